Source: an optimization exercise on an open RTL-to-GDS flow (aim: small area, a short achievable clock period and few clock cycles). Production flows keep margins and buffers that such runs may drop.
In this exercise RTL edits were held to simulation tests only and were not proved equivalent to the original.
Runs are listed by start time; runs that overlapped did not see each other's results, and the first one shown may already differ from the original design.
Not every run is shown, and edits may drop behaviour that the tests do not exercise.
Power figures rest on the tool's default switching activity, not on a simulated workload.

### run.sh
#!/bin/bash
# synth_recipe.tcl (not shown) runs the flow's synth.tcl, then flattens the netlist and writes it again
# the make line also repeats each setting of config.mk as NAME=value (left out here)
make -C /OpenROAD-flow-scripts/flow DESIGN_CONFIG=/design/flow/config.mk WORK_HOME=/design/flow/orfs CLKGATE_MAP_FILE= SYNTH_SCRIPT=/design/flow/synth_recipe.tcl finish
### config.mk
export PLATFORM = sky130hd
export DESIGN_NAME = Top
export DESIGN_NICKNAME = Top
export VERILOG_FILES = /design/flow/design.v
export SDC_FILE = /design/flow/constraint.sdc
export NUM_CORES = 4
export LEC_CHECK = 0
export CAP_MARGIN = 20
export CORE_MARGIN = 2
export CORE_UTILIZATION = 40
export SLEW_MARGIN = 20
### constraint.sdc
create_clock -name core_clock -period 10.0 [get_ports {CLK}]
set_input_delay 2.0000 -clock core_clock [delete_from_list [all_inputs] [get_ports {CLK}]]
set_output_delay 2.0000 -clock core_clock [all_outputs]
set_load 0.01 [all_outputs]
### design.v
`timescale 1ns / 1ps
module Multiplier(IN_A, IN_B, OUT);
input [7:0] IN_A, IN_B;
output [15:0] OUT;
assign OUT = ((IN_B[0] * IN_A)) + 
               ((IN_B[1] * IN_A) << 1) +
               ((IN_B[2] * IN_A) << 2) +
               ((IN_B[3] * IN_A) << 3) +
               ((IN_B[4] * IN_A) << 4) +
               ((IN_B[5] * IN_A) << 5) +
               ((IN_B[6] * IN_A) << 6) +
               ((IN_B[7] * IN_A) << 7);
endmodule
`timescale 1ns / 1ps
module ALU(CLK, SLOW_CLOCK_STRB, ARST_L, SELECT, EN, R0_INPUT, R1_INPUT, R2_INPUT, R3_INPUT, OUT, CONDITION_REG);
input [7:0] SELECT;
input CLK, SLOW_CLOCK_STRB, ARST_L;
input EN;
input [15:0] R0_INPUT;
input [15:0] R1_INPUT;
input [15:0] R2_INPUT;
input [15:0] R3_INPUT;
output reg [15:0] OUT;
wire [15:0] mul_out;
reg [15:0] in_a;
reg [15:0] in_b;
wire [3:0] reg_sel = SELECT[3:0];
Multiplier multiplier(.IN_A(in_a), .IN_B(in_b), .OUT(mul_out));
always @(*) begin
    case (reg_sel[3:2])
        2'b00:
            in_a = R0_INPUT;
        2'b01:
            in_a = R1_INPUT;
        2'b10:
            in_a = R2_INPUT;
        2'b11:
            in_a = R3_INPUT;
        default : in_a = 16'h0000;
    endcase
    case (reg_sel[1:0])
        2'b00:
            in_b = R0_INPUT;
        2'b01:
            in_b = R1_INPUT;
        2'b10:
            in_b = R2_INPUT;
        2'b11:
            in_b = R3_INPUT;
        default : in_b = 16'h0000;
    endcase
end
output reg [3:0] CONDITION_REG;  
always @(posedge CLK, negedge ARST_L)
begin
    if (ARST_L == 1'b0)
        CONDITION_REG <= 4'h0;
    else if (SLOW_CLOCK_STRB == 1) begin
        if (EN == 1'b1) begin
            if (OUT[15] == 1'b1)  
                CONDITION_REG[3] <= 1'b1;
            else
                CONDITION_REG[3] <= 1'b0;
            if (OUT == 16'h0000)  
                CONDITION_REG[2] <= 1'b1;
            else
                CONDITION_REG[2] <= 1'b0;
            if (SELECT[7:4] == 4'b0100 || SELECT[7:4] == 4'b0110 || SELECT[7:4] == 4'b1001) begin  
                if (OUT < in_a)
                    CONDITION_REG[1] <= 1'b1;
                else if (OUT < in_b)
                    CONDITION_REG[1] <= 1'b1;
                else
                    CONDITION_REG[1] <= 1'b0;
            end else
                CONDITION_REG[1] <= 1'b0;
            if (SELECT[7:4] == 4'b0100 || SELECT[7:4] == 4'b0110 || SELECT[7:4] == 4'b1001) begin  
                if (in_a[15] ^ in_b[15] != OUT[15])
                    CONDITION_REG[0] <= 1'b1;
                else
                    CONDITION_REG[0] <= 1'b0;
            end else
                CONDITION_REG[0] <= 1'b0;
        end
    end
end
always @(*) begin
    if (EN == 1'b1) begin
        case (SELECT[7:4])
            4'b0100: OUT = in_a + in_b;
            4'b0101: OUT = in_a - in_b;
            4'b0110: OUT = in_a << in_b;
            4'b0111: OUT = in_a >> in_b;
            4'b1000: OUT = in_a >>> in_b;
            4'b1001: OUT = mul_out;
            default: OUT = 16'h0000;
        endcase  
    end
    else
        OUT = 16'h0000;
end
endmodule
`timescale 1ns / 1ps
module Register(CLK, SLOW_CLOCK_STRB, ACLR_L, IN, OUT, IN_EN, MOV_EN);
input CLK, SLOW_CLOCK_STRB, ACLR_L, IN_EN, MOV_EN;
input [15:0] IN;
output [15:0] OUT;
reg [15:0] q_i;
always @(posedge CLK, negedge ACLR_L)
    begin
        if (ACLR_L == 1'b0)
            q_i <= 16'h0000;
        else if (SLOW_CLOCK_STRB == 1)
        begin
            if (IN_EN == 1'b1)
                q_i <= IN;
            else if (MOV_EN == 1'b1)
                q_i <= IN[7:0];
            else ;
        end
    end
assign OUT = q_i;
endmodule
`timescale 1ns / 1ps
module ProgramCounter(CLK, SLOW_CLOCK_STRB, ACLR_L, BRANCH, PC_COUNT, BRANCH_ADDRESS, PC_VAL);
input CLK, SLOW_CLOCK_STRB, ACLR_L, BRANCH, PC_COUNT;
input [7:0] BRANCH_ADDRESS;
output [7:0] PC_VAL;
reg [7:0] PC_VAL;
always @(posedge CLK, negedge ACLR_L)
    begin
        if (ACLR_L == 1'b0)
            PC_VAL <= 0;
        else if (SLOW_CLOCK_STRB == 1)
        begin
            if (PC_COUNT == 1'b1)
                PC_VAL <= PC_VAL + 1;
            else if (BRANCH == 1'b1)
                PC_VAL <= BRANCH_ADDRESS;
            else ;
        end
    end
endmodule
`timescale 1ns / 1ps
module CPULogic(
                CLK, SLOW_CLOCK_STRB, ARST_L, FULL_OPCODE, 
                ram_out, ram_wr, 
                pc_out, pc_count, 
                ir_in, ir_out, 
                r0_in, r0_mov, r0_out, 
                r1_in, r1_mov,  r1_out,
                r2_in, r2_mov,  r2_out,
                r3_in, r3_mov,  r3_out,
                out_in,
                alu_en, alu_sel, condition_flags,
                branch
);
input CLK, SLOW_CLOCK_STRB, ARST_L;
input [9:0] FULL_OPCODE;
input [3:0] condition_flags;
output ram_out, ram_wr;
output pc_out, pc_count;
output ir_in, ir_out;
output r0_in, r0_mov, r0_out;
output r1_in, r1_mov, r1_out;
output r2_in, r2_mov, r2_out;
output r3_in, r3_mov, r3_out;
output out_in;
output alu_en;
output [7:0] alu_sel;
output branch;
reg [1:0] fetch_step;
reg [1:0] next_fetch_step;
wire fetch_new;
wire [7:0] OPCODE;
assign OPCODE = FULL_OPCODE[9:2];
always @(posedge CLK, negedge ARST_L)
    begin
        if (ARST_L == 1'b0)
            fetch_step <= 2'b00;
        else if (SLOW_CLOCK_STRB == 1)
            fetch_step <= next_fetch_step;
    end
always @(fetch_step, fetch_new)
    begin
        casez ({fetch_step, fetch_new})
            3'b00_?: next_fetch_step = 2'b01;    
            3'b01_?: next_fetch_step = 2'b11;    
            3'b11_0: next_fetch_step = 2'b11;    
            3'b11_1: next_fetch_step = 2'b00;    
            default: next_fetch_step = 2'b11;
        endcase
    end
reg [1:0] op_step;
reg [1:0] next_op_step;
always @(posedge CLK, negedge ARST_L)
    begin
        if (ARST_L == 1'b0)
            op_step <= 2'b11;  
        else if (SLOW_CLOCK_STRB == 1)
            op_step <= next_op_step;
    end
always @(OPCODE, op_step, fetch_step)
    begin
        if (fetch_step == 2'b01)
            next_op_step <= 2'b00;  
        else begin
            casez ({OPCODE, op_step})
                11'b0000_????_00: next_op_step <= 2'b01;  
                11'b0000_????_01: next_op_step <= 2'b11;  
                11'b0001_????_00: next_op_step <= 2'b01;  
                11'b0001_????_01: next_op_step <= 2'b11;  
                11'b0010_????_00: next_op_step <= 2'b11;  
                11'b0100_????_00: next_op_step <= 2'b11;  
                11'b0101_????_00: next_op_step <= 2'b11;  
                11'b0110_????_00: next_op_step <= 2'b11;  
                11'b0111_????_00: next_op_step <= 2'b11;  
                11'b1000_????_00: next_op_step <= 2'b11;  
                11'b1001_????_00: next_op_step <= 2'b11;  
                11'b1110_????_00: next_op_step <= 2'b11;  
                11'b1111_????_00: next_op_step <= 2'b11;  
                11'b????_????_11: next_op_step <= 2'b11;
                default: next_op_step <= 2'b11;
            endcase
        end
    end
assign pc_out = (fetch_step == 2'b00) ? 1'b1 : 1'b0;
assign ram_out = (fetch_step == 2'b01 || (OPCODE[7:4] == 4'h0 && op_step == 2'b01)) ? 1'b1 : 1'b0;
assign ir_in = (fetch_step == 2'b01) ? 1'b1 : 1'b0;
assign pc_count = (fetch_step == 2'b01) ? 1'b1 : 1'b0;
assign ir_out = (OPCODE[7:4] == 4'h2 && op_step == 2'b00) || branch == 1'b1 ? 1'b1 : 1'b0;
assign r0_in = (OPCODE[7:2] == 6'b0000_00 && op_step == 2'b01) || ((OPCODE[7:4] >= 4'h4 && OPCODE[7:4] <= 4'h9) && FULL_OPCODE[1:0] == 2'b00 && op_step == 2'b00) ? 1'b1 : 1'b0;
assign r1_in = (OPCODE[7:2] == 6'b0000_01 && op_step == 2'b01) || ((OPCODE[7:4] >= 4'h4 && OPCODE[7:4] <= 4'h9) && FULL_OPCODE[1:0] == 2'b01 && op_step == 2'b00) ? 1'b1 : 1'b0;
assign r2_in = (OPCODE[7:2] == 6'b0000_10 && op_step == 2'b01) || ((OPCODE[7:4] >= 4'h4 && OPCODE[7:4] <= 4'h9) && FULL_OPCODE[1:0] == 2'b10 && op_step == 2'b00) ? 1'b1 : 1'b0;
assign r3_in = (OPCODE[7:2] == 6'b0000_11 && op_step == 2'b01) || ((OPCODE[7:4] >= 4'h4 && OPCODE[7:4] <= 4'h9) && FULL_OPCODE[1:0] == 2'b11 && op_step == 2'b00) ? 1'b1 : 1'b0;
assign ram_wr = (OPCODE[7:4] == 4'h1 && op_step == 2'b01) ? 1'b1 : 1'b0;
assign r0_out = ((OPCODE[7:4] == 4'h0 && OPCODE[1:0] == 2'b00 && op_step == 2'b00) || (OPCODE[7:4] == 4'h1 && OPCODE[1:0] == 2'b00 && op_step == 2'b00) || (OPCODE[7:2] == 6'b0001_00 && op_step == 2'b01) || (OPCODE == 8'hF0 && op_step == 2'b00)) ? 1'b1 : 1'b0;
assign r1_out = ((OPCODE[7:4] == 4'h0 && OPCODE[1:0] == 2'b01 && op_step == 2'b00) || (OPCODE[7:4] == 4'h1 && OPCODE[1:0] == 2'b01 && op_step == 2'b00) || (OPCODE[7:2] == 6'b0001_01 && op_step == 2'b01) || (OPCODE == 8'hF1 && op_step == 2'b00)) ? 1'b1 : 1'b0;
assign r2_out = ((OPCODE[7:4] == 4'h0 && OPCODE[1:0] == 2'b10 && op_step == 2'b00) || (OPCODE[7:4] == 4'h1 && OPCODE[1:0] == 2'b10 && op_step == 2'b00) || (OPCODE[7:2] == 6'b0001_10 && op_step == 2'b01) || (OPCODE == 8'hF2 && op_step == 2'b00)) ? 1'b1 : 1'b0;
assign r3_out = ((OPCODE[7:4] == 4'h0 && OPCODE[1:0] == 2'b11 && op_step == 2'b00) || (OPCODE[7:4] == 4'h1 && OPCODE[1:0] == 2'b11 && op_step == 2'b00) || (OPCODE[7:2] == 6'b0001_11 && op_step == 2'b01) || (OPCODE == 8'hF3 && op_step == 2'b00)) ? 1'b1 : 1'b0;
assign r0_mov = (OPCODE == 8'h20 && op_step == 2'b00) ? 1'b1 : 1'b0;
assign r1_mov = (OPCODE == 8'h21 && op_step == 2'b00) ? 1'b1 : 1'b0;
assign r2_mov = (OPCODE == 8'h22 && op_step == 2'b00) ? 1'b1 : 1'b0;
assign r3_mov = (OPCODE == 8'h23 && op_step == 2'b00) ? 1'b1 : 1'b0;
assign alu_en = (OPCODE[7:4] >= 4'h4 && OPCODE[7:4] <= 4'h9 && op_step == 2'b00) ? 1'b1 : 1'b0;
assign alu_sel = OPCODE;
assign branch = (OPCODE[7:4] == 4'hE && op_step == 2'b00) && 
                                 ((OPCODE[3:0] == 4'h0) ||  
    (OPCODE[3:0] == 4'h1 && condition_flags[2] == 1'b1) ||  
    (OPCODE[3:0] == 4'h2 && condition_flags[2] == 1'b0) ||  
    (OPCODE[3:0] == 4'h3 && condition_flags[1] == 1'b1) ||  
    (OPCODE[3:0] == 4'h4 && condition_flags[1] == 1'b0) ||  
    (OPCODE[3:0] == 4'h5 && condition_flags[3] == 1'b1) ||  
    (OPCODE[3:0] == 4'h6 && condition_flags[3] == 1'b0) ||  
    (OPCODE[3:0] == 4'h7 && condition_flags[0] == 1'b1) ||  
    (OPCODE[3:0] == 4'h8 && condition_flags[0] == 1'b0) ||  
    (OPCODE[3:0] == 4'h9 && condition_flags[2:1] == 2'b01) ||  
    (OPCODE[3:0] == 4'hA && (condition_flags[2] == 1'b1 || condition_flags[1] == 1'b1)) ||  
    (OPCODE[3:0] == 4'hB && condition_flags[3] == condition_flags[0]) ||  
    (OPCODE[3:0] == 4'hC && condition_flags[3] != condition_flags[0]) ||  
    (OPCODE[3:0] == 4'hD && (condition_flags[3] == condition_flags[0] && condition_flags[2] == 1'b0)) ||  
    (OPCODE[3:0] == 4'hE && (condition_flags[3] != condition_flags[0] && condition_flags[2] == 1'b1))) ? 1'b1 : 1'b0;  
assign out_in = (OPCODE[7:4] == 4'hF && op_step == 2'b00) ? 1'b1 : 1'b0;
assign fetch_new = (!(fetch_step == 2'b00 || fetch_step == 2'b01) && next_op_step == 2'b11);
endmodule
`timescale 1ns / 1ps
module Top(CLK, SLOW_CLOCK_STRB, ARST_L, SYS_OUT, OUT_VALID, MEM_ADDR, MEM_WDATA, MEM_WE, MEM_RDATA);
input CLK, SLOW_CLOCK_STRB, ARST_L;
output [15:0] SYS_OUT;
output reg OUT_VALID;
output [7:0] MEM_ADDR;
output [15:0] MEM_WDATA;
output MEM_WE;
input [15:0] MEM_RDATA;
wire [15:0] bus;
wire ram_out, ram_wr;  
wire branch, pc_out, pc_count;
wire r0_in, r1_in, r2_in, r3_in;
wire r0_out, r1_out, r2_out, r3_out;
wire r0_mov, r1_mov, r2_mov, r3_mov;
wire ir_in, ir_out;
wire out_in;
wire alu_en;
wire [7:0] alu_sel;
wire [3:0] condition_bus;
wire [15:0] r0_bus, r1_bus, r2_bus, r3_bus, ir_bus, ram_bus, alu_bus;
wire [7:0] pc_bus;
assign bus = (r0_out == 1'b1) ? r0_bus : (r1_out == 1'b1) ? r1_bus : (r2_out == 1'b1) ? r2_bus : (r3_out == 1'b1) ? r3_bus : (ir_out == 1'b1) ? ir_bus
 : (alu_en == 1'b1) ? alu_bus : (ram_out == 1'b1) ? ram_bus : (pc_out == 1'b1) ? {8'h00, pc_bus} : 16'h0000;
Register r0(
    .CLK(CLK),
    .SLOW_CLOCK_STRB(SLOW_CLOCK_STRB),
    .ACLR_L(ARST_L),
    .IN(bus),
    .OUT(r0_bus),
    .IN_EN(r0_in),
    .MOV_EN(r0_mov)
);
Register r1(
    .CLK(CLK),
    .SLOW_CLOCK_STRB(SLOW_CLOCK_STRB),
    .ACLR_L(ARST_L),
    .IN(bus),
    .OUT(r1_bus),
    .IN_EN(r1_in),
    .MOV_EN(r1_mov)
);
Register r2(
    .CLK(CLK),
    .SLOW_CLOCK_STRB(SLOW_CLOCK_STRB),
    .ACLR_L(ARST_L),
    .IN(bus),
    .OUT(r2_bus),
    .IN_EN(r2_in),
    .MOV_EN(r2_mov)
);
Register r3(
    .CLK(CLK),
    .SLOW_CLOCK_STRB(SLOW_CLOCK_STRB),
    .ACLR_L(ARST_L),
    .IN(bus),
    .OUT(r3_bus),
    .IN_EN(r3_in),
    .MOV_EN(r3_mov)
);
Register instruction_reg(
    .CLK(CLK),
    .SLOW_CLOCK_STRB(SLOW_CLOCK_STRB),
    .ACLR_L(ARST_L),
    .IN(bus),
    .OUT(ir_bus),
    .IN_EN(ir_in),
    .MOV_EN(1'b0)  
);
ALU alu(
    .CLK(CLK),
    .SLOW_CLOCK_STRB(SLOW_CLOCK_STRB),
    .ARST_L(ARST_L),
    .SELECT(alu_sel),
    .EN(alu_en),
    .R0_INPUT(r0_bus),
    .R1_INPUT(r1_bus),
    .R2_INPUT(r2_bus),
    .R3_INPUT(r3_bus),
    .OUT(alu_bus),
    .CONDITION_REG(condition_bus)
);
wire [7:0] store_addr = (ir_bus[9:8] == 2'b00) ? r0_bus[7:0] : (ir_bus[9:8] == 2'b01) ? r1_bus[7:0] :
                        (ir_bus[9:8] == 2'b10) ? r2_bus[7:0] : r3_bus[7:0];
assign ram_bus = MEM_RDATA;
assign MEM_ADDR = (ram_wr == 1'b1) ? store_addr : bus[7:0];
assign MEM_WDATA = bus;
assign MEM_WE = ram_wr;
ProgramCounter pc(
    .CLK(CLK),
    .SLOW_CLOCK_STRB(SLOW_CLOCK_STRB),
    .ACLR_L(ARST_L),
    .BRANCH(branch),
    .PC_COUNT(pc_count),
    .BRANCH_ADDRESS(bus[7:0]),
    .PC_VAL(pc_bus)
);
CPULogic cpu_logic(
    .CLK(CLK),
    .SLOW_CLOCK_STRB(SLOW_CLOCK_STRB),
    .ARST_L(ARST_L),
    .FULL_OPCODE(ir_bus[15:6]), 
    .ram_out(ram_out),
    .ram_wr(ram_wr),
    .pc_out(pc_out),
    .pc_count(pc_count),
    .ir_in(ir_in),
    .ir_out(ir_out),
    .r0_in(r0_in),
    .r1_in(r1_in),
    .r2_in(r2_in),
    .r3_in(r3_in),
    .r0_out(r0_out),
    .r1_out(r1_out),
    .r2_out(r2_out),
    .r3_out(r3_out),
    .r0_mov(r0_mov),
    .r1_mov(r1_mov),
    .r2_mov(r2_mov),
    .r3_mov(r3_mov),
    .out_in(out_in),
    .alu_en(alu_en),
    .alu_sel(alu_sel),
    .condition_flags(condition_bus),
    .branch(branch)
);
Register out(
    .CLK(CLK),
    .SLOW_CLOCK_STRB(SLOW_CLOCK_STRB),
    .ACLR_L(ARST_L),
    .IN(bus),
    .OUT(SYS_OUT),
    .IN_EN(out_in),
    .MOV_EN(1'b0)  
);
always @(posedge CLK, negedge ARST_L)
begin
    if (ARST_L == 1'b0)
        OUT_VALID <= 1'b0;
    else
        OUT_VALID <= out_in & SLOW_CLOCK_STRB;
end
endmodule
==> impl_results.html, run 1 <==
<table>
<tr><th>Metric</th><th>Value</th></tr>
<tr><th colspan="2">Clock tree</th></tr>
<tr><td>CTS Root Buffer Type</td><td>clkbuf_16</td></tr>
<tr><td>Total CTS buffers</td><td>17</td></tr>
<tr><td>CTS Buffer Depth</td><td>2</td></tr>
<tr><td>CTS clk-pin slew, worst paths</td><td>0.06 ns</td></tr>
<tr><td>Number of H-tree levels</td><td>4</td></tr>
<tr><td>Post-cts hold buffer count</td><td>0</td></tr>
<tr><td>Source-to-sink clock delay at the later pin of the worst-skew pair</td><td>0.43 ns</td></tr>
<tr><td>Clock tree sinks</td><td>113</td></tr>
<tr><td>TritonCTS clock tree</td><td>yes</td></tr>
<tr><th colspan="2">Timing</th></tr>
<tr><td>Pin slew with the least headroom to its limit</td><td>0.982 ns</td></tr>
<tr><td>Final Hold Slack</td><td>0.480 ns</td></tr>
<tr><td>Final worst-path cycle share</td><td>95.8%</td></tr>
<tr><td>Setup violation total in the final timing report</td><td>0</td></tr>
<tr><td>Setup repair after global routing missed its margin</td><td>false</td></tr>
<tr><td>Maximum frequency from static timing analysis</td><td>104 MHz</td></tr>
<tr><td>Normalized max-slew margin</td><td>34.5%</td></tr>
<tr><td>Setup skew after layout</td><td>0.00985 ns</td></tr>
<tr><td>Shortest clock period the worst path allows after layout</td><td>9.58 ns</td></tr>
<tr><td>Slew Limit Fails</td><td>0</td></tr>
<tr><td>Final setup TNS</td><td>0 ns</td></tr>
<tr><td>Final Hold Vio Count</td><td>0</td></tr>
<tr><th colspan="2">Floorplanning</th></tr>
<tr><td>Area of the core region</td><td>30300 um^2</td></tr>
<tr><td>Initial cell density of the core</td><td>40.3%</td></tr>
<tr><td>Die Outline Area</td><td>32000 um^2</td></tr>
<tr><td>Number of top-level pins</td><td>61</td></tr>
<tr><td>Die Ht</td><td>179 um</td></tr>
<tr><td>Std-Cell Rows</td><td>64</td></tr>
<tr><td>Horizontal die dimension</td><td>179 um</td></tr>
<tr><th colspan="2">Run status</th></tr>
<tr><td>Result of the run</td><td>no timing/DRC/antenna violations</td></tr>
<tr><th colspan="2">Yosys</th></tr>
<tr><td>Yosys synthesis warning count</td><td>7</td></tr>
<tr><td>Most frequent cell after synthesis</td><td>nand2_1</td></tr>
<tr><td>Asr flop ratio synth</td><td>100%</td></tr>
<tr><td>Top post-synthesis cells by count</td><td>167 x nand2_1, 158 x nor2_1, 111 x dfrtp_1</td></tr>
<tr><td>Number of instances in the synthesized netlist</td><td>1440</td></tr>
<tr><td>Prevailing post-synth register cell</td><td>dfrtp_1</td></tr>
<tr><td>Fraction of post-synthesis cell area in the top cell type by area</td><td>22.7%</td></tr>
<tr><td>Post-synth top area cell</td><td>dfrtp_1</td></tr>
<tr><td>Mean post-synth cell area</td><td>8.50 um^2</td></tr>
<tr><td>Distinct cell type count of the synthesized netlist</td><td>97</td></tr>
<tr><td>Synthesis-stage register bit count</td><td>113</td></tr>
<tr><td>Most area-consuming cells after synthesis</td><td>dfrtp_1 23%, ha_1 8.2%, fa_1 6.4%</td></tr>
<tr><td>EDFF count, synth</td><td>0</td></tr>
<tr><td>Cell area after synthesis</td><td>12200 um^2</td></tr>
<tr><td>Mapped Nets</td><td>1578</td></tr>
<tr><td>Register area share after synthesis</td><td>23.1%</td></tr>
<tr><th colspan="2">Routing</th></tr>
<tr><td>Total wire length</td><td>47.6 mm</td></tr>
<tr><td>Vias</td><td>12000</td></tr>
<tr><td>Vias/cell</td><td>6.40</td></tr>
<tr><td>Average wire length per cell after detail routing</td><td>25.4 um</td></tr>
<tr><td>Number of detailed-routing iterations run before antenna repair</td><td>6</td></tr>
<tr><td>DRC</td><td>0</td></tr>
<tr><td>1st-iter DRT viols</td><td>1259</td></tr>
<tr><td>Post-route antenna net violation count</td><td>0</td></tr>
<tr><th colspan="2">Setup path</th></tr>
<tr><td>Data required, critical path</td><td>8.00 ns</td></tr>
<tr><td>Critical Path Source Type</td><td>flop</td></tr>
<tr><td>Critical path endpoint category</td><td>primary output</td></tr>
<tr><td>Crit Path Class</td><td>reg -&gt; out</td></tr>
<tr><td>CP Max Fanout</td><td>35</td></tr>
<tr><td>Arrival time reported for the critical path endpoint</td><td>7.58 ns</td></tr>
<tr><th colspan="2">Global routing</th></tr>
<tr><td>Fraction of met1 tracks used by global routing</td><td>41.3%</td></tr>
<tr><td>Initial antenna violation count</td><td>0</td></tr>
<tr><td>Global-route met2 utilization</td><td>46.8%</td></tr>
<tr><td>Overflow left after global routing</td><td>0</td></tr>
<tr><td>Global-route wire length before repair</td><td>72.7 mm</td></tr>
<tr><td>Met3 track demand over resource</td><td>3.80%</td></tr>
<tr><td>Number of global-route vias before repair</td><td>11700</td></tr>
<tr><td>Tot GR Track Use</td><td>30.5%</td></tr>
<tr><td>Largest net degree at the start of global routing</td><td>77</td></tr>
<tr><td>GRT Max-Usage Layer</td><td>met2</td></tr>
<tr><th colspan="2">Placed design</th></tr>
<tr><td>Count of input and output buffers</td><td>60</td></tr>
<tr><td>HPWL after detailed placement</td><td>36.8 mm</td></tr>
<tr><td>Routability congestion estimate</td><td>1.01</td></tr>
<tr><th colspan="2">Worst hold path</th></tr>
<tr><td>Tightest Hold Check Type</td><td>reg -&gt; reg</td></tr>
<tr><th colspan="2">Cells and area</th></tr>
<tr><td>Core Util, Final</td><td>45.3%</td></tr>
<tr><td>Number of nets in the layout</td><td>1606</td></tr>
<tr><td>Growth of design area from synthesis to finish</td><td>12.3%</td></tr>
<tr><td>Antenna diode count</td><td>0</td></tr>
<tr><td>Share of final-layout standard cells stronger than drive strength 1</td><td>11.0%</td></tr>
<tr><th colspan="2">Flow run</th></tr>
<tr><td>Max-cap violations</td><td>0</td></tr>
</table>
## metrics by stage
stage,area [um^2],setup slack (ns),instances
floorplan,12200,1.88,1440
global placement,13100,0.742,1845
detailed placement,13200,0.631,1845
CTS,13700,0.148,1877
global route,13700,0.0157,1877
finish,13700,0.418,1877
## area by class of cell
class	instances	area, um^2
Clock buffer	17	425
Clock inverter	15	141
Fill cell	2999	16600
Inverter	93	353
Multi-Input combinational cell	1154	8670
Sequential cell	113	2830
Tap cell	396	495
Timing Repair Buffer	89	816
## path summary, 6_finish.rpt
kind	slack, ns	cells past startpoint	startpoint	endpoint
max	0.42	23	instruction_reg.q_i[8]$_DFFE_PN0P_	MEM_WDATA[15]
min	0.48	2	out.q_i[11]$_DFFE_PN0P_	out.q_i[11]$_DFFE_PN0P_
max reg2reg	2.46	26	instruction_reg.q_i[8]$_DFFE_PN0P_	alu.CONDITION_REG[1]$_DFFE_PN0P_
min reg2reg	0.48	2	out.q_i[11]$_DFFE_PN0P_	out.q_i[11]$_DFFE_PN0P_
max in group asynchronous	7.03	2	ARST_L	instruction_reg.q_i[9]$_DFFE_PN0P_
min in group asynchronous	1.54	1	ARST_L	out.q_i[3]$_DFFE_PN0P_
## cells in the final DEF (no fill, tap or decap), drive strengths merged, types with 28 or more instances in the layout
| cell type | instances |
|---|---|
| xnor2 | 28 |
| nand2 | 168 |
| ha | 80 |
| o21ai | 106 |
| nor2 | 160 |
| dfrtp | 111 |
| fa | 39 |
| a21oi | 70 |
| mux2i | 29 |
| inv | 96 |
| clkdlybuf4s50 | 59 |
| buf | 30 |
| mux4 | 32 |
## metal layers
layer	up-vias	wire length, um
met5	-	0
met4	0	3050
met3	146	3730
met2	725	21200
met1	5799	19600
li1	5347	-
## cell families after synthesis
logic type / synth area share, %
xor+xnor: 2.58
simple gates: 19.6
flops: 23.1
fa+ha+maj: 14.6
mux: 10.8
compound gates: 23.2
buf+inv: 6.13
## worst max-delay path, stage by stage, from the launching register on
cell and delay, ns:
dfrtp_1 0.37, buf_4 0.41, mux4_2 0.52, inv_1 0.39, nor2_1 0.11, fa_1 0.49
inv_1 0.05, fa_1 0.49, inv_1 0.05, fa_1 0.47, inv_1 0.05, fa_1 0.47
inv_1 0.04, ha_1 0.36, a21oi_1 0.11, nand2b_1 0.19, a311oi_1 0.33, a211oi_1 0.10
xnor2_1 0.51, nand2_1 0.14, a21oi_1 0.33, o21ai_1 0.24, a21oi_2 0.33, clkdlybuf4s50_1 0.60
## registers in the layout (all words and copies together), names as in the netlist
register and flops:
cpu_logic.fetch_step 2, instruction_reg.q_i 16, r3.q_i 16, r0.q_i 16, OUT_VALID 1, r1.q_i 16
cpu_logic.op_step 2, pc.PC_VAL 8, r2.q_i 16, out.q_i 16, alu.CONDITION_REG 4
## timing repair
action | in CTS | in global routing
setup endpoints to repair | 0 | 5
endpoints found under the hold margin | 0 | 0
buffers inserted | 0 | 0
resized for setup | 0 | 4
Testbench counts, summed over its fixed seeds: cycles 146,282.
Power of run 1 is not shown: default switching activity piles up to over one toggle a cycle in this logic, so the estimate is an artifact.
==> run 2, diff against run 1 <==
==> design.v (replaced) <==
module Top(CLK, SLOW_CLOCK_STRB, ARST_L, SYS_OUT, OUT_VALID, MEM_ADDR, MEM_WDATA, MEM_WE, MEM_RDATA);
input CLK, SLOW_CLOCK_STRB, ARST_L;
output reg [15:0] SYS_OUT;
output reg OUT_VALID;
output [7:0] MEM_ADDR;
output [15:0] MEM_WDATA;
output MEM_WE;
input [15:0] MEM_RDATA;
wire en = SLOW_CLOCK_STRB;
reg [15:0] r0, r1, r2, r3;
reg [3:0] flags;           
reg [7:0] pcd;             
reg dv;                    
reg [15:0] ir;             
reg iv;                    
reg ldp;                   
reg [1:0] ldx;             
reg rf;                    
wire [3:0] op = ir[15:12];
wire [1:0] fx = ir[11:10];
wire [1:0] fy = ir[9:8];
wire [1:0] fd = ir[7:6];
wire [7:0] imm = ir[7:0];
wire ex = iv & ~ldp;
wire is_ldr = (op == 4'h0);
wire is_str = (op == 4'h1);
wire is_mov = (op == 4'h2) & (fx == 2'b00);
wire is_alu = (op >= 4'h4) & (op <= 4'h9);
wire is_br  = (op == 4'hE);
wire is_out = (op == 4'hF);
reg [15:0] a, b;
always @(*) begin
    case (fx)
        2'd0: a = r0;
        2'd1: a = r1;
        2'd2: a = r2;
        default: a = r3;
    endcase
    case (fy)
        2'd0: b = r0;
        2'd1: b = r1;
        2'd2: b = r2;
        default: b = r3;
    endcase
end
wire fN = flags[3], fZ = flags[2], fC = flags[1], fV = flags[0];
reg cond;
always @(*) begin
    case (ir[11:8])
        4'h0: cond = 1'b1;
        4'h1: cond = fZ;
        4'h2: cond = ~fZ;
        4'h3: cond = fC;
        4'h4: cond = ~fC;
        4'h5: cond = fN;
        4'h6: cond = ~fN;
        4'h7: cond = fV;
        4'h8: cond = ~fV;
        4'h9: cond = ~fZ & fC;
        4'hA: cond = fZ | fC;
        4'hB: cond = (fN == fV);
        4'hC: cond = (fN != fV);
        4'hD: cond = (fN == fV) & ~fZ;
        4'hE: cond = (fN != fV) & fZ;
        default: cond = 1'b0;
    endcase
end
wire taken = ex & is_br & cond;
wire memop = ex & (is_ldr | is_str);
wire sub = (op == 4'h5);
wire [16:0] sum = {1'b0, a} + {1'b0, b ^ {16{sub}}} + {16'b0, sub};
wire big = |b[15:4];
wire [15:0] shl = big ? 16'h0000 : (a << b[3:0]);
wire [15:0] shr = big ? 16'h0000 : (a >> b[3:0]);
wire [15:0] prod = a[7:0] * b[7:0];
reg [15:0] res;
always @(*) begin
    case (op)
        4'h4, 4'h5: res = sum[15:0];
        4'h6: res = shl;
        4'h9: res = prod;
        default: res = shr;
    endcase
end
wire cmp_op = (op == 4'h6) | (op == 4'h9);
wire c_flag = (op == 4'h4) ? sum[16] : cmp_op ? ((res < a) | (res < b)) : 1'b0;
wire v_flag = ((op == 4'h4) | cmp_op) ? (a[15] ^ b[15] ^ res[15]) : 1'b0;
wire [3:0] new_flags = {res[15], res == 16'h0000, c_flag, v_flag};
wire [15:0] wval = is_mov ? {8'h00, imm} : res;
wire [1:0] wsel = is_mov ? fy : fd;
wire wr_ex = ex & (is_alu | is_mov);
wire [7:0] fetch_addr = pcd + {7'b0, ~rf};
assign MEM_ADDR = memop ? b[7:0] : taken ? imm : fetch_addr;
assign MEM_WE = ex & is_str;
assign MEM_WDATA = a;
wire str_hit = ex & is_str & dv & (b[7:0] == pcd);
always @(posedge CLK, negedge ARST_L) begin
    if (!ARST_L) begin
        r0 <= 16'h0; r1 <= 16'h0; r2 <= 16'h0; r3 <= 16'h0;
    end else if (en) begin
        if ((wr_ex && wsel == 2'd0) || (ldp && ldx == 2'd0)) r0 <= ldp ? MEM_RDATA : wval;
        if ((wr_ex && wsel == 2'd1) || (ldp && ldx == 2'd1)) r1 <= ldp ? MEM_RDATA : wval;
        if ((wr_ex && wsel == 2'd2) || (ldp && ldx == 2'd2)) r2 <= ldp ? MEM_RDATA : wval;
        if ((wr_ex && wsel == 2'd3) || (ldp && ldx == 2'd3)) r3 <= ldp ? MEM_RDATA : wval;
    end
end
always @(posedge CLK, negedge ARST_L) begin
    if (!ARST_L) begin
        flags <= 4'h0;
        pcd <= 8'hFF;
        dv <= 1'b0;
        iv <= 1'b0;
        ldp <= 1'b0;
        rf <= 1'b0;
        SYS_OUT <= 16'h0;
    end else if (en) begin
        if (ex & is_alu) flags <= new_flags;
        if (!memop) pcd <= MEM_ADDR;
        dv <= ~memop;
        if (!iv || ex) iv <= dv & ~taken & ~str_hit;
        ldp <= ex & is_ldr;
        rf <= str_hit;
        if (ex & is_out) SYS_OUT <= (fx == 2'b00) ? b : 16'h0000;
    end
end
always @(posedge CLK) begin
    if (en) begin
        if (!iv || ex) ir <= MEM_RDATA;
        if (ex) ldx <= fx;
    end
end
always @(posedge CLK, negedge ARST_L) begin
    if (!ARST_L)
        OUT_VALID <= 1'b0;
    else
        OUT_VALID <= ex & is_out & en;
end
endmodule
==> run 2 against run 1 <==
  * Die area is 5.4% lower
  * Flip-flop and latch count is 2 higher
  * Synthesized area is 5.6% lower
  * Sequential share of layout area is 2.3 points higher
  * Highest routed layer unchanged
==> impl_results.html, run 2 <==
<table>
<tr><th>Metric</th><th>Value</th></tr>
<tr><th colspan="2">Timing</th></tr>
<tr><td>Maximum frequency from static timing analysis</td><td>123 MHz (was 104 MHz)</td></tr>
<tr><td>Final worst-path cycle share</td><td>81.5% (was 95.8%)</td></tr>
<tr><td>Normalized max-slew margin</td><td>17.9% (was 34.5%)</td></tr>
<tr><td>Setup WS post-layout</td><td>1.85 ns (was 0.418 ns)</td></tr>
<tr><td>Setup skew after layout</td><td>0.0149 ns (was 0.00985 ns)</td></tr>
<tr><td>Shortest clock period the worst path allows after layout</td><td>8.15 ns (was 9.58 ns)</td></tr>
<tr><td>Setup repair after global routing missed its margin</td><td>false (unchanged)</td></tr>
<tr><td>Slew Limit Fails</td><td>0 (unchanged)</td></tr>
<tr><td>Final Hold Vio Count</td><td>0 (unchanged)</td></tr>
<tr><td>Setup violation total in the final timing report</td><td>0 (unchanged)</td></tr>
<tr><td>Final setup TNS</td><td>0 ns (unchanged)</td></tr>
<tr><td>Pin slew with the least headroom to its limit</td><td>1.20 ns (was 0.982 ns)</td></tr>
<tr><th colspan="2">Clock tree</th></tr>
<tr><td>CTS clk-pin slew, worst paths</td><td>0.06 ns (about the same)</td></tr>
<tr><td>Post-cts hold buffer count</td><td>0 (unchanged)</td></tr>
<tr><td>Number of H-tree levels</td><td>4 (unchanged)</td></tr>
<tr><td>CTS Root Buffer Type</td><td>clkbuf_16 (unchanged)</td></tr>
<tr><td>Post-CTS Resized</td><td>0 (unchanged)</td></tr>
<tr><td>TritonCTS clock tree</td><td>yes (unchanged)</td></tr>
<tr><td>Source-to-sink clock delay at the later pin of the worst-skew pair</td><td>0.42 ns (was 0.43 ns)</td></tr>
<tr><td>Clock tree sinks</td><td>115 (was 113)</td></tr>
<tr><td>Total CTS buffers</td><td>17 (unchanged)</td></tr>
<tr><td>Post-CTS Setup Repair Bufs</td><td>0 (unchanged)</td></tr>
<tr><td>CTS Buffer Depth</td><td>2 (unchanged)</td></tr>
<tr><th colspan="2">Floorplanning</th></tr>
<tr><td>Die Ht</td><td>174 um (was 179 um)</td></tr>
<tr><td>Area of the core region</td><td>28500 um^2 (was 30300 um^2)</td></tr>
<tr><td>Initial cell density of the core</td><td>40.5% (was 40.3%)</td></tr>
<tr><td>Std-Cell Rows</td><td>62 (was 64)</td></tr>
<tr><td>Number of top-level pins</td><td>61 (unchanged)</td></tr>
<tr><td>Horizontal die dimension</td><td>174 um (was 179 um)</td></tr>
<tr><td>Die Outline Area</td><td>30300 um^2 (was 32000 um^2)</td></tr>
<tr><th colspan="2">Global routing</th></tr>
<tr><td>Tot GR Track Use</td><td>25.7% (was 30.5%)</td></tr>
<tr><td>Largest net degree at the start of global routing</td><td>63 (was 77)</td></tr>
<tr><td>Number of global-route vias before repair</td><td>9990 (was 11700)</td></tr>
<tr><td>Global-route wire length before repair</td><td>60.1 mm (was 72.7 mm)</td></tr>
<tr><td>Initial antenna violation count</td><td>0 (unchanged)</td></tr>
<tr><td>Overflow left after global routing</td><td>0 (unchanged)</td></tr>
<tr><th colspan="2">Worst hold path</th></tr>
<tr><td>Hold Path End</td><td>r3[8]$_DFFE_PN0P_ (was out.q_i[11]$_DFFE_PN0P_)</td></tr>
<tr><td>Cells on Worst Hold Path</td><td>2 (unchanged)</td></tr>
<tr><td>Worst Min Path Start</td><td>r3[8]$_DFFE_PN0P_ (was out.q_i[11]$_DFFE_PN0P_)</td></tr>
<tr><td>Tightest Hold Check Type</td><td>reg -&gt; reg (unchanged)</td></tr>
<tr><th colspan="2">Routing</th></tr>
<tr><td>DRC</td><td>0 (unchanged)</td></tr>
<tr><td>Number of detailed-routing iterations run before antenna repair</td><td>5 (was 6)</td></tr>
<tr><td>Vias/cell</td><td>6.11 (was 6.40)</td></tr>
<tr><td>Post-route antenna net violation count</td><td>0 (unchanged)</td></tr>
<tr><td>1st-iter DRT viols</td><td>1028 (was 1259)</td></tr>
<tr><td>Total wire length</td><td>38.7 mm (was 47.6 mm)</td></tr>
<tr><td>Vias</td><td>10300 (was 12000)</td></tr>
<tr><td>Average wire length per cell after detail routing</td><td>22.9 um (was 25.4 um)</td></tr>
<tr><th colspan="2">Placed design</th></tr>
<tr><td>HPWL after detailed placement</td><td>28.1 mm (was 36.8 mm)</td></tr>
<tr><td>Pre-CTS WS</td><td>1.75 ns (was 0.631 ns)</td></tr>
<tr><td>Placed Cells incl. Taps</td><td>1657 (was 1845)</td></tr>
<tr><td>Routability congestion estimate</td><td>0.961 (was 1.01)</td></tr>
<tr><td>Count of input and output buffers</td><td>60 (unchanged)</td></tr>
<tr><th colspan="2">Yosys</th></tr>
<tr><td>Post-synth top area cell</td><td>dfrtp_1 (unchanged)</td></tr>
<tr><td>Most area-consuming cells after synthesis</td><td>dfrtp_1 19%, ha_1 9.0%, mux4_2 7.2% (was dfrtp_1 23%, ha_1 8.2%, fa_1 6.4%)</td></tr>
<tr><td>Simple-gate portion of the synthesized area</td><td>15.1% (was 19.6%)</td></tr>
<tr><td>Cell area after synthesis</td><td>11600 um^2 (was 12200 um^2)</td></tr>
<tr><td>Asr flop ratio synth</td><td>84.3% (was 100%)</td></tr>
<tr><td>Number of instances in the synthesized netlist</td><td>1284 (was 1440)</td></tr>
<tr><td>Mapped Nets</td><td>1423 (was 1578)</td></tr>
<tr><td>Main combinational cell family by area after synthesis</td><td>compound AO/OA/AOI/OAI gates (unchanged)</td></tr>
<tr><td>Xor and xnor fraction of the mapped netlist area</td><td>3.79% (was 2.58%)</td></tr>
<tr><td>Fraction of the mapped netlist area in compound gates</td><td>18.2% (was 23.2%)</td></tr>
<tr><td>Most frequent cell after synthesis</td><td>nand2_1 (unchanged)</td></tr>
<tr><td>Adder and majority cell fraction of the synthesized area</td><td>15.4% (was 14.6%)</td></tr>
<tr><td>EDFF count, synth</td><td>18 (was 0)</td></tr>
<tr><td>Prevailing post-synth register cell</td><td>dfrtp_1 (unchanged)</td></tr>
<tr><td>Multiplexer share of the synthesized area</td><td>15.1% (was 10.8%)</td></tr>
<tr><td>Register area share after synthesis</td><td>25.8% (was 23.1%)</td></tr>
<tr><td>Mean post-synth cell area</td><td>9.00 um^2 (was 8.50 um^2)</td></tr>
<tr><td>Distinct cell type count of the synthesized netlist</td><td>82 (was 97)</td></tr>
<tr><td>Top post-synthesis cells by count</td><td>124 x nand2_1, 107 x nor2_1, 95 x inv_1 (was 167 x nand2_1, 158 x nor2_1, 111 x dfrtp_1)</td></tr>
<tr><td>Yosys synthesis warning count</td><td>1 (was 7)</td></tr>
<tr><td>Synthesis-stage register bit count</td><td>115 (was 113)</td></tr>
<tr><td>Fraction of post-synthesis cell area in the top cell type by area</td><td>19.3% (was 22.7%)</td></tr>
<tr><th colspan="2">Setup path</th></tr>
<tr><td>CP Max Fanout</td><td>20 (was 35)</td></tr>
<tr><td>Worst R2R Setup Slack</td><td>1.85 ns (was 2.46 ns)</td></tr>
<tr><td>Crit Path Class</td><td>reg -&gt; reg (was reg -&gt; out)</td></tr>
<tr><td>Largest stage delay on the critical path</td><td>0.98 ns (was 0.60 ns)</td></tr>
<tr><td>R2r startpoint</td><td>ir[10]$_DFFE_PP_ (was instruction_reg.q_i[8]$_DFFE_PN0P_)</td></tr>
<tr><td>Cells along the critical path</td><td>mux4_2, inv_1, nor2_1, fa_1, fa_1, fa_1, inv_1, fa_1, inv_1, ha_1, or2_2, o311a_1, a41oi_1, nor2b_1, xor2_1, o22ai_1, or3_1, ha_1, a21o_1, a21oi_1, o21ai_0, nor4_1, o221ai_1, nand3_1 (was buf_4, mux4_2, inv_1, nor2_1, fa_1, inv_1, fa_1, inv_1, fa_1, inv_1, fa_1, inv_1, ha_1, a21oi_1, nand2b_1, a311oi_1, a211oi_1, xnor2_1, nand2_1, a21oi_1, o21ai_1, a21oi_2, clkdlybuf4s50_1)</td></tr>
<tr><td>R2R cell count</td><td>24 (was 26)</td></tr>
<tr><td>Critical path endpoint category</td><td>flop (was primary output)</td></tr>
<tr><td>Cell mode on critical path</td><td>fa_1 (was inv_1)</td></tr>
<tr><td>Crit-path slowest cell</td><td>edfxtp_1 (was clkdlybuf4s50_1)</td></tr>
<tr><td>Endpoint of the lowest-slack register-to-register path</td><td>flags[1]$_DFFE_PN0P_ (was alu.CONDITION_REG[1]$_DFFE_PN0P_)</td></tr>
<tr><td>Arrival time reported for the critical path endpoint</td><td>8.49 ns (was 7.58 ns)</td></tr>
<tr><td>Critical Path Source Type</td><td>flop (unchanged)</td></tr>
<tr><td>Data required, critical path</td><td>10.35 ns (was 8.00 ns)</td></tr>
<tr><th colspan="2">Pwr</th></tr>
<tr><td>Total power divided by cell area</td><td>285 nW/um^2</td></tr>
<tr><td>Total chip power</td><td>3.71 mW</td></tr>
<tr><td>Static leakage</td><td>5.60 nW</td></tr>
<tr><td>Maximum VDD drop</td><td>137 uV</td></tr>
<tr><th colspan="2">Cells and area</th></tr>
<tr><td>Filler-free cell count of the finished design</td><td>1690 (was 1877)</td></tr>
<tr><td>Core Util, Final</td><td>45.5% (was 45.3%)</td></tr>
<tr><td>Number of nets in the layout</td><td>1432 (was 1606)</td></tr>
<tr><td>Growth of design area from synthesis to finish</td><td>12.5% (was 12.3%)</td></tr>
<tr><td>Most frequent standard cell in the layout excluding fill and tap cells</td><td>nand2_1 (unchanged)</td></tr>
<tr><td>Most used cells in the layout excluding fill and tap cells</td><td>124 x nand2_1, 106 x nor2_1, 95 x inv_1 (was 167 x nand2_1, 158 x nor2_1, 109 x dfrtp_1)</td></tr>
<tr><td>Share of final-layout standard cells stronger than drive strength 1</td><td>10.6% (was 11.0%)</td></tr>
<tr><td>Antenna diode count</td><td>0 (unchanged)</td></tr>
<tr><th colspan="2">Run status</th></tr>
<tr><td>Result of the run</td><td>no timing/DRC/antenna violations (unchanged)</td></tr>
<tr><th colspan="2">Flow run</th></tr>
<tr><td>Max-cap violations</td><td>0 (unchanged)</td></tr>
</table>
-- run 2: changes by cell type in the layout (fill, tap and decap cells not counted), moves of 12 or more --
cell / change
buf_4: -17
dfrtp_1: -20
edfxtp_1: +18
mux2i_1: +20
nand2_1: -43
nor2_1: -52
o21ai_0: +15
o21ai_1: -22
o31ai_1: -17
xnor2_1: +12
-- run 2: area by class of cell --
cell class | instances | area (um^2)
tap | 384 | 480
clock inverter | 11 | 124
timing repair buffer | 74 | 718
inverter | 101 | 379
clock buffer | 21 | 483
sequential | 115 | 2980
fill | 2848 | 15500
multi-input combinational | 984 | 7840
-- run 2: logic make-up (layout without fill, tap and decap cells) --
| group | count (synthesis) | after routing |
|---|---|---|
| adder cells (fa/ha/maj) | 120 | 120 |
| XOR/XNOR | 50 | 50 |
| AND/OR/NAND/NOR | 373 | 373 |
| buffers and inverters | 185 | 207 |
| multiplexers | 121 | 121 |
| AO/OA/AOI/OAI | 320 | 320 |
| flip-flops | 115 | 115 |
-- run 2: worst max path at each step --
stage | from | to | slack [ns] | cells past startpoint
after floorplan | ir[8]$_DFFE_PP_ | flags[1]$_DFFE_PN0P_ | 2.99 | 27
after global placement | ir[8]$_DFFE_PP_ | flags[1]$_DFFE_PN0P_ | 1.95 | 24
after detailed placement | ir[8]$_DFFE_PP_ | flags[1]$_DFFE_PN0P_ | 1.75 | 24
after CTS | ir[8]$_DFFE_PP_ | flags[1]$_DFFE_PN0P_ | 1.72 | 24
after global routing | ir[8]$_DFFE_PP_ | flags[1]$_DFFE_PN0P_ | 1.39 | 25
final | ir[10]$_DFFE_PP_ | flags[1]$_DFFE_PN0P_ | 1.85 | 24
-- run 2: where the power goes --
| part | internal [mW] | switching [mW] |
|---|---|---|
| clock network | 0.397 | 0.226 |
| registers | 0.616 | 0.120 |
| logic | 0.909 | 1.44 |
-- run 2: worst max-delay path, delay by kind of cell, from the launching register on --
family / cells / cell delay (ns)
buffers and inverters: 3 / 0.50
xor gates and xnor gates: 1 / 0.20
muxes: 1 / 0.79
adders and majority gates: 6 / 2.74
DFF: 1 / 0.98
and+or+nand+nor: 6 / 1.56
AOI/OAI and AO/OA: 7 / 1.29
-- run 2: per-layer routing --
metal / global-route usage (%) / wire length (um) / vias to the layer above
met2: 40.8 / 18000 / 489
met4: 7.67 / 932 / 0
met1: 36.4 / 17200 / 5108
met5: 0 / 0 / -
met3: 4.05 / 2670 / 61
li1: - / - / 4670
-- run 2: per-stage QoR --
stage          instance area [um^2]  hold WS (ns)
2_1_floorplan                 11600         0.424
3_3_place_gp                  12400         0.478
3_5_place_dp                  12400         0.486
4_1_cts                       13000         0.499
5_1_grt                       13000         0.532
6_report                      13000         0.498
Testbench counts for the RTL of run 2, summed over its fixed seeds: cycles 58,587.
==> run 3, diff against run 2 <==
--- a/design.v
+++ b/design.v
@@ -1,3 +1,241 @@
+module mul8(input [7:0] a, input [7:0] b, output [15:0] p);
+wire [63:0] pp;
+assign pp[0] = a[0] & b[0];
+assign pp[1] = a[1] & b[0];
+assign pp[2] = a[2] & b[0];
+assign pp[3] = a[3] & b[0];
+assign pp[4] = a[4] & b[0];
+assign pp[5] = a[5] & b[0];
+assign pp[6] = a[6] & b[0];
+assign pp[7] = a[7] & b[0];
+assign pp[8] = a[0] & b[1];
+assign pp[9] = a[1] & b[1];
+assign pp[10] = a[2] & b[1];
+assign pp[11] = a[3] & b[1];
+assign pp[12] = a[4] & b[1];
+assign pp[13] = a[5] & b[1];
+assign pp[14] = a[6] & b[1];
+assign pp[15] = a[7] & b[1];
+assign pp[16] = a[0] & b[2];
+assign pp[17] = a[1] & b[2];
+assign pp[18] = a[2] & b[2];
+assign pp[19] = a[3] & b[2];
+assign pp[20] = a[4] & b[2];
+assign pp[21] = a[5] & b[2];
+assign pp[22] = a[6] & b[2];
+assign pp[23] = a[7] & b[2];
+assign pp[24] = a[0] & b[3];
+assign pp[25] = a[1] & b[3];
+assign pp[26] = a[2] & b[3];
+assign pp[27] = a[3] & b[3];
+assign pp[28] = a[4] & b[3];
+assign pp[29] = a[5] & b[3];
+assign pp[30] = a[6] & b[3];
+assign pp[31] = a[7] & b[3];
+assign pp[32] = a[0] & b[4];
+assign pp[33] = a[1] & b[4];
+assign pp[34] = a[2] & b[4];
+assign pp[35] = a[3] & b[4];
+assign pp[36] = a[4] & b[4];
+assign pp[37] = a[5] & b[4];
+assign pp[38] = a[6] & b[4];
+assign pp[39] = a[7] & b[4];
+assign pp[40] = a[0] & b[5];
+assign pp[41] = a[1] & b[5];
+assign pp[42] = a[2] & b[5];
+assign pp[43] = a[3] & b[5];
+assign pp[44] = a[4] & b[5];
+assign pp[45] = a[5] & b[5];
+assign pp[46] = a[6] & b[5];
+assign pp[47] = a[7] & b[5];
+assign pp[48] = a[0] & b[6];
+assign pp[49] = a[1] & b[6];
+assign pp[50] = a[2] & b[6];
+assign pp[51] = a[3] & b[6];
+assign pp[52] = a[4] & b[6];
+assign pp[53] = a[5] & b[6];
+assign pp[54] = a[6] & b[6];
+assign pp[55] = a[7] & b[6];
+assign pp[56] = a[0] & b[7];
+assign pp[57] = a[1] & b[7];
+assign pp[58] = a[2] & b[7];
+assign pp[59] = a[3] & b[7];
+assign pp[60] = a[4] & b[7];
+assign pp[61] = a[5] & b[7];
+assign pp[62] = a[6] & b[7];
+assign pp[63] = a[7] & b[7];
+wire t1;
+wire t2;
+assign t1 = pp[48] ^ pp[41];
+assign t2 = pp[48] & pp[41];
+wire t3;
+wire t4;
+assign t3 = pp[56] ^ pp[49] ^ pp[42];
+assign t4 = (pp[56] & pp[49]) | (pp[56] & pp[42]) | (pp[49] & pp[42]);
+wire t5;
+wire t6;
+assign t5 = pp[35] ^ pp[28];
+assign t6 = pp[35] & pp[28];
+wire t7;
+wire t8;
+assign t7 = pp[57] ^ pp[50] ^ pp[43];
+assign t8 = (pp[57] & pp[50]) | (pp[57] & pp[43]) | (pp[50] & pp[43]);
+wire t9;
+wire t10;
+assign t9 = pp[36] ^ pp[29];
+assign t10 = pp[36] & pp[29];
+wire t11;
+wire t12;
+assign t11 = pp[58] ^ pp[51] ^ pp[44];
+assign t12 = (pp[58] & pp[51]) | (pp[58] & pp[44]) | (pp[51] & pp[44]);
+wire t13;
+wire t14;
+assign t13 = pp[32] ^ pp[25];
+assign t14 = pp[32] & pp[25];
+wire t15;
+wire t16;
+assign t15 = pp[40] ^ pp[33] ^ pp[26];
+assign t16 = (pp[40] & pp[33]) | (pp[40] & pp[26]) | (pp[33] & pp[26]);
+wire t17;
+wire t18;
+assign t17 = pp[19] ^ pp[12];
+assign t18 = pp[19] & pp[12];
+wire t19;
+wire t20;
+assign t19 = pp[34] ^ pp[27] ^ pp[20];
+assign t20 = (pp[34] & pp[27]) | (pp[34] & pp[20]) | (pp[27] & pp[20]);
+wire t21;
+wire t22;
+assign t21 = pp[13] ^ pp[6] ^ t1;
+assign t22 = (pp[13] & pp[6]) | (pp[13] & t1) | (pp[6] & t1);
+wire t23;
+wire t24;
+assign t23 = pp[21] ^ pp[14] ^ pp[7];
+assign t24 = (pp[21] & pp[14]) | (pp[21] & pp[7]) | (pp[14] & pp[7]);
+wire t25;
+wire t26;
+assign t25 = t5 ^ t3 ^ t2;
+assign t26 = (t5 & t3) | (t5 & t2) | (t3 & t2);
+wire t27;
+wire t28;
+assign t27 = pp[22] ^ pp[15] ^ t9;
+assign t28 = (pp[22] & pp[15]) | (pp[22] & t9) | (pp[15] & t9);
+wire t29;
+wire t30;
+assign t29 = t7 ^ t6 ^ t4;
+assign t30 = (t7 & t6) | (t7 & t4) | (t6 & t4);
+wire t31;
+wire t32;
+assign t31 = pp[37] ^ pp[30] ^ pp[23];
+assign t32 = (pp[37] & pp[30]) | (pp[37] & pp[23]) | (pp[30] & pp[23]);
+wire t33;
+wire t34;
+assign t33 = t11 ^ t10 ^ t8;
+assign t34 = (t11 & t10) | (t11 & t8) | (t10 & t8);
+wire t35;
+wire t36;
+assign t35 = pp[59] ^ pp[52] ^ pp[45];
+assign t36 = (pp[59] & pp[52]) | (pp[59] & pp[45]) | (pp[52] & pp[45]);
+wire t37;
+wire t38;
+assign t37 = pp[38] ^ pp[31] ^ t12;
+assign t38 = (pp[38] & pp[31]) | (pp[38] & t12) | (pp[31] & t12);
+wire t39;
+wire t40;
+assign t39 = pp[60] ^ pp[53] ^ pp[46];
+assign t40 = (pp[60] & pp[53]) | (pp[60] & pp[46]) | (pp[53] & pp[46]);
+wire t41;
+wire t42;
+assign t41 = pp[24] ^ pp[17];
+assign t42 = pp[24] & pp[17];
+wire t43;
+wire t44;
+assign t43 = pp[18] ^ pp[11] ^ pp[4];
+assign t44 = (pp[18] & pp[11]) | (pp[18] & pp[4]) | (pp[11] & pp[4]);
+wire t45;
+wire t46;
+assign t45 = pp[5] ^ t17 ^ t15;
+assign t46 = (pp[5] & t17) | (pp[5] & t15) | (t17 & t15);
+wire t47;
+wire t48;
+assign t47 = t21 ^ t19 ^ t18;
+assign t48 = (t21 & t19) | (t21 & t18) | (t19 & t18);
+wire t49;
+wire t50;
+assign t49 = t25 ^ t23 ^ t22;
+assign t50 = (t25 & t23) | (t25 & t22) | (t23 & t22);
+wire t51;
+wire t52;
+assign t51 = t29 ^ t27 ^ t26;
+assign t52 = (t29 & t27) | (t29 & t26) | (t27 & t26);
+wire t53;
+wire t54;
+assign t53 = t33 ^ t31 ^ t30;
+assign t54 = (t33 & t31) | (t33 & t30) | (t31 & t30);
+wire t55;
+wire t56;
+assign t55 = t37 ^ t35 ^ t34;
+assign t56 = (t37 & t35) | (t37 & t34) | (t35 & t34);
+wire t57;
+wire t58;
+assign t57 = pp[39] ^ t39 ^ t38;
+assign t58 = (pp[39] & t39) | (pp[39] & t38) | (t39 & t38);
+wire t59;
+wire t60;
+assign t59 = pp[61] ^ pp[54] ^ pp[47];
+assign t60 = (pp[61] & pp[54]) | (pp[61] & pp[47]) | (pp[54] & pp[47]);
+wire t61;
+wire t62;
+assign t61 = pp[16] ^ pp[9];
+assign t62 = pp[16] & pp[9];
+wire t63;
+wire t64;
+assign t63 = pp[10] ^ pp[3] ^ t41;
+assign t64 = (pp[10] & pp[3]) | (pp[10] & t41) | (pp[3] & t41);
+wire t65;
+wire t66;
+assign t65 = t13 ^ t43 ^ t42;
+assign t66 = (t13 & t43) | (t13 & t42) | (t43 & t42);
+wire t67;
+wire t68;
+assign t67 = t14 ^ t45 ^ t44;
+assign t68 = (t14 & t45) | (t14 & t44) | (t45 & t44);
+wire t69;
+wire t70;
+assign t69 = t16 ^ t47 ^ t46;
+assign t70 = (t16 & t47) | (t16 & t46) | (t47 & t46);
+wire t71;
+wire t72;
+assign t71 = t20 ^ t49 ^ t48;
+assign t72 = (t20 & t49) | (t20 & t48) | (t49 & t48);
+wire t73;
+wire t74;
+assign t73 = t24 ^ t51 ^ t50;
+assign t74 = (t24 & t51) | (t24 & t50) | (t51 & t50);
+wire t75;
+wire t76;
+assign t75 = t28 ^ t53 ^ t52;
+assign t76 = (t28 & t53) | (t28 & t52) | (t53 & t52);
+wire t77;
+wire t78;
+assign t77 = t32 ^ t55 ^ t54;
+assign t78 = (t32 & t55) | (t32 & t54) | (t55 & t54);
+wire t79;
+wire t80;
+assign t79 = t36 ^ t57 ^ t56;
+assign t80 = (t36 & t57) | (t36 & t56) | (t57 & t56);
+wire t81;
+wire t82;
+assign t81 = t40 ^ t59 ^ t58;
+assign t82 = (t40 & t59) | (t40 & t58) | (t59 & t58);
+wire t83;
+wire t84;
+assign t83 = pp[62] ^ pp[55] ^ t60;
+assign t84 = (pp[62] & pp[55]) | (pp[62] & t60) | (pp[55] & t60);
+wire [15:0] ra = {1'b0, t84, t82, t80, t78, t76, t74, t72, t70, t68, t66, t64, t62, t61, pp[1], pp[0]};
+wire [15:0] rb = {1'b0, pp[63], t83, t81, t79, t77, t75, t73, t71, t69, t67, t65, t63, pp[2], pp[8], 1'b0};
+assign p = ra + rb;
+endmodule
 module Top(CLK, SLOW_CLOCK_STRB, ARST_L, SYS_OUT, OUT_VALID, MEM_ADDR, MEM_WDATA, MEM_WE, MEM_RDATA);
 input CLK, SLOW_CLOCK_STRB, ARST_L;
 output reg [15:0] SYS_OUT;
@@ -16,6 +254,7 @@
 reg ldp;                   
 reg [1:0] ldx;             
 reg rf;                    
+reg mc;                    
 wire [3:0] op = ir[15:12];
 wire [1:0] fx = ir[11:10];
 wire [1:0] fy = ir[9:8];
@@ -72,24 +311,29 @@
 wire big = |b[15:4];
 wire [15:0] shl = big ? 16'h0000 : (a << b[3:0]);
 wire [15:0] shr = big ? 16'h0000 : (a >> b[3:0]);
-wire [15:0] prod = a[7:0] * b[7:0];
+wire [15:0] prod;
+mul8 mul(.a(a[7:0]), .b(b[7:0]), .p(prod));
+wire cmp_op = (op == 4'h6) | (op == 4'h9);
+reg [15:0] tmp_q;
+always @(posedge CLK) tmp_q <= (op == 4'h9) ? prod : shl;
+wire mc_stall = ex & cmp_op & ~mc;    
 reg [15:0] res;
 always @(*) begin
     case (op)
         4'h4, 4'h5: res = sum[15:0];
-        4'h6: res = shl;
-        4'h9: res = prod;
+        4'h6, 4'h9: res = tmp_q;
         default: res = shr;
     endcase
 end
-wire cmp_op = (op == 4'h6) | (op == 4'h9);
 wire c_flag = (op == 4'h4) ? sum[16] : cmp_op ? ((res < a) | (res < b)) : 1'b0;
 wire v_flag = ((op == 4'h4) | cmp_op) ? (a[15] ^ b[15] ^ res[15]) : 1'b0;
 wire [3:0] new_flags = {res[15], res == 16'h0000, c_flag, v_flag};
 wire [15:0] wval = is_mov ? {8'h00, imm} : res;
 wire [1:0] wsel = is_mov ? fy : fd;
-wire wr_ex = ex & (is_alu | is_mov);
-wire [7:0] fetch_addr = pcd + {7'b0, ~rf};
+wire done = ex & ~mc_stall;
+wire wr_ex = done & (is_alu | is_mov);
+wire hold = rf | mc_stall;
+wire [7:0] fetch_addr = pcd + {7'b0, ~hold};
 assign MEM_ADDR = memop ? b[7:0] : taken ? imm : fetch_addr;
 assign MEM_WE = ex & is_str;
 assign MEM_WDATA = a;
@@ -112,12 +356,14 @@
         iv <= 1'b0;
         ldp <= 1'b0;
         rf <= 1'b0;
+        mc <= 1'b0;
         SYS_OUT <= 16'h0;
     end else if (en) begin
-        if (ex & is_alu) flags <= new_flags;
+        if (done & is_alu) flags <= new_flags;
         if (!memop) pcd <= MEM_ADDR;
-        dv <= ~memop;
-        if (!iv || ex) iv <= dv & ~taken & ~str_hit;
+        if (!mc_stall) dv <= ~memop;
+        if (!iv || done) iv <= dv & ~taken & ~str_hit;
+        mc <= mc_stall;
         ldp <= ex & is_ldr;
         rf <= str_hit;
         if (ex & is_out) SYS_OUT <= (fx == 2'b00) ? b : 16'h0000;
@@ -125,7 +371,7 @@
 end
 always @(posedge CLK) begin
     if (en) begin
-        if (!iv || ex) ir <= MEM_RDATA;
+        if (!iv || done) ir <= MEM_RDATA;
         if (ex) ldx <= fx;
     end
 end
==> run 3 against run 2 <==
  * Still clean
  * Synthesized area up 1.7%
  * Total power down 3.6%
  * Clock skew up 0.00051 ns
  * Sequential power up 12%
  * Design area up 1.4%
  * Hold slack better by 0.0051 ns
  * Final cell count down 1.2%
  * Count of clock-buffer cells in the layout down 4
  * Setup slack better by 1.5 ns
  * Critical endpoint unchanged
==> impl_results.html, run 3 <==
<table>
<tr><th>Metric</th><th>Value</th></tr>
<tr><th colspan="2">Timing</th></tr>
<tr><td>Setup skew after layout</td><td>0.0154 ns (was 0.0149 ns)</td></tr>
<tr><td>Slew Limit Fails</td><td>0 (unchanged)</td></tr>
<tr><td>Final worst-path cycle share</td><td>66.7% (was 81.5%)</td></tr>
<tr><td>Setup WS post-layout</td><td>3.33 ns (was 1.85 ns)</td></tr>
<tr><td>Pin slew with the least headroom to its limit</td><td>1.01 ns (was 1.20 ns)</td></tr>
<tr><td>Maximum frequency from static timing analysis</td><td>150 MHz (was 123 MHz)</td></tr>
<tr><td>Normalized max-slew margin</td><td>32.2% (was 17.9%)</td></tr>
<tr><td>Shortest clock period the worst path allows after layout</td><td>6.67 ns (was 8.15 ns)</td></tr>
<tr><td>Setup repair after global routing missed its margin</td><td>false (unchanged)</td></tr>
<tr><td>Final setup TNS</td><td>0 ns (unchanged)</td></tr>
<tr><td>Final Hold Vio Count</td><td>0 (unchanged)</td></tr>
<tr><td>Setup violation total in the final timing report</td><td>0 (unchanged)</td></tr>
<tr><th colspan="2">Clock tree</th></tr>
<tr><td>Source-to-sink clock delay at the later pin of the worst-skew pair</td><td>0.44 ns (was 0.42 ns)</td></tr>
<tr><td>TritonCTS clock tree</td><td>yes (unchanged)</td></tr>
<tr><td>Post-CTS Resized</td><td>0 (unchanged)</td></tr>
<tr><td>CTS Root Buffer Type</td><td>clkbuf_16 (unchanged)</td></tr>
<tr><td>Post-cts hold buffer count</td><td>0 (unchanged)</td></tr>
<tr><td>Total CTS buffers</td><td>17 (unchanged)</td></tr>
<tr><td>Post-CTS Setup Repair Bufs</td><td>0 (unchanged)</td></tr>
<tr><td>Clock tree sinks</td><td>132 (was 115)</td></tr>
<tr><td>CTS Buffer Depth</td><td>2 (unchanged)</td></tr>
<tr><td>CTS clk-pin slew, worst paths</td><td>0.08 ns (was 0.06 ns)</td></tr>
<tr><td>Number of H-tree levels</td><td>4 (unchanged)</td></tr>
<tr><th colspan="2">Yosys</th></tr>
<tr><td>Post-synth top area cell</td><td>dfrtp_1 (unchanged)</td></tr>
<tr><td>Cell area after synthesis</td><td>11700 um^2 (was 11600 um^2)</td></tr>
<tr><td>Most area-consuming cells after synthesis</td><td>dfrtp_1 19%, ha_1 7.5%, mux4_2 6.3% (was dfrtp_1 19%, ha_1 9.0%, mux4_2 7.2%)</td></tr>
<tr><td>Main combinational cell family by area after synthesis</td><td>compound AO/OA/AOI/OAI gates (unchanged)</td></tr>
<tr><td>Synthesis-stage register bit count</td><td>132 (was 115)</td></tr>
<tr><td>Asr flop ratio synth</td><td>74.2% (was 84.3%)</td></tr>
<tr><td>Xor and xnor fraction of the mapped netlist area</td><td>3.65% (was 3.79%)</td></tr>
<tr><td>Fraction of the mapped netlist area in compound gates</td><td>17.6% (was 18.2%)</td></tr>
<tr><td>Register area share after synthesis</td><td>28.3% (was 25.8%)</td></tr>
<tr><td>Multiplexer share of the synthesized area</td><td>15.6% (was 15.1%)</td></tr>
<tr><td>Distinct cell type count of the synthesized netlist</td><td>90 (was 82)</td></tr>
<tr><td>Fraction of post-synthesis cell area in the top cell type by area</td><td>19.2% (was 19.3%)</td></tr>
<tr><td>Most frequent cell after synthesis</td><td>nand2_1 (unchanged)</td></tr>
<tr><td>Mapped Nets</td><td>1378 (was 1423)</td></tr>
<tr><td>Number of instances in the synthesized netlist</td><td>1252 (was 1284)</td></tr>
<tr><td>Yosys synthesis warning count</td><td>1 (unchanged)</td></tr>
<tr><td>Prevailing post-synth register cell</td><td>dfrtp_1 (unchanged)</td></tr>
<tr><td>Mean post-synth cell area</td><td>9.38 um^2 (was 9.00 um^2)</td></tr>
<tr><td>Top post-synthesis cells by count</td><td>130 x nand2_1, 100 x inv_1, 98 x nor2_1 (was 124 x nand2_1, 107 x nor2_1, 95 x inv_1)</td></tr>
<tr><td>EDFF count, synth</td><td>18 (unchanged)</td></tr>
<tr><td>Adder and majority cell fraction of the synthesized area</td><td>13.8% (was 15.4%)</td></tr>
<tr><td>Simple-gate portion of the synthesized area</td><td>14.4% (was 15.1%)</td></tr>
<tr><th colspan="2">Pwr</th></tr>
<tr><td>Static leakage</td><td>5.81 nW (was 5.60 nW)</td></tr>
<tr><td>Total chip power</td><td>3.58 mW (was 3.71 mW)</td></tr>
<tr><td>Power spent charging and discharging nets</td><td>1.73 mW (was 1.79 mW)</td></tr>
<tr><td>Part of the total power dissipated in the clock network</td><td>18.1% (was 16.8%)</td></tr>
<tr><td>Gate power share</td><td>58.9% (was 63.4%)</td></tr>
<tr><td>Net Sw Frac</td><td>48.2% (about the same)</td></tr>
<tr><td>Internal Power</td><td>1.85 mW (was 1.92 mW)</td></tr>
<tr><td>Maximum VDD drop</td><td>106 uV (was 137 uV)</td></tr>
<tr><td>Flop pwr share</td><td>23.0% (was 19.8%)</td></tr>
<tr><td>Total power divided by cell area</td><td>271 nW/um^2 (was 285 nW/um^2)</td></tr>
<tr><th colspan="2">Cells and area</th></tr>
<tr><td>Most used cells in the layout excluding fill and tap cells</td><td>130 x nand2_1, 100 x inv_1, 98 x nor2_1 (was 124 x nand2_1, 106 x nor2_1, 95 x inv_1)</td></tr>
<tr><td>Antenna diode count</td><td>0 (unchanged)</td></tr>
<tr><td>Share of final-layout standard cells stronger than drive strength 1</td><td>13.9% (was 10.6%)</td></tr>
<tr><td>Number of nets in the layout</td><td>1398 (was 1432)</td></tr>
<tr><td>Most frequent standard cell in the layout excluding fill and tap cells</td><td>nand2_1 (unchanged)</td></tr>
<tr><td>Filler-free cell count of the finished design</td><td>1669 (was 1690)</td></tr>
<tr><td>Growth of design area from synthesis to finish</td><td>12.2% (was 12.5%)</td></tr>
<tr><td>Core Util, Final</td><td>45.8% (was 45.5%)</td></tr>
<tr><th colspan="2">Setup path</th></tr>
<tr><td>Data required, critical path</td><td>10.32 ns (was 10.35 ns)</td></tr>
<tr><td>Cells along the critical path</td><td>buf_4, mux4_2, buf_4, xor2_1, inv_1, fa_1, nor2b_1, o2111ai_1, and3_1, o31ai_1, a31oi_1, xnor2_1, a222oi_1, inv_1, ha_1, nand4_1, a2111oi_0, o31a_1, a2111oi_0, o21ai_0, a31oi_1, a211oi_1, nor2_1 (was mux4_2, inv_1, nor2_1, fa_1, fa_1, fa_1, inv_1, fa_1, inv_1, ha_1, or2_2, o311a_1, a41oi_1, nor2b_1, xor2_1, o22ai_1, or3_1, ha_1, a21o_1, a21oi_1, o21ai_0, nor4_1, o221ai_1, nand3_1)</td></tr>
<tr><td>Crit-path slowest cell</td><td>edfxtp_1 (unchanged)</td></tr>
<tr><td>Crit Path Class</td><td>reg -&gt; reg (unchanged)</td></tr>
<tr><td>Critical path endpoint category</td><td>flop (unchanged)</td></tr>
<tr><td>R2R cell count</td><td>23 (was 24)</td></tr>
<tr><td>WP buf/inv</td><td>4 (was 3)</td></tr>
<tr><td>CP Max Fanout</td><td>47 (was 20)</td></tr>
<tr><td>Cell class contributing the biggest share of worst-path delay</td><td>compound AO/OA/AOI/OAI gates (was adder cells)</td></tr>
<tr><td>Arrival time reported for the critical path endpoint</td><td>6.99 ns (was 8.49 ns)</td></tr>
<tr><td>Number of logic stages on the critical path including buffering</td><td>23 (was 24)</td></tr>
<tr><td>Critical Path Source Type</td><td>flop (unchanged)</td></tr>
<tr><td>Largest stage delay on the critical path</td><td>0.71 ns (was 0.98 ns)</td></tr>
<tr><th colspan="2">Placed design</th></tr>
<tr><td>Routability congestion estimate</td><td>0.943 (was 0.961)</td></tr>
<tr><td>Pre-CTS WS</td><td>3.49 ns (was 1.75 ns)</td></tr>
<tr><td>Count of input and output buffers</td><td>60 (unchanged)</td></tr>
<tr><td>Placed Cells incl. Taps</td><td>1637 (was 1657)</td></tr>
<tr><td>HPWL after detailed placement</td><td>27.4 mm (was 28.1 mm)</td></tr>
<tr><th colspan="2">Floorplanning</th></tr>
<tr><td>Initial cell density of the core</td><td>40.8% (was 40.5%)</td></tr>
<tr><td>Die Ht</td><td>175 um (was 174 um)</td></tr>
<tr><td>Std-Cell Rows</td><td>62 (unchanged)</td></tr>
<tr><td>Horizontal die dimension</td><td>175 um (was 174 um)</td></tr>
<tr><td>Number of top-level pins</td><td>61 (unchanged)</td></tr>
<tr><td>Die Outline Area</td><td>30800 um^2 (was 30300 um^2)</td></tr>
<tr><td>Area of the core region</td><td>28800 um^2 (was 28500 um^2)</td></tr>
<tr><th colspan="2">Worst hold path</th></tr>
<tr><td>Cells on Worst Hold Path</td><td>2 (unchanged)</td></tr>
<tr><td>Tightest Hold Check Type</td><td>reg -&gt; reg (unchanged)</td></tr>
<tr><th colspan="2">Routing</th></tr>
<tr><td>DRC</td><td>0 (unchanged)</td></tr>
<tr><td>1st-iter DRT viols</td><td>955 (was 1028)</td></tr>
<tr><td>Number of detailed-routing iterations run before antenna repair</td><td>7 (was 5)</td></tr>
<tr><td>Total wire length</td><td>37.7 mm (was 38.7 mm)</td></tr>
<tr><td>Average wire length per cell after detail routing</td><td>22.6 um (was 22.9 um)</td></tr>
<tr><td>Vias</td><td>9954 (was 10300)</td></tr>
<tr><td>Post-route antenna net violation count</td><td>0 (unchanged)</td></tr>
<tr><td>Vias/cell</td><td>5.96 (was 6.11)</td></tr>
<tr><th colspan="2">Global routing</th></tr>
<tr><td>Initial antenna violation count</td><td>0 (unchanged)</td></tr>
<tr><td>Global-route wire length before repair</td><td>58.7 mm (was 60.1 mm)</td></tr>
<tr><td>Largest net degree at the start of global routing</td><td>52 (was 63)</td></tr>
<tr><td>Tot GR Track Use</td><td>25.1% (was 25.7%)</td></tr>
<tr><td>Overflow left after global routing</td><td>0 (unchanged)</td></tr>
<tr><td>Number of global-route vias before repair</td><td>9656 (was 9990)</td></tr>
<tr><th colspan="2">Flow run</th></tr>
<tr><td>Max-cap violations</td><td>0 (unchanged)</td></tr>
<tr><th colspan="2">Run status</th></tr>
<tr><td>Result of the run</td><td>no timing/DRC/antenna violations (unchanged)</td></tr>
</table>
[run 3: kinds of logic after synthesis]
| logic type | count (synthesis) |
|---|---|
| and+or+nand+nor | 355 |
| AOI/OAI and AO/OA | 302 |
| buffers and inverters | 179 |
| DFF | 132 |
| muxes | 128 |
| adders and majority gates | 107 |
| xor gates and xnor gates | 49 |
[run 3: final cells by class]
class,instances,area [um^2]
inverters,105,394
fillers,2705,15600
well taps,384,480
repair buffers,75,711
clock buffers,17,425
multi-input cells,941,7670
clock inverters,15,179
flip-flops and latches,132,3320
[run 3: worst reg2reg max path, cell delays in order, from the launching register on]
cell	delay, ns
edfxtp_1	0.71
buf_4	0.37
mux4_2	0.53
buf_4	0.31
xor2_1	0.33
inv_1	0.08
fa_1	0.43
nor2b_1	0.17
o2111ai_1	0.14
and3_1	0.20
o31ai_1	0.52
a31oi_1	0.19
xnor2_1	0.16
a222oi_1	0.44
inv_1	0.18
ha_1	0.34
nand4_1	0.13
a2111oi_0	0.55
o31a_1	0.23
a2111oi_0	0.06
o21ai_0	0.09
a31oi_1	0.07
a211oi_1	0.26
nor2_1	0.08
[run 3: per-layer routing]
| metal | up-vias | wire length (um) | global-route usage, % |
|---|---|---|---|
| li1 | 4562 | - | - |
| met1 | 4878 | 16400 | 34.4 |
| met4 | 0 | 1550 | 10.6 |
| met3 | 86 | 2800 | 4.76 |
| met2 | 428 | 17000 | 38.7 |
| met5 | - | 0 | 0 |
[run 3: path summary, 6_finish.rpt]
kind,start,end,slack (ns)
worst max-delay path,ir[9]$_DFFE_PP_,flags[1]$_DFFE_PN0P_,3.33
worst min register to register,r0[10]$_DFFE_PN0P_,r0[10]$_DFFE_PN0P_,0.50
worst min-delay path,r0[10]$_DFFE_PN0P_,r0[10]$_DFFE_PN0P_,0.50
worst max register to register,ir[9]$_DFFE_PP_,flags[1]$_DFFE_PN0P_,3.33
max in group asynchronous,ARST_L,r3[1]$_DFFE_PN0P_,7.27
min in group asynchronous,ARST_L,r3[10]$_DFFE_PN0P_,1.59
[run 3: metrics by stage]
step | hold slack, ns | instance area, um^2
2_1_floorplan | 0.451 | 11700
3_3_place_gp | 0.474 | 12600
3_5_place_dp | 0.491 | 12600
4_1_cts | 0.508 | 13200
5_1_grt | 0.523 | 13200
6_report | 0.503 | 13200
[run 3: power groups by stage]
stage               clock network [mW]  registers (mW)  logic, mW
floorplan                            0           0.781       1.45
global placement                     0           0.822       2.05
detailed placement                   0           0.827       2.06
CTS                              0.656           0.819       2.07
global route                     0.681           0.842       2.29
finish                           0.649           0.823       2.11
Testbench counts for the RTL of run 3, summed over its fixed seeds: cycles 62,938.
==> run 4, diff against run 3 <==
--- a/config.mk
+++ b/config.mk
@@ -8,4 +8,5 @@
 export CAP_MARGIN = 20
 export CORE_MARGIN = 2
 export CORE_UTILIZATION = 40
+export SETUP_SLACK_MARGIN = 5
 export SLEW_MARGIN = 20
==> run 4 against run 3 <==
  * Design area up 14%
  * Flip-flop and latch count did not move
  * Synthesized area is the same
  * Largest power group unchanged
  * Sequential power grew 1%
  * Critical path type unchanged
  * Non-clock buffer count rose by 137
  * Combinational power is 26% higher
  * Clock power is 3% higher
  * Largest cell class unchanged
  * Count of clock-buffer cells in the layout unchanged
  * Wire length increased by 15%
  * Via count grew 11%
  * Clock skew decreased by 0.0014 ns
  * Register-to-register slack gained 1.4 ns
==> impl_results.html, run 4 <==
<table>
<tr><th>Metric</th><th>Value</th></tr>
<tr><th colspan="2">Setup path</th></tr>
<tr><td>Crit Path Class</td><td>reg -&gt; reg (unchanged)</td></tr>
<tr><td>Cells along the critical path</td><td>buf_12, buf_4, mux4_2, buf_12, xor2_1, ha_1, nor2b_4, o2111ai_2, nand3b_1, xor2_1, a222oi_1, nand2_1, ha_1, o21ai_0, nand2b_1, a21oi_1, nor3_1, o311ai_1, a211oi_2, nor2_1 (was buf_4, mux4_2, buf_4, xor2_1, inv_1, fa_1, nor2b_1, o2111ai_1, and3_1, o31ai_1, a31oi_1, xnor2_1, a222oi_1, inv_1, ha_1, nand4_1, a2111oi_0, o31a_1, a2111oi_0, o21ai_0, a31oi_1, a211oi_1, nor2_1)</td></tr>
<tr><td>Number of logic stages on the critical path including buffering</td><td>20 (was 23)</td></tr>
<tr><td>WP buf/inv</td><td>3 (was 4)</td></tr>
<tr><td>Worst setup endpoint</td><td>flags[1]$_DFFE_PN0P_ (unchanged)</td></tr>
<tr><td>Crit-path slowest cell</td><td>mux4_2 (was edfxtp_1)</td></tr>
<tr><td>Critical Path Source Type</td><td>flop (unchanged)</td></tr>
<tr><td>CP Max Fanout</td><td>8 (was 47)</td></tr>
<tr><td>Endpoint of the lowest-slack register-to-register path</td><td>flags[1]$_DFFE_PN0P_ (unchanged)</td></tr>
<tr><td>R2R cell count</td><td>20 (was 23)</td></tr>
<tr><td>Largest stage delay on the critical path</td><td>0.54 ns (was 0.71 ns)</td></tr>
<tr><td>Launching instance or port of the critical path</td><td>ir[9]$_DFFE_PP_ (unchanged)</td></tr>
<tr><td>Arrival time reported for the critical path endpoint</td><td>5.62 ns (was 6.99 ns)</td></tr>
<tr><td>Critical path endpoint category</td><td>flop (unchanged)</td></tr>
<tr><td>Worst R2R Setup Slack</td><td>4.70 ns (was 3.33 ns)</td></tr>
<tr><td>Data required, critical path</td><td>10.33 ns (was 10.32 ns)</td></tr>
<tr><td>Cell class contributing the biggest share of worst-path delay</td><td>compound AO/OA/AOI/OAI gates (unchanged)</td></tr>
<tr><td>R2r startpoint</td><td>ir[9]$_DFFE_PP_ (unchanged)</td></tr>
<tr><th colspan="2">Clock tree</th></tr>
<tr><td>Source-to-sink clock delay at the later pin of the worst-skew pair</td><td>0.44 ns (about the same)</td></tr>
<tr><td>Total CTS buffers</td><td>17 (unchanged)</td></tr>
<tr><td>CTS Root Buffer Type</td><td>clkbuf_16 (unchanged)</td></tr>
<tr><td>TritonCTS clock tree</td><td>yes (unchanged)</td></tr>
<tr><td>Number of H-tree levels</td><td>4 (unchanged)</td></tr>
<tr><td>CTS clk-pin slew, worst paths</td><td>0.07 ns (was 0.08 ns)</td></tr>
<tr><td>CTS Buffer Depth</td><td>2 (unchanged)</td></tr>
<tr><td>Post-cts hold buffer count</td><td>0 (unchanged)</td></tr>
<tr><td>Clock tree sinks</td><td>132 (unchanged)</td></tr>
<tr><th colspan="2">Cells and area</th></tr>
<tr><td>Growth of design area from synthesis to finish</td><td>28.4% (was 12.2%)</td></tr>
<tr><td>Antenna diode count</td><td>0 (unchanged)</td></tr>
<tr><td>Filler-free cell count of the finished design</td><td>1811 (was 1669)</td></tr>
<tr><td>Most frequent standard cell in the layout excluding fill and tap cells</td><td>nand2_1 (unchanged)</td></tr>
<tr><td>Number of nets in the layout</td><td>1540 (was 1398)</td></tr>
<tr><td>Core Util, Final</td><td>52.4% (was 45.8%)</td></tr>
<tr><td>Most used cells in the layout excluding fill and tap cells</td><td>129 x nand2_1, 126 x buf_4, 95 x nor2_1 (was 130 x nand2_1, 100 x inv_1, 98 x nor2_1)</td></tr>
<tr><td>Share of final-layout standard cells stronger than drive strength 1</td><td>28.4% (was 13.9%)</td></tr>
<tr><td>Area of all placed cells without fillers</td><td>15100 um^2 (was 13200 um^2)</td></tr>
<tr><th colspan="2">Timing</th></tr>
<tr><td>Maximum frequency from static timing analysis</td><td>189 MHz (was 150 MHz)</td></tr>
<tr><td>Final Hold Vio Count</td><td>0 (unchanged)</td></tr>
<tr><td>Setup skew after layout</td><td>0.0139 ns (was 0.0154 ns)</td></tr>
<tr><td>Slew Limit Fails</td><td>0 (unchanged)</td></tr>
<tr><td>Setup repair after global routing missed its margin</td><td>true (was false)</td></tr>
<tr><td>Setup WS post-layout</td><td>4.70 ns (was 3.33 ns)</td></tr>
<tr><td>Normalized max-slew margin</td><td>37.4% (was 32.2%)</td></tr>
<tr><td>Setup violation total in the final timing report</td><td>0 (unchanged)</td></tr>
<tr><td>Final Hold Slack</td><td>0.505 ns (was 0.503 ns)</td></tr>
<tr><td>Final setup TNS</td><td>0 ns (unchanged)</td></tr>
<tr><td>Final worst-path cycle share</td><td>53.0% (was 66.7%)</td></tr>
<tr><td>Shortest clock period the worst path allows after layout</td><td>5.30 ns (was 6.67 ns)</td></tr>
<tr><td>Pin slew with the least headroom to its limit</td><td>0.937 ns (was 1.01 ns)</td></tr>
<tr><th colspan="2">Routing</th></tr>
<tr><td>Post-route antenna net violation count</td><td>0 (unchanged)</td></tr>
<tr><td>DRC</td><td>0 (unchanged)</td></tr>
<tr><td>Total wire length</td><td>43.3 mm (was 37.7 mm)</td></tr>
<tr><td>Vias</td><td>11100 (was 9954)</td></tr>
<tr><td>Number of detailed-routing iterations run before antenna repair</td><td>5 (was 7)</td></tr>
<tr><td>1st-iter DRT viols</td><td>1307 (was 955)</td></tr>
<tr><td>Vias/cell</td><td>6.12 (was 5.96)</td></tr>
<tr><td>Average wire length per cell after detail routing</td><td>23.9 um (was 22.6 um)</td></tr>
<tr><th colspan="2">Floorplanning</th></tr>
<tr><td>Number of top-level pins</td><td>61 (unchanged)</td></tr>
<tr><td>Area of the core region</td><td>28800 um^2 (unchanged)</td></tr>
<tr><td>Initial cell density of the core</td><td>40.8% (unchanged)</td></tr>
<tr><td>Die Outline Area</td><td>30800 um^2 (unchanged)</td></tr>
<tr><td>Die Ht</td><td>175 um (unchanged)</td></tr>
<tr><td>Std-Cell Rows</td><td>62 (unchanged)</td></tr>
<tr><td>Horizontal die dimension</td><td>175 um (unchanged)</td></tr>
<tr><th colspan="2">Global routing</th></tr>
<tr><td>Tot GR Track Use</td><td>28.1% (was 25.1%)</td></tr>
<tr><td>Largest net degree at the start of global routing</td><td>63 (was 52)</td></tr>
<tr><td>Initial antenna violation count</td><td>0 (unchanged)</td></tr>
<tr><td>Overflow left after global routing</td><td>0 (unchanged)</td></tr>
<tr><td>Global-route wire length before repair</td><td>65.1 mm (was 58.7 mm)</td></tr>
<tr><td>Number of global-route vias before repair</td><td>10700 (was 9656)</td></tr>
<tr><th colspan="2">Placed design</th></tr>
<tr><td>Count of input and output buffers</td><td>60 (unchanged)</td></tr>
<tr><td>Instance area at placement</td><td>12600 um^2 (about the same)</td></tr>
<tr><td>Pre-CTS WS</td><td>3.76 ns (was 3.49 ns)</td></tr>
<tr><td>HPWL after detailed placement</td><td>27.2 mm (was 27.4 mm)</td></tr>
<tr><td>Routability congestion estimate</td><td>0.928 (was 0.943)</td></tr>
<tr><td>Placed Cells incl. Taps</td><td>1637 (unchanged)</td></tr>
<tr><th colspan="2">Pwr</th></tr>
<tr><td>Total chip power</td><td>4.16 mW (was 3.58 mW)</td></tr>
<tr><td>Maximum VDD drop</td><td>135 uV (was 106 uV)</td></tr>
<tr><td>Total power divided by cell area</td><td>276 nW/um^2 (was 271 nW/um^2)</td></tr>
<tr><td>Static leakage</td><td>6.70 nW (was 5.81 nW)</td></tr>
<tr><th colspan="2">Yosys</th></tr>
<tr><td>Mean post-synth cell area</td><td>9.38 um^2 (unchanged)</td></tr>
<tr><td>Distinct cell type count of the synthesized netlist</td><td>90 (unchanged)</td></tr>
<tr><td>EDFF count, synth</td><td>18 (unchanged)</td></tr>
<tr><td>Mapped Nets</td><td>1378 (unchanged)</td></tr>
<tr><td>Most frequent cell after synthesis</td><td>nand2_1 (unchanged)</td></tr>
<tr><td>Post-synth top area cell</td><td>dfrtp_1 (unchanged)</td></tr>
<tr><td>Number of instances in the synthesized netlist</td><td>1252 (unchanged)</td></tr>
<tr><td>Yosys synthesis warning count</td><td>1 (unchanged)</td></tr>
<tr><td>Asr flop ratio synth</td><td>74.2% (unchanged)</td></tr>
<tr><td>Prevailing post-synth register cell</td><td>dfrtp_1 (unchanged)</td></tr>
<tr><td>Most area-consuming cells after synthesis</td><td>dfrtp_1 19%, ha_1 7.5%, mux4_2 6.3% (unchanged)</td></tr>
<tr><td>Synthesis-stage register bit count</td><td>132 (unchanged)</td></tr>
<tr><td>Top post-synthesis cells by count</td><td>130 x nand2_1, 100 x inv_1, 98 x nor2_1 (unchanged)</td></tr>
<tr><td>Cell area after synthesis</td><td>11700 um^2 (unchanged)</td></tr>
<tr><td>Register area share after synthesis</td><td>28.3% (unchanged)</td></tr>
<tr><td>Fraction of post-synthesis cell area in the top cell type by area</td><td>19.2% (unchanged)</td></tr>
<tr><th colspan="2">Worst hold path</th></tr>
<tr><td>Cells on Worst Hold Path</td><td>2 (unchanged)</td></tr>
<tr><td>Tightest Hold Check Type</td><td>reg -&gt; reg (unchanged)</td></tr>
<tr><th colspan="2">Flow run</th></tr>
<tr><td>Max-cap violations</td><td>0 (unchanged)</td></tr>
<tr><th colspan="2">Run status</th></tr>
<tr><td>Result of the run</td><td>no timing/DRC/antenna violations (unchanged)</td></tr>
</table>
-- run 4: cell types whose count changed in the layout (fill, tap and decap cells not counted), moves of 7 or more --
cell,previous run,this run
buf_12,0,11
ha_1,70,59
inv_1,100,82
clkdlybuf4s50_1,59,51
buf_4,16,126
bufbuf_16,0,9
ha_4,0,8
buf_2,0,7
o21ai_0,67,59
a21oi_1,66,56
buf_6,0,7
inv_2,0,9
a21oi_2,0,7
-- run 4: metal layers --
layer,GRT usage [%],up-vias,wire [um]
li1,-,4862,-
met1,38.2,5399,17400
met2,43.5,665,19700
met3,4.83,149,4000
met4,13.5,0,2260
met5,0,-,0
-- run 4: repair_timing --
item | in CTS | in global routing
hold endpoints to repair | 0 | 0
resized for setup | 128 | 37
pin swaps | 50 | 30
setup endpoints to repair | 23 | 14
cloned | 14 | 0
buffers inserted | 102 | 26
-- run 4: worst min-delay path by stage --
stage	slack [ns]	to	start
2_1_floorplan	0.45	ldx[0]$_DFFE_PP_	ir[10]$_DFFE_PP_
3_3_place_gp	0.47	mc$_DFFE_PN0P_	mc$_DFFE_PN0P_
3_5_place_dp	0.49	mc$_DFFE_PN0P_	mc$_DFFE_PN0P_
4_1_cts	0.50	r2[10]$_DFFE_PN0P_	r2[10]$_DFFE_PN0P_
5_1_grt	0.52	SYS_OUT[7]$_DFFE_PN0P_	SYS_OUT[7]$_DFFE_PN0P_
6_report	0.51	r0[10]$_DFFE_PN0P_	r0[10]$_DFFE_PN0P_
-- run 4: layout make-up --
type / instances / area, um^2
repair inverters: 3 / 15.0
flip-flops and latches: 132 / 3320
clock inverters: 15 / 188
clock buffers: 17 / 425
repair buffers: 212 / 2090
multi-input cells: 943 / 8110
well taps: 384 / 480
fillers: 2529 / 13700
inverters: 105 / 443
-- run 4: power breakdown --
part | internal (mW) | leakage [nW] | total, mW | switching [mW]
logic | 1.15 | 4.81 | 2.66 | 1.52
clock network | 0.360 | 0.294 | 0.666 | 0.306
registers | 0.697 | 1.59 | 0.833 | 0.136
total | 2.21 | 6.70 | 4.16 | 1.96
-- run 4: kinds of logic (layout without fill, tap and decap cells) --
logic type      Yosys count  count (layout)  synth area share (%)
simple gates            355             356                  14.4
mux                     128             129                  15.6
compound gates          302             302                  17.6
xor+xnor                 49              49                  3.65
flops                   132             132                  28.3
buf+inv                 179             352                  6.65
fa+ha+maj               107             107                  13.8
-- run 4: tightest hold or removal path, delay by kind of cell (launching register included) --
kind	cells	cell delay, ns
simple gates	1	0.05
compound gates	1	0.06
flops	1	0.36
==> run 5, diff against run 4 <==
--- a/design.v
+++ b/design.v
@@ -307,27 +307,34 @@
 wire taken = ex & is_br & cond;
 wire memop = ex & (is_ldr | is_str);
 wire sub = (op == 4'h5);
-wire [16:0] sum = {1'b0, a} + {1'b0, b ^ {16{sub}}} + {16'b0, sub};
+wire [15:0] bx = b ^ {16{sub}};
+wire [16:0] sum = {1'b0, a} + {1'b0, bx} + {16'b0, sub};
+wire zsum = &((a ^ bx) ~^ {a[14:0] | bx[14:0], sub});
 wire big = |b[15:4];
-wire [15:0] shl = big ? 16'h0000 : (a << b[3:0]);
-wire [15:0] shr = big ? 16'h0000 : (a >> b[3:0]);
+wire lsl = (op == 4'h6);
+reg [15:0] a_rev, shl;
+integer i;
+always @(*) for (i = 0; i < 16; i = i + 1) a_rev[i] = a[15 - i];
+wire [15:0] sh_in = lsl ? a_rev : a;
+wire [15:0] shr = big ? 16'h0000 : (sh_in >> b[3:0]);
+always @(*) for (i = 0; i < 16; i = i + 1) shl[i] = shr[15 - i];
 wire [15:0] prod;
 mul8 mul(.a(a[7:0]), .b(b[7:0]), .p(prod));
-wire cmp_op = (op == 4'h6) | (op == 4'h9);
+wire cmp_op = lsl | (op == 4'h9);
 reg [15:0] tmp_q;
 always @(posedge CLK) tmp_q <= (op == 4'h9) ? prod : shl;
 wire mc_stall = ex & cmp_op & ~mc;    
+wire addsub = (op == 4'h4) | sub;
 reg [15:0] res;
 always @(*) begin
-    case (op)
-        4'h4, 4'h5: res = sum[15:0];
-        4'h6, 4'h9: res = tmp_q;
-        default: res = shr;
-    endcase
+    if (addsub) res = sum[15:0];
+    else if (cmp_op) res = tmp_q;
+    else res = shr;
 end
-wire c_flag = (op == 4'h4) ? sum[16] : cmp_op ? ((res < a) | (res < b)) : 1'b0;
+wire z_flag = addsub ? zsum : cmp_op ? ~|tmp_q : ~|shr;
+wire c_flag = (op == 4'h4) ? sum[16] : cmp_op ? ((tmp_q < a) | (tmp_q < b)) : 1'b0;
 wire v_flag = ((op == 4'h4) | cmp_op) ? (a[15] ^ b[15] ^ res[15]) : 1'b0;
-wire [3:0] new_flags = {res[15], res == 16'h0000, c_flag, v_flag};
+wire [3:0] new_flags = {res[15], z_flag, c_flag, v_flag};
 wire [15:0] wval = is_mov ? {8'h00, imm} : res;
 wire [1:0] wsel = is_mov ? fy : fd;
 wire done = ex & ~mc_stall;
==> run 5 against run 4 <==
  * Non-clock buffer count shrank 54
  * Critical path depth shrank 2
  * Flip-flop and latch count is the same
  * Utilization shrank 3.3 points
  * Wire length shrank 0.88%
  * Register-to-register slack gained 0.14 ns
  * Highest routed layer unchanged
==> impl_results.html, run 5 <==
<table>
<tr><th>Metric</th><th>Value</th></tr>
<tr><th colspan="2">Clock tree</th></tr>
<tr><td>Number of H-tree levels</td><td>4 (unchanged)</td></tr>
<tr><td>CTS Root Buffer Type</td><td>clkbuf_16 (unchanged)</td></tr>
<tr><td>Total CTS buffers</td><td>17 (unchanged)</td></tr>
<tr><td>Source-to-sink clock delay at the later pin of the worst-skew pair</td><td>0.45 ns (was 0.44 ns)</td></tr>
<tr><td>CTS Buffer Depth</td><td>2 (unchanged)</td></tr>
<tr><td>TritonCTS clock tree</td><td>yes (unchanged)</td></tr>
<tr><td>CTS clk-pin slew, worst paths</td><td>0.07 ns (about the same)</td></tr>
<tr><td>Clock tree sinks</td><td>132 (unchanged)</td></tr>
<tr><th colspan="2">Yosys</th></tr>
<tr><td>Adder and majority cell fraction of the synthesized area</td><td>15.0% (was 13.8%)</td></tr>
<tr><td>Prevailing post-synth register cell</td><td>dfrtp_1 (unchanged)</td></tr>
<tr><td>Fraction of post-synthesis cell area in the top cell type by area</td><td>19.0% (was 19.2%)</td></tr>
<tr><td>Cell area after synthesis</td><td>11800 um^2 (was 11700 um^2)</td></tr>
<tr><td>Most frequent cell after synthesis</td><td>nand2_1 (unchanged)</td></tr>
<tr><td>Xor and xnor fraction of the mapped netlist area</td><td>5.17% (was 3.65%)</td></tr>
<tr><td>Asr flop ratio synth</td><td>74.2% (unchanged)</td></tr>
<tr><td>Post-synth top area cell</td><td>dfrtp_1 (unchanged)</td></tr>
<tr><td>Number of instances in the synthesized netlist</td><td>1274 (was 1252)</td></tr>
<tr><td>Register area share after synthesis</td><td>28.0% (was 28.3%)</td></tr>
<tr><td>Synthesis-stage register bit count</td><td>132 (unchanged)</td></tr>
<tr><td>Fraction of the mapped netlist area in compound gates</td><td>16.3% (was 17.6%)</td></tr>
<tr><td>Distinct cell type count of the synthesized netlist</td><td>91 (was 90)</td></tr>
<tr><td>Simple-gate portion of the synthesized area</td><td>14.7% (was 14.4%)</td></tr>
<tr><td>Yosys synthesis warning count</td><td>1 (unchanged)</td></tr>
<tr><td>Mean post-synth cell area</td><td>9.30 um^2 (was 9.38 um^2)</td></tr>
<tr><td>EDFF count, synth</td><td>18 (unchanged)</td></tr>
<tr><td>Mapped Nets</td><td>1413 (was 1378)</td></tr>
<tr><td>Top post-synthesis cells by count</td><td>126 x nand2_1, 109 x inv_1, 99 x nor2_1 (was 130 x nand2_1, 100 x inv_1, 98 x nor2_1)</td></tr>
<tr><td>Main combinational cell family by area after synthesis</td><td>compound AO/OA/AOI/OAI gates (unchanged)</td></tr>
<tr><td>Multiplexer share of the synthesized area</td><td>14.2% (was 15.6%)</td></tr>
<tr><td>Most area-consuming cells after synthesis</td><td>dfrtp_1 19%, ha_1 8.8%, mux4_2 6.3% (was dfrtp_1 19%, ha_1 7.5%, mux4_2 6.3%)</td></tr>
<tr><th colspan="2">Cells and area</th></tr>
<tr><td>Area of the multi-input gates</td><td>8150 um^2 (was 8110 um^2)</td></tr>
<tr><td>Core Util, Final</td><td>49.1% (was 52.4%)</td></tr>
<tr><td>Number of nets in the layout</td><td>1519 (was 1540)</td></tr>
<tr><td>Fillers</td><td>2760 (was 2529)</td></tr>
<tr><td>Register cell area after layout</td><td>3320 um^2 (unchanged)</td></tr>
<tr><td>Area of all placed cells without fillers</td><td>14400 um^2 (was 15100 um^2)</td></tr>
<tr><td>Share of final-layout standard cells stronger than drive strength 1</td><td>22.6% (was 28.4%)</td></tr>
<tr><td>Antenna diode count</td><td>0 (unchanged)</td></tr>
<tr><td>Growth of design area from synthesis to finish</td><td>21.9% (was 28.4%)</td></tr>
<tr><td>Most used cells in the layout excluding fill and tap cells</td><td>124 x nand2_1, 95 x inv_1, 90 x dfrtp_1, 90 x nor2_1, 82 x buf_4 (was 129 x nand2_1, 126 x buf_4, 95 x nor2_1)</td></tr>
<tr><td>Most frequent standard cell in the layout excluding fill and tap cells</td><td>nand2_1 (unchanged)</td></tr>
<tr><th colspan="2">Timing</th></tr>
<tr><td>Shortest clock period the worst path allows after layout</td><td>5.16 ns (was 5.30 ns)</td></tr>
<tr><td>Setup repair after global routing missed its margin</td><td>true (unchanged)</td></tr>
<tr><td>Final Hold Vio Count</td><td>0 (unchanged)</td></tr>
<tr><td>Final setup TNS</td><td>0 ns (unchanged)</td></tr>
<tr><td>Slew Limit Fails</td><td>0 (unchanged)</td></tr>
<tr><td>Final worst-path cycle share</td><td>51.6% (was 53.0%)</td></tr>
<tr><td>Maximum frequency from static timing analysis</td><td>194 MHz (was 189 MHz)</td></tr>
<tr><td>Pin slew with the least headroom to its limit</td><td>0.993 ns (was 0.937 ns)</td></tr>
<tr><td>Normalized max-slew margin</td><td>33.7% (was 37.4%)</td></tr>
<tr><td>Setup skew after layout</td><td>0.0148 ns (was 0.0139 ns)</td></tr>
<tr><td>Setup violation total in the final timing report</td><td>0 (unchanged)</td></tr>
<tr><th colspan="2">Placed design</th></tr>
<tr><td>Count of input and output buffers</td><td>60 (unchanged)</td></tr>
<tr><td>Instance area at placement</td><td>12800 um^2 (was 12600 um^2)</td></tr>
<tr><td>Routability congestion estimate</td><td>0.991 (was 0.928)</td></tr>
<tr><td>HPWL after detailed placement</td><td>29.0 mm (was 27.2 mm)</td></tr>
<tr><th colspan="2">Setup path</th></tr>
<tr><td>Critical path endpoint category</td><td>flop (unchanged)</td></tr>
<tr><td>Arrival time reported for the critical path endpoint</td><td>5.49 ns (was 5.62 ns)</td></tr>
<tr><td>Data required, critical path</td><td>10.33 ns (about the same)</td></tr>
<tr><td>Critical Path Source Type</td><td>flop (unchanged)</td></tr>
<tr><td>CP Max Fanout</td><td>5 (was 8)</td></tr>
<tr><td>Endpoint of the lowest-slack register-to-register path</td><td>tmp_q[12]$_DFF_P_ (was flags[1]$_DFFE_PN0P_)</td></tr>
<tr><td>R2R cell count</td><td>18 (was 20)</td></tr>
<tr><td>R2r startpoint</td><td>ir[9]$_DFFE_PP_ (unchanged)</td></tr>
<tr><td>Worst R2R Setup Slack</td><td>4.84 ns (was 4.70 ns)</td></tr>
<tr><td>Crit Path Class</td><td>reg -&gt; reg (unchanged)</td></tr>
<tr><th colspan="2">Routing</th></tr>
<tr><td>Vias/cell</td><td>6.05 (was 6.12)</td></tr>
<tr><td>Total wire length</td><td>42.9 mm (was 43.3 mm)</td></tr>
<tr><td>Average wire length per cell after detail routing</td><td>24.1 um (was 23.9 um)</td></tr>
<tr><td>Vias</td><td>10800 (was 11100)</td></tr>
<tr><td>DRC</td><td>0 (unchanged)</td></tr>
<tr><td>Post-route antenna net violation count</td><td>0 (unchanged)</td></tr>
<tr><td>1st-iter DRT viols</td><td>1121 (was 1307)</td></tr>
<tr><td>Number of detailed-routing iterations run before antenna repair</td><td>5 (unchanged)</td></tr>
<tr><th colspan="2">Global routing</th></tr>
<tr><td>Overflow left after global routing</td><td>0 (unchanged)</td></tr>
<tr><td>Tot GR Track Use</td><td>28.1% (about the same)</td></tr>
<tr><td>Number of global-route vias before repair</td><td>10700 (about the same)</td></tr>
<tr><td>Initial antenna violation count</td><td>0 (unchanged)</td></tr>
<tr><td>Largest net degree at the start of global routing</td><td>67 (was 63)</td></tr>
<tr><td>Global-route wire length before repair</td><td>65.4 mm (was 65.1 mm)</td></tr>
<tr><th colspan="2">Floorplanning</th></tr>
<tr><td>Area of the core region</td><td>29400 um^2 (was 28800 um^2)</td></tr>
<tr><td>Die Outline Area</td><td>31000 um^2 (was 30800 um^2)</td></tr>
<tr><td>Number of top-level pins</td><td>61 (unchanged)</td></tr>
<tr><td>Die Ht</td><td>176 um (was 175 um)</td></tr>
<tr><td>Horizontal die dimension</td><td>176 um (was 175 um)</td></tr>
<tr><td>Std-Cell Rows</td><td>63 (was 62)</td></tr>
<tr><td>Initial cell density of the core</td><td>40.3% (was 40.8%)</td></tr>
<tr><th colspan="2">Worst hold path</th></tr>
<tr><td>Tightest Hold Check Type</td><td>reg -&gt; reg (unchanged)</td></tr>
<tr><td>Hold Path End</td><td>r3[9]$_DFFE_PN0P_ (was r0[10]$_DFFE_PN0P_)</td></tr>
<tr><td>Cells on Worst Hold Path</td><td>2 (unchanged)</td></tr>
<tr><td>Worst Min Path Start</td><td>r3[9]$_DFFE_PN0P_ (was r0[10]$_DFFE_PN0P_)</td></tr>
<tr><th colspan="2">Flow run</th></tr>
<tr><td>Max-cap violations</td><td>0 (unchanged)</td></tr>
<tr><th colspan="2">Run status</th></tr>
<tr><td>Result of the run</td><td>no timing/DRC/antenna violations (unchanged)</td></tr>
</table>
[run 5: cell count changes after synthesis, moves of 9 or more]
| cell | previous run | this run |
|---|---|---|
| ha_1 | 70 | 83 |
| xnor2_1 | 18 | 55 |
| xor2_1 | 31 | 15 |
| a21oi_1 | 66 | 57 |
| nand2b_1 | 15 | 6 |
| nor4_1 | 6 | 17 |
| inv_1 | 100 | 109 |
[run 5: layout make-up]
cell class / count / area share (%)
multi-input cells: 958 / 56.4
flip-flops and latches: 132 / 23.0
repair buffers: 158 / 9.94
well taps: 390 / 3.38
inverters: 112 / 3.15
clock buffers: 17 / 2.95
clock inverters: 15 / 1.12
repair inverters: 1 / 0.0347
[run 5: per-stage QoR]
stage	std cells	setup slack [ns]	hold WS [ns]
2_1_floorplan	1274	5.00	0.460
3_3_place_gp	1665	4.06	0.474
3_5_place_dp	1665	3.85	0.493
4_1_cts	1762	4.87	0.507
5_1_grt	1783	4.70	0.528
6_report	1783	4.84	0.505
[run 5: logic make-up (layout without fill, tap and decap cells)]
family / after synthesis / in the layout
fa+ha+maj: 120 / 120
mux: 120 / 122
simple gates: 358 / 359
xor+xnor: 70 / 70
flops: 132 / 132
buf+inv: 187 / 303
compound gates: 287 / 287
[run 5: routing by layer]
metal | track usage, % | up-vias | wire length [um]
met5 | 0 | - | 0
met4 | 10.5 | 0 | 1630
met3 | 7.00 | 103 | 4100
met2 | 43.2 | 535 | 19200
met1 | 38.3 | 5362 | 18000
li1 | - | 4793 | -
[run 5: timing repair]
action,CTS,global route
endpoints found under the setup margin,57,21
cloned,8,0
hold buffers,0,0
gates resized for setup,65,43
pin swaps,26,32
setup buffers,57,21
[run 5: worst max-delay path by stage]
stage | cells past startpoint | end | from | slack (ns)
3_5_place_dp | 18 | tmp_q[13]$_DFF_P_ | ir[8]$_DFFE_PP_ | 3.85
3_3_place_gp | 18 | tmp_q[15]$_DFF_P_ | ir[8]$_DFFE_PP_ | 4.06
5_1_grt | 18 | tmp_q[12]$_DFF_P_ | ir[9]$_DFFE_PP_ | 4.70
4_1_cts | 18 | tmp_q[12]$_DFF_P_ | ir[9]$_DFFE_PP_ | 4.87
2_1_floorplan | 18 | tmp_q[12]$_DFF_P_ | ir[11]$_DFFE_PP_ | 5.00
6_report | 18 | tmp_q[12]$_DFF_P_ | ir[9]$_DFFE_PP_ | 4.84
[run 5: worst max-delay path, cell delays in order, from the launching register on]
cell and delay, ns:
edfxtp_1 0.44, buf_6 0.16, mux4_2 0.64, inv_4 0.14
nor2_4 0.04, fa_1 0.51, inv_2 0.04, fa_1 0.49
inv_1 0.05, fa_1 0.49, inv_1 0.04, fa_1 0.49
inv_2 0.05, ha_4 0.28, nand3_2 0.08, o2111a_2 0.26
or3_4 0.42, xnor2_4 0.16, mux2_2 0.26
Testbench counts for the RTL of run 5, summed over its fixed seeds: cycles 62,938.
Power of run 5 is not shown: the default activity estimate is doubtful for this run.
==> run 6, diff against run 5 <==
--- a/config.mk
+++ b/config.mk
@@ -5,6 +5,7 @@
 export SDC_FILE = /design/flow/constraint.sdc
 export NUM_CORES = 4
 export LEC_CHECK = 0
+export ABC_AREA = 1
 export CAP_MARGIN = 20
 export CORE_MARGIN = 2
 export CORE_UTILIZATION = 40
==> run 6 against run 5 <==
  * Critical path depth down 3
  * Hold slack got worse by 0.021 ns
  * Final cell count rose by 22%
  * Via count is 17% higher
  * Global-route usage is 1.5 points higher
  * Synthesized area barely moved
  * Setup slack better by 0.19 ns
  * Wire length increased by 8.6%
  * Flip-flop and latch count did not move
  * Critical endpoint is now MEM_ADDR[0]
==> impl_results.html, run 6 <==
<table>
<tr><th>Metric</th><th>Value</th></tr>
<tr><th colspan="2">Setup path</th></tr>
<tr><td>Crit Path Class</td><td>reg -&gt; out (was reg -&gt; reg)</td></tr>
<tr><td>Critical path endpoint category</td><td>primary output (was flop)</td></tr>
<tr><td>Worst setup endpoint</td><td>MEM_ADDR[0] (was tmp_q[12]$_DFF_P_)</td></tr>
<tr><td>Data required, critical path</td><td>8.00 ns (was 10.33 ns)</td></tr>
<tr><td>Endpoint of the lowest-slack register-to-register path</td><td>tmp_q[13]$_DFF_P_ (was tmp_q[12]$_DFF_P_)</td></tr>
<tr><td>Cells along the critical path</td><td>buf_12, nor2_4, buf_6, buf_4, nand2_1, o2111ai_1, a22oi_2, buf_6, a41oi_4, buf_12, buf_4, nand2_1, o211ai_1, o21ai_1, dlygate4sd1_1 (was buf_6, mux4_2, inv_4, nor2_4, fa_1, inv_2, fa_1, inv_1, fa_1, inv_1, fa_1, inv_2, ha_4, nand3_2, o2111a_2, or3_4, xnor2_4, mux2_2)</td></tr>
<tr><td>Worst R2R Setup Slack</td><td>5.06 ns (was 4.84 ns)</td></tr>
<tr><td>Arrival time reported for the critical path endpoint</td><td>2.97 ns (was 5.49 ns)</td></tr>
<tr><td>R2R cell count</td><td>25 (was 18)</td></tr>
<tr><td>Largest stage delay on the critical path</td><td>0.43 ns (was 0.64 ns)</td></tr>
<tr><td>Critical Path Source Type</td><td>flop (unchanged)</td></tr>
<tr><td>CP Max Fanout</td><td>16 (was 5)</td></tr>
<tr><td>R2r startpoint</td><td>ir[8]$_DFFE_PP_ (was ir[9]$_DFFE_PP_)</td></tr>
<tr><td>Launching instance or port of the critical path</td><td>ir[9]$_DFFE_PP_ (unchanged)</td></tr>
<tr><td>Crit-path slowest cell</td><td>edfxtp_1 (was mux4_2)</td></tr>
<tr><th colspan="2">Clock tree</th></tr>
<tr><td>Post-cts hold buffer count</td><td>0 (unchanged)</td></tr>
<tr><td>Number of H-tree levels</td><td>4 (unchanged)</td></tr>
<tr><td>TritonCTS clock tree</td><td>yes (unchanged)</td></tr>
<tr><td>Source-to-sink clock delay at the later pin of the worst-skew pair</td><td>0.44 ns (was 0.45 ns)</td></tr>
<tr><td>Total CTS buffers</td><td>17 (unchanged)</td></tr>
<tr><td>CTS clk-pin slew, worst paths</td><td>0.07 ns (about the same)</td></tr>
<tr><td>Clock tree sinks</td><td>132 (unchanged)</td></tr>
<tr><td>CTS Buffer Depth</td><td>2 (unchanged)</td></tr>
<tr><td>CTS Root Buffer Type</td><td>clkbuf_16 (unchanged)</td></tr>
<tr><th colspan="2">Placed design</th></tr>
<tr><td>HPWL after detailed placement</td><td>33.7 mm (was 29.0 mm)</td></tr>
<tr><td>Count of input and output buffers</td><td>60 (unchanged)</td></tr>
<tr><td>Routability congestion estimate</td><td>0.999 (was 0.991)</td></tr>
<tr><td>Instance area at placement</td><td>12700 um^2 (was 12800 um^2)</td></tr>
<tr><th colspan="2">Yosys</th></tr>
<tr><td>Cell area after synthesis</td><td>11900 um^2 (was 11800 um^2)</td></tr>
<tr><td>Most area-consuming cells after synthesis</td><td>dfrtp_1 19%, nand2_1 11%, nand3_1 9.6% (was dfrtp_1 19%, ha_1 8.8%, mux4_2 6.3%)</td></tr>
<tr><td>Post-synth top area cell</td><td>dfrtp_1 (unchanged)</td></tr>
<tr><td>Distinct cell type count of the synthesized netlist</td><td>56 (was 91)</td></tr>
<tr><td>EDFF count, synth</td><td>18 (unchanged)</td></tr>
<tr><td>Synthesis-stage register bit count</td><td>132 (unchanged)</td></tr>
<tr><td>Yosys synthesis warning count</td><td>1 (unchanged)</td></tr>
<tr><td>Mean post-synth cell area</td><td>7.10 um^2 (was 9.30 um^2)</td></tr>
<tr><td>Fraction of post-synthesis cell area in the top cell type by area</td><td>19.0% (about the same)</td></tr>
<tr><td>Number of instances in the synthesized netlist</td><td>1669 (was 1274)</td></tr>
<tr><td>Top post-synthesis cells by count</td><td>350 x nand2_1, 227 x nand3_1, 193 x inv_1 (was 126 x nand2_1, 109 x inv_1, 99 x nor2_1)</td></tr>
<tr><td>Most frequent cell after synthesis</td><td>nand2_1 (unchanged)</td></tr>
<tr><td>Mapped Nets</td><td>1808 (was 1413)</td></tr>
<tr><td>Prevailing post-synth register cell</td><td>dfrtp_1 (unchanged)</td></tr>
<tr><td>Asr flop ratio synth</td><td>74.2% (unchanged)</td></tr>
<tr><td>Register area share after synthesis</td><td>28.0% (about the same)</td></tr>
<tr><th colspan="2">Routing</th></tr>
<tr><td>Met2 wire length</td><td>20.6 mm (was 19.2 mm)</td></tr>
<tr><td>Number of detailed-routing iterations run before antenna repair</td><td>6 (was 5)</td></tr>
<tr><td>Average wire length per cell after detail routing</td><td>21.3 um (was 24.1 um)</td></tr>
<tr><td>Post-route antenna net violation count</td><td>0 (unchanged)</td></tr>
<tr><td>WL met3</td><td>3.94 mm (was 4.10 mm)</td></tr>
<tr><td>Sum of routed wire segments on met1</td><td>19.8 mm (was 18.0 mm)</td></tr>
<tr><td>Total wire length</td><td>46.6 mm (was 42.9 mm)</td></tr>
<tr><td>Vias/cell</td><td>5.77 (was 6.05)</td></tr>
<tr><td>Highest metal layer with signal wires</td><td>met4 (unchanged)</td></tr>
<tr><td>1st-iter DRT viols</td><td>1726 (was 1121)</td></tr>
<tr><td>DRC</td><td>0 (unchanged)</td></tr>
<tr><td>Vias</td><td>12600 (was 10800)</td></tr>
<tr><th colspan="2">Cells and area</th></tr>
<tr><td>Growth of design area from synthesis to finish</td><td>22.5% (was 21.9%)</td></tr>
<tr><td>Antenna diode count</td><td>0 (unchanged)</td></tr>
<tr><td>Area of all placed cells without fillers</td><td>14500 um^2 (was 14400 um^2)</td></tr>
<tr><td>Most frequent standard cell in the layout excluding fill and tap cells</td><td>nand2_1 (unchanged)</td></tr>
<tr><td>Share of final-layout standard cells stronger than drive strength 1</td><td>15.6% (was 22.6%)</td></tr>
<tr><td>Most used cells in the layout excluding fill and tap cells</td><td>329 x nand2_1, 217 x nand3_1, 177 x inv_1 (was 124 x nand2_1, 95 x inv_1, 90 x dfrtp_1, 90 x nor2_1, 82 x buf_4)</td></tr>
<tr><td>Number of nets in the layout</td><td>1920 (was 1519)</td></tr>
<tr><th colspan="2">Global routing</th></tr>
<tr><td>Number of global-route vias before repair</td><td>11600 (was 10700)</td></tr>
<tr><td>Overflow left after global routing</td><td>0 (unchanged)</td></tr>
<tr><td>Global-route wire length before repair</td><td>69.1 mm (was 65.4 mm)</td></tr>
<tr><td>Largest net degree at the start of global routing</td><td>71 (was 67)</td></tr>
<tr><td>Tot GR Track Use</td><td>29.5% (was 28.1%)</td></tr>
<tr><td>Initial antenna violation count</td><td>0 (unchanged)</td></tr>
<tr><th colspan="2">Worst hold path</th></tr>
<tr><td>Worst Min Path Start</td><td>iv$_DFFE_PN0P_ (was r3[9]$_DFFE_PN0P_)</td></tr>
<tr><td>Tightest Hold Check Type</td><td>reg -&gt; reg (unchanged)</td></tr>
<tr><th colspan="2">Timing</th></tr>
<tr><td>Setup skew after layout</td><td>0.0134 ns (was 0.0148 ns)</td></tr>
<tr><td>Shortest clock period the worst path allows after layout</td><td>4.97 ns (was 5.16 ns)</td></tr>
<tr><td>Final Hold Vio Count</td><td>0 (unchanged)</td></tr>
<tr><td>Setup repair after global routing missed its margin</td><td>true (unchanged)</td></tr>
<tr><td>Maximum frequency from static timing analysis</td><td>201 MHz (was 194 MHz)</td></tr>
<tr><td>Final setup TNS</td><td>0 ns (unchanged)</td></tr>
<tr><td>Slew Limit Fails</td><td>0 (unchanged)</td></tr>
<tr><td>Final Hold Slack</td><td>0.484 ns (was 0.505 ns)</td></tr>
<tr><td>Final worst-path cycle share</td><td>49.7% (was 51.6%)</td></tr>
<tr><td>Normalized max-slew margin</td><td>37.8% (was 33.7%)</td></tr>
<tr><td>Setup violation total in the final timing report</td><td>0 (unchanged)</td></tr>
<tr><td>Pin slew with the least headroom to its limit</td><td>0.933 ns (was 0.993 ns)</td></tr>
<tr><th colspan="2">Flow run</th></tr>
<tr><td>Max-cap violations</td><td>0 (unchanged)</td></tr>
<tr><th colspan="2">Floorplanning</th></tr>
<tr><td>Horizontal die dimension</td><td>176 um (about the same)</td></tr>
<tr><td>Area of the core region</td><td>29400 um^2 (unchanged)</td></tr>
<tr><td>Initial cell density of the core</td><td>40.3% (about the same)</td></tr>
<tr><td>Die Ht</td><td>176 um (about the same)</td></tr>
<tr><td>Std-Cell Rows</td><td>63 (unchanged)</td></tr>
<tr><td>Die Outline Area</td><td>31000 um^2 (about the same)</td></tr>
<tr><td>Number of top-level pins</td><td>61 (unchanged)</td></tr>
<tr><th colspan="2">Run status</th></tr>
<tr><td>Result of the run</td><td>no timing/DRC/antenna violations (unchanged)</td></tr>
</table>
-- run 6: stage by stage --
stage	instances	utilization (%)	setup slack (ns)
final	2184	49.4	5.03
after global routing	2184	49.4	4.86
after CTS	2136	47.0	4.81
after detailed placement	2065	43.2	3.58
after global placement	2065	43.2	3.81
after floorplan	1669	-	5.04
-- run 6: how the worst min path moves through the flow --
| stage | end | slack, ns | cells after the start |
|---|---|---|---|
| after CTS | iv$_DFFE_PN0P_ | 0.49 | 2 |
| after global routing | rf$_DFFE_PN0P_ | 0.50 | 2 |
| after global placement | rf$_DFFE_PN0P_ | 0.46 | 2 |
| after detailed placement | rf$_DFFE_PN0P_ | 0.47 | 2 |
| after floorplan | ldx[0]$_DFFE_PP_ | 0.42 | 0 |
| final | iv$_DFFE_PN0P_ | 0.48 | 2 |
-- run 6: cells by family (layout without fill, tap and decap cells) --
family / count (synthesis) / count (layout) / synth area share (%)
flops: 132 / 132 / 28.0
buf+inv: 270 / 392 / 9.48
fa+ha+maj: 120 / 120 / 15.0
compound gates: 297 / 298 / 14.4
simple gates: 805 / 807 / 29.8
xor+xnor: 45 / 45 / 3.32
-- run 6: area by class of cell --
class	instances	area (um^2)
clock buffer	19	464
clock inverter	13	120
fill	2889	14900
inverter	202	822
multi-input combinational	1270	7870
sequential	132	3320
tap	390	488
timing repair buffer	158	1430
-- run 6: worst max-delay path, delay by kind of cell, from the launching register on --
kind / cells / cell delay [ns]
buffers and inverters: 7 / 1.14
AO/OA/AOI/OAI: 5 / 0.62
flip-flops: 1 / 0.43
AND/OR/NAND/NOR: 3 / 0.34
-- run 6: layer usage --
layer  up-vias  GRT usage, %
met3       124          4.50
met4         0          12.6
met2       688          45.2
met1      5982          41.5
met5         -             0
li1       5806             -
-- run 6: timing repair --
action	CTS	global route
gates resized for setup	65	105
pin swaps	11	38
endpoints found under the setup margin	34	17
buffers inserted	37	45
cloned	2	3
Power of run 6 is not shown: the default activity estimate is doubtful for this run.
==> run 7, diff against run 6 <==
--- a/config.mk
+++ b/config.mk
@@ -8,6 +8,6 @@
 export ABC_AREA = 1
 export CAP_MARGIN = 20
 export CORE_MARGIN = 2
-export CORE_UTILIZATION = 40
+export CORE_UTILIZATION = 65
 export SETUP_SLACK_MARGIN = 5
 export SLEW_MARGIN = 20
==> run 7 against run 6 <==
  * Count of clock-buffer cells in the layout stayed put
  * Still clean on timing, DRC and antenna
  * Final cell count shrank 7.1%
  * Register-to-register slack worse by 0.10 ns
  * Hold slack hardly changed
  * Clock skew down 0.0028 ns
  * Fmax shrank 1.5%
  * Design area decreased by 2.4%
  * Die area shrank 38%
  * Utilization increased by 30 points
  * Non-clock buffer count up 9
  * Sequential share of layout area is 0.55 points higher
  * Critical endpoint is now tmp_q[14]$_DFF_P_
  * Critical path depth rose by 8
==> impl_results.html, run 7 <==
<table>
<tr><th>Metric</th><th>Value</th></tr>
<tr><th colspan="2">Setup path</th></tr>
<tr><td>Critical Path Source Type</td><td>flop (unchanged)</td></tr>
<tr><td>Data required, critical path</td><td>10.31 ns (was 8.00 ns)</td></tr>
<tr><td>Endpoint of the lowest-slack register-to-register path</td><td>tmp_q[14]$_DFF_P_ (was tmp_q[13]$_DFF_P_)</td></tr>
<tr><td>Critical path endpoint category</td><td>flop (was primary output)</td></tr>
<tr><td>R2r startpoint</td><td>ir[10]$_DFFE_PP_ (was ir[8]$_DFFE_PP_)</td></tr>
<tr><td>R2R cell count</td><td>23 (was 25)</td></tr>
<tr><td>Arrival time reported for the critical path endpoint</td><td>5.35 ns (was 2.97 ns)</td></tr>
<tr><td>CP Max Fanout</td><td>6 (was 16)</td></tr>
<tr><td>Crit Path Class</td><td>reg -&gt; reg (was reg -&gt; out)</td></tr>
<tr><td>Worst R2R Setup Slack</td><td>4.96 ns (was 5.06 ns)</td></tr>
<tr><th colspan="2">Yosys</th></tr>
<tr><td>EDFF count, synth</td><td>18 (unchanged)</td></tr>
<tr><td>Distinct cell type count of the synthesized netlist</td><td>56 (unchanged)</td></tr>
<tr><td>Cell area after synthesis</td><td>11900 um^2 (unchanged)</td></tr>
<tr><td>Most frequent cell after synthesis</td><td>nand2_1 (unchanged)</td></tr>
<tr><td>Mapped Nets</td><td>1808 (unchanged)</td></tr>
<tr><td>Post-synth top area cell</td><td>dfrtp_1 (unchanged)</td></tr>
<tr><td>Most area-consuming cells after synthesis</td><td>dfrtp_1 19%, nand2_1 11%, nand3_1 9.6% (unchanged)</td></tr>
<tr><td>Top post-synthesis cells by count</td><td>350 x nand2_1, 227 x nand3_1, 193 x inv_1 (unchanged)</td></tr>
<tr><td>Prevailing post-synth register cell</td><td>dfrtp_1 (unchanged)</td></tr>
<tr><td>Fraction of post-synthesis cell area in the top cell type by area</td><td>19.0% (unchanged)</td></tr>
<tr><td>Mean post-synth cell area</td><td>7.10 um^2 (unchanged)</td></tr>
<tr><td>Register area share after synthesis</td><td>28.0% (unchanged)</td></tr>
<tr><td>Asr flop ratio synth</td><td>74.2% (unchanged)</td></tr>
<tr><td>Synthesis-stage register bit count</td><td>132 (unchanged)</td></tr>
<tr><td>Yosys synthesis warning count</td><td>1 (unchanged)</td></tr>
<tr><td>Number of instances in the synthesized netlist</td><td>1669 (unchanged)</td></tr>
<tr><th colspan="2">Routing</th></tr>
<tr><td>Vias/cell</td><td>6.48 (was 5.77)</td></tr>
<tr><td>DRC</td><td>0 (unchanged)</td></tr>
<tr><td>1st-iter DRT viols</td><td>1906 (was 1726)</td></tr>
<tr><td>Vias</td><td>13200 (was 12600)</td></tr>
<tr><td>Number of detailed-routing iterations run before antenna repair</td><td>8 (was 6)</td></tr>
<tr><td>Average wire length per cell after detail routing</td><td>21.8 um (was 21.3 um)</td></tr>
<tr><td>Post-route antenna net violation count</td><td>0 (unchanged)</td></tr>
<tr><td>Total wire length</td><td>44.2 mm (was 46.6 mm)</td></tr>
<tr><th colspan="2">Timing</th></tr>
<tr><td>Setup skew after layout</td><td>0.0106 ns (was 0.0134 ns)</td></tr>
<tr><td>Maximum frequency from static timing analysis</td><td>198 MHz (was 201 MHz)</td></tr>
<tr><td>Setup repair after global routing missed its margin</td><td>true (unchanged)</td></tr>
<tr><td>Final Hold Slack</td><td>0.484 ns (about the same)</td></tr>
<tr><td>Setup WS post-layout</td><td>4.96 ns (was 5.03 ns)</td></tr>
<tr><td>Setup violation total in the final timing report</td><td>0 (unchanged)</td></tr>
<tr><td>Shortest clock period the worst path allows after layout</td><td>5.04 ns (was 4.97 ns)</td></tr>
<tr><td>Normalized max-slew margin</td><td>28.1% (was 37.8%)</td></tr>
<tr><td>Final Hold Vio Count</td><td>0 (unchanged)</td></tr>
<tr><td>Pin slew with the least headroom to its limit</td><td>1.08 ns (was 0.933 ns)</td></tr>
<tr><td>Final setup TNS</td><td>0 ns (unchanged)</td></tr>
<tr><td>Final worst-path cycle share</td><td>50.4% (was 49.7%)</td></tr>
<tr><td>Slew Limit Fails</td><td>0 (unchanged)</td></tr>
<tr><th colspan="2">Placed design</th></tr>
<tr><td>Pre-CTS WS</td><td>3.76 ns (was 3.58 ns)</td></tr>
<tr><td>HPWL after detailed placement</td><td>30.5 mm (was 33.7 mm)</td></tr>
<tr><td>Routability congestion estimate</td><td>1.09 (was 0.999)</td></tr>
<tr><td>Count of input and output buffers</td><td>60 (unchanged)</td></tr>
<tr><td>Placed Cells incl. Taps</td><td>1904 (was 2065)</td></tr>
<tr><th colspan="2">Floorplanning</th></tr>
<tr><td>Number of top-level pins</td><td>61 (unchanged)</td></tr>
<tr><td>Die Ht</td><td>139 um (was 176 um)</td></tr>
<tr><td>Initial cell density of the core</td><td>66.2% (was 40.3%)</td></tr>
<tr><td>Std-Cell Rows</td><td>49 (was 63)</td></tr>
<tr><td>Area of the core region</td><td>17900 um^2 (was 29400 um^2)</td></tr>
<tr><td>Horizontal die dimension</td><td>139 um (was 176 um)</td></tr>
<tr><td>Die Outline Area</td><td>19300 um^2 (was 31000 um^2)</td></tr>
<tr><th colspan="2">Cells and area</th></tr>
<tr><td>Antenna diode count</td><td>0 (unchanged)</td></tr>
<tr><td>Most used cells in the layout excluding fill and tap cells</td><td>333 x nand2_1, 218 x nand3_1, 177 x inv_1 (was 329 x nand2_1, 217 x nand3_1, 177 x inv_1)</td></tr>
<tr><td>Filler-free cell count of the finished design</td><td>2030 (was 2184)</td></tr>
<tr><td>Growth of design area from synthesis to finish</td><td>19.6% (was 22.5%)</td></tr>
<tr><td>Share of final-layout standard cells stronger than drive strength 1</td><td>15.2% (was 15.6%)</td></tr>
<tr><td>Number of nets in the layout</td><td>1927 (was 1920)</td></tr>
<tr><td>Most frequent standard cell in the layout excluding fill and tap cells</td><td>nand2_1 (unchanged)</td></tr>
<tr><td>Fillers</td><td>1253 (was 2889)</td></tr>
<tr><th colspan="2">Clock tree</th></tr>
<tr><td>CTS Root Buffer Type</td><td>clkbuf_16 (unchanged)</td></tr>
<tr><td>Source-to-sink clock delay at the later pin of the worst-skew pair</td><td>0.44 ns (about the same)</td></tr>
<tr><td>CTS Buffer Depth</td><td>2 (unchanged)</td></tr>
<tr><td>CTS clk-pin slew, worst paths</td><td>0.07 ns (about the same)</td></tr>
<tr><td>Number of H-tree levels</td><td>4 (unchanged)</td></tr>
<tr><td>Total CTS buffers</td><td>17 (unchanged)</td></tr>
<tr><td>Clock tree sinks</td><td>132 (unchanged)</td></tr>
<tr><td>Post-cts hold buffer count</td><td>0 (unchanged)</td></tr>
<tr><td>TritonCTS clock tree</td><td>yes (unchanged)</td></tr>
<tr><th colspan="2">Global routing</th></tr>
<tr><td>Largest net degree at the start of global routing</td><td>75 (was 71)</td></tr>
<tr><td>Tot GR Track Use</td><td>43.5% (was 29.5%)</td></tr>
<tr><td>Met3 track demand over resource</td><td>9.98% (was 4.50%)</td></tr>
<tr><td>Initial antenna violation count</td><td>0 (unchanged)</td></tr>
<tr><td>GRT Max-Usage Layer</td><td>met2 (unchanged)</td></tr>
<tr><td>Overflow left after global routing</td><td>0 (unchanged)</td></tr>
<tr><td>Global-route met2 utilization</td><td>64.9% (was 45.2%)</td></tr>
<tr><td>Global-route wire length before repair</td><td>65.4 mm (was 69.1 mm)</td></tr>
<tr><td>Fraction of met1 tracks used by global routing</td><td>58.8% (was 41.5%)</td></tr>
<tr><td>Number of global-route vias before repair</td><td>11900 (was 11600)</td></tr>
<tr><th colspan="2">Worst hold path</th></tr>
<tr><td>Hold Path End</td><td>rf$_DFFE_PN0P_ (was iv$_DFFE_PN0P_)</td></tr>
<tr><td>Cells on Worst Hold Path</td><td>2 (unchanged)</td></tr>
<tr><td>Worst Min Path Start</td><td>rf$_DFFE_PN0P_ (was iv$_DFFE_PN0P_)</td></tr>
<tr><td>Tightest Hold Check Type</td><td>reg -&gt; reg (unchanged)</td></tr>
<tr><th colspan="2">Run status</th></tr>
<tr><td>Result of the run</td><td>no timing/DRC/antenna violations (unchanged)</td></tr>
<tr><th colspan="2">Flow run</th></tr>
<tr><td>Max-cap violations</td><td>0 (unchanged)</td></tr>
</table>
[run 7: changes by cell type in the layout (fill, tap and decap cells not counted), sizes merged, moves of 3 or more]
cell	previous run	this run
buf	98	107
dlygate4sd2	4	7
clkinv	10	3
inv	197	205
[run 7: layer usage]
metal  wire [um]  vias to the layer above
met3        6460                      252
met1       15900                     5977
met2       18700                     1120
li1            -                     5815
met5           0                        -
met4        3040                        0
[run 7: worst max-delay path by stage]
stage                      from  slack, ns                end
2_1_floorplan   ir[9]$_DFFE_PP_       5.04  tmp_q[13]$_DFF_P_
3_3_place_gp    ir[8]$_DFFE_PP_       3.99  tmp_q[14]$_DFF_P_
3_5_place_dp    ir[8]$_DFFE_PP_       3.76  tmp_q[14]$_DFF_P_
4_1_cts         ir[8]$_DFFE_PP_       4.80  tmp_q[14]$_DFF_P_
5_1_grt        ir[10]$_DFFE_PP_       4.78  tmp_q[14]$_DFF_P_
6_report       ir[10]$_DFFE_PP_       4.96  tmp_q[14]$_DFF_P_
[run 7: repair_timing]
action	CTS	global route
endpoints found under the setup margin	34	15
setup buffers	36	57
hold endpoints to repair	0	0
resized for setup	46	87
pin swaps	10	39
cloned	0	1
[run 7: worst max-delay path: stages, from the launching register on]
cell       delay [ns]
edfxtp_1         0.44
buf_6            0.16
buf_4            0.15
o21ai_1          0.16
nand3_2          0.15
nand2_4          0.15
nor2_1           0.08
fa_1             0.54
inv_1            0.06
fa_1             0.53
inv_1            0.06
fa_1             0.54
inv_1            0.06
fa_1             0.51
inv_1            0.07
ha_4             0.27
a21oi_2          0.17
o2111ai_2        0.17
nand2_1          0.11
inv_2            0.04
o21ai_2          0.12
nand2_1          0.07
xnor2_1          0.19
o21ai_1          0.09
[run 7: per-stage QoR]
stage | util [%] | area [um^2]
floorplan | - | 11900
global placement | 69.8 | 12500
detailed placement | 69.8 | 12500
CTS | 75.4 | 13500
global route | 79.2 | 14200
finish | 79.2 | 14200
[run 7: kinds of logic (layout without fill, tap and decap cells)]
| logic type | count (synthesis) | count (layout) | synth area share, % |
|---|---|---|---|
| AO/OA/AOI/OAI | 297 | 297 | 14.4 |
| XOR/XNOR | 45 | 45 | 3.32 |
| adder cells (fa/ha/maj) | 120 | 120 | 15.0 |
| buffers and inverters | 270 | 401 | 9.48 |
| flip-flops | 132 | 132 | 28.0 |
| AND/OR/NAND/NOR | 805 | 806 | 29.8 |
[run 7: cell type report]
cell class                      count  area (um^2)  area share, %
Timing Repair Buffer              167         1450           10.2
Clock inverter                     13          131          0.927
Multi-Input combinational cell   1268         7730           54.5
Tap cell                          229          287           2.02
Inverter                          202          801           5.65
Sequential cell                   132         3320           23.4
Clock buffer                       19          454           3.20
Power of run 7 is not shown: default switching activity piles up to over one toggle a cycle in this logic, so the estimate is an artifact.
==> run 8, diff against run 7 <==
--- a/design.v
+++ b/design.v
@@ -1,4 +1,4 @@
-module mul8(input [7:0] a, input [7:0] b, output [15:0] p);
+module mul8rows(input [7:0] a, input [7:0] b, output [15:0] ra, output [15:0] rb);
 wire [63:0] pp;
 assign pp[0] = a[0] & b[0];
 assign pp[1] = a[1] & b[0];
@@ -232,9 +232,8 @@
 wire t84;
 assign t83 = pp[62] ^ pp[55] ^ t60;
 assign t84 = (pp[62] & pp[55]) | (pp[62] & t60) | (pp[55] & t60);
-wire [15:0] ra = {1'b0, t84, t82, t80, t78, t76, t74, t72, t70, t68, t66, t64, t62, t61, pp[1], pp[0]};
-wire [15:0] rb = {1'b0, pp[63], t83, t81, t79, t77, t75, t73, t71, t69, t67, t65, t63, pp[2], pp[8], 1'b0};
-assign p = ra + rb;
+assign ra = {1'b0, t84, t82, t80, t78, t76, t74, t72, t70, t68, t66, t64, t62, t61, pp[1], pp[0]};
+assign rb = {1'b0, pp[63], t83, t81, t79, t77, t75, t73, t71, t69, t67, t65, t63, pp[2], pp[8], 1'b0};
 endmodule
 module Top(CLK, SLOW_CLOCK_STRB, ARST_L, SYS_OUT, OUT_VALID, MEM_ADDR, MEM_WDATA, MEM_WE, MEM_RDATA);
 input CLK, SLOW_CLOCK_STRB, ARST_L;
@@ -318,30 +317,39 @@
 wire [15:0] sh_in = lsl ? a_rev : a;
 wire [15:0] shr = big ? 16'h0000 : (sh_in >> b[3:0]);
 always @(*) for (i = 0; i < 16; i = i + 1) shl[i] = shr[15 - i];
-wire [15:0] prod;
-mul8 mul(.a(a[7:0]), .b(b[7:0]), .p(prod));
-wire cmp_op = lsl | (op == 4'h9);
+wire [15:0] pra, prb;
+mul8rows mul(.a(a[7:0]), .b(b[7:0]), .ra(pra), .rb(prb));
+wire mulop = (op == 4'h9);
+wire cmp_op = lsl | mulop;
 reg [15:0] tmp_q;
-always @(posedge CLK) tmp_q <= (op == 4'h9) ? prod : shl;
-wire mc_stall = ex & cmp_op & ~mc;    
+reg [14:1] tmp2_q;
+always @(posedge CLK) begin
+    tmp_q <= pra;
+    tmp2_q <= prb[14:1];
+end
+wire [15:0] t2 = tmp_q + {1'b0, tmp2_q, 1'b0};
+wire mc_stall = ex & mulop & ~mc;     
+wire [15:0] cres = lsl ? shl : t2;
 wire addsub = (op == 4'h4) | sub;
 reg [15:0] res;
 always @(*) begin
-    if (addsub) res = sum[15:0];
-    else if (cmp_op) res = tmp_q;
+    if (is_mov) res = {8'h00, imm};
+    else if (addsub) res = sum[15:0];
+    else if (cmp_op) res = cres;
     else res = shr;
 end
-wire z_flag = addsub ? zsum : cmp_op ? ~|tmp_q : ~|shr;
-wire c_flag = (op == 4'h4) ? sum[16] : cmp_op ? ((tmp_q < a) | (tmp_q < b)) : 1'b0;
+wire z_flag = addsub ? zsum : cmp_op ? ~|cres : ~|shr;
+wire c_flag = (op == 4'h4) ? sum[16] : cmp_op ? ((cres < a) | (cres < b)) : 1'b0;
 wire v_flag = ((op == 4'h4) | cmp_op) ? (a[15] ^ b[15] ^ res[15]) : 1'b0;
 wire [3:0] new_flags = {res[15], z_flag, c_flag, v_flag};
-wire [15:0] wval = is_mov ? {8'h00, imm} : res;
+wire [15:0] wval = res;
 wire [1:0] wsel = is_mov ? fy : fd;
 wire done = ex & ~mc_stall;
 wire wr_ex = done & (is_alu | is_mov);
 wire hold = rf | mc_stall;
-wire [7:0] fetch_addr = pcd + {7'b0, ~hold};
-assign MEM_ADDR = memop ? b[7:0] : taken ? imm : fetch_addr;
+wire [7:0] pcd1 = pcd + 8'd1;
+wire [7:0] fetch_addr = hold ? pcd : pcd1;
+assign MEM_ADDR = taken ? imm : memop ? b[7:0] : fetch_addr;
 assign MEM_WE = ex & is_str;
 assign MEM_WDATA = a;
 wire str_hit = ex & is_str & dv & (b[7:0] == pcd);
--- a/config.mk
+++ b/config.mk
@@ -8,6 +8,6 @@
 export ABC_AREA = 1
 export CAP_MARGIN = 20
 export CORE_MARGIN = 2
-export CORE_UTILIZATION = 65
+export CORE_UTILIZATION = 40
 export SETUP_SLACK_MARGIN = 5
 export SLEW_MARGIN = 20
==> run 8 against run 7 <==
  * Design area is 0.28% higher
  * First-iteration DRC count is 26% lower
  * Critical path depth is 11 lower
==> impl_results.html, run 8 <==
<table>
<tr><th>Metric</th><th>Value</th></tr>
<tr><th colspan="2">Setup path</th></tr>
<tr><td>Arrival time reported for the critical path endpoint</td><td>2.98 ns (was 5.35 ns)</td></tr>
<tr><td>Largest stage delay on the critical path</td><td>0.57 ns (was 0.54 ns)</td></tr>
<tr><td>WP buf/inv</td><td>4 (was 7)</td></tr>
<tr><td>Cells along the critical path</td><td>buf_12, nor2_4, inv_1, o221ai_1, a22oi_1, nand4_1, nand2_2, buf_4, o21ai_0, a21oi_1, a21oi_1, clkdlybuf4s50_1 (was buf_6, buf_4, o21ai_1, nand3_2, nand2_4, nor2_1, fa_1, inv_1, fa_1, inv_1, fa_1, inv_1, fa_1, inv_1, ha_4, a21oi_2, o2111ai_2, nand2_1, inv_2, o21ai_2, nand2_1, xnor2_1, o21ai_1)</td></tr>
<tr><td>Worst R2R Setup Slack</td><td>5.59 ns (was 4.96 ns)</td></tr>
<tr><td>Cell class contributing the biggest share of worst-path delay</td><td>buffers and inverters (was adder cells)</td></tr>
<tr><td>Critical Path Source Type</td><td>flop (unchanged)</td></tr>
<tr><td>Crit-path slowest cell</td><td>clkdlybuf4s50_1 (was fa_1)</td></tr>
<tr><td>Crit Path Class</td><td>reg -&gt; out (was reg -&gt; reg)</td></tr>
<tr><td>CP Max Fanout</td><td>10 (was 6)</td></tr>
<tr><td>Data required, critical path</td><td>8.00 ns (was 10.31 ns)</td></tr>
<tr><td>Critical path endpoint category</td><td>primary output (was flop)</td></tr>
<tr><td>Cell mode on critical path</td><td>a21oi_1</td></tr>
<tr><th colspan="2">Timing</th></tr>
<tr><td>Maximum frequency from static timing analysis</td><td>201 MHz (was 198 MHz)</td></tr>
<tr><td>Pin slew with the least headroom to its limit</td><td>0.977 ns (was 1.08 ns)</td></tr>
<tr><td>Normalized max-slew margin</td><td>34.6% (was 28.1%)</td></tr>
<tr><td>Final worst-path cycle share</td><td>49.8% (was 50.4%)</td></tr>
<tr><td>Shortest clock period the worst path allows after layout</td><td>4.98 ns (was 5.04 ns)</td></tr>
<tr><td>Setup WS post-layout</td><td>5.02 ns (was 4.96 ns)</td></tr>
<tr><td>Slew Limit Fails</td><td>0 (unchanged)</td></tr>
<tr><td>Setup skew after layout</td><td>0.0181 ns (was 0.0106 ns)</td></tr>
<tr><td>Setup violation total in the final timing report</td><td>0 (unchanged)</td></tr>
<tr><td>Final Hold Vio Count</td><td>0 (unchanged)</td></tr>
<tr><td>Setup repair after global routing missed its margin</td><td>true (unchanged)</td></tr>
<tr><td>Final setup TNS</td><td>0 ns (unchanged)</td></tr>
<tr><th colspan="2">Clock tree</th></tr>
<tr><td>CTS clk-pin slew, worst paths</td><td>0.07 ns (about the same)</td></tr>
<tr><td>CTS Root Buffer Type</td><td>clkbuf_16 (unchanged)</td></tr>
<tr><td>CTS Buffer Depth</td><td>2 (unchanged)</td></tr>
<tr><td>Clock tree sinks</td><td>145 (was 132)</td></tr>
<tr><td>Total CTS buffers</td><td>17 (unchanged)</td></tr>
<tr><td>Source-to-sink clock delay at the later pin of the worst-skew pair</td><td>0.45 ns (was 0.44 ns)</td></tr>
<tr><td>Post-cts hold buffer count</td><td>0 (unchanged)</td></tr>
<tr><td>Number of H-tree levels</td><td>4 (unchanged)</td></tr>
<tr><td>TritonCTS clock tree</td><td>yes (unchanged)</td></tr>
<tr><th colspan="2">Cells and area</th></tr>
<tr><td>Antenna diode count</td><td>0 (unchanged)</td></tr>
<tr><td>Most frequent standard cell in the layout excluding fill and tap cells</td><td>nand2_1 (unchanged)</td></tr>
<tr><td>Filler-free cell count of the finished design</td><td>2213 (was 2030)</td></tr>
<tr><td>Growth of design area from synthesis to finish</td><td>15.8% (was 19.6%)</td></tr>
<tr><td>Most used cells in the layout excluding fill and tap cells</td><td>418 x nand2_1, 187 x nand3_1, 183 x inv_1 (was 333 x nand2_1, 218 x nand3_1, 177 x inv_1)</td></tr>
<tr><td>Share of final-layout standard cells stronger than drive strength 1</td><td>10.5% (was 15.2%)</td></tr>
<tr><td>Number of nets in the layout</td><td>1942 (was 1927)</td></tr>
<tr><th colspan="2">Yosys</th></tr>
<tr><td>Main combinational cell family by area after synthesis</td><td>simple AND/OR/NAND/NOR gates (unchanged)</td></tr>
<tr><td>EDFF count, synth</td><td>18 (unchanged)</td></tr>
<tr><td>Prevailing post-synth register cell</td><td>dfrtp_1 (unchanged)</td></tr>
<tr><td>Asr flop ratio synth</td><td>67.6% (was 74.2%)</td></tr>
<tr><td>Most area-consuming cells after synthesis</td><td>dfrtp_1 18%, nand2_1 13%, ha_1 8.4% (was dfrtp_1 19%, nand2_1 11%, nand3_1 9.6%)</td></tr>
<tr><td>Mapped Nets</td><td>1870 (was 1808)</td></tr>
<tr><td>Simple-gate portion of the synthesized area</td><td>30.2% (was 29.8%)</td></tr>
<tr><td>Number of instances in the synthesized netlist</td><td>1732 (was 1669)</td></tr>
<tr><td>Multiplexer share of the synthesized area</td><td>0.0917% (was 0%)</td></tr>
<tr><td>Yosys synthesis warning count</td><td>1 (unchanged)</td></tr>
<tr><td>Fraction of post-synthesis cell area in the top cell type by area</td><td>18.3% (was 19.0%)</td></tr>
<tr><td>Mean post-synth cell area</td><td>7.09 um^2 (was 7.10 um^2)</td></tr>
<tr><td>Most frequent cell after synthesis</td><td>nand2_1 (unchanged)</td></tr>
<tr><td>Cell area after synthesis</td><td>12300 um^2 (was 11900 um^2)</td></tr>
<tr><td>Distinct cell type count of the synthesized netlist</td><td>54 (was 56)</td></tr>
<tr><td>Synthesis-stage register bit count</td><td>145 (was 132)</td></tr>
<tr><td>Xor and xnor fraction of the mapped netlist area</td><td>3.07% (was 3.32%)</td></tr>
<tr><td>Post-synth top area cell</td><td>dfrtp_1 (unchanged)</td></tr>
<tr><td>Top post-synthesis cells by count</td><td>422 x nand2_1, 187 x nand3_1, 186 x inv_1 (was 350 x nand2_1, 227 x nand3_1, 193 x inv_1)</td></tr>
<tr><td>Fraction of the mapped netlist area in compound gates</td><td>14.1% (was 14.4%)</td></tr>
<tr><td>Register area share after synthesis</td><td>29.2% (was 28.0%)</td></tr>
<tr><td>Adder and majority cell fraction of the synthesized area</td><td>14.4% (was 15.0%)</td></tr>
<tr><th colspan="2">Global routing</th></tr>
<tr><td>Global-route wire length before repair</td><td>70.9 mm (was 65.4 mm)</td></tr>
<tr><td>Overflow left after global routing</td><td>0 (unchanged)</td></tr>
<tr><td>Tot GR Track Use</td><td>29.8% (was 43.5%)</td></tr>
<tr><td>Largest net degree at the start of global routing</td><td>55 (was 75)</td></tr>
<tr><td>Number of global-route vias before repair</td><td>11700 (was 11900)</td></tr>
<tr><td>Initial antenna violation count</td><td>0 (unchanged)</td></tr>
<tr><th colspan="2">Pwr</th></tr>
<tr><td>Power spent charging and discharging nets</td><td>2.43 mW</td></tr>
<tr><td>Internal Power</td><td>2.28 mW</td></tr>
<tr><td>Gate power share</td><td>63.7%</td></tr>
<tr><td>Net Sw Frac</td><td>51.7%</td></tr>
<tr><td>Total power divided by cell area</td><td>331 nW/um^2</td></tr>
<tr><td>Static leakage</td><td>6.80 nW</td></tr>
<tr><td>Flop pwr share</td><td>22.0%</td></tr>
<tr><td>Part of the total power dissipated in the clock network</td><td>14.3%</td></tr>
<tr><td>Total chip power</td><td>4.71 mW</td></tr>
<tr><td>Maximum VDD drop</td><td>150 uV</td></tr>
<tr><th colspan="2">Flow run</th></tr>
<tr><td>Max-cap violations</td><td>0 (unchanged)</td></tr>
<tr><th colspan="2">Placed design</th></tr>
<tr><td>Count of input and output buffers</td><td>60 (unchanged)</td></tr>
<tr><td>Placed Cells incl. Taps</td><td>2138 (was 1904)</td></tr>
<tr><td>HPWL after detailed placement</td><td>35.4 mm (was 30.5 mm)</td></tr>
<tr><td>Pre-CTS WS</td><td>4.36 ns (was 3.76 ns)</td></tr>
<tr><td>Routability congestion estimate</td><td>0.987 (was 1.09)</td></tr>
<tr><th colspan="2">Routing</th></tr>
<tr><td>Number of detailed-routing iterations run before antenna repair</td><td>6 (was 8)</td></tr>
<tr><td>Total wire length</td><td>46.8 mm (was 44.2 mm)</td></tr>
<tr><td>Highest metal layer with signal wires</td><td>met4 (unchanged)</td></tr>
<tr><td>DRC</td><td>0 (unchanged)</td></tr>
<tr><td>Met2 wire length</td><td>20.9 mm (was 18.7 mm)</td></tr>
<tr><td>WL met3</td><td>3.71 mm (was 6.46 mm)</td></tr>
<tr><td>Average wire length per cell after detail routing</td><td>21.1 um (was 21.8 um)</td></tr>
<tr><td>Post-route antenna net violation count</td><td>0 (unchanged)</td></tr>
<tr><td>1st-iter DRT viols</td><td>1417 (was 1906)</td></tr>
<tr><td>Sum of routed wire segments on met1</td><td>20.7 mm (was 15.9 mm)</td></tr>
<tr><td>Vias</td><td>12500 (was 13200)</td></tr>
<tr><td>Vias/cell</td><td>5.64 (was 6.48)</td></tr>
<tr><th colspan="2">Floorplanning</th></tr>
<tr><td>Initial cell density of the core</td><td>40.4% (was 66.2%)</td></tr>
<tr><td>Std-Cell Rows</td><td>64 (was 49)</td></tr>
<tr><td>Die Outline Area</td><td>32100 um^2 (was 19300 um^2)</td></tr>
<tr><td>Number of top-level pins</td><td>61 (unchanged)</td></tr>
<tr><td>Area of the core region</td><td>30400 um^2 (was 17900 um^2)</td></tr>
<tr><td>Die Ht</td><td>179 um (was 139 um)</td></tr>
<tr><td>Horizontal die dimension</td><td>179 um (was 139 um)</td></tr>
<tr><th colspan="2">Run status</th></tr>
<tr><td>Result of the run</td><td>no timing/DRC/antenna violations (unchanged)</td></tr>
<tr><th colspan="2">Worst hold path</th></tr>
<tr><td>Tightest Hold Check Type</td><td>reg -&gt; reg (unchanged)</td></tr>
</table>
==> run 8: cell count changes in the layout (fill, tap and decap cells not counted), sizes merged, moves of 8 or more <==
cell	previous run	this run
o21ai	119	107
nand3	236	189
o211ai	3	12
dfxtp	16	29
buf	107	59
nand2	365	437
inv	205	213
nand4	8	19
==> run 8: kinds of logic (layout without fill, tap and decap cells) <==
logic type	Yosys count	after routing
multiplexers	1	1
XOR/XNOR	43	43
adder cells (fa/ha/maj)	119	119
flip-flops	145	145
AO/OA/AOI/OAI	299	299
AND/OR/NAND/NOR	856	856
buffers and inverters	269	354
==> run 8: routing by layer <==
layer / global-route usage (%) / up-vias
met3: 6.66 / 93
met5: 0 / -
met4: 9.21 / 0
met1: 40.9 / 6003
li1: - / 5875
met2: 46.8 / 517
==> run 8: worst paths after layout <==
path | cells past startpoint | startpoint | end
setup / recovery | 12 | ir[9]$_DFFE_PP_ | MEM_ADDR[2]
hold / removal | 2 | r3[5]$_DFFE_PN0P_ | r3[5]$_DFFE_PN0P_
setup reg to reg | 22 | ir[15]$_DFFE_PP_ | r3[15]$_DFFE_PN0P_
hold reg to reg | 2 | r3[5]$_DFFE_PN0P_ | r3[5]$_DFFE_PN0P_
max in group asynchronous | 2 | ARST_L | ldp$_DFFE_PN0P_
min in group asynchronous | 1 | ARST_L | r3[2]$_DFFE_PN0P_
==> run 8: area by class of cell <==
| class | count | area [um^2] |
|---|---|---|
| fill | 3139 | 16200 |
| timing repair buffer | 118 | 1070 |
| clock inverter | 15 | 181 |
| clock buffer | 17 | 425 |
| sequential | 145 | 3590 |
| tap | 396 | 495 |
| inverter | 204 | 779 |
| multi-input combinational | 1318 | 7680 |
==> run 8: worst register-to-register path, stage by stage, from the launching register on <==
cell and delay (ns):
edfxtp_1 0.42, buf_4 0.17, inv_1 0.11, nand2_1 0.11
nor2_1 0.57, clkinvlp_4 0.18, buf_4 0.23, xor2_1 0.20
ha_1 0.39, a21oi_1 0.25, o21ai_0 0.13, a21oi_1 0.13
o21ai_1 0.10, nand2_1 0.07, nand2_1 0.09, nand2_1 0.08
nand2_1 0.06, xnor2_1 0.24, a21oi_1 0.17, nand3_1 0.16
nand2_1 0.23, nand2_1 0.13, nand2_1 0.05
==> run 8: metrics by stage <==
stage	hold slack, ns	utilization [%]	instance area [um^2]
floorplan	0.449	-	12300
global placement	0.468	43.3	13200
detailed placement	0.482	43.3	13200
CTS	0.500	46.2	14100
global route	0.517	46.7	14200
finish	0.494	46.7	14200
==> run 8: power groups by stage <==
stage          sequential (mW)  combinational, mW  clock [mW]
2_1_floorplan            0.984               1.99           0
3_3_place_gp              1.05               2.87           0
3_5_place_dp              1.05               2.91           0
4_1_cts                   1.03               2.96       0.678
5_1_grt                   1.06               3.35       0.704
6_report                  1.04               3.00       0.673
==> run 8: timing repair <==
action,4_1_cts,5_1_grt
setup endpoints to repair,26,23
resized for setup,20,15
pin swaps,3,1
hold endpoints to repair,0,0
buffers inserted,31,12
Testbench counts for the RTL of run 8, summed over its fixed seeds: cycles 60,994.
==> run 9, diff against run 8 <==
--- a/config.mk
+++ b/config.mk
@@ -5,7 +5,6 @@
 export SDC_FILE = /design/flow/constraint.sdc
 export NUM_CORES = 4
 export LEC_CHECK = 0
-export ABC_AREA = 1
 export CAP_MARGIN = 20
 export CORE_MARGIN = 2
 export CORE_UTILIZATION = 40
==> run 9 against run 8 <==
  * Still clean on timing, DRC and antenna
  * Wire length fell by 13%
  * Synthesized area is 1.1% lower
  * Clock power up 2%
  * Register-to-register slack lost 0.36 ns
  * Die area down 1.0%
  * Hold slack improved by 0.013 ns
  * Clock skew up 0.0073 ns
  * Flip-flop and latch count did not move
==> impl_results.html, run 9 <==
<table>
<tr><th>Metric</th><th>Value</th></tr>
<tr><th colspan="2">Timing</th></tr>
<tr><td>Setup violation total in the final timing report</td><td>0 (unchanged)</td></tr>
<tr><td>Final Hold Vio Count</td><td>0 (unchanged)</td></tr>
<tr><td>Slew Limit Fails</td><td>0 (unchanged)</td></tr>
<tr><td>Final worst-path cycle share</td><td>49.4% (was 49.8%)</td></tr>
<tr><td>Setup repair after global routing missed its margin</td><td>true (unchanged)</td></tr>
<tr><td>Setup skew after layout</td><td>0.0254 ns (was 0.0181 ns)</td></tr>
<tr><td>Normalized max-slew margin</td><td>43.5% (was 34.6%)</td></tr>
<tr><td>Final setup TNS</td><td>0 ns (unchanged)</td></tr>
<tr><td>Setup WS post-layout</td><td>5.06 ns (was 5.02 ns)</td></tr>
<tr><td>Shortest clock period the worst path allows after layout</td><td>4.94 ns (was 4.98 ns)</td></tr>
<tr><td>Maximum frequency from static timing analysis</td><td>203 MHz (was 201 MHz)</td></tr>
<tr><td>Pin slew with the least headroom to its limit</td><td>0.844 ns (was 0.977 ns)</td></tr>
<tr><th colspan="2">Clock tree</th></tr>
<tr><td>CTS clk-pin slew, worst paths</td><td>0.07 ns (about the same)</td></tr>
<tr><td>Number of H-tree levels</td><td>4 (unchanged)</td></tr>
<tr><td>TritonCTS clock tree</td><td>yes (unchanged)</td></tr>
<tr><td>Source-to-sink clock delay at the later pin of the worst-skew pair</td><td>0.44 ns (was 0.45 ns)</td></tr>
<tr><td>Clock tree sinks</td><td>145 (unchanged)</td></tr>
<tr><td>Post-cts hold buffer count</td><td>0 (unchanged)</td></tr>
<tr><td>CTS Root Buffer Type</td><td>clkbuf_16 (unchanged)</td></tr>
<tr><td>Total CTS buffers</td><td>17 (unchanged)</td></tr>
<tr><td>CTS Buffer Depth</td><td>2 (unchanged)</td></tr>
<tr><th colspan="2">Floorplanning</th></tr>
<tr><td>Area of the core region</td><td>29800 um^2 (was 30400 um^2)</td></tr>
<tr><td>Die Ht</td><td>178 um (was 179 um)</td></tr>
<tr><td>Die Outline Area</td><td>31800 um^2 (was 32100 um^2)</td></tr>
<tr><td>Horizontal die dimension</td><td>178 um (was 179 um)</td></tr>
<tr><td>Number of top-level pins</td><td>61 (unchanged)</td></tr>
<tr><td>Initial cell density of the core</td><td>40.8% (was 40.4%)</td></tr>
<tr><td>Std-Cell Rows</td><td>63 (was 64)</td></tr>
<tr><th colspan="2">Placed design</th></tr>
<tr><td>Count of input and output buffers</td><td>60 (unchanged)</td></tr>
<tr><td>Routability congestion estimate</td><td>0.942 (was 0.987)</td></tr>
<tr><td>Pre-CTS WS</td><td>4.43 ns (was 4.36 ns)</td></tr>
<tr><td>HPWL after detailed placement</td><td>29.5 mm (was 35.4 mm)</td></tr>
<tr><th colspan="2">Yosys</th></tr>
<tr><td>Post-synth top area cell</td><td>dfrtp_1 (unchanged)</td></tr>
<tr><td>EDFF count, synth</td><td>18 (unchanged)</td></tr>
<tr><td>Mapped Nets</td><td>1487 (was 1870)</td></tr>
<tr><td>Synthesis-stage register bit count</td><td>145 (unchanged)</td></tr>
<tr><td>Yosys synthesis warning count</td><td>1 (unchanged)</td></tr>
<tr><td>Adder and majority cell fraction of the synthesized area</td><td>14.5% (was 14.4%)</td></tr>
<tr><td>Distinct cell type count of the synthesized netlist</td><td>81 (was 54)</td></tr>
<tr><td>Xor and xnor fraction of the mapped netlist area</td><td>5.41% (was 3.07%)</td></tr>
<tr><td>Register area share after synthesis</td><td>29.5% (was 29.2%)</td></tr>
<tr><td>Asr flop ratio synth</td><td>67.6% (unchanged)</td></tr>
<tr><td>Prevailing post-synth register cell</td><td>dfrtp_1 (unchanged)</td></tr>
<tr><td>Most area-consuming cells after synthesis</td><td>dfrtp_1 19%, ha_1 8.4%, fa_1 6.1% (was dfrtp_1 18%, nand2_1 13%, ha_1 8.4%)</td></tr>
<tr><td>Most frequent cell after synthesis</td><td>nand2_1 (unchanged)</td></tr>
<tr><td>Fraction of post-synthesis cell area in the top cell type by area</td><td>18.5% (was 18.3%)</td></tr>
<tr><td>Main combinational cell family by area after synthesis</td><td>compound AO/OA/AOI/OAI gates (was simple AND/OR/NAND/NOR gates)</td></tr>
<tr><td>Simple-gate portion of the synthesized area</td><td>15.0% (was 30.2%)</td></tr>
<tr><td>Mean post-synth cell area</td><td>9.01 um^2 (was 7.09 um^2)</td></tr>
<tr><td>Multiplexer share of the synthesized area</td><td>12.3% (was 0.0917%)</td></tr>
<tr><td>Number of instances in the synthesized netlist</td><td>1349 (was 1732)</td></tr>
<tr><td>Cell area after synthesis</td><td>12200 um^2 (was 12300 um^2)</td></tr>
<tr><td>Top post-synthesis cells by count</td><td>167 x nand2_1, 126 x o21ai_0, 93 x inv_1 (was 422 x nand2_1, 187 x nand3_1, 186 x inv_1)</td></tr>
<tr><td>Fraction of the mapped netlist area in compound gates</td><td>17.0% (was 14.1%)</td></tr>
<tr><th colspan="2">Routing</th></tr>
<tr><td>Post-route antenna net violation count</td><td>0 (unchanged)</td></tr>
<tr><td>Average wire length per cell after detail routing</td><td>22.8 um (was 21.1 um)</td></tr>
<tr><td>Total wire length</td><td>40.8 mm (was 46.8 mm)</td></tr>
<tr><td>DRC</td><td>0 (unchanged)</td></tr>
<tr><td>Number of detailed-routing iterations run before antenna repair</td><td>6 (unchanged)</td></tr>
<tr><td>1st-iter DRT viols</td><td>1100 (was 1417)</td></tr>
<tr><td>Vias/cell</td><td>5.95 (was 5.64)</td></tr>
<tr><td>Vias</td><td>10700 (was 12500)</td></tr>
<tr><th colspan="2">Global routing</th></tr>
<tr><td>Global-route wire length before repair</td><td>62.5 mm (was 70.9 mm)</td></tr>
<tr><td>Number of global-route vias before repair</td><td>10600 (was 11700)</td></tr>
<tr><td>Tot GR Track Use</td><td>26.3% (was 29.8%)</td></tr>
<tr><td>Initial antenna violation count</td><td>0 (unchanged)</td></tr>
<tr><td>Largest net degree at the start of global routing</td><td>61 (was 55)</td></tr>
<tr><td>Overflow left after global routing</td><td>0 (unchanged)</td></tr>
<tr><th colspan="2">Pwr</th></tr>
<tr><td>Maximum VDD drop</td><td>136 uV (was 150 uV)</td></tr>
<tr><td>Total power divided by cell area</td><td>291 nW/um^2 (was 331 nW/um^2)</td></tr>
<tr><td>Static leakage</td><td>5.99 nW (was 6.80 nW)</td></tr>
<tr><th colspan="2">Setup path</th></tr>
<tr><td>Crit Path Class</td><td>reg -&gt; out (unchanged)</td></tr>
<tr><td>Arrival time reported for the critical path endpoint</td><td>2.94 ns (was 2.98 ns)</td></tr>
<tr><td>Critical Path Source Type</td><td>flop (unchanged)</td></tr>
<tr><td>Data required, critical path</td><td>8.00 ns (about the same)</td></tr>
<tr><td>Critical path endpoint category</td><td>primary output (unchanged)</td></tr>
<tr><td>CP Max Fanout</td><td>9 (was 10)</td></tr>
<tr><th colspan="2">Cells and area</th></tr>
<tr><td>Share of final-layout standard cells stronger than drive strength 1</td><td>13.8% (was 10.5%)</td></tr>
<tr><td>Fillers</td><td>2897 (was 3139)</td></tr>
<tr><td>Register cell area after layout</td><td>3590 um^2 (unchanged)</td></tr>
<tr><td>Antenna diode count</td><td>0 (unchanged)</td></tr>
<tr><td>Area of the multi-input gates</td><td>7940 um^2 (was 7680 um^2)</td></tr>
<tr><td>Growth of design area from synthesis to finish</td><td>15.0% (was 15.8%)</td></tr>
<tr><td>Core Util, Final</td><td>46.9% (was 46.7%)</td></tr>
<tr><td>Number of nets in the layout</td><td>1525 (was 1942)</td></tr>
<tr><td>Most frequent standard cell in the layout excluding fill and tap cells</td><td>nand2_1 (unchanged)</td></tr>
<tr><td>Most used cells in the layout excluding fill and tap cells</td><td>164 x nand2_1, 124 x o21ai_0, 90 x inv_1 (was 418 x nand2_1, 187 x nand3_1, 183 x inv_1)</td></tr>
<tr><th colspan="2">Flow run</th></tr>
<tr><td>Max-cap violations</td><td>0 (unchanged)</td></tr>
<tr><th colspan="2">Worst hold path</th></tr>
<tr><td>Tightest Hold Check Type</td><td>reg -&gt; reg (unchanged)</td></tr>
<tr><th colspan="2">Run status</th></tr>
<tr><td>Result of the run</td><td>no timing/DRC/antenna violations (unchanged)</td></tr>
</table>
[run 9: cell types whose count changed after synthesis, sizes merged, moves of 19 or more]
cell	change
o21ai	+30
inv	-107
mux2i	+30
mux2	+32
xnor2	+24
nand2	-269
nor2	-90
nand3	-165
a31oi	-46
mux4	+34
clkbuf	+19
[run 9: logic make-up after synthesis]
kind of cell               count (synthesis)
xor gates and xnor gates                  75
AOI/OAI and AO/OA                        335
adders and majority gates                119
buffers and inverters                    182
and+or+nand+nor                          396
muxes                                     97
DFF                                      145
[run 9: final cells by class]
type | count | share of cell area [%]
clock buffer | 17 | 3.04
clock inverter | 15 | 1.42
inverter | 96 | 2.66
multi-input combinational | 1022 | 56.8
sequential | 145 | 25.7
tap | 390 | 3.49
timing repair buffer | 105 | 6.90
[run 9: path summary, 6_finish.rpt]
kind	from	end	slack (ns)	cells past startpoint
max	ir[9]$_DFFE_PP_	MEM_ADDR[0]	5.06	10
min	r3[10]$_DFFE_PN0P_	r3[10]$_DFFE_PN0P_	0.51	2
max reg2reg	ir[12]$_DFFE_PP_	flags[1]$_DFFE_PN0P_	5.23	18
min reg2reg	r3[10]$_DFFE_PN0P_	r3[10]$_DFFE_PN0P_	0.51	2
max in group asynchronous	ARST_L	ldp$_DFFE_PN0P_	7.21	2
min in group asynchronous	ARST_L	r3[13]$_DFFE_PN0P_	1.51	1
[run 9: timing repair]
item	in CTS	in global routing
gates resized for setup	19	20
pin swaps	0	2
buffers inserted	10	18
endpoints found under the setup margin	22	17
[run 9: routing by layer]
metal / track usage (%) / wire (um) / part of all wire, % / up-vias
met3: 3.92 / 2950 / 7.2 / 85
met4: 10.6 / 1540 / 3.8 / 0
met5: 0 / 0 / 0 / -
met2: 42.6 / 18600 / 46 / 500
li1: - / - / - / 4863
met1: 35.5 / 17700 / 43 / 5206
[run 9: stage by stage]
step / hold WS (ns) / total power [mW] / std cells / cell area, um^2
6_report: 0.507 / 4.07 / 1790 / 14000
3_5_place_dp: 0.488 / 3.23 / 1730 / 13000
4_1_cts: 0.504 / 3.97 / 1772 / 13800
3_3_place_gp: 0.476 / 3.23 / 1730 / 13000
5_1_grt: 0.535 / 4.34 / 1790 / 14000
2_1_floorplan: 0.451 / 2.48 / 1349 / 12200
[run 9: power by group]
part           total (mW)  switching, mW  internal (mW)
clock network       0.688          0.342          0.346
logic                2.49           1.51          0.977
registers           0.896          0.131          0.765
[run 9: critical path, stage by stage, from the launching register on]
cell             delay, ns
edfxtp_1              0.42
buf_4                 0.18
buf_4                 0.16
nor3_1                0.18
a21oi_1               0.06
o221ai_1              0.17
nor2_1                0.06
nor3_1                0.18
buf_4                 0.22
mux2_2                0.37
clkdlybuf4s50_1       0.49
==> run 10, diff against run 9 <==
--- a/config.mk
+++ b/config.mk
@@ -8,5 +8,6 @@
 export CAP_MARGIN = 20
 export CORE_MARGIN = 2
 export CORE_UTILIZATION = 40
+export CTS_BUF_LIST = sky130_fd_sc_hd__clkbuf_8
 export SETUP_SLACK_MARGIN = 5
 export SLEW_MARGIN = 20
==> run 10 against run 9 <==
  * Still clean on timing, DRC and antenna
  * Sequential share of layout area increased by 0.43 points
  * Clock skew increased by 0.0052 ns
  * Clock power decreased by 25%
  * Hold slack improved by 0.0055 ns
  * Die area unchanged
  * Setup slack got worse by 0.038 ns
  * Largest power group unchanged
==> impl_results.html, run 10 <==
<table>
<tr><th>Metric</th><th>Value</th></tr>
<tr><th colspan="2">Pwr</th></tr>
<tr><td>Total power divided by cell area</td><td>283 nW/um^2 (was 291 nW/um^2)</td></tr>
<tr><td>Flop pwr share</td><td>22.9% (was 22.0%)</td></tr>
<tr><td>Total chip power</td><td>3.88 mW (was 4.07 mW)</td></tr>
<tr><td>Gate power share</td><td>63.7% (was 61.1%)</td></tr>
<tr><td>Net Sw Frac</td><td>50.3% (was 48.7%)</td></tr>
<tr><td>Maximum VDD drop</td><td>131 uV (was 136 uV)</td></tr>
<tr><td>Internal Power</td><td>1.93 mW (was 2.09 mW)</td></tr>
<tr><td>Part of the total power dissipated in the clock network</td><td>13.4% (was 16.9%)</td></tr>
<tr><td>Power spent charging and discharging nets</td><td>1.95 mW (was 1.98 mW)</td></tr>
<tr><td>Static leakage</td><td>5.90 nW (was 5.99 nW)</td></tr>
<tr><th colspan="2">Setup path</th></tr>
<tr><td>Largest stage delay on the critical path</td><td>0.49 ns (about the same)</td></tr>
<tr><td>Critical Path Source Type</td><td>flop (unchanged)</td></tr>
<tr><td>Endpoint of the lowest-slack register-to-register path</td><td>flags[1]$_DFFE_PN0P_ (unchanged)</td></tr>
<tr><td>CP Max Fanout</td><td>9 (unchanged)</td></tr>
<tr><td>Crit-path slowest cell</td><td>clkdlybuf4s50_1 (unchanged)</td></tr>
<tr><td>R2R cell count</td><td>13 (was 18)</td></tr>
<tr><td>Critical path endpoint category</td><td>primary output (unchanged)</td></tr>
<tr><td>Arrival time reported for the critical path endpoint</td><td>2.97 ns (was 2.94 ns)</td></tr>
<tr><td>Worst R2R Setup Slack</td><td>5.21 ns (was 5.23 ns)</td></tr>
<tr><td>Data required, critical path</td><td>8.00 ns (about the same)</td></tr>
<tr><td>Cell mode on critical path</td><td>buf_4 (unchanged)</td></tr>
<tr><td>WP buf/inv</td><td>4 (unchanged)</td></tr>
<tr><td>Cells along the critical path</td><td>buf_4, buf_4, nor3_1, a21oi_1, o221ai_1, nor2_1, nor3_1, buf_4, mux2_2, clkdlybuf4s50_1 (unchanged)</td></tr>
<tr><td>R2r startpoint</td><td>ir[10]$_DFFE_PP_ (was ir[12]$_DFFE_PP_)</td></tr>
<tr><td>Crit Path Class</td><td>reg -&gt; out (unchanged)</td></tr>
<tr><td>Cell class contributing the biggest share of worst-path delay</td><td>buffers and inverters (unchanged)</td></tr>
<tr><th colspan="2">Routing</th></tr>
<tr><td>Number of detailed-routing iterations run before antenna repair</td><td>5 (was 6)</td></tr>
<tr><td>DRC</td><td>0 (unchanged)</td></tr>
<tr><td>1st-iter DRT viols</td><td>1083 (was 1100)</td></tr>
<tr><td>Post-route antenna net violation count</td><td>0 (unchanged)</td></tr>
<tr><td>Vias</td><td>10600 (was 10700)</td></tr>
<tr><td>Vias/cell</td><td>5.91 (was 5.95)</td></tr>
<tr><td>Average wire length per cell after detail routing</td><td>22.6 um (was 22.8 um)</td></tr>
<tr><td>Total wire length</td><td>40.5 mm (was 40.8 mm)</td></tr>
<tr><th colspan="2">Timing</th></tr>
<tr><td>Shortest clock period the worst path allows after layout</td><td>4.97 ns (was 4.94 ns)</td></tr>
<tr><td>Final worst-path cycle share</td><td>49.7% (was 49.4%)</td></tr>
<tr><td>Pin slew with the least headroom to its limit</td><td>0.890 ns (was 0.844 ns)</td></tr>
<tr><td>Setup skew after layout</td><td>0.0307 ns (was 0.0254 ns)</td></tr>
<tr><td>Final Hold Vio Count</td><td>0 (unchanged)</td></tr>
<tr><td>Normalized max-slew margin</td><td>40.5% (was 43.5%)</td></tr>
<tr><td>Final Hold Slack</td><td>0.513 ns (was 0.507 ns)</td></tr>
<tr><td>Final setup TNS</td><td>0 ns (unchanged)</td></tr>
<tr><td>Setup repair after global routing missed its margin</td><td>true (unchanged)</td></tr>
<tr><td>Maximum frequency from static timing analysis</td><td>201 MHz (was 203 MHz)</td></tr>
<tr><td>Setup violation total in the final timing report</td><td>0 (unchanged)</td></tr>
<tr><td>Slew Limit Fails</td><td>0 (unchanged)</td></tr>
<tr><td>Setup WS post-layout</td><td>5.03 ns (was 5.06 ns)</td></tr>
<tr><th colspan="2">Floorplanning</th></tr>
<tr><td>Std-Cell Rows</td><td>63 (unchanged)</td></tr>
<tr><td>Die Outline Area</td><td>31800 um^2 (unchanged)</td></tr>
<tr><td>Area of the core region</td><td>29800 um^2 (unchanged)</td></tr>
<tr><td>Horizontal die dimension</td><td>178 um (unchanged)</td></tr>
<tr><td>Die Ht</td><td>178 um (unchanged)</td></tr>
<tr><td>Number of top-level pins</td><td>61 (unchanged)</td></tr>
<tr><td>Initial cell density of the core</td><td>40.8% (unchanged)</td></tr>
<tr><th colspan="2">Global routing</th></tr>
<tr><td>Number of global-route vias before repair</td><td>10600 (about the same)</td></tr>
<tr><td>Overflow left after global routing</td><td>0 (unchanged)</td></tr>
<tr><td>Initial antenna violation count</td><td>0 (unchanged)</td></tr>
<tr><td>Tot GR Track Use</td><td>26.3% (about the same)</td></tr>
<tr><td>Largest net degree at the start of global routing</td><td>61 (unchanged)</td></tr>
<tr><td>Global-route wire length before repair</td><td>62.5 mm (about the same)</td></tr>
<tr><th colspan="2">Yosys</th></tr>
<tr><td>Synthesis-stage register bit count</td><td>145 (unchanged)</td></tr>
<tr><td>Asr flop ratio synth</td><td>67.6% (unchanged)</td></tr>
<tr><td>EDFF count, synth</td><td>18 (unchanged)</td></tr>
<tr><td>Fraction of post-synthesis cell area in the top cell type by area</td><td>18.5% (unchanged)</td></tr>
<tr><td>Most frequent cell after synthesis</td><td>nand2_1 (unchanged)</td></tr>
<tr><td>Mapped Nets</td><td>1487 (unchanged)</td></tr>
<tr><td>Most area-consuming cells after synthesis</td><td>dfrtp_1 19%, ha_1 8.4%, fa_1 6.1% (unchanged)</td></tr>
<tr><td>Number of instances in the synthesized netlist</td><td>1349 (unchanged)</td></tr>
<tr><td>Distinct cell type count of the synthesized netlist</td><td>81 (unchanged)</td></tr>
<tr><td>Register area share after synthesis</td><td>29.5% (unchanged)</td></tr>
<tr><td>Yosys synthesis warning count</td><td>1 (unchanged)</td></tr>
<tr><td>Cell area after synthesis</td><td>12200 um^2 (unchanged)</td></tr>
<tr><td>Mean post-synth cell area</td><td>9.01 um^2 (unchanged)</td></tr>
<tr><td>Prevailing post-synth register cell</td><td>dfrtp_1 (unchanged)</td></tr>
<tr><td>Top post-synthesis cells by count</td><td>167 x nand2_1, 126 x o21ai_0, 93 x inv_1 (unchanged)</td></tr>
<tr><td>Post-synth top area cell</td><td>dfrtp_1 (unchanged)</td></tr>
<tr><th colspan="2">Placed design</th></tr>
<tr><td>Pre-CTS WS</td><td>4.43 ns (unchanged)</td></tr>
<tr><td>Placed Cells incl. Taps</td><td>1730 (unchanged)</td></tr>
<tr><td>Count of input and output buffers</td><td>60 (unchanged)</td></tr>
<tr><td>Instance area at placement</td><td>13000 um^2 (unchanged)</td></tr>
<tr><td>HPWL after detailed placement</td><td>29.5 mm (unchanged)</td></tr>
<tr><td>Routability congestion estimate</td><td>0.942 (unchanged)</td></tr>
<tr><th colspan="2">Cells and area</th></tr>
<tr><td>Number of nets in the layout</td><td>1522 (was 1525)</td></tr>
<tr><td>Growth of design area from synthesis to finish</td><td>13.1% (was 15.0%)</td></tr>
<tr><td>Filler-free cell count of the finished design</td><td>1787 (was 1790)</td></tr>
<tr><td>Most frequent standard cell in the layout excluding fill and tap cells</td><td>nand2_1 (unchanged)</td></tr>
<tr><td>Antenna diode count</td><td>0 (unchanged)</td></tr>
<tr><td>Area of all placed cells without fillers</td><td>13700 um^2 (was 14000 um^2)</td></tr>
<tr><td>Core Util, Final</td><td>46.1% (was 46.9%)</td></tr>
<tr><td>Share of final-layout standard cells stronger than drive strength 1</td><td>13.4% (was 13.8%)</td></tr>
<tr><td>Most used cells in the layout excluding fill and tap cells</td><td>164 x nand2_1, 124 x o21ai_0, 90 x inv_1 (unchanged)</td></tr>
<tr><th colspan="2">Clock tree</th></tr>
<tr><td>CTS clk-pin slew, worst paths</td><td>0.10 ns (was 0.07 ns)</td></tr>
<tr><td>CTS Buffer Depth</td><td>2 (unchanged)</td></tr>
<tr><td>CTS Root Buffer Type</td><td>clkbuf_8 (was clkbuf_16)</td></tr>
<tr><td>Clock tree sinks</td><td>145 (unchanged)</td></tr>
<tr><td>Post-cts hold buffer count</td><td>0 (unchanged)</td></tr>
<tr><td>Number of H-tree levels</td><td>4 (unchanged)</td></tr>
<tr><td>Total CTS buffers</td><td>17 (unchanged)</td></tr>
<tr><td>Source-to-sink clock delay at the later pin of the worst-skew pair</td><td>0.49 ns (was 0.44 ns)</td></tr>
<tr><td>TritonCTS clock tree</td><td>yes (unchanged)</td></tr>
<tr><th colspan="2">Worst hold path</th></tr>
<tr><td>Hold Path End</td><td>r3[10]$_DFFE_PN0P_ (unchanged)</td></tr>
<tr><td>Tightest Hold Check Type</td><td>reg -&gt; reg (unchanged)</td></tr>
<tr><td>Cells on Worst Hold Path</td><td>2 (unchanged)</td></tr>
<tr><td>Worst Min Path Start</td><td>r3[10]$_DFFE_PN0P_ (unchanged)</td></tr>
<tr><th colspan="2">Flow run</th></tr>
<tr><td>Max-cap violations</td><td>0 (unchanged)</td></tr>
<tr><th colspan="2">Run status</th></tr>
<tr><td>Result of the run</td><td>no timing/DRC/antenna violations (unchanged)</td></tr>
</table>
==> run 10: cell counts after synthesis <==
No cell type changed its count.
==> run 10: cell families after synthesis <==
| family | after synthesis | share of synthesized area (%) |
|---|---|---|
| XOR/XNOR | 75 | 5.41 |
| flip-flops | 145 | 29.5 |
| multiplexers | 97 | 12.3 |
| buffers and inverters | 182 | 6.24 |
| AO/OA/AOI/OAI | 335 | 17.0 |
| AND/OR/NAND/NOR | 396 | 15.0 |
| adder cells (fa/ha/maj) | 119 | 14.5 |
==> run 10: layout make-up <==
class	instances	area [um^2]
clock buffer	17	234
clock inverter	15	199
fill	2921	16100
inverter	96	372
multi-input combinational	1022	7930
sequential	145	3590
tap	390	488
timing repair buffer	102	933
==> run 10: timing repair <==
action	4_1_cts	5_1_grt
endpoints found under the setup margin	22	16
gates resized for setup	18	14
hold endpoints to repair	0	0
buffers inserted	9	16
pin swaps	1	1
==> run 10: how the worst max path moves through the flow <==
stage / from / to / slack, ns / depth (start not counted)
2_1_floorplan: ir[9]$_DFFE_PP_ / MEM_ADDR[0] / 5.47 / 10
3_3_place_gp: ir[9]$_DFFE_PP_ / flags[1]$_DFFE_PN0P_ / 4.50 / 16
3_5_place_dp: ir[9]$_DFFE_PP_ / flags[1]$_DFFE_PN0P_ / 4.43 / 15
4_1_cts: ir[13]$_DFFE_PP_ / MEM_ADDR[7] / 4.99 / 10
5_1_grt: ir[8]$_DFFE_PP_ / MEM_ADDR[3] / 4.88 / 10
6_report: ir[9]$_DFFE_PP_ / MEM_ADDR[0] / 5.03 / 10
==> run 10: power groups by stage <==
stage          registers, mW  logic (mW)  clock network (mW)
2_1_floorplan          0.857        1.62                   0
6_report               0.891        2.47               0.519
3_5_place_dp           0.906        2.33                   0
3_3_place_gp           0.900        2.33                   0
5_1_grt                0.911        2.69               0.551
4_1_cts                0.889        2.37               0.528
==> run 10: routing by layer <==
| layer | GRT usage [%] | vias to the layer above | share of wire [%] |
|---|---|---|---|
| li1 | - | 4854 | - |
| met1 | 35.9 | 5161 | 44 |
| met2 | 42.3 | 473 | 46 |
| met3 | 3.99 | 82 | 7.1 |
| met4 | 9.76 | 0 | 3.7 |
| met5 | 0 | - | 0 |
==> run 10: worst reg2reg max path, delay by kind of cell, from the launching register on <==
family | cells | cell delay (ns)
DFF | 1 | 0.37
adders and majority gates | 1 | 0.36
AOI/OAI and AO/OA | 6 | 1.82
buffers and inverters | 1 | 0.30
muxes | 4 | 1.77
and+or+nand+nor | 1 | 0.12
==> run 11, diff against run 10 <==
--- a/config.mk
+++ b/config.mk
@@ -8,6 +8,7 @@
 export CAP_MARGIN = 20
 export CORE_MARGIN = 2
 export CORE_UTILIZATION = 40
-export CTS_BUF_LIST = sky130_fd_sc_hd__clkbuf_8
+export CTS_CLUSTER_DIAMETER = 100
+export CTS_CLUSTER_SIZE = 40
 export SETUP_SLACK_MARGIN = 5
 export SLEW_MARGIN = 20
==> run 11 against run 10 <==
  * Critical endpoint unchanged
  * Combinational power barely moved
  * Via count rose by 0.79%
  * Setup slack improved by 0.038 ns
  * Clock power rose by 33%
  * Register-to-register slack improved by 0.02 ns
  * Design area rose by 1.7%
  * Count of clock-buffer cells in the layout did not move
  * Wire length rose by 0.95%
  * Non-clock buffer count rose by 3
  * Synthesized cell count did not move
==> impl_results.html, run 11 <==
<table>
<tr><th>Metric</th><th>Value</th></tr>
<tr><th colspan="2">Routing</th></tr>
<tr><td>Total wire length</td><td>40.8 mm (was 40.5 mm)</td></tr>
<tr><td>Post-route antenna net violation count</td><td>0 (unchanged)</td></tr>
<tr><td>Vias/cell</td><td>5.95 (was 5.91)</td></tr>
<tr><td>DRC</td><td>0 (unchanged)</td></tr>
<tr><td>Vias</td><td>10700 (was 10600)</td></tr>
<tr><td>1st-iter DRT viols</td><td>1100 (was 1083)</td></tr>
<tr><td>Number of detailed-routing iterations run before antenna repair</td><td>6 (was 5)</td></tr>
<tr><td>Average wire length per cell after detail routing</td><td>22.8 um (was 22.6 um)</td></tr>
<tr><th colspan="2">Yosys</th></tr>
<tr><td>Mean post-synth cell area</td><td>9.01 um^2 (unchanged)</td></tr>
<tr><td>Cell area after synthesis</td><td>12200 um^2 (unchanged)</td></tr>
<tr><td>Synthesis-stage register bit count</td><td>145 (unchanged)</td></tr>
<tr><td>Top post-synthesis cells by count</td><td>167 x nand2_1, 126 x o21ai_0, 93 x inv_1 (unchanged)</td></tr>
<tr><td>Main combinational cell family by area after synthesis</td><td>compound AO/OA/AOI/OAI gates (unchanged)</td></tr>
<tr><td>Fraction of the mapped netlist area in compound gates</td><td>17.0% (unchanged)</td></tr>
<tr><td>Most area-consuming cells after synthesis</td><td>dfrtp_1 19%, ha_1 8.4%, fa_1 6.1% (unchanged)</td></tr>
<tr><td>Fraction of post-synthesis cell area in the top cell type by area</td><td>18.5% (unchanged)</td></tr>
<tr><td>Mapped Nets</td><td>1487 (unchanged)</td></tr>
<tr><td>Simple-gate portion of the synthesized area</td><td>15.0% (unchanged)</td></tr>
<tr><td>Most frequent cell after synthesis</td><td>nand2_1 (unchanged)</td></tr>
<tr><td>Xor and xnor fraction of the mapped netlist area</td><td>5.41% (unchanged)</td></tr>
<tr><td>Prevailing post-synth register cell</td><td>dfrtp_1 (unchanged)</td></tr>
<tr><td>EDFF count, synth</td><td>18 (unchanged)</td></tr>
<tr><td>Distinct cell type count of the synthesized netlist</td><td>81 (unchanged)</td></tr>
<tr><td>Register area share after synthesis</td><td>29.5% (unchanged)</td></tr>
<tr><td>Yosys synthesis warning count</td><td>1 (unchanged)</td></tr>
<tr><td>Adder and majority cell fraction of the synthesized area</td><td>14.5% (unchanged)</td></tr>
<tr><td>Multiplexer share of the synthesized area</td><td>12.3% (unchanged)</td></tr>
<tr><td>Post-synth top area cell</td><td>dfrtp_1 (unchanged)</td></tr>
<tr><td>Number of instances in the synthesized netlist</td><td>1349 (unchanged)</td></tr>
<tr><td>Asr flop ratio synth</td><td>67.6% (unchanged)</td></tr>
<tr><th colspan="2">Placed design</th></tr>
<tr><td>Routability congestion estimate</td><td>0.942 (unchanged)</td></tr>
<tr><td>HPWL after detailed placement</td><td>29.5 mm (unchanged)</td></tr>
<tr><td>Count of input and output buffers</td><td>60 (unchanged)</td></tr>
<tr><th colspan="2">Setup path</th></tr>
<tr><td>Arrival time reported for the critical path endpoint</td><td>2.94 ns (was 2.97 ns)</td></tr>
<tr><td>Crit Path Class</td><td>reg -&gt; out (unchanged)</td></tr>
<tr><td>Worst R2R Setup Slack</td><td>5.23 ns (was 5.21 ns)</td></tr>
<tr><td>Data required, critical path</td><td>8.00 ns (about the same)</td></tr>
<tr><td>R2r startpoint</td><td>ir[12]$_DFFE_PP_ (was ir[10]$_DFFE_PP_)</td></tr>
<tr><td>CP Max Fanout</td><td>9 (unchanged)</td></tr>
<tr><td>Launching instance or port of the critical path</td><td>ir[9]$_DFFE_PP_ (unchanged)</td></tr>
<tr><td>Critical Path Source Type</td><td>flop (unchanged)</td></tr>
<tr><td>Critical path endpoint category</td><td>primary output (unchanged)</td></tr>
<tr><th colspan="2">Global routing</th></tr>
<tr><td>Tot GR Track Use</td><td>26.3% (about the same)</td></tr>
<tr><td>Overflow left after global routing</td><td>0 (unchanged)</td></tr>
<tr><td>Global-route wire length before repair</td><td>62.5 mm (about the same)</td></tr>
<tr><td>Number of global-route vias before repair</td><td>10600 (about the same)</td></tr>
<tr><td>Initial antenna violation count</td><td>0 (unchanged)</td></tr>
<tr><td>Largest net degree at the start of global routing</td><td>61 (unchanged)</td></tr>
<tr><th colspan="2">Pwr</th></tr>
<tr><td>Total power divided by cell area</td><td>291 nW/um^2 (was 283 nW/um^2)</td></tr>
<tr><td>Total chip power</td><td>4.07 mW (was 3.88 mW)</td></tr>
<tr><td>Static leakage</td><td>5.99 nW (was 5.90 nW)</td></tr>
<tr><td>Maximum VDD drop</td><td>136 uV (was 131 uV)</td></tr>
<tr><th colspan="2">Cells and area</th></tr>
<tr><td>Growth of design area from synthesis to finish</td><td>15.0% (was 13.1%)</td></tr>
<tr><td>Most frequent standard cell in the layout excluding fill and tap cells</td><td>nand2_1 (unchanged)</td></tr>
<tr><td>Most used cells in the layout excluding fill and tap cells</td><td>164 x nand2_1, 124 x o21ai_0, 90 x inv_1 (unchanged)</td></tr>
<tr><td>Number of nets in the layout</td><td>1525 (was 1522)</td></tr>
<tr><td>Antenna diode count</td><td>0 (unchanged)</td></tr>
<tr><td>Share of final-layout standard cells stronger than drive strength 1</td><td>13.8% (was 13.4%)</td></tr>
<tr><th colspan="2">Floorplanning</th></tr>
<tr><td>Die Outline Area</td><td>31800 um^2 (unchanged)</td></tr>
<tr><td>Area of the core region</td><td>29800 um^2 (unchanged)</td></tr>
<tr><td>Std-Cell Rows</td><td>63 (unchanged)</td></tr>
<tr><td>Die Ht</td><td>178 um (unchanged)</td></tr>
<tr><td>Number of top-level pins</td><td>61 (unchanged)</td></tr>
<tr><td>Initial cell density of the core</td><td>40.8% (unchanged)</td></tr>
<tr><td>Horizontal die dimension</td><td>178 um (unchanged)</td></tr>
<tr><th colspan="2">Timing</th></tr>
<tr><td>Shortest clock period the worst path allows after layout</td><td>4.94 ns (was 4.97 ns)</td></tr>
<tr><td>Final worst-path cycle share</td><td>49.4% (was 49.7%)</td></tr>
<tr><td>Final setup TNS</td><td>0 ns (unchanged)</td></tr>
<tr><td>Setup violation total in the final timing report</td><td>0 (unchanged)</td></tr>
<tr><td>Normalized max-slew margin</td><td>43.5% (was 40.5%)</td></tr>
<tr><td>Slew Limit Fails</td><td>0 (unchanged)</td></tr>
<tr><td>Final Hold Vio Count</td><td>0 (unchanged)</td></tr>
<tr><td>Setup skew after layout</td><td>0.0254 ns (was 0.0307 ns)</td></tr>
<tr><td>Pin slew with the least headroom to its limit</td><td>0.844 ns (was 0.890 ns)</td></tr>
<tr><td>Setup repair after global routing missed its margin</td><td>true (unchanged)</td></tr>
<tr><td>Maximum frequency from static timing analysis</td><td>203 MHz (was 201 MHz)</td></tr>
<tr><th colspan="2">Worst hold path</th></tr>
<tr><td>Tightest Hold Check Type</td><td>reg -&gt; reg (unchanged)</td></tr>
<tr><td>Worst Min Path Start</td><td>r3[10]$_DFFE_PN0P_ (unchanged)</td></tr>
<tr><th colspan="2">Clock tree</th></tr>
<tr><td>CTS clk-pin slew, worst paths</td><td>0.07 ns (was 0.10 ns)</td></tr>
<tr><td>Source-to-sink clock delay at the later pin of the worst-skew pair</td><td>0.44 ns (was 0.49 ns)</td></tr>
<tr><td>CTS Buffer Depth</td><td>2 (unchanged)</td></tr>
<tr><td>Clock tree sinks</td><td>145 (unchanged)</td></tr>
<tr><td>Total CTS buffers</td><td>17 (unchanged)</td></tr>
<tr><td>CTS Root Buffer Type</td><td>clkbuf_16 (was clkbuf_8)</td></tr>
<tr><td>Post-cts hold buffer count</td><td>0 (unchanged)</td></tr>
<tr><td>Number of H-tree levels</td><td>4 (unchanged)</td></tr>
<tr><td>TritonCTS clock tree</td><td>yes (unchanged)</td></tr>
<tr><th colspan="2">Run status</th></tr>
<tr><td>Result of the run</td><td>no timing/DRC/antenna violations (unchanged)</td></tr>
<tr><th colspan="2">Flow run</th></tr>
<tr><td>Max-cap violations</td><td>0 (unchanged)</td></tr>
</table>
-- run 11: cell counts after synthesis --
No cell type changed its count.
-- run 11: final timing paths --
check                      cells after the start                   end
min in group asynchronous                      1    r3[13]$_DFFE_PN0P_
hold reg to reg                                2    r3[10]$_DFFE_PN0P_
max in group asynchronous                      2       ldp$_DFFE_PN0P_
hold / removal                                 2    r3[10]$_DFFE_PN0P_
setup / recovery                              10           MEM_ADDR[0]
setup reg to reg                              18  flags[1]$_DFFE_PN0P_
-- run 11: through the flow --
step	hold WS (ns)	area, um^2	util (%)	cells	setup slack, ns
after floorplan	0.451	12200	-	1349	5.47
after global placement	0.476	13000	43.6	1730	4.50
after detailed placement	0.488	13000	43.6	1730	4.43
after CTS	0.504	13800	46.2	1772	5.00
after global routing	0.535	14000	46.9	1790	4.93
final	0.507	14000	46.9	1790	5.06
-- run 11: kinds of logic after synthesis --
logic type	count (synthesis)
xor+xnor	75
buf+inv	182
mux	97
fa+ha+maj	119
compound gates	335
simple gates	396
flops	145
-- run 11: cell type report --
class / instances / area, um^2
Fill cell: 2897 / 15800
Multi-Input combinational cell: 1022 / 7940
Sequential cell: 145 / 3590
Timing Repair Buffer: 105 / 963
Tap cell: 390 / 488
Clock buffer: 17 / 425
Inverter: 96 / 372
Clock inverter: 15 / 199
-- run 11: routing by layer --
metal / share of wire (%) / wire, um / global-route usage, %
met5: 0 / 0 / 0
met4: 3.8 / 1540 / 10.6
met3: 7.2 / 2950 / 3.92
met2: 46 / 18600 / 42.6
met1: 43 / 17700 / 35.5
-- run 11: timing repair --
item                                    CTS  global route
endpoints found under the setup margin   22            17
pin swaps                                 0             2
buffers inserted                         10            18
resized for setup                        19            20
endpoints found under the hold margin     0             0
-- run 11: power by group --
group          switching, mW  internal [mW]  leakage (nW)
clock                  0.342          0.346         0.302
combinational           1.51          0.977          4.00
sequential             0.131          0.765          1.69
-- run 11: critical path, stage by stage, from the launching register on --
cell and delay (ns):
edfxtp_1 0.42, buf_4 0.18, buf_4 0.16, nor3_1 0.18
a21oi_1 0.06, o221ai_1 0.17, nor2_1 0.06, nor3_1 0.18
buf_4 0.22, mux2_2 0.37, clkdlybuf4s50_1 0.49
==> run 12, diff against run 11 <==
--- a/config.mk
+++ b/config.mk
@@ -8,7 +8,7 @@
 export CAP_MARGIN = 20
 export CORE_MARGIN = 2
 export CORE_UTILIZATION = 40
-export CTS_CLUSTER_DIAMETER = 100
-export CTS_CLUSTER_SIZE = 40
+export CTS_BUF_LIST = sky130_fd_sc_hd__clkbuf_8
+export CTS_CLUSTER_SIZE = 10
 export SETUP_SLACK_MARGIN = 5
 export SLEW_MARGIN = 20
==> run 12 against run 11 <==
  * Highest routed layer unchanged
  * Die area is the same
  * Sequential power decreased by 0.6%
  * Global-route usage about the same
  * Hold slack improved by 0.0055 ns
  * Register-to-register slack got worse by 0.02 ns
  * Design area is 1.6% lower
==> impl_results.html, run 12 <==
<table>
<tr><th>Metric</th><th>Value</th></tr>
<tr><th colspan="2">Pwr</th></tr>
<tr><td>Static leakage</td><td>5.90 nW (was 5.99 nW)</td></tr>
<tr><td>Maximum VDD drop</td><td>131 uV (was 136 uV)</td></tr>
<tr><td>Total power divided by cell area</td><td>283 nW/um^2 (was 291 nW/um^2)</td></tr>
<tr><th colspan="2">Run status</th></tr>
<tr><td>Result of the run</td><td>no timing/DRC/antenna violations (unchanged)</td></tr>
<tr><th colspan="2">Flow run</th></tr>
<tr><td>Max-cap violations</td><td>0 (unchanged)</td></tr>
<tr><th colspan="2">Clock tree</th></tr>
<tr><td>Clock tree sinks</td><td>145 (unchanged)</td></tr>
<tr><td>TritonCTS clock tree</td><td>yes (unchanged)</td></tr>
<tr><td>CTS Root Buffer Type</td><td>clkbuf_8 (was clkbuf_16)</td></tr>
<tr><td>Number of H-tree levels</td><td>4 (unchanged)</td></tr>
<tr><td>CTS clk-pin slew, worst paths</td><td>0.10 ns (was 0.07 ns)</td></tr>
<tr><td>Source-to-sink clock delay at the later pin of the worst-skew pair</td><td>0.49 ns (was 0.44 ns)</td></tr>
<tr><td>Post-cts hold buffer count</td><td>0 (unchanged)</td></tr>
<tr><td>CTS Buffer Depth</td><td>2 (unchanged)</td></tr>
<tr><td>Total CTS buffers</td><td>17 (unchanged)</td></tr>
<tr><th colspan="2">Worst hold path</th></tr>
<tr><td>Cells on Worst Hold Path</td><td>2 (unchanged)</td></tr>
<tr><td>Tightest Hold Check Type</td><td>reg -&gt; reg (unchanged)</td></tr>
<tr><td>Hold Path End</td><td>r3[10]$_DFFE_PN0P_ (unchanged)</td></tr>
<tr><td>Worst Min Path Start</td><td>r3[10]$_DFFE_PN0P_ (unchanged)</td></tr>
<tr><th colspan="2">Setup path</th></tr>
<tr><td>Arrival time reported for the critical path endpoint</td><td>2.97 ns (was 2.94 ns)</td></tr>
<tr><td>Critical Path Source Type</td><td>flop (unchanged)</td></tr>
<tr><td>Critical path endpoint category</td><td>primary output (unchanged)</td></tr>
<tr><td>CP Max Fanout</td><td>9 (unchanged)</td></tr>
<tr><td>R2r startpoint</td><td>ir[10]$_DFFE_PP_ (was ir[12]$_DFFE_PP_)</td></tr>
<tr><td>Endpoint of the lowest-slack register-to-register path</td><td>flags[1]$_DFFE_PN0P_ (unchanged)</td></tr>
<tr><td>Crit Path Class</td><td>reg -&gt; out (unchanged)</td></tr>
<tr><td>Worst R2R Setup Slack</td><td>5.21 ns (was 5.23 ns)</td></tr>
<tr><td>Data required, critical path</td><td>8.00 ns (about the same)</td></tr>
<tr><td>R2R cell count</td><td>13 (was 18)</td></tr>
<tr><th colspan="2">Placed design</th></tr>
<tr><td>Routability congestion estimate</td><td>0.942 (unchanged)</td></tr>
<tr><td>Count of input and output buffers</td><td>60 (unchanged)</td></tr>
<tr><td>Pre-CTS WS</td><td>4.43 ns (unchanged)</td></tr>
<tr><td>HPWL after detailed placement</td><td>29.5 mm (unchanged)</td></tr>
<tr><td>Instance area at placement</td><td>13000 um^2 (unchanged)</td></tr>
<tr><th colspan="2">Floorplanning</th></tr>
<tr><td>Initial cell density of the core</td><td>40.8% (unchanged)</td></tr>
<tr><td>Std-Cell Rows</td><td>63 (unchanged)</td></tr>
<tr><td>Horizontal die dimension</td><td>178 um (unchanged)</td></tr>
<tr><td>Area of the core region</td><td>29800 um^2 (unchanged)</td></tr>
<tr><td>Number of top-level pins</td><td>61 (unchanged)</td></tr>
<tr><td>Die Outline Area</td><td>31800 um^2 (unchanged)</td></tr>
<tr><td>Die Ht</td><td>178 um (unchanged)</td></tr>
<tr><th colspan="2">Timing</th></tr>
<tr><td>Maximum frequency from static timing analysis</td><td>201 MHz (was 203 MHz)</td></tr>
<tr><td>Setup WS post-layout</td><td>5.03 ns (was 5.06 ns)</td></tr>
<tr><td>Setup repair after global routing missed its margin</td><td>true (unchanged)</td></tr>
<tr><td>Final Hold Vio Count</td><td>0 (unchanged)</td></tr>
<tr><td>Shortest clock period the worst path allows after layout</td><td>4.97 ns (was 4.94 ns)</td></tr>
<tr><td>Pin slew with the least headroom to its limit</td><td>0.890 ns (was 0.844 ns)</td></tr>
<tr><td>Final Hold Slack</td><td>0.513 ns (was 0.507 ns)</td></tr>
<tr><td>Setup violation total in the final timing report</td><td>0 (unchanged)</td></tr>
<tr><td>Normalized max-slew margin</td><td>40.5% (was 43.5%)</td></tr>
<tr><td>Setup skew after layout</td><td>0.0307 ns (was 0.0254 ns)</td></tr>
<tr><td>Final worst-path cycle share</td><td>49.7% (was 49.4%)</td></tr>
<tr><td>Final setup TNS</td><td>0 ns (unchanged)</td></tr>
<tr><td>Slew Limit Fails</td><td>0 (unchanged)</td></tr>
<tr><th colspan="2">Yosys</th></tr>
<tr><td>EDFF count, synth</td><td>18 (unchanged)</td></tr>
<tr><td>Prevailing post-synth register cell</td><td>dfrtp_1 (unchanged)</td></tr>
<tr><td>Mapped Nets</td><td>1487 (unchanged)</td></tr>
<tr><td>Register area share after synthesis</td><td>29.5% (unchanged)</td></tr>
<tr><td>Synthesis-stage register bit count</td><td>145 (unchanged)</td></tr>
<tr><td>Cell area after synthesis</td><td>12200 um^2 (unchanged)</td></tr>
<tr><td>Fraction of post-synthesis cell area in the top cell type by area</td><td>18.5% (unchanged)</td></tr>
<tr><td>Number of instances in the synthesized netlist</td><td>1349 (unchanged)</td></tr>
<tr><td>Mean post-synth cell area</td><td>9.01 um^2 (unchanged)</td></tr>
<tr><td>Post-synth top area cell</td><td>dfrtp_1 (unchanged)</td></tr>
<tr><td>Distinct cell type count of the synthesized netlist</td><td>81 (unchanged)</td></tr>
<tr><td>Top post-synthesis cells by count</td><td>167 x nand2_1, 126 x o21ai_0, 93 x inv_1 (unchanged)</td></tr>
<tr><td>Most area-consuming cells after synthesis</td><td>dfrtp_1 19%, ha_1 8.4%, fa_1 6.1% (unchanged)</td></tr>
<tr><td>Most frequent cell after synthesis</td><td>nand2_1 (unchanged)</td></tr>
<tr><td>Yosys synthesis warning count</td><td>1 (unchanged)</td></tr>
<tr><td>Asr flop ratio synth</td><td>67.6% (unchanged)</td></tr>
<tr><th colspan="2">Global routing</th></tr>
<tr><td>GRT Max-Usage Layer</td><td>met2 (unchanged)</td></tr>
<tr><td>Largest net degree at the start of global routing</td><td>61 (unchanged)</td></tr>
<tr><td>Global-route wire length before repair</td><td>62.5 mm (about the same)</td></tr>
<tr><td>Tot GR Track Use</td><td>26.3% (about the same)</td></tr>
<tr><td>Initial antenna violation count</td><td>0 (unchanged)</td></tr>
<tr><td>Met3 track demand over resource</td><td>3.99% (was 3.92%)</td></tr>
<tr><td>Overflow left after global routing</td><td>0 (unchanged)</td></tr>
<tr><td>Fraction of met1 tracks used by global routing</td><td>35.9% (was 35.5%)</td></tr>
<tr><td>Global-route met2 utilization</td><td>42.3% (was 42.6%)</td></tr>
<tr><td>Number of global-route vias before repair</td><td>10600 (about the same)</td></tr>
<tr><th colspan="2">Routing</th></tr>
<tr><td>Average wire length per cell after detail routing</td><td>22.6 um (was 22.8 um)</td></tr>
<tr><td>Total wire length</td><td>40.5 mm (was 40.8 mm)</td></tr>
<tr><td>Vias/cell</td><td>5.91 (was 5.95)</td></tr>
<tr><td>Vias</td><td>10600 (was 10700)</td></tr>
<tr><td>1st-iter DRT viols</td><td>1083 (was 1100)</td></tr>
<tr><td>DRC</td><td>0 (unchanged)</td></tr>
<tr><td>Post-route antenna net violation count</td><td>0 (unchanged)</td></tr>
<tr><td>Number of detailed-routing iterations run before antenna repair</td><td>5 (was 6)</td></tr>
<tr><th colspan="2">Cells and area</th></tr>
<tr><td>Most used cells in the layout excluding fill and tap cells</td><td>164 x nand2_1, 124 x o21ai_0, 90 x inv_1 (unchanged)</td></tr>
<tr><td>Antenna diode count</td><td>0 (unchanged)</td></tr>
<tr><td>Number of nets in the layout</td><td>1522 (was 1525)</td></tr>
<tr><td>Core Util, Final</td><td>46.1% (was 46.9%)</td></tr>
<tr><td>Most frequent standard cell in the layout excluding fill and tap cells</td><td>nand2_1 (unchanged)</td></tr>
<tr><td>Share of final-layout standard cells stronger than drive strength 1</td><td>13.4% (was 13.8%)</td></tr>
<tr><td>Fillers</td><td>2921 (was 2897)</td></tr>
<tr><td>Growth of design area from synthesis to finish</td><td>13.1% (was 15.0%)</td></tr>
<tr><td>Area of all placed cells without fillers</td><td>13700 um^2 (was 14000 um^2)</td></tr>
</table>
-- run 12: cell count changes in the layout (fill, tap and decap cells not counted) --
cell,previous run,this run
nor2_1,83,84
mux4_1,1,3
buf_4,41,40
nor2_4,3,2
nand3_2,1,2
mux4_2,33,31
nand3_4,1,0
buf_6,4,2
clkbuf_8,0,17
clkbuf_16,17,0
-- run 12: logic make-up after synthesis --
family / Yosys count / synth area share [%]
AO/OA/AOI/OAI: 335 / 17.0
XOR/XNOR: 75 / 5.41
adder cells (fa/ha/maj): 119 / 14.5
buffers and inverters: 182 / 6.24
flip-flops: 145 / 29.5
multiplexers: 97 / 12.3
AND/OR/NAND/NOR: 396 / 15.0
-- run 12: worst max-delay path by stage --
stage,slack (ns),to,cells past startpoint,from
final,5.03,MEM_ADDR[0],10,ir[9]$_DFFE_PP_
after global routing,4.88,MEM_ADDR[3],10,ir[8]$_DFFE_PP_
after CTS,4.99,MEM_ADDR[7],10,ir[13]$_DFFE_PP_
after detailed placement,4.43,flags[1]$_DFFE_PN0P_,15,ir[9]$_DFFE_PP_
after global placement,4.50,flags[1]$_DFFE_PN0P_,16,ir[9]$_DFFE_PP_
after floorplan,5.47,MEM_ADDR[0],10,ir[9]$_DFFE_PP_
-- run 12: cell type report --
cell class	instances	area [um^2]	area share, %
timing repair buffer	102	933	6.79
clock inverter	15	199	1.45
clock buffer	17	234	1.70
multi-input combinational	1022	7930	57.7
inverter	96	372	2.70
sequential	145	3590	26.1
tap	390	488	3.55
-- run 12: repair_timing --
item,4_1_cts,5_1_grt
buffers inserted,9,16
hold endpoints to repair,0,0
endpoints found under the setup margin,22,16
gates resized for setup,18,14
pin swaps,1,1
-- run 12: routing by layer --
layer / vias up / part of all wire, %
li1: 4854 / -
met4: 0 / 3.7
met1: 5161 / 44
met2: 473 / 46
met3: 82 / 7.1
met5: - / 0
-- run 12: report_power, final --
part | internal (mW) | switching (mW)
sequential | 0.764 | 0.127
clock | 0.198 | 0.321
combinational | 0.969 | 1.50
-- run 12: worst max-delay path, cell delays in order, from the launching register on --
cell	delay [ns]
edfxtp_1	0.41
buf_4	0.18
buf_4	0.16
nor3_1	0.18
a21oi_1	0.06
o221ai_1	0.17
nor2_1	0.07
nor3_1	0.17
buf_4	0.22
mux2_2	0.38
clkdlybuf4s50_1	0.49
-- run 12: stage by stage --
step / total power [mW] / instances
after floorplan: 2.48 / 1349
after global placement: 3.23 / 1730
after detailed placement: 3.23 / 1730
after CTS: 3.79 / 1771
after global routing: 4.15 / 1787
final: 3.88 / 1787
==> run 13, diff against run 12 <==
--- a/config.mk
+++ b/config.mk
@@ -9,6 +9,6 @@
 export CORE_MARGIN = 2
 export CORE_UTILIZATION = 40
 export CTS_BUF_LIST = sky130_fd_sc_hd__clkbuf_8
-export CTS_CLUSTER_SIZE = 10
+export CTS_CLUSTER_DIAMETER = 40
 export SETUP_SLACK_MARGIN = 5
 export SLEW_MARGIN = 20
==> run 13 against run 12 <==
  * Die area stayed put
  * Largest cell class unchanged
  * Highest routed layer unchanged
  * Setup slack stayed put
  * Synthesized area stayed put
  * Still clean on timing, DRC and antenna
  * Largest power group unchanged
  * Clock power hardly changed
  * Critical path type unchanged
==> impl_results.html, run 13 <==
<table>
<tr><th>Metric</th><th>Value</th></tr>
<tr><th colspan="2">Run status</th></tr>
<tr><td>Result of the run</td><td>no timing/DRC/antenna violations (unchanged)</td></tr>
<tr><th colspan="2">Placed design</th></tr>
<tr><td>Count of input and output buffers</td><td>60 (unchanged)</td></tr>
<tr><td>Routability congestion estimate</td><td>0.942 (unchanged)</td></tr>
<tr><td>HPWL after detailed placement</td><td>29.5 mm (unchanged)</td></tr>
<tr><td>Instance area at placement</td><td>13000 um^2 (unchanged)</td></tr>
<tr><td>Pre-CTS WS</td><td>4.43 ns (unchanged)</td></tr>
<tr><th colspan="2">Setup path</th></tr>
<tr><td>Arrival time reported for the critical path endpoint</td><td>2.97 ns (about the same)</td></tr>
<tr><td>Endpoint of the lowest-slack register-to-register path</td><td>flags[1]$_DFFE_PN0P_ (unchanged)</td></tr>
<tr><td>Crit-path slowest cell</td><td>clkdlybuf4s50_1 (unchanged)</td></tr>
<tr><td>Critical Path Source Type</td><td>flop (unchanged)</td></tr>
<tr><td>Cell class contributing the biggest share of worst-path delay</td><td>buffers and inverters (unchanged)</td></tr>
<tr><td>Worst R2R Setup Slack</td><td>5.21 ns (about the same)</td></tr>
<tr><td>Largest stage delay on the critical path</td><td>0.49 ns (about the same)</td></tr>
<tr><td>Worst setup endpoint</td><td>MEM_ADDR[0] (unchanged)</td></tr>
<tr><td>Data required, critical path</td><td>8.00 ns (about the same)</td></tr>
<tr><td>Critical path endpoint category</td><td>primary output (unchanged)</td></tr>
<tr><td>R2R cell count</td><td>13 (unchanged)</td></tr>
<tr><td>Cells along the critical path</td><td>buf_4, buf_4, nor3_1, a21oi_1, o221ai_1, nor2_1, nor3_1, buf_4, mux2_2, clkdlybuf4s50_1 (unchanged)</td></tr>
<tr><td>Number of logic stages on the critical path including buffering</td><td>10 (unchanged)</td></tr>
<tr><td>CP Max Fanout</td><td>9 (unchanged)</td></tr>
<tr><td>Launching instance or port of the critical path</td><td>ir[9]$_DFFE_PP_ (unchanged)</td></tr>
<tr><td>Crit Path Class</td><td>reg -&gt; out (unchanged)</td></tr>
<tr><td>Cell mode on critical path</td><td>buf_4 (unchanged)</td></tr>
<tr><td>WP buf/inv</td><td>4 (unchanged)</td></tr>
<tr><td>R2r startpoint</td><td>ir[10]$_DFFE_PP_ (unchanged)</td></tr>
<tr><th colspan="2">Global routing</th></tr>
<tr><td>Fraction of met1 tracks used by global routing</td><td>35.9% (unchanged)</td></tr>
<tr><td>Number of global-route vias before repair</td><td>10600 (unchanged)</td></tr>
<tr><td>Largest net degree at the start of global routing</td><td>61 (unchanged)</td></tr>
<tr><td>Overflow left after global routing</td><td>0 (unchanged)</td></tr>
<tr><td>Global-route wire length before repair</td><td>62.5 mm (unchanged)</td></tr>
<tr><td>Global-route met2 utilization</td><td>42.3% (unchanged)</td></tr>
<tr><td>Met3 track demand over resource</td><td>3.99% (unchanged)</td></tr>
<tr><td>Initial antenna violation count</td><td>0 (unchanged)</td></tr>
<tr><td>Tot GR Track Use</td><td>26.3% (unchanged)</td></tr>
<tr><td>GRT Max-Usage Layer</td><td>met2 (unchanged)</td></tr>
<tr><th colspan="2">Yosys</th></tr>
<tr><td>EDFF count, synth</td><td>18 (unchanged)</td></tr>
<tr><td>Mapped Nets</td><td>1487 (unchanged)</td></tr>
<tr><td>Synthesis-stage register bit count</td><td>145 (unchanged)</td></tr>
<tr><td>Number of instances in the synthesized netlist</td><td>1349 (unchanged)</td></tr>
<tr><td>Top post-synthesis cells by count</td><td>167 x nand2_1, 126 x o21ai_0, 93 x inv_1 (unchanged)</td></tr>
<tr><td>Distinct cell type count of the synthesized netlist</td><td>81 (unchanged)</td></tr>
<tr><td>Post-synth top area cell</td><td>dfrtp_1 (unchanged)</td></tr>
<tr><td>Yosys synthesis warning count</td><td>1 (unchanged)</td></tr>
<tr><td>Prevailing post-synth register cell</td><td>dfrtp_1 (unchanged)</td></tr>
<tr><td>Fraction of post-synthesis cell area in the top cell type by area</td><td>18.5% (unchanged)</td></tr>
<tr><td>Mean post-synth cell area</td><td>9.01 um^2 (unchanged)</td></tr>
<tr><td>Register area share after synthesis</td><td>29.5% (unchanged)</td></tr>
<tr><td>Cell area after synthesis</td><td>12200 um^2 (unchanged)</td></tr>
<tr><td>Most frequent cell after synthesis</td><td>nand2_1 (unchanged)</td></tr>
<tr><td>Most area-consuming cells after synthesis</td><td>dfrtp_1 19%, ha_1 8.4%, fa_1 6.1% (unchanged)</td></tr>
<tr><td>Asr flop ratio synth</td><td>67.6% (unchanged)</td></tr>
<tr><th colspan="2">Routing</th></tr>
<tr><td>Post-route antenna net violation count</td><td>0 (unchanged)</td></tr>
<tr><td>Vias</td><td>10600 (unchanged)</td></tr>
<tr><td>DRC</td><td>0 (unchanged)</td></tr>
<tr><td>Average wire length per cell after detail routing</td><td>22.6 um (unchanged)</td></tr>
<tr><td>Vias/cell</td><td>5.91 (unchanged)</td></tr>
<tr><td>Number of detailed-routing iterations run before antenna repair</td><td>5 (unchanged)</td></tr>
<tr><td>Total wire length</td><td>40.5 mm (unchanged)</td></tr>
<tr><td>1st-iter DRT viols</td><td>1083 (unchanged)</td></tr>
<tr><th colspan="2">Clock tree</th></tr>
<tr><td>TritonCTS clock tree</td><td>yes (unchanged)</td></tr>
<tr><td>Number of H-tree levels</td><td>4 (unchanged)</td></tr>
<tr><td>Total CTS buffers</td><td>17 (unchanged)</td></tr>
<tr><td>Source-to-sink clock delay at the later pin of the worst-skew pair</td><td>0.49 ns (about the same)</td></tr>
<tr><td>CTS Buffer Depth</td><td>2 (unchanged)</td></tr>
<tr><td>CTS Root Buffer Type</td><td>clkbuf_8 (unchanged)</td></tr>
<tr><td>Clock tree sinks</td><td>145 (unchanged)</td></tr>
<tr><td>CTS clk-pin slew, worst paths</td><td>0.10 ns (about the same)</td></tr>
<tr><th colspan="2">Pwr</th></tr>
<tr><td>Static leakage</td><td>5.90 nW (unchanged)</td></tr>
<tr><td>Total chip power</td><td>3.88 mW (unchanged)</td></tr>
<tr><td>Maximum VDD drop</td><td>131 uV (unchanged)</td></tr>
<tr><td>Total power divided by cell area</td><td>283 nW/um^2 (unchanged)</td></tr>
<tr><th colspan="2">Cells and area</th></tr>
<tr><td>Share of final-layout standard cells stronger than drive strength 1</td><td>13.4% (unchanged)</td></tr>
<tr><td>Antenna diode count</td><td>0 (unchanged)</td></tr>
<tr><td>Number of nets in the layout</td><td>1522 (unchanged)</td></tr>
<tr><td>Growth of design area from synthesis to finish</td><td>13.1% (unchanged)</td></tr>
<tr><td>Most frequent standard cell in the layout excluding fill and tap cells</td><td>nand2_1 (unchanged)</td></tr>
<tr><td>Most used cells in the layout excluding fill and tap cells</td><td>164 x nand2_1, 124 x o21ai_0, 90 x inv_1 (unchanged)</td></tr>
<tr><td>Area of all placed cells without fillers</td><td>13700 um^2 (unchanged)</td></tr>
<tr><th colspan="2">Timing</th></tr>
<tr><td>Normalized max-slew margin</td><td>40.5% (unchanged)</td></tr>
<tr><td>Shortest clock period the worst path allows after layout</td><td>4.97 ns (unchanged)</td></tr>
<tr><td>Pin slew with the least headroom to its limit</td><td>0.890 ns (unchanged)</td></tr>
<tr><td>Maximum frequency from static timing analysis</td><td>201 MHz (unchanged)</td></tr>
<tr><td>Setup violation total in the final timing report</td><td>0 (unchanged)</td></tr>
<tr><td>Final worst-path cycle share</td><td>49.7% (unchanged)</td></tr>
<tr><td>Setup skew after layout</td><td>0.0307 ns (unchanged)</td></tr>
<tr><td>Final Hold Vio Count</td><td>0 (unchanged)</td></tr>
<tr><td>Setup WS post-layout</td><td>5.03 ns (unchanged)</td></tr>
<tr><td>Setup repair after global routing missed its margin</td><td>true (unchanged)</td></tr>
<tr><td>Final setup TNS</td><td>0 ns (unchanged)</td></tr>
<tr><td>Slew Limit Fails</td><td>0 (unchanged)</td></tr>
<tr><th colspan="2">Floorplanning</th></tr>
<tr><td>Die Ht</td><td>178 um (unchanged)</td></tr>
<tr><td>Initial cell density of the core</td><td>40.8% (unchanged)</td></tr>
<tr><td>Std-Cell Rows</td><td>63 (unchanged)</td></tr>
<tr><td>Die Outline Area</td><td>31800 um^2 (unchanged)</td></tr>
<tr><td>Number of top-level pins</td><td>61 (unchanged)</td></tr>
<tr><td>Area of the core region</td><td>29800 um^2 (unchanged)</td></tr>
<tr><td>Horizontal die dimension</td><td>178 um (unchanged)</td></tr>
<tr><th colspan="2">Flow run</th></tr>
<tr><td>Max-cap violations</td><td>0 (unchanged)</td></tr>
<tr><th colspan="2">Worst hold path</th></tr>
<tr><td>Tightest Hold Check Type</td><td>reg -&gt; reg (unchanged)</td></tr>
</table>
[run 13: cell counts after synthesis]
No cell type changed its count.
[run 13: worst register-to-register path, stage by stage (launching register included)]
cell and delay [ns]:
edfxtp_1 0.37, buf_6 0.30, mux4_1 0.86, mux2_4 0.42, mux2i_4 0.23, o22ai_1 0.14, o21ai_0 0.44, mux2i_1 0.26
ha_1 0.36, a21o_1 0.17, a2111oi_2 0.48, nor4_1 0.12, a2111oi_1 0.38, o32a_1 0.21
[run 13: how the worst min path moves through the flow]
stage                                  start                 end  slack (ns)  cells after the start
after floorplan             ir[10]$_DFFE_PP_    ldx[0]$_DFFE_PP_        0.45                      0
after global placement     r1[6]$_DFFE_PN0P_   r1[6]$_DFFE_PN0P_        0.48                      2
after detailed placement   r3[1]$_DFFE_PN0P_   r3[1]$_DFFE_PN0P_        0.49                      2
after CTS                  r3[1]$_DFFE_PN0P_   r3[1]$_DFFE_PN0P_        0.51                      2
after global routing       r1[5]$_DFFE_PN0P_   r1[5]$_DFFE_PN0P_        0.54                      2
final                     r3[10]$_DFFE_PN0P_  r3[10]$_DFFE_PN0P_        0.51                      2
[run 13: cells by family after synthesis]
group | after synthesis | synth area share [%]
buffers and inverters | 182 | 6.24
flip-flops | 145 | 29.5
XOR/XNOR | 75 | 5.41
multiplexers | 97 | 12.3
AND/OR/NAND/NOR | 396 | 15.0
adder cells (fa/ha/maj) | 119 | 14.5
AO/OA/AOI/OAI | 335 | 17.0
[run 13: timing repair]
action | 4_1_cts | 5_1_grt
setup buffers | 9 | 16
pin swaps | 1 | 1
setup endpoints to repair | 22 | 16
resized for setup | 18 | 14
hold buffers | 0 | 0
[run 13: cell type report]
cell class                 count  area [um^2]
fill                        2921        16100
multi-input combinational   1022         7930
sequential                   145         3590
timing repair buffer         102          933
tap                          390          488
inverter                      96          372
clock buffer                  17          234
clock inverter                15          199
[run 13: metrics by stage]
| stage | hold slack, ns | std cells | util (%) |
|---|---|---|---|
| 2_1_floorplan | 0.451 | 1349 | - |
| 3_3_place_gp | 0.476 | 1730 | 43.6 |
| 3_5_place_dp | 0.488 | 1730 | 43.6 |
| 4_1_cts | 0.510 | 1771 | 45.5 |
| 5_1_grt | 0.543 | 1787 | 46.1 |
| 6_report | 0.513 | 1787 | 46.1 |
[run 13: layer usage]
| metal | vias to the layer above | routed length (um) |
|---|---|---|
| met5 | - | 0 |
| met4 | 0 | 1480 |
| met3 | 82 | 2890 |
| met2 | 473 | 18400 |
| met1 | 5161 | 17700 |
| li1 | 4854 | - |
[run 13: report_power, final]
group / internal, mW / switching (mW)
Combinational: 0.969 / 1.50
Clock: 0.198 / 0.321
Sequential: 0.764 / 0.127
Total: 1.93 / 1.95
==> run 14, diff against run 13 <==
--- a/design.v
+++ b/design.v
@@ -321,13 +321,18 @@
 mul8rows mul(.a(a[7:0]), .b(b[7:0]), .ra(pra), .rb(prb));
 wire mulop = (op == 4'h9);
 wire cmp_op = lsl | mulop;
-reg [15:0] tmp_q;
-reg [14:1] tmp2_q;
+wire [8:0] plo = {1'b0, pra[7:0]} + {1'b0, prb[7:0]};
+reg [7:0] plo_q;
+reg pc8_q;
+reg [14:8] pha_q, phb_q;
 always @(posedge CLK) begin
-    tmp_q <= pra;
-    tmp2_q <= prb[14:1];
+    plo_q <= plo[7:0];
+    pc8_q <= plo[8];
+    pha_q <= pra[14:8];
+    phb_q <= prb[14:8];
 end
-wire [15:0] t2 = tmp_q + {1'b0, tmp2_q, 1'b0};
+wire [7:0] phi = {1'b0, pha_q} + {1'b0, phb_q} + {7'b0, pc8_q};
+wire [15:0] t2 = {phi, plo_q};
 wire mc_stall = ex & mulop & ~mc;     
 wire [15:0] cres = lsl ? shl : t2;
 wire addsub = (op == 4'h4) | sub;
--- a/config.mk
+++ b/config.mk
@@ -8,7 +8,5 @@
 export CAP_MARGIN = 20
 export CORE_MARGIN = 2
 export CORE_UTILIZATION = 40
-export CTS_BUF_LIST = sky130_fd_sc_hd__clkbuf_8
-export CTS_CLUSTER_DIAMETER = 40
 export SETUP_SLACK_MARGIN = 5
 export SLEW_MARGIN = 20
==> run 14 against run 13 <==
  * Still clean
  * First-iteration DRC count decreased by 2.4%
  * Synthesized cell count decreased by 3.9%
  * Non-clock buffer count decreased by 6
  * Count of clock-buffer cells in the layout unchanged
  * Sequential share of layout area decreased by 0.56 points
  * Via count decreased by 1.4%
  * Design area decreased by 1.3%
  * Critical path depth decreased by 1
  * Fmax decreased by 0.93%
  * Die area decreased by 3.5%
  * Largest cell class unchanged
==> impl_results.html, run 14 <==
<table>
<tr><th>Metric</th><th>Value</th></tr>
<tr><th colspan="2">Cells and area</th></tr>
<tr><td>Number of nets in the layout</td><td>1473 (was 1522)</td></tr>
<tr><td>Most used cells in the layout excluding fill and tap cells</td><td>164 x nand2_1, 97 x inv_1, 90 x dfrtp_1 (was 164 x nand2_1, 124 x o21ai_0, 90 x inv_1)</td></tr>
<tr><td>Growth of design area from synthesis to finish</td><td>15.7% (was 13.1%)</td></tr>
<tr><td>Register cell area after layout</td><td>3460 um^2 (was 3590 um^2)</td></tr>
<tr><td>Area of the multi-input gates</td><td>7700 um^2 (was 7930 um^2)</td></tr>
<tr><td>Fillers</td><td>2750 (was 2921)</td></tr>
<tr><td>Share of final-layout standard cells stronger than drive strength 1</td><td>12.5% (was 13.4%)</td></tr>
<tr><td>Most frequent standard cell in the layout excluding fill and tap cells</td><td>nand2_1 (unchanged)</td></tr>
<tr><th colspan="2">Timing</th></tr>
<tr><td>Shortest clock period the worst path allows after layout</td><td>5.02 ns (was 4.97 ns)</td></tr>
<tr><td>Final setup TNS</td><td>0 ns (unchanged)</td></tr>
<tr><td>Pin slew with the least headroom to its limit</td><td>1.09 ns (was 0.890 ns)</td></tr>
<tr><td>Final worst-path cycle share</td><td>50.2% (was 49.7%)</td></tr>
<tr><td>Setup violation total in the final timing report</td><td>0 (unchanged)</td></tr>
<tr><td>Maximum frequency from static timing analysis</td><td>199 MHz (was 201 MHz)</td></tr>
<tr><td>Final Hold Vio Count</td><td>0 (unchanged)</td></tr>
<tr><td>Final Hold Slack</td><td>0.508 ns (was 0.513 ns)</td></tr>
<tr><td>Normalized max-slew margin</td><td>27.2% (was 40.5%)</td></tr>
<tr><td>Slew Limit Fails</td><td>0 (unchanged)</td></tr>
<tr><td>Setup repair after global routing missed its margin</td><td>true (unchanged)</td></tr>
<tr><td>Setup skew after layout</td><td>0.0172 ns (was 0.0307 ns)</td></tr>
<tr><th colspan="2">Clock tree</th></tr>
<tr><td>CTS Buffer Depth</td><td>2 (unchanged)</td></tr>
<tr><td>Number of H-tree levels</td><td>4 (unchanged)</td></tr>
<tr><td>CTS Root Buffer Type</td><td>clkbuf_16 (was clkbuf_8)</td></tr>
<tr><td>Total CTS buffers</td><td>17 (unchanged)</td></tr>
<tr><td>CTS clk-pin slew, worst paths</td><td>0.07 ns (was 0.10 ns)</td></tr>
<tr><td>Clock tree sinks</td><td>139 (was 145)</td></tr>
<tr><td>TritonCTS clock tree</td><td>yes (unchanged)</td></tr>
<tr><td>Source-to-sink clock delay at the later pin of the worst-skew pair</td><td>0.44 ns (was 0.49 ns)</td></tr>
<tr><th colspan="2">Setup path</th></tr>
<tr><td>R2r startpoint</td><td>ir[8]$_DFFE_PP_ (was ir[10]$_DFFE_PP_)</td></tr>
<tr><td>Worst R2R Setup Slack</td><td>5.19 ns (was 5.21 ns)</td></tr>
<tr><td>Arrival time reported for the critical path endpoint</td><td>3.02 ns (was 2.97 ns)</td></tr>
<tr><td>Crit Path Class</td><td>reg -&gt; out (unchanged)</td></tr>
<tr><td>Data required, critical path</td><td>8.00 ns (about the same)</td></tr>
<tr><td>Endpoint of the lowest-slack register-to-register path</td><td>flags[1]$_DFFE_PN0P_ (unchanged)</td></tr>
<tr><td>R2R cell count</td><td>18 (was 13)</td></tr>
<tr><td>CP Max Fanout</td><td>27 (was 9)</td></tr>
<tr><td>Critical Path Source Type</td><td>flop (unchanged)</td></tr>
<tr><td>Critical path endpoint category</td><td>primary output (unchanged)</td></tr>
<tr><th colspan="2">Yosys</th></tr>
<tr><td>Register area share after synthesis</td><td>29.6% (was 29.5%)</td></tr>
<tr><td>Mean post-synth cell area</td><td>9.03 um^2 (was 9.01 um^2)</td></tr>
<tr><td>Top post-synthesis cells by count</td><td>165 x nand2_1, 100 x inv_1, 90 x dfrtp_1, 90 x nor2_1, 84 x o21ai_0 (was 167 x nand2_1, 126 x o21ai_0, 93 x inv_1)</td></tr>
<tr><td>EDFF count, synth</td><td>18 (unchanged)</td></tr>
<tr><td>Most frequent cell after synthesis</td><td>nand2_1 (unchanged)</td></tr>
<tr><td>Distinct cell type count of the synthesized netlist</td><td>75 (was 81)</td></tr>
<tr><td>Most area-consuming cells after synthesis</td><td>dfrtp_1 19%, ha_1 8.6%, fa_1 6.7% (was dfrtp_1 19%, ha_1 8.4%, fa_1 6.1%)</td></tr>
<tr><td>Yosys synthesis warning count</td><td>1 (unchanged)</td></tr>
<tr><td>Asr flop ratio synth</td><td>70.5% (was 67.6%)</td></tr>
<tr><td>Prevailing post-synth register cell</td><td>dfrtp_1 (unchanged)</td></tr>
<tr><td>Synthesis-stage register bit count</td><td>139 (was 145)</td></tr>
<tr><td>Mapped Nets</td><td>1436 (was 1487)</td></tr>
<tr><td>Cell area after synthesis</td><td>11700 um^2 (was 12200 um^2)</td></tr>
<tr><td>Number of instances in the synthesized netlist</td><td>1297 (was 1349)</td></tr>
<tr><td>Fraction of post-synthesis cell area in the top cell type by area</td><td>19.2% (was 18.5%)</td></tr>
<tr><td>Post-synth top area cell</td><td>dfrtp_1 (unchanged)</td></tr>
<tr><th colspan="2">Floorplanning</th></tr>
<tr><td>Area of the core region</td><td>28800 um^2 (was 29800 um^2)</td></tr>
<tr><td>Number of top-level pins</td><td>61 (unchanged)</td></tr>
<tr><td>Horizontal die dimension</td><td>175 um (was 178 um)</td></tr>
<tr><td>Die Outline Area</td><td>30700 um^2 (was 31800 um^2)</td></tr>
<tr><td>Initial cell density of the core</td><td>40.7% (was 40.8%)</td></tr>
<tr><td>Std-Cell Rows</td><td>62 (was 63)</td></tr>
<tr><td>Die Ht</td><td>175 um (was 178 um)</td></tr>
<tr><th colspan="2">Worst hold path</th></tr>
<tr><td>Tightest Hold Check Type</td><td>reg -&gt; reg (unchanged)</td></tr>
<tr><td>Cells on Worst Hold Path</td><td>2 (unchanged)</td></tr>
<tr><td>Worst Min Path Start</td><td>r0[11]$_DFFE_PN0P_ (was r3[10]$_DFFE_PN0P_)</td></tr>
<tr><td>Hold Path End</td><td>r0[11]$_DFFE_PN0P_ (was r3[10]$_DFFE_PN0P_)</td></tr>
<tr><th colspan="2">Placed design</th></tr>
<tr><td>HPWL after detailed placement</td><td>28.9 mm (was 29.5 mm)</td></tr>
<tr><td>Routability congestion estimate</td><td>0.965 (was 0.942)</td></tr>
<tr><td>Count of input and output buffers</td><td>60 (unchanged)</td></tr>
<tr><th colspan="2">Pwr</th></tr>
<tr><td>Maximum VDD drop</td><td>132 uV (was 131 uV)</td></tr>
<tr><td>Static leakage</td><td>5.87 nW (was 5.90 nW)</td></tr>
<tr><td>Total power divided by cell area</td><td>305 nW/um^2 (was 283 nW/um^2)</td></tr>
<tr><th colspan="2">Routing</th></tr>
<tr><td>DRC</td><td>0 (unchanged)</td></tr>
<tr><td>1st-iter DRT viols</td><td>1057 (was 1083)</td></tr>
<tr><td>Post-route antenna net violation count</td><td>0 (unchanged)</td></tr>
<tr><td>Vias</td><td>10400 (was 10600)</td></tr>
<tr><td>Total wire length</td><td>41.0 mm (was 40.5 mm)</td></tr>
<tr><td>Number of detailed-routing iterations run before antenna repair</td><td>6 (was 5)</td></tr>
<tr><td>Average wire length per cell after detail routing</td><td>23.7 um (was 22.6 um)</td></tr>
<tr><td>Vias/cell</td><td>6.02 (was 5.91)</td></tr>
<tr><th colspan="2">Global routing</th></tr>
<tr><td>Number of global-route vias before repair</td><td>10100 (was 10600)</td></tr>
<tr><td>Tot GR Track Use</td><td>25.8% (was 26.3%)</td></tr>
<tr><td>Overflow left after global routing</td><td>0 (unchanged)</td></tr>
<tr><td>Largest net degree at the start of global routing</td><td>66 (was 61)</td></tr>
<tr><td>Initial antenna violation count</td><td>3 (was 0)</td></tr>
<tr><td>Global-route wire length before repair</td><td>59.8 mm (was 62.5 mm)</td></tr>
<tr><th colspan="2">Flow run</th></tr>
<tr><td>Max-cap violations</td><td>0 (unchanged)</td></tr>
<tr><th colspan="2">Run status</th></tr>
<tr><td>Result of the run</td><td>no timing/DRC/antenna violations (unchanged)</td></tr>
</table>
-- run 14: cell type report --
cell class	instances	share of cell area [%]
diodes	2	0.0369
clock buffers	17	3.14
clock inverters	15	1.32
inverters	103	2.93
multi-input cells	976	56.8
flip-flops and latches	139	25.5
well taps	384	3.54
repair buffers	96	6.69
repair inverters	1	0.0369
-- run 14: kinds of logic after synthesis --
family	synth area share, %
AO/OA/AOI/OAI	17.3
XOR/XNOR	5.23
adder cells (fa/ha/maj)	15.3
buffers and inverters	6.31
flip-flops	29.6
multiplexers	11.7
AND/OR/NAND/NOR	14.6
-- run 14: layer usage --
| layer | wire (um) | up-vias | track usage [%] |
|---|---|---|---|
| li1 | - | 4674 | - |
| met1 | 17000 | 5106 | 35.2 |
| met2 | 18500 | 559 | 40.6 |
| met3 | 4050 | 86 | 4.48 |
| met4 | 1490 | 0 | 10.5 |
| met5 | 0 | - | 0 |
-- run 14: what timing repair did --
action,4_1_cts,5_1_grt
pin swaps,1,0
cloned,1,2
endpoints found under the setup margin,44,8
buffers inserted,12,10
gates resized for setup,11,14
hold buffers,0,0
-- run 14: worst max-delay path by stage --
stage                     slack (ns)  depth (start not counted)              endpoint              from
after CTS                       4.97                          9           MEM_ADDR[2]   ir[8]$_DFFE_PP_
after floorplan                 5.37                         17         pc8_q$_DFF_P_  ir[10]$_DFFE_PP_
final                           4.98                          9           MEM_ADDR[2]   ir[8]$_DFFE_PP_
after detailed placement        4.31                         16  flags[1]$_DFFE_PN0P_   ir[8]$_DFFE_PP_
after global routing            4.81                         10           MEM_ADDR[1]   ir[8]$_DFFE_PP_
after global placement          4.45                         16  flags[1]$_DFFE_PN0P_   ir[8]$_DFFE_PP_
-- run 14: power breakdown --
| part | internal (mW) | switching, mW |
|---|---|---|
| Clock | 0.338 | 0.328 |
| Sequential | 0.746 | 0.166 |
| Combinational | 1.00 | 1.56 |
| Total | 2.09 | 2.05 |
-- run 14: worst max-delay path: stages (launching register included) --
cell and delay (ns):
edfxtp_1 0.43, buf_12 0.20, mux2i_1 0.15, mux2i_2 0.17, buf_4 0.35, clkinvlp_4 0.22
nand2_1 0.10, o21ai_0 0.07, o21ai_0 0.25, clkdlybuf4s50_1 0.59
-- run 14: stage by stage --
step / utilization [%] / setup slack (ns) / power (mW) / area, um^2 / cells
after global routing: 47.1 / 4.81 / 4.39 / 13600 / 1732
final: 47.1 / 4.98 / 4.14 / 13600 / 1733
after detailed placement: 43.7 / 4.31 / 3.27 / 12600 / 1673
after global placement: 43.7 / 4.45 / 3.25 / 12600 / 1673
after CTS: 46.3 / 4.97 / 3.99 / 13300 / 1718
after floorplan: - / 5.37 / 2.50 / 11700 / 1297
Testbench counts for the RTL of run 14, summed over its fixed seeds: cycles 60,994.
==> run 15, diff against run 14 <==
--- a/config.mk
+++ b/config.mk
@@ -8,5 +8,6 @@
 export CAP_MARGIN = 20
 export CORE_MARGIN = 2
 export CORE_UTILIZATION = 40
+export CTS_BUF_LIST = sky130_fd_sc_hd__clkbuf_8 sky130_fd_sc_hd__clkbuf_16
 export SETUP_SLACK_MARGIN = 5
 export SLEW_MARGIN = 20
==> run 15 against run 14 <==
  * Clock power hardly changed
  * Critical path type unchanged
  * Global-route usage unchanged
  * Still clean
  * Critical path depth is the same
  * Utilization did not move
  * First-iteration DRC count is the same
  * Setup slack did not move
  * Critical endpoint unchanged
  * Fmax unchanged
  * Via count unchanged
  * Register-to-register slack about the same
  * Combinational power hardly changed
  * Highest routed layer unchanged
  * Synthesized area stayed put
==> impl_results.html, run 15 <==
<table>
<tr><th>Metric</th><th>Value</th></tr>
<tr><th colspan="2">Timing</th></tr>
<tr><td>Final Hold Vio Count</td><td>0 (unchanged)</td></tr>
<tr><td>Maximum frequency from static timing analysis</td><td>199 MHz (unchanged)</td></tr>
<tr><td>Setup skew after layout</td><td>0.0172 ns (unchanged)</td></tr>
<tr><td>Final worst-path cycle share</td><td>50.2% (unchanged)</td></tr>
<tr><td>Slew Limit Fails</td><td>0 (unchanged)</td></tr>
<tr><td>Final setup TNS</td><td>0 ns (unchanged)</td></tr>
<tr><td>Pin slew with the least headroom to its limit</td><td>1.09 ns (unchanged)</td></tr>
<tr><td>Setup violation total in the final timing report</td><td>0 (unchanged)</td></tr>
<tr><td>Normalized max-slew margin</td><td>27.2% (unchanged)</td></tr>
<tr><td>Shortest clock period the worst path allows after layout</td><td>5.02 ns (unchanged)</td></tr>
<tr><td>Setup repair after global routing missed its margin</td><td>true (unchanged)</td></tr>
<tr><th colspan="2">Yosys</th></tr>
<tr><td>Post-synth top area cell</td><td>dfrtp_1 (unchanged)</td></tr>
<tr><td>Asr flop ratio synth</td><td>70.5% (unchanged)</td></tr>
<tr><td>Distinct cell type count of the synthesized netlist</td><td>75 (unchanged)</td></tr>
<tr><td>Number of instances in the synthesized netlist</td><td>1297 (unchanged)</td></tr>
<tr><td>Multiplexer share of the synthesized area</td><td>11.7% (unchanged)</td></tr>
<tr><td>Adder and majority cell fraction of the synthesized area</td><td>15.3% (unchanged)</td></tr>
<tr><td>Most frequent cell after synthesis</td><td>nand2_1 (unchanged)</td></tr>
<tr><td>Register area share after synthesis</td><td>29.6% (unchanged)</td></tr>
<tr><td>Yosys synthesis warning count</td><td>1 (unchanged)</td></tr>
<tr><td>Prevailing post-synth register cell</td><td>dfrtp_1 (unchanged)</td></tr>
<tr><td>Most area-consuming cells after synthesis</td><td>dfrtp_1 19%, ha_1 8.6%, fa_1 6.7% (unchanged)</td></tr>
<tr><td>Fraction of post-synthesis cell area in the top cell type by area</td><td>19.2% (unchanged)</td></tr>
<tr><td>Cell area after synthesis</td><td>11700 um^2 (unchanged)</td></tr>
<tr><td>Mean post-synth cell area</td><td>9.03 um^2 (unchanged)</td></tr>
<tr><td>Simple-gate portion of the synthesized area</td><td>14.6% (unchanged)</td></tr>
<tr><td>Xor and xnor fraction of the mapped netlist area</td><td>5.23% (unchanged)</td></tr>
<tr><td>Fraction of the mapped netlist area in compound gates</td><td>17.3% (unchanged)</td></tr>
<tr><td>Top post-synthesis cells by count</td><td>165 x nand2_1, 100 x inv_1, 90 x dfrtp_1, 90 x nor2_1, 84 x o21ai_0 (unchanged)</td></tr>
<tr><td>Synthesis-stage register bit count</td><td>139 (unchanged)</td></tr>
<tr><td>Mapped Nets</td><td>1436 (unchanged)</td></tr>
<tr><td>EDFF count, synth</td><td>18 (unchanged)</td></tr>
<tr><td>Main combinational cell family by area after synthesis</td><td>compound AO/OA/AOI/OAI gates (unchanged)</td></tr>
<tr><th colspan="2">Cells and area</th></tr>
<tr><td>Number of nets in the layout</td><td>1473 (unchanged)</td></tr>
<tr><td>Area of all placed cells without fillers</td><td>13600 um^2 (unchanged)</td></tr>
<tr><td>Core Util, Final</td><td>47.1% (unchanged)</td></tr>
<tr><td>Growth of design area from synthesis to finish</td><td>15.7% (unchanged)</td></tr>
<tr><td>Most frequent standard cell in the layout excluding fill and tap cells</td><td>nand2_1 (unchanged)</td></tr>
<tr><td>Most used cells in the layout excluding fill and tap cells</td><td>164 x nand2_1, 97 x inv_1, 90 x dfrtp_1 (unchanged)</td></tr>
<tr><td>Share of final-layout standard cells stronger than drive strength 1</td><td>12.5% (unchanged)</td></tr>
<tr><th colspan="2">Setup path</th></tr>
<tr><td>Largest stage delay on the critical path</td><td>0.59 ns (about the same)</td></tr>
<tr><td>Arrival time reported for the critical path endpoint</td><td>3.02 ns (about the same)</td></tr>
<tr><td>Crit Path Class</td><td>reg -&gt; out (unchanged)</td></tr>
<tr><td>Critical path endpoint category</td><td>primary output (unchanged)</td></tr>
<tr><td>Crit-path slowest cell</td><td>clkdlybuf4s50_1 (unchanged)</td></tr>
<tr><td>CP Max Fanout</td><td>27 (unchanged)</td></tr>
<tr><td>Critical Path Source Type</td><td>flop (unchanged)</td></tr>
<tr><td>Cells along the critical path</td><td>buf_12, mux2i_1, mux2i_2, buf_4, clkinvlp_4, nand2_1, o21ai_0, o21ai_0, clkdlybuf4s50_1 (unchanged)</td></tr>
<tr><td>Cell mode on critical path</td><td>o21ai_0 (unchanged)</td></tr>
<tr><td>Data required, critical path</td><td>8.00 ns (about the same)</td></tr>
<tr><th colspan="2">Pwr</th></tr>
<tr><td>Static leakage</td><td>5.87 nW (unchanged)</td></tr>
<tr><td>Total power divided by cell area</td><td>305 nW/um^2 (unchanged)</td></tr>
<tr><td>Maximum VDD drop</td><td>132 uV (unchanged)</td></tr>
<tr><th colspan="2">Floorplanning</th></tr>
<tr><td>Std-Cell Rows</td><td>62 (unchanged)</td></tr>
<tr><td>Die Ht</td><td>175 um (unchanged)</td></tr>
<tr><td>Initial cell density of the core</td><td>40.7% (unchanged)</td></tr>
<tr><td>Horizontal die dimension</td><td>175 um (unchanged)</td></tr>
<tr><td>Die Outline Area</td><td>30700 um^2 (unchanged)</td></tr>
<tr><td>Number of top-level pins</td><td>61 (unchanged)</td></tr>
<tr><td>Area of the core region</td><td>28800 um^2 (unchanged)</td></tr>
<tr><th colspan="2">Clock tree</th></tr>
<tr><td>CTS Root Buffer Type</td><td>clkbuf_16 (unchanged)</td></tr>
<tr><td>TritonCTS clock tree</td><td>yes (unchanged)</td></tr>
<tr><td>Total CTS buffers</td><td>17 (unchanged)</td></tr>
<tr><td>CTS Buffer Depth</td><td>2 (unchanged)</td></tr>
<tr><td>Source-to-sink clock delay at the later pin of the worst-skew pair</td><td>0.44 ns (about the same)</td></tr>
<tr><td>CTS clk-pin slew, worst paths</td><td>0.07 ns (about the same)</td></tr>
<tr><td>Post-cts hold buffer count</td><td>0 (unchanged)</td></tr>
<tr><td>Number of H-tree levels</td><td>4 (unchanged)</td></tr>
<tr><td>Clock tree sinks</td><td>139 (unchanged)</td></tr>
<tr><th colspan="2">Routing</th></tr>
<tr><td>Number of detailed-routing iterations run before antenna repair</td><td>6 (unchanged)</td></tr>
<tr><td>Vias</td><td>10400 (unchanged)</td></tr>
<tr><td>Average wire length per cell after detail routing</td><td>23.7 um (unchanged)</td></tr>
<tr><td>Post-route antenna net violation count</td><td>0 (unchanged)</td></tr>
<tr><td>DRC</td><td>0 (unchanged)</td></tr>
<tr><td>1st-iter DRT viols</td><td>1057 (unchanged)</td></tr>
<tr><td>Vias/cell</td><td>6.02 (unchanged)</td></tr>
<tr><td>Total wire length</td><td>41.0 mm (unchanged)</td></tr>
<tr><th colspan="2">Placed design</th></tr>
<tr><td>Routability congestion estimate</td><td>0.965 (unchanged)</td></tr>
<tr><td>Count of input and output buffers</td><td>60 (unchanged)</td></tr>
<tr><td>HPWL after detailed placement</td><td>28.9 mm (unchanged)</td></tr>
<tr><td>Instance area at placement</td><td>12600 um^2 (unchanged)</td></tr>
<tr><th colspan="2">Flow run</th></tr>
<tr><td>Max-cap violations</td><td>0 (unchanged)</td></tr>
<tr><th colspan="2">Global routing</th></tr>
<tr><td>Tot GR Track Use</td><td>25.8% (unchanged)</td></tr>
<tr><td>Number of global-route vias before repair</td><td>10100 (unchanged)</td></tr>
<tr><td>Largest net degree at the start of global routing</td><td>66 (unchanged)</td></tr>
<tr><td>Global-route wire length before repair</td><td>59.8 mm (unchanged)</td></tr>
<tr><td>Overflow left after global routing</td><td>0 (unchanged)</td></tr>
<tr><td>Initial antenna violation count</td><td>3 (unchanged)</td></tr>
<tr><th colspan="2">Worst hold path</th></tr>
<tr><td>Tightest Hold Check Type</td><td>reg -&gt; reg (unchanged)</td></tr>
<tr><th colspan="2">Run status</th></tr>
<tr><td>Result of the run</td><td>no timing/DRC/antenna violations (unchanged)</td></tr>
</table>
## run 15: cell counts after synthesis
Identical to the previous run, type by type.
## run 15: final timing paths
| path | from | endpoint | slack (ns) | cells after the start |
|---|---|---|---|---|
| max in group asynchronous | ARST_L | SYS_OUT[2]$_DFFE_PN0P_ | 7.27 | 2 |
| setup reg to reg | ir[8]$_DFFE_PP_ | flags[1]$_DFFE_PN0P_ | 5.19 | 18 |
| setup / recovery | ir[8]$_DFFE_PP_ | MEM_ADDR[2] | 4.98 | 9 |
| hold / removal | r0[11]$_DFFE_PN0P_ | r0[11]$_DFFE_PN0P_ | 0.51 | 2 |
| hold reg to reg | r0[11]$_DFFE_PN0P_ | r0[11]$_DFFE_PN0P_ | 0.51 | 2 |
| min in group asynchronous | ARST_L | r3[5]$_DFFE_PN0P_ | 1.50 | 1 |
## run 15: timing repair
item	in CTS	in global routing
pin swaps	1	0
buffers inserted	12	10
gates cloned	1	2
gates resized for setup	11	14
setup endpoints to repair	44	8
## run 15: stage by stage
stage / worst slack, ns / std cells / power (mW) / hold slack [ns]
floorplan: 5.37 / 1297 / 2.50 / 0.424
global placement: 4.45 / 1673 / 3.25 / 0.476
detailed placement: 4.31 / 1673 / 3.27 / 0.493
CTS: 4.97 / 1718 / 3.99 / 0.510
global route: 4.81 / 1732 / 4.39 / 0.528
finish: 4.98 / 1733 / 4.14 / 0.508
## run 15: final cells by class
class / count / area (um^2)
antenna: 2 / 5.00
clock buffer: 17 / 425
clock inverter: 15 / 179
fill: 2750 / 15200
inverter: 103 / 398
multi-input combinational: 976 / 7700
sequential: 139 / 3460
tap: 384 / 480
timing repair buffer: 96 / 907
timing repair inverter: 1 / 5.00
## run 15: power breakdown
| part | switching (mW) | internal (mW) | leakage, nW |
|---|---|---|---|
| combinational | 1.56 | 1.00 | 3.94 |
| sequential | 0.166 | 0.746 | 1.64 |
| clock | 0.328 | 0.338 | 0.287 |
## run 15: cell families (layout without fill, tap and decap cells)
group                    after synthesis  count (layout)
AND/OR/NAND/NOR                      375             375
AO/OA/AOI/OAI                        317             317
buffers and inverters                184             232
flip-flops                           139             139
adder cells (fa/ha/maj)              120             120
multiplexers                          92              94
XOR/XNOR                              70              70
other                                  0               2
## run 15: per-layer routing
metal	global-route usage (%)	vias up	part of all wire (%)
met5	0	-	0
met4	10.5	0	3.6
met3	4.48	86	9.9
met2	40.6	559	45
met1	35.2	5106	41
li1	-	4674	-
## run 15: critical path, delay by kind of cell, from the launching register on
family                 cells  cell delay (ns)
DFF                        1             0.43
and+or+nand+nor            1             0.10
muxes                      2             0.32
buffers and inverters      4             1.36
AOI/OAI and AO/OA          2             0.32
==> run 16, diff against run 15 <==
--- a/config.mk
+++ b/config.mk
@@ -8,6 +8,6 @@
 export CAP_MARGIN = 20
 export CORE_MARGIN = 2
 export CORE_UTILIZATION = 40
-export CTS_BUF_LIST = sky130_fd_sc_hd__clkbuf_8 sky130_fd_sc_hd__clkbuf_16
+export CTS_BUF_LIST = sky130_fd_sc_hd__clkbuf_8
 export SETUP_SLACK_MARGIN = 5
 export SLEW_MARGIN = 20
==> run 16 against run 15 <==
  * Still clean on timing, DRC and antenna
  * Non-clock buffer count fell by 8
  * Register-to-register slack got worse by 0.07 ns
  * Flip-flop and latch count unchanged
  * Total power shrank 5.4%
  * Count of clock-buffer cells in the layout is the same
==> impl_results.html, run 16 <==
<table>
<tr><th>Metric</th><th>Value</th></tr>
<tr><th colspan="2">Yosys</th></tr>
<tr><td>Top post-synthesis cells by count</td><td>165 x nand2_1, 100 x inv_1, 90 x dfrtp_1, 90 x nor2_1, 84 x o21ai_0 (unchanged)</td></tr>
<tr><td>Prevailing post-synth register cell</td><td>dfrtp_1 (unchanged)</td></tr>
<tr><td>Distinct cell type count of the synthesized netlist</td><td>75 (unchanged)</td></tr>
<tr><td>Most area-consuming cells after synthesis</td><td>dfrtp_1 19%, ha_1 8.6%, fa_1 6.7% (unchanged)</td></tr>
<tr><td>Mapped Nets</td><td>1436 (unchanged)</td></tr>
<tr><td>Yosys synthesis warning count</td><td>1 (unchanged)</td></tr>
<tr><td>Register area share after synthesis</td><td>29.6% (unchanged)</td></tr>
<tr><td>Mean post-synth cell area</td><td>9.03 um^2 (unchanged)</td></tr>
<tr><td>Post-synth top area cell</td><td>dfrtp_1 (unchanged)</td></tr>
<tr><td>Number of instances in the synthesized netlist</td><td>1297 (unchanged)</td></tr>
<tr><td>Fraction of post-synthesis cell area in the top cell type by area</td><td>19.2% (unchanged)</td></tr>
<tr><td>EDFF count, synth</td><td>18 (unchanged)</td></tr>
<tr><td>Synthesis-stage register bit count</td><td>139 (unchanged)</td></tr>
<tr><td>Most frequent cell after synthesis</td><td>nand2_1 (unchanged)</td></tr>
<tr><td>Cell area after synthesis</td><td>11700 um^2 (unchanged)</td></tr>
<tr><td>Asr flop ratio synth</td><td>70.5% (unchanged)</td></tr>
<tr><th colspan="2">Global routing</th></tr>
<tr><td>Tot GR Track Use</td><td>25.7% (was 25.8%)</td></tr>
<tr><td>Global-route wire length before repair</td><td>59.9 mm (was 59.8 mm)</td></tr>
<tr><td>Number of global-route vias before repair</td><td>10100 (about the same)</td></tr>
<tr><td>Overflow left after global routing</td><td>0 (unchanged)</td></tr>
<tr><td>Largest net degree at the start of global routing</td><td>66 (unchanged)</td></tr>
<tr><td>Initial antenna violation count</td><td>0 (was 3)</td></tr>
<tr><th colspan="2">Clock tree</th></tr>
<tr><td>Clock tree sinks</td><td>139 (unchanged)</td></tr>
<tr><td>Source-to-sink clock delay at the later pin of the worst-skew pair</td><td>0.48 ns (was 0.44 ns)</td></tr>
<tr><td>Post-cts hold buffer count</td><td>0 (unchanged)</td></tr>
<tr><td>CTS clk-pin slew, worst paths</td><td>0.11 ns (was 0.07 ns)</td></tr>
<tr><td>Number of H-tree levels</td><td>4 (unchanged)</td></tr>
<tr><td>Total CTS buffers</td><td>17 (unchanged)</td></tr>
<tr><td>CTS Buffer Depth</td><td>2 (unchanged)</td></tr>
<tr><td>CTS Root Buffer Type</td><td>clkbuf_8 (was clkbuf_16)</td></tr>
<tr><td>TritonCTS clock tree</td><td>yes (unchanged)</td></tr>
<tr><th colspan="2">Floorplanning</th></tr>
<tr><td>Initial cell density of the core</td><td>40.7% (unchanged)</td></tr>
<tr><td>Horizontal die dimension</td><td>175 um (unchanged)</td></tr>
<tr><td>Number of top-level pins</td><td>61 (unchanged)</td></tr>
<tr><td>Std-Cell Rows</td><td>62 (unchanged)</td></tr>
<tr><td>Die Ht</td><td>175 um (unchanged)</td></tr>
<tr><td>Area of the core region</td><td>28800 um^2 (unchanged)</td></tr>
<tr><td>Die Outline Area</td><td>30700 um^2 (unchanged)</td></tr>
<tr><th colspan="2">Setup path</th></tr>
<tr><td>Cells along the critical path</td><td>buf_12, nor2_1, a22oi_1, a21oi_1, o221ai_1, nor2_1, nor3_1, buf_4, mux2_2, clkdlybuf4s50_1 (was buf_12, mux2i_1, mux2i_2, buf_4, clkinvlp_4, nand2_1, o21ai_0, o21ai_0, clkdlybuf4s50_1)</td></tr>
<tr><td>Arrival time reported for the critical path endpoint</td><td>3.04 ns (was 3.02 ns)</td></tr>
<tr><td>Cell mode on critical path</td><td>nor2_1 (was o21ai_0)</td></tr>
<tr><td>Crit Path Class</td><td>reg -&gt; out (unchanged)</td></tr>
<tr><td>Critical path endpoint category</td><td>primary output (unchanged)</td></tr>
<tr><td>CP Max Fanout</td><td>26 (was 27)</td></tr>
<tr><td>Endpoint of the lowest-slack register-to-register path</td><td>flags[1]$_DFFE_PN0P_ (unchanged)</td></tr>
<tr><td>Critical Path Source Type</td><td>flop (unchanged)</td></tr>
<tr><td>R2R cell count</td><td>18 (unchanged)</td></tr>
<tr><td>WP buf/inv</td><td>3 (was 4)</td></tr>
<tr><td>Largest stage delay on the critical path</td><td>0.48 ns (was 0.59 ns)</td></tr>
<tr><td>Worst R2R Setup Slack</td><td>5.12 ns (was 5.19 ns)</td></tr>
<tr><td>Data required, critical path</td><td>8.00 ns (about the same)</td></tr>
<tr><td>R2r startpoint</td><td>ir[8]$_DFFE_PP_ (unchanged)</td></tr>
<tr><td>Cell class contributing the biggest share of worst-path delay</td><td>buffers and inverters (unchanged)</td></tr>
<tr><td>Crit-path slowest cell</td><td>clkdlybuf4s50_1 (unchanged)</td></tr>
<tr><th colspan="2">Pwr</th></tr>
<tr><td>Static leakage</td><td>5.72 nW (was 5.87 nW)</td></tr>
<tr><td>Flop pwr share</td><td>23.0% (was 22.1%)</td></tr>
<tr><td>Gate power share</td><td>64.3% (was 61.9%)</td></tr>
<tr><td>Internal Power</td><td>1.92 mW (was 2.09 mW)</td></tr>
<tr><td>Net Sw Frac</td><td>50.9% (was 49.6%)</td></tr>
<tr><td>Power spent charging and discharging nets</td><td>1.99 mW (was 2.05 mW)</td></tr>
<tr><td>Part of the total power dissipated in the clock network</td><td>12.8% (was 16.1%)</td></tr>
<tr><td>Total power divided by cell area</td><td>295 nW/um^2 (was 305 nW/um^2)</td></tr>
<tr><td>Maximum VDD drop</td><td>124 uV (was 132 uV)</td></tr>
<tr><th colspan="2">Run status</th></tr>
<tr><td>Result of the run</td><td>no timing/DRC/antenna violations (unchanged)</td></tr>
<tr><th colspan="2">Cells and area</th></tr>
<tr><td>Growth of design area from synthesis to finish</td><td>13.2% (was 15.7%)</td></tr>
<tr><td>Number of nets in the layout</td><td>1464 (was 1473)</td></tr>
<tr><td>Most frequent standard cell in the layout excluding fill and tap cells</td><td>nand2_1 (unchanged)</td></tr>
<tr><td>Antenna diode count</td><td>0 (was 2)</td></tr>
<tr><td>Core Util, Final</td><td>46.1% (was 47.1%)</td></tr>
<tr><td>Filler-free cell count of the finished design</td><td>1722 (was 1733)</td></tr>
<tr><td>Share of final-layout standard cells stronger than drive strength 1</td><td>11.9% (was 12.5%)</td></tr>
<tr><td>Most used cells in the layout excluding fill and tap cells</td><td>164 x nand2_1, 98 x inv_1, 90 x dfrtp_1 (was 164 x nand2_1, 97 x inv_1, 90 x dfrtp_1)</td></tr>
<tr><th colspan="2">Timing</th></tr>
<tr><td>Setup repair after global routing missed its margin</td><td>true (unchanged)</td></tr>
<tr><td>Pin slew with the least headroom to its limit</td><td>1.07 ns (was 1.09 ns)</td></tr>
<tr><td>Final Hold Vio Count</td><td>0 (unchanged)</td></tr>
<tr><td>Maximum frequency from static timing analysis</td><td>199 MHz (about the same)</td></tr>
<tr><td>Normalized max-slew margin</td><td>28.7% (was 27.2%)</td></tr>
<tr><td>Setup violation total in the final timing report</td><td>0 (unchanged)</td></tr>
<tr><td>Final setup TNS</td><td>0 ns (unchanged)</td></tr>
<tr><td>Shortest clock period the worst path allows after layout</td><td>5.04 ns (was 5.02 ns)</td></tr>
<tr><td>Final worst-path cycle share</td><td>50.4% (was 50.2%)</td></tr>
<tr><td>Setup skew after layout</td><td>0.0242 ns (was 0.0172 ns)</td></tr>
<tr><td>Slew Limit Fails</td><td>0 (unchanged)</td></tr>
<tr><th colspan="2">Worst hold path</th></tr>
<tr><td>Tightest Hold Check Type</td><td>reg -&gt; reg (unchanged)</td></tr>
<tr><td>Worst Min Path Start</td><td>r0[11]$_DFFE_PN0P_ (unchanged)</td></tr>
<tr><td>Hold Path End</td><td>r0[11]$_DFFE_PN0P_ (unchanged)</td></tr>
<tr><td>Cells on Worst Hold Path</td><td>2 (unchanged)</td></tr>
<tr><th colspan="2">Routing</th></tr>
<tr><td>Vias/cell</td><td>5.94 (was 6.02)</td></tr>
<tr><td>Post-route antenna net violation count</td><td>0 (unchanged)</td></tr>
<tr><td>Average wire length per cell after detail routing</td><td>23.2 um (was 23.7 um)</td></tr>
<tr><td>DRC</td><td>0 (unchanged)</td></tr>
<tr><td>Total wire length</td><td>39.9 mm (was 41.0 mm)</td></tr>
<tr><td>1st-iter DRT viols</td><td>1121 (was 1057)</td></tr>
<tr><td>Number of detailed-routing iterations run before antenna repair</td><td>5 (was 6)</td></tr>
<tr><td>Vias</td><td>10200 (was 10400)</td></tr>
<tr><th colspan="2">Flow run</th></tr>
<tr><td>Max-cap violations</td><td>0 (unchanged)</td></tr>
<tr><th colspan="2">Placed design</th></tr>
<tr><td>HPWL after detailed placement</td><td>28.9 mm (unchanged)</td></tr>
<tr><td>Count of input and output buffers</td><td>60 (unchanged)</td></tr>
<tr><td>Placed Cells incl. Taps</td><td>1673 (unchanged)</td></tr>
<tr><td>Routability congestion estimate</td><td>0.965 (unchanged)</td></tr>
</table>
==> run 16: cell counts after synthesis <==
No cell type changed its count.
==> run 16: what timing repair did <==
item,in CTS,in global routing
setup buffers,14,1
pin swaps,1,0
cloned,1,1
endpoints found under the setup margin,44,8
resized for setup,16,10
==> run 16: logic make-up after synthesis <==
logic type | count (synthesis) | share of synthesized area, %
buffers and inverters | 184 | 6.31
adders and majority gates | 120 | 15.3
xor gates and xnor gates | 70 | 5.23
AOI/OAI and AO/OA | 317 | 17.3
and+or+nand+nor | 375 | 14.6
DFF | 139 | 29.6
muxes | 92 | 11.7
==> run 16: worst register-to-register path, stage by stage, from the launching register on <==
cell and delay, ns:
edfxtp_1 0.41, buf_12 0.22, mux4_2 0.88, or2_2 0.50, o22ai_1 0.38, nand2_1 0.13, o211ai_1 0.11, and3_1 0.30
ha_1 0.29, a21o_1 0.17, a21o_1 0.17, a21o_1 0.17, a21oi_1 0.14, nor2b_1 0.06, o21ai_0 0.17, nand2b_1 0.08
a221oi_1 0.26, o21ai_0 0.14, a31oi_1 0.22
==> run 16: final cells by class <==
cell class / instances / area [um^2]
clock buffers: 17 / 234
repair inverters: 1 / 5.00
repair buffers: 88 / 835
fillers: 2802 / 15500
flip-flops and latches: 139 / 3460
inverters: 103 / 394
multi-input cells: 975 / 7670
clock inverters: 15 / 179
well taps: 384 / 480
==> run 16: per-stage QoR <==
stage	hold WS (ns)	worst slack (ns)	power [mW]	area (um^2)
after floorplan	0.424	5.37	2.50	11700
after global placement	0.476	4.45	3.25	12600
after detailed placement	0.493	4.31	3.27	12600
after CTS	0.517	4.98	3.83	13200
after global routing	0.537	4.77	4.18	13300
final	0.514	4.96	3.91	13300
==> run 16: worst max path at each step <==
stage / to / startpoint / depth (start not counted) / slack (ns)
2_1_floorplan: pc8_q$_DFF_P_ / ir[10]$_DFFE_PP_ / 17 / 5.37
3_3_place_gp: flags[1]$_DFFE_PN0P_ / ir[8]$_DFFE_PP_ / 16 / 4.45
3_5_place_dp: flags[1]$_DFFE_PN0P_ / ir[8]$_DFFE_PP_ / 16 / 4.31
4_1_cts: MEM_ADDR[0] / ir[8]$_DFFE_PP_ / 6 / 4.98
5_1_grt: flags[1]$_DFFE_PN0P_ / ir[8]$_DFFE_PP_ / 19 / 4.77
6_report: MEM_ADDR[1] / ir[8]$_DFFE_PP_ / 10 / 4.96
==> run 16: per-layer routing <==
metal	part of all wire, %	GRT usage, %	up-vias	wire, um
li1	-	-	4648	-
met1	42	35.3	5006	16900
met3	8.6	4.53	91	3450
met5	0	0	-	0
met4	3.7	10.3	0	1490
met2	45	40.4	484	18100
==> run 16: power groups by stage <==
stage | Clock (mW) | Sequential (mW) | Combinational, mW
floorplan | 0 | 0.839 | 1.66
global placement | 0 | 0.894 | 2.36
detailed placement | 0 | 0.899 | 2.37
CTS | 0.504 | 0.882 | 2.44
global route | 0.528 | 0.916 | 2.74
finish | 0.499 | 0.899 | 2.52
==> run 17, diff against run 16 <==
--- a/config.mk
+++ b/config.mk
@@ -8,6 +8,5 @@
 export CAP_MARGIN = 20
 export CORE_MARGIN = 2
 export CORE_UTILIZATION = 40
-export CTS_BUF_LIST = sky130_fd_sc_hd__clkbuf_8
-export SETUP_SLACK_MARGIN = 5
+export SETUP_SLACK_MARGIN = 4.6
 export SLEW_MARGIN = 20
==> run 17 against run 16 <==
  * Still clean on timing, DRC and antenna
  * Combinational power about the same
  * Via count fell by 0.36%
  * Setup slack got worse by 0.11 ns
  * Register-to-register slack worse by 0.20 ns
  * Count of clock-buffer cells in the layout did not move
  * Final cell count barely moved
  * Clock skew decreased by 0.0018 ns
  * Hold slack worse by 0.0069 ns
  * Design area grew 0.85%
  * Sequential share of layout area shrank 0.22 points
  * Largest cell class unchanged
==> impl_results.html, run 17 <==
<table>
<tr><th>Metric</th><th>Value</th></tr>
<tr><th colspan="2">Cells and area</th></tr>
<tr><td>Share of final-layout standard cells stronger than drive strength 1</td><td>11.6% (was 11.9%)</td></tr>
<tr><td>Antenna diode count</td><td>0 (unchanged)</td></tr>
<tr><td>Area of all placed cells without fillers</td><td>13400 um^2 (was 13300 um^2)</td></tr>
<tr><td>Number of nets in the layout</td><td>1465 (was 1464)</td></tr>
<tr><td>Most frequent standard cell in the layout excluding fill and tap cells</td><td>nand2_1 (unchanged)</td></tr>
<tr><td>Growth of design area from synthesis to finish</td><td>14.1% (was 13.2%)</td></tr>
<tr><td>Most used cells in the layout excluding fill and tap cells</td><td>165 x nand2_1, 99 x inv_1, 90 x dfrtp_1 (was 164 x nand2_1, 98 x inv_1, 90 x dfrtp_1)</td></tr>
<tr><th colspan="2">Timing</th></tr>
<tr><td>Final worst-path cycle share</td><td>51.5% (was 50.4%)</td></tr>
<tr><td>Maximum frequency from static timing analysis</td><td>194 MHz (was 199 MHz)</td></tr>
<tr><td>Shortest clock period the worst path allows after layout</td><td>5.15 ns (was 5.04 ns)</td></tr>
<tr><td>Setup repair after global routing missed its margin</td><td>true (unchanged)</td></tr>
<tr><td>Pin slew with the least headroom to its limit</td><td>1.08 ns (was 1.07 ns)</td></tr>
<tr><td>Normalized max-slew margin</td><td>27.4% (was 28.7%)</td></tr>
<tr><td>Final Hold Vio Count</td><td>0 (unchanged)</td></tr>
<tr><td>Final setup TNS</td><td>0 ns (unchanged)</td></tr>
<tr><td>Setup violation total in the final timing report</td><td>0 (unchanged)</td></tr>
<tr><td>Slew Limit Fails</td><td>0 (unchanged)</td></tr>
<tr><td>Setup skew after layout</td><td>0.0224 ns (was 0.0242 ns)</td></tr>
<tr><th colspan="2">Yosys</th></tr>
<tr><td>Post-synth top area cell</td><td>dfrtp_1 (unchanged)</td></tr>
<tr><td>Prevailing post-synth register cell</td><td>dfrtp_1 (unchanged)</td></tr>
<tr><td>Top post-synthesis cells by count</td><td>165 x nand2_1, 100 x inv_1, 90 x dfrtp_1, 90 x nor2_1, 84 x o21ai_0 (unchanged)</td></tr>
<tr><td>Fraction of post-synthesis cell area in the top cell type by area</td><td>19.2% (unchanged)</td></tr>
<tr><td>Distinct cell type count of the synthesized netlist</td><td>75 (unchanged)</td></tr>
<tr><td>Most frequent cell after synthesis</td><td>nand2_1 (unchanged)</td></tr>
<tr><td>Cell area after synthesis</td><td>11700 um^2 (unchanged)</td></tr>
<tr><td>Mean post-synth cell area</td><td>9.03 um^2 (unchanged)</td></tr>
<tr><td>Mapped Nets</td><td>1436 (unchanged)</td></tr>
<tr><td>Synthesis-stage register bit count</td><td>139 (unchanged)</td></tr>
<tr><td>Asr flop ratio synth</td><td>70.5% (unchanged)</td></tr>
<tr><td>Most area-consuming cells after synthesis</td><td>dfrtp_1 19%, ha_1 8.6%, fa_1 6.7% (unchanged)</td></tr>
<tr><td>EDFF count, synth</td><td>18 (unchanged)</td></tr>
<tr><td>Number of instances in the synthesized netlist</td><td>1297 (unchanged)</td></tr>
<tr><td>Yosys synthesis warning count</td><td>1 (unchanged)</td></tr>
<tr><td>Register area share after synthesis</td><td>29.6% (unchanged)</td></tr>
<tr><th colspan="2">Floorplanning</th></tr>
<tr><td>Die Ht</td><td>175 um (unchanged)</td></tr>
<tr><td>Number of top-level pins</td><td>61 (unchanged)</td></tr>
<tr><td>Horizontal die dimension</td><td>175 um (unchanged)</td></tr>
<tr><td>Area of the core region</td><td>28800 um^2 (unchanged)</td></tr>
<tr><td>Initial cell density of the core</td><td>40.7% (unchanged)</td></tr>
<tr><td>Std-Cell Rows</td><td>62 (unchanged)</td></tr>
<tr><td>Die Outline Area</td><td>30700 um^2 (unchanged)</td></tr>
<tr><th colspan="2">Global routing</th></tr>
<tr><td>Initial antenna violation count</td><td>0 (unchanged)</td></tr>
<tr><td>Global-route wire length before repair</td><td>59.4 mm (was 59.9 mm)</td></tr>
<tr><td>Largest net degree at the start of global routing</td><td>66 (unchanged)</td></tr>
<tr><td>Overflow left after global routing</td><td>0 (unchanged)</td></tr>
<tr><td>Tot GR Track Use</td><td>25.6% (was 25.7%)</td></tr>
<tr><td>Number of global-route vias before repair</td><td>10000 (was 10100)</td></tr>
<tr><th colspan="2">Setup path</th></tr>
<tr><td>Crit Path Class</td><td>reg -&gt; out (unchanged)</td></tr>
<tr><td>CP Max Fanout</td><td>10 (was 26)</td></tr>
<tr><td>Critical Path Source Type</td><td>flop (unchanged)</td></tr>
<tr><td>Critical path endpoint category</td><td>primary output (unchanged)</td></tr>
<tr><td>Arrival time reported for the critical path endpoint</td><td>3.15 ns (was 3.04 ns)</td></tr>
<tr><td>Data required, critical path</td><td>8.00 ns (about the same)</td></tr>
<tr><th colspan="2">Routing</th></tr>
<tr><td>Number of detailed-routing iterations run before antenna repair</td><td>5 (unchanged)</td></tr>
<tr><td>Vias</td><td>10200 (about the same)</td></tr>
<tr><td>Vias/cell</td><td>5.92 (was 5.94)</td></tr>
<tr><td>Total wire length</td><td>38.9 mm (was 39.9 mm)</td></tr>
<tr><td>Post-route antenna net violation count</td><td>0 (unchanged)</td></tr>
<tr><td>DRC</td><td>0 (unchanged)</td></tr>
<tr><td>Average wire length per cell after detail routing</td><td>22.6 um (was 23.2 um)</td></tr>
<tr><td>1st-iter DRT viols</td><td>1038 (was 1121)</td></tr>
<tr><th colspan="2">Flow run</th></tr>
<tr><td>Max-cap violations</td><td>0 (unchanged)</td></tr>
<tr><th colspan="2">Worst hold path</th></tr>
<tr><td>Tightest Hold Check Type</td><td>reg -&gt; reg (unchanged)</td></tr>
<tr><th colspan="2">Clock tree</th></tr>
<tr><td>TritonCTS clock tree</td><td>yes (unchanged)</td></tr>
<tr><td>Total CTS buffers</td><td>17 (unchanged)</td></tr>
<tr><td>Number of H-tree levels</td><td>4 (unchanged)</td></tr>
<tr><td>Clock tree sinks</td><td>139 (unchanged)</td></tr>
<tr><td>CTS Buffer Depth</td><td>2 (unchanged)</td></tr>
<tr><td>CTS clk-pin slew, worst paths</td><td>0.07 ns (was 0.11 ns)</td></tr>
<tr><td>CTS Root Buffer Type</td><td>clkbuf_16 (was clkbuf_8)</td></tr>
<tr><td>Source-to-sink clock delay at the later pin of the worst-skew pair</td><td>0.45 ns (was 0.48 ns)</td></tr>
<tr><th colspan="2">Placed design</th></tr>
<tr><td>Count of input and output buffers</td><td>60 (unchanged)</td></tr>
<tr><td>Routability congestion estimate</td><td>0.965 (unchanged)</td></tr>
<tr><td>HPWL after detailed placement</td><td>28.9 mm (unchanged)</td></tr>
<tr><td>Instance area at placement</td><td>12600 um^2 (unchanged)</td></tr>
<tr><th colspan="2">Run status</th></tr>
<tr><td>Result of the run</td><td>no timing/DRC/antenna violations (unchanged)</td></tr>
<tr><th colspan="2">Pwr</th></tr>
<tr><td>Total power divided by cell area</td><td>302 nW/um^2 (was 295 nW/um^2)</td></tr>
<tr><td>Maximum VDD drop</td><td>130 uV (was 124 uV)</td></tr>
<tr><td>Static leakage</td><td>5.79 nW (was 5.72 nW)</td></tr>
</table>
==> run 17: cell counts after synthesis <==
No cell type changed its count.
==> run 17: stage by stage <==
stage / setup slack [ns] / util [%] / std cells / power (mW) / hold slack (ns)
final: 4.85 / 46.5 / 1723 / 4.04 / 0.507
after global routing: 4.54 / 46.5 / 1723 / 4.31 / 0.528
after CTS: 4.67 / 45.9 / 1707 / 3.95 / 0.510
after detailed placement: 4.31 / 43.7 / 1673 / 3.27 / 0.493
after global placement: 4.45 / 43.7 / 1673 / 3.25 / 0.476
after floorplan: 5.37 / - / 1297 / 2.50 / 0.424
==> run 17: critical path, cell delays in order, from the launching register on <==
cell	delay (ns)
edfxtp_1	0.67
nand3_2	0.29
nor3_2	0.24
nor2_2	0.11
and3_1	0.23
nand4_1	0.11
xnor2_1	0.13
mux2i_1	0.09
o21ai_0	0.26
clkdlybuf4s50_1	0.59
==> run 17: routing by layer <==
metal / GRT usage (%) / vias up / routed length [um]
met5: 0 / - / 0
met4: 10.6 / 0 / 1440
met3: 4.05 / 82 / 2730
met2: 40.3 / 456 / 18000
met1: 35.1 / 5012 / 16800
li1: - / 4642 / -
==> run 17: report_power, final <==
| group | total [mW] | switching (mW) | internal (mW) |
|---|---|---|---|
| Clock | 0.662 | 0.324 | 0.338 |
| Combinational | 2.49 | 1.51 | 0.983 |
| Sequential | 0.893 | 0.146 | 0.747 |
| Total | 4.04 | 1.98 | 2.07 |
==> run 17: cells by family (layout without fill, tap and decap cells) <==
| kind of cell | Yosys count | count (layout) | synth area share, % |
|---|---|---|---|
| simple gates | 375 | 375 | 14.6 |
| compound gates | 317 | 317 | 17.3 |
| buf+inv | 184 | 226 | 6.31 |
| flops | 139 | 139 | 29.6 |
| fa+ha+maj | 120 | 120 | 15.3 |
| mux | 92 | 92 | 11.7 |
| xor+xnor | 70 | 70 | 5.23 |
==> run 17: path summary, 6_finish.rpt <==
kind	startpoint	endpoint	slack (ns)	cells past startpoint
worst max-delay path	ir[15]$_DFFE_PP_	MEM_ADDR[5]	4.85	9
worst min-delay path	r3[12]$_DFFE_PN0P_	r3[12]$_DFFE_PN0P_	0.51	2
worst max register to register	ir[11]$_DFFE_PP_	plo_q[7]$_DFF_P_	4.92	11
worst min register to register	r3[12]$_DFFE_PN0P_	r3[12]$_DFFE_PN0P_	0.51	2
max in group asynchronous	ARST_L	SYS_OUT[10]$_DFFE_PN0P_	7.26	2
min in group asynchronous	ARST_L	r3[5]$_DFFE_PN0P_	1.50	1
==> run 17: area by class of cell <==
class / instances / area [um^2]
Fill cell: 2769 / 15400
Multi-Input combinational cell: 974 / 7590
Sequential cell: 139 / 3460
Timing Repair Buffer: 90 / 835
Tap cell: 384 / 480
Clock buffer: 17 / 425
Inverter: 103 / 390
Clock inverter: 15 / 179
Timing Repair inverter: 1 / 5.00
==> run 17: timing repair <==
action,in CTS,in global routing
endpoints found under the setup margin,9,6
buffers inserted,1,15
pin swaps,0,1
resized for setup,3,5
gates cloned,1,0
hold buffers,0,0
==> run 18, diff against run 17 <==
--- a/config.mk
+++ b/config.mk
@@ -5,8 +5,10 @@
 export SDC_FILE = /design/flow/constraint.sdc
 export NUM_CORES = 4
 export LEC_CHECK = 0
+export ABC_AREA = 1
 export CAP_MARGIN = 20
 export CORE_MARGIN = 2
 export CORE_UTILIZATION = 40
-export SETUP_SLACK_MARGIN = 4.6
+export CTS_BUF_LIST = sky130_fd_sc_hd__clkbuf_8
+export SETUP_SLACK_MARGIN = 5
 export SLEW_MARGIN = 20
==> run 18 against run 17 <==
  * Register-to-register slack improved by 0.53 ns
  * Hold slack worse by 0.014 ns
  * Count of clock-buffer cells in the layout stayed put
  * Design area is 3.4% higher
  * Wire length is 15% higher
  * Clock power shrank about 30%
  * Largest power group unchanged
  * Highest routed layer unchanged
==> impl_results.html, run 18 <==
<table>
<tr><th>Metric</th><th>Value</th></tr>
<tr><th colspan="2">Global routing</th></tr>
<tr><td>Overflow left after global routing</td><td>0 (unchanged)</td></tr>
<tr><td>Tot GR Track Use</td><td>28.4% (was 25.6%)</td></tr>
<tr><td>Initial antenna violation count</td><td>0 (unchanged)</td></tr>
<tr><td>Number of global-route vias before repair</td><td>11500 (was 10000)</td></tr>
<tr><td>Largest net degree at the start of global routing</td><td>53 (was 66)</td></tr>
<tr><td>Global-route wire length before repair</td><td>68.0 mm (was 59.4 mm)</td></tr>
<tr><th colspan="2">Timing</th></tr>
<tr><td>Setup repair after global routing missed its margin</td><td>false (was true)</td></tr>
<tr><td>Maximum frequency from static timing analysis</td><td>205 MHz (was 194 MHz)</td></tr>
<tr><td>Pin slew with the least headroom to its limit</td><td>1.03 ns (was 1.08 ns)</td></tr>
<tr><td>Setup violation total in the final timing report</td><td>0 (unchanged)</td></tr>
<tr><td>Normalized max-slew margin</td><td>31.2% (was 27.4%)</td></tr>
<tr><td>Final worst-path cycle share</td><td>48.7% (was 51.5%)</td></tr>
<tr><td>Final setup TNS</td><td>0 ns (unchanged)</td></tr>
<tr><td>Slew Limit Fails</td><td>0 (unchanged)</td></tr>
<tr><td>Setup skew after layout</td><td>0.0286 ns (was 0.0224 ns)</td></tr>
<tr><td>Shortest clock period the worst path allows after layout</td><td>4.87 ns (was 5.15 ns)</td></tr>
<tr><td>Final Hold Vio Count</td><td>0 (unchanged)</td></tr>
<tr><th colspan="2">Floorplanning</th></tr>
<tr><td>Die Ht</td><td>179 um (was 175 um)</td></tr>
<tr><td>Area of the core region</td><td>30400 um^2 (was 28800 um^2)</td></tr>
<tr><td>Number of top-level pins</td><td>61 (unchanged)</td></tr>
<tr><td>Horizontal die dimension</td><td>179 um (was 175 um)</td></tr>
<tr><td>Std-Cell Rows</td><td>64 (was 62)</td></tr>
<tr><td>Die Outline Area</td><td>32200 um^2 (was 30700 um^2)</td></tr>
<tr><td>Initial cell density of the core</td><td>40.4% (was 40.7%)</td></tr>
<tr><th colspan="2">Cells and area</th></tr>
<tr><td>Most used cells in the layout excluding fill and tap cells</td><td>344 x nand2_1, 194 x nand3_1, 188 x inv_1 (was 165 x nand2_1, 99 x inv_1, 90 x dfrtp_1)</td></tr>
<tr><td>Number of nets in the layout</td><td>1892 (was 1465)</td></tr>
<tr><td>Register cell area after layout</td><td>3470 um^2 (was 3460 um^2)</td></tr>
<tr><td>Antenna diode count</td><td>0 (unchanged)</td></tr>
<tr><td>Most frequent standard cell in the layout excluding fill and tap cells</td><td>nand2_1 (unchanged)</td></tr>
<tr><td>Growth of design area from synthesis to finish</td><td>12.4% (was 14.1%)</td></tr>
<tr><td>Area of the multi-input gates</td><td>7750 um^2 (was 7590 um^2)</td></tr>
<tr><td>Area of all placed cells without fillers</td><td>13800 um^2 (was 13400 um^2)</td></tr>
<tr><td>Share of final-layout standard cells stronger than drive strength 1</td><td>11.9% (was 11.6%)</td></tr>
<tr><td>Fillers</td><td>3187 (was 2769)</td></tr>
<tr><th colspan="2">Setup path</th></tr>
<tr><td>R2r startpoint</td><td>ir[9]$_DFFE_PP_ (was ir[11]$_DFFE_PP_)</td></tr>
<tr><td>CP Max Fanout</td><td>24 (was 10)</td></tr>
<tr><td>Data required, critical path</td><td>8.00 ns (about the same)</td></tr>
<tr><td>Arrival time reported for the critical path endpoint</td><td>2.87 ns (was 3.15 ns)</td></tr>
<tr><td>Worst setup endpoint</td><td>MEM_WDATA[6] (was MEM_ADDR[5])</td></tr>
<tr><td>Cell class contributing the biggest share of worst-path delay</td><td>buffers and inverters (was simple AND/OR/NAND/NOR gates)</td></tr>
<tr><td>Launching instance or port of the critical path</td><td>ir[10]$_DFFE_PP_ (was ir[15]$_DFFE_PP_)</td></tr>
<tr><td>Critical path endpoint category</td><td>primary output (unchanged)</td></tr>
<tr><td>Cells along the critical path</td><td>buf_4, inv_2, nor2_4, buf_4, nand2_1, nand3_1, nand2_1, inv_4, clkdlybuf4s50_1 (was nand3_2, nor3_2, nor2_2, and3_1, nand4_1, xnor2_1, mux2i_1, o21ai_0, clkdlybuf4s50_1)</td></tr>
<tr><td>Crit Path Class</td><td>reg -&gt; out (unchanged)</td></tr>
<tr><td>Endpoint of the lowest-slack register-to-register path</td><td>r0[10]$_DFFE_PN0P_ (was plo_q[7]$_DFF_P_)</td></tr>
<tr><td>R2R cell count</td><td>22 (was 11)</td></tr>
<tr><td>Crit-path slowest cell</td><td>clkdlybuf4s50_1 (was edfxtp_1)</td></tr>
<tr><td>WP buf/inv</td><td>5 (was 1)</td></tr>
<tr><td>Worst R2R Setup Slack</td><td>5.45 ns (was 4.92 ns)</td></tr>
<tr><td>Number of logic stages on the critical path including buffering</td><td>9 (unchanged)</td></tr>
<tr><td>Critical Path Source Type</td><td>flop (unchanged)</td></tr>
<tr><td>Largest stage delay on the critical path</td><td>0.57 ns (was 0.67 ns)</td></tr>
<tr><th colspan="2">Clock tree</th></tr>
<tr><td>CTS Buffer Depth</td><td>2 (unchanged)</td></tr>
<tr><td>CTS clk-pin slew, worst paths</td><td>0.09 ns (was 0.07 ns)</td></tr>
<tr><td>TritonCTS clock tree</td><td>yes (unchanged)</td></tr>
<tr><td>Clock tree sinks</td><td>139 (unchanged)</td></tr>
<tr><td>Source-to-sink clock delay at the later pin of the worst-skew pair</td><td>0.49 ns (was 0.45 ns)</td></tr>
<tr><td>Number of H-tree levels</td><td>4 (unchanged)</td></tr>
<tr><td>Post-cts hold buffer count</td><td>0 (unchanged)</td></tr>
<tr><td>Total CTS buffers</td><td>17 (unchanged)</td></tr>
<tr><td>CTS Root Buffer Type</td><td>clkbuf_8 (was clkbuf_16)</td></tr>
<tr><th colspan="2">Run status</th></tr>
<tr><td>Result of the run</td><td>no timing/DRC/antenna violations (unchanged)</td></tr>
<tr><th colspan="2">Placed design</th></tr>
<tr><td>Instance area at placement</td><td>13100 um^2 (was 12600 um^2)</td></tr>
<tr><td>Count of input and output buffers</td><td>60 (unchanged)</td></tr>
<tr><td>HPWL after detailed placement</td><td>33.5 mm (was 28.9 mm)</td></tr>
<tr><td>Routability congestion estimate</td><td>0.942 (was 0.965)</td></tr>
<tr><th colspan="2">Worst hold path</th></tr>
<tr><td>Tightest Hold Check Type</td><td>reg -&gt; reg (unchanged)</td></tr>
<tr><th colspan="2">Yosys</th></tr>
<tr><td>Register area share after synthesis</td><td>28.2% (was 29.6%)</td></tr>
<tr><td>Post-synth top area cell</td><td>dfrtp_1 (unchanged)</td></tr>
<tr><td>Asr flop ratio synth</td><td>70.5% (unchanged)</td></tr>
<tr><td>Prevailing post-synth register cell</td><td>dfrtp_1 (unchanged)</td></tr>
<tr><td>Number of instances in the synthesized netlist</td><td>1698 (was 1297)</td></tr>
<tr><td>Fraction of post-synthesis cell area in the top cell type by area</td><td>18.3% (was 19.2%)</td></tr>
<tr><td>Distinct cell type count of the synthesized netlist</td><td>64 (was 75)</td></tr>
<tr><td>Most area-consuming cells after synthesis</td><td>dfrtp_1 18%, nand2_1 11%, ha_1 8.2% (was dfrtp_1 19%, ha_1 8.6%, fa_1 6.7%)</td></tr>
<tr><td>Top post-synthesis cells by count</td><td>352 x nand2_1, 194 x nand3_1, 190 x inv_1 (was 165 x nand2_1, 100 x inv_1, 90 x dfrtp_1, 90 x nor2_1, 84 x o21ai_0)</td></tr>
<tr><td>Mean post-synth cell area</td><td>7.24 um^2 (was 9.03 um^2)</td></tr>
<tr><td>Cell area after synthesis</td><td>12300 um^2 (was 11700 um^2)</td></tr>
<tr><td>Synthesis-stage register bit count</td><td>139 (unchanged)</td></tr>
<tr><td>Mapped Nets</td><td>1837 (was 1436)</td></tr>
<tr><td>EDFF count, synth</td><td>18 (unchanged)</td></tr>
<tr><td>Yosys synthesis warning count</td><td>1 (unchanged)</td></tr>
<tr><td>Most frequent cell after synthesis</td><td>nand2_1 (unchanged)</td></tr>
<tr><th colspan="2">Pwr</th></tr>
<tr><td>Static leakage</td><td>6.58 nW (was 5.79 nW)</td></tr>
<tr><td>Maximum VDD drop</td><td>131 uV (was 130 uV)</td></tr>
<tr><td>Total power divided by cell area</td><td>345 nW/um^2 (was 302 nW/um^2)</td></tr>
<tr><th colspan="2">Routing</th></tr>
<tr><td>1st-iter DRT viols</td><td>1313 (was 1038)</td></tr>
<tr><td>Total wire length</td><td>44.9 mm (was 38.9 mm)</td></tr>
<tr><td>Average wire length per cell after detail routing</td><td>20.8 um (was 22.6 um)</td></tr>
<tr><td>Vias/cell</td><td>5.68 (was 5.92)</td></tr>
<tr><td>Post-route antenna net violation count</td><td>0 (unchanged)</td></tr>
<tr><td>Number of detailed-routing iterations run before antenna repair</td><td>7 (was 5)</td></tr>
<tr><td>Vias</td><td>12300 (was 10200)</td></tr>
<tr><td>DRC</td><td>0 (unchanged)</td></tr>
<tr><th colspan="2">Flow run</th></tr>
<tr><td>Max-cap violations</td><td>0 (unchanged)</td></tr>
</table>
==> run 18: changes by cell type in the layout (fill, tap and decap cells not counted), sizes merged, moves of 33 or more <==
| cell | previous run | this run |
|---|---|---|
| nand2 | 166 | 379 |
| nor2 | 90 | 190 |
| inv | 105 | 211 |
| nand3 | 15 | 208 |
| mux4 | 33 | 0 |
| a31oi | 13 | 52 |
==> run 18: kinds of logic (layout without fill, tap and decap cells) <==
logic type / Yosys count / count (layout) / synth area share (%)
and+or+nand+nor: 820 / 822 / 30.1
AOI/OAI and AO/OA: 289 / 289 / 13.9
buffers and inverters: 280 / 346 / 9.70
DFF: 139 / 139 / 28.2
adders and majority gates: 120 / 120 / 14.6
xor gates and xnor gates: 50 / 50 / 3.56
==> run 18: where the power goes <==
part | total, mW | switching [mW] | internal, mW
combinational | 3.28 | 2.09 | 1.19
clock | 0.463 | 0.266 | 0.197
sequential | 1.03 | 0.190 | 0.837
==> run 18: layer usage <==
| metal | wire length [um] | vias to the layer above | global-route usage [%] |
|---|---|---|---|
| met5 | 0 | - | 0 |
| met4 | 1270 | 0 | 8.10 |
| met3 | 3710 | 66 | 4.70 |
| met2 | 19700 | 564 | 43.8 |
| met1 | 20200 | 5914 | 40.9 |
| li1 | - | 5738 | - |
==> run 18: cell type report <==
type	count	share of cell area, %
clock buffer	17	1.69
clock inverter	15	0.923
inverter	208	5.76
multi-input combinational	1281	56.0
sequential	139	25.1
tap	396	3.58
timing repair buffer	106	6.91
==> run 18: worst reg2reg max path: stages (launching register included) <==
cell,delay (ns)
edfxtp_1,0.42
buf_12,0.17
buf_4,0.14
nand2_2,0.06
inv_2,0.08
nand2_1,0.14
nand4_4,0.49
o21ai_0,0.48
inv_1,0.12
fa_1,0.42
nand3_1,0.10
nand2_1,0.13
nand2_1,0.09
nand2_1,0.05
a21oi_1,0.19
o21ai_0,0.17
a21oi_1,0.16
nor2_1,0.05
nor2_1,0.11
xor2_1,0.25
a21oi_1,0.11
o21ai_1,0.30
a31oi_1,0.16
==> run 18: how the worst min path moves through the flow <==
stage / startpoint / end / slack [ns] / cells past startpoint
floorplan: r3[5]$_DFFE_PN0P_ / r3[5]$_DFFE_PN0P_ / 0.45 / 2
global placement: r3[3]$_DFFE_PN0P_ / r3[3]$_DFFE_PN0P_ / 0.47 / 2
detailed placement: r3[3]$_DFFE_PN0P_ / r3[3]$_DFFE_PN0P_ / 0.47 / 2
CTS: r3[3]$_DFFE_PN0P_ / r3[3]$_DFFE_PN0P_ / 0.49 / 2
global route: r3[3]$_DFFE_PN0P_ / r3[3]$_DFFE_PN0P_ / 0.53 / 2
finish: r3[15]$_DFFE_PN0P_ / r3[15]$_DFFE_PN0P_ / 0.49 / 2
==> run 18: metrics by stage <==
stage	utilization, %	instances	hold slack, ns	total power [mW]	setup WS [ns]
finish	45.4	2162	0.493	4.77	5.13
floorplan	-	1698	0.449	3.20	5.97
global route	45.4	2162	0.530	5.24	4.97
detailed placement	43.1	2098	0.467	4.23	4.62
global placement	43.1	2098	0.466	4.18	4.67
CTS	45.1	2153	0.493	4.73	4.79
==> run 18: what timing repair did <==
item | in CTS | in global routing
gates resized for setup | 25 | 21
pin swaps | 4 | 4
buffers inserted | 23 | 7
setup endpoints to repair | 23 | 17
gates cloned | 0 | 2
==> run 19, diff against run 18 <==
--- a/config.mk
+++ b/config.mk
@@ -5,10 +5,10 @@
 export SDC_FILE = /design/flow/constraint.sdc
 export NUM_CORES = 4
 export LEC_CHECK = 0
-export ABC_AREA = 1
 export CAP_MARGIN = 20
 export CORE_MARGIN = 2
 export CORE_UTILIZATION = 40
 export CTS_BUF_LIST = sky130_fd_sc_hd__clkbuf_8
+export GPL_TIMING_DRIVEN = 0
 export SETUP_SLACK_MARGIN = 5
 export SLEW_MARGIN = 20
==> run 19 against run 18 <==
  * Final cell count shrank 16%
  * Sequential power shrank 16%
  * Synthesized cell count shrank 24%
  * Clock power grew 15%
  * Highest routed layer unchanged
  * Still clean on timing, DRC and antenna
  * Clock skew shrank 0.0033 ns
  * Total power shrank 14%
==> impl_results.html, run 19 <==
<table>
<tr><th>Metric</th><th>Value</th></tr>
<tr><th colspan="2">Floorplanning</th></tr>
<tr><td>Number of top-level pins</td><td>61 (unchanged)</td></tr>
<tr><td>Std-Cell Rows</td><td>62 (was 64)</td></tr>
<tr><td>Area of the core region</td><td>28800 um^2 (was 30400 um^2)</td></tr>
<tr><td>Horizontal die dimension</td><td>175 um (was 179 um)</td></tr>
<tr><td>Initial cell density of the core</td><td>40.7% (was 40.4%)</td></tr>
<tr><td>Die Outline Area</td><td>30700 um^2 (was 32200 um^2)</td></tr>
<tr><td>Die Ht</td><td>175 um (was 179 um)</td></tr>
<tr><th colspan="2">Worst hold path</th></tr>
<tr><td>Hold Path End</td><td>ldx[0]$_DFFE_PP_ (was r3[15]$_DFFE_PN0P_)</td></tr>
<tr><td>Worst Min Path Start</td><td>ir[10]$_DFFE_PP_ (was r3[15]$_DFFE_PN0P_)</td></tr>
<tr><td>Cells on Worst Hold Path</td><td>0 (was 2)</td></tr>
<tr><td>Tightest Hold Check Type</td><td>reg -&gt; reg (unchanged)</td></tr>
<tr><th colspan="2">Setup path</th></tr>
<tr><td>Arrival time reported for the critical path endpoint</td><td>5.34 ns (was 2.87 ns)</td></tr>
<tr><td>R2r startpoint</td><td>ir[8]$_DFFE_PP_ (was ir[9]$_DFFE_PP_)</td></tr>
<tr><td>Largest stage delay on the critical path</td><td>0.65 ns (was 0.57 ns)</td></tr>
<tr><td>Critical path endpoint category</td><td>flop (was primary output)</td></tr>
<tr><td>Data required, critical path</td><td>10.40 ns (was 8.00 ns)</td></tr>
<tr><td>Worst R2R Setup Slack</td><td>5.06 ns (was 5.45 ns)</td></tr>
<tr><td>Crit Path Class</td><td>reg -&gt; reg (was reg -&gt; out)</td></tr>
<tr><td>R2R cell count</td><td>16 (was 22)</td></tr>
<tr><td>WP buf/inv</td><td>4 (was 5)</td></tr>
<tr><td>CP Max Fanout</td><td>9 (was 24)</td></tr>
<tr><td>Critical Path Source Type</td><td>flop (unchanged)</td></tr>
<tr><td>Cells along the critical path</td><td>buf_6, mux4_2, clkbuf_4, or4_4, nor4_4, buf_4, buf_4, a32oi_1, o21ai_1, ha_1, a21o_1, a2111oi_0, o21ai_1, a211oi_1, o21ai_2, a31oi_1 (was buf_4, inv_2, nor2_4, buf_4, nand2_1, nand3_1, nand2_1, inv_4, clkdlybuf4s50_1)</td></tr>
<tr><td>Endpoint of the lowest-slack register-to-register path</td><td>flags[1]$_DFFE_PN0P_ (was r0[10]$_DFFE_PN0P_)</td></tr>
<tr><td>Crit-path slowest cell</td><td>or4_4 (was clkdlybuf4s50_1)</td></tr>
<tr><td>Cell class contributing the biggest share of worst-path delay</td><td>compound AO/OA/AOI/OAI gates (was buffers and inverters)</td></tr>
<tr><th colspan="2">Routing</th></tr>
<tr><td>Number of detailed-routing iterations run before antenna repair</td><td>7 (unchanged)</td></tr>
<tr><td>Total wire length</td><td>42.5 mm (was 44.9 mm)</td></tr>
<tr><td>Vias/cell</td><td>5.91 (was 5.68)</td></tr>
<tr><td>Vias</td><td>10700 (was 12300)</td></tr>
<tr><td>1st-iter DRT viols</td><td>923 (was 1313)</td></tr>
<tr><td>Average wire length per cell after detail routing</td><td>23.5 um (was 20.8 um)</td></tr>
<tr><td>DRC</td><td>0 (unchanged)</td></tr>
<tr><td>Post-route antenna net violation count</td><td>0 (unchanged)</td></tr>
<tr><th colspan="2">Timing</th></tr>
<tr><td>Final worst-path cycle share</td><td>49.4% (was 48.7%)</td></tr>
<tr><td>Final Hold Slack</td><td>0.463 ns (was 0.493 ns)</td></tr>
<tr><td>Pin slew with the least headroom to its limit</td><td>0.748 ns (was 1.03 ns)</td></tr>
<tr><td>Maximum frequency from static timing analysis</td><td>202 MHz (was 205 MHz)</td></tr>
<tr><td>Setup WS post-layout</td><td>5.06 ns (was 5.13 ns)</td></tr>
<tr><td>Final Hold Vio Count</td><td>0 (unchanged)</td></tr>
<tr><td>Slew Limit Fails</td><td>0 (unchanged)</td></tr>
<tr><td>Setup skew after layout</td><td>0.0253 ns (was 0.0286 ns)</td></tr>
<tr><td>Normalized max-slew margin</td><td>49.8% (was 31.2%)</td></tr>
<tr><td>Final setup TNS</td><td>0 ns (unchanged)</td></tr>
<tr><td>Setup repair after global routing missed its margin</td><td>true (was false)</td></tr>
<tr><td>Shortest clock period the worst path allows after layout</td><td>4.94 ns (was 4.87 ns)</td></tr>
<tr><td>Setup violation total in the final timing report</td><td>0 (unchanged)</td></tr>
<tr><th colspan="2">Yosys</th></tr>
<tr><td>Mapped Nets</td><td>1436 (was 1837)</td></tr>
<tr><td>Most area-consuming cells after synthesis</td><td>dfrtp_1 19%, ha_1 8.6%, fa_1 6.7% (was dfrtp_1 18%, nand2_1 11%, ha_1 8.2%)</td></tr>
<tr><td>Fraction of post-synthesis cell area in the top cell type by area</td><td>19.2% (was 18.3%)</td></tr>
<tr><td>Prevailing post-synth register cell</td><td>dfrtp_1 (unchanged)</td></tr>
<tr><td>Top post-synthesis cells by count</td><td>165 x nand2_1, 100 x inv_1, 90 x dfrtp_1, 90 x nor2_1, 84 x o21ai_0 (was 352 x nand2_1, 194 x nand3_1, 190 x inv_1)</td></tr>
<tr><td>Most frequent cell after synthesis</td><td>nand2_1 (unchanged)</td></tr>
<tr><td>Yosys synthesis warning count</td><td>1 (unchanged)</td></tr>
<tr><td>Asr flop ratio synth</td><td>70.5% (unchanged)</td></tr>
<tr><td>Post-synth top area cell</td><td>dfrtp_1 (unchanged)</td></tr>
<tr><td>Number of instances in the synthesized netlist</td><td>1297 (was 1698)</td></tr>
<tr><td>Distinct cell type count of the synthesized netlist</td><td>75 (was 64)</td></tr>
<tr><td>Register area share after synthesis</td><td>29.6% (was 28.2%)</td></tr>
<tr><td>Cell area after synthesis</td><td>11700 um^2 (was 12300 um^2)</td></tr>
<tr><td>EDFF count, synth</td><td>18 (unchanged)</td></tr>
<tr><td>Synthesis-stage register bit count</td><td>139 (unchanged)</td></tr>
<tr><td>Mean post-synth cell area</td><td>9.03 um^2 (was 7.24 um^2)</td></tr>
<tr><th colspan="2">Placed design</th></tr>
<tr><td>Instance area at placement</td><td>12900 um^2 (was 13100 um^2)</td></tr>
<tr><td>Routability congestion estimate</td><td>0.981 (was 0.942)</td></tr>
<tr><td>HPWL after detailed placement</td><td>31.4 mm (was 33.5 mm)</td></tr>
<tr><td>Count of input and output buffers</td><td>59 (was 60)</td></tr>
<tr><td>Placed Cells incl. Taps</td><td>1742 (was 2098)</td></tr>
<tr><td>Pre-CTS WS</td><td>3.90 ns (was 4.62 ns)</td></tr>
<tr><th colspan="2">Clock tree</th></tr>
<tr><td>Source-to-sink clock delay at the later pin of the worst-skew pair</td><td>0.50 ns (was 0.49 ns)</td></tr>
<tr><td>Post-cts hold buffer count</td><td>0 (unchanged)</td></tr>
<tr><td>CTS Root Buffer Type</td><td>clkbuf_8 (unchanged)</td></tr>
<tr><td>TritonCTS clock tree</td><td>yes (unchanged)</td></tr>
<tr><td>Number of H-tree levels</td><td>4 (unchanged)</td></tr>
<tr><td>Total CTS buffers</td><td>17 (unchanged)</td></tr>
<tr><td>CTS clk-pin slew, worst paths</td><td>0.09 ns (about the same)</td></tr>
<tr><td>Clock tree sinks</td><td>139 (unchanged)</td></tr>
<tr><td>CTS Buffer Depth</td><td>2 (unchanged)</td></tr>
<tr><th colspan="2">Cells and area</th></tr>
<tr><td>Area of the multi-input gates</td><td>7770 um^2 (was 7750 um^2)</td></tr>
<tr><td>Register cell area after layout</td><td>3460 um^2 (was 3470 um^2)</td></tr>
<tr><td>Most used cells in the layout excluding fill and tap cells</td><td>164 x nand2_1, 98 x inv_1, 90 x dfrtp_1 (was 344 x nand2_1, 194 x nand3_1, 188 x inv_1)</td></tr>
<tr><td>Area of all placed cells without fillers</td><td>13900 um^2 (was 13800 um^2)</td></tr>
<tr><td>Growth of design area from synthesis to finish</td><td>18.8% (was 12.4%)</td></tr>
<tr><td>Share of final-layout standard cells stronger than drive strength 1</td><td>16.7% (was 11.9%)</td></tr>
<tr><td>Filler-free cell count of the finished design</td><td>1810 (was 2162)</td></tr>
<tr><td>Number of nets in the layout</td><td>1550 (was 1892)</td></tr>
<tr><td>Fillers</td><td>2760 (was 3187)</td></tr>
<tr><td>Core Util, Final</td><td>48.4% (was 45.4%)</td></tr>
<tr><td>Most frequent standard cell in the layout excluding fill and tap cells</td><td>nand2_1 (unchanged)</td></tr>
<tr><th colspan="2">Flow run</th></tr>
<tr><td>Max-cap violations</td><td>0 (unchanged)</td></tr>
<tr><th colspan="2">Pwr</th></tr>
<tr><td>Static leakage</td><td>6.06 nW (was 6.58 nW)</td></tr>
<tr><td>Total chip power</td><td>4.13 mW (was 4.77 mW)</td></tr>
<tr><td>Total power divided by cell area</td><td>296 nW/um^2 (was 345 nW/um^2)</td></tr>
<tr><td>Maximum VDD drop</td><td>121 uV (was 131 uV)</td></tr>
<tr><th colspan="2">Global routing</th></tr>
<tr><td>Initial antenna violation count</td><td>0 (unchanged)</td></tr>
<tr><td>Overflow left after global routing</td><td>0 (unchanged)</td></tr>
<tr><td>Largest net degree at the start of global routing</td><td>54 (was 53)</td></tr>
<tr><td>Tot GR Track Use</td><td>27.8% (was 28.4%)</td></tr>
<tr><td>Global-route wire length before repair</td><td>63.8 mm (was 68.0 mm)</td></tr>
<tr><td>Number of global-route vias before repair</td><td>10600 (was 11500)</td></tr>
<tr><th colspan="2">Run status</th></tr>
<tr><td>Result of the run</td><td>no timing/DRC/antenna violations (unchanged)</td></tr>
</table>
-- run 19: changes by cell type after synthesis, sizes merged, moves of 32 or more --
| cell | delta |
|---|---|
| inv | -106 |
| mux2i | +32 |
| nand3 | -193 |
| mux4 | +33 |
| nand2 | -213 |
| nor2 | -99 |
| a31oi | -39 |
| clkbuf | +36 |
-- run 19: how the worst max path moves through the flow --
stage	startpoint	to	depth (start not counted)
2_1_floorplan	ir[10]$_DFFE_PP_	pc8_q$_DFF_P_	17
3_3_place_gp	ARST_L	OUT_VALID$_DFF_PN0_	1
3_5_place_dp	ir[9]$_DFFE_PP_	MEM_ADDR[2]	10
4_1_cts	ir[8]$_DFFE_PP_	MEM_ADDR[4]	14
5_1_grt	ir[8]$_DFFE_PP_	flags[1]$_DFFE_PN0P_	16
6_report	ir[8]$_DFFE_PP_	flags[1]$_DFFE_PN0P_	16
-- run 19: final cells by class --
type / instances / share of cell area (%)
clock inverter: 14 / 1.31
tap: 384 / 3.45
inverter: 103 / 2.80
multi-input combinational: 974 / 55.8
clock buffer: 18 / 1.78
sequential: 139 / 24.9
timing repair buffer: 95 / 6.40
buffer: 81 / 3.54
antenna: 2 / 0.0359
-- run 19: cell families after synthesis --
group / share of synthesized area, %
buffers and inverters: 6.31
muxes: 11.7
DFF: 29.6
AOI/OAI and AO/OA: 17.3
adders and majority gates: 15.3
xor gates and xnor gates: 5.23
and+or+nand+nor: 14.6
-- run 19: what timing repair did --
item                                   in CTS  in global routing
endpoints found under the hold margin       0                  0
resized for setup                          94                 69
pin swaps                                   5                 17
setup endpoints to repair                  72                 29
buffers inserted                           14                 17
cloned                                      1                  2
-- run 19: worst register-to-register path, delay by kind of cell, from the launching register on --
kind | cells | cell delay (ns)
simple gates | 2 | 1.07
buf+inv | 4 | 0.72
compound gates | 8 | 1.89
flops | 1 | 0.34
mux | 1 | 0.50
fa+ha+maj | 1 | 0.34
-- run 19: metal layers --
layer / share of wire, % / vias up / track usage, %
met3: 7.7 / 101 / 5.27
met2: 47 / 486 / 45.5
met1: 42 / 5289 / 36.5
li1: - / 4817 / -
met4: 3.9 / 0 / 10.6
met5: 0 / - / 0
-- run 19: report_power, final --
group	switching (mW)	internal [mW]	total (mW)
registers	0.124	0.745	0.869
logic	1.67	1.06	2.72
clock network	0.274	0.260	0.533
total	2.06	2.06	4.13
==> run 20, diff against run 19 <==
==> config.mk (replaced) <==
export PLATFORM = sky130hd
export DESIGN_NAME = Top
export DESIGN_NICKNAME = Top
export VERILOG_FILES = /design/flow/design.v
export SDC_FILE = /design/flow/constraint.sdc
export NUM_CORES = 4
export LEC_CHECK = 0
export CAP_MARGIN = 5
export CORE_MARGIN = 2
export CORE_UTILIZATION = 40
export CTS_BUF_LIST = sky130_fd_sc_hd__clkbuf_8
export SETUP_SLACK_MARGIN = 5
export SLEW_MARGIN = 5
==> run 20 against run 19 <==
  * Critical endpoint is now MEM_ADDR[1]
  * Setup slack worse by 0.082 ns
  * Fmax decreased by 1.6%
  * Via count is 4.0% lower
  * Flip-flop and latch count unchanged
  * Clock power decreased by 6.4%
  * Wire length decreased by 6.0%
  * Non-clock buffer count decreased by 88
  * Still clean on timing, DRC and antenna
==> impl_results.html, run 20 <==
<table>
<tr><th>Metric</th><th>Value</th></tr>
<tr><th colspan="2">Run status</th></tr>
<tr><td>Result of the run</td><td>no timing/DRC/antenna violations (unchanged)</td></tr>
<tr><th colspan="2">Timing</th></tr>
<tr><td>Slew Limit Fails</td><td>0 (unchanged)</td></tr>
<tr><td>Setup repair after global routing missed its margin</td><td>true (unchanged)</td></tr>
<tr><td>Setup WS post-layout</td><td>4.98 ns (was 5.06 ns)</td></tr>
<tr><td>Pin slew with the least headroom to its limit</td><td>1.12 ns (was 0.748 ns)</td></tr>
<tr><td>Setup skew after layout</td><td>0.0244 ns (was 0.0253 ns)</td></tr>
<tr><td>Setup violation total in the final timing report</td><td>0 (unchanged)</td></tr>
<tr><td>Normalized max-slew margin</td><td>25.0% (was 49.8%)</td></tr>
<tr><td>Final worst-path cycle share</td><td>50.2% (was 49.4%)</td></tr>
<tr><td>Final setup TNS</td><td>0 ns (unchanged)</td></tr>
<tr><td>Maximum frequency from static timing analysis</td><td>199 MHz (was 202 MHz)</td></tr>
<tr><td>Final Hold Vio Count</td><td>0 (unchanged)</td></tr>
<tr><td>Shortest clock period the worst path allows after layout</td><td>5.02 ns (was 4.94 ns)</td></tr>
<tr><th colspan="2">Global routing</th></tr>
<tr><td>Initial antenna violation count</td><td>0 (unchanged)</td></tr>
<tr><td>Largest net degree at the start of global routing</td><td>66 (was 54)</td></tr>
<tr><td>Number of global-route vias before repair</td><td>10100 (was 10600)</td></tr>
<tr><td>Overflow left after global routing</td><td>0 (unchanged)</td></tr>
<tr><td>Tot GR Track Use</td><td>25.7% (was 27.8%)</td></tr>
<tr><td>Global-route wire length before repair</td><td>59.9 mm (was 63.8 mm)</td></tr>
<tr><th colspan="2">Routing</th></tr>
<tr><td>DRC</td><td>0 (unchanged)</td></tr>
<tr><td>Post-route antenna net violation count</td><td>0 (unchanged)</td></tr>
<tr><td>Average wire length per cell after detail routing</td><td>23.2 um (was 23.5 um)</td></tr>
<tr><td>Total wire length</td><td>39.9 mm (was 42.5 mm)</td></tr>
<tr><td>1st-iter DRT viols</td><td>1075 (was 923)</td></tr>
<tr><td>Number of detailed-routing iterations run before antenna repair</td><td>5 (was 7)</td></tr>
<tr><td>Vias</td><td>10300 (was 10700)</td></tr>
<tr><td>Vias/cell</td><td>5.96 (was 5.91)</td></tr>
<tr><th colspan="2">Placed design</th></tr>
<tr><td>Pre-CTS WS</td><td>4.31 ns (was 3.90 ns)</td></tr>
<tr><td>HPWL after detailed placement</td><td>28.9 mm (was 31.4 mm)</td></tr>
<tr><td>Count of input and output buffers</td><td>60 (was 59)</td></tr>
<tr><td>Routability congestion estimate</td><td>0.965 (was 0.981)</td></tr>
<tr><th colspan="2">Cells and area</th></tr>
<tr><td>Share of final-layout standard cells stronger than drive strength 1</td><td>11.9% (was 16.7%)</td></tr>
<tr><td>Antenna diode count</td><td>0 (was 2)</td></tr>
<tr><td>Growth of design area from synthesis to finish</td><td>13.1% (was 18.8%)</td></tr>
<tr><td>Area of the multi-input gates</td><td>7660 um^2 (was 7770 um^2)</td></tr>
<tr><td>Most used cells in the layout excluding fill and tap cells</td><td>164 x nand2_1, 98 x inv_1, 90 x dfrtp_1 (unchanged)</td></tr>
<tr><td>Register cell area after layout</td><td>3460 um^2 (unchanged)</td></tr>
<tr><td>Fillers</td><td>2803 (was 2760)</td></tr>
<tr><td>Number of nets in the layout</td><td>1464 (was 1550)</td></tr>
<tr><td>Most frequent standard cell in the layout excluding fill and tap cells</td><td>nand2_1 (unchanged)</td></tr>
<tr><th colspan="2">Clock tree</th></tr>
<tr><td>Source-to-sink clock delay at the later pin of the worst-skew pair</td><td>0.48 ns (was 0.50 ns)</td></tr>
<tr><td>CTS Root Buffer Type</td><td>clkbuf_8 (unchanged)</td></tr>
<tr><td>CTS Buffer Depth</td><td>2 (unchanged)</td></tr>
<tr><td>Number of H-tree levels</td><td>4 (unchanged)</td></tr>
<tr><td>Clock tree sinks</td><td>139 (unchanged)</td></tr>
<tr><td>Post-cts hold buffer count</td><td>0 (unchanged)</td></tr>
<tr><td>Total CTS buffers</td><td>17 (unchanged)</td></tr>
<tr><td>TritonCTS clock tree</td><td>yes (unchanged)</td></tr>
<tr><td>CTS clk-pin slew, worst paths</td><td>0.11 ns (was 0.09 ns)</td></tr>
<tr><th colspan="2">Yosys</th></tr>
<tr><td>Number of instances in the synthesized netlist</td><td>1297 (unchanged)</td></tr>
<tr><td>Prevailing post-synth register cell</td><td>dfrtp_1 (unchanged)</td></tr>
<tr><td>Yosys synthesis warning count</td><td>1 (unchanged)</td></tr>
<tr><td>Post-synth top area cell</td><td>dfrtp_1 (unchanged)</td></tr>
<tr><td>Cell area after synthesis</td><td>11700 um^2 (unchanged)</td></tr>
<tr><td>Synthesis-stage register bit count</td><td>139 (unchanged)</td></tr>
<tr><td>Most frequent cell after synthesis</td><td>nand2_1 (unchanged)</td></tr>
<tr><td>Fraction of post-synthesis cell area in the top cell type by area</td><td>19.2% (unchanged)</td></tr>
<tr><td>Distinct cell type count of the synthesized netlist</td><td>75 (unchanged)</td></tr>
<tr><td>EDFF count, synth</td><td>18 (unchanged)</td></tr>
<tr><td>Asr flop ratio synth</td><td>70.5% (unchanged)</td></tr>
<tr><td>Mean post-synth cell area</td><td>9.03 um^2 (unchanged)</td></tr>
<tr><td>Mapped Nets</td><td>1436 (unchanged)</td></tr>
<tr><td>Top post-synthesis cells by count</td><td>165 x nand2_1, 100 x inv_1, 90 x dfrtp_1, 90 x nor2_1, 84 x o21ai_0 (unchanged)</td></tr>
<tr><td>Register area share after synthesis</td><td>29.6% (unchanged)</td></tr>
<tr><td>Most area-consuming cells after synthesis</td><td>dfrtp_1 19%, ha_1 8.6%, fa_1 6.7% (unchanged)</td></tr>
<tr><th colspan="2">Pwr</th></tr>
<tr><td>Maximum VDD drop</td><td>124 uV (was 121 uV)</td></tr>
<tr><td>Total power divided by cell area</td><td>295 nW/um^2 (was 296 nW/um^2)</td></tr>
<tr><td>Static leakage</td><td>5.71 nW (was 6.06 nW)</td></tr>
<tr><td>Total chip power</td><td>3.91 mW (was 4.13 mW)</td></tr>
<tr><th colspan="2">Setup path</th></tr>
<tr><td>Arrival time reported for the critical path endpoint</td><td>3.02 ns (was 5.34 ns)</td></tr>
<tr><td>CP Max Fanout</td><td>26 (was 9)</td></tr>
<tr><td>Data required, critical path</td><td>8.00 ns (was 10.40 ns)</td></tr>
<tr><td>Crit Path Class</td><td>reg -&gt; out (was reg -&gt; reg)</td></tr>
<tr><td>Critical path endpoint category</td><td>primary output (was flop)</td></tr>
<tr><td>Critical Path Source Type</td><td>flop (unchanged)</td></tr>
<tr><th colspan="2">Floorplanning</th></tr>
<tr><td>Std-Cell Rows</td><td>62 (unchanged)</td></tr>
<tr><td>Initial cell density of the core</td><td>40.7% (unchanged)</td></tr>
<tr><td>Die Ht</td><td>175 um (unchanged)</td></tr>
<tr><td>Number of top-level pins</td><td>61 (unchanged)</td></tr>
<tr><td>Horizontal die dimension</td><td>175 um (unchanged)</td></tr>
<tr><td>Die Outline Area</td><td>30700 um^2 (unchanged)</td></tr>
<tr><td>Area of the core region</td><td>28800 um^2 (unchanged)</td></tr>
<tr><th colspan="2">Flow run</th></tr>
<tr><td>Max-cap violations</td><td>0 (unchanged)</td></tr>
<tr><th colspan="2">Worst hold path</th></tr>
<tr><td>Tightest Hold Check Type</td><td>reg -&gt; reg (unchanged)</td></tr>
</table>
[run 20: cell counts after synthesis]
Identical to the previous run, type by type.
[run 20: layout make-up]
class	count	share of cell area [%]
Multi-Input combinational cell	975	57.8
Sequential cell	139	26.1
Clock buffer	17	1.77
Timing Repair inverter	1	0.0378
Inverter	103	2.97
Clock inverter	15	1.35
Tap cell	384	3.63
Timing Repair Buffer	88	6.30
[run 20: what timing repair did]
action / 4_1_cts / 5_1_grt
pin swaps: 1 / 0
cloned: 1 / 1
setup buffers: 14 / 1
endpoints found under the setup margin: 44 / 8
hold endpoints to repair: 0 / 0
resized for setup: 16 / 10
[run 20: logic make-up after synthesis]
| kind of cell | share of synthesized area (%) |
|---|---|
| multiplexers | 11.7 |
| XOR/XNOR | 5.23 |
| flip-flops | 29.6 |
| buffers and inverters | 6.31 |
| adder cells (fa/ha/maj) | 15.3 |
| AND/OR/NAND/NOR | 14.6 |
| AO/OA/AOI/OAI | 17.3 |
[run 20: through the flow]
stage	utilization, %	hold WS, ns	instances	cell area [um^2]
after detailed placement	43.7	0.493	1673	12600
final	46.0	0.513	1722	13300
after global routing	46.0	0.537	1722	13300
after CTS	45.8	0.517	1720	13200
after global placement	43.7	0.476	1673	12600
after floorplan	-	0.424	1297	11700
[run 20: path summary, 6_finish.rpt]
kind	slack [ns]	startpoint	depth (start not counted)	to
min in group asynchronous	1.46	ARST_L	1	r3[5]$_DFFE_PN0P_
worst max-delay path	4.98	ir[8]$_DFFE_PP_	10	MEM_ADDR[1]
worst min register to register	0.51	r0[11]$_DFFE_PN0P_	2	r0[11]$_DFFE_PN0P_
max in group asynchronous	7.30	ARST_L	2	SYS_OUT[0]$_DFFE_PN0P_
worst min-delay path	0.51	r0[11]$_DFFE_PN0P_	2	r0[11]$_DFFE_PN0P_
worst max register to register	5.15	ir[8]$_DFFE_PP_	18	flags[1]$_DFFE_PN0P_
[run 20: metal layers]
metal	global-route usage, %	wire length (um)
met5	0	0
met4	10.3	1380
met3	4.53	3350
met2	40.4	18200
met1	35.3	17000
[run 20: critical path, cell delays in order, from the launching register on]
cell	delay (ns)
edfxtp_1	0.41
buf_12	0.22
nor2_1	0.09
a22oi_1	0.16
a21oi_1	0.09
o221ai_1	0.19
nor2_1	0.06
nor3_1	0.21
buf_4	0.25
mux2_2	0.37
clkdlybuf4s50_1	0.48
[run 20: where the power goes]
group / internal (mW) / total [mW] / leakage (nW) / switching (mW)
sequential: 0.746 / 0.898 / 1.64 / 0.152
combinational: 0.986 / 2.52 / 3.87 / 1.53
clock: 0.191 / 0.499 / 0.200 / 0.308
==> run 21, diff against run 20 <==
--- a/config.mk
+++ b/config.mk
@@ -5,9 +5,10 @@
 export SDC_FILE = /design/flow/constraint.sdc
 export NUM_CORES = 4
 export LEC_CHECK = 0
-export CAP_MARGIN = 5
+export CAP_MARGIN = 20
 export CORE_MARGIN = 2
 export CORE_UTILIZATION = 40
 export CTS_BUF_LIST = sky130_fd_sc_hd__clkbuf_8
+export PLACE_DENSITY = 0.75
 export SETUP_SLACK_MARGIN = 5
-export SLEW_MARGIN = 5
+export SLEW_MARGIN = 20
==> run 21 against run 20 <==
  * Largest cell class unchanged
  * Critical path depth stayed put
  * Via count increased by 2.8%
  * Utilization increased by 0.087 points
  * Sequential power about the same
  * Sequential share of layout area barely moved
  * Total power up 1.0%
  * Hold slack worse by 0.0025 ns
  * Combinational power about the same
  * Largest power group unchanged
  * Non-clock buffer count is 5 higher
  * Clock power up 3%
  * Register-to-register slack lost 0.03 ns
  * Wire length down 0.36%
==> impl_results.html, run 21 <==
<table>
<tr><th>Metric</th><th>Value</th></tr>
<tr><th colspan="2">Run status</th></tr>
<tr><td>Result of the run</td><td>no timing/DRC/antenna violations (unchanged)</td></tr>
<tr><th colspan="2">Pwr</th></tr>
<tr><td>Total power divided by cell area</td><td>298 nW/um^2 (was 295 nW/um^2)</td></tr>
<tr><td>Total chip power</td><td>3.96 mW (was 3.91 mW)</td></tr>
<tr><td>Maximum VDD drop</td><td>107 uV (was 124 uV)</td></tr>
<tr><td>Static leakage</td><td>5.74 nW (was 5.71 nW)</td></tr>
<tr><th colspan="2">Yosys</th></tr>
<tr><td>Fraction of post-synthesis cell area in the top cell type by area</td><td>19.2% (unchanged)</td></tr>
<tr><td>Synthesis-stage register bit count</td><td>139 (unchanged)</td></tr>
<tr><td>Register area share after synthesis</td><td>29.6% (unchanged)</td></tr>
<tr><td>Top post-synthesis cells by count</td><td>165 x nand2_1, 100 x inv_1, 90 x dfrtp_1, 90 x nor2_1, 84 x o21ai_0 (unchanged)</td></tr>
<tr><td>Mapped Nets</td><td>1436 (unchanged)</td></tr>
<tr><td>Mean post-synth cell area</td><td>9.03 um^2 (unchanged)</td></tr>
<tr><td>Post-synth top area cell</td><td>dfrtp_1 (unchanged)</td></tr>
<tr><td>Prevailing post-synth register cell</td><td>dfrtp_1 (unchanged)</td></tr>
<tr><td>Most area-consuming cells after synthesis</td><td>dfrtp_1 19%, ha_1 8.6%, fa_1 6.7% (unchanged)</td></tr>
<tr><td>Number of instances in the synthesized netlist</td><td>1297 (unchanged)</td></tr>
<tr><td>Asr flop ratio synth</td><td>70.5% (unchanged)</td></tr>
<tr><td>Most frequent cell after synthesis</td><td>nand2_1 (unchanged)</td></tr>
<tr><td>EDFF count, synth</td><td>18 (unchanged)</td></tr>
<tr><td>Distinct cell type count of the synthesized netlist</td><td>75 (unchanged)</td></tr>
<tr><td>Yosys synthesis warning count</td><td>1 (unchanged)</td></tr>
<tr><td>Cell area after synthesis</td><td>11700 um^2 (unchanged)</td></tr>
<tr><th colspan="2">Timing</th></tr>
<tr><td>Final setup TNS</td><td>0 ns (unchanged)</td></tr>
<tr><td>Final Hold Vio Count</td><td>0 (unchanged)</td></tr>
<tr><td>Pin slew with the least headroom to its limit</td><td>1.05 ns (was 1.12 ns)</td></tr>
<tr><td>Slew Limit Fails</td><td>0 (unchanged)</td></tr>
<tr><td>Maximum frequency from static timing analysis</td><td>199 MHz (about the same)</td></tr>
<tr><td>Setup repair after global routing missed its margin</td><td>true (unchanged)</td></tr>
<tr><td>Setup violation total in the final timing report</td><td>0 (unchanged)</td></tr>
<tr><td>Setup skew after layout</td><td>0.0246 ns (was 0.0244 ns)</td></tr>
<tr><td>Normalized max-slew margin</td><td>29.6% (was 25.0%)</td></tr>
<tr><td>Final Hold Slack</td><td>0.511 ns (was 0.513 ns)</td></tr>
<tr><td>Shortest clock period the worst path allows after layout</td><td>5.03 ns (was 5.02 ns)</td></tr>
<tr><td>Final worst-path cycle share</td><td>50.3% (was 50.2%)</td></tr>
<tr><th colspan="2">Placed design</th></tr>
<tr><td>HPWL after detailed placement</td><td>28.5 mm (was 28.9 mm)</td></tr>
<tr><td>Routability congestion estimate</td><td>0.999 (was 0.965)</td></tr>
<tr><td>Placed Cells incl. Taps</td><td>1672 (was 1673)</td></tr>
<tr><td>Count of input and output buffers</td><td>60 (unchanged)</td></tr>
<tr><th colspan="2">Worst hold path</th></tr>
<tr><td>Hold Path End</td><td>r1[2]$_DFFE_PN0P_ (was r0[11]$_DFFE_PN0P_)</td></tr>
<tr><td>Cells on Worst Hold Path</td><td>2 (unchanged)</td></tr>
<tr><td>Worst Min Path Start</td><td>r1[2]$_DFFE_PN0P_ (was r0[11]$_DFFE_PN0P_)</td></tr>
<tr><td>Tightest Hold Check Type</td><td>reg -&gt; reg (unchanged)</td></tr>
<tr><th colspan="2">Routing</th></tr>
<tr><td>Vias</td><td>10500 (was 10300)</td></tr>
<tr><td>Post-route antenna net violation count</td><td>0 (unchanged)</td></tr>
<tr><td>Total wire length</td><td>39.8 mm (was 39.9 mm)</td></tr>
<tr><td>DRC</td><td>0 (unchanged)</td></tr>
<tr><td>Vias/cell</td><td>6.10 (was 5.96)</td></tr>
<tr><td>Number of detailed-routing iterations run before antenna repair</td><td>6 (was 5)</td></tr>
<tr><td>Average wire length per cell after detail routing</td><td>23.0 um (was 23.2 um)</td></tr>
<tr><td>1st-iter DRT viols</td><td>1021 (was 1075)</td></tr>
<tr><th colspan="2">Cells and area</th></tr>
<tr><td>Number of nets in the layout</td><td>1469 (was 1464)</td></tr>
<tr><td>Area of the multi-input gates</td><td>7630 um^2 (was 7660 um^2)</td></tr>
<tr><td>Growth of design area from synthesis to finish</td><td>13.3% (was 13.1%)</td></tr>
<tr><td>Most frequent standard cell in the layout excluding fill and tap cells</td><td>nand2_1 (unchanged)</td></tr>
<tr><td>Register cell area after layout</td><td>3460 um^2 (unchanged)</td></tr>
<tr><td>Filler-free cell count of the finished design</td><td>1728 (was 1722)</td></tr>
<tr><td>Share of final-layout standard cells stronger than drive strength 1</td><td>12.0% (was 11.9%)</td></tr>
<tr><td>Most used cells in the layout excluding fill and tap cells</td><td>164 x nand2_1, 98 x inv_1, 90 x dfrtp_1 (unchanged)</td></tr>
<tr><td>Fillers</td><td>2687 (was 2803)</td></tr>
<tr><th colspan="2">Floorplanning</th></tr>
<tr><td>Initial cell density of the core</td><td>40.7% (unchanged)</td></tr>
<tr><td>Horizontal die dimension</td><td>175 um (unchanged)</td></tr>
<tr><td>Number of top-level pins</td><td>61 (unchanged)</td></tr>
<tr><td>Area of the core region</td><td>28800 um^2 (unchanged)</td></tr>
<tr><td>Die Ht</td><td>175 um (unchanged)</td></tr>
<tr><td>Die Outline Area</td><td>30700 um^2 (unchanged)</td></tr>
<tr><td>Std-Cell Rows</td><td>62 (unchanged)</td></tr>
<tr><th colspan="2">Clock tree</th></tr>
<tr><td>CTS Root Buffer Type</td><td>clkbuf_8 (unchanged)</td></tr>
<tr><td>Total CTS buffers</td><td>17 (unchanged)</td></tr>
<tr><td>CTS clk-pin slew, worst paths</td><td>0.11 ns (about the same)</td></tr>
<tr><td>Post-cts hold buffer count</td><td>0 (unchanged)</td></tr>
<tr><td>TritonCTS clock tree</td><td>yes (unchanged)</td></tr>
<tr><td>Number of H-tree levels</td><td>4 (unchanged)</td></tr>
<tr><td>Source-to-sink clock delay at the later pin of the worst-skew pair</td><td>0.49 ns (was 0.48 ns)</td></tr>
<tr><td>Clock tree sinks</td><td>139 (unchanged)</td></tr>
<tr><td>CTS Buffer Depth</td><td>2 (unchanged)</td></tr>
<tr><th colspan="2">Flow run</th></tr>
<tr><td>Max-cap violations</td><td>0 (unchanged)</td></tr>
<tr><th colspan="2">Global routing</th></tr>
<tr><td>Initial antenna violation count</td><td>2 (was 0)</td></tr>
<tr><td>Overflow left after global routing</td><td>0 (unchanged)</td></tr>
<tr><td>Largest net degree at the start of global routing</td><td>65 (was 66)</td></tr>
<tr><td>Global-route wire length before repair</td><td>61.3 mm (was 59.9 mm)</td></tr>
<tr><td>Tot GR Track Use</td><td>26.2% (was 25.7%)</td></tr>
<tr><td>Number of global-route vias before repair</td><td>10500 (was 10100)</td></tr>
<tr><th colspan="2">Setup path</th></tr>
<tr><td>Endpoint of the lowest-slack register-to-register path</td><td>flags[1]$_DFFE_PN0P_ (unchanged)</td></tr>
<tr><td>Critical Path Source Type</td><td>flop (unchanged)</td></tr>
<tr><td>Critical path endpoint category</td><td>primary output (unchanged)</td></tr>
<tr><td>Worst R2R Setup Slack</td><td>5.12 ns (was 5.15 ns)</td></tr>
<tr><td>R2r startpoint</td><td>ir[8]$_DFFE_PP_ (unchanged)</td></tr>
<tr><td>Arrival time reported for the critical path endpoint</td><td>3.03 ns (was 3.02 ns)</td></tr>
<tr><td>Data required, critical path</td><td>8.00 ns (about the same)</td></tr>
<tr><td>Launching instance or port of the critical path</td><td>ir[8]$_DFFE_PP_ (unchanged)</td></tr>
<tr><td>R2R cell count</td><td>18 (unchanged)</td></tr>
<tr><td>Crit Path Class</td><td>reg -&gt; out (unchanged)</td></tr>
<tr><td>CP Max Fanout</td><td>26 (unchanged)</td></tr>
</table>
run 21: cell counts after synthesis:
No cell type changed its count.
run 21: timing repair:
item                       CTS  global route
buffers inserted            20             0
gates resized for setup     12             5
pin swaps                    1             0
gates cloned                 2             0
setup endpoints to repair   53            13
run 21: stage by stage:
stage	cell area [um^2]	util [%]	setup WS, ns
floorplan	11700	-	5.37
global placement	12600	43.7	4.42
detailed placement	12600	43.7	4.33
CTS	13200	46.0	4.95
global route	13300	46.1	4.79
finish	13300	46.1	4.97
run 21: worst max-delay path, stage by stage (launching register included):
cell             delay, ns
edfxtp_1              0.44
buf_12                0.23
nor2_1                0.09
a22oi_1               0.14
a21oi_1               0.09
o221ai_1              0.18
nor2_1                0.07
nor3_1                0.19
buf_4                 0.24
mux2_2                0.38
clkdlybuf4s50_1       0.48
run 21: layout make-up:
| type | instances | share of cell area, % |
|---|---|---|
| Clock buffer | 17 | 1.76 |
| Timing Repair inverter | 1 | 0.0377 |
| Tap cell | 384 | 3.62 |
| Timing Repair Buffer | 93 | 6.67 |
| Multi-Input combinational cell | 975 | 57.5 |
| Inverter | 103 | 2.97 |
| Sequential cell | 139 | 26.1 |
| Antenna cell | 1 | 0.0188 |
| Clock inverter | 15 | 1.34 |
run 21: how the worst max path moves through the flow:
stage                                       to
final                              MEM_ADDR[0]
after global routing               MEM_ADDR[0]
after CTS                          MEM_ADDR[2]
after detailed placement  flags[1]$_DFFE_PN0P_
after global placement    flags[1]$_DFFE_PN0P_
after floorplan                  pc8_q$_DFF_P_
run 21: cells by family after synthesis:
group	after synthesis	synth area share (%)
AND/OR/NAND/NOR	375	14.6
AO/OA/AOI/OAI	317	17.3
buffers and inverters	184	6.31
flip-flops	139	29.6
adder cells (fa/ha/maj)	120	15.3
multiplexers	92	11.7
XOR/XNOR	70	5.23
run 21: per-layer routing:
| layer | part of all wire, % | routed length [um] | track usage [%] |
|---|---|---|---|
| met1 | 40 | 15800 | 34.1 |
| met5 | 0.028 | 11 | 0 |
| met2 | 46 | 18100 | 41.3 |
| met4 | 4.9 | 1960 | 12.8 |
| met3 | 9.8 | 3890 | 5.57 |
run 21: report_power, final:
part	internal (mW)	switching [mW]	total [mW]
clock	0.212	0.300	0.512
combinational	0.993	1.55	2.54
sequential	0.746	0.155	0.901
==> run 22, diff against run 21 <==
==> config.mk (replaced) <==
export PLATFORM = sky130hd
export DESIGN_NAME = Top
export DESIGN_NICKNAME = Top
export VERILOG_FILES = /design/flow/design.v
export SDC_FILE = /design/flow/constraint.sdc
export NUM_CORES = 4
export LEC_CHECK = 0
export CAP_MARGIN = 5
export CORE_MARGIN = 2
export CORE_UTILIZATION = 55
export CTS_BUF_LIST = sky130_fd_sc_hd__clkbuf_8
export SETUP_SLACK_MARGIN = 5
export SLEW_MARGIN = 5
==> run 22 against run 21 <==
  * Still clean on timing, DRC and antenna
  * Clock skew fell by 0.0056 ns
  * Global-route usage rose by 11 points
  * Combinational power barely moved
  * Wire length rose by 0.36%
  * Utilization rose by 17 points
  * Largest power group unchanged
  * Highest routed layer is now met4
==> impl_results.html, run 22 <==
<table>
<tr><th>Metric</th><th>Value</th></tr>
<tr><th colspan="2">Pwr</th></tr>
<tr><td>Total chip power</td><td>3.97 mW (was 3.96 mW)</td></tr>
<tr><td>Gate power share</td><td>64.3% (about the same)</td></tr>
<tr><td>Static leakage</td><td>5.82 nW (was 5.74 nW)</td></tr>
<tr><td>Flop pwr share</td><td>22.9% (was 22.8%)</td></tr>
<tr><td>Power spent charging and discharging nets</td><td>2.00 mW (was 2.01 mW)</td></tr>
<tr><td>Total power divided by cell area</td><td>299 nW/um^2 (was 298 nW/um^2)</td></tr>
<tr><td>Internal Power</td><td>1.96 mW (was 1.95 mW)</td></tr>
<tr><td>Part of the total power dissipated in the clock network</td><td>12.8% (was 12.9%)</td></tr>
<tr><td>Maximum VDD drop</td><td>173 uV (was 107 uV)</td></tr>
<tr><td>Net Sw Frac</td><td>50.5% (was 50.7%)</td></tr>
<tr><th colspan="2">Cells and area</th></tr>
<tr><td>Filler-free cell count of the finished design</td><td>1626 (was 1728)</td></tr>
<tr><td>Most used cells in the layout excluding fill and tap cells</td><td>164 x nand2_1, 98 x inv_1, 90 x dfrtp_1 (unchanged)</td></tr>
<tr><td>Growth of design area from synthesis to finish</td><td>13.3% (about the same)</td></tr>
<tr><td>Share of final-layout standard cells stronger than drive strength 1</td><td>12.7% (was 12.0%)</td></tr>
<tr><td>Core Util, Final</td><td>63.4% (was 46.1%)</td></tr>
<tr><td>Area of all placed cells without fillers</td><td>13300 um^2 (about the same)</td></tr>
<tr><td>Most frequent standard cell in the layout excluding fill and tap cells</td><td>nand2_1 (unchanged)</td></tr>
<tr><td>Number of nets in the layout</td><td>1475 (was 1469)</td></tr>
<tr><th colspan="2">Yosys</th></tr>
<tr><td>Register area share after synthesis</td><td>29.6% (unchanged)</td></tr>
<tr><td>Fraction of post-synthesis cell area in the top cell type by area</td><td>19.2% (unchanged)</td></tr>
<tr><td>Post-synth top area cell</td><td>dfrtp_1 (unchanged)</td></tr>
<tr><td>Adder and majority cell fraction of the synthesized area</td><td>15.3% (unchanged)</td></tr>
<tr><td>Asr flop ratio synth</td><td>70.5% (unchanged)</td></tr>
<tr><td>Xor and xnor fraction of the mapped netlist area</td><td>5.23% (unchanged)</td></tr>
<tr><td>Top post-synthesis cells by count</td><td>165 x nand2_1, 100 x inv_1, 90 x dfrtp_1, 90 x nor2_1, 84 x o21ai_0 (unchanged)</td></tr>
<tr><td>Number of instances in the synthesized netlist</td><td>1297 (unchanged)</td></tr>
<tr><td>Prevailing post-synth register cell</td><td>dfrtp_1 (unchanged)</td></tr>
<tr><td>Mapped Nets</td><td>1436 (unchanged)</td></tr>
<tr><td>Distinct cell type count of the synthesized netlist</td><td>75 (unchanged)</td></tr>
<tr><td>Main combinational cell family by area after synthesis</td><td>compound AO/OA/AOI/OAI gates (unchanged)</td></tr>
<tr><td>Most area-consuming cells after synthesis</td><td>dfrtp_1 19%, ha_1 8.6%, fa_1 6.7% (unchanged)</td></tr>
<tr><td>Simple-gate portion of the synthesized area</td><td>14.6% (unchanged)</td></tr>
<tr><td>Most frequent cell after synthesis</td><td>nand2_1 (unchanged)</td></tr>
<tr><td>EDFF count, synth</td><td>18 (unchanged)</td></tr>
<tr><td>Synthesis-stage register bit count</td><td>139 (unchanged)</td></tr>
<tr><td>Cell area after synthesis</td><td>11700 um^2 (unchanged)</td></tr>
<tr><td>Multiplexer share of the synthesized area</td><td>11.7% (unchanged)</td></tr>
<tr><td>Fraction of the mapped netlist area in compound gates</td><td>17.3% (unchanged)</td></tr>
<tr><td>Mean post-synth cell area</td><td>9.03 um^2 (unchanged)</td></tr>
<tr><td>Yosys synthesis warning count</td><td>1 (unchanged)</td></tr>
<tr><th colspan="2">Clock tree</th></tr>
<tr><td>Post-cts hold buffer count</td><td>0 (unchanged)</td></tr>
<tr><td>Number of H-tree levels</td><td>4 (unchanged)</td></tr>
<tr><td>CTS Buffer Depth</td><td>2 (unchanged)</td></tr>
<tr><td>CTS Root Buffer Type</td><td>clkbuf_8 (unchanged)</td></tr>
<tr><td>Total CTS buffers</td><td>17 (unchanged)</td></tr>
<tr><td>CTS clk-pin slew, worst paths</td><td>0.10 ns (was 0.11 ns)</td></tr>
<tr><td>TritonCTS clock tree</td><td>yes (unchanged)</td></tr>
<tr><td>Source-to-sink clock delay at the later pin of the worst-skew pair</td><td>0.48 ns (was 0.49 ns)</td></tr>
<tr><td>Clock tree sinks</td><td>139 (unchanged)</td></tr>
<tr><th colspan="2">Placed design</th></tr>
<tr><td>Instance area at placement</td><td>12500 um^2 (was 12600 um^2)</td></tr>
<tr><td>Placed Cells incl. Taps</td><td>1566 (was 1672)</td></tr>
<tr><td>Pre-CTS WS</td><td>4.68 ns (was 4.33 ns)</td></tr>
<tr><td>HPWL after detailed placement</td><td>27.8 mm (was 28.5 mm)</td></tr>
<tr><td>Count of input and output buffers</td><td>60 (unchanged)</td></tr>
<tr><td>Routability congestion estimate</td><td>1.03 (was 0.999)</td></tr>
<tr><th colspan="2">Worst hold path</th></tr>
<tr><td>Tightest Hold Check Type</td><td>reg -&gt; reg (unchanged)</td></tr>
<tr><td>Hold Path End</td><td>r2[12]$_DFFE_PN0P_ (was r1[2]$_DFFE_PN0P_)</td></tr>
<tr><td>Worst Min Path Start</td><td>r2[12]$_DFFE_PN0P_ (was r1[2]$_DFFE_PN0P_)</td></tr>
<tr><td>Cells on Worst Hold Path</td><td>2 (unchanged)</td></tr>
<tr><th colspan="2">Setup path</th></tr>
<tr><td>Crit Path Class</td><td>reg -&gt; out (unchanged)</td></tr>
<tr><td>Endpoint of the lowest-slack register-to-register path</td><td>r2[15]$_DFFE_PN0P_ (was flags[1]$_DFFE_PN0P_)</td></tr>
<tr><td>Arrival time reported for the critical path endpoint</td><td>3.06 ns (was 3.03 ns)</td></tr>
<tr><td>R2r startpoint</td><td>ir[8]$_DFFE_PP_ (unchanged)</td></tr>
<tr><td>Critical Path Source Type</td><td>flop (unchanged)</td></tr>
<tr><td>Worst R2R Setup Slack</td><td>5.13 ns (was 5.12 ns)</td></tr>
<tr><td>Critical path endpoint category</td><td>primary output (unchanged)</td></tr>
<tr><td>CP Max Fanout</td><td>16 (was 26)</td></tr>
<tr><td>R2R cell count</td><td>18 (unchanged)</td></tr>
<tr><td>Data required, critical path</td><td>8.00 ns (about the same)</td></tr>
<tr><th colspan="2">Timing</th></tr>
<tr><td>Normalized max-slew margin</td><td>25.7% (was 29.6%)</td></tr>
<tr><td>Pin slew with the least headroom to its limit</td><td>1.11 ns (was 1.05 ns)</td></tr>
<tr><td>Setup violation total in the final timing report</td><td>0 (unchanged)</td></tr>
<tr><td>Final Hold Slack</td><td>0.514 ns (was 0.511 ns)</td></tr>
<tr><td>Shortest clock period the worst path allows after layout</td><td>5.06 ns (was 5.03 ns)</td></tr>
<tr><td>Slew Limit Fails</td><td>0 (unchanged)</td></tr>
<tr><td>Setup repair after global routing missed its margin</td><td>true (unchanged)</td></tr>
<tr><td>Final worst-path cycle share</td><td>50.6% (was 50.3%)</td></tr>
<tr><td>Setup skew after layout</td><td>0.0190 ns (was 0.0246 ns)</td></tr>
<tr><td>Final setup TNS</td><td>0 ns (unchanged)</td></tr>
<tr><td>Maximum frequency from static timing analysis</td><td>198 MHz (was 199 MHz)</td></tr>
<tr><td>Setup WS post-layout</td><td>4.94 ns (was 4.97 ns)</td></tr>
<tr><td>Final Hold Vio Count</td><td>0 (unchanged)</td></tr>
<tr><th colspan="2">Floorplanning</th></tr>
<tr><td>Number of top-level pins</td><td>61 (unchanged)</td></tr>
<tr><td>Area of the core region</td><td>21000 um^2 (was 28800 um^2)</td></tr>
<tr><td>Die Ht</td><td>150 um (was 175 um)</td></tr>
<tr><td>Initial cell density of the core</td><td>55.9% (was 40.7%)</td></tr>
<tr><td>Die Outline Area</td><td>22500 um^2 (was 30700 um^2)</td></tr>
<tr><td>Horizontal die dimension</td><td>150 um (was 175 um)</td></tr>
<tr><td>Std-Cell Rows</td><td>53 (was 62)</td></tr>
<tr><th colspan="2">Global routing</th></tr>
<tr><td>Global-route wire length before repair</td><td>60.8 mm (was 61.3 mm)</td></tr>
<tr><td>Initial antenna violation count</td><td>1 (was 2)</td></tr>
<tr><td>Overflow left after global routing</td><td>0 (unchanged)</td></tr>
<tr><td>Tot GR Track Use</td><td>36.8% (was 26.2%)</td></tr>
<tr><td>Largest net degree at the start of global routing</td><td>55 (was 65)</td></tr>
<tr><td>Number of global-route vias before repair</td><td>10100 (was 10500)</td></tr>
<tr><th colspan="2">Routing</th></tr>
<tr><td>1st-iter DRT viols</td><td>1130 (was 1021)</td></tr>
<tr><td>Vias</td><td>10500 (about the same)</td></tr>
<tr><td>Total wire length</td><td>39.9 mm (was 39.8 mm)</td></tr>
<tr><td>Number of detailed-routing iterations run before antenna repair</td><td>8 (was 6)</td></tr>
<tr><td>Average wire length per cell after detail routing</td><td>24.6 um (was 23.0 um)</td></tr>
<tr><td>Post-route antenna net violation count</td><td>0 (unchanged)</td></tr>
<tr><td>Vias/cell</td><td>6.46 (was 6.10)</td></tr>
<tr><td>DRC</td><td>0 (unchanged)</td></tr>
<tr><th colspan="2">Run status</th></tr>
<tr><td>Result of the run</td><td>no timing/DRC/antenna violations (unchanged)</td></tr>
<tr><th colspan="2">Flow run</th></tr>
<tr><td>Max-cap violations</td><td>0 (unchanged)</td></tr>
</table>
==> run 22: kinds of logic after synthesis <==
| logic type | count (synthesis) |
|---|---|
| xor+xnor | 70 |
| mux | 92 |
| buf+inv | 184 |
| simple gates | 375 |
| compound gates | 317 |
| flops | 139 |
| fa+ha+maj | 120 |
==> run 22: layout make-up <==
type,count,area (um^2)
Multi-Input combinational cell,976,7690
Fill cell,1821,7680
Sequential cell,139,3460
Timing Repair Buffer,99,953
Inverter,103,394
Tap cell,275,344
Clock buffer,17,234
Clock inverter,15,194
Antenna cell,2,5.00
==> run 22: power groups by stage <==
| stage | Clock, mW | Sequential (mW) | Combinational (mW) |
|---|---|---|---|
| floorplan | 0 | 0.839 | 1.66 |
| global placement | 0 | 0.895 | 2.35 |
| detailed placement | 0 | 0.897 | 2.36 |
| CTS | 0.516 | 0.900 | 2.42 |
| global route | 0.532 | 0.929 | 2.74 |
| finish | 0.506 | 0.910 | 2.55 |
==> run 22: timing repair <==
action                     CTS  global route
cloned                       2             2
setup buffers               12            10
resized for setup           12            22
hold endpoints to repair     0             0
setup endpoints to repair   14             9
pin swaps                    2             0
==> run 22: metal layers <==
layer | vias up | share of wire [%] | global-route usage, %
met1 | 5101 | 42 | 51.7
met4 | 0 | 4.1 | 15.6
met2 | 608 | 44 | 55.3
met3 | 119 | 9.8 | 7.65
met5 | - | 0 | 0
li1 | 4684 | - | -
==> run 22: worst max-delay path by stage <==
stage                           startpoint                    to  slack [ns]  depth (start not counted)
final                      ir[8]$_DFFE_PP_           MEM_ADDR[1]        4.94                          9
after global routing       ir[8]$_DFFE_PP_           MEM_ADDR[4]        4.81                         10
after CTS                  ir[8]$_DFFE_PP_           MEM_ADDR[1]        4.98                         10
after detailed placement   ir[8]$_DFFE_PP_  flags[1]$_DFFE_PN0P_        4.68                         18
after global placement     ir[8]$_DFFE_PP_  flags[1]$_DFFE_PN0P_        4.79                         18
after floorplan           ir[10]$_DFFE_PP_         pc8_q$_DFF_P_        5.37                         17
==> run 22: worst max-delay path, cell delays in order, from the launching register on <==
cell and delay, ns:
edfxtp_1 0.50, clkbuf_16 0.25, a22oi_1 0.17, a21oi_1 0.10, o221ai_1 0.23, nor2_1 0.10, nor3_2 0.20, buf_4 0.20
mux2_2 0.35, clkdlybuf4s50_1 0.50
==> run 23, diff against run 22 <==
--- a/config.mk
+++ b/config.mk
@@ -7,7 +7,8 @@
 export LEC_CHECK = 0
 export CAP_MARGIN = 5
 export CORE_MARGIN = 2
-export CORE_UTILIZATION = 55
+export CORE_UTILIZATION = 40
 export CTS_BUF_LIST = sky130_fd_sc_hd__clkbuf_8
 export SETUP_SLACK_MARGIN = 5
 export SLEW_MARGIN = 5
+export SYNTH_HIERARCHICAL = 1
==> run 23 against run 22 <==
  * Clock power fell by 9.3%
  * Still clean
  * Hold slack lost 0.011 ns
  * Total power up 7.0%
  * Design area is 5.6% higher
  * Non-clock buffer count down 4
  * Fmax is 1.6% lower
  * Synthesized cell count is 5.2% higher
  * Register-to-register slack lost 0.21 ns
  * Largest power group unchanged
  * Die area is 47% higher
  * Sequential power is 2% higher
  * Flip-flop and latch count unchanged
==> impl_results.html, run 23 <==
<table>
<tr><th>Metric</th><th>Value</th></tr>
<tr><th colspan="2">Run status</th></tr>
<tr><td>Result of the run</td><td>no timing/DRC/antenna violations (unchanged)</td></tr>
<tr><th colspan="2">Global routing</th></tr>
<tr><td>Tot GR Track Use</td><td>25.6% (was 36.8%)</td></tr>
<tr><td>Initial antenna violation count</td><td>0 (was 1)</td></tr>
<tr><td>Largest net degree at the start of global routing</td><td>68 (was 55)</td></tr>
<tr><td>Overflow left after global routing</td><td>0 (unchanged)</td></tr>
<tr><td>Global-route wire length before repair</td><td>64.0 mm (was 60.8 mm)</td></tr>
<tr><td>Number of global-route vias before repair</td><td>10600 (was 10100)</td></tr>
<tr><th colspan="2">Timing</th></tr>
<tr><td>Normalized max-slew margin</td><td>20.3% (was 25.7%)</td></tr>
<tr><td>Shortest clock period the worst path allows after layout</td><td>5.14 ns (was 5.06 ns)</td></tr>
<tr><td>Slew Limit Fails</td><td>0 (unchanged)</td></tr>
<tr><td>Pin slew with the least headroom to its limit</td><td>1.19 ns (was 1.11 ns)</td></tr>
<tr><td>Setup repair after global routing missed its margin</td><td>true (unchanged)</td></tr>
<tr><td>Maximum frequency from static timing analysis</td><td>195 MHz (was 198 MHz)</td></tr>
<tr><td>Setup skew after layout</td><td>0.0331 ns (was 0.0190 ns)</td></tr>
<tr><td>Final Hold Slack</td><td>0.503 ns (was 0.514 ns)</td></tr>
<tr><td>Setup violation total in the final timing report</td><td>0 (unchanged)</td></tr>
<tr><td>Final setup TNS</td><td>0 ns (unchanged)</td></tr>
<tr><td>Final worst-path cycle share</td><td>51.4% (was 50.6%)</td></tr>
<tr><td>Final Hold Vio Count</td><td>0 (unchanged)</td></tr>
<tr><th colspan="2">Setup path</th></tr>
<tr><td>Critical path endpoint category</td><td>primary output (unchanged)</td></tr>
<tr><td>CP Max Fanout</td><td>10 (was 16)</td></tr>
<tr><td>Arrival time reported for the critical path endpoint</td><td>3.14 ns (was 3.06 ns)</td></tr>
<tr><td>R2r startpoint</td><td>ir[8]$_DFFE_PP_ (unchanged)</td></tr>
<tr><td>Data required, critical path</td><td>8.00 ns (about the same)</td></tr>
<tr><td>R2R cell count</td><td>18 (unchanged)</td></tr>
<tr><td>Critical Path Source Type</td><td>flop (unchanged)</td></tr>
<tr><td>Worst R2R Setup Slack</td><td>4.92 ns (was 5.13 ns)</td></tr>
<tr><td>Endpoint of the lowest-slack register-to-register path</td><td>flags[1]$_DFFE_PN0P_ (was r2[15]$_DFFE_PN0P_)</td></tr>
<tr><td>Crit Path Class</td><td>reg -&gt; out (unchanged)</td></tr>
<tr><th colspan="2">Worst hold path</th></tr>
<tr><td>Tightest Hold Check Type</td><td>reg -&gt; reg (unchanged)</td></tr>
<tr><td>Worst Min Path Start</td><td>r2[2]$_DFFE_PN0P_ (was r2[12]$_DFFE_PN0P_)</td></tr>
<tr><td>Hold Path End</td><td>r2[2]$_DFFE_PN0P_ (was r2[12]$_DFFE_PN0P_)</td></tr>
<tr><td>Cells on Worst Hold Path</td><td>2 (unchanged)</td></tr>
<tr><th colspan="2">Routing</th></tr>
<tr><td>Vias</td><td>10900 (was 10500)</td></tr>
<tr><td>Post-route antenna net violation count</td><td>0 (unchanged)</td></tr>
<tr><td>1st-iter DRT viols</td><td>964 (was 1130)</td></tr>
<tr><td>Average wire length per cell after detail routing</td><td>23.3 um (was 24.6 um)</td></tr>
<tr><td>Total wire length</td><td>41.9 mm (was 39.9 mm)</td></tr>
<tr><td>DRC</td><td>0 (unchanged)</td></tr>
<tr><td>Vias/cell</td><td>6.09 (was 6.46)</td></tr>
<tr><td>Number of detailed-routing iterations run before antenna repair</td><td>5 (was 8)</td></tr>
<tr><th colspan="2">Clock tree</th></tr>
<tr><td>TritonCTS clock tree</td><td>yes (unchanged)</td></tr>
<tr><td>Number of H-tree levels</td><td>4 (unchanged)</td></tr>
<tr><td>Source-to-sink clock delay at the later pin of the worst-skew pair</td><td>0.49 ns (was 0.48 ns)</td></tr>
<tr><td>Clock tree sinks</td><td>139 (unchanged)</td></tr>
<tr><td>Post-cts hold buffer count</td><td>0 (unchanged)</td></tr>
<tr><td>CTS Buffer Depth</td><td>2 (unchanged)</td></tr>
<tr><td>Total CTS buffers</td><td>17 (unchanged)</td></tr>
<tr><td>CTS clk-pin slew, worst paths</td><td>0.09 ns (was 0.10 ns)</td></tr>
<tr><td>CTS Root Buffer Type</td><td>clkbuf_8 (unchanged)</td></tr>
<tr><th colspan="2">Cells and area</th></tr>
<tr><td>Growth of design area from synthesis to finish</td><td>11.1% (was 13.3%)</td></tr>
<tr><td>Number of nets in the layout</td><td>1520 (was 1475)</td></tr>
<tr><td>Share of final-layout standard cells stronger than drive strength 1</td><td>14.6% (was 12.7%)</td></tr>
<tr><td>Filler-free cell count of the finished design</td><td>1796 (was 1626)</td></tr>
<tr><td>Most used cells in the layout excluding fill and tap cells</td><td>120 x nand2_1, 108 x inv_1, 90 x dfrtp_1 (was 164 x nand2_1, 98 x inv_1, 90 x dfrtp_1)</td></tr>
<tr><td>Antenna diode count</td><td>0 (was 2)</td></tr>
<tr><td>Most frequent standard cell in the layout excluding fill and tap cells</td><td>nand2_1 (unchanged)</td></tr>
<tr><td>Fillers</td><td>3020 (was 1821)</td></tr>
<tr><th colspan="2">Flow run</th></tr>
<tr><td>Max-cap violations</td><td>0 (unchanged)</td></tr>
<tr><th colspan="2">Floorplanning</th></tr>
<tr><td>Die Ht</td><td>182 um (was 150 um)</td></tr>
<tr><td>Number of top-level pins</td><td>61 (unchanged)</td></tr>
<tr><td>Die Outline Area</td><td>33000 um^2 (was 22500 um^2)</td></tr>
<tr><td>Horizontal die dimension</td><td>182 um (was 150 um)</td></tr>
<tr><td>Initial cell density of the core</td><td>40.3% (was 55.9%)</td></tr>
<tr><td>Area of the core region</td><td>31300 um^2 (was 21000 um^2)</td></tr>
<tr><td>Std-Cell Rows</td><td>65 (was 53)</td></tr>
<tr><th colspan="2">Pwr</th></tr>
<tr><td>Total power divided by cell area</td><td>303 nW/um^2 (was 299 nW/um^2)</td></tr>
<tr><td>Maximum VDD drop</td><td>214 uV (was 173 uV)</td></tr>
<tr><td>Static leakage</td><td>6.03 nW (was 5.82 nW)</td></tr>
<tr><th colspan="2">Yosys</th></tr>
<tr><td>Mapped Nets</td><td>1504 (was 1436)</td></tr>
<tr><td>Mean post-synth cell area</td><td>9.24 um^2 (was 9.03 um^2)</td></tr>
<tr><td>Number of instances in the synthesized netlist</td><td>1365 (was 1297)</td></tr>
<tr><td>Cell area after synthesis</td><td>12600 um^2 (was 11700 um^2)</td></tr>
<tr><td>Yosys synthesis warning count</td><td>7 (was 1)</td></tr>
<tr><th colspan="2">Placed design</th></tr>
<tr><td>Placed Cells incl. Taps</td><td>1744 (was 1566)</td></tr>
<tr><td>HPWL after detailed placement</td><td>30.0 mm (was 27.8 mm)</td></tr>
<tr><td>Routability congestion estimate</td><td>0.955 (was 1.03)</td></tr>
<tr><td>Count of input and output buffers</td><td>60 (unchanged)</td></tr>
</table>
## run 23: worst max-delay path, stage by stage, from the launching register on
cell             delay (ns)
edfxtp_1               0.44
buf_4                  0.16
buf_4                  0.13
bufbuf_16              0.27
nor3_1                 0.16
a21oi_1                0.11
a311oi_2               0.33
or3_4                  0.24
mux2_2                 0.35
clkdlybuf4s50_1        0.48
## run 23: routing by layer
metal  track usage [%]  wire length, um
met2              41.1            19300
met3              5.31             3180
met1              34.1            18000
met5                 0                0
met4              9.89             1470
## run 23: power by group
part	total (mW)	switching, mW	internal [mW]
combinational	2.86	1.73	1.13
sequential	0.926	0.154	0.771
clock	0.459	0.250	0.208
total	4.24	2.13	2.11
## run 23: layout make-up
class | instances | area (um^2) | share of cell area (%)
multi-input cells | 1020 | 8340 | 59.5
flip-flops and latches | 139 | 3460 | 24.7
repair buffers | 95 | 921 | 6.57
well taps | 402 | 503 | 3.59
inverters | 108 | 405 | 2.89
clock buffers | 18 | 248 | 1.77
clock inverters | 14 | 133 | 0.946
## run 23: timing repair
action | 4_1_cts | 5_1_grt
setup endpoints to repair | 20 | 15
buffers inserted | 10 | 8
gates cloned | 1 | 1
gates resized for setup | 9 | 20
pin swaps | 0 | 4
## run 23: stage by stage
stage | utilization (%) | worst slack [ns] | instance area [um^2] | total power [mW]
2_1_floorplan | - | 5.38 | 12600 | 2.92
3_3_place_gp | 42.6 | 4.52 | 13300 | 3.70
3_5_place_dp | 42.6 | 4.46 | 13300 | 3.71
4_1_cts | 44.3 | 4.84 | 13900 | 4.21
5_1_grt | 44.8 | 4.68 | 14000 | 4.56
6_report | 44.8 | 4.86 | 14000 | 4.24
## run 23: worst max-delay path by stage
| stage | start | endpoint | slack (ns) |
|---|---|---|---|
| floorplan | ir[8]$_DFFE_PP_ | MEM_ADDR[0] | 5.38 |
| global placement | ir[9]$_DFFE_PP_ | flags[1]$_DFFE_PN0P_ | 4.52 |
| detailed placement | ir[9]$_DFFE_PP_ | flags[1]$_DFFE_PN0P_ | 4.46 |
| CTS | ir[8]$_DFFE_PP_ | MEM_ADDR[7] | 4.84 |
| global route | ir[8]$_DFFE_PP_ | flags[1]$_DFFE_PN0P_ | 4.68 |
| finish | ir[8]$_DFFE_PP_ | MEM_ADDR[4] | 4.86 |
==> run 24, diff against run 23 <==
--- a/config.mk
+++ b/config.mk
@@ -11,4 +11,4 @@
 export CTS_BUF_LIST = sky130_fd_sc_hd__clkbuf_8
 export SETUP_SLACK_MARGIN = 5
 export SLEW_MARGIN = 5
-export SYNTH_HIERARCHICAL = 1
+export TNS_END_PERCENT = 30
==> run 24 against run 23 <==
  * Design area fell by 5.5%
  * Global-route usage rose by 0.13 points
  * Count of clock-buffer cells in the layout fell by 1
  * Hold slack improved by 0.011 ns
  * Synthesized area fell by 7.1%
  * Still clean on timing, DRC and antenna
  * Sequential share of layout area rose by 1.4 points
  * Largest power group unchanged
  * Wire length fell by 4.6%
  * Non-clock buffer count fell by 7
==> impl_results.html, run 24 <==
<table>
<tr><th>Metric</th><th>Value</th></tr>
<tr><th colspan="2">Global routing</th></tr>
<tr><td>Tot GR Track Use</td><td>25.7% (was 25.6%)</td></tr>
<tr><td>Largest net degree at the start of global routing</td><td>66 (was 68)</td></tr>
<tr><td>Global-route wire length before repair</td><td>59.9 mm (was 64.0 mm)</td></tr>
<tr><td>Number of global-route vias before repair</td><td>10100 (was 10600)</td></tr>
<tr><td>Initial antenna violation count</td><td>0 (unchanged)</td></tr>
<tr><td>Overflow left after global routing</td><td>0 (unchanged)</td></tr>
<tr><th colspan="2">Setup path</th></tr>
<tr><td>Critical Path Source Type</td><td>flop (unchanged)</td></tr>
<tr><td>Critical path endpoint category</td><td>primary output (unchanged)</td></tr>
<tr><td>Data required, critical path</td><td>8.00 ns (about the same)</td></tr>
<tr><td>Arrival time reported for the critical path endpoint</td><td>3.02 ns (was 3.14 ns)</td></tr>
<tr><td>Endpoint of the lowest-slack register-to-register path</td><td>flags[1]$_DFFE_PN0P_ (unchanged)</td></tr>
<tr><td>R2r startpoint</td><td>ir[8]$_DFFE_PP_ (unchanged)</td></tr>
<tr><td>Worst R2R Setup Slack</td><td>5.10 ns (was 4.92 ns)</td></tr>
<tr><td>CP Max Fanout</td><td>26 (was 10)</td></tr>
<tr><td>Crit Path Class</td><td>reg -&gt; out (unchanged)</td></tr>
<tr><td>R2R cell count</td><td>19 (was 18)</td></tr>
<tr><th colspan="2">Yosys</th></tr>
<tr><td>Number of instances in the synthesized netlist</td><td>1297 (was 1365)</td></tr>
<tr><td>Most area-consuming cells after synthesis</td><td>dfrtp_1 19%, ha_1 8.6%, fa_1 6.7%</td></tr>
<tr><td>Mean post-synth cell area</td><td>9.03 um^2 (was 9.24 um^2)</td></tr>
<tr><td>Post-synth top area cell</td><td>dfrtp_1</td></tr>
<tr><td>Synthesis-stage register bit count</td><td>139</td></tr>
<tr><td>Fraction of post-synthesis cell area in the top cell type by area</td><td>19.2%</td></tr>
<tr><td>Most frequent cell after synthesis</td><td>nand2_1</td></tr>
<tr><td>Top post-synthesis cells by count</td><td>165 x nand2_1, 100 x inv_1, 90 x dfrtp_1, 90 x nor2_1, 84 x o21ai_0</td></tr>
<tr><td>Multiplexer share of the synthesized area</td><td>11.7%</td></tr>
<tr><td>Main combinational cell family by area after synthesis</td><td>compound AO/OA/AOI/OAI gates</td></tr>
<tr><td>Xor and xnor fraction of the mapped netlist area</td><td>5.23%</td></tr>
<tr><td>Asr flop ratio synth</td><td>70.5%</td></tr>
<tr><td>Distinct cell type count of the synthesized netlist</td><td>75</td></tr>
<tr><td>Cell area after synthesis</td><td>11700 um^2 (was 12600 um^2)</td></tr>
<tr><td>Register area share after synthesis</td><td>29.6%</td></tr>
<tr><td>Adder and majority cell fraction of the synthesized area</td><td>15.3%</td></tr>
<tr><td>Mapped Nets</td><td>1436 (was 1504)</td></tr>
<tr><td>EDFF count, synth</td><td>18</td></tr>
<tr><td>Simple-gate portion of the synthesized area</td><td>14.6%</td></tr>
<tr><td>Prevailing post-synth register cell</td><td>dfrtp_1</td></tr>
<tr><td>Yosys synthesis warning count</td><td>1 (was 7)</td></tr>
<tr><td>Fraction of the mapped netlist area in compound gates</td><td>17.3%</td></tr>
<tr><th colspan="2">Timing</th></tr>
<tr><td>Final Hold Slack</td><td>0.514 ns (was 0.503 ns)</td></tr>
<tr><td>Setup skew after layout</td><td>0.0257 ns (was 0.0331 ns)</td></tr>
<tr><td>Maximum frequency from static timing analysis</td><td>199 MHz (was 195 MHz)</td></tr>
<tr><td>Normalized max-slew margin</td><td>23.7% (was 20.3%)</td></tr>
<tr><td>Pin slew with the least headroom to its limit</td><td>1.14 ns (was 1.19 ns)</td></tr>
<tr><td>Slew Limit Fails</td><td>0 (unchanged)</td></tr>
<tr><td>Setup violation total in the final timing report</td><td>0 (unchanged)</td></tr>
<tr><td>Setup WS post-layout</td><td>4.98 ns (was 4.86 ns)</td></tr>
<tr><td>Shortest clock period the worst path allows after layout</td><td>5.02 ns (was 5.14 ns)</td></tr>
<tr><td>Final Hold Vio Count</td><td>0 (unchanged)</td></tr>
<tr><td>Setup repair after global routing missed its margin</td><td>true (unchanged)</td></tr>
<tr><td>Final worst-path cycle share</td><td>50.2% (was 51.4%)</td></tr>
<tr><td>Final setup TNS</td><td>0 ns (unchanged)</td></tr>
<tr><th colspan="2">Pwr</th></tr>
<tr><td>Part of the total power dissipated in the clock network</td><td>12.7% (was 10.8%)</td></tr>
<tr><td>Total power divided by cell area</td><td>295 nW/um^2 (was 303 nW/um^2)</td></tr>
<tr><td>Static leakage</td><td>5.71 nW (was 6.03 nW)</td></tr>
<tr><td>Flop pwr share</td><td>22.9% (was 21.8%)</td></tr>
<tr><td>Gate power share</td><td>64.4% (was 67.4%)</td></tr>
<tr><td>Power spent charging and discharging nets</td><td>1.99 mW (was 2.13 mW)</td></tr>
<tr><td>Net Sw Frac</td><td>50.9% (was 50.3%)</td></tr>
<tr><td>Internal Power</td><td>1.92 mW (was 2.11 mW)</td></tr>
<tr><td>Maximum VDD drop</td><td>124 uV (was 214 uV)</td></tr>
<tr><th colspan="2">Clock tree</th></tr>
<tr><td>TritonCTS clock tree</td><td>yes (unchanged)</td></tr>
<tr><td>Post-cts hold buffer count</td><td>0 (unchanged)</td></tr>
<tr><td>Clock tree sinks</td><td>139 (unchanged)</td></tr>
<tr><td>Source-to-sink clock delay at the later pin of the worst-skew pair</td><td>0.48 ns (was 0.49 ns)</td></tr>
<tr><td>CTS Buffer Depth</td><td>2 (unchanged)</td></tr>
<tr><td>Total CTS buffers</td><td>17 (unchanged)</td></tr>
<tr><td>CTS Root Buffer Type</td><td>clkbuf_8 (unchanged)</td></tr>
<tr><td>Number of H-tree levels</td><td>4 (unchanged)</td></tr>
<tr><td>CTS clk-pin slew, worst paths</td><td>0.11 ns (was 0.09 ns)</td></tr>
<tr><th colspan="2">Cells and area</th></tr>
<tr><td>Most used cells in the layout excluding fill and tap cells</td><td>164 x nand2_1, 98 x inv_1, 90 x dfrtp_1 (was 120 x nand2_1, 108 x inv_1, 90 x dfrtp_1)</td></tr>
<tr><td>Area of the multi-input gates</td><td>7650 um^2 (was 8340 um^2)</td></tr>
<tr><td>Number of nets in the layout</td><td>1464 (was 1520)</td></tr>
<tr><td>Fillers</td><td>2806 (was 3020)</td></tr>
<tr><td>Share of final-layout standard cells stronger than drive strength 1</td><td>11.9% (was 14.6%)</td></tr>
<tr><td>Antenna diode count</td><td>0 (unchanged)</td></tr>
<tr><td>Area of all placed cells without fillers</td><td>13200 um^2 (was 14000 um^2)</td></tr>
<tr><td>Growth of design area from synthesis to finish</td><td>13.0% (was 11.1%)</td></tr>
<tr><td>Most frequent standard cell in the layout excluding fill and tap cells</td><td>nand2_1 (unchanged)</td></tr>
<tr><td>Register cell area after layout</td><td>3460 um^2 (unchanged)</td></tr>
<tr><td>Filler-free cell count of the finished design</td><td>1722 (was 1796)</td></tr>
<tr><th colspan="2">Floorplanning</th></tr>
<tr><td>Area of the core region</td><td>28800 um^2 (was 31300 um^2)</td></tr>
<tr><td>Horizontal die dimension</td><td>175 um (was 182 um)</td></tr>
<tr><td>Std-Cell Rows</td><td>62 (was 65)</td></tr>
<tr><td>Initial cell density of the core</td><td>40.7% (was 40.3%)</td></tr>
<tr><td>Die Ht</td><td>175 um (was 182 um)</td></tr>
<tr><td>Number of top-level pins</td><td>61 (unchanged)</td></tr>
<tr><td>Die Outline Area</td><td>30700 um^2 (was 33000 um^2)</td></tr>
<tr><th colspan="2">Placed design</th></tr>
<tr><td>Pre-CTS WS</td><td>4.31 ns (was 4.46 ns)</td></tr>
<tr><td>Instance area at placement</td><td>12600 um^2 (was 13300 um^2)</td></tr>
<tr><td>Routability congestion estimate</td><td>0.965 (was 0.955)</td></tr>
<tr><td>Placed Cells incl. Taps</td><td>1673 (was 1744)</td></tr>
<tr><td>Count of input and output buffers</td><td>60 (unchanged)</td></tr>
<tr><td>HPWL after detailed placement</td><td>28.9 mm (was 30.0 mm)</td></tr>
<tr><th colspan="2">Routing</th></tr>
<tr><td>Average wire length per cell after detail routing</td><td>23.2 um (was 23.3 um)</td></tr>
<tr><td>DRC</td><td>0 (unchanged)</td></tr>
<tr><td>Post-route antenna net violation count</td><td>0 (unchanged)</td></tr>
<tr><td>Vias/cell</td><td>5.98 (was 6.09)</td></tr>
<tr><td>Vias</td><td>10300 (was 10900)</td></tr>
<tr><td>Total wire length</td><td>40.0 mm (was 41.9 mm)</td></tr>
<tr><td>1st-iter DRT viols</td><td>1067 (was 964)</td></tr>
<tr><td>Number of detailed-routing iterations run before antenna repair</td><td>5 (unchanged)</td></tr>
<tr><th colspan="2">Run status</th></tr>
<tr><td>Result of the run</td><td>no timing/DRC/antenna violations (unchanged)</td></tr>
<tr><th colspan="2">Worst hold path</th></tr>
<tr><td>Hold Path End</td><td>r3[12]$_DFFE_PN0P_ (was r2[2]$_DFFE_PN0P_)</td></tr>
<tr><td>Tightest Hold Check Type</td><td>reg -&gt; reg (unchanged)</td></tr>
<tr><td>Worst Min Path Start</td><td>r3[12]$_DFFE_PN0P_ (was r2[2]$_DFFE_PN0P_)</td></tr>
<tr><td>Cells on Worst Hold Path</td><td>2 (unchanged)</td></tr>
<tr><th colspan="2">Flow run</th></tr>
<tr><td>Max-cap violations</td><td>0 (unchanged)</td></tr>
</table>
-- run 24: metrics by stage --
step	utilization, %	power [mW]
4_1_cts	45.8	3.83
2_1_floorplan	-	2.50
3_3_place_gp	43.7	3.25
6_report	46.0	3.91
5_1_grt	46.0	4.18
3_5_place_dp	43.7	3.27
-- run 24: routing by layer --
metal	vias up	part of all wire [%]	GRT usage, %
met5	-	0	0
met4	0	3.4	10.3
met3	78	8.9	4.53
met2	508	45	40.4
met1	5061	42	35.3
li1	4650	-	-
-- run 24: kinds of logic (layout without fill, tap and decap cells) --
logic type,after synthesis,in the layout
AND/OR/NAND/NOR,375,375
flip-flops,139,139
multiplexers,92,93
XOR/XNOR,70,70
buffers and inverters,184,224
AO/OA/AOI/OAI,317,317
adder cells (fa/ha/maj),120,120
-- run 24: power groups by stage --
stage,clock network [mW],registers (mW),logic [mW]
detailed placement,0,0.899,2.37
global route,0.528,0.916,2.74
floorplan,0,0.839,1.66
global placement,0,0.894,2.36
finish,0.499,0.896,2.52
CTS,0.504,0.882,2.44
-- run 24: final cells by class --
cell class	instances	area share (%)
multi-input combinational	975	57.8
sequential	139	26.1
timing repair buffer	88	6.30
tap	384	3.63
inverter	103	2.98
clock buffer	17	1.77
clock inverter	15	1.35
timing repair inverter	1	0.0378
-- run 24: how the worst max path moves through the flow --
| stage | startpoint | to | cells after the start |
|---|---|---|---|
| 4_1_cts | ir[8]$_DFFE_PP_ | MEM_ADDR[0] | 6 |
| 5_1_grt | ir[8]$_DFFE_PP_ | flags[1]$_DFFE_PN0P_ | 19 |
| 3_3_place_gp | ir[8]$_DFFE_PP_ | flags[1]$_DFFE_PN0P_ | 16 |
| 2_1_floorplan | ir[10]$_DFFE_PP_ | pc8_q$_DFF_P_ | 17 |
| 3_5_place_dp | ir[8]$_DFFE_PP_ | flags[1]$_DFFE_PN0P_ | 16 |
| 6_report | ir[8]$_DFFE_PP_ | MEM_ADDR[1] | 10 |
-- run 24: critical path, cell delays in order (launching register included) --
cell and delay [ns]:
edfxtp_1 0.41, buf_12 0.22, nor2_1 0.09, a22oi_1 0.15, a21oi_1 0.09, o221ai_1 0.19, nor2_1 0.06, nor3_1 0.21
buf_4 0.25, mux2_2 0.37, clkdlybuf4s50_1 0.48
-- run 24: timing repair --
action | CTS | global route
cloned | 1 | 1
buffers inserted | 14 | 1
pin swaps | 1 | 0
endpoints found under the setup margin | 44 | 8
resized for setup | 16 | 9
==> run 25, diff against run 24 <==
--- a/config.mk
+++ b/config.mk
@@ -11,4 +11,4 @@
 export CTS_BUF_LIST = sky130_fd_sc_hd__clkbuf_8
 export SETUP_SLACK_MARGIN = 5
 export SLEW_MARGIN = 5
-export TNS_END_PERCENT = 30
+export TNS_END_PERCENT = 60
==> run 25 against run 24 <==
  * Clock skew about the same
  * Final cell count unchanged
  * Register-to-register slack better by 0.04 ns
  * Global-route usage unchanged
  * Count of clock-buffer cells in the layout unchanged
  * Utilization unchanged
  * Via count about the same
  * Synthesized cell count unchanged
  * First-iteration DRC count down 5.9%
  * Largest cell class unchanged
  * Combinational power about the same
  * Critical path depth unchanged
  * Still clean
  * Flip-flop and latch count unchanged
==> impl_results.html, run 25 <==
<table>
<tr><th>Metric</th><th>Value</th></tr>
<tr><th colspan="2">Timing</th></tr>
<tr><td>Setup violation total in the final timing report</td><td>0 (unchanged)</td></tr>
<tr><td>Setup repair after global routing missed its margin</td><td>true (unchanged)</td></tr>
<tr><td>Final setup TNS</td><td>0 ns (unchanged)</td></tr>
<tr><td>Normalized max-slew margin</td><td>24.0% (was 23.7%)</td></tr>
<tr><td>Final worst-path cycle share</td><td>50.2% (about the same)</td></tr>
<tr><td>Maximum frequency from static timing analysis</td><td>199 MHz (about the same)</td></tr>
<tr><td>Final Hold Vio Count</td><td>0 (unchanged)</td></tr>
<tr><td>Slew Limit Fails</td><td>0 (unchanged)</td></tr>
<tr><td>Final Hold Slack</td><td>0.513 ns (was 0.514 ns)</td></tr>
<tr><td>Pin slew with the least headroom to its limit</td><td>1.13 ns (was 1.14 ns)</td></tr>
<tr><td>Setup skew after layout</td><td>0.0254 ns (was 0.0257 ns)</td></tr>
<tr><td>Setup WS post-layout</td><td>4.98 ns (about the same)</td></tr>
<tr><td>Shortest clock period the worst path allows after layout</td><td>5.02 ns (about the same)</td></tr>
<tr><th colspan="2">Pwr</th></tr>
<tr><td>Total power divided by cell area</td><td>296 nW/um^2 (was 295 nW/um^2)</td></tr>
<tr><td>Static leakage</td><td>5.71 nW (unchanged)</td></tr>
<tr><td>Total chip power</td><td>3.91 mW (about the same)</td></tr>
<tr><td>Maximum VDD drop</td><td>124 uV (about the same)</td></tr>
<tr><th colspan="2">Worst hold path</th></tr>
<tr><td>Cells on Worst Hold Path</td><td>2 (unchanged)</td></tr>
<tr><td>Tightest Hold Check Type</td><td>reg -&gt; reg (unchanged)</td></tr>
<tr><td>Worst Min Path Start</td><td>r0[11]$_DFFE_PN0P_ (was r3[12]$_DFFE_PN0P_)</td></tr>
<tr><td>Hold Path End</td><td>r0[11]$_DFFE_PN0P_ (was r3[12]$_DFFE_PN0P_)</td></tr>
<tr><th colspan="2">Yosys</th></tr>
<tr><td>EDFF count, synth</td><td>18 (unchanged)</td></tr>
<tr><td>Post-synth top area cell</td><td>dfrtp_1 (unchanged)</td></tr>
<tr><td>Most area-consuming cells after synthesis</td><td>dfrtp_1 19%, ha_1 8.6%, fa_1 6.7% (unchanged)</td></tr>
<tr><td>Cell area after synthesis</td><td>11700 um^2 (unchanged)</td></tr>
<tr><td>Mean post-synth cell area</td><td>9.03 um^2 (unchanged)</td></tr>
<tr><td>Number of instances in the synthesized netlist</td><td>1297 (unchanged)</td></tr>
<tr><td>Top post-synthesis cells by count</td><td>165 x nand2_1, 100 x inv_1, 90 x dfrtp_1, 90 x nor2_1, 84 x o21ai_0 (unchanged)</td></tr>
<tr><td>Fraction of post-synthesis cell area in the top cell type by area</td><td>19.2% (unchanged)</td></tr>
<tr><td>Mapped Nets</td><td>1436 (unchanged)</td></tr>
<tr><td>Prevailing post-synth register cell</td><td>dfrtp_1 (unchanged)</td></tr>
<tr><td>Asr flop ratio synth</td><td>70.5% (unchanged)</td></tr>
<tr><td>Distinct cell type count of the synthesized netlist</td><td>75 (unchanged)</td></tr>
<tr><td>Most frequent cell after synthesis</td><td>nand2_1 (unchanged)</td></tr>
<tr><td>Register area share after synthesis</td><td>29.6% (unchanged)</td></tr>
<tr><td>Synthesis-stage register bit count</td><td>139 (unchanged)</td></tr>
<tr><td>Yosys synthesis warning count</td><td>1 (unchanged)</td></tr>
<tr><th colspan="2">Floorplanning</th></tr>
<tr><td>Std-Cell Rows</td><td>62 (unchanged)</td></tr>
<tr><td>Area of the core region</td><td>28800 um^2 (unchanged)</td></tr>
<tr><td>Die Ht</td><td>175 um (unchanged)</td></tr>
<tr><td>Number of top-level pins</td><td>61 (unchanged)</td></tr>
<tr><td>Horizontal die dimension</td><td>175 um (unchanged)</td></tr>
<tr><td>Initial cell density of the core</td><td>40.7% (unchanged)</td></tr>
<tr><td>Die Outline Area</td><td>30700 um^2 (unchanged)</td></tr>
<tr><th colspan="2">Placed design</th></tr>
<tr><td>Routability congestion estimate</td><td>0.965 (unchanged)</td></tr>
<tr><td>Count of input and output buffers</td><td>60 (unchanged)</td></tr>
<tr><td>HPWL after detailed placement</td><td>28.9 mm (unchanged)</td></tr>
<tr><td>Placed Cells incl. Taps</td><td>1673 (unchanged)</td></tr>
<tr><td>Pre-CTS WS</td><td>4.31 ns (unchanged)</td></tr>
<tr><th colspan="2">Setup path</th></tr>
<tr><td>Cell mode on critical path</td><td>nor2_1 (unchanged)</td></tr>
<tr><td>R2r startpoint</td><td>ir[8]$_DFFE_PP_ (unchanged)</td></tr>
<tr><td>Arrival time reported for the critical path endpoint</td><td>3.02 ns (about the same)</td></tr>
<tr><td>Cell class contributing the biggest share of worst-path delay</td><td>buffers and inverters (unchanged)</td></tr>
<tr><td>CP Max Fanout</td><td>26 (unchanged)</td></tr>
<tr><td>Worst R2R Setup Slack</td><td>5.14 ns (was 5.10 ns)</td></tr>
<tr><td>Crit-path slowest cell</td><td>clkdlybuf4s50_1 (unchanged)</td></tr>
<tr><td>Endpoint of the lowest-slack register-to-register path</td><td>flags[1]$_DFFE_PN0P_ (unchanged)</td></tr>
<tr><td>Critical Path Source Type</td><td>flop (unchanged)</td></tr>
<tr><td>Data required, critical path</td><td>8.00 ns (about the same)</td></tr>
<tr><td>Cells along the critical path</td><td>buf_12, nor2_1, a22oi_1, a21oi_1, o221ai_1, nor2_1, nor3_1, buf_4, mux2_2, clkdlybuf4s50_1 (unchanged)</td></tr>
<tr><td>WP buf/inv</td><td>3 (unchanged)</td></tr>
<tr><td>R2R cell count</td><td>19 (unchanged)</td></tr>
<tr><td>Largest stage delay on the critical path</td><td>0.48 ns (about the same)</td></tr>
<tr><td>Critical path endpoint category</td><td>primary output (unchanged)</td></tr>
<tr><td>Crit Path Class</td><td>reg -&gt; out (unchanged)</td></tr>
<tr><th colspan="2">Global routing</th></tr>
<tr><td>Number of global-route vias before repair</td><td>10100 (unchanged)</td></tr>
<tr><td>Global-route wire length before repair</td><td>59.9 mm (unchanged)</td></tr>
<tr><td>Largest net degree at the start of global routing</td><td>66 (unchanged)</td></tr>
<tr><td>Overflow left after global routing</td><td>0 (unchanged)</td></tr>
<tr><td>Tot GR Track Use</td><td>25.7% (unchanged)</td></tr>
<tr><td>Initial antenna violation count</td><td>0 (unchanged)</td></tr>
<tr><th colspan="2">Run status</th></tr>
<tr><td>Result of the run</td><td>no timing/DRC/antenna violations (unchanged)</td></tr>
<tr><th colspan="2">Cells and area</th></tr>
<tr><td>Most frequent standard cell in the layout excluding fill and tap cells</td><td>nand2_1 (unchanged)</td></tr>
<tr><td>Filler-free cell count of the finished design</td><td>1722 (unchanged)</td></tr>
<tr><td>Growth of design area from synthesis to finish</td><td>13.0% (unchanged)</td></tr>
<tr><td>Number of nets in the layout</td><td>1464 (unchanged)</td></tr>
<tr><td>Antenna diode count</td><td>0 (unchanged)</td></tr>
<tr><td>Most used cells in the layout excluding fill and tap cells</td><td>164 x nand2_1, 98 x inv_1, 90 x dfrtp_1 (unchanged)</td></tr>
<tr><td>Share of final-layout standard cells stronger than drive strength 1</td><td>11.9% (unchanged)</td></tr>
<tr><td>Fillers</td><td>2806 (unchanged)</td></tr>
<tr><th colspan="2">Routing</th></tr>
<tr><td>Vias/cell</td><td>5.98 (about the same)</td></tr>
<tr><td>Vias</td><td>10300 (about the same)</td></tr>
<tr><td>Number of detailed-routing iterations run before antenna repair</td><td>5 (unchanged)</td></tr>
<tr><td>DRC</td><td>0 (unchanged)</td></tr>
<tr><td>Post-route antenna net violation count</td><td>0 (unchanged)</td></tr>
<tr><td>1st-iter DRT viols</td><td>1004 (was 1067)</td></tr>
<tr><td>Total wire length</td><td>40.0 mm (about the same)</td></tr>
<tr><td>Average wire length per cell after detail routing</td><td>23.2 um (about the same)</td></tr>
<tr><th colspan="2">Clock tree</th></tr>
<tr><td>Clock tree sinks</td><td>139 (unchanged)</td></tr>
<tr><td>TritonCTS clock tree</td><td>yes (unchanged)</td></tr>
<tr><td>CTS Root Buffer Type</td><td>clkbuf_8 (unchanged)</td></tr>
<tr><td>CTS clk-pin slew, worst paths</td><td>0.11 ns (about the same)</td></tr>
<tr><td>CTS Buffer Depth</td><td>2 (unchanged)</td></tr>
<tr><td>Source-to-sink clock delay at the later pin of the worst-skew pair</td><td>0.48 ns (about the same)</td></tr>
<tr><td>Post-cts hold buffer count</td><td>0 (unchanged)</td></tr>
<tr><td>Total CTS buffers</td><td>17 (unchanged)</td></tr>
<tr><td>Number of H-tree levels</td><td>4 (unchanged)</td></tr>
<tr><th colspan="2">Flow run</th></tr>
<tr><td>Max-cap violations</td><td>0 (unchanged)</td></tr>
</table>
-- run 25: cell counts in the layout (fill, tap and decap cells not counted) --
No cell type changed its count.
-- run 25: through the flow --
step / area, um^2 / util (%)
4_1_cts: 13200 / 45.8
6_report: 13200 / 46.0
5_1_grt: 13200 / 46.0
3_5_place_dp: 12600 / 43.7
2_1_floorplan: 11700 / -
3_3_place_gp: 12600 / 43.7
-- run 25: power by group --
group          total, mW  internal (mW)  switching (mW)
logic               2.52          0.985            1.54
clock network      0.498          0.191           0.307
registers          0.897          0.746           0.151
-- run 25: worst reg2reg max path: cells and delay by family, from the launching register on --
| family | cells | cell delay, ns |
|---|---|---|
| fa+ha+maj | 1 | 0.20 |
| compound gates | 12 | 2.31 |
| flops | 1 | 0.41 |
| buf+inv | 2 | 0.35 |
| mux | 1 | 0.89 |
| simple gates | 3 | 0.64 |
-- run 25: logic make-up after synthesis --
kind of cell	synth area share, %
xor+xnor	5.23
fa+ha+maj	15.3
mux	11.7
buf+inv	6.31
flops	29.6
compound gates	17.3
simple gates	14.6
-- run 25: final cells by class --
cell class                 count  area, um^2  share of cell area [%]
timing repair inverter         1        5.00                  0.0378
tap                          384         480                    3.63
multi-input combinational    975        7650                    57.8
clock buffer                  17         234                    1.77
inverter                     103         394                    2.98
sequential                   139        3460                    26.1
timing repair buffer          88         835                    6.30
clock inverter                15         179                    1.35
-- run 25: worst max-delay path by stage --
stage	start	cells past startpoint	endpoint	slack, ns
6_report	ir[8]$_DFFE_PP_	10	MEM_ADDR[1]	4.98
5_1_grt	ir[8]$_DFFE_PP_	19	flags[1]$_DFFE_PN0P_	4.77
4_1_cts	ir[8]$_DFFE_PP_	6	MEM_ADDR[0]	4.98
3_5_place_dp	ir[8]$_DFFE_PP_	16	flags[1]$_DFFE_PN0P_	4.31
3_3_place_gp	ir[8]$_DFFE_PP_	16	flags[1]$_DFFE_PN0P_	4.45
2_1_floorplan	ir[10]$_DFFE_PP_	17	pc8_q$_DFF_P_	5.37
-- run 25: metal layers --
metal	vias up	global-route usage (%)	share of wire [%]
met5	-	0	0
met4	0	10.3	3.7
met3	92	4.53	8.7
met2	526	40.4	46
met1	5034	35.3	42
li1	4644	-	-
-- run 25: timing repair --
action                     CTS  global route
pin swaps                    1             0
gates resized for setup     16             9
buffers inserted            14             1
cloned                       1             1
setup endpoints to repair   44             8

afterwards: timing with drivers on the ports:
The flow's constraints put no driver on any port. The routed layouts listed below were extracted and timed again, unchanged, in two steps. Step 1 assumes that a clkbuf_16 drives the clock port and a buf_2 every other input. Step 2 also shifts input and output timing later by t, the mid clock arrival at the registers, as if the neighbouring blocks saw the same clock. Three values: no drivers, after step 1, after step 2; two values: the first two.
run | t (ns) | setup WS [ns] | latest minus earliest clock arrival (ns) | slew at the worst register clock pin (ns)
run 1 | 0.464 | 0.418 / 0.378 / 0.842 | 0.009 / 0.010 | 0.07 / 0.07
run 2 | 0.457 | 1.853 / 1.853 / 1.853 | 0.015 / 0.015 | 0.06 / 0.06
run 3 | 0.481 | 3.328 / 3.328 / 3.328 | 0.015 / 0.015 | 0.08 / 0.08
run 4 | 0.486 | 4.703 / 4.703 / 4.703 | 0.013 / 0.014 | 0.08 / 0.08
run 5 | 0.488 | 4.841 / 4.841 / 4.841 | 0.015 / 0.015 | 0.07 / 0.07
run 6 | 0.475 | 5.029 / 4.983 / 5.065 | 0.013 / 0.013 | 0.07 / 0.07
run 7 | 0.486 | 4.956 / 4.956 / 4.956 | 0.012 / 0.012 | 0.07 / 0.07
run 8 | 0.491 | 5.025 / 4.975 / 5.118 | 0.019 / 0.019 | 0.08 / 0.08
run 9 | 0.479 | 5.064 / 5.017 / 5.046 | 0.026 / 0.026 | 0.09 / 0.09
run 10 | 0.522 | 5.026 / 4.983 / 5.062 | 0.031 / 0.031 | 0.12 / 0.12
run 11 | 0.479 | 5.064 / 5.017 / 5.046 | 0.026 / 0.026 | 0.09 / 0.09
run 12 | 0.522 | 5.026 / 4.983 / 5.062 | 0.031 / 0.031 | 0.12 / 0.12
run 13 | 0.522 | 5.026 / 4.983 / 5.062 | 0.031 / 0.031 | 0.12 / 0.12
run 14 | 0.489 | 4.980 / 4.927 / 4.775 | 0.022 / 0.022 | 0.08 / 0.08
run 15 | 0.489 | 4.980 / 4.927 / 4.775 | 0.022 / 0.022 | 0.08 / 0.08
run 16 | 0.516 | 4.963 / 4.920 / 4.854 | 0.028 / 0.028 | 0.12 / 0.12
run 17 | 0.486 | 4.854 / 4.800 / 4.760 | 0.028 / 0.028 | 0.08 / 0.08
run 18 | 0.522 | 5.131 / 5.083 / 5.033 | 0.029 / 0.029 | 0.11 / 0.11
run 19 | 0.530 | 5.059 / 5.035 / 5.059 | 0.025 / 0.025 | 0.11 / 0.11
run 20 | 0.510 | 4.978 / 4.935 / 4.863 | 0.029 / 0.029 | 0.12 / 0.12
run 21 | 0.520 | 4.969 / 4.926 / 5.122 | 0.024 / 0.024 | 0.12 / 0.12
run 22 | 0.517 | 4.941 / 4.894 / 4.797 | 0.020 / 0.020 | 0.11 / 0.11
run 23 | 0.522 | 4.859 / 4.811 / 4.918 | 0.033 / 0.033 | 0.11 / 0.11
run 24 | 0.510 | 4.983 / 4.940 / 4.874 | 0.033 / 0.033 | 0.12 / 0.12
run 25 | 0.509 | 4.975 / 4.932 / 4.862 | 0.029 / 0.028 | 0.12 / 0.12
After both steps setup and hold are still met in every run listed.
